Background: an optimization exercise with open tools, aiming at small area and a short achievable clock period. Do not read the settings as production practice.
RTL that was checked went through simulation tests only; none was proved equivalent to the original.
Order is by start time. A run may have started before the one above it ended, and the first run may already hold edits.
Some runs may be left out. An edit can pass the tests and still lose a function that they never use.
For runs 2, 3, 11, 13, 15, 17, 25, 27, 30 to 32, 35, 36 and 39 to 41, only the layout was checked, not whether the RTL still works.

$ cat flow/run.sh
#!/bin/bash
# synth_recipe.tcl (not shown) runs the flow's synth.tcl, then flattens the netlist and writes it again
# the make line also repeats each setting of config.mk as NAME=value (left out here)
make -C /OpenROAD-flow-scripts/flow DESIGN_CONFIG=/design/flow/config.mk WORK_HOME=/design/flow/orfs CLKGATE_MAP_FILE= SYNTH_SCRIPT=/design/flow/synth_recipe.tcl finish
$ cat flow/config.mk
export PLATFORM = sky130hd
export DESIGN_NAME = top
export DESIGN_NICKNAME = top
export VERILOG_FILES = /design/flow/design.v
export SDC_FILE = /design/flow/constraint.sdc
export NUM_CORES = 4
export LEC_CHECK = 0
export CAP_MARGIN = 20
export CORE_MARGIN = 2
export CORE_UTILIZATION = 40
export SLEW_MARGIN = 20
$ cat flow/constraint.sdc
create_clock -name core_clock -period 12.5 [get_ports {clk}]
set_input_delay 2.5000 -clock core_clock [delete_from_list [all_inputs] [get_ports {clk}]]
set_output_delay 2.5000 -clock core_clock [all_outputs]
set_load 0.01 [all_outputs]
$ cat flow/design.v
`timescale 1ns / 1ps
module pid_controller(
    input  logic        clk,
    input  logic        rst_n,
    input  logic [15:0] setpoint,
    input  logic [15:0] feedback,
    input  logic [15:0] Kp,
    input  logic [15:0] Ki,
    input  logic [15:0] Kd,
    input  logic [15:0] clk_prescaler,
    output logic [15:0] control_signal
);
    logic signed [16:0]  error_s;         
    logic signed [16:0]  prev_error_s;
    logic signed [31:0]  integral_s;      
    logic signed [31:0]  derivative_s;
    logic [15:0] clk_divider;
    logic        sampling_flag;
    logic signed [31:0] kp_mul, ki_mul;
    logic signed [31:0] kd_mul;
    logic signed [31:0] control_calc;
    always_ff @(posedge clk or negedge rst_n) begin
        if (!rst_n) begin
            clk_divider    <= 16'h0000;
            sampling_flag  <= 1'b0;
        end else if (clk_divider == clk_prescaler) begin
            clk_divider    <= 16'h0000;
            sampling_flag  <= 1'b1;
        end else begin
            clk_divider    <= clk_divider + 16'd1;
            sampling_flag  <= 1'b0;
        end
    end
    always_comb begin
        error_s = $signed({1'b0, setpoint}) - $signed({1'b0, feedback});
        kp_mul = $signed({1'b0, Kp}) * error_s;
        ki_mul = $signed({1'b0, Ki}) * error_s;
        kd_mul = $signed({1'b0, Kd}) * (error_s - prev_error_s);
        control_calc = kp_mul + integral_s + kd_mul;
    end
    always_ff @(posedge clk or negedge rst_n) begin
        if (!rst_n) begin
            prev_error_s   <= '0;
            integral_s     <= '0;
            derivative_s   <= '0;
            control_signal <= 16'h0000;
        end else if (sampling_flag) begin
            integral_s   <= integral_s + ki_mul;
            derivative_s <= kd_mul;
            control_signal <= control_calc[15:0];
            prev_error_s <= error_s;
        end
    end
endmodule
`timescale 1ns/1ps
module top (
  input  logic        clk,
  input  logic        rst_n,
  input  logic [15:0] setpoint,
  input  logic [15:0] feedback,
  input  logic [15:0] Kp,
  input  logic [15:0] Ki,
  input  logic [15:0] Kd,
  input  logic [15:0] clk_prescaler,
  output logic [15:0] control_signal
);
  pid_controller u_dut (
    .clk(clk),
    .rst_n(rst_n),
    .setpoint(setpoint),
    .feedback(feedback),
    .Kp(Kp),
    .Ki(Ki),
    .Kd(Kd),
    .clk_prescaler(clk_prescaler),
    .control_signal(control_signal)
  );
endmodule
==> results of run 1 <==
-- cell usage after synthesis, types with 3 or more instances --
cell and number:
o21ai_0 39, a21oi_1 32, or2_2 4, xnor2_1 116
nand2b_1 26, a211oi_1 4, o41ai_1 3, nand4_1 4
o2111ai_1 4, dfrtp_1 65, clkbuf_1 57, nand3_1 14
o21a_1 6, nand3b_1 4, inv_1 412, and2_1 171
nand2_1 219, nor3_1 11, fa_1 293, nor4_1 3
and3_1 8, mux2_2 17, nor2_1 43, xnor3_1 6
o21bai_1 5, ha_1 195, xor2_1 33, a21o_1 14
nor2b_1 45, a31oi_1 5
-- layout by cell type (no fill, tap or decap), drive strengths merged, types with 14 or more instances in the layout --
cell type      instances
a21o                  14
a21oi                 32
and2                 172
buf                   34
clkdlybuf4s50        112
dfrtp                 65
fa                   293
ha                   195
inv                  414
mux2                  18
nand2                221
nand2b                26
nand3                 14
nor2                  43
nor2b                 45
o21ai                 41
xnor2                118
xor2                  36
-- metal layers --
metal / wire length [microns] / vias to the layer above / GRT usage
li1: - / 5922 / -
met1: 18200 / 6231 / 0.253
met2: 20800 / 262 / 0.354
met3: 1690 / 49 / 0.0266
met4: 1070 / 0 / 0.0542
met5: 0 / - / 0
-- logic make-up (layout without fill, tap and decap cells) --
| group | Yosys count | after routing | share of synthesized area |
|---|---|---|---|
| simple gates | 567 | 567 | 0.168 |
| flops | 65 | 65 | 0.0943 |
| fa+ha+maj | 488 | 488 | 0.481 |
| xor+xnor | 162 | 162 | 0.0917 |
| compound gates | 130 | 130 | 0.0476 |
| buf+inv | 475 | 575 | 0.105 |
| mux | 19 | 19 | 0.0123 |
| other cells | 0 | 2 | 0 |
-- metrics by stage --
step / setup TNS [ns] / instance area [sq um] / utilization / std cells / hold slack, ns
after global routing: -0.00639 / 19400 / 0.455 / 2553 / 0.513
after detailed placement: -0.0625 / 19100 / 0.446 / 2536 / 0.495
final: 0 / 19500 / 0.455 / 2554 / 0.503
after floorplan: 0 / 17300 / - / 1906 / 0.474
after CTS: 0 / 19400 / 0.453 / 2552 / 0.507
after global placement: 0 / 19100 / 0.446 / 2536 / 0.490
-- worst paths after layout --
check                                        start                       end  slack (ns)
min                        u_dut.control_signal[3]   u_dut.control_signal[3]        0.50
min reg2reg                u_dut.control_signal[3]   u_dut.control_signal[3]        0.50
min in group asynchronous                    rst_n      u_dut.clk_divider[1]        2.31
max                                    feedback[0]  u_dut.control_signal[15]        0.39
max reg2reg                  u_dut.prev_error_s[0]  u_dut.control_signal[15]        3.68
max in group asynchronous                    rst_n   u_dut.control_signal[7]        9.55
-- cell type report --
type | instances | area (sq um)
antenna | 2 | 5.00
tap | 546 | 683
inverter | 413 | 1550
sequential | 65 | 1630
timing repair buffer | 146 | 1370
fill | 4200 | 23300
multi-input combinational | 1366 | 13900
clock inverter | 7 | 78.8
clock buffer | 9 | 225
-- state kept, by name, summed over array words and instances (netlist names) --
name,count
u_dut.clk_divider,16
u_dut.control_signal,16
u_dut.integral_s,16
u_dut.prev_error_s,16
u_dut.sampling_flag,1
-- what timing repair did --
action / in CTS / in global routing
endpoints found under the setup margin: 0 / 1
hold endpoints to repair: 0 / 0
setup buffers: 0 / 0
gates resized for setup: 0 / 10
==> run_results.csv, run 1 <==
group,metric,value,unit
setup_path,cpPeakStageDelay,0.56,ns
synthesis,ys_ff_latch,65,
clock_network,clk_pin_slew,0.06,ns
drt,drtPass1Iterations,5,
setup_path,crit_top_cell,"fa_1",
clock_network,clk_latency,0.36,ns
clock_network,cts_tree,"done",
synthesis,synth_top_area_cell,"fa_1",
drt,wl_per_cell,16.3,microns
global_route,grt_max_degree,68,
floorplanning,num_rows,76,
floorplanning,die_w,212,microns
floorplanning,dieArea,0.0448,sq mm
drt,routed_wl,41700,microns
setup_path,critPathTopFamily,"adder cells",
worst_hold_path,hp-class,"reg -> reg",
setup_path,arrival,12.36,ns
global_route,grt_pass1_vias,13500,
placement,dp_slack,-0.0625,ns
placement,gp_congestion,0.863,
global_route,grt_use_total,0.199,
sta,setup_violations,0,
finish,drive_gt1_frac,0.0518,
sta,slew_violations,0,
setup_path,cp.buffers_inverters,9,
synthesis,synth_area_leaders,"fa_1 (34%), ha_1 (14%), dfrtp_1 (9.4%)",
clock_network,clock-sinks,65,
drt,route.detailed.drc,0,
synthesis,syn_area,0.0173,sq mm
setup_path,crit_cells,38,
drt,first_iter_violations,555,
setup_path,critPathLaunchType,"input pin",
sta,worst_slack,0.386,ns
setup_path,path_class,"in -> reg",
synthesis,synth_warnings,1,
synthesis,synth_top_area_frac,0.340,
global_route,antenna_found_initial,2,
sta,post-route-period-util,0.969,
sta,tightest_slew,0.896,ns
drt,dr_total_vias,12500,
synthesis,synth_flop_cell,"dfrtp_1",
sta,relSlewSlack,0.403,
setup_path,required,12.75,ns
placement,dp.final_hpwl,34700,microns
setup_path,end_kind,"flop",
clock_network,clockRootBuffer,"clkbuf_16",
clock_network,clock_path_buffers,2,
drt,antenna_left,0,
setup_path,cpMaxStageDelayCell,"fa_1",
synthesis,async_flop_share,1.00,
floorplanning,die_h,212,microns
sta,period_minus_slack,12.11,ns
finish,area_growth,12.7,%
floorplanning,start_util,0.403,
sta,max_freq,0.0825,GHz
floorplanning,core,0.0428,sq mm
clock_network,htree_levels,3,
synthesis,synth_enable_flop_cells,0,
setup_path,crit_fanout,7,
run,maxCapViolations,0,
synthesis,syn_area_per_cell,9.05,sq um
synthesis,synthCells,1906,
clock_network,hold_buffers,0,
drt,via_per_inst,4.88,
outcome,outcome,"finished clean",
clock_network,cts_buffers,9,
global_route,gr-total-overflow,0,
worst_hold_path,whs_path_depth,1,
finish,fin_nets,2587,
global_route,grt_pass1_wl,69000,microns
setup_path,reg2regPathDepth,33,
placement,port_buffers,113,
synthesis,ys_types,70,
floorplanning,num_io_pins,114,
synthesis,yosysSeqAreaShare,0.0943,
sta,finalHoldViolCount,0,
sta,skew,0.00950,ns
Power of run 1 is left out: the tool's default activity adds up to more than one toggle a clock period on the data nets, which glitch-free logic cannot reach.
==> run 2, diff against run 1 <==
==> flow/design.v (replaced) <==
`timescale 1ns / 1ps
module pid_controller(
    input  logic        clk,
    input  logic        rst_n,
    input  logic [15:0] setpoint,
    input  logic [15:0] feedback,
    input  logic [15:0] Kp,
    input  logic [15:0] Ki,
    input  logic [15:0] Kd,
    input  logic [15:0] clk_prescaler,
    output logic [15:0] control_signal
);
  logic [15:0] clk_divider;
  logic        smp;
  logic [15:0] prev;
  logic [15:0] I0, I1;    
  logic [15:0] C0, C1;    
  wire [16:0] inc_c;
  assign inc_c[0] = 1'b1;
  wire [15:0] cnt_inc;
  genvar g;
  generate for (g = 0; g < 16; g = g + 1) begin : g_inc
    assign cnt_inc[g] = clk_divider[g] ^ inc_c[g];
    assign inc_c[g+1] = clk_divider[g] & inc_c[g];
  end endgenerate
  always_ff @(posedge clk or negedge rst_n) begin
    if (!rst_n) begin
      clk_divider <= 16'h0000;
      smp <= 1'b0;
    end else if (clk_divider == clk_prescaler) begin
      clk_divider <= 16'h0000;
      smp <= 1'b1;
    end else begin
      clk_divider <= cnt_inc;
      smp <= 1'b0;
    end
  end
  wire [15:0] kig  = Ki & {16{smp}};
  wire [15:0] kpg  = Kp & {16{smp}};
  wire [15:0] kdg  = Kd & {16{smp}};
  wire [15:0] ksum = kpg + kdg;
  wire [15:0] e    = setpoint - feedback;
  wire [15:0] X0   = smp ? I0 : C0;
  wire [15:0] X1   = smp ? I1 : C1;
  wire ed_one0 = e[0] ^ 1'b0;
  wire ed_two0 = (e[1] & ~e[0] & ~1'b0) | (~e[1] & e[0] & 1'b0);
  wire ed_neg0 = e[1] & ~(e[0] & 1'b0);
  wire ed_one1 = e[2] ^ e[1];
  wire ed_two1 = (e[3] & ~e[2] & ~e[1]) | (~e[3] & e[2] & e[1]);
  wire ed_neg1 = e[3] & ~(e[2] & e[1]);
  wire ed_one2 = e[4] ^ e[3];
  wire ed_two2 = (e[5] & ~e[4] & ~e[3]) | (~e[5] & e[4] & e[3]);
  wire ed_neg2 = e[5] & ~(e[4] & e[3]);
  wire ed_one3 = e[6] ^ e[5];
  wire ed_two3 = (e[7] & ~e[6] & ~e[5]) | (~e[7] & e[6] & e[5]);
  wire ed_neg3 = e[7] & ~(e[6] & e[5]);
  wire ed_one4 = e[8] ^ e[7];
  wire ed_two4 = (e[9] & ~e[8] & ~e[7]) | (~e[9] & e[8] & e[7]);
  wire ed_neg4 = e[9] & ~(e[8] & e[7]);
  wire ed_one5 = e[10] ^ e[9];
  wire ed_two5 = (e[11] & ~e[10] & ~e[9]) | (~e[11] & e[10] & e[9]);
  wire ed_neg5 = e[11] & ~(e[10] & e[9]);
  wire ed_one6 = e[12] ^ e[11];
  wire ed_two6 = (e[13] & ~e[12] & ~e[11]) | (~e[13] & e[12] & e[11]);
  wire ed_neg6 = e[13] & ~(e[12] & e[11]);
  wire ed_one7 = e[14] ^ e[13];
  wire ed_two7 = (e[15] & ~e[14] & ~e[13]) | (~e[15] & e[14] & e[13]);
  wire ed_neg7 = e[15] & ~(e[14] & e[13]);
  wire pd_one0 = prev[0] ^ 1'b0;
  wire pd_two0 = (prev[1] & ~prev[0] & ~1'b0) | (~prev[1] & prev[0] & 1'b0);
  wire pd_neg0 = ~prev[1] & (prev[0] | 1'b0);
  wire pd_one1 = prev[2] ^ prev[1];
  wire pd_two1 = (prev[3] & ~prev[2] & ~prev[1]) | (~prev[3] & prev[2] & prev[1]);
  wire pd_neg1 = ~prev[3] & (prev[2] | prev[1]);
  wire pd_one2 = prev[4] ^ prev[3];
  wire pd_two2 = (prev[5] & ~prev[4] & ~prev[3]) | (~prev[5] & prev[4] & prev[3]);
  wire pd_neg2 = ~prev[5] & (prev[4] | prev[3]);
  wire pd_one3 = prev[6] ^ prev[5];
  wire pd_two3 = (prev[7] & ~prev[6] & ~prev[5]) | (~prev[7] & prev[6] & prev[5]);
  wire pd_neg3 = ~prev[7] & (prev[6] | prev[5]);
  wire pd_one4 = prev[8] ^ prev[7];
  wire pd_two4 = (prev[9] & ~prev[8] & ~prev[7]) | (~prev[9] & prev[8] & prev[7]);
  wire pd_neg4 = ~prev[9] & (prev[8] | prev[7]);
  wire pd_one5 = prev[10] ^ prev[9];
  wire pd_two5 = (prev[11] & ~prev[10] & ~prev[9]) | (~prev[11] & prev[10] & prev[9]);
  wire pd_neg5 = ~prev[11] & (prev[10] | prev[9]);
  wire pd_one6 = prev[12] ^ prev[11];
  wire pd_two6 = (prev[13] & ~prev[12] & ~prev[11]) | (~prev[13] & prev[12] & prev[11]);
  wire pd_neg6 = ~prev[13] & (prev[12] | prev[11]);
  wire pd_one7 = prev[14] ^ prev[13];
  wire pd_two7 = (prev[15] & ~prev[14] & ~prev[13]) | (~prev[15] & prev[14] & prev[13]);
  wire pd_neg7 = ~prev[15] & (prev[14] | prev[13]);
  wire [15:0] kie_x0 = kig ^ {16{ed_neg0}};
  wire kie_p0_0 = (ed_one0 & kie_x0[0]) | (ed_two0 & ed_neg0);
  wire kie_p0_1 = (ed_one0 & kie_x0[1]) | (ed_two0 & kie_x0[0]);
  wire kie_p0_2 = (ed_one0 & kie_x0[2]) | (ed_two0 & kie_x0[1]);
  wire kie_p0_3 = (ed_one0 & kie_x0[3]) | (ed_two0 & kie_x0[2]);
  wire kie_p0_4 = (ed_one0 & kie_x0[4]) | (ed_two0 & kie_x0[3]);
  wire kie_p0_5 = (ed_one0 & kie_x0[5]) | (ed_two0 & kie_x0[4]);
  wire kie_p0_6 = (ed_one0 & kie_x0[6]) | (ed_two0 & kie_x0[5]);
  wire kie_p0_7 = (ed_one0 & kie_x0[7]) | (ed_two0 & kie_x0[6]);
  wire kie_p0_8 = (ed_one0 & kie_x0[8]) | (ed_two0 & kie_x0[7]);
  wire kie_p0_9 = (ed_one0 & kie_x0[9]) | (ed_two0 & kie_x0[8]);
  wire kie_p0_10 = (ed_one0 & kie_x0[10]) | (ed_two0 & kie_x0[9]);
  wire kie_p0_11 = (ed_one0 & kie_x0[11]) | (ed_two0 & kie_x0[10]);
  wire kie_p0_12 = (ed_one0 & kie_x0[12]) | (ed_two0 & kie_x0[11]);
  wire kie_p0_13 = (ed_one0 & kie_x0[13]) | (ed_two0 & kie_x0[12]);
  wire kie_p0_14 = (ed_one0 & kie_x0[14]) | (ed_two0 & kie_x0[13]);
  wire kie_p0_15 = (ed_one0 & kie_x0[15]) | (ed_two0 & kie_x0[14]);
  wire [15:0] kie_x1 = kig ^ {16{ed_neg1}};
  wire kie_p1_0 = (ed_one1 & kie_x1[0]) | (ed_two1 & ed_neg1);
  wire kie_p1_1 = (ed_one1 & kie_x1[1]) | (ed_two1 & kie_x1[0]);
  wire kie_p1_2 = (ed_one1 & kie_x1[2]) | (ed_two1 & kie_x1[1]);
  wire kie_p1_3 = (ed_one1 & kie_x1[3]) | (ed_two1 & kie_x1[2]);
  wire kie_p1_4 = (ed_one1 & kie_x1[4]) | (ed_two1 & kie_x1[3]);
  wire kie_p1_5 = (ed_one1 & kie_x1[5]) | (ed_two1 & kie_x1[4]);
  wire kie_p1_6 = (ed_one1 & kie_x1[6]) | (ed_two1 & kie_x1[5]);
  wire kie_p1_7 = (ed_one1 & kie_x1[7]) | (ed_two1 & kie_x1[6]);
  wire kie_p1_8 = (ed_one1 & kie_x1[8]) | (ed_two1 & kie_x1[7]);
  wire kie_p1_9 = (ed_one1 & kie_x1[9]) | (ed_two1 & kie_x1[8]);
  wire kie_p1_10 = (ed_one1 & kie_x1[10]) | (ed_two1 & kie_x1[9]);
  wire kie_p1_11 = (ed_one1 & kie_x1[11]) | (ed_two1 & kie_x1[10]);
  wire kie_p1_12 = (ed_one1 & kie_x1[12]) | (ed_two1 & kie_x1[11]);
  wire kie_p1_13 = (ed_one1 & kie_x1[13]) | (ed_two1 & kie_x1[12]);
  wire [15:0] kie_x2 = kig ^ {16{ed_neg2}};
  wire kie_p2_0 = (ed_one2 & kie_x2[0]) | (ed_two2 & ed_neg2);
  wire kie_p2_1 = (ed_one2 & kie_x2[1]) | (ed_two2 & kie_x2[0]);
  wire kie_p2_2 = (ed_one2 & kie_x2[2]) | (ed_two2 & kie_x2[1]);
  wire kie_p2_3 = (ed_one2 & kie_x2[3]) | (ed_two2 & kie_x2[2]);
  wire kie_p2_4 = (ed_one2 & kie_x2[4]) | (ed_two2 & kie_x2[3]);
  wire kie_p2_5 = (ed_one2 & kie_x2[5]) | (ed_two2 & kie_x2[4]);
  wire kie_p2_6 = (ed_one2 & kie_x2[6]) | (ed_two2 & kie_x2[5]);
  wire kie_p2_7 = (ed_one2 & kie_x2[7]) | (ed_two2 & kie_x2[6]);
  wire kie_p2_8 = (ed_one2 & kie_x2[8]) | (ed_two2 & kie_x2[7]);
  wire kie_p2_9 = (ed_one2 & kie_x2[9]) | (ed_two2 & kie_x2[8]);
  wire kie_p2_10 = (ed_one2 & kie_x2[10]) | (ed_two2 & kie_x2[9]);
  wire kie_p2_11 = (ed_one2 & kie_x2[11]) | (ed_two2 & kie_x2[10]);
  wire [15:0] kie_x3 = kig ^ {16{ed_neg3}};
  wire kie_p3_0 = (ed_one3 & kie_x3[0]) | (ed_two3 & ed_neg3);
  wire kie_p3_1 = (ed_one3 & kie_x3[1]) | (ed_two3 & kie_x3[0]);
  wire kie_p3_2 = (ed_one3 & kie_x3[2]) | (ed_two3 & kie_x3[1]);
  wire kie_p3_3 = (ed_one3 & kie_x3[3]) | (ed_two3 & kie_x3[2]);
  wire kie_p3_4 = (ed_one3 & kie_x3[4]) | (ed_two3 & kie_x3[3]);
  wire kie_p3_5 = (ed_one3 & kie_x3[5]) | (ed_two3 & kie_x3[4]);
  wire kie_p3_6 = (ed_one3 & kie_x3[6]) | (ed_two3 & kie_x3[5]);
  wire kie_p3_7 = (ed_one3 & kie_x3[7]) | (ed_two3 & kie_x3[6]);
  wire kie_p3_8 = (ed_one3 & kie_x3[8]) | (ed_two3 & kie_x3[7]);
  wire kie_p3_9 = (ed_one3 & kie_x3[9]) | (ed_two3 & kie_x3[8]);
  wire [15:0] kie_x4 = kig ^ {16{ed_neg4}};
  wire kie_p4_0 = (ed_one4 & kie_x4[0]) | (ed_two4 & ed_neg4);
  wire kie_p4_1 = (ed_one4 & kie_x4[1]) | (ed_two4 & kie_x4[0]);
  wire kie_p4_2 = (ed_one4 & kie_x4[2]) | (ed_two4 & kie_x4[1]);
  wire kie_p4_3 = (ed_one4 & kie_x4[3]) | (ed_two4 & kie_x4[2]);
  wire kie_p4_4 = (ed_one4 & kie_x4[4]) | (ed_two4 & kie_x4[3]);
  wire kie_p4_5 = (ed_one4 & kie_x4[5]) | (ed_two4 & kie_x4[4]);
  wire kie_p4_6 = (ed_one4 & kie_x4[6]) | (ed_two4 & kie_x4[5]);
  wire kie_p4_7 = (ed_one4 & kie_x4[7]) | (ed_two4 & kie_x4[6]);
  wire [15:0] kie_x5 = kig ^ {16{ed_neg5}};
  wire kie_p5_0 = (ed_one5 & kie_x5[0]) | (ed_two5 & ed_neg5);
  wire kie_p5_1 = (ed_one5 & kie_x5[1]) | (ed_two5 & kie_x5[0]);
  wire kie_p5_2 = (ed_one5 & kie_x5[2]) | (ed_two5 & kie_x5[1]);
  wire kie_p5_3 = (ed_one5 & kie_x5[3]) | (ed_two5 & kie_x5[2]);
  wire kie_p5_4 = (ed_one5 & kie_x5[4]) | (ed_two5 & kie_x5[3]);
  wire kie_p5_5 = (ed_one5 & kie_x5[5]) | (ed_two5 & kie_x5[4]);
  wire [15:0] kie_x6 = kig ^ {16{ed_neg6}};
  wire kie_p6_0 = (ed_one6 & kie_x6[0]) | (ed_two6 & ed_neg6);
  wire kie_p6_1 = (ed_one6 & kie_x6[1]) | (ed_two6 & kie_x6[0]);
  wire kie_p6_2 = (ed_one6 & kie_x6[2]) | (ed_two6 & kie_x6[1]);
  wire kie_p6_3 = (ed_one6 & kie_x6[3]) | (ed_two6 & kie_x6[2]);
  wire [15:0] kie_x7 = kig ^ {16{ed_neg7}};
  wire kie_p7_0 = (ed_one7 & kie_x7[0]) | (ed_two7 & ed_neg7);
  wire kie_p7_1 = (ed_one7 & kie_x7[1]) | (ed_two7 & kie_x7[0]);
  wire [15:0] kse_x0 = ksum ^ {16{ed_neg0}};
  wire kse_p0_0 = (ed_one0 & kse_x0[0]) | (ed_two0 & ed_neg0);
  wire kse_p0_1 = (ed_one0 & kse_x0[1]) | (ed_two0 & kse_x0[0]);
  wire kse_p0_2 = (ed_one0 & kse_x0[2]) | (ed_two0 & kse_x0[1]);
  wire kse_p0_3 = (ed_one0 & kse_x0[3]) | (ed_two0 & kse_x0[2]);
  wire kse_p0_4 = (ed_one0 & kse_x0[4]) | (ed_two0 & kse_x0[3]);
  wire kse_p0_5 = (ed_one0 & kse_x0[5]) | (ed_two0 & kse_x0[4]);
  wire kse_p0_6 = (ed_one0 & kse_x0[6]) | (ed_two0 & kse_x0[5]);
  wire kse_p0_7 = (ed_one0 & kse_x0[7]) | (ed_two0 & kse_x0[6]);
  wire kse_p0_8 = (ed_one0 & kse_x0[8]) | (ed_two0 & kse_x0[7]);
  wire kse_p0_9 = (ed_one0 & kse_x0[9]) | (ed_two0 & kse_x0[8]);
  wire kse_p0_10 = (ed_one0 & kse_x0[10]) | (ed_two0 & kse_x0[9]);
  wire kse_p0_11 = (ed_one0 & kse_x0[11]) | (ed_two0 & kse_x0[10]);
  wire kse_p0_12 = (ed_one0 & kse_x0[12]) | (ed_two0 & kse_x0[11]);
  wire kse_p0_13 = (ed_one0 & kse_x0[13]) | (ed_two0 & kse_x0[12]);
  wire kse_p0_14 = (ed_one0 & kse_x0[14]) | (ed_two0 & kse_x0[13]);
  wire kse_p0_15 = (ed_one0 & kse_x0[15]) | (ed_two0 & kse_x0[14]);
  wire [15:0] kse_x1 = ksum ^ {16{ed_neg1}};
  wire kse_p1_0 = (ed_one1 & kse_x1[0]) | (ed_two1 & ed_neg1);
  wire kse_p1_1 = (ed_one1 & kse_x1[1]) | (ed_two1 & kse_x1[0]);
  wire kse_p1_2 = (ed_one1 & kse_x1[2]) | (ed_two1 & kse_x1[1]);
  wire kse_p1_3 = (ed_one1 & kse_x1[3]) | (ed_two1 & kse_x1[2]);
  wire kse_p1_4 = (ed_one1 & kse_x1[4]) | (ed_two1 & kse_x1[3]);
  wire kse_p1_5 = (ed_one1 & kse_x1[5]) | (ed_two1 & kse_x1[4]);
  wire kse_p1_6 = (ed_one1 & kse_x1[6]) | (ed_two1 & kse_x1[5]);
  wire kse_p1_7 = (ed_one1 & kse_x1[7]) | (ed_two1 & kse_x1[6]);
  wire kse_p1_8 = (ed_one1 & kse_x1[8]) | (ed_two1 & kse_x1[7]);
  wire kse_p1_9 = (ed_one1 & kse_x1[9]) | (ed_two1 & kse_x1[8]);
  wire kse_p1_10 = (ed_one1 & kse_x1[10]) | (ed_two1 & kse_x1[9]);
  wire kse_p1_11 = (ed_one1 & kse_x1[11]) | (ed_two1 & kse_x1[10]);
  wire kse_p1_12 = (ed_one1 & kse_x1[12]) | (ed_two1 & kse_x1[11]);
  wire kse_p1_13 = (ed_one1 & kse_x1[13]) | (ed_two1 & kse_x1[12]);
  wire [15:0] kse_x2 = ksum ^ {16{ed_neg2}};
  wire kse_p2_0 = (ed_one2 & kse_x2[0]) | (ed_two2 & ed_neg2);
  wire kse_p2_1 = (ed_one2 & kse_x2[1]) | (ed_two2 & kse_x2[0]);
  wire kse_p2_2 = (ed_one2 & kse_x2[2]) | (ed_two2 & kse_x2[1]);
  wire kse_p2_3 = (ed_one2 & kse_x2[3]) | (ed_two2 & kse_x2[2]);
  wire kse_p2_4 = (ed_one2 & kse_x2[4]) | (ed_two2 & kse_x2[3]);
  wire kse_p2_5 = (ed_one2 & kse_x2[5]) | (ed_two2 & kse_x2[4]);
  wire kse_p2_6 = (ed_one2 & kse_x2[6]) | (ed_two2 & kse_x2[5]);
  wire kse_p2_7 = (ed_one2 & kse_x2[7]) | (ed_two2 & kse_x2[6]);
  wire kse_p2_8 = (ed_one2 & kse_x2[8]) | (ed_two2 & kse_x2[7]);
  wire kse_p2_9 = (ed_one2 & kse_x2[9]) | (ed_two2 & kse_x2[8]);
  wire kse_p2_10 = (ed_one2 & kse_x2[10]) | (ed_two2 & kse_x2[9]);
  wire kse_p2_11 = (ed_one2 & kse_x2[11]) | (ed_two2 & kse_x2[10]);
  wire [15:0] kse_x3 = ksum ^ {16{ed_neg3}};
  wire kse_p3_0 = (ed_one3 & kse_x3[0]) | (ed_two3 & ed_neg3);
  wire kse_p3_1 = (ed_one3 & kse_x3[1]) | (ed_two3 & kse_x3[0]);
  wire kse_p3_2 = (ed_one3 & kse_x3[2]) | (ed_two3 & kse_x3[1]);
  wire kse_p3_3 = (ed_one3 & kse_x3[3]) | (ed_two3 & kse_x3[2]);
  wire kse_p3_4 = (ed_one3 & kse_x3[4]) | (ed_two3 & kse_x3[3]);
  wire kse_p3_5 = (ed_one3 & kse_x3[5]) | (ed_two3 & kse_x3[4]);
  wire kse_p3_6 = (ed_one3 & kse_x3[6]) | (ed_two3 & kse_x3[5]);
  wire kse_p3_7 = (ed_one3 & kse_x3[7]) | (ed_two3 & kse_x3[6]);
  wire kse_p3_8 = (ed_one3 & kse_x3[8]) | (ed_two3 & kse_x3[7]);
  wire kse_p3_9 = (ed_one3 & kse_x3[9]) | (ed_two3 & kse_x3[8]);
  wire [15:0] kse_x4 = ksum ^ {16{ed_neg4}};
  wire kse_p4_0 = (ed_one4 & kse_x4[0]) | (ed_two4 & ed_neg4);
  wire kse_p4_1 = (ed_one4 & kse_x4[1]) | (ed_two4 & kse_x4[0]);
  wire kse_p4_2 = (ed_one4 & kse_x4[2]) | (ed_two4 & kse_x4[1]);
  wire kse_p4_3 = (ed_one4 & kse_x4[3]) | (ed_two4 & kse_x4[2]);
  wire kse_p4_4 = (ed_one4 & kse_x4[4]) | (ed_two4 & kse_x4[3]);
  wire kse_p4_5 = (ed_one4 & kse_x4[5]) | (ed_two4 & kse_x4[4]);
  wire kse_p4_6 = (ed_one4 & kse_x4[6]) | (ed_two4 & kse_x4[5]);
  wire kse_p4_7 = (ed_one4 & kse_x4[7]) | (ed_two4 & kse_x4[6]);
  wire [15:0] kse_x5 = ksum ^ {16{ed_neg5}};
  wire kse_p5_0 = (ed_one5 & kse_x5[0]) | (ed_two5 & ed_neg5);
  wire kse_p5_1 = (ed_one5 & kse_x5[1]) | (ed_two5 & kse_x5[0]);
  wire kse_p5_2 = (ed_one5 & kse_x5[2]) | (ed_two5 & kse_x5[1]);
  wire kse_p5_3 = (ed_one5 & kse_x5[3]) | (ed_two5 & kse_x5[2]);
  wire kse_p5_4 = (ed_one5 & kse_x5[4]) | (ed_two5 & kse_x5[3]);
  wire kse_p5_5 = (ed_one5 & kse_x5[5]) | (ed_two5 & kse_x5[4]);
  wire [15:0] kse_x6 = ksum ^ {16{ed_neg6}};
  wire kse_p6_0 = (ed_one6 & kse_x6[0]) | (ed_two6 & ed_neg6);
  wire kse_p6_1 = (ed_one6 & kse_x6[1]) | (ed_two6 & kse_x6[0]);
  wire kse_p6_2 = (ed_one6 & kse_x6[2]) | (ed_two6 & kse_x6[1]);
  wire kse_p6_3 = (ed_one6 & kse_x6[3]) | (ed_two6 & kse_x6[2]);
  wire [15:0] kse_x7 = ksum ^ {16{ed_neg7}};
  wire kse_p7_0 = (ed_one7 & kse_x7[0]) | (ed_two7 & ed_neg7);
  wire kse_p7_1 = (ed_one7 & kse_x7[1]) | (ed_two7 & kse_x7[0]);
  wire [15:0] kdp_x0 = kdg ^ {16{pd_neg0}};
  wire kdp_p0_0 = (pd_one0 & kdp_x0[0]) | (pd_two0 & pd_neg0);
  wire kdp_p0_1 = (pd_one0 & kdp_x0[1]) | (pd_two0 & kdp_x0[0]);
  wire kdp_p0_2 = (pd_one0 & kdp_x0[2]) | (pd_two0 & kdp_x0[1]);
  wire kdp_p0_3 = (pd_one0 & kdp_x0[3]) | (pd_two0 & kdp_x0[2]);
  wire kdp_p0_4 = (pd_one0 & kdp_x0[4]) | (pd_two0 & kdp_x0[3]);
  wire kdp_p0_5 = (pd_one0 & kdp_x0[5]) | (pd_two0 & kdp_x0[4]);
  wire kdp_p0_6 = (pd_one0 & kdp_x0[6]) | (pd_two0 & kdp_x0[5]);
  wire kdp_p0_7 = (pd_one0 & kdp_x0[7]) | (pd_two0 & kdp_x0[6]);
  wire kdp_p0_8 = (pd_one0 & kdp_x0[8]) | (pd_two0 & kdp_x0[7]);
  wire kdp_p0_9 = (pd_one0 & kdp_x0[9]) | (pd_two0 & kdp_x0[8]);
  wire kdp_p0_10 = (pd_one0 & kdp_x0[10]) | (pd_two0 & kdp_x0[9]);
  wire kdp_p0_11 = (pd_one0 & kdp_x0[11]) | (pd_two0 & kdp_x0[10]);
  wire kdp_p0_12 = (pd_one0 & kdp_x0[12]) | (pd_two0 & kdp_x0[11]);
  wire kdp_p0_13 = (pd_one0 & kdp_x0[13]) | (pd_two0 & kdp_x0[12]);
  wire kdp_p0_14 = (pd_one0 & kdp_x0[14]) | (pd_two0 & kdp_x0[13]);
  wire kdp_p0_15 = (pd_one0 & kdp_x0[15]) | (pd_two0 & kdp_x0[14]);
  wire [15:0] kdp_x1 = kdg ^ {16{pd_neg1}};
  wire kdp_p1_0 = (pd_one1 & kdp_x1[0]) | (pd_two1 & pd_neg1);
  wire kdp_p1_1 = (pd_one1 & kdp_x1[1]) | (pd_two1 & kdp_x1[0]);
  wire kdp_p1_2 = (pd_one1 & kdp_x1[2]) | (pd_two1 & kdp_x1[1]);
  wire kdp_p1_3 = (pd_one1 & kdp_x1[3]) | (pd_two1 & kdp_x1[2]);
  wire kdp_p1_4 = (pd_one1 & kdp_x1[4]) | (pd_two1 & kdp_x1[3]);
  wire kdp_p1_5 = (pd_one1 & kdp_x1[5]) | (pd_two1 & kdp_x1[4]);
  wire kdp_p1_6 = (pd_one1 & kdp_x1[6]) | (pd_two1 & kdp_x1[5]);
  wire kdp_p1_7 = (pd_one1 & kdp_x1[7]) | (pd_two1 & kdp_x1[6]);
  wire kdp_p1_8 = (pd_one1 & kdp_x1[8]) | (pd_two1 & kdp_x1[7]);
  wire kdp_p1_9 = (pd_one1 & kdp_x1[9]) | (pd_two1 & kdp_x1[8]);
  wire kdp_p1_10 = (pd_one1 & kdp_x1[10]) | (pd_two1 & kdp_x1[9]);
  wire kdp_p1_11 = (pd_one1 & kdp_x1[11]) | (pd_two1 & kdp_x1[10]);
  wire kdp_p1_12 = (pd_one1 & kdp_x1[12]) | (pd_two1 & kdp_x1[11]);
  wire kdp_p1_13 = (pd_one1 & kdp_x1[13]) | (pd_two1 & kdp_x1[12]);
  wire [15:0] kdp_x2 = kdg ^ {16{pd_neg2}};
  wire kdp_p2_0 = (pd_one2 & kdp_x2[0]) | (pd_two2 & pd_neg2);
  wire kdp_p2_1 = (pd_one2 & kdp_x2[1]) | (pd_two2 & kdp_x2[0]);
  wire kdp_p2_2 = (pd_one2 & kdp_x2[2]) | (pd_two2 & kdp_x2[1]);
  wire kdp_p2_3 = (pd_one2 & kdp_x2[3]) | (pd_two2 & kdp_x2[2]);
  wire kdp_p2_4 = (pd_one2 & kdp_x2[4]) | (pd_two2 & kdp_x2[3]);
  wire kdp_p2_5 = (pd_one2 & kdp_x2[5]) | (pd_two2 & kdp_x2[4]);
  wire kdp_p2_6 = (pd_one2 & kdp_x2[6]) | (pd_two2 & kdp_x2[5]);
  wire kdp_p2_7 = (pd_one2 & kdp_x2[7]) | (pd_two2 & kdp_x2[6]);
  wire kdp_p2_8 = (pd_one2 & kdp_x2[8]) | (pd_two2 & kdp_x2[7]);
  wire kdp_p2_9 = (pd_one2 & kdp_x2[9]) | (pd_two2 & kdp_x2[8]);
  wire kdp_p2_10 = (pd_one2 & kdp_x2[10]) | (pd_two2 & kdp_x2[9]);
  wire kdp_p2_11 = (pd_one2 & kdp_x2[11]) | (pd_two2 & kdp_x2[10]);
  wire [15:0] kdp_x3 = kdg ^ {16{pd_neg3}};
  wire kdp_p3_0 = (pd_one3 & kdp_x3[0]) | (pd_two3 & pd_neg3);
  wire kdp_p3_1 = (pd_one3 & kdp_x3[1]) | (pd_two3 & kdp_x3[0]);
  wire kdp_p3_2 = (pd_one3 & kdp_x3[2]) | (pd_two3 & kdp_x3[1]);
  wire kdp_p3_3 = (pd_one3 & kdp_x3[3]) | (pd_two3 & kdp_x3[2]);
  wire kdp_p3_4 = (pd_one3 & kdp_x3[4]) | (pd_two3 & kdp_x3[3]);
  wire kdp_p3_5 = (pd_one3 & kdp_x3[5]) | (pd_two3 & kdp_x3[4]);
  wire kdp_p3_6 = (pd_one3 & kdp_x3[6]) | (pd_two3 & kdp_x3[5]);
  wire kdp_p3_7 = (pd_one3 & kdp_x3[7]) | (pd_two3 & kdp_x3[6]);
  wire kdp_p3_8 = (pd_one3 & kdp_x3[8]) | (pd_two3 & kdp_x3[7]);
  wire kdp_p3_9 = (pd_one3 & kdp_x3[9]) | (pd_two3 & kdp_x3[8]);
  wire [15:0] kdp_x4 = kdg ^ {16{pd_neg4}};
  wire kdp_p4_0 = (pd_one4 & kdp_x4[0]) | (pd_two4 & pd_neg4);
  wire kdp_p4_1 = (pd_one4 & kdp_x4[1]) | (pd_two4 & kdp_x4[0]);
  wire kdp_p4_2 = (pd_one4 & kdp_x4[2]) | (pd_two4 & kdp_x4[1]);
  wire kdp_p4_3 = (pd_one4 & kdp_x4[3]) | (pd_two4 & kdp_x4[2]);
  wire kdp_p4_4 = (pd_one4 & kdp_x4[4]) | (pd_two4 & kdp_x4[3]);
  wire kdp_p4_5 = (pd_one4 & kdp_x4[5]) | (pd_two4 & kdp_x4[4]);
  wire kdp_p4_6 = (pd_one4 & kdp_x4[6]) | (pd_two4 & kdp_x4[5]);
  wire kdp_p4_7 = (pd_one4 & kdp_x4[7]) | (pd_two4 & kdp_x4[6]);
  wire [15:0] kdp_x5 = kdg ^ {16{pd_neg5}};
  wire kdp_p5_0 = (pd_one5 & kdp_x5[0]) | (pd_two5 & pd_neg5);
  wire kdp_p5_1 = (pd_one5 & kdp_x5[1]) | (pd_two5 & kdp_x5[0]);
  wire kdp_p5_2 = (pd_one5 & kdp_x5[2]) | (pd_two5 & kdp_x5[1]);
  wire kdp_p5_3 = (pd_one5 & kdp_x5[3]) | (pd_two5 & kdp_x5[2]);
  wire kdp_p5_4 = (pd_one5 & kdp_x5[4]) | (pd_two5 & kdp_x5[3]);
  wire kdp_p5_5 = (pd_one5 & kdp_x5[5]) | (pd_two5 & kdp_x5[4]);
  wire [15:0] kdp_x6 = kdg ^ {16{pd_neg6}};
  wire kdp_p6_0 = (pd_one6 & kdp_x6[0]) | (pd_two6 & pd_neg6);
  wire kdp_p6_1 = (pd_one6 & kdp_x6[1]) | (pd_two6 & kdp_x6[0]);
  wire kdp_p6_2 = (pd_one6 & kdp_x6[2]) | (pd_two6 & kdp_x6[1]);
  wire kdp_p6_3 = (pd_one6 & kdp_x6[3]) | (pd_two6 & kdp_x6[2]);
  wire [15:0] kdp_x7 = kdg ^ {16{pd_neg7}};
  wire kdp_p7_0 = (pd_one7 & kdp_x7[0]) | (pd_two7 & pd_neg7);
  wire kdp_p7_1 = (pd_one7 & kdp_x7[1]) | (pd_two7 & kdp_x7[0]);
  wire it_1 = I0[0] ^ I1[0] ^ ed_neg0;
  wire it_2 = (I0[0] & I1[0]) | (I0[0] & ed_neg0) | (I1[0] & ed_neg0);
  wire it_3 = I0[1] ^ I1[1] ^ it_2;
  wire it_4 = (I0[1] & I1[1]) | (I0[1] & it_2) | (I1[1] & it_2);
  wire it_5 = I0[2] ^ I1[2] ^ ed_neg1;
  wire it_6 = (I0[2] & I1[2]) | (I0[2] & ed_neg1) | (I1[2] & ed_neg1);
  wire it_7 = kie_p0_2 ^ kie_p1_0 ^ it_5;
  wire it_8 = (kie_p0_2 & kie_p1_0) | (kie_p0_2 & it_5) | (kie_p1_0 & it_5);
  wire it_9 = I0[3] ^ I1[3] ^ it_6;
  wire it_10 = (I0[3] & I1[3]) | (I0[3] & it_6) | (I1[3] & it_6);
  wire it_11 = kie_p0_3 ^ kie_p1_1 ^ it_8;
  wire it_12 = (kie_p0_3 & kie_p1_1) | (kie_p0_3 & it_8) | (kie_p1_1 & it_8);
  wire it_13 = I0[4] ^ I1[4] ^ ed_neg2;
  wire it_14 = (I0[4] & I1[4]) | (I0[4] & ed_neg2) | (I1[4] & ed_neg2);
  wire it_15 = kie_p0_4 ^ kie_p1_2 ^ kie_p2_0;
  wire it_16 = (kie_p0_4 & kie_p1_2) | (kie_p0_4 & kie_p2_0) | (kie_p1_2 & kie_p2_0);
  wire it_17 = it_13 ^ it_10 ^ it_15;
  wire it_18 = (it_13 & it_10) | (it_13 & it_15) | (it_10 & it_15);
  wire it_19 = I0[5] ^ I1[5] ^ it_14;
  wire it_20 = (I0[5] & I1[5]) | (I0[5] & it_14) | (I1[5] & it_14);
  wire it_21 = kie_p0_5 ^ kie_p1_3 ^ kie_p2_1;
  wire it_22 = (kie_p0_5 & kie_p1_3) | (kie_p0_5 & kie_p2_1) | (kie_p1_3 & kie_p2_1);
  wire it_23 = it_16 ^ it_19 ^ it_21;
  wire it_24 = (it_16 & it_19) | (it_16 & it_21) | (it_19 & it_21);
  wire it_25 = I0[6] ^ I1[6] ^ ed_neg3;
  wire it_26 = (I0[6] & I1[6]) | (I0[6] & ed_neg3) | (I1[6] & ed_neg3);
  wire it_27 = kie_p0_6 ^ kie_p1_4 ^ kie_p2_2;
  wire it_28 = (kie_p0_6 & kie_p1_4) | (kie_p0_6 & kie_p2_2) | (kie_p1_4 & kie_p2_2);
  wire it_29 = kie_p3_0 ^ it_25 ^ it_20;
  wire it_30 = (kie_p3_0 & it_25) | (kie_p3_0 & it_20) | (it_25 & it_20);
  wire it_31 = it_22 ^ it_27 ^ it_29;
  wire it_32 = (it_22 & it_27) | (it_22 & it_29) | (it_27 & it_29);
  wire it_33 = I0[7] ^ I1[7] ^ it_26;
  wire it_34 = (I0[7] & I1[7]) | (I0[7] & it_26) | (I1[7] & it_26);
  wire it_35 = kie_p0_7 ^ kie_p1_5 ^ kie_p2_3;
  wire it_36 = (kie_p0_7 & kie_p1_5) | (kie_p0_7 & kie_p2_3) | (kie_p1_5 & kie_p2_3);
  wire it_37 = kie_p3_1 ^ it_28 ^ it_33;
  wire it_38 = (kie_p3_1 & it_28) | (kie_p3_1 & it_33) | (it_28 & it_33);
  wire it_39 = it_35 ^ it_30 ^ it_37;
  wire it_40 = (it_35 & it_30) | (it_35 & it_37) | (it_30 & it_37);
  wire it_41 = I0[8] ^ I1[8] ^ ed_neg4;
  wire it_42 = (I0[8] & I1[8]) | (I0[8] & ed_neg4) | (I1[8] & ed_neg4);
  wire it_43 = kie_p0_8 ^ kie_p1_6 ^ kie_p2_4;
  wire it_44 = (kie_p0_8 & kie_p1_6) | (kie_p0_8 & kie_p2_4) | (kie_p1_6 & kie_p2_4);
  wire it_45 = kie_p3_2 ^ kie_p4_0 ^ it_41;
  wire it_46 = (kie_p3_2 & kie_p4_0) | (kie_p3_2 & it_41) | (kie_p4_0 & it_41);
  wire it_47 = it_34 ^ it_36 ^ it_43;
  wire it_48 = (it_34 & it_36) | (it_34 & it_43) | (it_36 & it_43);
  wire it_49 = it_45 ^ it_38 ^ it_47;
  wire it_50 = (it_45 & it_38) | (it_45 & it_47) | (it_38 & it_47);
  wire it_51 = I0[9] ^ I1[9] ^ it_42;
  wire it_52 = (I0[9] & I1[9]) | (I0[9] & it_42) | (I1[9] & it_42);
  wire it_53 = kie_p0_9 ^ kie_p1_7 ^ kie_p2_5;
  wire it_54 = (kie_p0_9 & kie_p1_7) | (kie_p0_9 & kie_p2_5) | (kie_p1_7 & kie_p2_5);
  wire it_55 = kie_p3_3 ^ kie_p4_1 ^ it_44;
  wire it_56 = (kie_p3_3 & kie_p4_1) | (kie_p3_3 & it_44) | (kie_p4_1 & it_44);
  wire it_57 = it_46 ^ it_51 ^ it_53;
  wire it_58 = (it_46 & it_51) | (it_46 & it_53) | (it_51 & it_53);
  wire it_59 = it_48 ^ it_55 ^ it_57;
  wire it_60 = (it_48 & it_55) | (it_48 & it_57) | (it_55 & it_57);
  wire it_61 = I0[10] ^ I1[10] ^ ed_neg5;
  wire it_62 = (I0[10] & I1[10]) | (I0[10] & ed_neg5) | (I1[10] & ed_neg5);
  wire it_63 = kie_p0_10 ^ kie_p1_8 ^ kie_p2_6;
  wire it_64 = (kie_p0_10 & kie_p1_8) | (kie_p0_10 & kie_p2_6) | (kie_p1_8 & kie_p2_6);
  wire it_65 = kie_p3_4 ^ kie_p4_2 ^ kie_p5_0;
  wire it_66 = (kie_p3_4 & kie_p4_2) | (kie_p3_4 & kie_p5_0) | (kie_p4_2 & kie_p5_0);
  wire it_67 = it_61 ^ it_52 ^ it_54;
  wire it_68 = (it_61 & it_52) | (it_61 & it_54) | (it_52 & it_54);
  wire it_69 = it_63 ^ it_65 ^ it_56;
  wire it_70 = (it_63 & it_65) | (it_63 & it_56) | (it_65 & it_56);
  wire it_71 = it_58 ^ it_67 ^ it_69;
  wire it_72 = (it_58 & it_67) | (it_58 & it_69) | (it_67 & it_69);
  wire it_73 = I0[11] ^ I1[11] ^ it_62;
  wire it_74 = (I0[11] & I1[11]) | (I0[11] & it_62) | (I1[11] & it_62);
  wire it_75 = kie_p0_11 ^ kie_p1_9 ^ kie_p2_7;
  wire it_76 = (kie_p0_11 & kie_p1_9) | (kie_p0_11 & kie_p2_7) | (kie_p1_9 & kie_p2_7);
  wire it_77 = kie_p3_5 ^ kie_p4_3 ^ kie_p5_1;
  wire it_78 = (kie_p3_5 & kie_p4_3) | (kie_p3_5 & kie_p5_1) | (kie_p4_3 & kie_p5_1);
  wire it_79 = it_64 ^ it_66 ^ it_73;
  wire it_80 = (it_64 & it_66) | (it_64 & it_73) | (it_66 & it_73);
  wire it_81 = it_75 ^ it_77 ^ it_68;
  wire it_82 = (it_75 & it_77) | (it_75 & it_68) | (it_77 & it_68);
  wire it_83 = it_79 ^ it_70 ^ it_81;
  wire it_84 = (it_79 & it_70) | (it_79 & it_81) | (it_70 & it_81);
  wire it_85 = I0[12] ^ I1[12] ^ ed_neg6;
  wire it_86 = (I0[12] & I1[12]) | (I0[12] & ed_neg6) | (I1[12] & ed_neg6);
  wire it_87 = kie_p0_12 ^ kie_p1_10 ^ kie_p2_8;
  wire it_88 = (kie_p0_12 & kie_p1_10) | (kie_p0_12 & kie_p2_8) | (kie_p1_10 & kie_p2_8);
  wire it_89 = kie_p3_6 ^ kie_p4_4 ^ kie_p5_2;
  wire it_90 = (kie_p3_6 & kie_p4_4) | (kie_p3_6 & kie_p5_2) | (kie_p4_4 & kie_p5_2);
  wire it_91 = kie_p6_0 ^ it_85 ^ it_74;
  wire it_92 = (kie_p6_0 & it_85) | (kie_p6_0 & it_74) | (it_85 & it_74);
  wire it_93 = it_76 ^ it_78 ^ it_87;
  wire it_94 = (it_76 & it_78) | (it_76 & it_87) | (it_78 & it_87);
  wire it_95 = it_89 ^ it_80 ^ it_91;
  wire it_96 = (it_89 & it_80) | (it_89 & it_91) | (it_80 & it_91);
  wire it_97 = it_93 ^ it_82 ^ it_95;
  wire it_98 = (it_93 & it_82) | (it_93 & it_95) | (it_82 & it_95);
  wire it_99 = I0[13] ^ I1[13] ^ it_86;
  wire it_100 = (I0[13] & I1[13]) | (I0[13] & it_86) | (I1[13] & it_86);
  wire it_101 = kie_p0_13 ^ kie_p1_11 ^ kie_p2_9;
  wire it_102 = (kie_p0_13 & kie_p1_11) | (kie_p0_13 & kie_p2_9) | (kie_p1_11 & kie_p2_9);
  wire it_103 = kie_p3_7 ^ kie_p4_5 ^ kie_p5_3;
  wire it_104 = (kie_p3_7 & kie_p4_5) | (kie_p3_7 & kie_p5_3) | (kie_p4_5 & kie_p5_3);
  wire it_105 = kie_p6_1 ^ it_88 ^ it_90;
  wire it_106 = (kie_p6_1 & it_88) | (kie_p6_1 & it_90) | (it_88 & it_90);
  wire it_107 = it_99 ^ it_101 ^ it_103;
  wire it_108 = (it_99 & it_101) | (it_99 & it_103) | (it_101 & it_103);
  wire it_109 = it_92 ^ it_94 ^ it_105;
  wire it_110 = (it_92 & it_94) | (it_92 & it_105) | (it_94 & it_105);
  wire it_111 = it_107 ^ it_96 ^ it_109;
  wire it_112 = (it_107 & it_96) | (it_107 & it_109) | (it_96 & it_109);
  wire it_113 = I0[14] ^ I1[14] ^ ed_neg7;
  wire it_114 = (I0[14] & I1[14]) | (I0[14] & ed_neg7) | (I1[14] & ed_neg7);
  wire it_115 = kie_p0_14 ^ kie_p1_12 ^ kie_p2_10;
  wire it_116 = (kie_p0_14 & kie_p1_12) | (kie_p0_14 & kie_p2_10) | (kie_p1_12 & kie_p2_10);
  wire it_117 = kie_p3_8 ^ kie_p4_6 ^ kie_p5_4;
  wire it_118 = (kie_p3_8 & kie_p4_6) | (kie_p3_8 & kie_p5_4) | (kie_p4_6 & kie_p5_4);
  wire it_119 = kie_p6_2 ^ kie_p7_0 ^ it_113;
  wire it_120 = (kie_p6_2 & kie_p7_0) | (kie_p6_2 & it_113) | (kie_p7_0 & it_113);
  wire it_121 = it_100 ^ it_102 ^ it_104;
  wire it_122 = (it_100 & it_102) | (it_100 & it_104) | (it_102 & it_104);
  wire it_123 = it_115 ^ it_117 ^ it_119;
  wire it_124 = (it_115 & it_117) | (it_115 & it_119) | (it_117 & it_119);
  wire it_125 = it_106 ^ it_108 ^ it_121;
  wire it_126 = (it_106 & it_108) | (it_106 & it_121) | (it_108 & it_121);
  wire it_127 = it_123 ^ it_110 ^ it_125;
  wire it_128 = (it_123 & it_110) | (it_123 & it_125) | (it_110 & it_125);
  wire it_129 = I0[15] ^ I1[15] ^ it_114;
  wire it_130 = kie_p0_15 ^ kie_p1_13 ^ kie_p2_11;
  wire it_131 = kie_p3_9 ^ kie_p4_7 ^ kie_p5_5;
  wire it_132 = kie_p6_3 ^ kie_p7_1 ^ it_116;
  wire it_133 = it_118 ^ it_120 ^ it_129;
  wire it_134 = it_130 ^ it_131 ^ it_122;
  wire it_135 = it_124 ^ it_132 ^ it_133;
  wire it_136 = it_126 ^ it_134 ^ it_135;
  wire ct_1 = pd_neg0 ^ X0[0] ^ X1[0];
  wire ct_2 = (pd_neg0 & X0[0]) | (pd_neg0 & X1[0]) | (X0[0] & X1[0]);
  wire ct_3 = ct_1 ^ kdp_p0_0 ^ ed_neg0;
  wire ct_4 = (ct_1 & kdp_p0_0) | (ct_1 & ed_neg0) | (kdp_p0_0 & ed_neg0);
  wire ct_5 = X0[1] ^ X1[1] ^ ct_2;
  wire ct_6 = (X0[1] & X1[1]) | (X0[1] & ct_2) | (X1[1] & ct_2);
  wire ct_7 = ct_5 ^ kdp_p0_1 ^ ct_4;
  wire ct_8 = (ct_5 & kdp_p0_1) | (ct_5 & ct_4) | (kdp_p0_1 & ct_4);
  wire ct_9 = pd_neg1 ^ X0[2] ^ X1[2];
  wire ct_10 = (pd_neg1 & X0[2]) | (pd_neg1 & X1[2]) | (X0[2] & X1[2]);
  wire ct_11 = ct_9 ^ ct_6 ^ kdp_p0_2;
  wire ct_12 = (ct_9 & ct_6) | (ct_9 & kdp_p0_2) | (ct_6 & kdp_p0_2);
  wire ct_13 = kdp_p1_0 ^ ct_11 ^ ed_neg1;
  wire ct_14 = (kdp_p1_0 & ct_11) | (kdp_p1_0 & ed_neg1) | (ct_11 & ed_neg1);
  wire ct_15 = kse_p0_2 ^ kse_p1_0 ^ ct_13;
  wire ct_16 = (kse_p0_2 & kse_p1_0) | (kse_p0_2 & ct_13) | (kse_p1_0 & ct_13);
  wire ct_17 = X0[3] ^ X1[3] ^ ct_10;
  wire ct_18 = (X0[3] & X1[3]) | (X0[3] & ct_10) | (X1[3] & ct_10);
  wire ct_19 = ct_17 ^ kdp_p0_3 ^ kdp_p1_1;
  wire ct_20 = (ct_17 & kdp_p0_3) | (ct_17 & kdp_p1_1) | (kdp_p0_3 & kdp_p1_1);
  wire ct_21 = ct_12 ^ ct_19 ^ ct_14;
  wire ct_22 = (ct_12 & ct_19) | (ct_12 & ct_14) | (ct_19 & ct_14);
  wire ct_23 = kse_p0_3 ^ kse_p1_1 ^ ct_16;
  wire ct_24 = (kse_p0_3 & kse_p1_1) | (kse_p0_3 & ct_16) | (kse_p1_1 & ct_16);
  wire ct_25 = pd_neg2 ^ X0[4] ^ X1[4];
  wire ct_26 = (pd_neg2 & X0[4]) | (pd_neg2 & X1[4]) | (X0[4] & X1[4]);
  wire ct_27 = ct_25 ^ ct_18 ^ kdp_p0_4;
  wire ct_28 = (ct_25 & ct_18) | (ct_25 & kdp_p0_4) | (ct_18 & kdp_p0_4);
  wire ct_29 = kdp_p1_2 ^ kdp_p2_0 ^ ct_20;
  wire ct_30 = (kdp_p1_2 & kdp_p2_0) | (kdp_p1_2 & ct_20) | (kdp_p2_0 & ct_20);
  wire ct_31 = ct_27 ^ ed_neg2 ^ ct_29;
  wire ct_32 = (ct_27 & ed_neg2) | (ct_27 & ct_29) | (ed_neg2 & ct_29);
  wire ct_33 = kse_p0_4 ^ kse_p1_2 ^ kse_p2_0;
  wire ct_34 = (kse_p0_4 & kse_p1_2) | (kse_p0_4 & kse_p2_0) | (kse_p1_2 & kse_p2_0);
  wire ct_35 = ct_31 ^ ct_22 ^ ct_33;
  wire ct_36 = (ct_31 & ct_22) | (ct_31 & ct_33) | (ct_22 & ct_33);
  wire ct_37 = X0[5] ^ X1[5] ^ ct_26;
  wire ct_38 = (X0[5] & X1[5]) | (X0[5] & ct_26) | (X1[5] & ct_26);
  wire ct_39 = ct_37 ^ kdp_p0_5 ^ kdp_p1_3;
  wire ct_40 = (ct_37 & kdp_p0_5) | (ct_37 & kdp_p1_3) | (kdp_p0_5 & kdp_p1_3);
  wire ct_41 = kdp_p2_1 ^ ct_28 ^ ct_39;
  wire ct_42 = (kdp_p2_1 & ct_28) | (kdp_p2_1 & ct_39) | (ct_28 & ct_39);
  wire ct_43 = ct_30 ^ ct_41 ^ kse_p0_5;
  wire ct_44 = (ct_30 & ct_41) | (ct_30 & kse_p0_5) | (ct_41 & kse_p0_5);
  wire ct_45 = kse_p1_3 ^ kse_p2_1 ^ ct_32;
  wire ct_46 = (kse_p1_3 & kse_p2_1) | (kse_p1_3 & ct_32) | (kse_p2_1 & ct_32);
  wire ct_47 = ct_34 ^ ct_43 ^ ct_45;
  wire ct_48 = (ct_34 & ct_43) | (ct_34 & ct_45) | (ct_43 & ct_45);
  wire ct_49 = pd_neg3 ^ X0[6] ^ X1[6];
  wire ct_50 = (pd_neg3 & X0[6]) | (pd_neg3 & X1[6]) | (X0[6] & X1[6]);
  wire ct_51 = ct_49 ^ ct_38 ^ kdp_p0_6;
  wire ct_52 = (ct_49 & ct_38) | (ct_49 & kdp_p0_6) | (ct_38 & kdp_p0_6);
  wire ct_53 = kdp_p1_4 ^ kdp_p2_2 ^ kdp_p3_0;
  wire ct_54 = (kdp_p1_4 & kdp_p2_2) | (kdp_p1_4 & kdp_p3_0) | (kdp_p2_2 & kdp_p3_0);
  wire ct_55 = ct_40 ^ ct_51 ^ ct_53;
  wire ct_56 = (ct_40 & ct_51) | (ct_40 & ct_53) | (ct_51 & ct_53);
  wire ct_57 = ed_neg3 ^ ct_42 ^ ct_55;
  wire ct_58 = (ed_neg3 & ct_42) | (ed_neg3 & ct_55) | (ct_42 & ct_55);
  wire ct_59 = kse_p0_6 ^ kse_p1_4 ^ kse_p2_2;
  wire ct_60 = (kse_p0_6 & kse_p1_4) | (kse_p0_6 & kse_p2_2) | (kse_p1_4 & kse_p2_2);
  wire ct_61 = kse_p3_0 ^ ct_57 ^ ct_44;
  wire ct_62 = (kse_p3_0 & ct_57) | (kse_p3_0 & ct_44) | (ct_57 & ct_44);
  wire ct_63 = ct_59 ^ ct_46 ^ ct_61;
  wire ct_64 = (ct_59 & ct_46) | (ct_59 & ct_61) | (ct_46 & ct_61);
  wire ct_65 = X0[7] ^ X1[7] ^ ct_50;
  wire ct_66 = (X0[7] & X1[7]) | (X0[7] & ct_50) | (X1[7] & ct_50);
  wire ct_67 = ct_65 ^ kdp_p0_7 ^ kdp_p1_5;
  wire ct_68 = (ct_65 & kdp_p0_7) | (ct_65 & kdp_p1_5) | (kdp_p0_7 & kdp_p1_5);
  wire ct_69 = kdp_p2_3 ^ kdp_p3_1 ^ ct_52;
  wire ct_70 = (kdp_p2_3 & kdp_p3_1) | (kdp_p2_3 & ct_52) | (kdp_p3_1 & ct_52);
  wire ct_71 = ct_54 ^ ct_67 ^ ct_56;
  wire ct_72 = (ct_54 & ct_67) | (ct_54 & ct_56) | (ct_67 & ct_56);
  wire ct_73 = ct_69 ^ kse_p0_7 ^ kse_p1_5;
  wire ct_74 = (ct_69 & kse_p0_7) | (ct_69 & kse_p1_5) | (kse_p0_7 & kse_p1_5);
  wire ct_75 = kse_p2_3 ^ kse_p3_1 ^ ct_71;
  wire ct_76 = (kse_p2_3 & kse_p3_1) | (kse_p2_3 & ct_71) | (kse_p3_1 & ct_71);
  wire ct_77 = ct_58 ^ ct_60 ^ ct_73;
  wire ct_78 = (ct_58 & ct_60) | (ct_58 & ct_73) | (ct_60 & ct_73);
  wire ct_79 = ct_75 ^ ct_62 ^ ct_77;
  wire ct_80 = (ct_75 & ct_62) | (ct_75 & ct_77) | (ct_62 & ct_77);
  wire ct_81 = pd_neg4 ^ X0[8] ^ X1[8];
  wire ct_82 = (pd_neg4 & X0[8]) | (pd_neg4 & X1[8]) | (X0[8] & X1[8]);
  wire ct_83 = ct_81 ^ ct_66 ^ kdp_p0_8;
  wire ct_84 = (ct_81 & ct_66) | (ct_81 & kdp_p0_8) | (ct_66 & kdp_p0_8);
  wire ct_85 = kdp_p1_6 ^ kdp_p2_4 ^ kdp_p3_2;
  wire ct_86 = (kdp_p1_6 & kdp_p2_4) | (kdp_p1_6 & kdp_p3_2) | (kdp_p2_4 & kdp_p3_2);
  wire ct_87 = kdp_p4_0 ^ ct_68 ^ ct_83;
  wire ct_88 = (kdp_p4_0 & ct_68) | (kdp_p4_0 & ct_83) | (ct_68 & ct_83);
  wire ct_89 = ct_85 ^ ed_neg4 ^ ct_70;
  wire ct_90 = (ct_85 & ed_neg4) | (ct_85 & ct_70) | (ed_neg4 & ct_70);
  wire ct_91 = ct_87 ^ kse_p0_8 ^ kse_p1_6;
  wire ct_92 = (ct_87 & kse_p0_8) | (ct_87 & kse_p1_6) | (kse_p0_8 & kse_p1_6);
  wire ct_93 = kse_p2_4 ^ kse_p3_2 ^ kse_p4_0;
  wire ct_94 = (kse_p2_4 & kse_p3_2) | (kse_p2_4 & kse_p4_0) | (kse_p3_2 & kse_p4_0);
  wire ct_95 = ct_72 ^ ct_89 ^ ct_74;
  wire ct_96 = (ct_72 & ct_89) | (ct_72 & ct_74) | (ct_89 & ct_74);
  wire ct_97 = ct_91 ^ ct_93 ^ ct_76;
  wire ct_98 = (ct_91 & ct_93) | (ct_91 & ct_76) | (ct_93 & ct_76);
  wire ct_99 = ct_78 ^ ct_95 ^ ct_97;
  wire ct_100 = (ct_78 & ct_95) | (ct_78 & ct_97) | (ct_95 & ct_97);
  wire ct_101 = X0[9] ^ X1[9] ^ ct_82;
  wire ct_102 = (X0[9] & X1[9]) | (X0[9] & ct_82) | (X1[9] & ct_82);
  wire ct_103 = ct_101 ^ kdp_p0_9 ^ kdp_p1_7;
  wire ct_104 = (ct_101 & kdp_p0_9) | (ct_101 & kdp_p1_7) | (kdp_p0_9 & kdp_p1_7);
  wire ct_105 = kdp_p2_5 ^ kdp_p3_3 ^ kdp_p4_1;
  wire ct_106 = (kdp_p2_5 & kdp_p3_3) | (kdp_p2_5 & kdp_p4_1) | (kdp_p3_3 & kdp_p4_1);
  wire ct_107 = ct_84 ^ ct_86 ^ ct_103;
  wire ct_108 = (ct_84 & ct_86) | (ct_84 & ct_103) | (ct_86 & ct_103);
  wire ct_109 = ct_105 ^ ct_88 ^ ct_107;
  wire ct_110 = (ct_105 & ct_88) | (ct_105 & ct_107) | (ct_88 & ct_107);
  wire ct_111 = kse_p0_9 ^ kse_p1_7 ^ kse_p2_5;
  wire ct_112 = (kse_p0_9 & kse_p1_7) | (kse_p0_9 & kse_p2_5) | (kse_p1_7 & kse_p2_5);
  wire ct_113 = kse_p3_3 ^ kse_p4_1 ^ ct_90;
  wire ct_114 = (kse_p3_3 & kse_p4_1) | (kse_p3_3 & ct_90) | (kse_p4_1 & ct_90);
  wire ct_115 = ct_109 ^ ct_92 ^ ct_94;
  wire ct_116 = (ct_109 & ct_92) | (ct_109 & ct_94) | (ct_92 & ct_94);
  wire ct_117 = ct_111 ^ ct_113 ^ ct_96;
  wire ct_118 = (ct_111 & ct_113) | (ct_111 & ct_96) | (ct_113 & ct_96);
  wire ct_119 = ct_115 ^ ct_98 ^ ct_117;
  wire ct_120 = (ct_115 & ct_98) | (ct_115 & ct_117) | (ct_98 & ct_117);
  wire ct_121 = pd_neg5 ^ X0[10] ^ X1[10];
  wire ct_122 = (pd_neg5 & X0[10]) | (pd_neg5 & X1[10]) | (X0[10] & X1[10]);
  wire ct_123 = ct_121 ^ ct_102 ^ kdp_p0_10;
  wire ct_124 = (ct_121 & ct_102) | (ct_121 & kdp_p0_10) | (ct_102 & kdp_p0_10);
  wire ct_125 = kdp_p1_8 ^ kdp_p2_6 ^ kdp_p3_4;
  wire ct_126 = (kdp_p1_8 & kdp_p2_6) | (kdp_p1_8 & kdp_p3_4) | (kdp_p2_6 & kdp_p3_4);
  wire ct_127 = kdp_p4_2 ^ kdp_p5_0 ^ ct_104;
  wire ct_128 = (kdp_p4_2 & kdp_p5_0) | (kdp_p4_2 & ct_104) | (kdp_p5_0 & ct_104);
  wire ct_129 = ct_106 ^ ct_123 ^ ct_125;
  wire ct_130 = (ct_106 & ct_123) | (ct_106 & ct_125) | (ct_123 & ct_125);
  wire ct_131 = ed_neg5 ^ ct_108 ^ ct_127;
  wire ct_132 = (ed_neg5 & ct_108) | (ed_neg5 & ct_127) | (ct_108 & ct_127);
  wire ct_133 = ct_129 ^ kse_p0_10 ^ kse_p1_8;
  wire ct_134 = (ct_129 & kse_p0_10) | (ct_129 & kse_p1_8) | (kse_p0_10 & kse_p1_8);
  wire ct_135 = kse_p2_6 ^ kse_p3_4 ^ kse_p4_2;
  wire ct_136 = (kse_p2_6 & kse_p3_4) | (kse_p2_6 & kse_p4_2) | (kse_p3_4 & kse_p4_2);
  wire ct_137 = kse_p5_0 ^ ct_110 ^ ct_131;
  wire ct_138 = (kse_p5_0 & ct_110) | (kse_p5_0 & ct_131) | (ct_110 & ct_131);
  wire ct_139 = ct_112 ^ ct_133 ^ ct_135;
  wire ct_140 = (ct_112 & ct_133) | (ct_112 & ct_135) | (ct_133 & ct_135);
  wire ct_141 = ct_114 ^ ct_137 ^ ct_116;
  wire ct_142 = (ct_114 & ct_137) | (ct_114 & ct_116) | (ct_137 & ct_116);
  wire ct_143 = ct_139 ^ ct_118 ^ ct_141;
  wire ct_144 = (ct_139 & ct_118) | (ct_139 & ct_141) | (ct_118 & ct_141);
  wire ct_145 = X0[11] ^ X1[11] ^ ct_122;
  wire ct_146 = (X0[11] & X1[11]) | (X0[11] & ct_122) | (X1[11] & ct_122);
  wire ct_147 = ct_145 ^ kdp_p0_11 ^ kdp_p1_9;
  wire ct_148 = (ct_145 & kdp_p0_11) | (ct_145 & kdp_p1_9) | (kdp_p0_11 & kdp_p1_9);
  wire ct_149 = kdp_p2_7 ^ kdp_p3_5 ^ kdp_p4_3;
  wire ct_150 = (kdp_p2_7 & kdp_p3_5) | (kdp_p2_7 & kdp_p4_3) | (kdp_p3_5 & kdp_p4_3);
  wire ct_151 = kdp_p5_1 ^ ct_124 ^ ct_126;
  wire ct_152 = (kdp_p5_1 & ct_124) | (kdp_p5_1 & ct_126) | (ct_124 & ct_126);
  wire ct_153 = ct_147 ^ ct_149 ^ ct_128;
  wire ct_154 = (ct_147 & ct_149) | (ct_147 & ct_128) | (ct_149 & ct_128);
  wire ct_155 = ct_130 ^ ct_151 ^ kse_p0_11;
  wire ct_156 = (ct_130 & ct_151) | (ct_130 & kse_p0_11) | (ct_151 & kse_p0_11);
  wire ct_157 = kse_p1_9 ^ kse_p2_7 ^ kse_p3_5;
  wire ct_158 = (kse_p1_9 & kse_p2_7) | (kse_p1_9 & kse_p3_5) | (kse_p2_7 & kse_p3_5);
  wire ct_159 = kse_p4_3 ^ kse_p5_1 ^ ct_153;
  wire ct_160 = (kse_p4_3 & kse_p5_1) | (kse_p4_3 & ct_153) | (kse_p5_1 & ct_153);
  wire ct_161 = ct_132 ^ ct_134 ^ ct_136;
  wire ct_162 = (ct_132 & ct_134) | (ct_132 & ct_136) | (ct_134 & ct_136);
  wire ct_163 = ct_155 ^ ct_157 ^ ct_138;
  wire ct_164 = (ct_155 & ct_157) | (ct_155 & ct_138) | (ct_157 & ct_138);
  wire ct_165 = ct_159 ^ ct_140 ^ ct_161;
  wire ct_166 = (ct_159 & ct_140) | (ct_159 & ct_161) | (ct_140 & ct_161);
  wire ct_167 = ct_163 ^ ct_142 ^ ct_165;
  wire ct_168 = (ct_163 & ct_142) | (ct_163 & ct_165) | (ct_142 & ct_165);
  wire ct_169 = pd_neg6 ^ X0[12] ^ X1[12];
  wire ct_170 = (pd_neg6 & X0[12]) | (pd_neg6 & X1[12]) | (X0[12] & X1[12]);
  wire ct_171 = ct_169 ^ ct_146 ^ kdp_p0_12;
  wire ct_172 = (ct_169 & ct_146) | (ct_169 & kdp_p0_12) | (ct_146 & kdp_p0_12);
  wire ct_173 = kdp_p1_10 ^ kdp_p2_8 ^ kdp_p3_6;
  wire ct_174 = (kdp_p1_10 & kdp_p2_8) | (kdp_p1_10 & kdp_p3_6) | (kdp_p2_8 & kdp_p3_6);
  wire ct_175 = kdp_p4_4 ^ kdp_p5_2 ^ kdp_p6_0;
  wire ct_176 = (kdp_p4_4 & kdp_p5_2) | (kdp_p4_4 & kdp_p6_0) | (kdp_p5_2 & kdp_p6_0);
  wire ct_177 = ct_148 ^ ct_150 ^ ct_171;
  wire ct_178 = (ct_148 & ct_150) | (ct_148 & ct_171) | (ct_150 & ct_171);
  wire ct_179 = ct_173 ^ ct_175 ^ ed_neg6;
  wire ct_180 = (ct_173 & ct_175) | (ct_173 & ed_neg6) | (ct_175 & ed_neg6);
  wire ct_181 = ct_152 ^ ct_177 ^ kse_p0_12;
  wire ct_182 = (ct_152 & ct_177) | (ct_152 & kse_p0_12) | (ct_177 & kse_p0_12);
  wire ct_183 = kse_p1_10 ^ kse_p2_8 ^ kse_p3_6;
  wire ct_184 = (kse_p1_10 & kse_p2_8) | (kse_p1_10 & kse_p3_6) | (kse_p2_8 & kse_p3_6);
  wire ct_185 = kse_p4_4 ^ kse_p5_2 ^ kse_p6_0;
  wire ct_186 = (kse_p4_4 & kse_p5_2) | (kse_p4_4 & kse_p6_0) | (kse_p5_2 & kse_p6_0);
  wire ct_187 = ct_179 ^ ct_154 ^ ct_156;
  wire ct_188 = (ct_179 & ct_154) | (ct_179 & ct_156) | (ct_154 & ct_156);
  wire ct_189 = ct_158 ^ ct_181 ^ ct_183;
  wire ct_190 = (ct_158 & ct_181) | (ct_158 & ct_183) | (ct_181 & ct_183);
  wire ct_191 = ct_185 ^ ct_160 ^ ct_162;
  wire ct_192 = (ct_185 & ct_160) | (ct_185 & ct_162) | (ct_160 & ct_162);
  wire ct_193 = ct_187 ^ ct_189 ^ ct_164;
  wire ct_194 = (ct_187 & ct_189) | (ct_187 & ct_164) | (ct_189 & ct_164);
  wire ct_195 = ct_166 ^ ct_191 ^ ct_193;
  wire ct_196 = (ct_166 & ct_191) | (ct_166 & ct_193) | (ct_191 & ct_193);
  wire ct_197 = X0[13] ^ X1[13] ^ ct_170;
  wire ct_198 = (X0[13] & X1[13]) | (X0[13] & ct_170) | (X1[13] & ct_170);
  wire ct_199 = ct_197 ^ kdp_p0_13 ^ kdp_p1_11;
  wire ct_200 = (ct_197 & kdp_p0_13) | (ct_197 & kdp_p1_11) | (kdp_p0_13 & kdp_p1_11);
  wire ct_201 = kdp_p2_9 ^ kdp_p3_7 ^ kdp_p4_5;
  wire ct_202 = (kdp_p2_9 & kdp_p3_7) | (kdp_p2_9 & kdp_p4_5) | (kdp_p3_7 & kdp_p4_5);
  wire ct_203 = kdp_p5_3 ^ kdp_p6_1 ^ ct_172;
  wire ct_204 = (kdp_p5_3 & kdp_p6_1) | (kdp_p5_3 & ct_172) | (kdp_p6_1 & ct_172);
  wire ct_205 = ct_174 ^ ct_176 ^ ct_199;
  wire ct_206 = (ct_174 & ct_176) | (ct_174 & ct_199) | (ct_176 & ct_199);
  wire ct_207 = ct_201 ^ ct_178 ^ ct_203;
  wire ct_208 = (ct_201 & ct_178) | (ct_201 & ct_203) | (ct_178 & ct_203);
  wire ct_209 = ct_205 ^ ct_180 ^ kse_p0_13;
  wire ct_210 = (ct_205 & ct_180) | (ct_205 & kse_p0_13) | (ct_180 & kse_p0_13);
  wire ct_211 = kse_p1_11 ^ kse_p2_9 ^ kse_p3_7;
  wire ct_212 = (kse_p1_11 & kse_p2_9) | (kse_p1_11 & kse_p3_7) | (kse_p2_9 & kse_p3_7);
  wire ct_213 = kse_p4_5 ^ kse_p5_3 ^ kse_p6_1;
  wire ct_214 = (kse_p4_5 & kse_p5_3) | (kse_p4_5 & kse_p6_1) | (kse_p5_3 & kse_p6_1);
  wire ct_215 = ct_207 ^ ct_182 ^ ct_184;
  wire ct_216 = (ct_207 & ct_182) | (ct_207 & ct_184) | (ct_182 & ct_184);
  wire ct_217 = ct_186 ^ ct_209 ^ ct_211;
  wire ct_218 = (ct_186 & ct_209) | (ct_186 & ct_211) | (ct_209 & ct_211);
  wire ct_219 = ct_213 ^ ct_188 ^ ct_190;
  wire ct_220 = (ct_213 & ct_188) | (ct_213 & ct_190) | (ct_188 & ct_190);
  wire ct_221 = ct_215 ^ ct_217 ^ ct_192;
  wire ct_222 = (ct_215 & ct_217) | (ct_215 & ct_192) | (ct_217 & ct_192);
  wire ct_223 = ct_219 ^ ct_194 ^ ct_221;
  wire ct_224 = (ct_219 & ct_194) | (ct_219 & ct_221) | (ct_194 & ct_221);
  wire ct_225 = pd_neg7 ^ X0[14] ^ X1[14];
  wire ct_226 = (pd_neg7 & X0[14]) | (pd_neg7 & X1[14]) | (X0[14] & X1[14]);
  wire ct_227 = ct_225 ^ ct_198 ^ kdp_p0_14;
  wire ct_228 = (ct_225 & ct_198) | (ct_225 & kdp_p0_14) | (ct_198 & kdp_p0_14);
  wire ct_229 = kdp_p1_12 ^ kdp_p2_10 ^ kdp_p3_8;
  wire ct_230 = (kdp_p1_12 & kdp_p2_10) | (kdp_p1_12 & kdp_p3_8) | (kdp_p2_10 & kdp_p3_8);
  wire ct_231 = kdp_p4_6 ^ kdp_p5_4 ^ kdp_p6_2;
  wire ct_232 = (kdp_p4_6 & kdp_p5_4) | (kdp_p4_6 & kdp_p6_2) | (kdp_p5_4 & kdp_p6_2);
  wire ct_233 = kdp_p7_0 ^ ct_200 ^ ct_202;
  wire ct_234 = (kdp_p7_0 & ct_200) | (kdp_p7_0 & ct_202) | (ct_200 & ct_202);
  wire ct_235 = ct_227 ^ ct_229 ^ ct_231;
  wire ct_236 = (ct_227 & ct_229) | (ct_227 & ct_231) | (ct_229 & ct_231);
  wire ct_237 = ed_neg7 ^ ct_204 ^ ct_206;
  wire ct_238 = (ed_neg7 & ct_204) | (ed_neg7 & ct_206) | (ct_204 & ct_206);
  wire ct_239 = ct_233 ^ ct_235 ^ kse_p0_14;
  wire ct_240 = (ct_233 & ct_235) | (ct_233 & kse_p0_14) | (ct_235 & kse_p0_14);
  wire ct_241 = kse_p1_12 ^ kse_p2_10 ^ kse_p3_8;
  wire ct_242 = (kse_p1_12 & kse_p2_10) | (kse_p1_12 & kse_p3_8) | (kse_p2_10 & kse_p3_8);
  wire ct_243 = kse_p4_6 ^ kse_p5_4 ^ kse_p6_2;
  wire ct_244 = (kse_p4_6 & kse_p5_4) | (kse_p4_6 & kse_p6_2) | (kse_p5_4 & kse_p6_2);
  wire ct_245 = kse_p7_0 ^ ct_208 ^ ct_237;
  wire ct_246 = (kse_p7_0 & ct_208) | (kse_p7_0 & ct_237) | (ct_208 & ct_237);
  wire ct_247 = ct_210 ^ ct_212 ^ ct_214;
  wire ct_248 = (ct_210 & ct_212) | (ct_210 & ct_214) | (ct_212 & ct_214);
  wire ct_249 = ct_239 ^ ct_241 ^ ct_243;
  wire ct_250 = (ct_239 & ct_241) | (ct_239 & ct_243) | (ct_241 & ct_243);
  wire ct_251 = ct_245 ^ ct_216 ^ ct_218;
  wire ct_252 = (ct_245 & ct_216) | (ct_245 & ct_218) | (ct_216 & ct_218);
  wire ct_253 = ct_247 ^ ct_249 ^ ct_220;
  wire ct_254 = (ct_247 & ct_249) | (ct_247 & ct_220) | (ct_249 & ct_220);
  wire ct_255 = ct_251 ^ ct_222 ^ ct_253;
  wire ct_256 = (ct_251 & ct_222) | (ct_251 & ct_253) | (ct_222 & ct_253);
  wire ct_257 = X0[15] ^ X1[15] ^ ct_226;
  wire ct_258 = ct_257 ^ kdp_p0_15 ^ kdp_p1_13;
  wire ct_259 = kdp_p2_11 ^ kdp_p3_9 ^ kdp_p4_7;
  wire ct_260 = kdp_p5_5 ^ kdp_p6_3 ^ kdp_p7_1;
  wire ct_261 = ct_228 ^ ct_230 ^ ct_232;
  wire ct_262 = ct_258 ^ ct_259 ^ ct_260;
  wire ct_263 = ct_234 ^ ct_236 ^ ct_261;
  wire ct_264 = ct_262 ^ kse_p0_15 ^ kse_p1_13;
  wire ct_265 = kse_p2_11 ^ kse_p3_9 ^ kse_p4_7;
  wire ct_266 = kse_p5_5 ^ kse_p6_3 ^ kse_p7_1;
  wire ct_267 = ct_238 ^ ct_263 ^ ct_240;
  wire ct_268 = ct_242 ^ ct_244 ^ ct_264;
  wire ct_269 = ct_265 ^ ct_266 ^ ct_246;
  wire ct_270 = ct_248 ^ ct_250 ^ ct_267;
  wire ct_271 = ct_268 ^ ct_269 ^ ct_252;
  wire ct_272 = ct_270 ^ ct_254 ^ ct_271;
  always_ff @(posedge clk or negedge rst_n) begin
    if (!rst_n) begin
      prev <= 16'h0000;
      I0 <= 16'h0000;
      I1 <= 16'h0000;
      C0 <= 16'h0000;
      C1 <= 16'h0000;
    end else begin
      if (smp) prev <= e;
      I0 <= {it_128, it_112, it_98, it_84, it_72, it_60, it_50, it_40, it_32, it_24, it_18, it_12, it_9, it_4, kie_p0_1, kie_p0_0};
      I1 <= {it_136, it_127, it_111, it_97, it_83, it_71, it_59, it_49, it_39, it_31, it_23, it_17, it_11, it_7, it_3, it_1};
      C0 <= {ct_256, ct_224, ct_196, ct_168, ct_144, ct_120, ct_100, ct_80, ct_64, ct_48, ct_36, ct_24, ct_21, ct_8, kse_p0_1, kse_p0_0};
      C1 <= {ct_272, ct_255, ct_223, ct_195, ct_167, ct_143, ct_119, ct_99, ct_79, ct_63, ct_47, ct_35, ct_23, ct_15, ct_7, ct_3};
    end
  end
  assign control_signal = C0 + C1;
endmodule
`timescale 1ns/1ps
module top (
  input  logic        clk,
  input  logic        rst_n,
  input  logic [15:0] setpoint,
  input  logic [15:0] feedback,
  input  logic [15:0] Kp,
  input  logic [15:0] Ki,
  input  logic [15:0] Kd,
  input  logic [15:0] clk_prescaler,
  output logic [15:0] control_signal
);
  pid_controller u_dut (
    .clk(clk),
    .rst_n(rst_n),
    .setpoint(setpoint),
    .feedback(feedback),
    .Kp(Kp),
    .Ki(Ki),
    .Kd(Kd),
    .clk_prescaler(clk_prescaler),
    .control_signal(control_signal)
  );
endmodule
==> run 2 against run 1 <==
  * Synthesized area down 7.5%
  * Die area down 7.4%
  * Fmax up 21%
  * Sequential share of layout area up 5.2 points
  * Utilization down 0.20 points
  * Clock-buffer cell count up 3
  * Hold slack better by 0.014 ns
  * Critical path type unchanged
  * Highest routed layer unchanged
==> run_results.csv, run 2 <==
group,metric,value,unit
synthesis,synth_warnings,1,
clock_network,clock_path_buffers,2,
setup_path,end_kind,"flop",
outcome,outcome,"finished clean",
clock_network,clockRootBuffer,"clkbuf_16",
global_route,gr-total-overflow,0,
synthesis,async_flop_share,1.00,
finish,fin_nets,2214,
run,maxCapViolations,0,
floorplanning,core,0.0395,sq mm
setup_path,required,12.75,ns
drt,dr_total_vias,13200,
finish,multi_input_area,0.0121,sq mm
synthesis,syn_area,0.0160,sq mm
floorplanning,num_io_pins,114,
synthesis,yosysSeqAreaShare,0.152,
clock_network,cts_resized,0,
sta,tightest_slew,1.15,ns
drt,antenna_left,0,
drt,drtPass1Iterations,5,
drt,wl_met3,2820,microns
setup_path,arrival,10.25,ns
synthesis,synth_area_leaders,"fa_1 (24%), dfrtp_1 (15%), xnor2_1 (9.1%)",
drt,wl_met1,21300,microns
clock_network,cts_buffers,9,
drt,via_per_inst,5.57,
setup_path,crit_fanout,15,
sta,skew,0.0183,ns
setup_path,critPathLaunchType,"input pin",
finish,layout_commonest_cell,"inv_1",
finish,final_cell_mix,"inv_1 (254), fa_1 (194), xnor2_1 (165)",
synthesis,synth.most_common_cell,"inv_1",
finish,num-fill-cells,3876,
sta,slew_violations,0,
sta,period_minus_slack,10.0,ns
synthesis,synth.top_cells.by_count,"inv_1 (254), fa_1 (195), xnor2_1 (165)",
sta,rsz0062_at_grt,"no",
global_route,grt_use_total,0.246,
synthesis,synth_top_area_frac,0.245,
placement,dp.final_hpwl,40100,microns
drt,first_iter_violations,1285,
global_route,grt_pass1_wl,77700,microns
finish,n_antenna_cell,0,
sta,finalHoldViolCount,0,
finish,regArea,0.00243,sq mm
floorplanning,die_w,204,microns
clock_network,htree_levels,3,
placement,port_buffers,113,
finish,final_core_util,0.453,
drt,topRoutingLayerUsed,"met4",
clock_network,cts_tree,"done",
sta,post-route-period-util,0.800,
sta,fin_setup_tns,0,ns
floorplanning,start_util,0.404,
synthesis,ys_ff_latch,97,
drt,met2WireLength,24000,microns
global_route,antenna_found_initial,0,
drt,route.detailed.drc,0,
worst_hold_path,hp-class,"reg -> reg",
clock_network,hold_buffers,0,
synthesis,synth_top_area_cell,"fa_1",
clock_network,clk_latency,0.38,ns
synthesis,syn_area_per_cell,8.90,sq um
floorplanning,dieArea,0.0415,sq mm
drt,wl_per_cell,20.9,microns
clock_network,clock-sinks,97,
synthesis,synth_flop_cell,"dfrtp_1",
synthesis,ys_types,75,
synthesis,synth_enable_flop_cells,0,
clock_network,postCtsSetupRepairBufs,0,
floorplanning,die_h,204,microns
synthesis,synthCells,1794,
global_route,grt_max_degree,64,
clock_network,clk_pin_slew,0.07,ns
sta,relSlewSlack,0.227,
floorplanning,num_rows,73,
placement,gp_congestion,0.956,
finish,area_growth,12.1,%
finish,drive_gt1_frac,0.0491,
sta,max_freq,0.100,GHz
global_route,grt_pass1_vias,13300,
sta,setup_violations,0,
setup_path,path_class,"in -> reg",
drt,routed_wl,49800,microns
run 2: cell types whose count changed in the layout (fill, tap and decap cells not counted), sizes merged, moves of 89 or more:
cell / before / now
ha: 195 / 73
a22oi: 0 / 123
fa: 293 / 195
inv: 414 / 256
nand2: 221 / 96
and2: 172 / 33
o21ai: 41 / 130
run 2: worst max-delay path, stage by stage:
cell,delay (ns)
clkdlybuf4s50_1,0.45
inv_1,0.07
ha_1,0.29
nor2b_1,0.16
o31ai_1,0.92
a21oi_1,0.18
xnor2_1,0.46
inv_1,0.16
ha_1,0.67
clkinv_1,0.42
a21oi_1,0.46
o21ai_0,0.17
o21a_1,0.15
fa_1,0.41
fa_1,0.47
fa_1,0.39
xor2_1,0.16
xnor2_1,0.14
xnor2_1,0.25
xnor2_1,0.17
xnor2_1,0.17
xor3_1,0.31
xnor2_1,0.28
xnor3_1,0.27
xnor2_1,0.13
run 2: path summary, 6_finish.rpt:
kind                                            from               endpoint  slack, ns  depth (start not counted)
worst max-delay path                     feedback[1]           u_dut.I1[15]       2.50                         25
worst min register to register  u_dut.clk_divider[0]   u_dut.clk_divider[0]       0.52                          1
worst min-delay path            u_dut.clk_divider[0]   u_dut.clk_divider[0]       0.52                          1
max in group asynchronous                      rst_n           u_dut.I0[14]       9.15                          2
min in group asynchronous                      rst_n  u_dut.clk_divider[15]       2.09                          1
worst max register to register             u_dut.smp           u_dut.C1[15]       4.36                         29
run 2: area by class of cell:
class | count | share of cell area
Clock buffer | 12 | 0.0132
Inverter | 260 | 0.0552
Clock inverter | 4 | 0.00433
Multi-Input combinational cell | 1336 | 0.679
Sequential cell | 97 | 0.136
Tap cell | 525 | 0.0367
Timing Repair Buffer | 144 | 0.0761
run 2: cell families after synthesis:
kind of cell    count (synthesis)  synth area share
fa+ha+maj                     268             0.302
mux                            55            0.0364
buf+inv                       361            0.0875
flops                          97             0.152
xor+xnor                      232             0.133
simple gates                  290            0.0867
compound gates                491             0.203
run 2: routing by layer:
metal | GRT usage | vias up
li1 | - | 6131
met1 | 0.330 | 6557
met2 | 0.414 | 473
met3 | 0.0252 | 87
met4 | 0.0881 | 0
met5 | 0 | -
run 2: through the flow:
| stage | hold slack (ns) | instance area, sq um | cells | setup slack, ns |
|---|---|---|---|---|
| after floorplan | 0.449 | 16000 | 1794 | 3.49 |
| after CTS | 0.509 | 17900 | 2378 | 2.67 |
| after detailed placement | 0.499 | 17600 | 2362 | 2.29 |
| final | 0.517 | 17900 | 2378 | 2.50 |
| after global routing | 0.530 | 17900 | 2378 | 2.04 |
| after global placement | 0.492 | 17600 | 2362 | 2.36 |
Power of run 2 is not shown: the default activity estimate is doubtful for this run.
==> run 3, diff against run 2 <==
--- a/flow/config.mk
+++ b/flow/config.mk
@@ -5,6 +5,7 @@
 export SDC_FILE = /design/flow/constraint.sdc
 export NUM_CORES = 4
 export LEC_CHECK = 0
+export ABC_AREA = 1
 export CAP_MARGIN = 20
 export CORE_MARGIN = 2
 export CORE_UTILIZATION = 40
==> run 3 against run 2 <==
  * Critical path depth increased by 15
  * Sequential share of layout area decreased by 0.56 points
  * Register-to-register slack improved by 1.4 ns
  * Clock-buffer cell count decreased by 2
  * Global-route usage increased by 1.6 points
  * Die area increased by 4.9%
  * Hold slack got worse by 0.018 ns
  * Critical endpoint is now u_dut.C1[15]
  * Largest cell class unchanged
  * Highest routed layer unchanged
==> run_results.csv, run 3 <==
group,metric,value,unit
placement,dp.final_hpwl,47300,microns
floorplanning,dieArea,0.0436,sq mm
synthesis,syn_area_per_cell,7.17,sq um
sta,setup_violations,0,
drt,route.detailed.drc,0,
outcome,outcome,"finished clean",
finish,num-fill-cells,4288,
clock_network,clk_latency,0.39,ns
drt,dr_total_vias,15200,
synthesis,ys_types,47,
synthesis,async_flop_share,1.00,
synthesis,synth.most_common_cell,"nand2_1",
clock_network,hold_buffers,0,
sta,max_freq,0.120,GHz
drt,drtPass1Iterations,6,
worst_hold_path,whs_path_depth,1,
worst_hold_path,holdPathEnd,"u_dut.clk_divider[0]",
setup_path,reg2regPathDepth,37,
finish,drive_gt1_frac,0.0410,
global_route,met2_usage,0.420,
setup_path,path_class,"in -> reg",
synthesis,synth_enable_flop_cells,0,
setup_path,end_kind,"flop",
sta,tightest_slew,1.03,ns
floorplanning,num_rows,74,
sta,slew_violations,0,
setup_path,cpMaxStageDelayCell,"nand3_2",
synthesis,synth_warnings,1,
clock_network,htree_levels,3,
global_route,grt_pass1_wl,86300,microns
clock_network,clock_path_buffers,2,
setup_path,crit_fanout,27,
setup_path,critPathLaunchType,"input pin",
global_route,grt_max_degree,61,
clock_network,cts_resized,0,
finish,multi_input_area,0.0120,sq mm
setup_path,reg2reg_slack,5.78,ns
global_route,use_met1,0.355,
sta,post-route-period-util,0.669,
global_route,grt_use_total,0.263,
finish,final_cell_mix,"nand2_1 (578), inv_1 (528), fa_1 (195)",
drt,routed_wl,56000,microns
setup_path,r2r-start,"u_dut.smp",
finish,fin_nets,2776,
floorplanning,start_util,0.408,
placement,port_buffers,113,
clock_network,clock-sinks,97,
global_route,busiest_layer,"met2",
floorplanning,num_io_pins,114,
setup_path,crit_top_cell,"nand2_1",
synthesis,syn_area,0.0168,sq mm
floorplanning,die_h,209,microns
synthesis,synth_flop_cell,"dfrtp_1",
drt,via_per_inst,5.17,
clock_network,clockRootBuffer,"clkbuf_16",
floorplanning,core,0.0411,sq mm
global_route,grt_pass1_vias,15100,
clock_network,postCtsSetupRepairBufs,0,
finish,final_core_util,0.454,
drt,antenna_left,0,
clock_network,cts_buffers,9,
finish,layout_commonest_cell,"nand2_1",
setup_path,rr_endpoint,"u_dut.C1[15]",
setup_path,cpPeakStageDelay,0.76,ns
synthesis,yosysSeqAreaShare,0.145,
global_route,antenna_found_initial,1,
worst_hold_path,worstHoldStart,"u_dut.clk_divider[0]",
setup_path,arrival,8.66,ns
sta,fin_setup_tns,0,ns
finish,area_growth,11.4,%
floorplanning,die_w,209,microns
worst_hold_path,hp-class,"reg -> reg",
sta,skew,0.0184,ns
drt,first_iter_violations,1290,
setup_path,required,12.80,ns
sta,period_minus_slack,8.37,ns
synthesis,synth.top_cells.by_count,"nand2_1 (578), inv_1 (528), fa_1 (195)",
clock_network,cts_tree,"done",
clock_network,clk_pin_slew,0.08,ns
global_route,met3_usage,0.0494,
synthesis,synth_top_area_frac,0.233,
global_route,gr-total-overflow,0,
finish,n_antenna_cell,0,
sta,relSlewSlack,0.312,
drt,wl_per_cell,19.0,microns
finish,regArea,0.00243,sq mm
sta,finalHoldViolCount,0,
sta,rsz0062_at_grt,"no",
synthesis,ys_ff_latch,97,
synthesis,synth_area_leaders,"fa_1 (23%), dfrtp_1 (14%), nand2_1 (13%)",
run,maxCapViolations,0,
placement,gp_congestion,1.01,
synthesis,synthCells,2336,
synthesis,synth_top_area_cell,"fa_1",
## run 3: changes by cell type after synthesis, moves of 28 or more
| cell | before | now |
|---|---|---|
| a21oi_1 | 69 | 38 |
| a22oi_1 | 122 | 0 |
| and2_1 | 33 | 5 |
| clkbuf_1 | 75 | 39 |
| inv_1 | 254 | 528 |
| mux2i_1 | 40 | 10 |
| nand2_1 | 96 | 578 |
| nand3_1 | 9 | 130 |
| o21ai_0 | 125 | 94 |
| o22ai_1 | 45 | 142 |
| xnor2_1 | 165 | 26 |
| xor2_1 | 60 | 155 |
## run 3: final cells by class
cell class,instances,share of cell area
inverter,557,0.112
multi-input combinational,1624,0.643
clock buffer,10,0.0128
tap,532,0.0357
timing repair buffer,121,0.0637
sequential,97,0.130
clock inverter,6,0.00295
## run 3: metal layers
metal / wire length, microns / share of wire / vias up
li1: - / - / 7330
met1: 24800 / 0.44 / 7267
met2: 25100 / 0.45 / 553
met3: 4050 / 0.072 / 88
met4: 2050 / 0.037 / 0
met5: 0 / 0 / -
## run 3: how the worst max path moves through the flow
| stage | end | from | slack [ns] | depth (start not counted) |
|---|---|---|---|---|
| 3_5_place_dp | u_dut.C1[15] | feedback[0] | 3.75 | 40 |
| 4_1_cts | u_dut.C1[15] | feedback[0] | 4.15 | 40 |
| 2_1_floorplan | u_dut.C1[15] | setpoint[0] | 5.29 | 42 |
| 6_report | u_dut.C1[15] | feedback[0] | 4.13 | 40 |
| 5_1_grt | u_dut.C1[15] | feedback[0] | 3.62 | 40 |
| 3_3_place_gp | u_dut.C1[15] | feedback[0] | 3.88 | 40 |
## run 3: logic make-up after synthesis
logic type               synth area share
AND/OR/NAND/NOR                     0.217
XOR/XNOR                           0.0998
buffers and inverters               0.140
AO/OA/AOI/OAI                       0.105
adder cells (fa/ha/maj)             0.287
flip-flops                          0.145
multiplexers                      0.00597
## run 3: metrics by stage
| step | hold slack, ns | instances | cell area [sq um] | setup WS [ns] |
|---|---|---|---|---|
| detailed placement | 0.491 | 2930 | 18400 | 3.75 |
| CTS | 0.503 | 2946 | 18700 | 4.15 |
| floorplan | 0.453 | 2336 | 16800 | 5.29 |
| global route | 0.516 | 2947 | 18700 | 3.62 |
| global placement | 0.484 | 2930 | 18400 | 3.88 |
| finish | 0.500 | 2947 | 18700 | 4.13 |
## run 3: worst max-delay path, delay by kind of cell
family / cells / cell delay (ns)
compound gates: 1 / 0.11
xor+xnor: 2 / 0.73
fa+ha+maj: 7 / 2.15
buf+inv: 12 / 1.21
simple gates: 18 / 1.90
Power of run 3 is not shown: the default activity estimate is doubtful for this run.
==> run 4: too many edits to list; what changed since run 3 <==
flow/design.v: 781 -> 813 lines; modules unchanged: 1
  pid_controller: edited, 756 -> 780 lines, shown in part
  pid_fa: new, 4 lines
  pid_ha: new, 4 lines
==> module pid_controller as of run 4, first 44 of 780 lines <==
module pid_controller(
    input  logic        clk,
    input  logic        rst_n,
    input  logic [15:0] setpoint,
    input  logic [15:0] feedback,
    input  logic [15:0] Kp,
    input  logic [15:0] Ki,
    input  logic [15:0] Kd,
    input  logic [15:0] clk_prescaler,
    output logic [15:0] control_signal
);
  logic [15:0] clk_divider;
  logic        smp;
  logic [15:0] prev;
  logic [15:0] I0, I1;    
  logic [15:0] C0, C1;    
  wire [16:0] inc_c;
  assign inc_c[0] = 1'b1;
  wire [15:0] cnt_inc;
  genvar g;
  generate for (g = 0; g < 16; g = g + 1) begin : g_inc
    assign cnt_inc[g] = clk_divider[g] ^ inc_c[g];
    assign inc_c[g+1] = clk_divider[g] & inc_c[g];
  end endgenerate
  always_ff @(posedge clk or negedge rst_n) begin
    if (!rst_n) begin
      clk_divider <= 16'h0000;
      smp <= 1'b0;
    end else if (clk_divider == clk_prescaler) begin
      clk_divider <= 16'h0000;
      smp <= 1'b1;
    end else begin
      clk_divider <= cnt_inc;
      smp <= 1'b0;
    end
  end
  wire [15:0] kig  = Ki & {16{smp}};
  wire [15:0] kpg  = Kp & {16{smp}};
  wire [15:0] kdg  = Kd & {16{smp}};
  wire [15:0] ksum = kpg + kdg;
  wire [15:0] e    = setpoint - feedback;
  wire [15:0] X0   = smp ? I0 : C0;
  wire [15:0] X1   = smp ? I1 : C1;
  wire ed_one0 = e[0] ^ 1'b0;
==> module pid_fa as of run 4 <==
module pid_fa(input logic a, b, c, output logic s, co);
  assign s = a ^ b ^ c;
  assign co = (a & b) | (a & c) | (b & c);
endmodule
==> module pid_ha as of run 4 <==
module pid_ha(input logic a, b, output logic s, co);
  assign s = a ^ b;
  assign co = a & b;
endmodule
--- a/flow/config.mk
+++ b/flow/config.mk
@@ -5,8 +5,10 @@
 export SDC_FILE = /design/flow/constraint.sdc
 export NUM_CORES = 4
 export LEC_CHECK = 0
-export ABC_AREA = 1
 export CAP_MARGIN = 20
 export CORE_MARGIN = 2
 export CORE_UTILIZATION = 40
+export SETUP_SLACK_MARGIN = 4.5
 export SLEW_MARGIN = 20
+export SYNTH_HIERARCHICAL = 1
+export SYNTH_MINIMUM_KEEP_SIZE = 0
==> run 4 against run 3 <==
  * Clock skew is 0.0054 ns lower
  * Sequential share of layout area grew 1.0 points
  * Critical endpoint unchanged
  * Via count is 19% lower
  * Cell area decreased by 7.1%
  * Routed wire length decreased by 17%
  * Critical path depth fell by 22
  * Non-clock buffer count is 28 higher
  * Largest cell class unchanged
==> run_results.csv, run 4 <==
group,metric,value,unit
setup_path,cp.buffers_inverters,2,
finish,fin_nets,2047,
drt,via_per_inst,5.69,
synthesis,synthAdderAreaFrac,0.347,
finish,layout_commonest_cell,"fa_1",
global_route,grt_max_degree,64,
global_route,met2_usage,0.400,
synthesis,synth_top_area_frac,0.287,
finish,n_antenna_cell,0,
floorplanning,die_h,199,microns
finish,num-fill-cells,3588,
drt,dr_total_vias,12400,
setup_path,critPathTopFamily,"adder cells",
clock_network,clk_latency,0.37,ns
placement,gp_congestion,0.911,
setup_path,required,12.73,ns
global_route,busiest_layer,"met2",
sta,finalHoldViolCount,0,
global_route,met3_usage,0.0370,
synthesis,ys_ff_latch,97,
finish,regArea,0.00243,sq mm
drt,drtPass1Iterations,5,
clock_network,hold_buffers,0,
floorplanning,num_io_pins,114,
sta,rsz0062_at_grt,"no",
clock_network,clk_pin_slew,0.07,ns
drt,wl_per_cell,21.4,microns
sta,post-route-period-util,0.630,
placement,dp.final_hpwl,37200,microns
setup_path,cpMaxStageDelayCell,"fa_1",
setup_path,path_cells,"clkdlybuf4s50_1 > inv_1 > ha_1 > nor2b_1 > o2111a_1 > or3_4 > a31o_1 > a21oi_4 > xnor2_4 > ha_1 > or3_4 > xnor2_1 > a22o_1 > fa_1 > fa_1 > fa_1 > fa_1 > fa_1",
setup_path,path_class,"in -> reg",
global_route,antenna_found_initial,0,
sta,setup_violations,0,
floorplanning,dieArea,0.0397,sq mm
finish,drive_gt1_frac,0.0776,
synthesis,ys_types,64,
setup_path,cpPeakStageDelay,0.51,ns
drt,route.detailed.drc,0,
floorplanning,num_rows,71,
global_route,use_met1,0.333,
synthesis,synth-simple-area-share,0.0902,
sta,skew,0.0130,ns
synthesis,synth.most_common_cell,"fa_1",
synthesis,syn_area,0.0153,sq mm
synthesis,yosysSeqAreaShare,0.159,
clock_network,htree_levels,3,
synthesis,synth_xor_area_frac,0.103,
synthesis,synthCells,1611,
synthesis,synth_compound_area_frac,0.204,
synthesis,syn_area_per_cell,9.47,sq um
synthesis,synth_mux_area_frac,0.0467,
finish,final_cell_mix,"fa_1 (218), o21ai_0 (144), nand2_1 (120)",
finish,final_core_util,0.461,
clock_network,cts_buffers,9,
placement,port_buffers,113,
clock_network,clockRootBuffer,"clkbuf_16",
run,maxCapViolations,0,
clock_network,clock-sinks,97,
placement,dpl-instance-area,0.0168,sq mm
global_route,grt_pass1_wl,72500,microns
synthesis,synth_area_leaders,"fa_1 (29%), dfrtp_1 (16%), xor2_1 (6.4%)",
setup_path,crit_fanout,14,
worst_hold_path,hp-class,"reg -> reg",
finish,stdcell_area,0.0173,sq mm
synthesis,synth_enable_flop_cells,0,
sta,fin_setup_tns,0,ns
sta,max_freq,0.127,GHz
clock_network,cts_tree,"done",
global_route,grt_pass1_vias,12300,
synthesis,async_flop_share,1.00,
setup_path,crit_top_cell,"fa_1",
floorplanning,core,0.0376,sq mm
sta,worst_slack,4.63,ns
global_route,grt_use_total,0.241,
placement,dp_slack,3.78,ns
synthesis,synth_flop_cell,"dfrtp_1",
setup_path,critPathLaunchType,"input pin",
finish,multi_input_area,0.0122,sq mm
floorplanning,die_w,199,microns
synthesis,synth_top_area_cell,"fa_1",
sta,relSlewSlack,0.283,
clock_network,clock_path_buffers,2,
sta,period_minus_slack,7.87,ns
finish,area_growth,13.6,%
synthesis,synth_top_family_by_area,"adder cells",
global_route,gr-total-overflow,0,
drt,routed_wl,46500,microns
sta,slew_violations,0,
synthesis,synth_warnings,7,
setup_path,end_kind,"flop",
sta,tightest_slew,1.07,ns
outcome,outcome,"finished clean",
drt,first_iter_violations,1135,
drt,antenna_left,0,
floorplanning,start_util,0.406,
setup_path,arrival,8.11,ns
synthesis,synth.top_cells.by_count,"fa_1 (219), o21ai_0 (147), nand2_1 (122)",
-- run 4: per-module statistics from Yosys, one instance, submodules excluded, excerpt --
module	flip-flops and latches	area (sq um)
pid_fa	0	20.0
pid_controller	97	10900
-- run 4: repair_timing --
action / in CTS / in global routing
endpoints found under the setup margin: 7 / 14
pin swaps: 0 / 5
cloned: 0 / 1
gates resized for setup: 9 / 25
setup buffers: 0 / 8
-- run 4: layout make-up --
type                            instances  share of cell area
Timing Repair Buffer                  149              0.0811
Inverter                               84              0.0185
Clock buffer                           10              0.0132
Multi-Input combinational cell       1316               0.705
Tap cell                              511              0.0369
Clock inverter                          6             0.00469
Sequential cell                        97               0.140
-- run 4: cells by family (layout without fill, tap and decap cells) --
kind of cell | after synthesis | in the layout
compound gates | 484 | 484
xor+xnor | 178 | 178
fa+ha+maj | 292 | 292
buf+inv | 199 | 249
flops | 97 | 97
mux | 65 | 65
simple gates | 296 | 297
-- run 4: stage by stage --
step	hold slack, ns	cells
2_1_floorplan	0.449	1611
3_3_place_gp	0.506	2147
3_5_place_dp	0.515	2147
4_1_cts	0.530	2163
5_1_grt	0.552	2173
6_report	0.524	2173
-- run 4: per-layer routing --
metal | part of all wire | wire length [microns]
met5 | 0 | 0
met4 | 0.023 | 1050
met3 | 0.062 | 2860
met2 | 0.48 | 22400
met1 | 0.43 | 20200
-- run 4: path summary, 6_finish.rpt --
path / start / endpoint / slack, ns / cells past startpoint
max in group asynchronous: rst_n / u_dut.prev[14] / 9.18 / 2
hold reg to reg: u_dut.clk_divider[0] / u_dut.clk_divider[0] / 0.52 / 1
min in group asynchronous: rst_n / u_dut.clk_divider[12] / 2.16 / 1
setup / recovery: feedback[1] / u_dut.C1[15] / 4.63 / 18
setup reg to reg: u_dut.smp / u_dut.C1[15] / 5.93 / 17
hold / removal: u_dut.clk_divider[0] / u_dut.clk_divider[0] / 0.52 / 1
Power of run 4 is not shown: the default activity estimate is doubtful for this run.
==> run 5, diff against run 4 <==
--- a/flow/config.mk
+++ b/flow/config.mk
@@ -5,6 +5,7 @@
 export SDC_FILE = /design/flow/constraint.sdc
 export NUM_CORES = 4
 export LEC_CHECK = 0
+export ABC_AREA = 1
 export CAP_MARGIN = 20
 export CORE_MARGIN = 2
 export CORE_UTILIZATION = 40
==> run 5 against run 4 <==
  * Routed wire length rose by 9.6%
  * Via count is 13% higher
  * Final cell count up 21%
  * Fmax increased by 3.2%
  * First-iteration DRC count up 30%
  * Global-route usage grew 1.6 points
  * Critical endpoint unchanged
  * Largest cell class unchanged
==> run_results.csv, run 5 <==
group,metric,value,unit
finish,final_cell_mix,"nand2_1 (751), fa_1 (218), inv_1 (202)",
sta,rsz0062_at_grt,"no",
clock_network,cts_tree,"done",
global_route,grt_use_total,0.257,
drt,wl_per_cell,19.4,microns
sta,relSlewSlack,0.328,
global_route,grt_pass1_wl,80400,microns
sta,fin_setup_tns,0,ns
floorplanning,core,0.0386,sq mm
clock_network,clk_latency,0.39,ns
clock_network,clock-sinks,97,
synthesis,synth_warnings,7,
clock_network,hold_buffers,0,
drt,via_per_inst,5.29,
synthesis,synth_flop_cell,"dfrtp_1",
synthesis,synth_area_leaders,"fa_1 (28%), nand2_1 (18%), dfrtp_1 (15%)",
finish,layout_commonest_cell,"nand2_1",
clock_network,clk_pin_slew,0.09,ns
clock_network,cts_resized,0,
clock_network,cts_buffers,9,
setup_path,required,12.77,ns
placement,port_buffers,113,
finish,area_growth,11.8,%
run,maxCapViolations,0,
synthesis,syn_area,0.0157,sq mm
finish,final_core_util,0.453,
synthesis,syn_area_per_cell,7.70,sq um
global_route,grt_max_degree,74,
sta,skew,0.0157,ns
setup_path,end_kind,"flop",
floorplanning,start_util,0.405,
synthesis,synthCells,2034,
sta,finalHoldViolCount,0,
drt,topRoutingLayerUsed,"met4",
drt,wl_met3,4290,microns
sta,worst_slack,4.87,ns
floorplanning,num_rows,72,
setup_path,r2r-start,"u_dut.smp",
clock_network,clockRootBuffer,"clkbuf_16",
clock_network,postCtsSetupRepairBufs,0,
synthesis,async_flop_share,1.00,
synthesis,yosysSeqAreaShare,0.155,
synthesis,synth_enable_flop_cells,0,
synthesis,synth_top_area_cell,"fa_1",
placement,dp_slack,4.50,ns
drt,met2WireLength,23200,microns
synthesis,ys_ff_latch,97,
drt,route.detailed.drc,0,
sta,post-route-period-util,0.610,
sta,setup_violations,0,
sta,period_minus_slack,7.63,ns
floorplanning,die_h,202,microns
synthesis,synth_top_area_frac,0.280,
setup_path,path_class,"in -> reg",
finish,n_antenna_cell,0,
global_route,gr-total-overflow,0,
setup_path,critPathLaunchType,"input pin",
setup_path,crit_fanout,9,
drt,dr_total_vias,13900,
clock_network,clock_path_buffers,2,
floorplanning,dieArea,0.0408,sq mm
drt,wl_met1,22200,microns
synthesis,synth.most_common_cell,"nand2_1",
drt,drtPass1Iterations,6,
global_route,antenna_found_initial,0,
worst_hold_path,hp-class,"reg -> reg",
global_route,grt_pass1_vias,13800,
drt,antenna_left,0,
placement,dp.final_hpwl,41600,microns
outcome,outcome,"finished clean",
floorplanning,die_w,202,microns
sta,tightest_slew,1.01,ns
synthesis,synth.top_cells.by_count,"nand2_1 (751), fa_1 (219), inv_1 (202)",
finish,drive_gt1_frac,0.0365,
drt,routed_wl,51000,microns
setup_path,reg2reg_slack,5.77,ns
synthesis,ys_types,49,
setup_path,crit_path_start,"Kd[0]",
placement,dpl-instance-area,0.0172,sq mm
finish,fin_nets,2497,
sta,slew_violations,0,
setup_path,arrival,7.90,ns
drt,first_iter_violations,1470,
floorplanning,num_io_pins,114,
finish,stdcell_area,0.0175,sq mm
sta,max_freq,0.131,GHz
placement,gp_congestion,0.997,
worst_hold_path,worstHoldStart,"u_dut.prev[14]",
clock_network,htree_levels,3,
run 5: cell count changes after synthesis, sizes merged, moves of 33 or more:
| cell | previous run | this run |
|---|---|---|
| nand2 | 122 | 774 |
| inv | 83 | 206 |
| nand3 | 12 | 110 |
| o21ai | 157 | 75 |
| clkbuf | 89 | 32 |
| a22oi | 45 | 0 |
| a22o | 43 | 0 |
| and2 | 39 | 1 |
| xnor2 | 67 | 29 |
| mux2 | 33 | 0 |
run 5: per-stage QoR:
step | std cells | hold slack (ns)
finish | 2630 | 0.497
global placement | 2613 | 0.472
floorplan | 2034 | 0.453
global route | 2630 | 0.534
CTS | 2629 | 0.499
detailed placement | 2613 | 0.477
run 5: critical path: stages:
cell             delay, ns
clkdlybuf4s50_1       0.39
nand2_1               0.42
inv_1                 0.21
ha_1                  0.29
fa_1                  0.46
xor2_1                0.58
clkinv_1              0.47
nand2_1               0.18
nand2_1               0.08
nand2_1               0.06
nand2_1               0.08
fa_1                  0.44
fa_1                  0.44
fa_1                  0.39
fa_1                  0.51
fa_1                  0.40
run 5: logic make-up (layout without fill, tap and decap cells):
logic type               count (synthesis)  after routing  share of synthesized area
AND/OR/NAND/NOR                        979            979                      0.254
adder cells (fa/ha/maj)                292            292                      0.338
buffers and inverters                  281            359                     0.0739
AO/OA/AOI/OAI                          226            226                     0.0867
XOR/XNOR                               159            159                     0.0925
flip-flops                              97             97                      0.155
run 5: cell type report:
cell class | count | area, sq um
clock inverter | 7 | 81.3
fill | 3890 | 21100
inverter | 215 | 807
sequential | 97 | 2430
clock buffer | 9 | 225
tap | 518 | 648
multi-input combinational | 1656 | 12100
timing repair buffer | 128 | 1240
run 5: metal layers:
metal  up-vias  global-route usage
li1       6540                   -
met1      6706               0.363
met3        72              0.0384
met5         -                   0
met2       588               0.410
met4         0              0.0754
run 5: final timing paths:
check | to | cells past startpoint
min reg2reg | u_dut.prev[14] | 2
max reg2reg | u_dut.C1[15] | 14
min | u_dut.prev[14] | 2
max | u_dut.C1[15] | 16
max in group asynchronous | u_dut.smp | 2
min in group asynchronous | u_dut.prev[0] | 1
run 5: modules after synthesis (local to each module, per instance), excerpt:
module          copies in the design  flops+latches  cells
pid_fa                           216              0      1
pid_controller                     1             97   1818
Power of run 5 is not shown: the default activity estimate is doubtful for this run.
## Run 6: large edit since run 5, in outline
flow/design.v: 813 -> 968 lines; modules unchanged: 3
  pid_controller: edited, 780 -> 907 lines, not shown
  pid_pg: new, 4 lines
  pid_carry16: new, 24 lines
==> module pid_pg as of run 6 <==
module pid_pg(input logic a, b, output logic g, p);
  assign g = a & b;
  assign p = a ^ b;
endmodule
==> module pid_carry16 as of run 6 <==
module pid_carry16(input logic [15:0] g, input logic [15:0] p, input logic ci,
                   output logic [15:0] c);
  logic [15:0] G [0:4];
  logic [15:0] P [0:4];
  integer i, l;
  always_comb begin
    G[0] = g;
    P[0] = p;
    G[0][0] = g[0] | (p[0] & ci);
    for (l = 0; l < 4; l = l + 1) begin
      for (i = 0; i < 16; i = i + 1) begin
        if (((i >> l) & 1) == 1) begin
          G[l+1][i] = G[l][i] | (P[l][i] & G[l][((i >> l) << l) - 1]);
          P[l+1][i] = P[l][i] & P[l][((i >> l) << l) - 1];
        end else begin
          G[l+1][i] = G[l][i];
          P[l+1][i] = P[l][i];
        end
      end
    end
    c[0] = ci;
    for (i = 1; i < 16; i = i + 1) c[i] = G[4][i-1];
  end
endmodule
--- a/flow/config.mk
+++ b/flow/config.mk
@@ -9,7 +9,7 @@
 export CAP_MARGIN = 20
 export CORE_MARGIN = 2
 export CORE_UTILIZATION = 40
-export SETUP_SLACK_MARGIN = 4.5
+export SETUP_SLACK_MARGIN = 5
 export SLEW_MARGIN = 20
 export SYNTH_HIERARCHICAL = 1
 export SYNTH_MINIMUM_KEEP_SIZE = 0
==> run 6 against run 5 <==
  * Clock-buffer cell count stayed put
  * Sequential share of layout area shrank 0.43 points
  * Synthesized area is essentially flat
  * Die area hardly changed
==> run_results.csv, run 6 <==
group,metric,value,unit
clock_network,clock_path_buffers,2,
setup_path,crit_path_start,"feedback[1]",
setup_path,path_class,"in -> reg",
setup_path,arrival,7.54,ns
synthesis,synth_area_leaders,"fa_1 (28%), dfrtp_1 (15%), nand2_1 (15%)",
sta,fin_setup_tns,0,ns
synthesis,synth_warnings,10,
drt,via_per_inst,5.08,
setup_path,end_kind,"flop",
synthesis,synth_flop_cell,"dfrtp_1",
sta,slew_violations,0,
setup_path,critPathLaunchType,"input pin",
setup_path,worstSetupEndpoint,"u_dut.C1[15]",
setup_path,crit_fanout,8,
floorplanning,die_w,202,microns
sta,relSlewSlack,0.275,
global_route,gr-total-overflow,0,
synthesis,synth_top_area_cell,"fa_1",
finish,num-fill-cells,3814,
synthesis,async_flop_share,1.00,
global_route,grt_max_degree,67,
synthesis,synthCells,1923,
drt,routed_wl,47000,microns
sta,setup_violations,0,
synthesis,synth_top_area_frac,0.276,
placement,port_buffers,113,
global_route,antenna_found_initial,1,
finish,drive_gt1_frac,0.0766,
drt,route.detailed.drc,0,
drt,drtPass1Iterations,7,
placement,gp_congestion,0.981,
finish,fin_nets,2441,
global_route,grt_use_total,0.237,
drt,antenna_left,0,
synthesis,synth.most_common_cell,"nand2_1",
clock_network,cts_buffers,9,
setup_path,reg2regPathDepth,17,
synthesis,ys_types,43,
clock_network,clk_pin_slew,0.09,ns
floorplanning,num_io_pins,114,
synthesis,syn_area,0.0157,sq mm
floorplanning,start_util,0.405,
finish,layout_commonest_cell,"nand2_1",
global_route,grt_pass1_wl,74600,microns
floorplanning,core,0.0386,sq mm
synthesis,synth_enable_flop_cells,0,
synthesis,ys_ff_latch,97,
run,maxCapViolations,0,
global_route,grt_pass1_vias,13300,
drt,dr_total_vias,13000,
clock_network,hold_buffers,0,
setup_path,reg2reg_slack,6.48,ns
sta,rsz0062_at_grt,"no",
sta,skew,0.0200,ns
finish,final_cell_mix,"nand2_1 (632), inv_1 (215), fa_1 (215)",
setup_path,rr_endpoint,"u_dut.C1[14]",
setup_path,required,12.75,ns
drt,wl_per_cell,18.3,microns
sta,post-route-period-util,0.583,
outcome,outcome,"finished clean",
sta,max_freq,0.137,GHz
worst_hold_path,worstHoldStart,"u_dut.clk_divider[0]",
synthesis,yosysSeqAreaShare,0.155,
sta,tightest_slew,1.09,ns
clock_network,clockRootBuffer,"clkbuf_16",
sta,period_minus_slack,7.29,ns
clock_network,clock-sinks,97,
placement,dp.final_hpwl,38600,microns
synthesis,syn_area_per_cell,8.15,sq um
floorplanning,dieArea,0.0408,sq mm
sta,finalHoldViolCount,0,
clock_network,cts_tree,"done",
floorplanning,num_rows,72,
synthesis,synth.top_cells.by_count,"nand2_1 (637), inv_1 (217), fa_1 (216)",
clock_network,htree_levels,3,
clock_network,clk_latency,0.37,ns
drt,first_iter_violations,802,
setup_path,r2r-start,"u_dut.smp",
worst_hold_path,hp-class,"reg -> reg",
floorplanning,die_h,202,microns
finish,area_growth,15.3,%
## run 6: cell types whose count changed in the layout (fill, tap and decap cells not counted), moves of 13 or more
cell,delta
xor2_1,-28
buf_4,+33
nor2_1,-22
a21oi_1,+15
inv_1,+13
nand3_1,-87
o22ai_1,-17
xnor2_1,+81
o21ai_0,+21
nand2_4,+13
nand2_1,-119
## run 6: through the flow
stage	area (sq um)	setup WS, ns	hold WS, ns	instances	utilization
after floorplan	15700	5.31	0.449	1927	-
after global placement	17200	4.11	0.481	2513	0.446
after detailed placement	17200	4.02	0.489	2513	0.446
after CTS	17700	5.00	0.499	2537	0.458
after global routing	18100	4.99	0.516	2567	0.467
final	18100	5.21	0.493	2568	0.467
## run 6: worst min path at each step
| stage | cells past startpoint | to | slack, ns |
|---|---|---|---|
| 2_1_floorplan | 1 | u_dut.clk_divider[0] | 0.45 |
| 3_3_place_gp | 1 | u_dut.clk_divider[0] | 0.48 |
| 3_5_place_dp | 1 | u_dut.clk_divider[0] | 0.49 |
| 4_1_cts | 1 | u_dut.clk_divider[0] | 0.50 |
| 5_1_grt | 1 | u_dut.clk_divider[0] | 0.52 |
| 6_report | 1 | u_dut.clk_divider[0] | 0.49 |
## run 6: area by class of cell
class	instances	area, sq um	area share
inverter	223	843	0.0467
antenna	1	2.50	0.000139
sequential	97	2430	0.134
timing repair buffer	165	1560	0.0864
clock inverter	7	96.3	0.00533
tap	518	648	0.0359
clock buffer	9	225	0.0125
multi-input combinational	1548	12300	0.679
## run 6: kinds of logic after synthesis
| family | synth area share |
|---|---|
| adders and majority gates | 0.342 |
| buffers and inverters | 0.0752 |
| xor gates and xnor gates | 0.133 |
| other | 0.000479 |
| and+or+nand+nor | 0.199 |
| DFF | 0.155 |
| AOI/OAI and AO/OA | 0.0954 |
## run 6: critical path, stage by stage
cell	delay (ns)
clkdlybuf4s50_1	0.45
inv_1	0.04
ha_1	0.43
nand2_2	0.11
nand2_4	0.11
nand2_4	0.06
nand2_4	0.11
nand2_4	0.08
nand2_8	0.10
nand2_1	0.06
nand2_1	0.10
inv_1	0.05
nand2_1	0.10
nand2_4	0.14
inv_4	0.14
ha_2	0.22
nor2_4	0.07
fa_1	0.40
fa_1	0.53
fa_1	0.42
fa_1	0.39
fa_1	0.51
fa_1	0.40
## run 6: timing repair
item	in CTS	in global routing
buffers inserted	8	28
setup endpoints to repair	12	6
gates cloned	0	0
gates resized for setup	14	20
pin swaps	3	9
## run 6: modules after synthesis, one instance, submodules excluded, a selection
module	copies in the design	flip-flops and latches
pid_controller	1	97
pid_carry16	3	0
pid_pg	48	0
pid_fa	216	0
## run 6: per-layer routing
metal,global-route usage,share of wire,up-vias
met5,0,0,-
met2,0.396,0.47,427
li1,-,-,6209
met4,0.0562,0.022,0
met1,0.322,0.44,6336
met3,0.0397,0.060,64
Power of run 6 is not shown: the default activity estimate is doubtful for this run.
==> run 7, diff against run 6 <==
==> flow/flow/run.sh (new file) <==
#!/bin/bash
# The standard layout, with the port buffers made of plain buf_2 cells
# instead of the delay buffers buffer_ports picks on its own.
set -euo pipefail
export BUFFER_PORTS_ARGS="-buffer_cell sky130_fd_sc_hd__buf_2"
bash standard.sh finish > standard.log 2>&1
==> flow/standard.sh (new file) <==
#!/bin/bash
# synth_recipe.tcl (not shown) runs the flow's synth.tcl, then flattens the netlist and writes it again
# the make line also repeats each setting of config.mk as NAME=value (left out here)
make -C /OpenROAD-flow-scripts/flow DESIGN_CONFIG=/design/flow/config.mk WORK_HOME=/design/flow/orfs CLKGATE_MAP_FILE= SYNTH_SCRIPT=/design/flow/synth_recipe.tcl "${@:-finish}"
removed: flow/run.sh
==> run 7 against run 6 <==
  * Sequential share of layout area is 0.74 points higher
  * Worst setup slack worse by 0.033 ns
  * Hold slack worse by 0.0084 ns
  * Clock skew is 0.011 ns lower
  * Fmax is 0.45% lower
  * Global-route usage is 0.26 points higher
  * Routed wire length is 1.5% higher
  * Non-clock buffer count is 30 lower
  * Register-to-register slack worse by 0.17 ns
  * Critical path depth is 2 lower
  * Critical path type unchanged
  * Critical endpoint unchanged
  * Largest cell class unchanged
==> run_results.csv, run 7 <==
group,metric,value,unit
sta,post-route-period-util,0.586,
drt,wl_per_cell,18.8,microns
sta,slew_violations,0,
synthesis,syn_area_per_cell,8.15,sq um
sta,period_minus_slack,7.32,ns
floorplanning,num_rows,72,
setup_path,required,12.73,ns
synthesis,synth_area_leaders,"fa_1 (28%), dfrtp_1 (15%), nand2_1 (15%)",
global_route,antenna_found_initial,0,
drt,routed_wl,47700,microns
finish,fin_nets,2411,
floorplanning,start_util,0.405,
clock_network,hold_buffers,0,
sta,skew,0.00941,ns
clock_network,cts_tree,"done",
outcome,outcome,"finished clean",
worst_hold_path,holdPathEnd,"u_dut.clk_divider[0]",
run,maxCapViolations,0,
synthesis,synth_enable_flop_cells,0,
global_route,grt_pass1_vias,13000,
drt,route.detailed.drc,0,
floorplanning,die_w,202,microns
global_route,grt_max_degree,69,
setup_path,path_class,"in -> reg",
finish,final_cell_mix,"nand2_1 (635), inv_1 (217), fa_1 (216)",
drt,antenna_left,0,
synthesis,synth.top_cells.by_count,"nand2_1 (637), inv_1 (217), fa_1 (216)",
finish,drive_gt1_frac,0.114,
synthesis,synth_flop_cell,"dfrtp_1",
synthesis,yosysSeqAreaShare,0.155,
setup_path,critPathLaunchType,"input pin",
synthesis,syn_area,0.0157,sq mm
clock_network,clockRootBuffer,"clkbuf_16",
drt,drtPass1Iterations,7,
synthesis,ys_types,43,
synthesis,async_flop_share,1.00,
sta,rsz0062_at_grt,"no",
global_route,gr-total-overflow,0,
synthesis,ys_ff_latch,97,
setup_path,arrival,7.55,ns
placement,gp_congestion,0.964,
worst_hold_path,whs_path_depth,1,
floorplanning,core,0.0386,sq mm
setup_path,cpPeakStageDelay,0.62,ns
worst_hold_path,worstHoldStart,"u_dut.clk_divider[0]",
global_route,grt_pass1_wl,74400,microns
drt,first_iter_violations,1184,
drt,dr_total_vias,13000,
global_route,met2_usage,0.385,
synthesis,synthCells,1923,
worst_hold_path,hp-class,"reg -> reg",
sta,fin_setup_tns,0,ns
sta,tightest_slew,1.19,ns
synthesis,synth.most_common_cell,"nand2_1",
setup_path,rr_endpoint,"u_dut.C1[15]",
sta,setup_violations,0,
setup_path,reg2regPathDepth,21,
synthesis,synth_warnings,10,
synthesis,synth_top_area_frac,0.276,
placement,port_buffers,113,
finish,area_growth,9.24,%
floorplanning,num_io_pins,114,
global_route,busiest_layer,"met2",
synthesis,synth_top_area_cell,"fa_1",
clock_network,clock-sinks,97,
setup_path,crit_fanout,12,
finish,n_antenna_cell,0,
clock_network,htree_levels,3,
setup_path,reg2reg_slack,6.31,ns
global_route,use_met1,0.331,
clock_network,cts_buffers,9,
finish,layout_commonest_cell,"nand2_1",
setup_path,cpMaxStageDelayCell,"xnor2_1",
clock_network,clk_pin_slew,0.07,ns
sta,finalHoldViolCount,0,
global_route,grt_use_total,0.240,
clock_network,clk_latency,0.36,ns
drt,via_per_inst,5.13,
setup_path,r2r-start,"u_dut.smp",
floorplanning,dieArea,0.0408,sq mm
setup_path,end_kind,"flop",
sta,relSlewSlack,0.207,
setup_path,path_cells,"buf_2 > nand2_1 > inv_1 > ha_1 > nand2_2 > nand2_4 > nand2_4 > nand2_4 > nand2_4 > nand2_4 > nand2_1 > nand2_1 > xnor2_1 > xnor2_1 > nand2_1 > nand2_1 > fa_1 > fa_1 > fa_1 > fa_1 > fa_1",
placement,dp.final_hpwl,38600,microns
clock_network,clock_path_buffers,2,
sta,max_freq,0.137,GHz
global_route,met3_usage,0.0484,
floorplanning,die_h,202,microns
## run 7: cell families (layout without fill, tap and decap cells)
| family | Yosys count | after routing | synth area share |
|---|---|---|---|
| flops | 97 | 97 | 0.155 |
| fa+ha+maj | 299 | 299 | 0.342 |
| buf+inv | 282 | 374 | 0.0752 |
| xor+xnor | 224 | 224 | 0.133 |
| simple gates | 764 | 764 | 0.199 |
| other cells | 2 | 6 | 0.000479 |
| compound gates | 255 | 255 | 0.0954 |
## run 7: how the worst max path moves through the flow
stage	endpoint	slack [ns]	startpoint	cells past startpoint
2_1_floorplan	u_dut.C1[15]	5.31	feedback[0]	24
3_3_place_gp	u_dut.C1[15]	4.62	feedback[0]	26
3_5_place_dp	u_dut.C1[15]	4.49	feedback[0]	26
4_1_cts	u_dut.C1[15]	5.01	setpoint[0]	21
5_1_grt	u_dut.C1[15]	5.00	Kd[1]	21
6_report	u_dut.C1[15]	5.18	Kd[1]	21
## run 7: final cells by class
cell class / count / area (sq um)
clock inverter: 7 / 95.1
multi-input combinational: 1548 / 12100
sequential: 97 / 2430
tap: 518 / 648
timing repair buffer: 135 / 733
fill: 3874 / 21500
clock buffer: 9 / 225
inverter: 223 / 837
## run 7: what timing repair did
item	4_1_cts	5_1_grt
pin swaps	0	2
setup buffers	0	6
cloned	0	0
endpoints found under the setup margin	2	5
gates resized for setup	3	8
## run 7: critical path: cells and delay by family
family	cells	cell delay, ns
buffers and inverters	2	0.20
and+or+nand+nor	11	1.41
xor gates and xnor gates	2	0.81
adders and majority gates	6	2.61
## run 7: stage by stage
step | area (sq um) | util | worst slack (ns) | instances | hold WS, ns
global route | 17100 | 0.443 | 5.00 | 2537 | 0.540
floorplan | 15700 | - | 5.31 | 1927 | 0.449
CTS | 17000 | 0.440 | 5.01 | 2531 | 0.490
global placement | 16700 | 0.432 | 4.62 | 2515 | 0.476
finish | 17100 | 0.443 | 5.18 | 2537 | 0.485
detailed placement | 16700 | 0.432 | 4.49 | 2515 | 0.479
## run 7: per-module statistics from Yosys, one instance, submodules excluded, excerpt
module          cell area, sq um  cells  flip-flops and latches
pid_fa                      20.0      1                       0
pid_carry16                  350     69                       0
pid_controller              9690   1452                      97
pid_pg                      12.5      1                       0
## run 7: routing by layer
metal / vias to the layer above / routed length, microns
met5: - / 0
met4: 0 / 1360
met3: 71 / 3570
met2: 495 / 21900
met1: 6322 / 20900
li1: 6133 / -
Power of run 7 is not shown: the default activity estimate is doubtful for this run.
==> run 8, diff against run 7 <==
==> flow/flow/run.sh (replaced) <==
#!/bin/bash
# The standard layout, with the port buffers made of plain buf_1 cells
# instead of the delay buffers buffer_ports picks on its own, and power
# recovery (downsizing of cells off the critical paths) after global routing.
set -euo pipefail
export BUFFER_PORTS_ARGS="-buffer_cell sky130_fd_sc_hd__buf_1"
export RECOVER_POWER=100
bash standard.sh finish > standard.log 2>&1
==> run 8 against run 7 <==
  * Now fails the layout checks on max-capacitance violations, max-slew violations
  * First-iteration DRC count decreased by 13%
  * Worst setup slack got worse by 1.4 ns
  * Routed wire length decreased by 2.7%
  * Clock-buffer cell count unchanged
  * Utilization decreased by 0.87 points
  * Final cell count decreased by 0.12%
  * Synthesized area unchanged
  * Highest routed layer is now met5
==> run_results.csv, run 8 <==
group,metric,value,unit
floorplanning,num_io_pins,114,
sta,post-route-period-util,0.698,
synthesis,synth_area_leaders,"fa_1 (28%), dfrtp_1 (15%), nand2_1 (15%)",
finish,fin_nets,2408,
synthesis,synth_xor_area_frac,0.133,
synthesis,synth-simple-area-share,0.199,
global_route,grt_use_total,0.235,
clock_network,clockRootBuffer,"clkbuf_16",
clock_network,clock-sinks,97,
synthesis,synth_top_area_cell,"fa_1",
setup_path,end_kind,"flop",
sta,slew_violations,164,
setup_path,required,12.75,ns
placement,dp.final_hpwl,38200,microns
finish,area_growth,7.10,%
floorplanning,dieArea,0.0408,sq mm
run,maxCapViolations,6,
clock_network,hold_buffers,0,
finish,final_cell_mix,"nand2_1 (650), inv_1 (218), fa_1 (216)",
drt,routed_wl,46400,microns
outcome,outcome,"finished with violations",
synthesis,synthCells,1923,
floorplanning,start_util,0.405,
sta,tightest_slew,3.90,ns
synthesis,syn_area,0.0157,sq mm
synthesis,synth.top_cells.by_count,"nand2_1 (637), inv_1 (217), fa_1 (216)",
clock_network,htree_levels,3,
finish,layout_commonest_cell,"nand2_1",
synthesis,synth_warnings,10,
placement,gp_congestion,0.945,
clock_network,cts_tree,"done",
drt,via_per_inst,5.09,
synthesis,synth_top_family_by_area,"adder cells",
sta,fin_setup_tns,0,ns
global_route,grt_pass1_vias,13200,
drt,antenna_left,0,
drt,wl_met3,3630,microns
setup_path,path_class,"in -> reg",
synthesis,ys_ff_latch,97,
sta,max_freq,0.115,GHz
worst_hold_path,hp-class,"reg -> reg",
synthesis,synth_compound_area_frac,0.0954,
drt,dr_total_vias,12900,
placement,port_buffers,113,
finish,n_antenna_cell,0,
synthesis,synthAdderAreaFrac,0.342,
drt,met2WireLength,21000,microns
outcome,check.faults,"max-capacitance violations, max-slew violations",
global_route,grt_pass1_wl,73200,microns
sta,relSlewSlack,-1.60,
drt,first_iter_violations,1028,
drt,drtPass1Iterations,6,
drt,wl_per_cell,18.3,microns
clock_network,clk_latency,0.37,ns
synthesis,syn_area_per_cell,8.15,sq um
floorplanning,die_h,202,microns
synthesis,synth_top_area_frac,0.276,
clock_network,clk_pin_slew,0.08,ns
clock_network,cts_buffers,9,
synthesis,yosysSeqAreaShare,0.155,
drt,topRoutingLayerUsed,"met5",
finish,drive_gt1_frac,0.0422,
sta,period_minus_slack,8.73,ns
synthesis,synth_enable_flop_cells,0,
sta,skew,0.0152,ns
sta,finalHoldViolCount,0,
setup_path,arrival,8.98,ns
drt,wl_met1,20300,microns
sta,rsz0062_at_grt,"yes",
synthesis,synth.most_common_cell,"nand2_1",
sta,setup_violations,0,
floorplanning,num_rows,72,
setup_path,critPathLaunchType,"input pin",
setup_path,crit_fanout,16,
global_route,gr-total-overflow,0,
drt,route.detailed.drc,0,
synthesis,synth_mux_area_frac,0,
synthesis,ys_types,43,
floorplanning,die_w,202,microns
floorplanning,core,0.0386,sq mm
synthesis,async_flop_share,1.00,
synthesis,synth_flop_cell,"dfrtp_1",
global_route,antenna_found_initial,2,
global_route,grt_max_degree,72,
clock_network,clock_path_buffers,2,
[run 8: cell type report]
type                            count  area [sq um]
Inverter                          223           837
Tap cell                          518           648
Multi-Input combinational cell   1548         12000
Clock buffer                        9           225
Timing Repair Buffer              132           548
Clock inverter                      7          96.3
Sequential cell                    97          2430
Fill cell                        3929         21900
[run 8: timing repair]
item                       4_1_cts  5_1_grt
pin swaps                        0        1
hold endpoints to repair         0        0
setup buffers                    0        3
gates resized for setup          2        7
setup endpoints to repair        3        3
[run 8: stage by stage]
stage | worst slack, ns | instance area [sq um] | instances | util | hold slack (ns)
after floorplan | 5.31 | 15700 | 1927 | - | 0.449
after global placement | 4.50 | 16500 | 2514 | 0.428 | 0.469
after detailed placement | 4.40 | 16500 | 2514 | 0.428 | 0.480
after CTS | 5.06 | 16900 | 2530 | 0.436 | 0.495
after global routing | 3.49 | 16800 | 2534 | 0.434 | 0.512
final | 3.77 | 16800 | 2534 | 0.434 | 0.491
[run 8: cell families after synthesis]
kind of cell | count (synthesis)
buffers and inverters | 282
other | 2
adder cells (fa/ha/maj) | 299
AND/OR/NAND/NOR | 764
flip-flops | 97
XOR/XNOR | 224
AO/OA/AOI/OAI | 255
[run 8: path summary, 6_finish.rpt]
check,end,depth (start not counted),slack (ns),startpoint
worst max-delay path,u_dut.C1[15],20,3.77,feedback[0]
worst min-delay path,u_dut.clk_divider[0],1,0.49,u_dut.clk_divider[0]
worst max register to register,u_dut.C1[15],16,6.08,u_dut.smp
worst min register to register,u_dut.clk_divider[0],1,0.49,u_dut.clk_divider[0]
max in group asynchronous,u_dut.smp,2,5.26,rst_n
min in group asynchronous,u_dut.I0[15],1,2.53,rst_n
[run 8: metal layers]
layer / GRT usage / up-vias
met1: 0.320 / 6208
li1: - / 6124
met2: 0.372 / 467
met4: 0.0764 / 4
met5: 0 / -
met3: 0.0526 / 84
[run 8: per-module statistics from Yosys (local to each module, per instance), a selection]
module / cells / flops+latches / copies in the design
pid_carry16: 69 / 0 / 3
pid_controller: 1452 / 97 / 1
pid_fa: 1 / 0 / 216
pid_pg: 1 / 0 / 48
[run 8: worst max-delay path: stages]
cell and delay (ns):
buf_1 0.07, inv_1 0.04, ha_1 0.29, nand2_1 0.08
nand2_1 0.18, nand2_1 0.13, nand2_1 0.13, xnor2_1 1.41
inv_1 0.25, ha_1 0.32, nor2_2 0.10, clkbuf_1 0.89
xnor2_1 0.19, nand2_1 0.10, nand2_1 0.10, fa_1 0.50
fa_1 0.39, fa_1 0.39, fa_1 0.50, fa_1 0.42
Power of run 8 is not shown: the default activity estimate is doubtful for this run.
==> run 9, diff against run 8 <==
==> flow/flow/run.sh (replaced) <==
#!/bin/bash
# The standard layout, with the port buffers made of plain buf_1 cells
# instead of the delay buffers buffer_ports picks on its own, and a larger
# setup margin for timing repair.
set -euo pipefail
export BUFFER_PORTS_ARGS="-buffer_cell sky130_fd_sc_hd__buf_1"
bash standard.sh SETUP_SLACK_MARGIN=6.5 finish > standard.log 2>&1
--- a/flow/config.mk
+++ b/flow/config.mk
@@ -8,7 +8,7 @@
 export ABC_AREA = 1
 export CAP_MARGIN = 20
 export CORE_MARGIN = 2
-export CORE_UTILIZATION = 40
+export CORE_UTILIZATION = 55
 export SETUP_SLACK_MARGIN = 5
 export SLEW_MARGIN = 20
 export SYNTH_HIERARCHICAL = 1
==> run 9 against run 8 <==
  * The run now finishes clean
  * Register-to-register slack better by 0.49 ns
  * Synthesized cell count unchanged
  * Via count rose by 5.6%
  * Hold slack better by 0.0041 ns
  * Routed wire length is 5.3% higher
  * Final cell count fell by 2.1%
  * Fmax is 36% higher
  * Cell area rose by 12%
  * Critical path depth grew 5
==> run_results.csv, run 9 <==
group,metric,value,unit
outcome,outcome,"finished clean",
setup_path,r2r-start,"u_dut.smp",
drt,via_per_inst,5.49,
floorplanning,die_h,173,microns
synthesis,synth_top_area_frac,0.276,
drt,first_iter_violations,1309,
synthesis,yosysSeqAreaShare,0.155,
setup_path,crit_fanout,8,
setup_path,arrival,6.65,ns
finish,area_growth,20.3,%
global_route,antenna_found_initial,0,
synthesis,synthCells,1923,
clock_network,htree_levels,3,
setup_path,crit_path_start,"feedback[0]",
sta,max_freq,0.156,GHz
sta,tightest_slew,1.12,ns
finish,final_cell_mix,"nand2_1 (585), inv_1 (197), fa_1 (165)",
drt,dr_total_vias,13600,
floorplanning,num_rows,61,
sta,post-route-period-util,0.512,
clock_network,clock-sinks,97,
sta,slew_violations,0,
setup_path,rr_endpoint,"u_dut.C1[15]",
drt,route.detailed.drc,0,
placement,gp_congestion,0.985,
synthesis,ys_ff_latch,97,
global_route,grt_pass1_vias,13700,
clock_network,clock_path_buffers,2,
global_route,grt_max_degree,68,
synthesis,async_flop_share,1.00,
finish,fin_nets,2494,
global_route,gr-total-overflow,0,
synthesis,synth_warnings,10,
run,maxCapViolations,0,
clock_network,clk_latency,0.37,ns
clock_network,clockRootBuffer,"clkbuf_16",
global_route,grt_use_total,0.333,
drt,drtPass1Iterations,7,
sta,skew,0.0183,ns
clock_network,cts_buffers,9,
setup_path,cpPeakStageDelay,0.58,ns
synthesis,ys_types,43,
floorplanning,start_util,0.561,
sta,rsz0062_at_grt,"yes",
synthesis,synth_area_leaders,"fa_1 (28%), dfrtp_1 (15%), nand2_1 (15%)",
setup_path,required,12.75,ns
setup_path,critPathLaunchType,"input pin",
setup_path,cp.buffers_inverters,4,
finish,drive_gt1_frac,0.191,
synthesis,synth.most_common_cell,"nand2_1",
setup_path,end_kind,"flop",
placement,port_buffers,113,
synthesis,synth_enable_flop_cells,0,
floorplanning,num_io_pins,114,
placement,dp.final_hpwl,36800,microns
synthesis,synth_flop_cell,"dfrtp_1",
setup_path,crit_top_cell,"nand2_4",
drt,routed_wl,48800,microns
finish,layout_commonest_cell,"nand2_1",
sta,finalHoldViolCount,0,
setup_path,path_class,"in -> reg",
synthesis,syn_area_per_cell,8.15,sq um
sta,fin_setup_tns,0,ns
drt,antenna_left,0,
floorplanning,dieArea,0.0299,sq mm
worst_hold_path,hp-class,"reg -> reg",
clock_network,cts_tree,"done",
sta,setup_violations,0,
sta,relSlewSlack,0.249,
setup_path,reg2reg_slack,6.57,ns
floorplanning,die_w,173,microns
synthesis,synth.top_cells.by_count,"nand2_1 (637), inv_1 (217), fa_1 (216)",
setup_path,worstSetupEndpoint,"u_dut.C1[14]",
drt,wl_per_cell,19.7,microns
setup_path,critPathTopFamily,"adder cells",
synthesis,syn_area,0.0157,sq mm
sta,period_minus_slack,6.40,ns
setup_path,cpMaxStageDelayCell,"fa_1",
finish,n_antenna_cell,0,
clock_network,clk_pin_slew,0.08,ns
synthesis,synth_top_area_cell,"fa_1",
setup_path,reg2regPathDepth,12,
setup_path,crit_cells,25,
clock_network,hold_buffers,0,
global_route,grt_pass1_wl,76700,microns
floorplanning,core,0.0279,sq mm
==> run 9: cell counts after synthesis <==
Identical to the previous run, type by type.
==> run 9: kinds of logic (layout without fill, tap and decap cells) <==
group | count (synthesis) | count (layout) | synth area share
AOI/OAI and AO/OA | 255 | 255 | 0.0954
xor gates and xnor gates | 224 | 224 | 0.133
adders and majority gates | 299 | 299 | 0.342
buffers and inverters | 282 | 455 | 0.0752
DFF | 97 | 97 | 0.155
other | 2 | 6 | 0.000479
and+or+nand+nor | 764 | 766 | 0.199
==> run 9: through the flow <==
step | hold slack [ns] | util | cells | area (sq um) | worst slack, ns
6_report | 0.495 | 0.675 | 2480 | 18900 | 6.10
5_1_grt | 0.523 | 0.675 | 2480 | 18900 | 5.95
4_1_cts | 0.487 | 0.657 | 2461 | 18400 | 6.15
3_5_place_dp | 0.474 | 0.602 | 2368 | 16800 | 5.11
3_3_place_gp | 0.469 | 0.602 | 2368 | 16800 | 5.16
2_1_floorplan | 0.449 | - | 1927 | 16200 | 5.99
==> run 9: how the worst min path moves through the flow <==
stage | startpoint | end | cells after the start
5_1_grt | u_dut.clk_divider[0] | u_dut.clk_divider[0] | 1
4_1_cts | u_dut.clk_divider[0] | u_dut.clk_divider[0] | 1
6_report | u_dut.clk_divider[0] | u_dut.clk_divider[0] | 1
3_5_place_dp | u_dut.clk_divider[0] | u_dut.clk_divider[0] | 1
3_3_place_gp | u_dut.clk_divider[0] | u_dut.clk_divider[0] | 1
2_1_floorplan | u_dut.clk_divider[0] | u_dut.clk_divider[0] | 1
==> run 9: cell type report <==
| type | instances | area [sq um] |
|---|---|---|
| Tap cell | 378 | 473 |
| Timing Repair Buffer | 216 | 1370 |
| Clock inverter | 7 | 85.1 |
| Inverter | 223 | 877 |
| Sequential cell | 97 | 2430 |
| Fill cell | 2343 | 9080 |
| Multi-Input combinational cell | 1550 | 13400 |
| Clock buffer | 9 | 225 |
==> run 9: routing by layer <==
metal / vias up / global-route usage / part of all wire
met5: - / 0 / 0
met4: 0 / 0.103 / 0.039
met3: 124 / 0.0624 / 0.078
met2: 573 / 0.540 / 0.46
met1: 6587 / 0.458 / 0.43
li1: 6320 / - / -
==> run 9: modules after synthesis (local to each module, per instance), a selection <==
module | copies in the design | cell area [sq um]
pid_controller | 1 | 9690
pid_fa | 216 | 20.0
pid_carry16 | 3 | 350
pid_pg | 48 | 12.5
==> run 9: what timing repair did <==
action,CTS,global route
cloned,1,1
pin swaps,67,53
gates resized for setup,140,86
buffers inserted,76,18
setup endpoints to repair,26,24
Power of run 9 is not shown: the default activity estimate is doubtful for this run.
==> run 10, diff against run 9 <==
--- a/flow/flow/run.sh
+++ b/flow/flow/run.sh
@@ -4,4 +4,4 @@
 # setup margin for timing repair.
 set -euo pipefail
 export BUFFER_PORTS_ARGS="-buffer_cell sky130_fd_sc_hd__buf_1"
-bash standard.sh SETUP_SLACK_MARGIN=6.5 finish > standard.log 2>&1
+bash standard.sh SETUP_SLACK_MARGIN=8 finish > standard.log 2>&1
--- a/flow/config.mk
+++ b/flow/config.mk
@@ -8,7 +8,7 @@
 export ABC_AREA = 1
 export CAP_MARGIN = 20
 export CORE_MARGIN = 2
-export CORE_UTILIZATION = 55
+export CORE_UTILIZATION = 40
 export SETUP_SLACK_MARGIN = 5
 export SLEW_MARGIN = 20
 export SYNTH_HIERARCHICAL = 1
==> run 10 against run 9 <==
  * Still clean
  * Register-to-register slack worse by 0.04 ns
  * Clock-buffer cell count unchanged
  * Utilization down 15 points
  * Non-clock buffer count up 37
  * Critical path type unchanged
  * Critical endpoint unchanged
==> run_results.csv, run 10 <==
group,metric,value,unit
outcome,outcome,"finished clean",
clock_network,clk_pin_slew,0.08,ns
drt,route.detailed.drc,0,
setup_path,crit_fanout,7,
drt,wl_per_cell,19.0,microns
clock_network,htree_levels,3,
synthesis,synth_enable_flop_cells,0,
finish,layout_commonest_cell,"nand2_1",
floorplanning,die_h,202,microns
synthesis,synth_warnings,10,
floorplanning,num_io_pins,114,
setup_path,critPathTopFamily,"adder cells",
finish,n_antenna_cell,0,
setup_path,cp.buffers_inverters,6,
finish,final_cell_mix,"nand2_1 (554), inv_1 (185), fa_1 (137)",
placement,port_buffers,113,
sta,period_minus_slack,6.40,ns
run,maxCapViolations,0,
sta,fin_setup_tns,0,ns
synthesis,ys_ff_latch,97,
synthesis,async_flop_share,1.00,
placement,dpl-instance-area,0.0174,sq mm
setup_path,cpPeakStageDelay,0.55,ns
synthesis,ys_types,43,
synthesis,synth.most_common_cell,"nand2_1",
synthesis,syn_area_per_cell,8.15,sq um
global_route,antenna_found_initial,1,
sta,tightest_slew,1.21,ns
finish,stdcell_area,0.0204,sq mm
placement,dp.final_hpwl,38600,microns
synthesis,synth_top_area_frac,0.276,
worst_hold_path,worstHoldStart,"u_dut.clk_divider[0]",
floorplanning,num_rows,72,
floorplanning,start_util,0.405,
setup_path,reg2reg_slack,6.53,ns
drt,dr_total_vias,13600,
synthesis,synth_top_area_cell,"fa_1",
worst_hold_path,whs_path_depth,1,
sta,worst_slack,6.10,ns
setup_path,critPathLaunchType,"input pin",
drt,antenna_left,0,
setup_path,crit_top_cell,"nand2_4",
finish,area_growth,30.3,%
clock_network,clockRootBuffer,"clkbuf_16",
sta,slew_violations,0,
sta,setup_violations,0,
clock_network,clock_path_buffers,2,
clock_network,cts_tree,"done",
sta,finalHoldViolCount,0,
sta,skew,0.0163,ns
floorplanning,dieArea,0.0408,sq mm
floorplanning,core,0.0386,sq mm
drt,via_per_inst,5.13,
finish,drive_gt1_frac,0.276,
synthesis,synth.top_cells.by_count,"nand2_1 (637), inv_1 (217), fa_1 (216)",
global_route,grt_pass1_wl,78600,microns
sta,post-route-period-util,0.512,
finish,fin_nets,2530,
sta,max_freq,0.156,GHz
synthesis,syn_area,0.0157,sq mm
placement,dp_slack,5.06,ns
placement,gp_congestion,0.917,
setup_path,arrival,6.65,ns
floorplanning,die_w,202,microns
clock_network,hold_buffers,0,
drt,routed_wl,50300,microns
global_route,grt_pass1_vias,14000,
synthesis,yosysSeqAreaShare,0.155,
worst_hold_path,holdPathEnd,"u_dut.clk_divider[0]",
setup_path,reg2regPathDepth,12,
setup_path,end_kind,"flop",
global_route,grt_use_total,0.250,
clock_network,clock-sinks,97,
synthesis,synth_flop_cell,"dfrtp_1",
global_route,gr-total-overflow,0,
setup_path,required,12.75,ns
setup_path,cpMaxStageDelayCell,"fa_1",
sta,rsz0062_at_grt,"yes",
finish,num-fill-cells,3493,
clock_network,clk_latency,0.37,ns
setup_path,rr_endpoint,"u_dut.C1[14]",
clock_network,cts_buffers,9,
drt,drtPass1Iterations,5,
setup_path,path_class,"in -> reg",
setup_path,crit_path_start,"feedback[0]",
sta,relSlewSlack,0.194,
global_route,grt_max_degree,75,
setup_path,r2r-start,"u_dut.prev[9]",
drt,first_iter_violations,981,
synthesis,synth_area_leaders,"fa_1 (28%), dfrtp_1 (15%), nand2_1 (15%)",
synthesis,synthCells,1923,
worst_hold_path,hp-class,"reg -> reg",
==> run 10: cell families after synthesis <==
group | count (synthesis) | share of synthesized area
AO/OA/AOI/OAI | 255 | 0.0954
other | 2 | 0.000479
buffers and inverters | 282 | 0.0752
XOR/XNOR | 224 | 0.133
adder cells (fa/ha/maj) | 299 | 0.342
flip-flops | 97 | 0.155
AND/OR/NAND/NOR | 764 | 0.199
==> run 10: layout make-up <==
class | instances | area, sq um | area share
well taps | 518 | 648 | 0.0317
multi-input cells | 1549 | 14200 | 0.698
flip-flops and latches | 97 | 2430 | 0.119
repair buffers | 253 | 1890 | 0.0924
clock inverters | 7 | 81.3 | 0.00398
clock buffers | 9 | 225 | 0.0110
inverters | 223 | 900 | 0.0441
==> run 10: worst register-to-register path, delay by kind of cell, from the launching register on <==
kind                       cells  cell delay (ns)
buffers and inverters          1             0.16
adders and majority gates     10             4.37
DFF                            1             0.50
and+or+nand+nor                1             0.84
==> run 10: Yosys stat by module, one instance, submodules excluded, a selection <==
module          flops+latches  times used  cells
pid_carry16                 0           3     69
pid_fa                      0         216      1
pid_controller             97           1   1452
pid_pg                      0          48      1
==> run 10: layer usage <==
| layer | global-route usage | part of all wire |
|---|---|---|
| met5 | 0 | 0.00020 |
| met4 | 0.0796 | 0.032 |
| met3 | 0.0453 | 0.073 |
| met2 | 0.419 | 0.49 |
| met1 | 0.330 | 0.41 |
==> run 10: worst max-delay path by stage <==
stage / slack, ns / endpoint / depth (start not counted)
after floorplan: 5.99 / u_dut.C1[14] / 23
after global placement: 5.15 / u_dut.C1[14] / 22
after detailed placement: 5.06 / u_dut.C1[14] / 22
after CTS: 6.17 / u_dut.C1[15] / 25
after global routing: 5.95 / u_dut.C1[15] / 26
final: 6.10 / u_dut.C1[14] / 28
==> run 10: through the flow <==
step                instances  utilization  hold slack [ns]
CTS                      2625        0.505            0.501
global placement         2507        0.449            0.480
global route             2656        0.528            0.527
floorplan                1927            -            0.449
detailed placement       2507        0.449            0.487
finish                   2656        0.528            0.498
==> run 10: repair_timing <==
action,4_1_cts,5_1_grt
gates resized for setup,221,133
cloned,1,0
pin swaps,88,93
endpoints found under the setup margin,63,62
setup buffers,101,31
endpoints found under the hold margin,0,0
Power of run 10 is not shown: the default activity estimate is doubtful for this run.
## Run 11: large edit since run 10, in outline
flow/design.v: 968 -> 968 lines; modules unchanged: 5
  pid_controller: edited, 907 -> 907 lines, not shown
--- a/flow/flow/run.sh
+++ b/flow/flow/run.sh
@@ -4,4 +4,4 @@
 # setup margin for timing repair.
 set -euo pipefail
 export BUFFER_PORTS_ARGS="-buffer_cell sky130_fd_sc_hd__buf_1"
-bash standard.sh SETUP_SLACK_MARGIN=8 finish > standard.log 2>&1
+bash standard.sh SETUP_SLACK_MARGIN=6.5 finish > standard.log 2>&1
--- a/flow/config.mk
+++ b/flow/config.mk
@@ -5,7 +5,6 @@
 export SDC_FILE = /design/flow/constraint.sdc
 export NUM_CORES = 4
 export LEC_CHECK = 0
-export ABC_AREA = 1
 export CAP_MARGIN = 20
 export CORE_MARGIN = 2
 export CORE_UTILIZATION = 40
==> run 11 against run 10 <==
  * Worst setup slack worse by 0.48 ns
  * Cell area down 10%
  * Register-to-register slack better by 0.12 ns
  * Global-route usage down 1.8 points
  * Still clean on timing, DRC and antenna
  * Routed wire length down 11%
  * Sequential share of layout area up 1.3 points
  * Largest cell class unchanged
  * Utilization down 4.0 points
  * Sequential cell count unchanged
  * Via count down 14%
==> run_results.csv, run 11 <==
group,metric,value,unit
synthesis,synthAdderAreaFrac,0.350,
floorplanning,die_w,200,microns
synthesis,syn_area_per_cell,10.0,sq um
synthesis,synthCells,1532,
synthesis,ys_ff_latch,97,
sta,worst_slack,5.62,ns
global_route,grt_use_total,0.232,
drt,routed_wl,44700,microns
global_route,gr-total-overflow,0,
synthesis,synth.top_cells.by_count,"fa_1 (216), xnor2_1 (211), nand2_1 (150)",
setup_path,reg2reg_slack,6.65,ns
synthesis,synth_area_leaders,"fa_1 (28%), dfrtp_1 (16%), xnor2_1 (12%)",
drt,via_per_inst,5.35,
floorplanning,die_h,200,microns
synthesis,synth_compound_area_frac,0.141,
finish,drive_gt1_frac,0.199,
drt,route.detailed.drc,0,
finish,final_cell_mix,"xnor2_1 (178), fa_1 (168), nand2_1 (135)",
clock_network,clock_path_buffers,2,
global_route,grt_pass1_wl,68900,microns
setup_path,arrival,7.11,ns
synthesis,synth.most_common_cell,"fa_1",
synthesis,synth_top_area_frac,0.282,
outcome,outcome,"finished clean",
setup_path,end_kind,"flop",
sta,fin_setup_tns,0,ns
floorplanning,start_util,0.407,
sta,relSlewSlack,0.278,
sta,post-route-period-util,0.550,
floorplanning,num_io_pins,114,
floorplanning,core,0.0377,sq mm
synthesis,synth_enable_flop_cells,0,
setup_path,crit_fanout,4,
setup_path,required,12.73,ns
sta,period_minus_slack,6.88,ns
placement,port_buffers,113,
floorplanning,num_rows,71,
finish,layout_commonest_cell,"xnor2_1",
drt,antenna_left,0,
worst_hold_path,worstHoldStart,"u_dut.clk_divider[0]",
clock_network,hold_buffers,0,
floorplanning,dieArea,0.0399,sq mm
setup_path,path_class,"in -> reg",
global_route,grt_pass1_vias,11900,
global_route,grt_max_degree,78,
drt,drtPass1Iterations,5,
finish,fin_nets,2073,
synthesis,synth_top_family_by_area,"adder cells",
synthesis,syn_area,0.0153,sq mm
synthesis,async_flop_share,1.00,
finish,stdcell_count,2192,
sta,tightest_slew,1.08,ns
drt,wl_per_cell,20.4,microns
clock_network,clk_latency,0.37,ns
sta,rsz0062_at_grt,"yes",
synthesis,yosysSeqAreaShare,0.158,
synthesis,synth-simple-area-share,0.128,
drt,first_iter_violations,864,
setup_path,r2r-start,"u_dut.smp",
run,maxCapViolations,0,
setup_path,critPathLaunchType,"input pin",
worst_hold_path,hp-class,"reg -> reg",
clock_network,clockRootBuffer,"clkbuf_16",
synthesis,ys_types,51,
finish,area_growth,19.9,%
sta,slew_violations,0,
synthesis,synth_flop_cell,"dfrtp_1",
placement,dp.cells,2103,
placement,dp_slack,4.13,ns
setup_path,crit_path_start,"feedback[0]",
finish,n_antenna_cell,0,
finish,regArea,0.00243,sq mm
sta,skew,0.0113,ns
clock_network,clock-sinks,97,
placement,gp_congestion,0.914,
clock_network,clk_pin_slew,0.08,ns
sta,max_freq,0.145,GHz
drt,dr_total_vias,11700,
clock_network,cts_tree,"done",
global_route,antenna_found_initial,1,
synthesis,synth_top_area_cell,"fa_1",
sta,setup_violations,0,
synthesis,synth_mux_area_frac,0.0334,
synthesis,synth_xor_area_frac,0.147,
synthesis,synth_warnings,10,
clock_network,htree_levels,3,
sta,finalHoldViolCount,0,
clock_network,cts_buffers,9,
finish,num-fill-cells,3542,
placement,dp.final_hpwl,35700,microns
finish,multi_input_area,0.0134,sq mm
-- run 11: repair_timing --
action,in CTS,in global routing
cloned,0,0
pin swaps,80,19
setup buffers,58,15
endpoints found under the setup margin,39,33
resized for setup,140,41
-- run 11: through the flow --
| step | instance area, sq um | utilization | hold slack (ns) |
|---|---|---|---|
| 6_report | 18400 | 0.488 | 0.491 |
| 3_5_place_dp | 16600 | 0.442 | 0.487 |
| 5_1_grt | 18400 | 0.488 | 0.520 |
| 3_3_place_gp | 16600 | 0.442 | 0.483 |
| 4_1_cts | 18100 | 0.480 | 0.498 |
| 2_1_floorplan | 15800 | - | 0.449 |
-- run 11: logic make-up after synthesis --
group / after synthesis
simple gates: 389
other cells: 2
fa+ha+maj: 299
mux: 47
buf+inv: 151
compound gates: 294
flops: 97
xor+xnor: 253
-- run 11: area by class of cell --
cell class | instances | share of cell area
multi-input cells | 1288 | 0.727
flip-flops and latches | 97 | 0.132
repair buffers | 205 | 0.0722
well taps | 511 | 0.0348
inverters | 75 | 0.0171
clock buffers | 9 | 0.0123
clock inverters | 7 | 0.00443
-- run 11: worst paths after layout --
check / end / cells past startpoint
max: u_dut.C1[15] / 19
min: u_dut.clk_divider[0] / 1
max reg2reg: u_dut.C1[15] / 17
min reg2reg: u_dut.clk_divider[0] / 1
max in group asynchronous: u_dut.prev[5] / 2
min in group asynchronous: u_dut.clk_divider[2] / 1
-- run 11: critical path: stages --
cell and delay (ns):
buf_8 0.08, inv_8 0.03, ha_4 0.26, a21o_4 0.12, nand4_1 0.15, a21oi_2 0.24
o2111ai_4 0.19, buf_12 0.19, a31oi_4 0.18, xor2_4 0.20, ha_2 0.23, nor2_4 0.05
xnor2_1 0.14, a22o_1 0.30, fa_1 0.57, fa_1 0.43, fa_2 0.35, fa_1 0.50
fa_1 0.41
-- run 11: modules after synthesis, one instance, submodules excluded, excerpt --
module          times used  cells inside  area [sq um]  flip-flops and latches
pid_fa                 216             1          20.0                       0
pid_pg                  48             1          12.5                       0
pid_controller           1          1136          9590                      97
pid_carry16              3            44           272                       0
-- run 11: routing by layer --
metal / GRT usage / vias up / share of wire
li1: - / 5453 / -
met1: 0.315 / 5827 / 0.43
met2: 0.377 / 382 / 0.47
met3: 0.0460 / 59 / 0.069
met4: 0.0680 / 2 / 0.029
met5: 0 / - / 0.00029
Power of run 11 is not shown: the default activity estimate is doubtful for this run.
==> run 12, diff against run 11 <==
==> flow/design.v: back to that of run 6 <==
--- a/flow/config.mk
+++ b/flow/config.mk
@@ -5,6 +5,7 @@
 export SDC_FILE = /design/flow/constraint.sdc
 export NUM_CORES = 4
 export LEC_CHECK = 0
+export ABC_AREA = 1
 export CAP_MARGIN = 20
 export CORE_MARGIN = 2
 export CORE_UTILIZATION = 40
==> run 12 against run 11 <==
  * Fmax grew 7.3%
  * Synthesized area increased by 2.2%
  * Clock-buffer cell count unchanged
  * Sequential share of layout area is 0.18 points lower
  * Register-to-register slack worse by 0.03 ns
  * Largest cell class unchanged
  * Clock skew shrank 0.00051 ns
==> run_results.csv, run 12 <==
group,metric,value,unit
setup_path,required,12.74,ns
synthesis,yosysSeqAreaShare,0.155,
floorplanning,dieArea,0.0408,sq mm
sta,rsz0062_at_grt,"yes",
drt,dr_total_vias,13300,
drt,first_iter_violations,1042,
clock_network,htree_levels,3,
finish,area_growth,18.8,%
drt,routed_wl,48300,microns
placement,dp.final_hpwl,38400,microns
clock_network,clk_latency,0.38,ns
synthesis,syn_area,0.0157,sq mm
finish,num-fill-cells,3713,
global_route,gr-total-overflow,0,
global_route,grt_use_total,0.245,
sta,finalHoldViolCount,0,
sta,hold-worst-slack,0.491,ns
synthesis,ys_types,43,
floorplanning,core,0.0386,sq mm
sta,fin_setup_tns,0,ns
worst_hold_path,hp-class,"reg -> reg",
synthesis,synth.top_cells.by_count,"nand2_1 (637), inv_1 (217), fa_1 (216)",
drt,via_per_inst,5.13,
drt,drtPass1Iterations,5,
setup_path,r2r-start,"u_dut.smp",
clock_network,clk_pin_slew,0.08,ns
global_route,antenna_found_initial,0,
synthesis,async_flop_share,1.00,
synthesis,ys_ff_latch,97,
global_route,grt_pass1_wl,76300,microns
sta,worst_slack,6.09,ns
synthesis,synth.most_common_cell,"nand2_1",
finish,final_cell_mix,"nand2_1 (595), inv_1 (193), fa_1 (175)",
synthesis,synth_area_leaders,"fa_1 (28%), dfrtp_1 (15%), nand2_1 (15%)",
finish,stdcell_area,0.0186,sq mm
global_route,grt_pass1_vias,13800,
clock_network,clockRootBuffer,"clkbuf_16",
setup_path,end_kind,"flop",
sta,period_minus_slack,6.41,ns
synthesis,synthCells,1923,
placement,port_buffers,113,
drt,route.detailed.drc,0,
worst_hold_path,worstHoldStart,"u_dut.clk_divider[0]",
floorplanning,die_w,202,microns
sta,max_freq,0.156,GHz
floorplanning,die_h,202,microns
finish,n_antenna_cell,0,
setup_path,crit_fanout,5,
setup_path,path_class,"in -> reg",
drt,antenna_left,0,
sta,tightest_slew,1.10,ns
setup_path,arrival,6.65,ns
clock_network,clock-sinks,97,
floorplanning,start_util,0.405,
placement,gp_congestion,0.986,
placement,dp_slack,5.15,ns
sta,setup_violations,0,
placement,dpl-instance-area,0.0170,sq mm
outcome,outcome,"finished clean",
clock_network,clock_path_buffers,2,
floorplanning,num_rows,72,
run,maxCapViolations,0,
clock_network,cts_buffers,9,
sta,slew_violations,0,
drt,wl_per_cell,18.6,microns
finish,fin_nets,2472,
synthesis,synth_top_area_frac,0.276,
setup_path,crit_path_start,"Kd[7]",
sta,relSlewSlack,0.264,
clock_network,cts_tree,"done",
synthesis,synth_warnings,10,
sta,skew,0.0108,ns
setup_path,critPathLaunchType,"input pin",
synthesis,synth_flop_cell,"dfrtp_1",
synthesis,syn_area_per_cell,8.15,sq um
finish,layout_commonest_cell,"nand2_1",
synthesis,synth_top_area_cell,"fa_1",
floorplanning,num_io_pins,114,
synthesis,synth_enable_flop_cells,0,
global_route,grt_max_degree,82,
sta,post-route-period-util,0.513,
finish,drive_gt1_frac,0.165,
run 12: metal layers:
| metal | up-vias | track usage | share of wire |
|---|---|---|---|
| li1 | 6261 | - | - |
| met1 | 6517 | 0.321 | 0.42 |
| met2 | 454 | 0.400 | 0.47 |
| met3 | 107 | 0.0503 | 0.067 |
| met4 | 0 | 0.0911 | 0.041 |
| met5 | - | 0 | 0 |
run 12: critical path, cell delays in order:
cell and delay, ns:
buf_1 0.14, nand2_4 0.13, buf_4 0.24, xor2_1 0.22, o22ai_1 0.13, fa_1 0.46, fa_1 0.45, fa_1 0.47
fa_1 0.41, fa_1 0.60, fa_1 0.45, fa_1 0.46
run 12: kinds of logic (layout without fill, tap and decap cells):
| kind of cell | after synthesis | in the layout | synth area share |
|---|---|---|---|
| AND/OR/NAND/NOR | 764 | 765 | 0.199 |
| adder cells (fa/ha/maj) | 299 | 299 | 0.342 |
| buffers and inverters | 282 | 434 | 0.0752 |
| AO/OA/AOI/OAI | 255 | 255 | 0.0954 |
| XOR/XNOR | 224 | 224 | 0.133 |
| flip-flops | 97 | 97 | 0.155 |
| other | 2 | 6 | 0.000479 |
run 12: layout make-up:
cell class	count	area, sq um	share of cell area
inverters	223	880	0.0473
clock buffers	9	225	0.0121
well taps	518	648	0.0348
flip-flops and latches	97	2430	0.130
multi-input cells	1549	13100	0.706
clock inverters	7	81.3	0.00437
repair buffers	195	1200	0.0645
run 12: path summary, 6_finish.rpt:
kind                       cells past startpoint               endpoint  slack (ns)
max                                           12           u_dut.C1[15]        6.09
min                                            1   u_dut.clk_divider[0]        0.49
max reg2reg                                   12           u_dut.C1[15]        6.62
min reg2reg                                    1   u_dut.clk_divider[0]        0.49
max in group asynchronous                      2              u_dut.smp        9.43
min in group asynchronous                      1  u_dut.clk_divider[15]        2.00
run 12: Yosys stat by module (local to each module, per instance), a selection:
module	cell area [sq um]	copies in the design	cells	flip-flops and latches
pid_carry16	350	3	69	0
pid_controller	9690	1	1452	97
pid_fa	20.0	216	1	0
pid_pg	12.5	48	1	0
run 12: repair_timing:
action / 4_1_cts / 5_1_grt
cloned: 2 / 1
pin swaps: 53 / 52
hold buffers: 0 / 0
setup endpoints to repair: 21 / 24
setup buffers: 55 / 16
gates resized for setup: 96 / 69
run 12: stage by stage:
stage,std cells,utilization
after floorplan,1927,-
after global placement,2508,0.439
after detailed placement,2508,0.439
after CTS,2581,0.471
after global routing,2598,0.482
final,2598,0.482
Power of run 12 is not shown: the default activity estimate is doubtful for this run.
==> run 13, diff against run 12 <==
==> flow/design.v: back to that of run 11 <==
==> run 13 against run 12 <==
  * Still clean
  * Hold slack better by 0.0093 ns
  * Synthesized area is the same
  * Fmax is 2.3% lower
  * Critical endpoint unchanged
  * Largest cell class unchanged
==> run_results.csv, run 13 <==
group,metric,value,unit
synthesis,synth_area_leaders,"fa_1 (28%), dfrtp_1 (15%), nand2_1 (15%)",
floorplanning,dieArea,0.0408,sq mm
global_route,met2_usage,0.417,
drt,drtPass1Iterations,5,
finish,num-fill-cells,3667,
global_route,grt_pass1_wl,77200,microns
floorplanning,die_h,202,microns
global_route,grt_pass1_vias,13700,
placement,gp_congestion,0.966,
floorplanning,num_rows,72,
setup_path,crit_fanout,9,
clock_network,clockRootBuffer,"clkbuf_16",
synthesis,synth.most_common_cell,"nand2_1",
sta,rsz0062_at_grt,"yes",
sta,tightest_slew,1.22,ns
sta,max_freq,0.152,GHz
sta,post-route-period-util,0.525,
synthesis,synth_top_area_cell,"fa_1",
global_route,met3_usage,0.0385,
setup_path,reg2regPathDepth,16,
setup_path,crit_path_start,"Kd[0]",
sta,slew_violations,0,
outcome,outcome,"finished clean",
synthesis,synth.top_cells.by_count,"nand2_1 (637), inv_1 (217), fa_1 (216)",
synthesis,synth_warnings,10,
sta,setup_violations,0,
setup_path,arrival,6.80,ns
drt,routed_wl,49300,microns
finish,stdcell_count,2621,
drt,route.detailed.drc,0,
clock_network,cts_tree,"done",
setup_path,worstSetupEndpoint,"u_dut.C1[15]",
setup_path,end_kind,"flop",
global_route,antenna_found_initial,0,
drt,antenna_left,0,
synthesis,synth_top_area_frac,0.276,
placement,port_buffers,113,
finish,area_growth,21.7,%
placement,dp.final_hpwl,38600,microns
drt,first_iter_violations,1052,
finish,final_core_util,0.493,
drt,wl_per_cell,18.8,microns
sta,period_minus_slack,6.57,ns
drt,dr_total_vias,13400,
floorplanning,core,0.0386,sq mm
global_route,use_met1,0.335,
synthesis,yosysSeqAreaShare,0.155,
synthesis,synth_enable_flop_cells,0,
clock_network,clk_pin_slew,0.08,ns
global_route,grt_max_degree,65,
run,maxCapViolations,0,
synthesis,async_flop_share,1.00,
finish,final_cell_mix,"nand2_1 (590), inv_1 (199), fa_1 (166)",
worst_hold_path,hp-class,"reg -> reg",
setup_path,path_class,"in -> reg",
floorplanning,num_io_pins,114,
synthesis,synth_flop_cell,"dfrtp_1",
synthesis,syn_area,0.0157,sq mm
setup_path,r2r-start,"u_dut.smp",
clock_network,clk_latency,0.37,ns
finish,drive_gt1_frac,0.187,
finish,fin_nets,2495,
synthesis,ys_ff_latch,97,
setup_path,required,12.73,ns
drt,via_per_inst,5.10,
floorplanning,die_w,202,microns
global_route,busiest_layer,"met2",
clock_network,clock-sinks,97,
floorplanning,start_util,0.405,
sta,finalHoldViolCount,0,
finish,layout_commonest_cell,"nand2_1",
synthesis,syn_area_per_cell,8.15,sq um
global_route,gr-total-overflow,0,
sta,fin_setup_tns,0,ns
setup_path,reg2reg_slack,6.47,ns
synthesis,synthCells,1923,
clock_network,clock_path_buffers,2,
worst_hold_path,whs_path_depth,1,
placement,dp.cells,2508,
setup_path,critPathLaunchType,"input pin",
clock_network,htree_levels,3,
sta,relSlewSlack,0.180,
sta,skew,0.0122,ns
clock_network,cts_buffers,9,
global_route,grt_use_total,0.248,
setup_path,rr_endpoint,"u_dut.C1[15]",
synthesis,ys_types,43,
finish,n_antenna_cell,0,
## run 13: cell types whose count changed in the layout (fill, tap and decap cells not counted), moves of 4 or more
cell and change:
buf_4 +5, inv_1 +6, buf_6 +11, fa_2 +9, xnor2_2 +13, fa_1 -9
nand2_1 -5, xor2_1 -5, xnor2_1 -13, buf_12 +4, xor2_2 +5, nand2_4 +8
## run 13: metal layers
layer | up-vias | routed length (microns) | share of wire
met5 | - | 0 | 0
met4 | 0 | 1310 | 0.027
met3 | 72 | 3180 | 0.065
met2 | 428 | 23600 | 0.48
met1 | 6567 | 21200 | 0.43
li1 | 6305 | - | -
## run 13: repair_timing
action,CTS,global route
gates resized for setup,109,109
setup buffers,63,33
hold buffers,0,0
cloned,1,0
setup endpoints to repair,28,25
pin swaps,47,38
## run 13: how the worst min path moves through the flow
stage	start	to	slack, ns
4_1_cts	u_dut.prev[14]	u_dut.prev[14]	0.50
2_1_floorplan	u_dut.clk_divider[0]	u_dut.clk_divider[0]	0.45
6_report	u_dut.clk_divider[0]	u_dut.clk_divider[0]	0.50
5_1_grt	u_dut.clk_divider[0]	u_dut.clk_divider[0]	0.53
3_3_place_gp	u_dut.clk_divider[0]	u_dut.clk_divider[0]	0.48
3_5_place_dp	u_dut.prev[14]	u_dut.prev[14]	0.49
## run 13: final cells by class
class	instances	area, sq um	share of cell area
tap	518	648	0.0340
clock buffer	9	225	0.0118
inverter	223	870	0.0456
multi-input combinational	1549	13400	0.701
timing repair buffer	218	1440	0.0757
clock inverter	7	93.8	0.00492
sequential	97	2430	0.127
## run 13: Yosys stat by module, one instance, submodules excluded, a selection
module	cell area [sq um]	cells
pid_pg	12.5	1
pid_controller	9690	1452
pid_carry16	350	69
pid_fa	20.0	1
## run 13: cell families (layout without fill, tap and decap cells)
logic type               count (synthesis)  after routing  synth area share
adder cells (fa/ha/maj)                299            299             0.342
AND/OR/NAND/NOR                        764            765             0.199
buffers and inverters                  282            457            0.0752
flip-flops                              97             97             0.155
AO/OA/AOI/OAI                          255            255            0.0954
XOR/XNOR                               224            224             0.133
other                                    2              6          0.000479
## run 13: worst max-delay path, stage by stage
cell,delay (ns)
buf_1,0.10
nand2_4,0.08
inv_2,0.07
ha_1,0.18
inv_2,0.05
nand2_2,0.07
xnor2_2,0.95
inv_1,0.40
a21boi_0,0.28
o21ai_0,0.11
nand2_1,0.09
fa_1,0.46
fa_1,0.48
fa_1,0.57
fa_1,0.41
## run 13: per-stage QoR
stage / setup WS, ns / hold slack, ns / area (sq um)
6_report: 5.93 / 0.500 / 19100
5_1_grt: 5.77 / 0.528 / 19100
4_1_cts: 5.91 / 0.505 / 18400
3_5_place_dp: 4.84 / 0.487 / 17000
3_3_place_gp: 4.94 / 0.476 / 17000
2_1_floorplan: 5.80 / 0.449 / 16200
Power of run 13 is not shown: the default activity estimate is doubtful for this run.
==> run 14, diff against run 13 <==
==> flow/design.v: back to that of run 6 <==
--- a/flow/flow/run.sh
+++ b/flow/flow/run.sh
@@ -4,4 +4,4 @@
 # setup margin for timing repair.
 set -euo pipefail
 export BUFFER_PORTS_ARGS="-buffer_cell sky130_fd_sc_hd__buf_1"
-bash standard.sh SETUP_SLACK_MARGIN=6.5 finish > standard.log 2>&1
+bash standard.sh SETUP_SLACK_MARGIN=7.2 finish > standard.log 2>&1
==> run 14 against run 13 <==
  * Worst setup slack improved by 0.17 ns
  * Utilization increased by 1.5 points
  * Critical path depth grew 10
  * Die area stayed put
  * Synthesized area is the same
  * Hold slack got worse by 0.0064 ns
  * Sequential cell count did not move
  * Global-route usage grew 0.47 points
  * Cell area increased by 3.0%
  * Final cell count increased by 0.95%
  * Largest cell class unchanged
==> run_results.csv, run 14 <==
group,metric,value,unit
synthesis,synth_top_area_cell,"fa_1",
floorplanning,start_util,0.405,
floorplanning,dieArea,0.0408,sq mm
finish,layout_commonest_cell,"nand2_1",
synthesis,synth_flop_cell,"dfrtp_1",
floorplanning,die_h,202,microns
floorplanning,num_io_pins,114,
sta,fin_setup_tns,0,ns
setup_path,crit_fanout,8,
synthesis,synth_top_area_frac,0.276,
finish,n_antenna_cell,0,
run,maxCapViolations,0,
synthesis,synth_warnings,10,
setup_path,reg2reg_slack,6.77,ns
drt,drtPass1Iterations,5,
drt,first_iter_violations,1089,
sta,worst_slack,6.10,ns
placement,port_buffers,113,
global_route,grt_pass1_wl,78300,microns
drt,wl_per_cell,19.0,microns
sta,rsz0062_at_grt,"yes",
worst_hold_path,hp-class,"reg -> reg",
finish,num-fill-cells,3608,
clock_network,clock-sinks,97,
clock_network,clock_path_buffers,2,
synthesis,ys_types,43,
sta,period_minus_slack,6.40,ns
finish,area_growth,25.3,%
synthesis,synthCells,1923,
floorplanning,die_w,202,microns
clock_network,htree_levels,3,
global_route,grt_max_degree,74,
synthesis,async_flop_share,1.00,
placement,dp.final_hpwl,38800,microns
global_route,grt_pass1_vias,13700,
setup_path,end_kind,"flop",
drt,antenna_left,0,
setup_path,critPathLaunchType,"input pin",
outcome,outcome,"finished clean",
synthesis,yosysSeqAreaShare,0.155,
placement,dp_slack,5.07,ns
setup_path,arrival,6.64,ns
clock_network,clk_pin_slew,0.08,ns
setup_path,required,12.75,ns
finish,drive_gt1_frac,0.234,
clock_network,cts_tree,"done",
floorplanning,core,0.0386,sq mm
sta,relSlewSlack,0.169,
drt,routed_wl,50400,microns
sta,post-route-period-util,0.512,
placement,gp_congestion,0.974,
clock_network,clockRootBuffer,"clkbuf_16",
sta,setup_violations,0,
drt,route.detailed.drc,0,
clock_network,clk_latency,0.38,ns
drt,via_per_inst,5.16,
sta,tightest_slew,1.24,ns
sta,max_freq,0.156,GHz
sta,slew_violations,0,
synthesis,synth.most_common_cell,"nand2_1",
finish,final_cell_mix,"nand2_1 (579), inv_1 (187), fa_1 (141)",
global_route,gr-total-overflow,0,
clock_network,hold_buffers,0,
synthesis,syn_area_per_cell,8.15,sq um
synthesis,synth_area_leaders,"fa_1 (28%), dfrtp_1 (15%), nand2_1 (15%)",
sta,skew,0.00999,ns
drt,dr_total_vias,13600,
synthesis,ys_ff_latch,97,
sta,finalHoldViolCount,0,
synthesis,synth.top_cells.by_count,"nand2_1 (637), inv_1 (217), fa_1 (216)",
global_route,grt_use_total,0.253,
synthesis,synth_enable_flop_cells,0,
synthesis,syn_area,0.0157,sq mm
clock_network,cts_buffers,9,
finish,fin_nets,2520,
floorplanning,num_rows,72,
sta,hold-worst-slack,0.494,ns
setup_path,path_class,"in -> reg",
global_route,antenna_found_initial,0,
run 14: per-layer routing:
| metal | track usage | wire (microns) | vias to the layer above |
|---|---|---|---|
| li1 | - | - | 6364 |
| met1 | 0.342 | 21700 | 6710 |
| met2 | 0.431 | 24600 | 485 |
| met3 | 0.0264 | 2780 | 87 |
| met4 | 0.0691 | 1340 | 0 |
| met5 | 0 | 0 | - |
run 14: layout make-up:
type,instances,area (sq um),share of cell area
clock buffers,9,225,0.0115
well taps,518,648,0.0330
inverters,223,888,0.0452
repair buffers,244,1750,0.0890
flip-flops and latches,97,2430,0.124
multi-input cells,1548,13600,0.693
clock inverters,7,78.8,0.00401
run 14: critical path, cell delays in order:
cell     delay (ns)
buf_6          0.10
ha_4           0.24
nand2_4        0.06
nand2_4        0.05
nand2_4        0.06
nand2_4        0.06
nand2_4        0.09
nand2_8        0.07
nand2_4        0.09
nand2_8        0.09
buf_6          0.14
xnor2_4        0.25
inv_2          0.10
ha_4           0.17
nor2_4         0.11
buf_12         0.15
buf_12         0.12
xnor2_4        0.06
nand2_1        0.09
nand2_2        0.07
fa_2           0.34
fa_2           0.35
fa_2           0.34
fa_1           0.50
fa_2           0.44
run 14: repair_timing:
item,4_1_cts,5_1_grt
pin swaps,68,43
resized for setup,151,99
setup endpoints to repair,43,43
buffers inserted,81,42
run 14: path summary, 6_finish.rpt:
kind,start,to,depth (start not counted)
hold reg to reg,u_dut.clk_divider[0],u_dut.clk_divider[0],1
hold / removal,u_dut.clk_divider[0],u_dut.clk_divider[0],1
setup / recovery,setpoint[0],u_dut.C1[13],25
min in group asynchronous,rst_n,u_dut.clk_divider[14],1
max in group asynchronous,rst_n,u_dut.prev[10],2
setup reg to reg,u_dut.smp,u_dut.C1[15],12
run 14: Yosys stat by module (local to each module, per instance), a selection:
module / cell area (sq um) / copies in the design / flip-flops and latches
pid_controller: 9690 / 1 / 97
pid_carry16: 350 / 3 / 0
pid_fa: 20.0 / 216 / 0
pid_pg: 12.5 / 48 / 0
run 14: cells by family (layout without fill, tap and decap cells):
| kind of cell | count (synthesis) | count (layout) | synth area share |
|---|---|---|---|
| simple gates | 764 | 764 | 0.199 |
| other cells | 2 | 6 | 0.000479 |
| fa+ha+maj | 299 | 299 | 0.342 |
| buf+inv | 282 | 483 | 0.0752 |
| xor+xnor | 224 | 224 | 0.133 |
| flops | 97 | 97 | 0.155 |
| compound gates | 255 | 255 | 0.0954 |
run 14: per-stage QoR:
step	util	std cells	cell area, sq um
after floorplan	-	1927	16500
after global placement	0.446	2507	17200
after detailed placement	0.446	2507	17200
after CTS	0.489	2604	18900
after global routing	0.508	2646	19600
final	0.508	2646	19600
Power of run 14 is not shown: the default activity estimate is doubtful for this run.
==> run 15, diff against run 14 <==
--- a/flow/design.v
+++ b/flow/design.v
@@ -13,8 +13,11 @@
   logic [15:0] clk_divider;
   logic        smp;
   logic [15:0] prev;
-  logic [15:0] I0, I1;    
-  logic [15:0] C0, C1;    
+  logic [15:0] I0;
+  logic [15:0] I1;
+  logic [15:0] C0;
+  logic [15:0] C1;
+  logic [15:0] C2;
   wire [16:0] inc_c;
   assign inc_c[0] = 1'b1;
   wire [15:0] cnt_inc;
@@ -38,8 +41,57 @@
   wire [15:0] kig  = Ki & {16{smp}};
   wire [15:0] kpg  = Kp & {16{smp}};
   wire [15:0] kdg  = Kd & {16{smp}};
-  wire [15:0] X0   = smp ? I0 : C0;
-  wire [15:0] X1   = smp ? I1 : C1;
+  wire [15:0] X0;
+  assign X0[0] = smp ? I0[0] : C0[0];
+  assign X0[1] = smp ? I0[1] : C0[1];
+  assign X0[2] = smp ? I0[2] : C0[2];
+  assign X0[3] = smp ? I0[3] : C0[3];
+  assign X0[4] = smp ? I0[4] : C0[4];
+  assign X0[5] = smp ? I0[5] : C0[5];
+  assign X0[6] = smp ? I0[6] : C0[6];
+  assign X0[7] = smp ? I0[7] : C0[7];
+  assign X0[8] = smp ? I0[8] : C0[8];
+  assign X0[9] = smp ? I0[9] : C0[9];
+  assign X0[10] = smp ? I0[10] : C0[10];
+  assign X0[11] = smp ? I0[11] : C0[11];
+  assign X0[12] = smp ? I0[12] : C0[12];
+  assign X0[13] = smp ? I0[13] : C0[13];
+  assign X0[14] = smp ? I0[14] : C0[14];
+  assign X0[15] = smp ? I0[15] : C0[15];
+  wire [15:0] X1;
+  assign X1[0] = smp ? I1[0] : C1[0];
+  assign X1[1] = smp ? I1[1] : C1[1];
+  assign X1[2] = smp ? I1[2] : C1[2];
+  assign X1[3] = smp ? I1[3] : C1[3];
+  assign X1[4] = smp ? I1[4] : C1[4];
+  assign X1[5] = smp ? I1[5] : C1[5];
+  assign X1[6] = smp ? I1[6] : C1[6];
+  assign X1[7] = smp ? I1[7] : C1[7];
+  assign X1[8] = smp ? I1[8] : C1[8];
+  assign X1[9] = smp ? I1[9] : C1[9];
+  assign X1[10] = smp ? I1[10] : C1[10];
+  assign X1[11] = smp ? I1[11] : C1[11];
+  assign X1[12] = smp ? I1[12] : C1[12];
+  assign X1[13] = smp ? I1[13] : C1[13];
+  assign X1[14] = smp ? I1[14] : C1[14];
+  assign X1[15] = smp ? I1[15] : C1[15];
+  wire [15:0] X2;
+  assign X2[0] = 1'b0;
+  assign X2[1] = 1'b0;
+  assign X2[2] = 1'b0;
+  assign X2[3] = 1'b0;
+  assign X2[4] = 1'b0;
+  assign X2[5] = 1'b0;
+  assign X2[6] = 1'b0;
+  assign X2[7] = 1'b0;
+  assign X2[8] = 1'b0;
+  assign X2[9] = 1'b0;
+  assign X2[10] = 1'b0;
+  assign X2[11] = 1'b0;
+  assign X2[12] = ~smp & C2[12];
+  assign X2[13] = ~smp & C2[13];
+  assign X2[14] = ~smp & C2[14];
+  assign X2[15] = ~smp & C2[15];
   wire e_p0, e_g0;
   pid_pg u_e_pg0 (.a(setpoint[0]), .b(~feedback[0]), .g(e_g0), .p(e_p0));
   wire e_p1, e_g1;
@@ -737,123 +789,123 @@
   wire ct_169, ct_170;
   pid_fa u_ct_169 (.a(pd_neg6), .b(X0[12]), .c(X1[12]), .s(ct_169), .co(ct_170));
   wire ct_171, ct_172;
-  pid_fa u_ct_171 (.a(ct_169), .b(ct_146), .c(kdp_p0_12), .s(ct_171), .co(ct_172));
+  pid_fa u_ct_171 (.a(X2[12]), .b(ct_169), .c(ct_146), .s(ct_171), .co(ct_172));
   wire ct_173, ct_174;
-  pid_fa u_ct_173 (.a(kdp_p1_10), .b(kdp_p2_8), .c(kdp_p3_6), .s(ct_173), .co(ct_174));
+  pid_fa u_ct_173 (.a(ct_171), .b(kdp_p0_12), .c(kdp_p1_10), .s(ct_173), .co(ct_174));
   wire ct_175, ct_176;
-  pid_fa u_ct_175 (.a(kdp_p4_4), .b(kdp_p5_2), .c(kdp_p6_0), .s(ct_175), .co(ct_176));
+  pid_fa u_ct_175 (.a(kdp_p2_8), .b(kdp_p3_6), .c(kdp_p4_4), .s(ct_175), .co(ct_176));
   wire ct_177, ct_178;
-  pid_fa u_ct_177 (.a(ct_148), .b(ct_150), .c(ct_171), .s(ct_177), .co(ct_178));
+  pid_fa u_ct_177 (.a(kdp_p5_2), .b(kdp_p6_0), .c(ct_148), .s(ct_177), .co(ct_178));
   wire ct_179, ct_180;
-  pid_fa u_ct_179 (.a(ct_173), .b(ct_175), .c(ed_neg6), .s(ct_179), .co(ct_180));
+  pid_fa u_ct_179 (.a(ct_150), .b(ct_173), .c(ct_175), .s(ct_179), .co(ct_180));
   wire ct_181, ct_182;
-  pid_fa u_ct_181 (.a(ct_152), .b(ct_177), .c(kse_p0_12), .s(ct_181), .co(ct_182));
+  pid_fa u_ct_181 (.a(ed_neg6), .b(ct_152), .c(ct_177), .s(ct_181), .co(ct_182));
   wire ct_183, ct_184;
-  pid_fa u_ct_183 (.a(kse_p1_10), .b(kse_p2_8), .c(kse_p3_6), .s(ct_183), .co(ct_184));
+  pid_fa u_ct_183 (.a(ct_179), .b(kse_p0_12), .c(kse_p1_10), .s(ct_183), .co(ct_184));
   wire ct_185, ct_186;
-  pid_fa u_ct_185 (.a(kse_p4_4), .b(kse_p5_2), .c(kse_p6_0), .s(ct_185), .co(ct_186));
+  pid_fa u_ct_185 (.a(kse_p2_8), .b(kse_p3_6), .c(kse_p4_4), .s(ct_185), .co(ct_186));
   wire ct_187, ct_188;
-  pid_fa u_ct_187 (.a(ct_179), .b(ct_154), .c(ct_156), .s(ct_187), .co(ct_188));
+  pid_fa u_ct_187 (.a(kse_p5_2), .b(kse_p6_0), .c(ct_154), .s(ct_187), .co(ct_188));
   wire ct_189, ct_190;
-  pid_fa u_ct_189 (.a(ct_158), .b(ct_181), .c(ct_183), .s(ct_189), .co(ct_190));
+  pid_fa u_ct_189 (.a(ct_181), .b(ct_156), .c(ct_158), .s(ct_189), .co(ct_190));
   wire ct_191, ct_192;
-  pid_fa u_ct_191 (.a(ct_185), .b(ct_160), .c(ct_162), .s(ct_191), .co(ct_192));
+  pid_fa u_ct_191 (.a(ct_183), .b(ct_185), .c(ct_160), .s(ct_191), .co(ct_192));
   wire ct_193, ct_194;
-  pid_fa u_ct_193 (.a(ct_187), .b(ct_189), .c(ct_164), .s(ct_193), .co(ct_194));
+  pid_fa u_ct_193 (.a(ct_187), .b(ct_162), .c(ct_189), .s(ct_193), .co(ct_194));
   wire ct_195, ct_196;
-  pid_fa u_ct_195 (.a(ct_166), .b(ct_191), .c(ct_193), .s(ct_195), .co(ct_196));
+  pid_fa u_ct_195 (.a(ct_164), .b(ct_191), .c(ct_166), .s(ct_195), .co(ct_196));
   wire ct_197, ct_198;
-  pid_fa u_ct_197 (.a(X0[13]), .b(X1[13]), .c(ct_170), .s(ct_197), .co(ct_198));
+  pid_fa u_ct_197 (.a(X0[13]), .b(X1[13]), .c(X2[13]), .s(ct_197), .co(ct_198));
   wire ct_199, ct_200;
-  pid_fa u_ct_199 (.a(ct_197), .b(kdp_p0_13), .c(kdp_p1_11), .s(ct_199), .co(ct_200));
+  pid_fa u_ct_199 (.a(ct_170), .b(ct_197), .c(ct_172), .s(ct_199), .co(ct_200));
   wire ct_201, ct_202;
-  pid_fa u_ct_201 (.a(kdp_p2_9), .b(kdp_p3_7), .c(kdp_p4_5), .s(ct_201), .co(ct_202));
+  pid_fa u_ct_201 (.a(ct_199), .b(kdp_p0_13), .c(kdp_p1_11), .s(ct_201), .co(ct_202));
   wire ct_203, ct_204;
-  pid_fa u_ct_203 (.a(kdp_p5_3), .b(kdp_p6_1), .c(ct_172), .s(ct_203), .co(ct_204));
+  pid_fa u_ct_203 (.a(kdp_p2_9), .b(kdp_p3_7), .c(kdp_p4_5), .s(ct_203), .co(ct_204));
   wire ct_205, ct_206;
-  pid_fa u_ct_205 (.a(ct_174), .b(ct_176), .c(ct_199), .s(ct_205), .co(ct_206));
+  pid_fa u_ct_205 (.a(kdp_p5_3), .b(kdp_p6_1), .c(ct_174), .s(ct_205), .co(ct_206));
   wire ct_207, ct_208;
-  pid_fa u_ct_207 (.a(ct_201), .b(ct_178), .c(ct_203), .s(ct_207), .co(ct_208));
+  pid_fa u_ct_207 (.a(ct_176), .b(ct_201), .c(ct_203), .s(ct_207), .co(ct_208));
   wire ct_209, ct_210;
-  pid_fa u_ct_209 (.a(ct_205), .b(ct_180), .c(kse_p0_13), .s(ct_209), .co(ct_210));
+  pid_fa u_ct_209 (.a(ct_178), .b(ct_180), .c(ct_205), .s(ct_209), .co(ct_210));
   wire ct_211, ct_212;
-  pid_fa u_ct_211 (.a(kse_p1_11), .b(kse_p2_9), .c(kse_p3_7), .s(ct_211), .co(ct_212));
+  pid_fa u_ct_211 (.a(ct_207), .b(kse_p0_13), .c(kse_p1_11), .s(ct_211), .co(ct_212));
   wire ct_213, ct_214;
-  pid_fa u_ct_213 (.a(kse_p4_5), .b(kse_p5_3), .c(kse_p6_1), .s(ct_213), .co(ct_214));
+  pid_fa u_ct_213 (.a(kse_p2_9), .b(kse_p3_7), .c(kse_p4_5), .s(ct_213), .co(ct_214));
   wire ct_215, ct_216;
-  pid_fa u_ct_215 (.a(ct_207), .b(ct_182), .c(ct_184), .s(ct_215), .co(ct_216));
+  pid_fa u_ct_215 (.a(kse_p5_3), .b(kse_p6_1), .c(ct_182), .s(ct_215), .co(ct_216));
   wire ct_217, ct_218;
-  pid_fa u_ct_217 (.a(ct_186), .b(ct_209), .c(ct_211), .s(ct_217), .co(ct_218));
+  pid_fa u_ct_217 (.a(ct_209), .b(ct_184), .c(ct_186), .s(ct_217), .co(ct_218));
   wire ct_219, ct_220;
-  pid_fa u_ct_219 (.a(ct_213), .b(ct_188), .c(ct_190), .s(ct_219), .co(ct_220));
+  pid_fa u_ct_219 (.a(ct_211), .b(ct_213), .c(ct_188), .s(ct_219), .co(ct_220));
   wire ct_221, ct_222;
-  pid_fa u_ct_221 (.a(ct_215), .b(ct_217), .c(ct_192), .s(ct_221), .co(ct_222));
+  pid_fa u_ct_221 (.a(ct_215), .b(ct_190), .c(ct_217), .s(ct_221), .co(ct_222));
   wire ct_223, ct_224;
-  pid_fa u_ct_223 (.a(ct_219), .b(ct_194), .c(ct_221), .s(ct_223), .co(ct_224));
+  pid_fa u_ct_223 (.a(ct_192), .b(ct_219), .c(ct_194), .s(ct_223), .co(ct_224));
   wire ct_225, ct_226;
   pid_fa u_ct_225 (.a(pd_neg7), .b(X0[14]), .c(X1[14]), .s(ct_225), .co(ct_226));
   wire ct_227, ct_228;
-  pid_fa u_ct_227 (.a(ct_225), .b(ct_198), .c(kdp_p0_14), .s(ct_227), .co(ct_228));
+  pid_fa u_ct_227 (.a(X2[14]), .b(ct_198), .c(ct_225), .s(ct_227), .co(ct_228));
   wire ct_229, ct_230;
-  pid_fa u_ct_229 (.a(kdp_p1_12), .b(kdp_p2_10), .c(kdp_p3_8), .s(ct_229), .co(ct_230));
+  pid_fa u_ct_229 (.a(ct_227), .b(ct_200), .c(kdp_p0_14), .s(ct_229), .co(ct_230));
   wire ct_231, ct_232;
-  pid_fa u_ct_231 (.a(kdp_p4_6), .b(kdp_p5_4), .c(kdp_p6_2), .s(ct_231), .co(ct_232));
+  pid_fa u_ct_231 (.a(kdp_p1_12), .b(kdp_p2_10), .c(kdp_p3_8), .s(ct_231), .co(ct_232));
   wire ct_233, ct_234;
-  pid_fa u_ct_233 (.a(kdp_p7_0), .b(ct_200), .c(ct_202), .s(ct_233), .co(ct_234));
+  pid_fa u_ct_233 (.a(kdp_p4_6), .b(kdp_p5_4), .c(kdp_p6_2), .s(ct_233), .co(ct_234));
   wire ct_235, ct_236;
-  pid_fa u_ct_235 (.a(ct_227), .b(ct_229), .c(ct_231), .s(ct_235), .co(ct_236));
+  pid_fa u_ct_235 (.a(kdp_p7_0), .b(ct_202), .c(ct_204), .s(ct_235), .co(ct_236));
   wire ct_237, ct_238;
-  pid_fa u_ct_237 (.a(ed_neg7), .b(ct_204), .c(ct_206), .s(ct_237), .co(ct_238));
+  pid_fa u_ct_237 (.a(ct_229), .b(ct_231), .c(ct_233), .s(ct_237), .co(ct_238));
   wire ct_239, ct_240;
-  pid_fa u_ct_239 (.a(ct_233), .b(ct_235), .c(kse_p0_14), .s(ct_239), .co(ct_240));
+  pid_fa u_ct_239 (.a(ed_neg7), .b(ct_206), .c(ct_208), .s(ct_239), .co(ct_240));
   wire ct_241, ct_242;
-  pid_fa u_ct_241 (.a(kse_p1_12), .b(kse_p2_10), .c(kse_p3_8), .s(ct_241), .co(ct_242));
+  pid_fa u_ct_241 (.a(ct_235), .b(ct_237), .c(kse_p0_14), .s(ct_241), .co(ct_242));
   wire ct_243, ct_244;
-  pid_fa u_ct_243 (.a(kse_p4_6), .b(kse_p5_4), .c(kse_p6_2), .s(ct_243), .co(ct_244));
+  pid_fa u_ct_243 (.a(kse_p1_12), .b(kse_p2_10), .c(kse_p3_8), .s(ct_243), .co(ct_244));
   wire ct_245, ct_246;
-  pid_fa u_ct_245 (.a(kse_p7_0), .b(ct_208), .c(ct_237), .s(ct_245), .co(ct_246));
+  pid_fa u_ct_245 (.a(kse_p4_6), .b(kse_p5_4), .c(kse_p6_2), .s(ct_245), .co(ct_246));
   wire ct_247, ct_248;
-  pid_fa u_ct_247 (.a(ct_210), .b(ct_212), .c(ct_214), .s(ct_247), .co(ct_248));
+  pid_fa u_ct_247 (.a(kse_p7_0), .b(ct_210), .c(ct_239), .s(ct_247), .co(ct_248));
   wire ct_249, ct_250;
-  pid_fa u_ct_249 (.a(ct_239), .b(ct_241), .c(ct_243), .s(ct_249), .co(ct_250));
+  pid_fa u_ct_249 (.a(ct_212), .b(ct_214), .c(ct_241), .s(ct_249), .co(ct_250));
   wire ct_251, ct_252;
-  pid_fa u_ct_251 (.a(ct_245), .b(ct_216), .c(ct_218), .s(ct_251), .co(ct_252));
+  pid_fa u_ct_251 (.a(ct_243), .b(ct_245), .c(ct_216), .s(ct_251), .co(ct_252));
   wire ct_253, ct_254;
-  pid_fa u_ct_253 (.a(ct_247), .b(ct_249), .c(ct_220), .s(ct_253), .co(ct_254));
+  pid_fa u_ct_253 (.a(ct_247), .b(ct_218), .c(ct_220), .s(ct_253), .co(ct_254));
   wire ct_255, ct_256;
-  pid_fa u_ct_255 (.a(ct_251), .b(ct_222), .c(ct_253), .s(ct_255), .co(ct_256));
+  pid_fa u_ct_255 (.a(ct_249), .b(ct_251), .c(ct_222), .s(ct_255), .co(ct_256));
   wire ct_257, ct_258;
-  pid_fa u_ct_257 (.a(X0[15]), .b(X1[15]), .c(ct_226), .s(ct_257), .co(ct_258));
+  pid_fa u_ct_257 (.a(X0[15]), .b(X1[15]), .c(X2[15]), .s(ct_257), .co(ct_258));
   wire ct_259, ct_260;
-  pid_fa u_ct_259 (.a(ct_257), .b(kdp_p0_15), .c(kdp_p1_13), .s(ct_259), .co(ct_260));
+  pid_fa u_ct_259 (.a(ct_226), .b(ct_257), .c(ct_228), .s(ct_259), .co(ct_260));
   wire ct_261, ct_262;
-  pid_fa u_ct_261 (.a(kdp_p2_11), .b(kdp_p3_9), .c(kdp_p4_7), .s(ct_261), .co(ct_262));
+  pid_fa u_ct_261 (.a(ct_259), .b(kdp_p0_15), .c(kdp_p1_13), .s(ct_261), .co(ct_262));
   wire ct_263, ct_264;
-  pid_fa u_ct_263 (.a(kdp_p5_5), .b(kdp_p6_3), .c(kdp_p7_1), .s(ct_263), .co(ct_264));
+  pid_fa u_ct_263 (.a(kdp_p2_11), .b(kdp_p3_9), .c(kdp_p4_7), .s(ct_263), .co(ct_264));
   wire ct_265, ct_266;
-  pid_fa u_ct_265 (.a(ct_228), .b(ct_230), .c(ct_232), .s(ct_265), .co(ct_266));
+  pid_fa u_ct_265 (.a(kdp_p5_5), .b(kdp_p6_3), .c(kdp_p7_1), .s(ct_265), .co(ct_266));
   wire ct_267, ct_268;
-  pid_fa u_ct_267 (.a(ct_259), .b(ct_261), .c(ct_263), .s(ct_267), .co(ct_268));
+  pid_fa u_ct_267 (.a(ct_230), .b(ct_232), .c(ct_234), .s(ct_267), .co(ct_268));
   wire ct_269, ct_270;
-  pid_fa u_ct_269 (.a(ct_234), .b(ct_236), .c(ct_265), .s(ct_269), .co(ct_270));
+  pid_fa u_ct_269 (.a(ct_261), .b(ct_263), .c(ct_265), .s(ct_269), .co(ct_270));
   wire ct_271, ct_272;
-  pid_fa u_ct_271 (.a(ct_267), .b(kse_p0_15), .c(kse_p1_13), .s(ct_271), .co(ct_272));
+  pid_fa u_ct_271 (.a(ct_236), .b(ct_238), .c(ct_267), .s(ct_271), .co(ct_272));
   wire ct_273, ct_274;
-  pid_fa u_ct_273 (.a(kse_p2_11), .b(kse_p3_9), .c(kse_p4_7), .s(ct_273), .co(ct_274));
+  pid_fa u_ct_273 (.a(ct_269), .b(kse_p0_15), .c(kse_p1_13), .s(ct_273), .co(ct_274));
   wire ct_275, ct_276;
-  pid_fa u_ct_275 (.a(kse_p5_5), .b(kse_p6_3), .c(kse_p7_1), .s(ct_275), .co(ct_276));
+  pid_fa u_ct_275 (.a(kse_p2_11), .b(kse_p3_9), .c(kse_p4_7), .s(ct_275), .co(ct_276));
   wire ct_277, ct_278;
-  pid_fa u_ct_277 (.a(ct_238), .b(ct_269), .c(ct_240), .s(ct_277), .co(ct_278));
+  pid_fa u_ct_277 (.a(kse_p5_5), .b(kse_p6_3), .c(kse_p7_1), .s(ct_277), .co(ct_278));
   wire ct_279, ct_280;
-  pid_fa u_ct_279 (.a(ct_242), .b(ct_244), .c(ct_271), .s(ct_279), .co(ct_280));
+  pid_fa u_ct_279 (.a(ct_240), .b(ct_271), .c(ct_242), .s(ct_279), .co(ct_280));
   wire ct_281, ct_282;
-  pid_fa u_ct_281 (.a(ct_273), .b(ct_275), .c(ct_246), .s(ct_281), .co(ct_282));
+  pid_fa u_ct_281 (.a(ct_244), .b(ct_246), .c(ct_273), .s(ct_281), .co(ct_282));
   wire ct_283, ct_284;
-  pid_fa u_ct_283 (.a(ct_248), .b(ct_250), .c(ct_277), .s(ct_283), .co(ct_284));
+  pid_fa u_ct_283 (.a(ct_275), .b(ct_277), .c(ct_248), .s(ct_283), .co(ct_284));
   wire ct_285, ct_286;
-  pid_fa u_ct_285 (.a(ct_279), .b(ct_281), .c(ct_252), .s(ct_285), .co(ct_286));
+  pid_fa u_ct_285 (.a(ct_250), .b(ct_279), .c(ct_281), .s(ct_285), .co(ct_286));
   wire ct_287, ct_288;
-  pid_fa u_ct_287 (.a(ct_283), .b(ct_254), .c(ct_285), .s(ct_287), .co(ct_288));
+  pid_fa u_ct_287 (.a(ct_252), .b(ct_283), .c(ct_254), .s(ct_287), .co(ct_288));
   always_ff @(posedge clk or negedge rst_n) begin
     if (!rst_n) begin
       prev <= 16'h0000;
@@ -861,14 +913,24 @@
       I1 <= 16'h0000;
       C0 <= 16'h0000;
       C1 <= 16'h0000;
+      C2 <= 16'h0000;
     end else begin
       if (smp) prev <= e;
       I0 <= {it_128, it_112, it_98, it_84, it_72, it_60, it_50, it_40, it_37, it_24, it_18, it_15, it_8, kie_p1_0, it_3, it_1};
       I1 <= {it_143, it_127, it_111, it_97, it_83, it_71, it_59, it_49, it_39, it_31, it_23, it_17, it_11, it_7, kie_p0_1, kie_p0_0};
-      C0 <= {ct_256, ct_224, ct_196, ct_168, ct_144, ct_120, ct_100, ct_80, ct_64, ct_48, ct_36, ct_24, ct_21, ct_8, kse_p0_1, kse_p0_0};
-      C1 <= {ct_287, ct_255, ct_223, ct_195, ct_167, ct_143, ct_119, ct_99, ct_79, ct_63, ct_47, ct_35, ct_23, ct_15, ct_7, ct_3};
+      C0 <= {ct_285, ct_253, ct_221, ct_193, ct_144, ct_120, ct_100, ct_80, ct_64, ct_48, ct_36, ct_24, ct_21, ct_8, kse_p0_1, kse_p0_0};
+      C1 <= {ct_256, ct_224, ct_196, ct_168, ct_167, ct_143, ct_119, ct_99, ct_79, ct_63, ct_47, ct_35, ct_23, ct_15, ct_7, ct_3};
+      C2 <= {ct_287, ct_255, ct_223, ct_195, 1'b0, 1'b0, 1'b0, 1'b0, 1'b0, 1'b0, 1'b0, 1'b0, 1'b0, 1'b0, 1'b0, 1'b0};
     end
   end
+  wire ot_1, ot_2;
+  pid_ha u_ot_1 (.a(C0[12]), .b(C1[12]), .s(ot_1), .co(ot_2));
+  wire ot_3, ot_4;
+  pid_fa u_ot_3 (.a(C0[13]), .b(C1[13]), .c(C2[13]), .s(ot_3), .co(ot_4));
+  wire ot_5, ot_6;
+  pid_fa u_ot_5 (.a(C0[14]), .b(C1[14]), .c(C2[14]), .s(ot_5), .co(ot_6));
+  wire ot_7, ot_8;
+  pid_fa u_ot_7 (.a(C0[15]), .b(C1[15]), .c(C2[15]), .s(ot_7), .co(ot_8));
   wire csum_p0, csum_g0;
   pid_pg u_csum_pg0 (.a(C0[0]), .b(C1[0]), .g(csum_g0), .p(csum_p0));
   wire csum_p1, csum_g1;
@@ -894,13 +956,13 @@
   wire csum_p11, csum_g11;
   pid_pg u_csum_pg11 (.a(C0[11]), .b(C1[11]), .g(csum_g11), .p(csum_p11));
   wire csum_p12, csum_g12;
-  pid_pg u_csum_pg12 (.a(C0[12]), .b(C1[12]), .g(csum_g12), .p(csum_p12));
+  pid_pg u_csum_pg12 (.a(C2[12]), .b(ot_1), .g(csum_g12), .p(csum_p12));
   wire csum_p13, csum_g13;
-  pid_pg u_csum_pg13 (.a(C0[13]), .b(C1[13]), .g(csum_g13), .p(csum_p13));
+  pid_pg u_csum_pg13 (.a(ot_2), .b(ot_3), .g(csum_g13), .p(csum_p13));
   wire csum_p14, csum_g14;
-  pid_pg u_csum_pg14 (.a(C0[14]), .b(C1[14]), .g(csum_g14), .p(csum_p14));
+  pid_pg u_csum_pg14 (.a(ot_4), .b(ot_5), .g(csum_g14), .p(csum_p14));
   wire csum_p15, csum_g15;
-  pid_pg u_csum_pg15 (.a(C0[15]), .b(C1[15]), .g(csum_g15), .p(csum_p15));
+  pid_pg u_csum_pg15 (.a(ot_6), .b(ot_7), .g(csum_g15), .p(csum_p15));
   wire [15:0] csum_c;
   pid_carry16 u_csum_cy (.g({csum_g15, csum_g14, csum_g13, csum_g12, csum_g11, csum_g10, csum_g9, csum_g8, csum_g7, csum_g6, csum_g5, csum_g4, csum_g3, csum_g2, csum_g1, csum_g0}), .p({csum_p15, csum_p14, csum_p13, csum_p12, csum_p11, csum_p10, csum_p9, csum_p8, csum_p7, csum_p6, csum_p5, csum_p4, csum_p3, csum_p2, csum_p1, csum_p0}), .ci(1'b0), .c(csum_c));
   wire [15:0] csum = {csum_p15, csum_p14, csum_p13, csum_p12, csum_p11, csum_p10, csum_p9, csum_p8, csum_p7, csum_p6, csum_p5, csum_p4, csum_p3, csum_p2, csum_p1, csum_p0} ^ csum_c;
--- a/flow/flow/run.sh
+++ b/flow/flow/run.sh
@@ -4,4 +4,4 @@
 # setup margin for timing repair.
 set -euo pipefail
 export BUFFER_PORTS_ARGS="-buffer_cell sky130_fd_sc_hd__buf_1"
-bash standard.sh SETUP_SLACK_MARGIN=7.2 finish > standard.log 2>&1
+bash standard.sh SETUP_SLACK_MARGIN=6.5 finish > standard.log 2>&1
==> run 15 against run 14 <==
  * Clock skew grew 0.0024 ns
  * Routed wire length down 1.1%
  * Clock-buffer cell count unchanged
  * Synthesized cell count rose by 0.83%
  * Synthesized area up 1.4%
  * Fmax up 4.4%
  * Global-route usage is 0.16 points lower
  * Largest cell class unchanged
==> run_results.csv, run 15 <==
group,metric,value,unit
sta,finalHoldViolCount,0,
sta,relSlewSlack,0.245,
synthesis,async_flop_share,1.00,
setup_path,end_kind,"flop",
clock_network,clock_path_buffers,2,
floorplanning,dieArea,0.0413,sq mm
synthesis,ys_ff_latch,101,
sta,period_minus_slack,6.13,ns
setup_path,critPathLaunchType,"input pin",
synthesis,synth_area_leaders,"fa_1 (28%), dfrtp_1 (16%), nand2_1 (15%)",
setup_path,cpPeakStageDelay,0.58,ns
floorplanning,die_w,203,microns
floorplanning,num_io_pins,114,
clock_network,clk_pin_slew,0.08,ns
floorplanning,core,0.0395,sq mm
finish,final_core_util,0.486,
placement,dp.final_hpwl,39200,microns
clock_network,hold_buffers,0,
worst_hold_path,hp-class,"reg -> reg",
synthesis,yosysSeqAreaShare,0.159,
clock_network,cts_buffers,9,
floorplanning,num_rows,73,
clock_network,clockRootBuffer,"clkbuf_16",
setup_path,path_class,"in -> reg",
synthesis,syn_area,0.0159,sq mm
synthesis,synth_enable_flop_cells,0,
sta,rsz0062_at_grt,"yes",
clock_network,clk_latency,0.37,ns
finish,layout_commonest_cell,"nand2_1",
sta,tightest_slew,1.13,ns
clock_network,cts_tree,"done",
sta,slew_violations,0,
sta,skew,0.0124,ns
setup_path,required,12.81,ns
synthesis,synth_warnings,10,
placement,gp_congestion,0.968,
finish,fin_nets,2521,
setup_path,crit_top_cell,"nand2_4",
sta,setup_violations,0,
global_route,gr-total-overflow,0,
placement,dp_slack,5.00,ns
synthesis,synth.top_cells.by_count,"nand2_1 (631), inv_1 (222), fa_1 (219)",
drt,route.detailed.drc,0,
drt,via_per_inst,5.12,
global_route,grt_pass1_wl,78700,microns
floorplanning,start_util,0.403,
run,maxCapViolations,0,
sta,max_freq,0.163,GHz
drt,wl_per_cell,18.8,microns
finish,final_cell_mix,"nand2_1 (594), inv_1 (203), fa_1 (179)",
finish,multi_input_area,0.0133,sq mm
finish,num-fill-cells,3816,
finish,drive_gt1_frac,0.179,
floorplanning,die_h,203,microns
finish,area_growth,20.6,%
drt,dr_total_vias,13600,
setup_path,arrival,6.44,ns
synthesis,synth_top_area_cell,"fa_1",
setup_path,crit_fanout,7,
sta,post-route-period-util,0.491,
finish,n_antenna_cell,0,
drt,routed_wl,49800,microns
clock_network,htree_levels,3,
clock_network,clock-sinks,101,
setup_path,critPathTopFamily,"adder cells",
synthesis,ys_types,45,
setup_path,cp.buffers_inverters,4,
global_route,grt_pass1_vias,13800,
sta,fin_setup_tns,0,ns
finish,regArea,0.00253,sq mm
setup_path,cpMaxStageDelayCell,"fa_2",
drt,drtPass1Iterations,7,
global_route,grt_max_degree,85,
global_route,grt_use_total,0.251,
outcome,outcome,"finished clean",
drt,antenna_left,0,
global_route,antenna_found_initial,0,
synthesis,synth_flop_cell,"dfrtp_1",
sta,worst_slack,6.37,ns
drt,first_iter_violations,1124,
synthesis,synth.most_common_cell,"nand2_1",
synthesis,syn_area_per_cell,8.20,sq um
setup_path,path_cells,"buf_8 > inv_12 > ha_4 > nand2_4 > nand2_8 > nand2_4 > nand2_4 > nand2_4 > nand2_8 > nand2_4 > nand2_8 > nand2_1 > nand2_1 > nand2_1 > nand2_4 > inv_4 > ha_4 > nor2_4 > buf_4 > fa_1 > fa_1 > fa_1 > fa_2",
synthesis,synthCells,1939,
synthesis,synth_top_area_frac,0.276,
placement,port_buffers,113,
[run 15: final cells by class]
type | instances | share of cell area
multi-input combinational | 1555 | 0.693
clock buffer | 9 | 0.0118
timing repair buffer | 225 | 0.0749
clock inverter | 7 | 0.00673
inverter | 228 | 0.0471
sequential | 101 | 0.132
tap | 525 | 0.0343
[run 15: timing repair]
action                     CTS  global route
setup endpoints to repair   36            26
gates resized for setup     79            90
buffers inserted            79            24
pin swaps                   56            50
[run 15: layer usage]
metal	global-route usage	up-vias	routed length [microns]
met2	0.406	479	22900
met5	0	-	0
met1	0.344	6637	21800
met3	0.0431	89	3420
li1	-	6369	-
met4	0.0792	0	1730
[run 15: path summary, 6_finish.rpt]
path                            cells past startpoint            from  slack [ns]              to
max in group asynchronous                           2           rst_n        9.03       u_dut.smp
min in group asynchronous                           1           rst_n        2.15    u_dut.I1[15]
worst max-delay path                               23     feedback[0]        6.37    u_dut.C1[10]
worst max register to register                     13       u_dut.smp        6.67    u_dut.C2[15]
worst min register to register                      2  u_dut.prev[14]        0.50  u_dut.prev[14]
worst min-delay path                                2  u_dut.prev[14]        0.50  u_dut.prev[14]
[run 15: worst reg2reg max path, cell delays in order, from the launching register on]
cell     delay (ns)
dfrtp_2        0.42
buf_6          0.29
nand2_1        0.29
nand2_1        0.10
fa_1           0.41
fa_1           0.43
fa_1           0.40
fa_1           0.48
fa_1           0.58
fa_1           0.49
fa_1           0.54
fa_2           0.42
fa_2           0.37
fa_1           0.47
[run 15: per-stage QoR]
stage	cells	hold WS (ns)	instance area (sq um)
6_report	2650	0.503	19200
5_1_grt	2650	0.539	19200
4_1_cts	2625	0.502	18600
3_5_place_dp	2530	0.482	17200
3_3_place_gp	2530	0.476	17200
2_1_floorplan	1943	0.449	16400
[run 15: modules after synthesis, one instance, submodules excluded, a selection]
module / flip-flops and latches / cells inside
pid_fa: 0 / 1
pid_carry16: 0 / 69
pid_ha: 0 / 1
pid_pg: 0 / 1
pid_controller: 101 / 1464
[run 15: logic make-up after synthesis]
group	Yosys count	share of synthesized area
other	2	0.000473
XOR/XNOR	225	0.132
buffers and inverters	287	0.0744
adder cells (fa/ha/maj)	303	0.342
AND/OR/NAND/NOR	767	0.198
flip-flops	101	0.159
AO/OA/AOI/OAI	254	0.0936
Power of run 15 is not shown: the default activity estimate is doubtful for this run.
## Run 16: large edit since run 15, in outline
flow/design.v: 1030 -> 1069 lines; modules unchanged: 5
  pid_controller: edited, 969 -> 1008 lines, not shown
--- a/flow/flow/run.sh
+++ b/flow/flow/run.sh
@@ -4,4 +4,4 @@
 # setup margin for timing repair.
 set -euo pipefail
 export BUFFER_PORTS_ARGS="-buffer_cell sky130_fd_sc_hd__buf_1"
-bash standard.sh SETUP_SLACK_MARGIN=6.5 finish > standard.log 2>&1
+bash standard.sh SETUP_SLACK_MARGIN=7.5 finish > standard.log 2>&1
==> run 16 against run 15 <==
  * Synthesized cell count grew 2.4%
  * Clock skew down 0.0020 ns
  * Via count increased by 6.6%
  * Worst setup slack improved by 0.54 ns
  * Clock-buffer cell count up 8
  * Routed wire length rose by 9.5%
  * Non-clock buffer count grew 64
  * Still clean on timing, DRC and antenna
  * Cell area rose by 14%
  * Utilization up 5.2 points
  * Sequential cell count rose by 14
  * Fmax is 9.6% higher
  * First-iteration DRC count shrank 7.6%
==> run_results.csv, run 16 <==
group,metric,value,unit
clock_network,clock-sinks,115,
sta,period_minus_slack,5.59,ns
synthesis,synth_top_area_frac,0.274,
floorplanning,die_h,207,microns
synthesis,synth_warnings,10,
finish,multi_input_area,0.0145,sq mm
floorplanning,num_rows,74,
clock_network,clock_path_buffers,2,
synthesis,synth.most_common_cell,"nand2_1",
placement,port_buffers,113,
placement,dp.final_hpwl,40800,microns
synthesis,synth.top_cells.by_count,"nand2_1 (652), fa_1 (226), inv_1 (224)",
drt,routed_wl,54600,microns
floorplanning,num_io_pins,114,
synthesis,yosysSeqAreaShare,0.175,
clock_network,clk_latency,0.44,ns
worst_hold_path,hp-class,"reg -> reg",
floorplanning,core,0.0407,sq mm
clock_network,htree_levels,4,
synthesis,async_flop_share,1.00,
clock_network,clockRootBuffer,"clkbuf_16",
finish,drive_gt1_frac,0.281,
sta,skew,0.0103,ns
setup_path,cpPeakStageDelay,0.60,ns
outcome,outcome,"finished clean",
setup_path,crit_top_cell,"fa_2",
sta,relSlewSlack,0.177,
synthesis,syn_area_per_cell,8.31,sq um
global_route,gr-total-overflow,0,
global_route,antenna_found_initial,1,
drt,dr_total_vias,14500,
drt,first_iter_violations,1039,
sta,worst_slack,6.91,ns
synthesis,syn_area,0.0165,sq mm
synthesis,synth_flop_cell,"dfrtp_1",
finish,n_antenna_cell,0,
sta,max_freq,0.179,GHz
synthesis,ys_ff_latch,115,
synthesis,synthCells,1985,
sta,slew_violations,0,
setup_path,cpMaxStageDelayCell,"fa_2",
run,maxCapViolations,0,
setup_path,path_class,"reg -> reg",
finish,stdcell_area,0.0219,sq mm
floorplanning,start_util,0.405,
setup_path,critPathLaunchType,"flop",
floorplanning,die_w,207,microns
clock_network,cts_buffers,17,
sta,finalHoldViolCount,0,
synthesis,synth_area_leaders,"fa_1 (27%), dfrtp_1 (17%), nand2_1 (15%)",
finish,area_growth,32.9,%
setup_path,path_cells,"clkinv_8 > buf_12 > nand2_4 > nand2_2 > fa_1 > fa_2 > fa_2 > fa_2 > fa_2 > fa_2 > fa_2 > fa_2 > fa_2 > fa_2",
placement,gp_congestion,0.953,
sta,hold-worst-slack,0.494,ns
synthesis,ys_types,43,
synthesis,synth_enable_flop_cells,0,
drt,drtPass1Iterations,6,
clock_network,cts_tree,"done",
global_route,grt_use_total,0.258,
setup_path,required,12.87,ns
finish,layout_commonest_cell,"nand2_1",
placement,dpl-instance-area,0.0182,sq mm
setup_path,crit_fanout,6,
sta,post-route-period-util,0.447,
sta,rsz0062_at_grt,"yes",
setup_path,end_kind,"flop",
drt,via_per_inst,5.20,
global_route,grt_pass1_wl,85000,microns
finish,fin_nets,2647,
finish,final_cell_mix,"nand2_1 (576), inv_1 (201), fa_1 (136)",
finish,regArea,0.00288,sq mm
drt,antenna_left,0,
synthesis,synth_top_area_cell,"fa_1",
sta,tightest_slew,1.23,ns
floorplanning,dieArea,0.0429,sq mm
finish,num-fill-cells,3704,
placement,dp_slack,5.65,ns
sta,fin_setup_tns,0,ns
clock_network,clk_pin_slew,0.06,ns
drt,wl_per_cell,19.6,microns
drt,route.detailed.drc,0,
global_route,grt_max_degree,64,
global_route,grt_pass1_vias,15000,
setup_path,arrival,5.96,ns
sta,setup_violations,0,
-- run 16: changes by cell type after synthesis, sizes merged, moves of 3 or more --
cell / previous run / this run
nand2: 664 / 684
dfrtp: 101 / 115
fa: 219 / 226
buf: 39 / 42
-- run 16: final timing paths --
path                                      start                   end  slack [ns]  cells past startpoint
max in group asynchronous                 rst_n          u_dut.C0[10]        8.95                      2
min reg2reg                u_dut.clk_divider[0]  u_dut.clk_divider[0]        0.49                      1
min in group asynchronous                 rst_n  u_dut.clk_divider[7]        2.22                      1
max                                   u_dut.smp          u_dut.C3[14]        6.91                     14
min                        u_dut.clk_divider[0]  u_dut.clk_divider[0]        0.49                      1
max reg2reg                           u_dut.smp          u_dut.C3[14]        6.91                     14
-- run 16: worst max-delay path: cells and delay by family, from the launching register on --
| family | cells | cell delay, ns |
|---|---|---|
| adders and majority gates | 10 | 4.53 |
| buffers and inverters | 2 | 0.30 |
| DFF | 1 | 0.56 |
| and+or+nand+nor | 2 | 0.12 |
-- run 16: metal layers --
layer / track usage / wire length (microns) / part of all wire / up-vias
met1: 0.344 / 23200 / 0.43 / 7210
li1: - / - / - / 6641
met4: 0.0988 / 2010 / 0.037 / 2
met3: 0.0461 / 3360 / 0.062 / 119
met2: 0.421 / 25900 / 0.48 / 501
met5: 0 / 13 / 0.00024 / -
-- run 16: repair_timing --
item / in CTS / in global routing
hold endpoints to repair: 0 / 0
pin swaps: 141 / 106
setup buffers: 117 / 38
cloned: 7 / 2
hold buffers: 0 / 0
resized for setup: 252 / 112
endpoints found under the setup margin: 69 / 70
-- run 16: final cells by class --
cell class	instances	share of cell area
Timing Repair Buffer	289	0.109
Sequential cell	115	0.132
Tap cell	532	0.0304
Inverter	231	0.0428
Clock buffer	17	0.0194
Clock inverter	15	0.00668
Multi-Input combinational cell	1584	0.660
-- run 16: logic make-up (layout without fill, tap and decap cells) --
group	after synthesis	count (layout)	share of synthesized area
and+or+nand+nor	790	791	0.195
adders and majority gates	311	311	0.339
buffers and inverters	291	552	0.0740
AOI/OAI and AO/OA	251	251	0.0893
xor gates and xnor gates	225	225	0.128
DFF	115	115	0.175
other	2	6	0.000456
-- run 16: modules after synthesis (local to each module, per instance), excerpt --
module / flops+latches / cells inside
pid_carry16: 0 / 69
pid_controller: 115 / 1502
pid_pg: 0 / 1
pid_fa: 0 / 1
pid_ha: 0 / 1
-- run 16: per-stage QoR --
step / std cells / utilization
after floorplan: 1989 / -
after global placement: 2586 / 0.446
after detailed placement: 2586 / 0.446
after CTS: 2742 / 0.516
after global routing: 2783 / 0.538
final: 2783 / 0.538
Power of run 16 is not shown: the default activity estimate is doubtful for this run.
--- run 17: outline of the changes from run 16 ---
flow/design.v: 1069 -> 1077 lines; modules unchanged: 5
  pid_controller: edited, 1008 -> 1016 lines, shown in part
==> module pid_controller, changes in run 17, first 43 of 479 lines <==
@@ -83,10 +83,10 @@
   assign X2[3] = 1'b0;
   assign X2[4] = 1'b0;
   assign X2[5] = 1'b0;
-  assign X2[6] = 1'b0;
-  assign X2[7] = 1'b0;
-  assign X2[8] = ~smp & C2[8];
-  assign X2[9] = ~smp & C2[9];
+  assign X2[6] = ~smp & C2[6];
+  assign X2[7] = ~smp & C2[7];
+  assign X2[8] = smp ? I2[8] : C2[8];
+  assign X2[9] = smp ? I2[9] : C2[9];
   assign X2[10] = smp ? I2[10] : C2[10];
   assign X2[11] = smp ? I2[11] : C2[11];
   assign X2[12] = smp ? I2[12] : C2[12];
@@ -104,8 +104,8 @@
   assign X3[7] = 1'b0;
   assign X3[8] = 1'b0;
   assign X3[9] = 1'b0;
-  assign X3[10] = 1'b0;
-  assign X3[11] = 1'b0;
+  assign X3[10] = ~smp & C3[10];
+  assign X3[11] = ~smp & C3[11];
   assign X3[12] = ~smp & C3[12];
   assign X3[13] = ~smp & C3[13];
   assign X3[14] = ~smp & C3[14];
@@ -533,47 +533,47 @@
   wire it_39, it_40;
   pid_fa u_it_39 (.a(it_30), .b(it_35), .c(it_32), .s(it_39), .co(it_40));
   wire it_41, it_42;
-  pid_fa u_it_41 (.a(I0[8]), .b(I1[8]), .c(kid_neg4), .s(it_41), .co(it_42));
+  pid_fa u_it_41 (.a(I0[8]), .b(I1[8]), .c(I2[8]), .s(it_41), .co(it_42));
   wire it_43, it_44;
-  pid_fa u_it_43 (.a(it_41), .b(it_34), .c(kie_p0_8), .s(it_43), .co(it_44));
+  pid_fa u_it_43 (.a(it_41), .b(kid_neg4), .c(it_34), .s(it_43), .co(it_44));
   wire it_45, it_46;
-  pid_fa u_it_45 (.a(kie_p1_6), .b(kie_p2_4), .c(kie_p3_2), .s(it_45), .co(it_46));
+  pid_fa u_it_45 (.a(kie_p0_8), .b(kie_p1_6), .c(kie_p2_4), .s(it_45), .co(it_46));
   wire it_47, it_48;
-  pid_fa u_it_47 (.a(kie_p4_0), .b(it_36), .c(it_43), .s(it_47), .co(it_48));
+  pid_fa u_it_47 (.a(kie_p3_2), .b(kie_p4_0), .c(it_43), .s(it_47), .co(it_48));
   wire it_49, it_50;
-  pid_fa u_it_49 (.a(it_45), .b(it_38), .c(it_47), .s(it_49), .co(it_50));
==> run 17 against run 16 <==
  * Final cell count is 0.40% higher
  * Via count is 0.53% lower
  * Still clean on timing, DRC and antenna
  * Critical endpoint is now u_dut.C3[15]
  * Global-route usage is 0.57 points lower
  * Sequential cell count is 6 higher
==> run_results.csv, run 17 <==
group,metric,value,unit
clock_network,clk_latency,0.45,ns
finish,fin_nets,2662,
sta,finalHoldViolCount,0,
finish,final_cell_mix,"nand2_1 (578), inv_1 (193), fa_1 (134)",
sta,rsz0062_at_grt,"yes",
floorplanning,start_util,0.408,
synthesis,syn_area_per_cell,8.35,sq um
sta,setup_violations,0,
synthesis,ys_types,44,
finish,stdcell_area,0.0221,sq mm
floorplanning,die_h,209,microns
finish,drive_gt1_frac,0.286,
synthesis,synth.top_cells.by_count,"nand2_1 (657), fa_1 (230), inv_1 (224)",
sta,fin_setup_tns,0,ns
synthesis,synth_top_area_frac,0.275,
sta,worst_slack,6.87,ns
drt,wl_per_cell,19.3,microns
synthesis,yosysSeqAreaShare,0.181,
synthesis,synth_flop_cell,"dfrtp_1",
drt,route.detailed.drc,0,
sta,period_minus_slack,5.63,ns
sta,slew_violations,0,
floorplanning,die_w,209,microns
finish,num-fill-cells,3662,
synthesis,async_flop_share,1.00,
clock_network,clock_path_buffers,2,
clock_network,clk_pin_slew,0.07,ns
floorplanning,core,0.0411,sq mm
drt,antenna_left,0,
synthesis,syn_area,0.0168,sq mm
sta,post-route-period-util,0.450,
setup_path,critPathLaunchType,"input pin",
outcome,outcome,"finished clean",
worst_hold_path,hp-class,"reg -> reg",
sta,relSlewSlack,0.242,
drt,via_per_inst,5.15,
synthesis,ys_ff_latch,121,
sta,tightest_slew,1.13,ns
synthesis,synth_area_leaders,"fa_1 (27%), dfrtp_1 (18%), nand2_1 (15%)",
global_route,gr-total-overflow,0,
global_route,grt_pass1_wl,83600,microns
drt,first_iter_violations,975,
finish,regArea,0.00303,sq mm
synthesis,synthCells,2006,
synthesis,synth.most_common_cell,"nand2_1",
placement,gp_congestion,0.923,
placement,dp_slack,5.60,ns
finish,multi_input_area,0.0147,sq mm
floorplanning,dieArea,0.0435,sq mm
setup_path,required,12.82,ns
run,maxCapViolations,0,
finish,layout_commonest_cell,"nand2_1",
clock_network,clockRootBuffer,"clkbuf_16",
synthesis,synth_enable_flop_cells,0,
drt,dr_total_vias,14400,
clock_network,cts_tree,"done",
synthesis,synth_top_area_cell,"fa_1",
drt,drtPass1Iterations,5,
finish,area_growth,32.0,%
placement,dpl-instance-area,0.0184,sq mm
global_route,grt_pass1_vias,14900,
global_route,antenna_found_initial,0,
sta,max_freq,0.178,GHz
global_route,grt_use_total,0.253,
clock_network,cts_buffers,17,
placement,port_buffers,113,
floorplanning,num_io_pins,114,
synthesis,synth_warnings,10,
clock_network,clock-sinks,121,
drt,routed_wl,54000,microns
setup_path,crit_fanout,7,
global_route,grt_max_degree,70,
setup_path,arrival,5.95,ns
sta,skew,0.00909,ns
floorplanning,num_rows,74,
finish,n_antenna_cell,0,
clock_network,htree_levels,4,
setup_path,end_kind,"flop",
setup_path,path_class,"in -> reg",
placement,dp.final_hpwl,40300,microns
## run 17: cell count changes after synthesis, moves of 3 or more
cell,previous run,this run
buf_1,10,4
buf_2,13,19
dfrtp_1,115,121
fa_1,226,230
nand2_1,652,657
nand3_1,26,23
nor2_1,58,61
## run 17: final timing paths
check | start | endpoint | slack [ns] | cells after the start
worst max-delay path | feedback[0] | u_dut.C3[15] | 6.87 | 25
worst min-delay path | u_dut.clk_divider[0] | u_dut.clk_divider[0] | 0.48 | 1
worst max register to register | u_dut.prev[7] | u_dut.C3[14] | 7.10 | 13
worst min register to register | u_dut.clk_divider[0] | u_dut.clk_divider[0] | 0.48 | 1
max in group asynchronous | rst_n | u_dut.prev[7] | 8.83 | 2
min in group asynchronous | rst_n | u_dut.clk_divider[15] | 2.13 | 1
## run 17: routing by layer
metal	up-vias	track usage	wire length [microns]
met5	-	0	0
met4	0	0.0938	2060
met3	112	0.0582	3320
met2	476	0.418	26100
met1	7111	0.324	22600
li1	6698	-	-
## run 17: worst max-delay path, cell delays in order
cell and delay, ns:
buf_8 0.10, inv_8 0.04, ha_4 0.19, nand2_4 0.06
nand2_4 0.05, nand2_4 0.09, nand2_8 0.06, nand2_4 0.08
nand2_8 0.06, nand2_4 0.09, nand2_8 0.07, nand2_4 0.07
nand2_4 0.06, xnor2_4 0.23, inv_2 0.09, ha_4 0.17
nor2_4 0.10, buf_6 0.13, buf_6 0.11, xnor2_4 0.11
nand2_1 0.08, nand2_2 0.08, fa_2 0.45, fa_2 0.37
fa_1 0.49
## run 17: per-module statistics from Yosys, one instance, submodules excluded, a selection
module / cells inside / copies in the design / cell area, sq um
pid_controller: 1519 / 1 / 10500
pid_carry16: 69 / 3 / 350
pid_fa: 1 / 230 / 20.0
pid_ha: 1 / 2 / 12.5
pid_pg: 1 / 48 / 12.5
## run 17: metrics by stage
stage | hold slack [ns] | utilization | std cells
final | 0.478 | 0.538 | 2794
after global routing | 0.517 | 0.538 | 2794
after CTS | 0.487 | 0.522 | 2765
after floorplan | 0.449 | - | 2010
after detailed placement | 0.476 | 0.448 | 2606
after global placement | 0.475 | 0.448 | 2606
## run 17: cell families after synthesis
family                     after synthesis  synth area share
AOI/OAI and AO/OA                      254            0.0887
xor gates and xnor gates               225             0.126
adders and majority gates              315             0.338
buffers and inverters                  293            0.0726
DFF                                    121             0.181
other                                    2          0.000448
and+or+nand+nor                        796             0.194
## run 17: what timing repair did
item,4_1_cts,5_1_grt
pin swaps,135,88
cloned,4,0
endpoints found under the hold margin,0,0
setup endpoints to repair,77,73
buffers inserted,123,29
resized for setup,294,112
hold buffers,0,0
## run 17: layout make-up
| cell class | instances | share of cell area |
|---|---|---|
| Tap cell | 532 | 0.0301 |
| Multi-Input combinational cell | 1596 | 0.663 |
| Sequential cell | 121 | 0.137 |
| Clock inverter | 15 | 0.00701 |
| Timing Repair Buffer | 281 | 0.101 |
| Inverter | 232 | 0.0426 |
| Clock buffer | 17 | 0.0192 |
Power of run 17 is not shown: the default activity estimate is doubtful for this run.
==> run 18, diff against run 17 <==
==> flow/design.v: back to that of run 16 <==
--- a/flow/flow/run.sh
+++ b/flow/flow/run.sh
@@ -4,4 +4,4 @@
 # setup margin for timing repair.
 set -euo pipefail
 export BUFFER_PORTS_ARGS="-buffer_cell sky130_fd_sc_hd__buf_1"
-bash standard.sh SETUP_SLACK_MARGIN=7.5 finish > standard.log 2>&1
+bash standard.sh SETUP_SLACK_MARGIN=5.5 finish > standard.log 2>&1
==> run 18 against run 17 <==
  * Still clean on timing, DRC and antenna
  * Via count down 6.9%
  * Die area down 1.6%
  * Critical path depth down 2
  * Cell area down 19%
  * Synthesized area down 1.6%
  * Synthesized cell count down 1.0%
  * Register-to-register slack worse by 1.1 ns
  * Final cell count down 6.2%
  * First-iteration DRC count up 9.5%
  * Routed wire length down 9.4%
  * Fmax down 16%
  * Non-clock buffer count down 154
  * Largest cell class unchanged
==> run_results.csv, run 18 <==
group,metric,value,unit
global_route,grt_pass1_vias,13500,
setup_path,crit_path_start,"feedback[0]",
clock_network,cts_buffers,17,
finish,layout_commonest_cell,"nand2_1",
clock_network,clock-sinks,115,
drt,wl_per_cell,18.7,microns
drt,drtPass1Iterations,5,
synthesis,synthAdderAreaFrac,0.339,
drt,dr_total_vias,13400,
setup_path,arrival,6.97,ns
sta,worst_slack,5.83,ns
drt,via_per_inst,5.11,
placement,dpl-instance-area,0.0174,sq mm
sta,finalHoldViolCount,0,
setup_path,r2r-start,"u_dut.prev[9]",
sta,max_freq,0.150,GHz
setup_path,end_kind,"flop",
sta,skew,0.0105,ns
sta,relSlewSlack,0.239,
finish,regArea,0.00288,sq mm
synthesis,synthCells,1985,
synthesis,synth_xor_area_frac,0.128,
placement,gp_congestion,0.920,
sta,setup_violations,0,
synthesis,synth_top_family_by_area,"adder cells",
floorplanning,num_io_pins,114,
setup_path,reg2reg_slack,5.95,ns
clock_network,postCtsSetupRepairBufs,0,
worst_hold_path,hp-class,"reg -> reg",
setup_path,critPathLaunchType,"input pin",
floorplanning,core,0.0407,sq mm
floorplanning,start_util,0.405,
floorplanning,die_h,207,microns
synthesis,ys_types,43,
setup_path,cpMaxStageDelayCell,"xnor2_1",
setup_path,path_class,"in -> reg",
synthesis,synth_compound_area_frac,0.0893,
synthesis,synth_top_area_frac,0.274,
drt,antenna_left,0,
sta,rsz0062_at_grt,"no",
finish,final_cell_mix,"nand2_1 (652), fa_1 (226), inv_1 (224)",
synthesis,synth_area_leaders,"fa_1 (27%), dfrtp_1 (17%), nand2_1 (15%)",
setup_path,required,12.80,ns
setup_path,path_cells,"buf_1 > inv_1 > ha_1 > nand2_1 > nand2_2 > nand2_2 > nand2_4 > nand2_4 > nand2_4 > nand2_4 > nand2_4 > nand2_1 > nand2_1 > xnor2_1 > inv_1 > ha_1 > nor2_2 > xnor2_1 > nand2_1 > nand2_1 > fa_1 > fa_1 > fa_1",
synthesis,async_flop_share,1.00,
sta,post-route-period-util,0.533,
floorplanning,dieArea,0.0429,sq mm
synthesis,ys_ff_latch,115,
clock_network,clk_latency,0.43,ns
clock_network,clock_path_buffers,2,
finish,stdcell_area,0.0180,sq mm
worst_hold_path,worstHoldStart,"u_dut.clk_divider[0]",
drt,routed_wl,49000,microns
synthesis,synth_flop_cell,"dfrtp_1",
outcome,outcome,"finished clean",
placement,dp.final_hpwl,40100,microns
drt,route.detailed.drc,0,
global_route,grt_use_total,0.234,
worst_hold_path,whs_path_depth,1,
synthesis,synth_warnings,10,
placement,port_buffers,113,
sta,period_minus_slack,6.67,ns
run,maxCapViolations,0,
finish,num-fill-cells,4093,
synthesis,syn_area,0.0165,sq mm
global_route,antenna_found_initial,0,
finish,fin_nets,2484,
synthesis,synth_mux_area_frac,0,
floorplanning,die_w,207,microns
clock_network,cts_tree,"done",
global_route,grt_max_degree,71,
sta,hold-worst-slack,0.483,ns
clock_network,htree_levels,4,
setup_path,crit_fanout,8,
synthesis,synth.top_cells.by_count,"nand2_1 (652), fa_1 (226), inv_1 (224)",
synthesis,synth.most_common_cell,"nand2_1",
finish,drive_gt1_frac,0.0584,
global_route,gr-total-overflow,0,
global_route,grt_pass1_wl,77400,microns
sta,fin_setup_tns,0,ns
floorplanning,num_rows,74,
synthesis,synth-simple-area-share,0.195,
clock_network,clockRootBuffer,"clkbuf_16",
drt,first_iter_violations,1068,
synthesis,synth_top_area_cell,"fa_1",
clock_network,clk_pin_slew,0.06,ns
sta,slew_violations,0,
setup_path,reg2regPathDepth,13,
placement,dp_slack,5.26,ns
setup_path,cpPeakStageDelay,0.66,ns
synthesis,syn_area_per_cell,8.31,sq um
finish,multi_input_area,0.0124,sq mm
finish,area_growth,8.89,%
synthesis,synth_enable_flop_cells,0,
synthesis,yosysSeqAreaShare,0.175,
clock_network,hold_buffers,0,
sta,tightest_slew,1.13,ns
==> run 18: final timing paths <==
path | to
setup / recovery | u_dut.C3[15]
hold / removal | u_dut.clk_divider[0]
setup reg to reg | u_dut.C3[14]
hold reg to reg | u_dut.clk_divider[0]
max in group asynchronous | u_dut.C3[15]
min in group asynchronous | u_dut.clk_divider[8]
==> run 18: metrics by stage <==
stage,utilization,cells
after floorplan,-,1989
after global placement,0.426,2588
after detailed placement,0.426,2588
after CTS,0.440,2620
after global routing,0.441,2620
final,0.441,2621
==> run 18: timing repair <==
action                                  4_1_cts  5_1_grt
endpoints found under the hold margin         0        0
endpoints found under the setup margin        0        5
gates resized for setup                       0        1
==> run 18: cells by family (layout without fill, tap and decap cells) <==
| logic type | after synthesis | in the layout |
|---|---|---|
| xor+xnor | 225 | 225 |
| simple gates | 790 | 790 |
| flops | 115 | 115 |
| buf+inv | 291 | 390 |
| other cells | 2 | 7 |
| fa+ha+maj | 311 | 311 |
| compound gates | 251 | 251 |
==> run 18: per-layer routing <==
layer	global-route usage	routed length, microns	vias up	part of all wire
met2	0.393	23800	456	0.48
met4	0.0552	885	0	0.018
met5	0	0	-	0
met1	0.321	21600	6562	0.44
met3	0.0337	2760	53	0.056
li1	-	-	6333	-
==> run 18: area by class of cell <==
| type | count | area share |
|---|---|---|
| multi-input combinational | 1583 | 0.692 |
| timing repair buffer | 127 | 0.0297 |
| sequential | 115 | 0.161 |
| inverter | 231 | 0.0483 |
| clock inverter | 15 | 0.00892 |
| tap | 532 | 0.0371 |
| antenna | 1 | 0.000139 |
| clock buffer | 17 | 0.0237 |
==> run 18: worst max-delay path, delay by kind of cell <==
family,cells,cell delay [ns]
simple gates,13,1.45
xor+xnor,2,0.81
buf+inv,3,0.28
fa+ha+maj,5,1.91
==> run 18: Yosys stat by module (local to each module, per instance), a selection <==
| module | flops+latches | copies in the design | cells inside | area [sq um] |
|---|---|---|---|---|
| pid_pg | 0 | 48 | 1 | 12.5 |
| pid_controller | 115 | 1 | 1502 | 10300 |
| pid_ha | 0 | 2 | 1 | 12.5 |
| pid_carry16 | 0 | 3 | 69 | 350 |
| pid_fa | 0 | 226 | 1 | 20.0 |
Power of run 18 is not shown: the default activity estimate is doubtful for this run.
==> run 19, diff against run 18 <==
--- a/flow/flow/run.sh
+++ b/flow/flow/run.sh
@@ -4,4 +4,4 @@
 # setup margin for timing repair.
 set -euo pipefail
 export BUFFER_PORTS_ARGS="-buffer_cell sky130_fd_sc_hd__buf_1"
-bash standard.sh SETUP_SLACK_MARGIN=5.5 finish > standard.log 2>&1
+bash standard.sh SETUP_SLACK_MARGIN=6.0 finish > standard.log 2>&1
==> run 19 against run 18 <==
  * Critical endpoint unchanged
  * Clock skew rose by 0.0029 ns
  * Synthesized cell count did not move
  * Clock-buffer cell count did not move
  * Highest routed layer unchanged
  * Critical path depth rose by 1
  * Final cell count barely moved
  * Utilization rose by 0.27 points
  * Die area did not move
  * Sequential cell count did not move
  * First-iteration DRC count rose by 2.5%
  * Global-route usage barely moved
==> run_results.csv, run 19 <==
group,metric,value,unit
drt,dr_total_vias,13400,
sta,max_freq,0.157,GHz
global_route,met3_usage,0.0337,
outcome,outcome,"finished clean",
floorplanning,start_util,0.405,
setup_path,cpMaxStageDelayCell,"fa_1",
synthesis,synth.top_cells.by_count,"nand2_1 (652), fa_1 (226), inv_1 (224)",
synthesis,synth_flop_cell,"dfrtp_1",
sta,finalHoldViolCount,0,
synthesis,synth_warnings,10,
setup_path,crit_fanout,9,
sta,tightest_slew,1.13,ns
finish,multi_input_area,0.0125,sq mm
synthesis,ys_types,43,
setup_path,critPathLaunchType,"input pin",
synthesis,syn_area_per_cell,8.31,sq um
finish,stdcell_area,0.0181,sq mm
floorplanning,num_rows,74,
synthesis,ys_ff_latch,115,
drt,route.detailed.drc,0,
clock_network,hold_buffers,0,
global_route,antenna_found_initial,0,
setup_path,end_kind,"flop",
synthesis,synthCells,1985,
global_route,grt_pass1_wl,77500,microns
placement,port_buffers,113,
setup_path,reg2reg_slack,6.22,ns
run,maxCapViolations,0,
floorplanning,die_w,207,microns
finish,drive_gt1_frac,0.0627,
setup_path,rr_endpoint,"u_dut.C3[15]",
sta,fin_setup_tns,0,ns
clock_network,clk_latency,0.44,ns
placement,dp.final_hpwl,40100,microns
synthesis,synth_top_area_cell,"fa_1",
synthesis,synth_area_leaders,"fa_1 (27%), dfrtp_1 (17%), nand2_1 (15%)",
setup_path,arrival,6.67,ns
finish,final_cell_mix,"nand2_1 (651), fa_1 (226), inv_1 (224)",
global_route,grt_pass1_vias,13600,
synthesis,yosysSeqAreaShare,0.175,
drt,antenna_left,0,
setup_path,cpPeakStageDelay,0.53,ns
clock_network,clock-sinks,115,
synthesis,syn_area,0.0165,sq mm
finish,layout_commonest_cell,"nand2_1",
global_route,use_met1,0.321,
global_route,gr-total-overflow,0,
drt,drtPass1Iterations,6,
sta,post-route-period-util,0.509,
synthesis,async_flop_share,1.00,
floorplanning,core,0.0407,sq mm
worst_hold_path,hp-class,"reg -> reg",
global_route,grt_max_degree,71,
placement,dp_slack,5.26,ns
sta,relSlewSlack,0.240,
sta,period_minus_slack,6.36,ns
placement,gp_congestion,0.920,
setup_path,r2r-start,"u_dut.prev[9]",
global_route,busiest_layer,"met2",
finish,fin_nets,2486,
drt,first_iter_violations,1095,
finish,regArea,0.00288,sq mm
finish,n_antenna_cell,0,
setup_path,crit_path_start,"feedback[0]",
synthesis,synth_top_area_frac,0.274,
setup_path,reg2regPathDepth,13,
floorplanning,die_h,207,microns
finish,num-fill-cells,4087,
floorplanning,dieArea,0.0429,sq mm
setup_path,crit_top_cell,"nand2_1",
global_route,grt_use_total,0.234,
setup_path,worstSetupEndpoint,"u_dut.C3[15]",
clock_network,cts_buffers,17,
clock_network,clock_path_buffers,2,
setup_path,required,12.81,ns
synthesis,synth_enable_flop_cells,0,
placement,dpl-instance-area,0.0174,sq mm
sta,rsz0062_at_grt,"yes",
sta,slew_violations,0,
sta,skew,0.0134,ns
finish,area_growth,9.56,%
drt,via_per_inst,5.11,
drt,wl_per_cell,18.7,microns
global_route,met2_usage,0.393,
sta,worst_slack,6.14,ns
floorplanning,num_io_pins,114,
clock_network,clk_pin_slew,0.07,ns
clock_network,htree_levels,4,
drt,routed_wl,49100,microns
clock_network,clockRootBuffer,"clkbuf_16",
setup_path,path_class,"in -> reg",
clock_network,cts_tree,"done",
setup_path,path_cells,"buf_1 > inv_1 > ha_1 > nand2_1 > nand2_2 > nand2_2 > nand2_4 > nand2_4 > nand2_4 > nand2_4 > nand2_4 > nand2_1 > nand2_1 > nand2_1 > nand2_2 > inv_1 > ha_1 > nor2_2 > xnor2_1 > nand2_1 > nand2_1 > fa_1 > fa_1 > fa_1",
synthesis,synth.most_common_cell,"nand2_1",
sta,setup_violations,0,
-- run 19: stage by stage --
step	util	hold WS, ns	std cells
2_1_floorplan	-	0.449	1989
3_3_place_gp	0.426	0.477	2588
3_5_place_dp	0.426	0.481	2588
4_1_cts	0.441	0.490	2620
5_1_grt	0.443	0.502	2622
6_report	0.443	0.483	2622
-- run 19: worst min path at each step --
stage / to / start / cells after the start / slack [ns]
6_report: u_dut.clk_divider[0] / u_dut.clk_divider[0] / 1 / 0.48
5_1_grt: u_dut.clk_divider[0] / u_dut.clk_divider[0] / 1 / 0.50
4_1_cts: u_dut.clk_divider[0] / u_dut.clk_divider[0] / 1 / 0.49
3_5_place_dp: u_dut.clk_divider[0] / u_dut.clk_divider[0] / 1 / 0.48
3_3_place_gp: u_dut.clk_divider[0] / u_dut.clk_divider[0] / 1 / 0.48
2_1_floorplan: u_dut.clk_divider[0] / u_dut.clk_divider[0] / 1 / 0.45
-- run 19: cells by family after synthesis --
family	count (synthesis)	share of synthesized area
AND/OR/NAND/NOR	790	0.195
buffers and inverters	291	0.0740
XOR/XNOR	225	0.128
adder cells (fa/ha/maj)	311	0.339
flip-flops	115	0.175
other	2	0.000456
AO/OA/AOI/OAI	251	0.0893
-- run 19: repair_timing --
action	CTS	global route
pin swaps	0	3
endpoints found under the setup margin	18	18
gates resized for setup	7	10
buffers inserted	0	2
-- run 19: worst max-delay path: cells and delay by family --
kind          cells  cell delay (ns)
buf+inv           3             0.31
simple gates     15             1.79
xor+xnor          1             0.14
fa+ha+maj         5             1.91
-- run 19: cell type report --
class	instances	area share
clock buffer	17	0.0236
clock inverter	15	0.00887
inverter	231	0.0480
multi-input combinational	1583	0.692
sequential	115	0.160
tap	532	0.0368
timing repair buffer	129	0.0314
-- run 19: routing by layer --
| layer | part of all wire | routed length [microns] |
|---|---|---|
| met1 | 0.44 | 21800 |
| met5 | 0 | 0 |
| met4 | 0.020 | 996 |
| met3 | 0.054 | 2650 |
| met2 | 0.48 | 23700 |
-- run 19: modules after synthesis, one instance, submodules excluded, excerpt --
module | times used | area [sq um]
pid_controller | 1 | 10300
pid_ha | 2 | 12.5
pid_pg | 48 | 12.5
pid_carry16 | 3 | 350
pid_fa | 226 | 20.0
Power of run 19 is not shown: the default activity estimate is doubtful for this run.
## Run 20: large edit since run 19, in outline
flow/design.v: 1069 -> 1288 lines; modules unchanged: 5
  pid_controller: edited, 1008 -> 1224 lines, not shown
  pid_bpp: new, 3 lines
==> module pid_bpp as of run 20 <==
module pid_bpp(input logic one, two, a, b, output logic p);
  assign p = (one & a) | (two & b);
endmodule
--- a/flow/flow/run.sh
+++ b/flow/flow/run.sh
@@ -4,4 +4,4 @@
 # setup margin for timing repair.
 set -euo pipefail
 export BUFFER_PORTS_ARGS="-buffer_cell sky130_fd_sc_hd__buf_1"
-bash standard.sh SETUP_SLACK_MARGIN=6.0 finish > standard.log 2>&1
+bash standard.sh SETUP_SLACK_MARGIN=6.5 finish > standard.log 2>&1
--- a/flow/config.mk
+++ b/flow/config.mk
@@ -5,7 +5,6 @@
 export SDC_FILE = /design/flow/constraint.sdc
 export NUM_CORES = 4
 export LEC_CHECK = 0
-export ABC_AREA = 1
 export CAP_MARGIN = 20
 export CORE_MARGIN = 2
 export CORE_UTILIZATION = 40
==> run 20 against run 19 <==
  * Still clean
  * Register-to-register slack gained 0.45 ns
  * Sequential share of layout area shrank 0.39 points
  * Utilization grew 3.7 points
  * Via count shrank 15%
  * Largest cell class unchanged
==> run_results.csv, run 20 <==
group,metric,value,unit
finish,final_cell_mix,"a22o_1 (216), fa_1 (212), xnor2_1 (209)",
synthesis,synthAdderAreaFrac,0.358,
sta,slew_violations,0,
sta,max_freq,0.168,GHz
worst_hold_path,hp-class,"reg -> reg",
synthesis,synth_top_area_cell,"fa_1",
global_route,grt_pass1_vias,11800,
clock_network,cts_buffers,17,
clock_network,clockRootBuffer,"clkbuf_16",
synthesis,synth.most_common_cell,"xnor2_1",
synthesis,syn_area,0.0156,sq mm
clock_network,htree_levels,4,
global_route,grt_max_degree,63,
global_route,grt_use_total,0.219,
outcome,outcome,"finished clean",
drt,antenna_left,0,
drt,route.detailed.drc,0,
synthesis,synth.top_cells.by_count,"xnor2_1 (233), fa_1 (226), a22o_1 (216)",
synthesis,synth_flop_cell,"dfrtp_1",
setup_path,required,12.79,ns
clock_network,clk_latency,0.42,ns
synthesis,synth_warnings,10,
finish,fin_nets,1958,
setup_path,reg2regPathDepth,11,
sta,worst_slack,6.55,ns
setup_path,arrival,6.24,ns
global_route,grt_pass1_wl,68100,microns
finish,area_growth,18.7,%
drt,routed_wl,43200,microns
finish,drive_gt1_frac,0.181,
placement,gp_congestion,0.872,
sta,tightest_slew,0.953,ns
placement,dp.cells,1999,
synthesis,synthCells,1385,
clock_network,cts_tree,"done",
placement,port_buffers,113,
floorplanning,start_util,0.405,
floorplanning,dieArea,0.0406,sq mm
floorplanning,die_h,202,microns
floorplanning,num_io_pins,114,
clock_network,clk_pin_slew,0.06,ns
clock_network,clock-sinks,115,
setup_path,r2r-start,"u_dut.smp",
floorplanning,num_rows,72,
placement,dp.final_hpwl,34800,microns
drt,wl_per_cell,20.8,microns
setup_path,crit_fanout,7,
synthesis,syn_area_per_cell,11.3,sq um
setup_path,critPathLaunchType,"input pin",
clock_network,hold_buffers,0,
synthesis,synth_top_area_frac,0.290,
sta,skew,0.00966,ns
run,maxCapViolations,0,
clock_network,clock_path_buffers,2,
sta,setup_violations,0,
synthesis,async_flop_share,1.00,
synthesis,synth_compound_area_frac,0.170,
synthesis,synth-simple-area-share,0.0684,
drt,first_iter_violations,818,
global_route,antenna_found_initial,0,
synthesis,ys_ff_latch,115,
sta,period_minus_slack,5.95,ns
finish,num-fill-cells,3635,
synthesis,synth_enable_flop_cells,0,
finish,regArea,0.00288,sq mm
global_route,gr-total-overflow,0,
floorplanning,die_w,202,microns
synthesis,synth_area_leaders,"fa_1 (29%), dfrtp_1 (18%), xnor2_1 (13%)",
finish,stdcell_count,2081,
setup_path,rr_endpoint,"u_dut.C3[14]",
synthesis,synth_mux_area_frac,0.0281,
sta,post-route-period-util,0.476,
setup_path,end_kind,"flop",
sta,relSlewSlack,0.359,
setup_path,reg2reg_slack,6.67,ns
sta,rsz0062_at_grt,"yes",
floorplanning,core,0.0386,sq mm
drt,via_per_inst,5.44,
sta,fin_setup_tns,0,ns
finish,multi_input_area,0.0130,sq mm
finish,layout_commonest_cell,"a22o_1",
synthesis,synth_top_family_by_area,"adder cells",
setup_path,path_class,"in -> reg",
setup_path,worstSetupEndpoint,"u_dut.C3[15]",
sta,finalHoldViolCount,0,
drt,drtPass1Iterations,5,
drt,dr_total_vias,11300,
synthesis,yosysSeqAreaShare,0.184,
synthesis,synth_xor_area_frac,0.160,
setup_path,crit_path_start,"feedback[5]",
synthesis,ys_types,45,
placement,dp_slack,5.38,ns
-- run 20: cell types whose count changed in the layout (fill, tap and decap cells not counted), moves of 28 or more --
cell     change
o22ai_1     -63
buf_4       +44
mux2_2      +39
xor2_1      -58
and2_1      +38
nand2_1    -615
xnor2_1     +98
inv_1      -161
a22o_1     +216
nor2_1      -28
o21ai_0     -69
-- run 20: per-stage QoR --
| stage | hold slack, ns | utilization | area (sq um) |
|---|---|---|---|
| 6_report | 0.523 | 0.480 | 18500 |
| 5_1_grt | 0.560 | 0.480 | 18500 |
| 4_1_cts | 0.541 | 0.472 | 18200 |
| 3_5_place_dp | 0.532 | 0.438 | 16900 |
| 3_3_place_gp | 0.530 | 0.438 | 16900 |
| 2_1_floorplan | 0.449 | - | 15900 |
-- run 20: worst max-delay path: stages --
cell and delay, ns:
buf_1 0.06, inv_1 0.04, ha_2 0.43, a21oi_1 0.11, o21ai_2 0.21, nor2_1 0.09
a21oi_2 0.20, xnor2_2 0.15, inv_2 0.15, ha_1 0.26, nor2_4 0.21, xnor2_1 0.18
a22o_1 0.29, fa_2 0.40, fa_1 0.53, fa_1 0.42
-- run 20: Yosys stat by module (local to each module, per instance), excerpt --
module          cells inside  times used  area [sq um]  flip-flops and latches
pid_bpp                    1         216          8.76                       0
pid_pg                     1          48          12.5                       0
pid_carry16               44           3           272                       0
pid_ha                     1           2          12.5                       0
pid_fa                     1         226          20.0                       0
pid_controller           761           1          7750                     115
-- run 20: cell families after synthesis --
logic type,after synthesis
flops,115
other cells,2
mux,39
simple gates,197
fa+ha+maj,311
xor+xnor,281
buf+inv,111
compound gates,329
-- run 20: area by class of cell --
cell class | instances | area share
multi-input combinational | 1163 | 0.704
clock inverter | 15 | 0.00878
inverter | 70 | 0.0154
tap | 518 | 0.0350
sequential | 115 | 0.156
timing repair buffer | 182 | 0.0581
antenna | 1 | 0.000135
clock buffer | 17 | 0.0230
-- run 20: timing repair --
action / in CTS / in global routing
resized for setup: 54 / 51
endpoints found under the hold margin: 0 / 0
pin swaps: 23 / 27
buffers inserted: 38 / 11
setup endpoints to repair: 43 / 26
-- run 20: how the worst min path moves through the flow --
stage / startpoint / to / slack [ns] / cells after the start
3_3_place_gp: u_dut.clk_divider[0] / u_dut.clk_divider[0] / 0.53 / 1
2_1_floorplan: u_dut.clk_divider[0] / u_dut.clk_divider[0] / 0.45 / 1
6_report: u_dut.clk_divider[0] / u_dut.clk_divider[0] / 0.52 / 1
3_5_place_dp: u_dut.clk_divider[0] / u_dut.clk_divider[0] / 0.53 / 1
4_1_cts: u_dut.clk_divider[0] / u_dut.clk_divider[0] / 0.54 / 1
5_1_grt: u_dut.clk_divider[0] / u_dut.clk_divider[0] / 0.56 / 1
-- run 20: layer usage --
layer,global-route usage,vias up,wire length [microns]
met4,0.0685,0,1190
li1,-,5166,-
met2,0.349,366,20400
met5,0,-,0
met1,0.306,5745,19400
met3,0.0340,53,2270
Power of run 20 is not shown: the default activity estimate is doubtful for this run.
==> run 21, diff against run 20 <==
==> flow/design.v: back to that of run 16 <==
--- a/flow/config.mk
+++ b/flow/config.mk
@@ -5,6 +5,7 @@
 export SDC_FILE = /design/flow/constraint.sdc
 export NUM_CORES = 4
 export LEC_CHECK = 0
+export ABC_AREA = 1
 export CAP_MARGIN = 20
 export CORE_MARGIN = 2
 export CORE_UTILIZATION = 40
==> run 21 against run 20 <==
  * Still clean on timing, DRC and antenna
  * First-iteration DRC count grew 25%
  * Non-clock buffer count fell by 12
  * Critical path depth increased by 1
  * Global-route usage is 1.2 points higher
  * Utilization down 2.1 points
==> run_results.csv, run 21 <==
group,metric,value,unit
worst_hold_path,hp-class,"reg -> reg",
finish,drive_gt1_frac,0.0933,
clock_network,htree_levels,4,
sta,setup_violations,0,
synthesis,synth_flop_cell,"dfrtp_1",
drt,first_iter_violations,1024,
outcome,outcome,"finished clean",
setup_path,crit_fanout,10,
clock_network,clockRootBuffer,"clkbuf_16",
finish,area_growth,13.5,%
floorplanning,die_w,207,microns
floorplanning,core,0.0407,sq mm
finish,fin_nets,2528,
sta,post-route-period-util,0.472,
floorplanning,die_h,207,microns
clock_network,cts_tree,"done",
synthesis,synth_enable_flop_cells,0,
setup_path,end_kind,"flop",
synthesis,yosysSeqAreaShare,0.175,
synthesis,synthCells,1985,
finish,layout_commonest_cell,"nand2_1",
floorplanning,start_util,0.405,
finish,multi_input_area,0.0127,sq mm
floorplanning,num_rows,74,
setup_path,crit_path_start,"Kd[5]",
clock_network,cts_buffers,17,
sta,rsz0062_at_grt,"yes",
synthesis,synth_top_area_frac,0.274,
finish,n_antenna_cell,0,
sta,max_freq,0.169,GHz
global_route,grt_pass1_wl,76200,microns
setup_path,crit_top_cell,"nand2_1",
sta,hold-worst-slack,0.496,ns
placement,gp_congestion,0.903,
synthesis,synth_area_leaders,"fa_1 (27%), dfrtp_1 (17%), nand2_1 (15%)",
drt,antenna_left,0,
global_route,gr-total-overflow,0,
synthesis,synth.most_common_cell,"nand2_1",
global_route,grt_pass1_vias,13500,
global_route,grt_max_degree,64,
synthesis,synth.top_cells.by_count,"nand2_1 (652), fa_1 (226), inv_1 (224)",
setup_path,r2r-start,"u_dut.prev[9]",
drt,drtPass1Iterations,7,
setup_path,required,12.80,ns
floorplanning,num_io_pins,114,
drt,routed_wl,49300,microns
synthesis,synth_warnings,10,
synthesis,synth_top_area_cell,"fa_1",
sta,period_minus_slack,5.91,ns
drt,route.detailed.drc,0,
synthesis,ys_ff_latch,115,
clock_network,clk_latency,0.44,ns
sta,skew,0.0140,ns
setup_path,path_cells,"buf_1 > nand2_4 > inv_1 > ha_1 > a21o_1 > inv_1 > o21a_1 > nand2_4 > nand2_1 > nand2_1 > xnor2_1 > xnor2_1 > nand2_1 > nand2_1 > fa_1 > fa_1 > fa_1",
synthesis,async_flop_share,1.00,
sta,finalHoldViolCount,0,
setup_path,cpMaxStageDelayCell,"fa_1",
drt,dr_total_vias,13600,
sta,relSlewSlack,0.233,
clock_network,clock-sinks,115,
sta,fin_setup_tns,0,ns
finish,regArea,0.00288,sq mm
drt,wl_per_cell,18.5,microns
floorplanning,dieArea,0.0429,sq mm
setup_path,critPathLaunchType,"input pin",
drt,via_per_inst,5.09,
synthesis,syn_area_per_cell,8.31,sq um
synthesis,syn_area,0.0165,sq mm
clock_network,clock_path_buffers,2,
worst_hold_path,worstHoldStart,"u_dut.clk_divider[0]",
setup_path,arrival,6.21,ns
placement,port_buffers,113,
setup_path,cpPeakStageDelay,0.59,ns
clock_network,hold_buffers,0,
placement,dp.final_hpwl,39300,microns
sta,slew_violations,0,
setup_path,path_class,"in -> reg",
finish,final_cell_mix,"nand2_1 (642), fa_1 (223), inv_1 (221)",
global_route,antenna_found_initial,2,
synthesis,ys_types,43,
finish,num-fill-cells,3979,
run,maxCapViolations,0,
sta,tightest_slew,1.14,ns
clock_network,clk_pin_slew,0.07,ns
global_route,grt_use_total,0.231,
-- run 21: cell count changes in the layout (fill, tap and decap cells not counted), moves of 25 or more --
cell,previous run,this run
nand2_1,36,642
xor2_1,39,97
mux2_2,39,0
a21oi_1,19,44
xnor2_1,209,108
inv_1,63,221
a22o_1,216,0
o21ai_0,21,88
and2_1,39,1
o22ai_1,1,64
nor2_1,26,54
-- run 21: what timing repair did --
action                                  4_1_cts  5_1_grt
setup buffers                                15       29
pin swaps                                     5       12
endpoints found under the setup margin       22       19
gates cloned                                  0        2
gates resized for setup                      26       27
-- run 21: critical path, delay by kind of cell --
family | cells | cell delay (ns)
AO/OA/AOI/OAI | 2 | 0.36
XOR/XNOR | 2 | 0.64
adder cells (fa/ha/maj) | 4 | 1.83
buffers and inverters | 3 | 0.25
AND/OR/NAND/NOR | 6 | 0.62
-- run 21: cells by family (layout without fill, tap and decap cells) --
logic type / Yosys count / in the layout / synth area share
AO/OA/AOI/OAI: 251 / 251 / 0.0893
XOR/XNOR: 225 / 225 / 0.128
adder cells (fa/ha/maj): 311 / 311 / 0.339
buffers and inverters: 291 / 434 / 0.0740
flip-flops: 115 / 115 / 0.175
other: 2 / 6 / 0.000456
AND/OR/NAND/NOR: 790 / 790 / 0.195
-- run 21: cell type report --
class | count | share of cell area
timing repair buffer | 170 | 0.0517
inverter | 231 | 0.0473
clock buffer | 17 | 0.0227
timing repair inverter | 1 | 0.000468
sequential | 115 | 0.154
clock inverter | 15 | 0.00883
multi-input combinational | 1583 | 0.679
tap | 532 | 0.0356
-- run 21: layer usage --
layer	global-route usage	routed length, microns	share of wire
met1	0.312	21000	0.43
met2	0.368	22900	0.46
met3	0.0499	3480	0.071
met4	0.0793	1880	0.038
met5	0	25	0.00051
-- run 21: worst paths after layout --
| kind | to | depth (start not counted) | slack [ns] |
|---|---|---|---|
| worst max-delay path | u_dut.C3[15] | 17 | 6.59 |
| min in group asynchronous | u_dut.clk_divider[8] | 1 | 2.21 |
| worst max register to register | u_dut.C3[15] | 13 | 6.62 |
| max in group asynchronous | u_dut.C3[15] | 2 | 9.03 |
| worst min-delay path | u_dut.clk_divider[0] | 1 | 0.50 |
| worst min register to register | u_dut.clk_divider[0] | 1 | 0.50 |
-- run 21: through the flow --
step	utilization	std cells	worst slack (ns)	cell area, sq um
2_1_floorplan	-	1989	6.47	16600
3_3_place_gp	0.428	2586	5.78	17400
3_5_place_dp	0.428	2586	5.65	17400
4_1_cts	0.449	2633	6.45	18300
5_1_grt	0.459	2664	6.46	18700
6_report	0.459	2664	6.59	18700
-- run 21: Yosys stat by module (local to each module, per instance), excerpt --
module	area, sq um	flip-flops and latches	cells	copies in the design
pid_carry16	350	0	69	3
pid_controller	10300	115	1502	1
pid_fa	20.0	0	1	226
pid_ha	12.5	0	1	2
pid_pg	12.5	0	1	48
Power of run 21 is not shown: the default activity estimate is doubtful for this run.
## Run 22: large edit since run 21, in outline
flow/design.v: 1069 -> 1264 lines; modules unchanged: 5
  pid_controller: edited, 1008 -> 1200 lines, shown in part
  pid_bpp: new, 3 lines
==> module pid_controller as of run 22, first 55 of 1200 lines <==
module pid_controller(
    input  logic        clk,
    input  logic        rst_n,
    input  logic [15:0] setpoint,
    input  logic [15:0] feedback,
    input  logic [15:0] Kp,
    input  logic [15:0] Ki,
    input  logic [15:0] Kd,
    input  logic [15:0] clk_prescaler,
    output logic [15:0] control_signal
);
  logic [15:0] clk_divider;
  logic        smp;
  logic [15:0] prev;
  logic [15:0] I0;
  logic [15:0] I1;
  logic [15:0] I2;
  logic [15:0] C0;
  logic [15:0] C1;
  logic [15:0] C2;
  logic [15:0] C3;
  wire [16:0] inc_c;
  assign inc_c[0] = 1'b1;
  wire [15:0] cnt_inc;
  genvar g;
  generate for (g = 0; g < 16; g = g + 1) begin : g_inc
    assign cnt_inc[g] = clk_divider[g] ^ inc_c[g];
    assign inc_c[g+1] = clk_divider[g] & inc_c[g];
  end endgenerate
  always_ff @(posedge clk or negedge rst_n) begin
    if (!rst_n) begin
      clk_divider <= 16'h0000;
      smp <= 1'b0;
    end else if (clk_divider == clk_prescaler) begin
      clk_divider <= 16'h0000;
      smp <= 1'b1;
    end else begin
      clk_divider <= cnt_inc;
      smp <= 1'b0;
    end
  end
  wire [15:0] kig  = Ki & {16{smp}};
  wire [15:0] kpg  = Kp & {16{smp}};
  wire [15:0] kdg  = Kd & {16{smp}};
  wire [15:0] X0;
  assign X0[0] = smp ? I0[0] : C0[0];
  assign X0[1] = smp ? I0[1] : C0[1];
  assign X0[2] = smp ? I0[2] : C0[2];
  assign X0[3] = smp ? I0[3] : C0[3];
  assign X0[4] = smp ? I0[4] : C0[4];
  assign X0[5] = smp ? I0[5] : C0[5];
  assign X0[6] = smp ? I0[6] : C0[6];
  assign X0[7] = smp ? I0[7] : C0[7];
  assign X0[8] = smp ? I0[8] : C0[8];
  assign X0[9] = smp ? I0[9] : C0[9];
==> module pid_bpp as of run 22 <==
module pid_bpp(input logic one, two, a, b, output logic p);
  assign p = (one & a) | (two & b);
endmodule
--- a/flow/config.mk
+++ b/flow/config.mk
@@ -5,7 +5,6 @@
 export SDC_FILE = /design/flow/constraint.sdc
 export NUM_CORES = 4
 export LEC_CHECK = 0
-export ABC_AREA = 1
 export CAP_MARGIN = 20
 export CORE_MARGIN = 2
 export CORE_UTILIZATION = 40
==> run 22 against run 21 <==
  * Die area fell by 7.4%
  * Synthesized cell count shrank 32%
  * Global-route usage fell by 0.33 points
  * Routed wire length shrank 12%
  * Register-to-register slack got worse by 0.07 ns
  * Critical path depth grew 1
  * Still clean
  * Sequential cell count unchanged
  * Final cell count fell by 23%
  * Clock-buffer cell count rose by 1
  * Via count is 17% lower
  * First-iteration DRC count down 7.7%
  * Non-clock buffer count increased by 22
==> run_results.csv, run 22 <==
group,metric,value,unit
outcome,outcome,"finished clean",
sta,period_minus_slack,6.01,ns
placement,dp.final_hpwl,32800,microns
clock_network,clockRootBuffer,"clkbuf_16",
clock_network,cts_buffers,17,
setup_path,critPathLaunchType,"input pin",
sta,rsz0062_at_grt,"yes",
clock_network,cts_tree,"done",
synthesis,synth_flop_cell,"dfrtp_1",
clock_network,clock_path_buffers,2,
sta,relSlewSlack,0.251,
finish,layout_commonest_cell,"a22o_1",
sta,max_freq,0.166,GHz
drt,drtPass1Iterations,5,
floorplanning,core,0.0376,sq mm
drt,antenna_left,0,
floorplanning,num_io_pins,114,
clock_network,clk_latency,0.44,ns
setup_path,reg2reg_slack,6.55,ns
finish,final_cell_mix,"a22o_1 (216), xnor2_1 (208), fa_1 (194)",
clock_network,hold_buffers,0,
drt,routed_wl,43600,microns
drt,first_iter_violations,945,
synthesis,synth.top_cells.by_count,"xnor2_1 (242), fa_1 (226), a22o_1 (216)",
global_route,grt_max_degree,69,
synthesis,synth_top_area_frac,0.297,
setup_path,end_kind,"flop",
finish,drive_gt1_frac,0.194,
drt,wl_met1,18500,microns
worst_hold_path,holdPathEnd,"u_dut.clk_divider[0]",
synthesis,synthCells,1344,
sta,fin_setup_tns,0,ns
synthesis,ys_ff_latch,115,
worst_hold_path,hp-class,"reg -> reg",
sta,tightest_slew,1.12,ns
synthesis,synth_top_area_cell,"fa_1",
floorplanning,start_util,0.406,
placement,gp_congestion,0.878,
synthesis,synth_warnings,10,
drt,via_per_inst,5.47,
sta,post-route-period-util,0.481,
synthesis,syn_area,0.0152,sq mm
floorplanning,num_rows,71,
global_route,grt_pass1_wl,67500,microns
drt,wl_met3,2430,microns
worst_hold_path,worstHoldStart,"u_dut.clk_divider[0]",
drt,topRoutingLayerUsed,"met4",
synthesis,synth_area_leaders,"fa_1 (30%), dfrtp_1 (19%), xnor2_1 (14%)",
drt,route.detailed.drc,0,
finish,area_growth,20.3,%
setup_path,required,12.87,ns
synthesis,synth_enable_flop_cells,0,
synthesis,async_flop_share,1.00,
setup_path,path_class,"in -> reg",
drt,met2WireLength,21600,microns
setup_path,rr_endpoint,"u_dut.C3[14]",
synthesis,yosysSeqAreaShare,0.189,
finish,fin_nets,1926,
worst_hold_path,whs_path_depth,1,
clock_network,clock-sinks,115,
global_route,grt_pass1_vias,11500,
sta,slew_violations,0,
floorplanning,dieArea,0.0397,sq mm
clock_network,htree_levels,4,
setup_path,arrival,6.39,ns
clock_network,clk_pin_slew,0.07,ns
synthesis,synth.most_common_cell,"xnor2_1",
global_route,antenna_found_initial,0,
finish,final_core_util,0.488,
drt,wl_per_cell,21.3,microns
sta,finalHoldViolCount,0,
setup_path,crit_fanout,5,
synthesis,ys_types,38,
global_route,grt_use_total,0.228,
drt,dr_total_vias,11200,
setup_path,reg2regPathDepth,11,
global_route,gr-total-overflow,0,
finish,n_antenna_cell,0,
sta,setup_violations,0,
floorplanning,die_h,199,microns
finish,num-fill-cells,3441,
floorplanning,die_w,199,microns
setup_path,r2r-start,"u_dut.smp",
sta,skew,0.0160,ns
placement,port_buffers,113,
run,maxCapViolations,0,
synthesis,syn_area_per_cell,11.3,sq um
-- run 22: cell types whose count changed in the layout (fill, tap and decap cells not counted), sizes merged, moves of 64 or more --
cell / delta
nand2: -630
a22o: +216
inv: -163
xnor2: +118
o21ai: -76
o22ai: -64
-- run 22: layout make-up --
| type | count | area, sq um | area share |
|---|---|---|---|
| clock buffer | 18 | 439 | 0.0239 |
| sequential | 115 | 2880 | 0.157 |
| multi-input combinational | 1128 | 12700 | 0.691 |
| timing repair buffer | 192 | 1310 | 0.0715 |
| inverter | 70 | 265 | 0.0145 |
| clock inverter | 14 | 128 | 0.00696 |
| tap | 511 | 639 | 0.0349 |
-- run 22: stage by stage --
stage	hold WS, ns	cell area, sq um	std cells	setup slack, ns
6_report	0.477	18300	2048	6.49
4_1_cts	0.483	17800	2030	6.44
5_1_grt	0.514	18300	2048	6.37
3_3_place_gp	0.466	16500	1957	5.43
3_5_place_dp	0.471	16500	1957	5.31
2_1_floorplan	0.449	15500	1348	6.20
-- run 22: timing repair --
action,in CTS,in global routing
buffers inserted,38,17
gates resized for setup,71,66
cloned,3,1
pin swaps,36,56
setup endpoints to repair,50,38
hold endpoints to repair,0,0
-- run 22: how the worst max path moves through the flow --
stage	startpoint	depth (start not counted)	to
after global placement	feedback[0]	17	u_dut.I2[15]
after global routing	feedback[0]	18	u_dut.I2[15]
final	setpoint[2]	18	u_dut.I2[11]
after CTS	setpoint[0]	17	u_dut.I2[15]
after detailed placement	feedback[2]	17	u_dut.I2[15]
after floorplan	setpoint[2]	15	u_dut.I1[9]
-- run 22: modules after synthesis (local to each module, per instance), a selection --
module          area [sq um]  flip-flops and latches  cells inside  times used
pid_ha                  12.5                       0             1           2
pid_fa                  20.0                       0             1         226
pid_pg                  12.5                       0             1          48
pid_carry16              272                       0            44           3
pid_bpp                 8.76                       0             1         216
pid_controller          7390                     115           720           1
-- run 22: critical path: stages --
cell	delay [ns]
buf_6	0.10
ha_4	0.24
a21o_1	0.20
a21oi_4	0.17
nand2_2	0.09
a21o_4	0.24
a21o_1	0.21
xnor2_2	0.19
inv_2	0.07
ha_4	0.16
nor2_4	0.20
buf_12	0.15
buf_16	0.15
xnor2_2	0.10
a22o_1	0.24
fa_1	0.45
fa_2	0.37
fa_2	0.54
-- run 22: cell families after synthesis --
kind of cell | Yosys count | share of synthesized area
compound gates | 320 | 0.170
fa+ha+maj | 304 | 0.361
xor+xnor | 281 | 0.162
simple gates | 177 | 0.0581
flops | 115 | 0.189
buf+inv | 106 | 0.0312
mux | 39 | 0.0288
other cells | 2 | 0.000493
-- run 22: per-layer routing --
layer	track usage	vias up
li1	-	5050
met1	0.307	5716
met2	0.385	389
met3	0.0314	51
met4	0.0605	0
met5	0	-
Power of run 22 is not shown: the default activity estimate is doubtful for this run.
==> run 23, diff against run 22 <==
==> flow/design.v: back to that of run 20 <==
--- a/flow/flow/run.sh
+++ b/flow/flow/run.sh
@@ -4,4 +4,4 @@
 # setup margin for timing repair.
 set -euo pipefail
 export BUFFER_PORTS_ARGS="-buffer_cell sky130_fd_sc_hd__buf_1"
-bash standard.sh SETUP_SLACK_MARGIN=6.5 finish > standard.log 2>&1
+bash standard.sh SETUP_SLACK_MARGIN=6.8 finish > standard.log 2>&1
==> run 23 against run 22 <==
  * Die area up 2.3%
  * Clock-buffer cell count fell by 1
  * Final cell count up 2.6%
  * Critical path depth did not move
  * Synthesized area up 2.3%
  * Fmax is 0.99% higher
  * Routed wire length increased by 4.2%
==> run_results.csv, run 23 <==
group,metric,value,unit
outcome,outcome,"finished clean",
clock_network,clockRootBuffer,"clkbuf_16",
setup_path,critPathLaunchType,"input pin",
synthesis,synth.most_common_cell,"xnor2_1",
finish,layout_commonest_cell,"a22o_1",
setup_path,end_kind,"flop",
global_route,grt_use_total,0.229,
setup_path,path_cells,"buf_6 > ha_4 > a21o_1 > a21oi_4 > nand2_2 > a21o_4 > a31o_4 > xnor2_4 > inv_4 > ha_4 > nor2_4 > buf_12 > buf_8 > xnor2_2 > a22o_1 > fa_2 > fa_1 > fa_2",
drt,route.detailed.drc,0,
setup_path,arrival,6.27,ns
finish,fin_nets,1980,
placement,dp.final_hpwl,35700,microns
floorplanning,die_h,202,microns
synthesis,synth_warnings,10,
synthesis,ys_types,45,
setup_path,crit_fanout,4,
sta,rsz0062_at_grt,"yes",
synthesis,synth_top_area_frac,0.290,
floorplanning,core,0.0386,sq mm
setup_path,reg2regPathDepth,14,
global_route,grt_max_degree,68,
synthesis,synth_top_area_cell,"fa_1",
drt,first_iter_violations,789,
floorplanning,dieArea,0.0406,sq mm
worst_hold_path,hp-class,"reg -> reg",
drt,via_per_inst,5.49,
sta,post-route-period-util,0.476,
setup_path,path_class,"in -> reg",
worst_hold_path,worstHoldStart,"u_dut.clk_divider[0]",
clock_network,clock-sinks,115,
synthesis,yosysSeqAreaShare,0.184,
synthesis,synth.top_cells.by_count,"xnor2_1 (233), fa_1 (226), a22o_1 (216)",
setup_path,cpMaxStageDelayCell,"fa_1",
synthesis,synth_area_leaders,"fa_1 (29%), dfrtp_1 (18%), xnor2_1 (13%)",
sta,fin_setup_tns,0,ns
sta,hold-worst-slack,0.496,ns
finish,regArea,0.00288,sq mm
synthesis,syn_area_per_cell,11.3,sq um
placement,dp.cells,2000,
sta,skew,0.0110,ns
setup_path,cpPeakStageDelay,0.53,ns
placement,gp_congestion,0.907,
drt,routed_wl,45400,microns
finish,drive_gt1_frac,0.226,
sta,slew_violations,0,
drt,wl_per_cell,21.6,microns
sta,period_minus_slack,5.95,ns
global_route,grt_pass1_vias,12200,
placement,port_buffers,113,
drt,drtPass1Iterations,5,
sta,max_freq,0.168,GHz
sta,relSlewSlack,0.264,
drt,dr_total_vias,11500,
finish,final_cell_mix,"a22o_1 (216), xnor2_1 (199), fa_1 (185)",
sta,tightest_slew,1.09,ns
floorplanning,die_w,202,microns
synthesis,async_flop_share,1.00,
sta,finalHoldViolCount,0,
clock_network,htree_levels,4,
setup_path,required,12.81,ns
finish,final_core_util,0.496,
synthesis,ys_ff_latch,115,
global_route,antenna_found_initial,0,
finish,n_antenna_cell,0,
synthesis,synth_enable_flop_cells,0,
clock_network,clock_path_buffers,2,
clock_network,cts_tree,"done",
finish,area_growth,22.5,%
setup_path,rr_endpoint,"u_dut.C3[15]",
synthesis,syn_area,0.0156,sq mm
clock_network,clk_pin_slew,0.07,ns
worst_hold_path,whs_path_depth,1,
synthesis,synthCells,1385,
clock_network,hold_buffers,0,
global_route,grt_pass1_wl,70700,microns
setup_path,reg2reg_slack,6.70,ns
floorplanning,num_rows,72,
floorplanning,num_io_pins,114,
finish,num-fill-cells,3547,
finish,stdcell_count,2102,
floorplanning,start_util,0.405,
sta,setup_violations,0,
synthesis,synth_flop_cell,"dfrtp_1",
run,maxCapViolations,0,
clock_network,cts_buffers,17,
clock_network,clk_latency,0.44,ns
finish,multi_input_area,0.0134,sq mm
global_route,gr-total-overflow,0,
worst_hold_path,holdPathEnd,"u_dut.clk_divider[0]",
setup_path,r2r-start,"u_dut.prev[9]",
drt,antenna_left,0,
[run 23: cell count changes after synthesis, sizes merged, moves of 8 or more]
cell / before / now
xor2: 37 / 46
o21ai: 21 / 29
and2: 33 / 47
xnor2: 244 / 235
[run 23: per-module statistics from Yosys (local to each module, per instance), a selection]
module | cell area (sq um) | times used | cells | flops+latches
pid_bpp | 8.76 | 216 | 1 | 0
pid_fa | 20.0 | 226 | 1 | 0
pid_ha | 12.5 | 2 | 1 | 0
pid_controller | 7750 | 1 | 761 | 115
pid_pg | 12.5 | 48 | 1 | 0
pid_carry16 | 272 | 3 | 44 | 0
[run 23: logic make-up (layout without fill, tap and decap cells)]
family,after synthesis,after routing,share of synthesized area
AOI/OAI and AO/OA,329,329,0.170
adders and majority gates,311,311,0.358
xor gates and xnor gates,281,281,0.160
and+or+nand+nor,197,197,0.0684
DFF,115,115,0.184
buffers and inverters,111,306,0.0310
muxes,39,39,0.0281
other,2,6,0.000481
[run 23: timing repair]
item                                    in CTS  in global routing
endpoints found under the setup margin      64                 46
gates resized for setup                    116                 70
buffers inserted                            57                 13
pin swaps                                   42                 49
[run 23: area by class of cell]
type / instances / area share
clock buffer: 17 / 0.0222
inverter: 70 / 0.0154
tap: 518 / 0.0339
sequential: 115 / 0.151
multi-input combinational: 1163 / 0.698
clock inverter: 15 / 0.00772
timing repair buffer: 204 / 0.0717
[run 23: through the flow]
step / cell area [sq um] / setup WS (ns)
5_1_grt: 19100 / 6.45
6_report: 19100 / 6.55
2_1_floorplan: 15900 / 6.30
3_5_place_dp: 16900 / 5.47
3_3_place_gp: 16900 / 5.57
4_1_cts: 18700 / 6.60
[run 23: how the worst max path moves through the flow]
stage | startpoint | endpoint | slack, ns
5_1_grt | feedback[0] | u_dut.C2[11] | 6.45
3_3_place_gp | feedback[0] | u_dut.C3[15] | 5.57
6_report | setpoint[2] | u_dut.C2[11] | 6.55
2_1_floorplan | setpoint[2] | u_dut.C3[15] | 6.30
3_5_place_dp | feedback[0] | u_dut.C3[15] | 5.47
4_1_cts | feedback[2] | u_dut.C2[11] | 6.60
[run 23: metal layers]
| metal | part of all wire | track usage | wire [microns] | vias to the layer above |
|---|---|---|---|---|
| met5 | 0 | 0 | 0 | - |
| met4 | 0.034 | 0.0843 | 1550 | 0 |
| met3 | 0.054 | 0.0444 | 2430 | 78 |
| met2 | 0.49 | 0.376 | 22100 | 374 |
| met1 | 0.43 | 0.302 | 19300 | 5874 |
| li1 | - | - | - | 5206 |
[run 23: worst max-delay path: cells and delay by family]
family / cells / cell delay [ns]
adder cells (fa/ha/maj): 5 / 1.75
AO/OA/AOI/OAI: 5 / 1.11
buffers and inverters: 4 / 0.40
XOR/XNOR: 2 / 0.30
AND/OR/NAND/NOR: 2 / 0.20
Power of run 23 is not shown: the default activity estimate is doubtful for this run.
==> run 24, diff against run 23 <==
==> flow/design.v: back to that of run 22 <==
--- a/flow/flow/run.sh
+++ b/flow/flow/run.sh
@@ -4,4 +4,4 @@
 # setup margin for timing repair.
 set -euo pipefail
 export BUFFER_PORTS_ARGS="-buffer_cell sky130_fd_sc_hd__buf_1"
-bash standard.sh SETUP_SLACK_MARGIN=6.8 finish > standard.log 2>&1
+bash standard.sh SETUP_SLACK_MARGIN=6.5 finish > standard.log 2>&1
--- a/flow/config.mk
+++ b/flow/config.mk
@@ -7,7 +7,7 @@
 export LEC_CHECK = 0
 export CAP_MARGIN = 20
 export CORE_MARGIN = 2
-export CORE_UTILIZATION = 40
+export CORE_UTILIZATION = 30
 export SETUP_SLACK_MARGIN = 5
 export SLEW_MARGIN = 20
 export SYNTH_HIERARCHICAL = 1
==> run 24 against run 23 <==
  * Still clean on timing, DRC and antenna
  * Fmax is 2.5% lower
  * Critical path depth decreased by 1
  * Via count down 1.5%
  * Global-route usage shrank 5.4 points
  * Sequential cell count is the same
  * Clock-buffer cell count unchanged
==> run_results.csv, run 24 <==
group,metric,value,unit
setup_path,end_kind,"flop",
setup_path,reg2reg_slack,6.45,ns
sta,period_minus_slack,6.11,ns
global_route,met2_usage,0.306,
floorplanning,die_w,229,microns
clock_network,clock_path_buffers,2,
setup_path,r2r-start,"u_dut.prev[9]",
drt,via_per_inst,5.13,
synthesis,ys_types,38,
outcome,outcome,"finished clean",
floorplanning,num_rows,82,
global_route,gr-total-overflow,0,
synthesis,synth_area_leaders,"fa_1 (30%), dfrtp_1 (19%), xnor2_1 (14%)",
placement,dp.final_hpwl,34500,microns
placement,port_buffers,113,
finish,layout_commonest_cell,"a22o_1",
global_route,grt_pass1_vias,11900,
drt,wl_per_cell,20.7,microns
synthesis,syn_area_per_cell,11.3,sq um
worst_hold_path,holdPathEnd,"u_dut.clk_divider[0]",
sta,setup_violations,0,
synthesis,synth_top_area_cell,"fa_1",
sta,rsz0062_at_grt,"yes",
setup_path,reg2regPathDepth,13,
sta,skew,0.0162,ns
setup_path,crit_fanout,5,
finish,final_cell_mix,"a22o_1 (216), xnor2_1 (213), fa_1 (195)",
run,maxCapViolations,0,
sta,fin_setup_tns,0,ns
clock_network,cts_tree,"done",
global_route,antenna_found_initial,0,
sta,tightest_slew,1.11,ns
synthesis,synth.top_cells.by_count,"xnor2_1 (242), fa_1 (226), a22o_1 (216)",
floorplanning,start_util,0.304,
clock_network,cts_buffers,17,
finish,num-fill-cells,4916,
synthesis,async_flop_share,1.00,
clock_network,htree_levels,4,
synthesis,synth_compound_area_frac,0.170,
finish,area_growth,21.6,%
synthesis,synth_warnings,10,
synthesis,syn_area,0.0152,sq mm
synthesis,synth-simple-area-share,0.0581,
finish,drive_gt1_frac,0.190,
drt,drtPass1Iterations,6,
floorplanning,core,0.0502,sq mm
sta,relSlewSlack,0.257,
clock_network,clock-sinks,115,
drt,first_iter_violations,807,
global_route,grt_pass1_wl,70600,microns
setup_path,rr_endpoint,"u_dut.C3[14]",
global_route,grt_max_degree,69,
finish,n_antenna_cell,0,
global_route,use_met1,0.220,
clock_network,clk_pin_slew,0.06,ns
synthesis,synth_top_area_frac,0.297,
synthesis,synthCells,1344,
synthesis,synth_top_family_by_area,"adder cells",
floorplanning,num_io_pins,114,
synthesis,ys_ff_latch,115,
synthesis,yosysSeqAreaShare,0.189,
drt,antenna_left,0,
global_route,grt_use_total,0.175,
sta,finalHoldViolCount,0,
setup_path,required,12.80,ns
global_route,met3_usage,0.0313,
clock_network,clockRootBuffer,"clkbuf_16",
sta,post-route-period-util,0.488,
worst_hold_path,worstHoldStart,"u_dut.clk_divider[0]",
sta,max_freq,0.164,GHz
synthesis,synthAdderAreaFrac,0.361,
synthesis,synth_xor_area_frac,0.162,
finish,fin_nets,1931,
setup_path,arrival,6.41,ns
synthesis,synth_flop_cell,"dfrtp_1",
drt,route.detailed.drc,0,
global_route,busiest_layer,"met2",
synthesis,synth_mux_area_frac,0.0288,
setup_path,critPathLaunchType,"input pin",
floorplanning,die_h,229,microns
worst_hold_path,hp-class,"reg -> reg",
sta,slew_violations,0,
worst_hold_path,whs_path_depth,1,
clock_network,clk_latency,0.44,ns
drt,dr_total_vias,11400,
clock_network,hold_buffers,0,
floorplanning,dieArea,0.0526,sq mm
placement,gp_congestion,0.839,
drt,routed_wl,45800,microns
synthesis,synth.most_common_cell,"xnor2_1",
synthesis,synth_enable_flop_cells,0,
setup_path,path_class,"in -> reg",
[run 24: metrics by stage]
stage	instances	util	hold slack, ns	worst slack [ns]	area, sq um
5_1_grt	2214	0.370	0.531	6.26	18500
4_1_cts	2207	0.363	0.484	6.40	18200
3_5_place_dp	2118	0.332	0.476	5.16	16700
6_report	2214	0.370	0.481	6.39	18500
3_3_place_gp	2118	0.332	0.467	5.27	16700
2_1_floorplan	1348	-	0.449	6.20	15500
[run 24: metal layers]
metal | up-vias | wire [microns] | part of all wire
met3 | 76 | 2970 | 0.065
met2 | 450 | 23400 | 0.51
li1 | 5059 | - | -
met1 | 5772 | 18100 | 0.40
met4 | 0 | 1290 | 0.028
met5 | - | 0 | 0
[run 24: worst max-delay path: stages]
cell and delay [ns]:
buf_1 0.09, inv_2 0.05, ha_4 0.28, a21o_4 0.13
nand4_1 0.14, buf_4 0.19, a21oi_4 0.15, o2111ai_4 0.18
a32oi_2 0.31, xnor2_2 0.16, inv_1 0.09, ha_2 0.19
nor2_4 0.17, fa_1 0.48, fa_2 0.48, fa_2 0.36
fa_1 0.47
[run 24: layout make-up]
| cell class | instances | area, sq um | area share |
|---|---|---|---|
| Sequential cell | 115 | 2880 | 0.155 |
| Clock inverter | 15 | 140 | 0.00756 |
| Tap cell | 672 | 841 | 0.0454 |
| Inverter | 70 | 265 | 0.0143 |
| Timing Repair Buffer | 196 | 1340 | 0.0723 |
| Clock buffer | 17 | 425 | 0.0229 |
| Multi-Input combinational cell | 1129 | 12600 | 0.682 |
[run 24: worst max-delay path by stage]
stage / startpoint / end / slack (ns)
after floorplan: setpoint[2] / u_dut.I1[9] / 6.20
after global routing: feedback[0] / u_dut.I2[15] / 6.26
final: feedback[0] / u_dut.I2[15] / 6.39
after CTS: feedback[0] / u_dut.I2[15] / 6.40
after detailed placement: feedback[5] / u_dut.I2[15] / 5.16
after global placement: feedback[5] / u_dut.I2[15] / 5.27
[run 24: Yosys stat by module, one instance, submodules excluded, excerpt]
module	copies in the design	cells inside	cell area, sq um
pid_controller	1	720	7390
pid_pg	48	1	12.5
pid_bpp	216	1	8.76
pid_ha	2	1	12.5
pid_fa	226	1	20.0
pid_carry16	3	44	272
[run 24: what timing repair did]
item                       4_1_cts  5_1_grt
pin swaps                       45       32
buffers inserted                53        6
gates cloned                     4        1
gates resized for setup         76       54
setup endpoints to repair       64       39
[run 24: kinds of logic after synthesis]
group	after synthesis
other	2
buffers and inverters	106
XOR/XNOR	281
AND/OR/NAND/NOR	177
adder cells (fa/ha/maj)	304
multiplexers	39
flip-flops	115
AO/OA/AOI/OAI	320
Power of run 24 is not shown: the default activity estimate is doubtful for this run.
--- run 25: outline of the changes from run 24 ---
flow/design.v: 1264 -> 1296 lines; modules unchanged: 6
  pid_controller: edited, 1200 -> 1232 lines, not shown
--- a/flow/config.mk
+++ b/flow/config.mk
@@ -7,7 +7,7 @@
 export LEC_CHECK = 0
 export CAP_MARGIN = 20
 export CORE_MARGIN = 2
-export CORE_UTILIZATION = 30
+export CORE_UTILIZATION = 40
 export SETUP_SLACK_MARGIN = 5
 export SLEW_MARGIN = 20
 export SYNTH_HIERARCHICAL = 1
==> run 25 against run 24 <==
  * Sequential share of layout area grew 0.50 points
  * Cell area grew 1.9%
  * Register-to-register slack gained 0.23 ns
  * Largest cell class unchanged
  * Critical path depth grew 1
  * Clock skew shrank 0.0054 ns
  * Worst setup slack gained 0.16 ns
  * Final cell count shrank 4.8%
  * Non-clock buffer count is the same
  * Utilization grew 12 points
  * Critical endpoint is now u_dut.C3[12]
  * Via count grew 1.5%
  * Fmax grew 2.7%
  * Global-route usage grew 4.8 points
==> run_results.csv, run 25 <==
group,metric,value,unit
outcome,outcome,"finished clean",
finish,drive_gt1_frac,0.182,
setup_path,arrival,6.31,ns
clock_network,htree_levels,4,
floorplanning,num_rows,72,
run,maxCapViolations,0,
floorplanning,num_io_pins,114,
placement,port_buffers,113,
setup_path,required,12.87,ns
clock_network,clockRootBuffer,"clkbuf_16",
setup_path,path_class,"in -> reg",
drt,via_per_inst,5.47,
sta,skew,0.0108,ns
synthesis,syn_area_per_cell,11.3,sq um
clock_network,clock_path_buffers,2,
drt,routed_wl,44500,microns
clock_network,cts_tree,"done",
finish,area_growth,19.1,%
floorplanning,die_w,203,microns
finish,layout_commonest_cell,"fa_1",
synthesis,synth_warnings,10,
setup_path,critPathLaunchType,"input pin",
drt,drtPass1Iterations,5,
placement,gp_congestion,0.893,
clock_network,clk_latency,0.43,ns
setup_path,critPathTopFamily,"adder cells",
synthesis,synth_top_area_cell,"fa_1",
finish,fin_nets,1990,
placement,dp_slack,5.21,ns
synthesis,ys_types,45,
synthesis,synth_area_leaders,"fa_1 (29%), dfrtp_1 (19%), xnor2_1 (13%)",
sta,max_freq,0.168,GHz
sta,fin_setup_tns,0,ns
sta,finalHoldViolCount,0,
setup_path,cp.buffers_inverters,4,
setup_path,cpMaxStageDelayCell,"fa_2",
clock_network,cts_buffers,17,
worst_hold_path,hp-class,"reg -> reg",
global_route,grt_pass1_vias,12000,
global_route,grt_max_degree,71,
global_route,antenna_found_initial,0,
setup_path,crit_top_cell,"fa_2",
floorplanning,dieArea,0.0413,sq mm
drt,route.detailed.drc,0,
synthesis,syn_area,0.0159,sq mm
synthesis,synth_enable_flop_cells,0,
synthesis,ys_ff_latch,121,
global_route,gr-total-overflow,0,
finish,final_cell_mix,"fa_1 (222), a22o_1 (216), xnor2_1 (204)",
setup_path,reg2reg_slack,6.68,ns
global_route,grt_pass1_wl,70100,microns
sta,relSlewSlack,0.298,
sta,post-route-period-util,0.476,
floorplanning,core,0.0389,sq mm
drt,dr_total_vias,11500,
floorplanning,start_util,0.408,
synthesis,synth_flop_cell,"dfrtp_1",
sta,period_minus_slack,5.95,ns
clock_network,clk_pin_slew,0.06,ns
finish,num-fill-cells,3580,
sta,slew_violations,0,
setup_path,crit_fanout,6,
sta,setup_violations,0,
clock_network,clock-sinks,121,
setup_path,path_cells,"clkbuf_2 > ha_4 > a21o_4 > nand4_1 > nand2_2 > a21o_4 > a31o_4 > xnor2_4 > inv_6 > ha_4 > nor2_4 > buf_12 > buf_4 > xnor2_1 > a22o_1 > fa_2 > fa_2 > fa_2",
synthesis,synth_top_area_frac,0.290,
setup_path,cpPeakStageDelay,0.54,ns
finish,multi_input_area,0.0131,sq mm
synthesis,yosysSeqAreaShare,0.191,
synthesis,synth.most_common_cell,"xnor2_1",
placement,dp.final_hpwl,35700,microns
floorplanning,die_h,203,microns
synthesis,async_flop_share,1.00,
setup_path,end_kind,"flop",
finish,n_antenna_cell,0,
global_route,grt_use_total,0.224,
sta,rsz0062_at_grt,"yes",
finish,regArea,0.00303,sq mm
synthesis,synth.top_cells.by_count,"xnor2_1 (233), fa_1 (230), a22o_1 (216)",
sta,tightest_slew,1.04,ns
drt,first_iter_violations,728,
synthesis,synthCells,1399,
drt,antenna_left,0,
drt,wl_per_cell,21.1,microns
sta,worst_slack,6.55,ns
[run 25: modules after synthesis, one instance, submodules excluded, excerpt]
module | cell area, sq um | flip-flops and latches
pid_controller | 7930 | 121
pid_carry16 | 272 | 0
pid_fa | 20.0 | 0
pid_ha | 12.5 | 0
pid_pg | 12.5 | 0
pid_bpp | 8.76 | 0
[run 25: cells by family (layout without fill, tap and decap cells)]
family | after synthesis | count (layout) | synth area share
AO/OA/AOI/OAI | 329 | 329 | 0.167
XOR/XNOR | 281 | 281 | 0.157
adder cells (fa/ha/maj) | 315 | 315 | 0.357
buffers and inverters | 111 | 298 | 0.0304
flip-flops | 121 | 121 | 0.191
multiplexers | 41 | 41 | 0.0291
other | 2 | 6 | 0.000473
AND/OR/NAND/NOR | 199 | 199 | 0.0682
[run 25: final timing paths]
| check | from | end | depth (start not counted) |
|---|---|---|---|
| setup / recovery | setpoint[0] | u_dut.C3[12] | 18 |
| max in group asynchronous | rst_n | u_dut.prev[6] | 2 |
| hold / removal | u_dut.clk_divider[0] | u_dut.clk_divider[0] | 1 |
| setup reg to reg | u_dut.smp | u_dut.C3[14] | 12 |
| min in group asynchronous | rst_n | u_dut.clk_divider[0] | 1 |
| hold reg to reg | u_dut.clk_divider[0] | u_dut.clk_divider[0] | 1 |
[run 25: stage by stage]
stage          cell area (sq um)  std cells   util  hold slack, ns
2_1_floorplan              16100       1403      -           0.449
3_3_place_gp               17200       2017  0.442           0.488
3_5_place_dp               17200       2017  0.442           0.499
4_1_cts                    18400       2083  0.474           0.508
5_1_grt                    18900       2108  0.486           0.522
6_report                   18900       2108  0.486           0.496
[run 25: timing repair]
action / CTS / global route
hold buffers: 0 / 0
endpoints found under the setup margin: 43 / 15
setup buffers: 33 / 25
cloned: 1 / 0
pin swaps: 25 / 38
resized for setup: 46 / 52
[run 25: per-layer routing]
| layer | GRT usage | up-vias | routed length [microns] | part of all wire |
|---|---|---|---|---|
| met3 | 0.0324 | 37 | 2350 | 0.053 |
| met4 | 0.0469 | 0 | 771 | 0.017 |
| met1 | 0.311 | 5920 | 19600 | 0.44 |
| li1 | - | 5233 | - | - |
| met5 | 0 | - | 0 | 0 |
| met2 | 0.372 | 343 | 21800 | 0.49 |
[run 25: cell type report]
class | count | share of cell area
clock buffer | 18 | 0.0227
clock inverter | 14 | 0.00861
inverter | 70 | 0.0151
multi-input combinational | 1171 | 0.693
sequential | 121 | 0.160
tap | 518 | 0.0343
timing repair buffer | 196 | 0.0657
Power of run 25 is not shown: the default activity estimate is doubtful for this run.
==> run 26, diff against run 25 <==
==> flow/design.v: back to that of run 22 <==
--- a/flow/config.mk
+++ b/flow/config.mk
@@ -8,6 +8,8 @@
 export CAP_MARGIN = 20
 export CORE_MARGIN = 2
 export CORE_UTILIZATION = 40
+export CTS_BUF_LIST = sky130_fd_sc_hd__clkbuf_4 sky130_fd_sc_hd__clkbuf_8
+export CTS_CLUSTER_SIZE = 40
 export SETUP_SLACK_MARGIN = 5
 export SLEW_MARGIN = 20
 export SYNTH_HIERARCHICAL = 1
==> run 26 against run 25 <==
  * Synthesized area decreased by 3.9%
  * Utilization fell by 0.23 points
  * Via count fell by 2.3%
  * Hold slack worse by 0.015 ns
==> run_results.csv, run 26 <==
group,metric,value,unit
setup_path,crit_top_cell,"fa_1",
synthesis,ys_ff_latch,115,
global_route,gr-total-overflow,0,
synthesis,synth_top_area_frac,0.297,
sta,max_freq,0.165,GHz
floorplanning,core,0.0376,sq mm
floorplanning,num_io_pins,114,
floorplanning,dieArea,0.0397,sq mm
finish,drive_gt1_frac,0.188,
synthesis,synthAdderAreaFrac,0.361,
synthesis,ys_types,38,
synthesis,synth.most_common_cell,"xnor2_1",
global_route,grt_use_total,0.226,
synthesis,synth.top_cells.by_count,"xnor2_1 (242), fa_1 (226), a22o_1 (216)",
finish,final_cell_mix,"a22o_1 (216), xnor2_1 (210), fa_1 (198)",
placement,gp_congestion,0.878,
setup_path,reg2reg_slack,6.63,ns
synthesis,syn_area,0.0152,sq mm
floorplanning,num_rows,71,
sta,skew,0.0244,ns
setup_path,cpPeakStageDelay,0.53,ns
setup_path,critPathTopFamily,"adder cells",
setup_path,reg2regPathDepth,13,
synthesis,synth_compound_area_frac,0.170,
synthesis,synth_top_area_cell,"fa_1",
sta,setup_violations,0,
placement,dp.final_hpwl,32800,microns
synthesis,yosysSeqAreaShare,0.189,
worst_hold_path,holdPathEnd,"u_dut.clk_divider[0]",
placement,dp_slack,5.31,ns
setup_path,required,12.85,ns
synthesis,synth_mux_area_frac,0.0288,
setup_path,rr_endpoint,"u_dut.C3[15]",
setup_path,crit_fanout,5,
worst_hold_path,whs_path_depth,1,
drt,first_iter_violations,908,
sta,tightest_slew,1.12,ns
synthesis,syn_area_per_cell,11.3,sq um
setup_path,path_class,"in -> reg",
global_route,antenna_found_initial,0,
synthesis,synthCells,1344,
drt,via_per_inst,5.50,
synthesis,synth-simple-area-share,0.0581,
drt,wl_per_cell,21.3,microns
setup_path,crit_cells,16,
global_route,grt_pass1_wl,67100,microns
clock_network,clock_path_buffers,2,
drt,antenna_left,0,
sta,period_minus_slack,6.05,ns
setup_path,end_kind,"flop",
clock_network,cts_tree,"done",
drt,routed_wl,43600,microns
clock_network,htree_levels,4,
worst_hold_path,hp-class,"reg -> reg",
clock_network,hold_buffers,0,
drt,dr_total_vias,11300,
floorplanning,die_h,199,microns
synthesis,synth_area_leaders,"fa_1 (30%), dfrtp_1 (19%), xnor2_1 (14%)",
sta,fin_setup_tns,0,ns
finish,n_antenna_cell,0,
run,maxCapViolations,0,
outcome,outcome,"finished clean",
global_route,grt_pass1_vias,11500,
drt,drtPass1Iterations,7,
synthesis,synth_warnings,10,
setup_path,critPathLaunchType,"input pin",
synthesis,synth_xor_area_frac,0.162,
synthesis,async_flop_share,1.00,
setup_path,cpMaxStageDelayCell,"fa_1",
clock_network,cts_buffers,17,
setup_path,cp.buffers_inverters,3,
synthesis,synth_flop_cell,"dfrtp_1",
setup_path,path_cells,"clkbuf_2 > ha_4 > a21o_4 > nand4_1 > nand2_2 > a21o_4 > a31o_1 > xnor2_2 > inv_2 > ha_4 > nor2_4 > buf_12 > fa_1 > fa_2 > fa_1 > fa_1",
synthesis,synth_enable_flop_cells,0,
finish,area_growth,19.1,%
global_route,grt_max_degree,69,
finish,layout_commonest_cell,"a22o_1",
sta,post-route-period-util,0.484,
floorplanning,die_w,199,microns
setup_path,r2r-start,"u_dut.prev[9]",
setup_path,arrival,6.41,ns
sta,finalHoldViolCount,0,
floorplanning,start_util,0.406,
clock_network,clk_latency,0.48,ns
synthesis,synth_top_family_by_area,"adder cells",
clock_network,clock-sinks,115,
setup_path,crit_path_start,"setpoint[0]",
sta,relSlewSlack,0.249,
worst_hold_path,worstHoldStart,"u_dut.clk_divider[0]",
finish,num-fill-cells,3470,
placement,port_buffers,113,
sta,worst_slack,6.45,ns
clock_network,clk_pin_slew,0.10,ns
sta,rsz0062_at_grt,"yes",
finish,final_core_util,0.483,
drt,route.detailed.drc,0,
sta,slew_violations,0,
clock_network,clockRootBuffer,"clkbuf_8",
finish,fin_nets,1924,
sta,hold-worst-slack,0.481,ns
run 26: changes by cell type in the layout (fill, tap and decap cells not counted), moves of 8 or more:
| cell | previous run | this run |
|---|---|---|
| a21oi_1 | 21 | 29 |
| and2_1 | 39 | 25 |
| buf_4 | 67 | 52 |
| clkbuf_16 | 17 | 2 |
| clkbuf_8 | 0 | 18 |
| fa_1 | 222 | 198 |
| fa_2 | 8 | 28 |
| ha_1 | 74 | 65 |
run 26: worst max-delay path by stage:
stage	endpoint	slack, ns
2_1_floorplan	u_dut.I1[9]	6.20
4_1_cts	u_dut.I2[15]	6.48
5_1_grt	u_dut.I2[15]	6.32
3_5_place_dp	u_dut.I2[15]	5.31
6_report	u_dut.I1[9]	6.45
3_3_place_gp	u_dut.I2[15]	5.43
run 26: final cells by class:
cell class | instances | area [sq um] | share of cell area
Clock buffer | 18 | 248 | 0.0136
Sequential cell | 115 | 2880 | 0.159
Timing Repair Buffer | 190 | 1290 | 0.0711
Inverter | 70 | 265 | 0.0146
Tap cell | 511 | 639 | 0.0352
Multi-Input combinational cell | 1128 | 12700 | 0.700
Clock inverter | 14 | 128 | 0.00703
run 26: stage by stage:
step | area, sq um | std cells
finish | 18200 | 2046
floorplan | 15500 | 1348
CTS | 17500 | 2020
detailed placement | 16500 | 1957
global placement | 16500 | 1957
global route | 18200 | 2046
run 26: worst register-to-register path: stages (launching register included):
cell     delay (ns)
dfrtp_1        0.47
inv_1          0.12
ha_1           0.24
nor2_4         0.24
fa_1           0.45
fa_1           0.40
fa_1           0.39
fa_1           0.38
fa_1           0.54
fa_1           0.60
fa_1           0.48
fa_1           0.49
fa_1           0.47
fa_1           0.49
run 26: cell families (layout without fill, tap and decap cells):
family,after synthesis,in the layout
AO/OA/AOI/OAI,320,320
XOR/XNOR,281,281
adder cells (fa/ha/maj),304,304
buffers and inverters,106,292
flip-flops,115,115
multiplexers,39,39
other,2,6
AND/OR/NAND/NOR,177,178
run 26: repair_timing:
item	CTS	global route
setup endpoints to repair	50	38
gates cloned	3	2
pin swaps	23	63
resized for setup	55	76
setup buffers	28	24
run 26: layer usage:
layer  vias up  track usage  part of all wire
li1       5040            -                 -
met3        74       0.0299             0.061
met5         -            0                 0
met2       405        0.377              0.49
met4         0       0.0647             0.030
met1      5744        0.307              0.42
run 26: per-module statistics from Yosys (local to each module, per instance), a selection:
module,copies in the design,cell area (sq um),flops+latches,cells
pid_bpp,216,8.76,0,1
pid_carry16,3,272,0,44
pid_controller,1,7390,115,720
pid_fa,226,20.0,0,1
pid_ha,2,12.5,0,1
pid_pg,48,12.5,0,1
Power of run 26 is not shown: the default activity estimate is doubtful for this run.
==> run 27: too many edits to list; what changed since run 26 <==
flow/design.v: 1264 -> 1285 lines; modules unchanged: 6
  pid_controller: edited, 1200 -> 1221 lines, shown in part
==> module pid_controller, changes in run 27, first 45 of 523 lines <==
@@ -14,7 +14,6 @@
   logic [15:0] prev;
   logic [15:0] I0;
   logic [15:0] I1;
-  logic [15:0] I2;
   logic [15:0] C0;
   logic [15:0] C1;
   logic [15:0] C2;
@@ -87,12 +86,12 @@
   assign X2[7] = 1'b0;
   assign X2[8] = ~smp & C2[8];
   assign X2[9] = ~smp & C2[9];
-  assign X2[10] = smp ? I2[10] : C2[10];
-  assign X2[11] = smp ? I2[11] : C2[11];
-  assign X2[12] = smp ? I2[12] : C2[12];
-  assign X2[13] = smp ? I2[13] : C2[13];
-  assign X2[14] = smp ? I2[14] : C2[14];
-  assign X2[15] = smp ? I2[15] : C2[15];
+  assign X2[10] = ~smp & C2[10];
+  assign X2[11] = ~smp & C2[11];
+  assign X2[12] = ~smp & C2[12];
+  assign X2[13] = ~smp & C2[13];
+  assign X2[14] = ~smp & C2[14];
+  assign X2[15] = ~smp & C2[15];
   wire [15:0] X3;
   assign X3[0] = 1'b0;
   assign X3[1] = 1'b0;
@@ -228,158 +227,182 @@
   wire pd_one7 = prev[14] ^ prev[13];
   wire pd_two7 = (prev[15] & ~prev[14] & ~prev[13]) | (~prev[15] & prev[14] & prev[13]);
   wire pd_neg7 = ~prev[15] & (prev[14] | prev[13]);
-  wire [15:0] kie_x0 = kig ^ {16{ed_neg0}};
+  wire kid_one0 = kig[0] ^ 1'b0;
+  wire kid_two0 = (kig[1] & ~kig[0] & ~1'b0) | (~kig[1] & kig[0] & 1'b0);
+  wire kid_neg0 = kig[1] & ~(kig[0] & 1'b0);
+  wire kid_one1 = kig[2] ^ kig[1];
+  wire kid_two1 = (kig[3] & ~kig[2] & ~kig[1]) | (~kig[3] & kig[2] & kig[1]);
+  wire kid_neg1 = kig[3] & ~(kig[2] & kig[1]);
+  wire kid_one2 = kig[4] ^ kig[3];
+  wire kid_two2 = (kig[5] & ~kig[4] & ~kig[3]) | (~kig[5] & kig[4] & kig[3]);
+  wire kid_neg2 = kig[5] & ~(kig[4] & kig[3]);
+  wire kid_one3 = kig[6] ^ kig[5];
+  wire kid_two3 = (kig[7] & ~kig[6] & ~kig[5]) | (~kig[7] & kig[6] & kig[5]);
+  wire kid_neg3 = kig[7] & ~(kig[6] & kig[5]);
+  wire kid_one4 = kig[8] ^ kig[7];
==> run 27 against run 26 <==
  * Worst setup slack got worse by 0.065 ns
  * Critical path type unchanged
  * Routed wire length increased by 1.6%
  * Highest routed layer unchanged
  * Fmax decreased by 1.1%
  * Utilization increased by 0.25 points
==> run_results.csv, run 27 <==
group,metric,value,unit
setup_path,cpMaxStageDelayCell,"fa_1",
floorplanning,core,0.0378,sq mm
synthesis,synth_mux_area_frac,0.0241,
floorplanning,num_rows,71,
synthesis,synth_enable_flop_cells,0,
run,maxCapViolations,0,
setup_path,required,12.79,ns
setup_path,critPathLaunchType,"input pin",
clock_network,clock-sinks,109,
floorplanning,die_w,200,microns
finish,drive_gt1_frac,0.200,
drt,dr_total_vias,11500,
clock_network,cts_tree,"done",
finish,final_cell_mix,"a22o_1 (216), xnor2_1 (200), fa_1 (197)",
setup_path,arrival,6.41,ns
placement,port_buffers,113,
sta,max_freq,0.163,GHz
setup_path,path_cells,"buf_1 > inv_1 > ha_4 > nand4_1 > a21oi_2 > o2111ai_4 > a31oi_4 > xor2_4 > xnor2_2 > a22o_1 > fa_2 > fa_1 > fa_1 > fa_1",
finish,multi_input_area,0.0131,sq mm
synthesis,synth.most_common_cell,"xnor2_1",
sta,finalHoldViolCount,0,
clock_network,clockRootBuffer,"clkbuf_8",
global_route,grt_use_total,0.224,
sta,relSlewSlack,0.308,
finish,layout_commonest_cell,"a22o_1",
synthesis,ys_types,45,
sta,post-route-period-util,0.490,
floorplanning,dieArea,0.0401,sq mm
global_route,grt_max_degree,63,
finish,num-fill-cells,3540,
floorplanning,num_io_pins,114,
placement,dp.final_hpwl,34900,microns
drt,drtPass1Iterations,6,
synthesis,synth_top_family_by_area,"adder cells",
synthesis,synth_top_area_frac,0.293,
sta,rsz0062_at_grt,"yes",
sta,fin_setup_tns,0,ns
synthesis,synth_top_area_cell,"fa_1",
outcome,outcome,"finished clean",
finish,n_antenna_cell,0,
synthesis,synth_flop_cell,"dfrtp_1",
synthesis,synth_warnings,10,
sta,slew_violations,0,
synthesis,syn_area,0.0154,sq mm
floorplanning,start_util,0.407,
worst_hold_path,hp-class,"reg -> reg",
synthesis,async_flop_share,1.00,
sta,skew,0.0149,ns
global_route,antenna_found_initial,0,
clock_network,htree_levels,3,
drt,routed_wl,44300,microns
synthesis,synth.top_cells.by_count,"xnor2_1 (233), fa_1 (226), a22o_1 (216)",
floorplanning,die_h,200,microns
drt,antenna_left,0,
finish,stdcell_area,0.0184,sq mm
setup_path,crit_top_cell,"fa_1",
synthesis,ys_ff_latch,109,
synthesis,yosysSeqAreaShare,0.177,
setup_path,cp.buffers_inverters,2,
placement,dpl-instance-area,0.0167,sq mm
finish,regArea,0.00273,sq mm
synthesis,synth_xor_area_frac,0.162,
synthesis,synth_area_leaders,"fa_1 (29%), dfrtp_1 (18%), xnor2_1 (13%)",
clock_network,clk_pin_slew,0.12,ns
synthesis,synthCells,1379,
sta,tightest_slew,1.03,ns
drt,wl_per_cell,21.3,microns
finish,fin_nets,1974,
global_route,grt_pass1_wl,69800,microns
synthesis,syn_area_per_cell,11.2,sq um
setup_path,crit_fanout,5,
sta,hold-worst-slack,0.509,ns
clock_network,cts_buffers,9,
drt,route.detailed.drc,0,
synthesis,synth-simple-area-share,0.0716,
global_route,gr-total-overflow,0,
sta,period_minus_slack,6.12,ns
setup_path,cpPeakStageDelay,0.57,ns
synthesis,synth_compound_area_frac,0.172,
placement,gp_congestion,0.900,
clock_network,clk_latency,0.41,ns
synthesis,synthAdderAreaFrac,0.362,
finish,area_growth,19.2,%
clock_network,hold_buffers,0,
setup_path,critPathTopFamily,"adder cells",
sta,setup_violations,0,
setup_path,end_kind,"flop",
drt,first_iter_violations,829,
clock_network,clock_path_buffers,2,
drt,via_per_inst,5.52,
global_route,grt_pass1_vias,11900,
setup_path,path_class,"in -> reg",
run 27: cell types whose count changed in the layout (fill, tap and decap cells not counted), sizes merged, moves of 8 or more:
cell	delta
and2	+14
buf	+24
clkbuf	-12
o21ai	+8
xnor2	-9
xor2	+9
run 27: cell families (layout without fill, tap and decap cells):
kind of cell    count (synthesis)  count (layout)
xor+xnor                      281             281
compound gates                329             329
fa+ha+maj                     311             311
other cells                     2               6
simple gates                  203             203
mux                            33              33
flops                         109             109
buf+inv                       111             298
run 27: layer usage:
layer | track usage | vias up | routed length, microns
met5 | 0 | - | 0
met4 | 0.0627 | 0 | 1170
met3 | 0.0301 | 50 | 2470
met2 | 0.370 | 377 | 21600
met1 | 0.309 | 5879 | 19100
li1 | - | 5173 | -
run 27: repair_timing:
item,in CTS,in global routing
setup endpoints to repair,48,29
gates cloned,1,1
pin swaps,48,44
gates resized for setup,78,56
buffers inserted,48,27
run 27: layout make-up:
class	instances	area share
Inverter	70	0.0157
Tap cell	511	0.0348
Clock buffer	9	0.00674
Sequential cell	109	0.149
Timing Repair Buffer	212	0.0762
Multi-Input combinational cell	1163	0.714
Clock inverter	7	0.00361
run 27: modules after synthesis, one instance, submodules excluded, a selection:
| module | flip-flops and latches | cells inside | copies in the design | area (sq um) |
|---|---|---|---|---|
| pid_fa | 0 | 1 | 226 | 20.0 |
| pid_carry16 | 0 | 44 | 3 | 272 |
| pid_pg | 0 | 1 | 48 | 12.5 |
| pid_ha | 0 | 1 | 2 | 12.5 |
| pid_controller | 109 | 755 | 1 | 7560 |
| pid_bpp | 0 | 1 | 216 | 8.76 |
run 27: path summary, 6_finish.rpt:
path	start	depth (start not counted)	to	slack, ns
setup / recovery	feedback[6]	14	u_dut.I1[15]	6.38
hold / removal	u_dut.clk_divider[0]	1	u_dut.clk_divider[0]	0.51
setup reg to reg	u_dut.smp	12	u_dut.C3[14]	6.57
hold reg to reg	u_dut.clk_divider[0]	1	u_dut.clk_divider[0]	0.51
max in group asynchronous	rst_n	2	u_dut.prev[9]	8.98
min in group asynchronous	rst_n	1	u_dut.clk_divider[0]	2.14
run 27: metrics by stage:
step	cells	setup slack (ns)	utilization
floorplan	1383	6.23	-
global placement	1988	5.55	0.442
detailed placement	1988	5.42	0.442
CTS	2053	6.41	0.473
global route	2081	6.26	0.486
finish	2081	6.38	0.486
Power of run 27 is not shown: the default activity estimate is doubtful for this run.
==> run 28, diff against run 27 <==
==> flow/design.v: back to that of run 20 <==
==> run 28 against run 27 <==
  * Routed wire length down 3.0%
  * Utilization is 1.3 points lower
  * Still clean
  * Highest routed layer unchanged
  * Clock-buffer cell count rose by 8
  * Worst setup slack better by 0.18 ns
  * First-iteration DRC count up 6.6%
  * Sequential cell count rose by 6
==> run_results.csv, run 28 <==
group,metric,value,unit
sta,post-route-period-util,0.475,
clock_network,clock-sinks,115,
floorplanning,start_util,0.405,
global_route,grt_pass1_vias,11700,
floorplanning,core,0.0386,sq mm
finish,final_core_util,0.473,
clock_network,clk_latency,0.46,ns
global_route,gr-total-overflow,0,
global_route,busiest_layer,"met2",
placement,dp.final_hpwl,34800,microns
synthesis,syn_area,0.0156,sq mm
finish,stdcell_area,0.0182,sq mm
global_route,grt_pass1_wl,67500,microns
setup_path,required,12.82,ns
finish,area_growth,16.9,%
sta,tightest_slew,1.00,ns
synthesis,synth.most_common_cell,"xnor2_1",
synthesis,ys_ff_latch,115,
setup_path,crit_fanout,12,
sta,skew,0.0174,ns
sta,max_freq,0.168,GHz
sta,period_minus_slack,5.94,ns
synthesis,synth_xor_area_frac,0.160,
sta,slew_violations,0,
synthesis,async_flop_share,1.00,
floorplanning,num_io_pins,114,
worst_hold_path,hp-class,"reg -> reg",
clock_network,cts_buffers,17,
global_route,met2_usage,0.354,
global_route,grt_use_total,0.216,
synthesis,synth_top_area_cell,"fa_1",
sta,finalHoldViolCount,0,
clock_network,clockRootBuffer,"clkbuf_8",
drt,antenna_left,0,
synthesis,synthCells,1385,
synthesis,synth.top_cells.by_count,"xnor2_1 (233), fa_1 (226), a22o_1 (216)",
synthesis,syn_area_per_cell,11.3,sq um
synthesis,synth_warnings,10,
sta,setup_violations,0,
floorplanning,die_h,202,microns
setup_path,end_kind,"flop",
outcome,outcome,"finished clean",
sta,hold-worst-slack,0.526,ns
synthesis,ys_types,45,
setup_path,critPathLaunchType,"input pin",
finish,drive_gt1_frac,0.175,
placement,dpl-instance-area,0.0169,sq mm
run,maxCapViolations,0,
setup_path,path_class,"in -> reg",
finish,num-fill-cells,3660,
synthesis,synthAdderAreaFrac,0.358,
floorplanning,die_w,202,microns
synthesis,synth_compound_area_frac,0.170,
finish,fin_nets,1953,
placement,port_buffers,113,
floorplanning,num_rows,72,
clock_network,cts_tree,"done",
drt,wl_per_cell,20.7,microns
finish,layout_commonest_cell,"a22o_1",
clock_network,clk_pin_slew,0.09,ns
sta,rsz0062_at_grt,"yes",
drt,drtPass1Iterations,6,
drt,routed_wl,43000,microns
finish,final_cell_mix,"a22o_1 (216), fa_1 (215), xnor2_1 (209)",
drt,dr_total_vias,11300,
synthesis,synth_top_family_by_area,"adder cells",
sta,relSlewSlack,0.325,
drt,via_per_inst,5.44,
placement,gp_congestion,0.872,
global_route,antenna_found_initial,0,
drt,first_iter_violations,884,
synthesis,synth_enable_flop_cells,0,
clock_network,clock_path_buffers,2,
synthesis,synth_area_leaders,"fa_1 (29%), dfrtp_1 (18%), xnor2_1 (13%)",
global_route,use_met1,0.306,
floorplanning,dieArea,0.0406,sq mm
setup_path,arrival,6.26,ns
synthesis,synth_mux_area_frac,0.0281,
synthesis,yosysSeqAreaShare,0.184,
clock_network,htree_levels,4,
global_route,grt_max_degree,63,
synthesis,synth_flop_cell,"dfrtp_1",
global_route,met3_usage,0.0292,
synthesis,synth-simple-area-share,0.0684,
drt,route.detailed.drc,0,
synthesis,synth_top_area_frac,0.290,
sta,fin_setup_tns,0,ns
-- run 28: cell types whose count changed in the layout (fill, tap and decap cells not counted), sizes merged, moves of 6 or more --
| cell | previous run | this run |
|---|---|---|
| inv | 73 | 79 |
| dfrtp | 109 | 115 |
| nor2b | 15 | 9 |
| buf | 209 | 175 |
| clkbuf | 11 | 19 |
| mux2 | 33 | 39 |
-- run 28: repair_timing --
action	in CTS	in global routing
setup buffers	35	9
pin swaps	17	21
endpoints found under the setup margin	36	27
resized for setup	43	50
gates cloned	0	0
hold buffers	0	0
-- run 28: per-stage QoR --
stage               std cells  setup WS, ns
floorplan                1389          6.30
global placement         1998          5.27
detailed placement       1999          5.38
CTS                      2066          6.48
global route             2075          6.44
finish                   2076          6.56
-- run 28: layer usage --
| metal | routed length [microns] | vias to the layer above | part of all wire |
|---|---|---|---|
| met5 | 0 | - | 0 |
| met4 | 659 | 0 | 0.015 |
| met3 | 2260 | 33 | 0.052 |
| met2 | 20800 | 360 | 0.48 |
| met1 | 19200 | 5750 | 0.45 |
| li1 | - | 5156 | - |
-- run 28: area by class of cell --
class	instances	area [sq um]	area share
Sequential cell	115	2880	0.158
Multi-Input combinational cell	1163	13000	0.712
Tap cell	518	648	0.0355
Inverter	70	283	0.0155
Antenna cell	1	2.50	0.000137
Timing Repair Buffer	177	1040	0.0571
Clock buffer	17	234	0.0128
Clock inverter	15	163	0.00891
-- run 28: worst paths after layout --
path | startpoint | to | slack [ns] | cells past startpoint
setup / recovery | feedback[0] | u_dut.C3[15] | 6.56 | 16
hold / removal | u_dut.clk_divider[0] | u_dut.clk_divider[0] | 0.53 | 1
setup reg to reg | u_dut.smp | u_dut.C3[14] | 6.68 | 11
hold reg to reg | u_dut.clk_divider[0] | u_dut.clk_divider[0] | 0.53 | 1
max in group asynchronous | rst_n | u_dut.prev[9] | 9.01 | 2
min in group asynchronous | rst_n | u_dut.clk_divider[15] | 2.16 | 1
-- run 28: Yosys stat by module, one instance, submodules excluded, a selection --
module,copies in the design,cells inside
pid_controller,1,761
pid_carry16,3,44
pid_bpp,216,1
pid_pg,48,1
pid_ha,2,1
pid_fa,226,1
-- run 28: critical path, stage by stage --
cell and delay, ns:
buf_1 0.07, inv_1 0.08, ha_4 0.21, a21o_4 0.22, a21o_1 0.20, a21o_1 0.24
xnor2_4 0.33, inv_4 0.18, ha_4 0.21, nor2_4 0.12, buf_12 0.16, xnor2_1 0.09
a22o_1 0.25, fa_1 0.42, fa_1 0.56, fa_1 0.41
-- run 28: cell families after synthesis --
kind of cell / count (synthesis)
compound gates: 329
fa+ha+maj: 311
xor+xnor: 281
simple gates: 197
flops: 115
buf+inv: 111
mux: 39
other cells: 2
Power of run 28 is not shown: the default activity estimate is doubtful for this run.
==> run 29, diff against run 28 <==
==> flow/run.sh (new file) <==
#!/bin/bash
# synth_recipe.tcl (not shown) runs the flow's synth.tcl, then flattens the netlist and writes it again
# the make line also repeats each setting of config.mk as NAME=value (left out here)
make -C /OpenROAD-flow-scripts/flow DESIGN_CONFIG=/design/flow/config.mk WORK_HOME=/design/flow/orfs CLKGATE_MAP_FILE= SYNTH_SCRIPT=/design/flow/synth_recipe.tcl finish
removed: flow/flow/run.sh
removed: flow/standard.sh
==> run 29 against run 28 <==
  * Synthesized cell count unchanged
  * Die area unchanged
  * First-iteration DRC count decreased by 20%
  * Utilization decreased by 0.96 points
  * Sequential cell count unchanged
  * Critical endpoint unchanged
  * Still clean
  * Critical path type unchanged
==> run_results.csv, run 29 <==
group,metric,value,unit
worst_hold_path,worstHoldStart,"u_dut.clk_divider[0]",
global_route,antenna_found_initial,0,
drt,route.detailed.drc,0,
synthesis,synth.top_cells.by_count,"xnor2_1 (233), fa_1 (226), a22o_1 (216)",
finish,fin_nets,1920,
finish,final_cell_mix,"xnor2_1 (233), fa_1 (226), a22o_1 (216)",
synthesis,synth_top_family_by_area,"adder cells",
finish,n_antenna_cell,0,
sta,period_minus_slack,7.28,ns
worst_hold_path,hp-class,"reg -> reg",
setup_path,rr_endpoint,"u_dut.C3[14]",
floorplanning,die_h,202,microns
setup_path,r2r-start,"u_dut.smp",
global_route,gr-total-overflow,0,
global_route,grt_pass1_wl,67000,microns
floorplanning,dieArea,0.0406,sq mm
placement,gp_congestion,0.887,
synthesis,ys_types,45,
placement,dp.final_hpwl,34900,microns
finish,final_core_util,0.464,
global_route,grt_pass1_vias,11500,
setup_path,cpMaxStageDelayCell,"xnor2_1",
floorplanning,num_io_pins,114,
sta,skew,0.0179,ns
run,maxCapViolations,0,
drt,drtPass1Iterations,5,
sta,finalHoldViolCount,0,
synthesis,synth.most_common_cell,"xnor2_1",
clock_network,cts_buffers,17,
clock_network,clockRootBuffer,"clkbuf_8",
drt,via_per_inst,5.40,
setup_path,arrival,7.60,ns
sta,fin_setup_tns,0,ns
clock_network,clock-sinks,115,
synthesis,synthCells,1385,
synthesis,synthAdderAreaFrac,0.358,
floorplanning,num_rows,72,
synthesis,synth_enable_flop_cells,0,
synthesis,yosysSeqAreaShare,0.184,
sta,worst_slack,5.22,ns
finish,area_growth,14.6,%
synthesis,syn_area_per_cell,11.3,sq um
clock_network,clock_path_buffers,2,
sta,setup_violations,0,
synthesis,async_flop_share,1.00,
sta,slew_violations,0,
synthesis,syn_area,0.0156,sq mm
global_route,grt_max_degree,80,
drt,antenna_left,0,
drt,first_iter_violations,711,
synthesis,synth_top_area_cell,"fa_1",
placement,dp_slack,4.70,ns
synthesis,synth-simple-area-share,0.0684,
setup_path,path_cells,"clkdlybuf4s50_1 > inv_1 > ha_1 > a21o_1 > a21oi_2 > nand2_1 > a21o_1 > a31o_1 > xnor2_1 > inv_2 > ha_1 > nor2_4 > xnor2_1 > a22o_1 > fa_1 > fa_1 > fa_1",
clock_network,htree_levels,4,
synthesis,synth_flop_cell,"dfrtp_1",
setup_path,reg2reg_slack,6.13,ns
synthesis,synth_top_area_frac,0.290,
clock_network,clk_pin_slew,0.09,ns
drt,wl_per_cell,20.4,microns
clock_network,clk_latency,0.45,ns
setup_path,reg2regPathDepth,12,
drt,routed_wl,41600,microns
clock_network,postCtsSetupRepairBufs,0,
synthesis,ys_ff_latch,115,
clock_network,cts_tree,"done",
sta,relSlewSlack,0.247,
setup_path,path_class,"in -> reg",
setup_path,required,12.82,ns
sta,max_freq,0.137,GHz
placement,port_buffers,113,
finish,layout_commonest_cell,"xnor2_1",
floorplanning,die_w,202,microns
setup_path,crit_fanout,10,
sta,tightest_slew,1.13,ns
sta,rsz0062_at_grt,"no",
synthesis,synth_xor_area_frac,0.160,
synthesis,synth_compound_area_frac,0.170,
outcome,outcome,"finished clean",
finish,drive_gt1_frac,0.0984,
setup_path,end_kind,"flop",
global_route,grt_use_total,0.213,
setup_path,crit_top_cell,"fa_1",
floorplanning,start_util,0.405,
floorplanning,core,0.0386,sq mm
setup_path,critPathLaunchType,"input pin",
clock_network,hold_buffers,0,
synthesis,synth_area_leaders,"fa_1 (29%), dfrtp_1 (18%), xnor2_1 (13%)",
synthesis,synth_mux_area_frac,0.0281,
sta,post-route-period-util,0.583,
worst_hold_path,whs_path_depth,1,
worst_hold_path,holdPathEnd,"u_dut.clk_divider[0]",
drt,dr_total_vias,11000,
synthesis,synth_warnings,10,
setup_path,cpPeakStageDelay,0.54,ns
## run 29: metal layers
layer,track usage,vias up,share of wire
met2,0.354,305,0.48
met1,0.302,5621,0.45
met3,0.0274,32,0.049
met4,0.0399,0,0.013
met5,0,-,0
li1,-,5079,-
## run 29: stage by stage
| step | std cells | hold slack, ns | cell area, sq um |
|---|---|---|---|
| 2_1_floorplan | 1389 | 0.449 | 15600 |
| 3_3_place_gp | 2010 | 0.478 | 17400 |
| 3_5_place_dp | 2010 | 0.477 | 17400 |
| 4_1_cts | 2042 | 0.489 | 17900 |
| 5_1_grt | 2042 | 0.514 | 17900 |
| 6_report | 2042 | 0.483 | 17900 |
## run 29: worst max path at each step
stage / start / to
floorplan: feedback[2] / u_dut.C3[15]
global placement: feedback[0] / u_dut.C3[14]
detailed placement: feedback[2] / u_dut.C3[15]
CTS: feedback[2] / u_dut.C3[15]
global route: feedback[2] / u_dut.C3[15]
finish: feedback[2] / u_dut.C3[15]
## run 29: Yosys stat by module, one instance, submodules excluded, excerpt
module          cells  cell area [sq um]  flip-flops and latches
pid_bpp             1               8.76                       0
pid_fa              1               20.0                       0
pid_carry16        44                272                       0
pid_pg              1               12.5                       0
pid_ha              1               12.5                       0
pid_controller    761               7750                     115
## run 29: repair_timing
item	CTS	global route
setup endpoints to repair	0	1
hold endpoints to repair	0	0
resized for setup	0	2
## run 29: cell type report
cell class,instances,area [sq um]
fillers,3649,20700
multi-input cells,1163,12300
flip-flops and latches,115,2880
repair buffers,144,1360
well taps,518,648
inverters,70,263
clock buffers,18,248
clock inverters,14,189
## run 29: logic make-up (layout without fill, tap and decap cells)
family | Yosys count | count (layout)
adders and majority gates | 311 | 311
and+or+nand+nor | 197 | 197
other | 2 | 6
DFF | 115 | 115
AOI/OAI and AO/OA | 329 | 329
muxes | 39 | 39
xor gates and xnor gates | 281 | 281
buffers and inverters | 111 | 246
## run 29: worst max-delay path: cells and delay by family
family / cells / cell delay, ns
xor gates and xnor gates: 2 / 0.72
adders and majority gates: 5 / 2.05
buffers and inverters: 3 / 0.76
AOI/OAI and AO/OA: 5 / 1.12
and+or+nand+nor: 2 / 0.46
Power of run 29 is not shown: the default activity estimate is doubtful for this run.
## Run 30: large edit since run 29, in outline
flow/design.v: 1288 -> 1288 lines; modules unchanged: 6
  pid_controller: edited, 1224 -> 1224 lines, not shown
removed: flow/run.sh
==> flow/flow/run.sh (new file) <==
#!/bin/bash
# The standard layout, with the port buffers made of plain buf_1 cells
# instead of the delay buffers buffer_ports picks on its own, and a larger
# setup margin for timing repair.
set -euo pipefail
export BUFFER_PORTS_ARGS="-buffer_cell sky130_fd_sc_hd__buf_1"
bash standard.sh SETUP_SLACK_MARGIN=6.5 finish > standard.log 2>&1
==> flow/standard.sh (new file) <==
#!/bin/bash
# synth_recipe.tcl (not shown) runs the flow's synth.tcl, then flattens the netlist and writes it again
# the make line also repeats each setting of config.mk as NAME=value (left out here)
make -C /OpenROAD-flow-scripts/flow DESIGN_CONFIG=/design/flow/config.mk WORK_HOME=/design/flow/orfs CLKGATE_MAP_FILE= SYNTH_SCRIPT=/design/flow/synth_recipe.tcl "${@:-finish}"
==> run 30 against run 29 <==
  * Still clean on timing, DRC and antenna
  * Via count increased by 3.9%
  * Global-route usage increased by 1.0 points
  * Sequential cell count unchanged
  * Synthesized cell count unchanged
  * First-iteration DRC count increased by 22%
  * Synthesized area unchanged
  * Critical path type unchanged
  * Highest routed layer is now met5
==> run_results.csv, run 30 <==
group,metric,value,unit
outcome,outcome,"finished clean",
finish,drive_gt1_frac,0.178,
synthesis,synthCells,1385,
setup_path,critPathTopFamily,"adder cells",
setup_path,path_cells,"buf_1 > nand2_4 > inv_1 > ha_1 > nand4_1 > a21oi_1 > o2111ai_2 > a32oi_2 > xnor2_2 > xnor2_1 > a22o_1 > fa_1 > fa_2 > fa_2",
finish,n_antenna_cell,0,
synthesis,synth_top_area_frac,0.290,
sta,max_freq,0.168,GHz
synthesis,synth.most_common_cell,"xnor2_1",
finish,area_growth,17.2,%
worst_hold_path,hp-class,"reg -> reg",
synthesis,synth_top_area_cell,"fa_1",
drt,route.detailed.drc,0,
setup_path,reg2regPathDepth,12,
clock_network,cts_tree,"done",
finish,stdcell_count,2087,
synthesis,ys_types,45,
floorplanning,core,0.0386,sq mm
floorplanning,die_w,202,microns
synthesis,syn_area_per_cell,11.3,sq um
sta,period_minus_slack,5.95,ns
finish,final_core_util,0.474,
global_route,grt_max_degree,70,
run,maxCapViolations,0,
setup_path,cp.buffers_inverters,2,
setup_path,cpPeakStageDelay,0.54,ns
setup_path,path_class,"in -> reg",
setup_path,crit_cells,14,
sta,finalHoldViolCount,0,
synthesis,ys_ff_latch,115,
drt,routed_wl,44400,microns
drt,first_iter_violations,867,
clock_network,clk_latency,0.47,ns
drt,wl_per_cell,21.3,microns
finish,fin_nets,1965,
synthesis,syn_area,0.0156,sq mm
sta,post-route-period-util,0.476,
setup_path,crit_top_cell,"fa_2",
global_route,grt_pass1_vias,11900,
sta,hold-worst-slack,0.494,ns
setup_path,arrival,6.36,ns
setup_path,cpMaxStageDelayCell,"fa_2",
setup_path,end_kind,"flop",
setup_path,critPathLaunchType,"input pin",
placement,port_buffers,113,
synthesis,synth_enable_flop_cells,0,
global_route,grt_use_total,0.224,
drt,antenna_left,0,
setup_path,required,12.91,ns
clock_network,cts_buffers,17,
sta,setup_violations,0,
clock_network,clock_path_buffers,2,
setup_path,crit_fanout,8,
placement,gp_congestion,0.905,
placement,dp.final_hpwl,35000,microns
sta,relSlewSlack,0.303,
floorplanning,die_h,202,microns
floorplanning,start_util,0.405,
floorplanning,num_rows,72,
global_route,grt_pass1_wl,69400,microns
placement,dp.cells,1997,
global_route,antenna_found_initial,1,
synthesis,synth_flop_cell,"dfrtp_1",
clock_network,hold_buffers,0,
drt,dr_total_vias,11500,
clock_network,clock-sinks,115,
sta,tightest_slew,1.04,ns
synthesis,synth_area_leaders,"fa_1 (29%), dfrtp_1 (18%), xnor2_1 (13%)",
sta,fin_setup_tns,0,ns
sta,rsz0062_at_grt,"yes",
global_route,gr-total-overflow,0,
drt,drtPass1Iterations,5,
finish,layout_commonest_cell,"a22o_1",
drt,via_per_inst,5.49,
worst_hold_path,whs_path_depth,1,
synthesis,synth_warnings,10,
synthesis,yosysSeqAreaShare,0.184,
floorplanning,dieArea,0.0406,sq mm
finish,final_cell_mix,"a22o_1 (216), fa_1 (210), xnor2_1 (205)",
sta,skew,0.0208,ns
synthesis,async_flop_share,1.00,
synthesis,synth.top_cells.by_count,"xnor2_1 (233), fa_1 (226), a22o_1 (216)",
floorplanning,num_io_pins,114,
clock_network,htree_levels,4,
clock_network,clk_pin_slew,0.09,ns
sta,slew_violations,0,
clock_network,clockRootBuffer,"clkbuf_8",
==> run 30: cell counts after synthesis <==
Identical to the previous run, type by type.
==> run 30: cells by family (layout without fill, tap and decap cells) <==
logic type	Yosys count	count (layout)	synth area share
AOI/OAI and AO/OA	329	329	0.170
xor gates and xnor gates	281	281	0.160
adders and majority gates	311	311	0.358
buffers and inverters	111	290	0.0310
DFF	115	115	0.184
muxes	39	39	0.0281
other	2	6	0.000481
and+or+nand+nor	197	198	0.0684
==> run 30: layout make-up <==
cell class / count / area, sq um
clock buffer: 17 / 234
clock inverter: 15 / 160
fill: 3659 / 20300
inverter: 70 / 278
multi-input combinational: 1164 / 12900
sequential: 115 / 2880
tap: 518 / 648
timing repair buffer: 188 / 1140
==> run 30: stage by stage <==
step / worst slack, ns / instance area (sq um)
floorplan: 6.34 / 15900
global placement: 5.50 / 16900
detailed placement: 5.39 / 16900
CTS: 6.43 / 17700
global route: 6.44 / 18300
finish: 6.55 / 18300
==> run 30: final timing paths <==
path / from / endpoint / slack (ns)
setup / recovery: Kd[3] / u_dut.C3[14] / 6.55
hold reg to reg: u_dut.clk_divider[0] / u_dut.clk_divider[0] / 0.49
max in group asynchronous: rst_n / u_dut.smp / 8.93
min in group asynchronous: rst_n / u_dut.clk_divider[14] / 2.08
setup reg to reg: u_dut.smp / u_dut.C3[15] / 6.56
hold / removal: u_dut.clk_divider[0] / u_dut.clk_divider[0] / 0.49
==> run 30: repair_timing <==
action	in CTS	in global routing
endpoints found under the setup margin	45	33
buffers inserted	24	31
pin swaps	8	28
gates cloned	1	2
resized for setup	40	50
==> run 30: Yosys stat by module (local to each module, per instance), a selection <==
module | flip-flops and latches | cells
pid_carry16 | 0 | 44
pid_controller | 115 | 761
pid_bpp | 0 | 1
pid_pg | 0 | 1
pid_ha | 0 | 1
pid_fa | 0 | 1
==> run 30: layer usage <==
layer	GRT usage	vias up	part of all wire
met2	0.364	373	0.48
met5	0	-	0.00016
met3	0.0361	69	0.052
met1	0.304	5852	0.43
li1	-	5169	-
met4	0.0772	2	0.034
Power of run 30 is not shown: the default activity estimate is doubtful for this run.
==> run 31: too many edits to list; what changed since run 30 <==
flow/design.v: 1288 -> 1400 lines; modules unchanged: 6
  pid_controller: edited, 1224 -> 1336 lines, not shown
==> run 31 against run 30 <==
  * Via count rose by 5.1%
  * Synthesized area rose by 5.4%
  * Still clean on timing, DRC and antenna
  * Non-clock buffer count fell by 18
  * Utilization fell by 0.94 points
  * Die area rose by 5.3%
  * Global-route usage fell by 0.46 points
==> run_results.csv, run 31 <==
group,metric,value,unit
outcome,outcome,"finished clean",
worst_hold_path,hp-class,"reg -> reg",
sta,setup_violations,0,
placement,gp_congestion,0.905,
finish,final_cell_mix,"fa_1 (222), a22o_1 (216), xnor2_1 (213)",
floorplanning,die_w,207,microns
floorplanning,dieArea,0.0428,sq mm
sta,slew_violations,0,
clock_network,cts_tree,"done",
setup_path,crit_top_cell,"fa_1",
sta,fin_setup_tns,0,ns
placement,dp.cells,2105,
setup_path,required,12.83,ns
drt,routed_wl,45300,microns
synthesis,synth.top_cells.by_count,"xnor2_1 (227), fa_1 (226), a22o_1 (216)",
sta,period_minus_slack,5.96,ns
floorplanning,die_h,207,microns
setup_path,end_kind,"flop",
finish,n_antenna_cell,0,
global_route,antenna_found_initial,0,
placement,dp.final_hpwl,37400,microns
synthesis,async_flop_share,1.00,
clock_network,clock-sinks,115,
synthesis,syn_area_per_cell,11.2,sq um
synthesis,synthCells,1474,
synthesis,ys_types,48,
finish,fin_nets,2056,
run,maxCapViolations,0,
drt,wl_per_cell,20.9,microns
setup_path,arrival,6.29,ns
clock_network,clk_latency,0.46,ns
synthesis,synth.most_common_cell,"xnor2_1",
setup_path,path_class,"in -> reg",
floorplanning,num_rows,74,
sta,rsz0062_at_grt,"yes",
clock_network,clock_path_buffers,2,
sta,post-route-period-util,0.477,
global_route,gr-total-overflow,0,
setup_path,cpPeakStageDelay,0.47,ns
finish,area_growth,15.2,%
clock_network,htree_levels,4,
drt,via_per_inst,5.55,
synthesis,synth_top_area_cell,"fa_1",
drt,first_iter_violations,845,
synthesis,yosysSeqAreaShare,0.175,
synthesis,synth_enable_flop_cells,0,
sta,hold-worst-slack,0.521,ns
drt,dr_total_vias,12000,
drt,route.detailed.drc,0,
sta,tightest_slew,0.966,ns
sta,max_freq,0.168,GHz
synthesis,synth_top_area_frac,0.275,
finish,drive_gt1_frac,0.150,
synthesis,ys_ff_latch,115,
finish,num-fill-cells,3808,
clock_network,clockRootBuffer,"clkbuf_8",
clock_network,clk_pin_slew,0.08,ns
synthesis,synth_flop_cell,"dfrtp_1",
sta,finalHoldViolCount,0,
sta,relSlewSlack,0.353,
drt,drtPass1Iterations,5,
sta,skew,0.0204,ns
synthesis,synth_area_leaders,"fa_1 (27%), dfrtp_1 (17%), xnor2_1 (12%)",
drt,antenna_left,0,
setup_path,cpMaxStageDelayCell,"fa_1",
setup_path,path_cells,"buf_1 > nand2_2 > inv_1 > ha_2 > nand4_1 > a21oi_2 > o2111ai_2 > a31oi_2 > xnor2_2 > xor2_1 > a22o_1 > fa_1 > fa_1 > fa_1",
floorplanning,start_util,0.404,
floorplanning,num_io_pins,114,
floorplanning,core,0.0407,sq mm
setup_path,critPathLaunchType,"input pin",
synthesis,synth_warnings,10,
global_route,grt_pass1_wl,70700,microns
global_route,grt_max_degree,67,
global_route,grt_pass1_vias,12400,
synthesis,syn_area,0.0165,sq mm
clock_network,cts_buffers,17,
finish,stdcell_count,2171,
global_route,grt_use_total,0.219,
finish,final_core_util,0.465,
setup_path,crit_fanout,7,
finish,layout_commonest_cell,"fa_1",
placement,port_buffers,113,
==> run 31: cell count changes after synthesis, sizes merged, moves of 5 or more <==
cell	change
xor2	+24
ha	+21
nor2	+14
and2	+12
mux2	+8
xnor2	-8
nand2b	+7
o32ai	+7
or2	+7
a21oi	-6
buf	-6
clkbuf	+6
nand3	-6
mux4	+5
==> run 31: through the flow <==
step                setup slack [ns]  cell area, sq um
finish                          6.54             18900
global route                    6.39             18900
CTS                             6.42             18600
detailed placement              5.48             17700
global placement                5.61             17700
floorplan                       6.47             16600
==> run 31: repair_timing <==
item | CTS | global route
endpoints found under the setup margin | 40 | 34
hold buffers | 0 | 0
setup buffers | 15 | 19
resized for setup | 33 | 31
cloned | 0 | 0
pin swaps | 8 | 17
==> run 31: area by class of cell <==
type	count	area, sq um	share of cell area
multi-input combinational	1250	13700	0.722
sequential	115	2880	0.152
timing repair buffer	170	980	0.0517
tap	532	666	0.0351
inverter	72	270	0.0143
clock buffer	19	262	0.0138
clock inverter	13	205	0.0108
==> run 31: per-layer routing <==
metal,part of all wire,track usage
met2,0.49,0.368
met1,0.43,0.294
met3,0.052,0.0350
met4,0.026,0.0633
met5,0,0
==> run 31: modules after synthesis (local to each module, per instance), a selection <==
module          copies in the design  flops+latches  area, sq um
pid_controller                     1            115         8600
pid_carry16                        3              0          272
pid_fa                           226              0         20.0
pid_ha                             2              0         12.5
pid_pg                            48              0         12.5
pid_bpp                          216              0         8.76
==> run 31: logic make-up (layout without fill, tap and decap cells) <==
kind of cell / after synthesis / in the layout / synth area share
AOI/OAI and AO/OA: 333 / 333 / 0.168
xor gates and xnor gates: 297 / 297 / 0.158
adders and majority gates: 332 / 332 / 0.356
buffers and inverters: 113 / 274 / 0.0294
DFF: 115 / 115 / 0.175
muxes: 52 / 52 / 0.0395
other: 2 / 6 / 0.000456
and+or+nand+nor: 230 / 230 / 0.0745
==> run 31: worst paths after layout <==
path                                             end  slack, ns            startpoint  cells past startpoint
worst max-delay path                    u_dut.C3[14]       6.54                 Kd[5]                     14
max in group asynchronous               u_dut.I0[10]       9.05                 rst_n                      2
worst min register to register  u_dut.clk_divider[0]       0.52  u_dut.clk_divider[0]                      1
worst max register to register          u_dut.C3[15]       6.60         u_dut.prev[9]                     13
worst min-delay path            u_dut.clk_divider[0]       0.52  u_dut.clk_divider[0]                      1
min in group asynchronous       u_dut.clk_divider[4]       2.21                 rst_n                      1
==> run 31: critical path: cells and delay by family <==
family          cells  cell delay (ns)
compound gates      4             0.97
buf+inv             2             0.17
fa+ha+maj           4             1.77
simple gates        2             0.41
xor+xnor            2             0.46
Power of run 31 is not shown: the default activity estimate is doubtful for this run.
==> run 32, diff against run 31 <==
==> flow/design.v: back to that of run 25 <==
--- a/flow/flow/run.sh
+++ b/flow/flow/run.sh
@@ -4,4 +4,4 @@
 # setup margin for timing repair.
 set -euo pipefail
 export BUFFER_PORTS_ARGS="-buffer_cell sky130_fd_sc_hd__buf_1"
-bash standard.sh SETUP_SLACK_MARGIN=6.5 finish > standard.log 2>&1
+bash standard.sh SETUP_SLACK_MARGIN=7.0 finish > standard.log 2>&1
==> run 32 against run 31 <==
  * Still clean on timing, DRC and antenna
  * Register-to-register slack better by 0.24 ns
  * Clock-buffer cell count is 2 lower
  * Utilization is 5.0 points higher
  * Synthesized cell count is 5.1% lower
  * Non-clock buffer count is 78 higher
  * Die area is 3.5% lower
  * Routed wire length is 4.9% higher
  * Worst setup slack better by 0.14 ns
  * Global-route usage is 1.4 points higher
  * Largest cell class unchanged
  * Highest routed layer unchanged
==> run_results.csv, run 32 <==
group,metric,value,unit
outcome,outcome,"finished clean",
placement,gp_congestion,0.888,
sta,rsz0062_at_grt,"yes",
sta,finalHoldViolCount,0,
finish,drive_gt1_frac,0.278,
global_route,antenna_found_initial,0,
floorplanning,num_io_pins,114,
drt,routed_wl,47500,microns
synthesis,synth.most_common_cell,"xnor2_1",
setup_path,crit_top_cell,"fa_2",
finish,area_growth,26.4,%
global_route,use_met1,0.311,
sta,fin_setup_tns,0,ns
floorplanning,num_rows,72,
finish,final_cell_mix,"a22o_1 (216), xnor2_1 (186), fa_1 (165)",
setup_path,path_class,"in -> reg",
placement,dp.cells,2014,
global_route,grt_max_degree,66,
sta,tightest_slew,1.07,ns
placement,dp.final_hpwl,35900,microns
worst_hold_path,hp-class,"reg -> reg",
setup_path,end_kind,"flop",
drt,via_per_inst,5.54,
synthesis,synth_flop_cell,"dfrtp_1",
floorplanning,start_util,0.408,
clock_network,cts_buffers,17,
placement,port_buffers,113,
global_route,grt_use_total,0.233,
global_route,grt_pass1_wl,72600,microns
finish,num-fill-cells,3438,
global_route,met2_usage,0.380,
setup_path,cpPeakStageDelay,0.54,ns
drt,dr_total_vias,12000,
global_route,met3_usage,0.0417,
synthesis,synth_enable_flop_cells,0,
finish,fin_nets,2042,
setup_path,cp.buffers_inverters,2,
run,maxCapViolations,0,
drt,route.detailed.drc,0,
clock_network,cts_tree,"done",
floorplanning,core,0.0389,sq mm
floorplanning,dieArea,0.0413,sq mm
clock_network,clock-sinks,121,
sta,max_freq,0.172,GHz
synthesis,syn_area_per_cell,11.3,sq um
sta,slew_violations,0,
sta,post-route-period-util,0.466,
sta,period_minus_slack,5.82,ns
global_route,grt_pass1_vias,12400,
sta,relSlewSlack,0.281,
setup_path,critPathLaunchType,"input pin",
drt,wl_per_cell,22.0,microns
synthesis,synth_warnings,10,
setup_path,cpMaxStageDelayCell,"fa_2",
synthesis,yosysSeqAreaShare,0.191,
sta,skew,0.0160,ns
floorplanning,die_w,203,microns
synthesis,synth_top_area_cell,"fa_1",
finish,stdcell_count,2160,
synthesis,async_flop_share,1.00,
global_route,gr-total-overflow,0,
synthesis,ys_types,45,
global_route,busiest_layer,"met2",
clock_network,htree_levels,4,
setup_path,arrival,6.22,ns
finish,regArea,0.00303,sq mm
setup_path,critPathTopFamily,"adder cells",
synthesis,synthCells,1399,
clock_network,clk_latency,0.47,ns
synthesis,synth_top_area_frac,0.290,
finish,n_antenna_cell,0,
finish,multi_input_area,0.0139,sq mm
setup_path,path_cells,"buf_6 > ha_4 > a21o_1 > a21oi_2 > a21oi_2 > o2111ai_4 > a31oi_4 > xor2_2 > buf_6 > ha_4 > nor2b_4 > xnor2_2 > a22o_1 > fa_2 > fa_2 > fa_2",
synthesis,ys_ff_latch,121,
clock_network,clock_path_buffers,2,
setup_path,required,12.90,ns
finish,layout_commonest_cell,"a22o_1",
synthesis,synth.top_cells.by_count,"xnor2_1 (233), fa_1 (230), a22o_1 (216)",
drt,antenna_left,0,
clock_network,clk_pin_slew,0.08,ns
drt,first_iter_violations,905,
synthesis,synth_area_leaders,"fa_1 (29%), dfrtp_1 (19%), xnor2_1 (13%)",
drt,drtPass1Iterations,5,
floorplanning,die_h,203,microns
sta,setup_violations,0,
clock_network,clockRootBuffer,"clkbuf_8",
setup_path,crit_fanout,5,
synthesis,syn_area,0.0159,sq mm
[run 32: final cells by class]
class	instances	area share
multi-input cells	1171	0.692
flip-flops and latches	121	0.151
repair buffers	248	0.0899
well taps	518	0.0323
inverters	70	0.0150
clock buffers	17	0.0117
clock inverters	15	0.00805
[run 32: final timing paths]
| kind | cells past startpoint | endpoint | slack, ns | startpoint |
|---|---|---|---|---|
| max in group asynchronous | 2 | u_dut.prev[7] | 8.96 | rst_n |
| worst min register to register | 1 | u_dut.clk_divider[0] | 0.51 | u_dut.clk_divider[0] |
| min in group asynchronous | 1 | u_dut.clk_divider[11] | 2.17 | rst_n |
| worst min-delay path | 1 | u_dut.clk_divider[0] | 0.51 | u_dut.clk_divider[0] |
| worst max register to register | 12 | u_dut.C3[14] | 6.84 | u_dut.smp |
| worst max-delay path | 16 | u_dut.C3[14] | 6.68 | setpoint[2] |
[run 32: worst reg2reg max path, stage by stage, from the launching register on]
cell and delay, ns:
dfrtp_4 0.54, buf_16 0.17, mux2_2 0.29, fa_1 0.45, fa_1 0.42, fa_1 0.40, fa_2 0.38, fa_2 0.42
fa_1 0.47, fa_1 0.55, fa_2 0.49, fa_1 0.46, fa_2 0.55
[run 32: stage by stage]
stage / setup WS (ns) / hold slack (ns) / cell area (sq um) / utilization
floorplan: 6.33 / 0.449 / 16300 / -
global placement: 5.37 / 0.502 / 17300 / 0.444
detailed placement: 5.25 / 0.510 / 17300 / 0.444
CTS: 6.70 / 0.523 / 19300 / 0.497
global route: 6.61 / 0.536 / 20100 / 0.515
finish: 6.68 / 0.508 / 20100 / 0.515
[run 32: metal layers]
layer  up-vias  wire (microns)
met4         0            1690
li1       5334               -
met5         -               0
met1      6138           19800
met3        75            2870
met2       412           23100
[run 32: per-module statistics from Yosys, one instance, submodules excluded, excerpt]
| module | flip-flops and latches | copies in the design | area, sq um | cells |
|---|---|---|---|---|
| pid_controller | 121 | 1 | 7930 | 771 |
| pid_carry16 | 0 | 3 | 272 | 44 |
| pid_fa | 0 | 230 | 20.0 | 1 |
| pid_ha | 0 | 2 | 12.5 | 1 |
| pid_pg | 0 | 48 | 12.5 | 1 |
| pid_bpp | 0 | 216 | 8.76 | 1 |
[run 32: timing repair]
item	in CTS	in global routing
gates resized for setup	172	85
setup endpoints to repair	68	55
hold buffers	0	0
hold endpoints to repair	0	0
setup buffers	75	36
gates cloned	3	0
pin swaps	84	63
[run 32: cells by family after synthesis]
kind of cell / share of synthesized area
AO/OA/AOI/OAI: 0.167
adder cells (fa/ha/maj): 0.357
XOR/XNOR: 0.157
AND/OR/NAND/NOR: 0.0682
flip-flops: 0.191
buffers and inverters: 0.0304
multiplexers: 0.0291
other: 0.000473
Power of run 32 is not shown: the default activity estimate is doubtful for this run.
==> run 33, diff against run 32 <==
==> flow/design.v: back to that of run 20 <==
--- a/flow/flow/run.sh
+++ b/flow/flow/run.sh
@@ -4,4 +4,4 @@
 # setup margin for timing repair.
 set -euo pipefail
 export BUFFER_PORTS_ARGS="-buffer_cell sky130_fd_sc_hd__buf_1"
-bash standard.sh SETUP_SLACK_MARGIN=7.0 finish > standard.log 2>&1
+bash standard.sh SETUP_SLACK_MARGIN=6.5 finish > standard.log 2>&1
--- a/flow/config.mk
+++ b/flow/config.mk
@@ -8,8 +8,9 @@
 export CAP_MARGIN = 20
 export CORE_MARGIN = 2
 export CORE_UTILIZATION = 40
-export CTS_BUF_LIST = sky130_fd_sc_hd__clkbuf_4 sky130_fd_sc_hd__clkbuf_8
-export CTS_CLUSTER_SIZE = 40
+export CTS_BUF_LIST = sky130_fd_sc_hd__clkbuf_2 sky130_fd_sc_hd__clkbuf_4 sky130_fd_sc_hd__clkbuf_8
+export CTS_CLUSTER_DIAMETER = 100
+export CTS_CLUSTER_SIZE = 60
 export SETUP_SLACK_MARGIN = 5
 export SLEW_MARGIN = 20
 export SYNTH_HIERARCHICAL = 1
==> run 33 against run 32 <==
  * Still clean
  * Utilization shrank 4.2 points
  * Cell area decreased by 9.0%
  * Hold slack improved by 0.018 ns
  * Global-route usage decreased by 1.6 points
  * Register-to-register slack got worse by 0.16 ns
  * Clock-buffer cell count stayed put
  * Synthesized area down 1.7%
  * Routed wire length shrank 9.5%
  * Synthesized cell count decreased by 1.0%
  * Non-clock buffer count is 71 lower
  * Worst setup slack lost 0.11 ns
  * Largest cell class unchanged
  * Highest routed layer unchanged
==> run_results.csv, run 33 <==
group,metric,value,unit
outcome,outcome,"finished clean",
floorplanning,dieArea,0.0406,sq mm
synthesis,async_flop_share,1.00,
finish,area_growth,16.9,%
clock_network,cts_buffers,17,
finish,regArea,0.00288,sq mm
setup_path,r2r-start,"u_dut.smp",
synthesis,synth_top_area_cell,"fa_1",
worst_hold_path,whs_path_depth,1,
floorplanning,die_w,202,microns
finish,final_core_util,0.473,
synthesis,yosysSeqAreaShare,0.184,
synthesis,synthCells,1385,
sta,finalHoldViolCount,0,
worst_hold_path,worstHoldStart,"u_dut.clk_divider[0]",
setup_path,crit_top_cell,"fa_1",
sta,hold-worst-slack,0.526,ns
synthesis,synth_flop_cell,"dfrtp_1",
synthesis,syn_area_per_cell,11.3,sq um
global_route,grt_pass1_vias,11700,
drt,routed_wl,43000,microns
worst_hold_path,holdPathEnd,"u_dut.clk_divider[0]",
clock_network,cts_tree,"done",
setup_path,crit_fanout,12,
setup_path,path_cells,"buf_1 > inv_1 > ha_4 > a21o_4 > a21o_1 > a21o_1 > xnor2_4 > inv_4 > ha_4 > nor2_4 > buf_12 > xnor2_1 > a22o_1 > fa_1 > fa_1 > fa_1",
run,maxCapViolations,0,
finish,final_cell_mix,"a22o_1 (216), fa_1 (215), xnor2_1 (209)",
global_route,grt_use_total,0.216,
finish,layout_commonest_cell,"a22o_1",
floorplanning,core,0.0386,sq mm
synthesis,ys_types,45,
global_route,grt_max_degree,63,
sta,slew_violations,0,
setup_path,crit_path_start,"feedback[0]",
sta,period_minus_slack,5.94,ns
setup_path,rr_endpoint,"u_dut.C3[14]",
synthesis,ys_ff_latch,115,
placement,dp.final_hpwl,34800,microns
floorplanning,num_rows,72,
finish,multi_input_area,0.0130,sq mm
worst_hold_path,hp-class,"reg -> reg",
placement,dpl-instance-area,0.0169,sq mm
synthesis,synth.most_common_cell,"xnor2_1",
drt,drtPass1Iterations,6,
sta,setup_violations,0,
drt,first_iter_violations,884,
clock_network,clk_latency,0.46,ns
floorplanning,num_io_pins,114,
sta,tightest_slew,1.00,ns
clock_network,clockRootBuffer,"clkbuf_8",
finish,stdcell_area,0.0182,sq mm
drt,wl_per_cell,20.7,microns
global_route,antenna_found_initial,0,
synthesis,synth_area_leaders,"fa_1 (29%), dfrtp_1 (18%), xnor2_1 (13%)",
synthesis,synth_warnings,10,
placement,port_buffers,113,
sta,post-route-period-util,0.475,
placement,gp_congestion,0.872,
setup_path,reg2reg_slack,6.68,ns
finish,fin_nets,1953,
drt,via_per_inst,5.44,
setup_path,arrival,6.26,ns
setup_path,required,12.82,ns
sta,fin_setup_tns,0,ns
setup_path,reg2regPathDepth,11,
drt,dr_total_vias,11300,
finish,drive_gt1_frac,0.175,
global_route,gr-total-overflow,0,
clock_network,hold_buffers,0,
synthesis,synth_top_area_frac,0.290,
clock_network,htree_levels,4,
drt,route.detailed.drc,0,
sta,rsz0062_at_grt,"yes",
sta,relSlewSlack,0.325,
setup_path,cpMaxStageDelayCell,"fa_1",
floorplanning,die_h,202,microns
drt,antenna_left,0,
sta,skew,0.0174,ns
finish,num-fill-cells,3660,
clock_network,clk_pin_slew,0.09,ns
global_route,grt_pass1_wl,67500,microns
sta,max_freq,0.168,GHz
setup_path,end_kind,"flop",
clock_network,clock-sinks,115,
clock_network,clock_path_buffers,2,
synthesis,synth.top_cells.by_count,"xnor2_1 (233), fa_1 (226), a22o_1 (216)",
synthesis,syn_area,0.0156,sq mm
setup_path,path_class,"in -> reg",
synthesis,synth_enable_flop_cells,0,
setup_path,critPathLaunchType,"input pin",
setup_path,cpPeakStageDelay,0.56,ns
floorplanning,start_util,0.405,
run 33: changes by cell type after synthesis, sizes merged:
| cell | delta |
|---|---|
| fa | -4 |
| dfrtp | -6 |
| nor2b | -2 |
| mux2 | -2 |
run 33: logic make-up after synthesis:
family	count (synthesis)	synth area share
multiplexers	39	0.0281
adder cells (fa/ha/maj)	311	0.358
AND/OR/NAND/NOR	197	0.0684
buffers and inverters	111	0.0310
XOR/XNOR	281	0.160
AO/OA/AOI/OAI	329	0.170
flip-flops	115	0.184
other	2	0.000481
run 33: layout make-up:
cell class / count / share of cell area
Inverter: 70 / 0.0155
Clock inverter: 15 / 0.00891
Timing Repair Buffer: 177 / 0.0571
Sequential cell: 115 / 0.158
Clock buffer: 17 / 0.0128
Multi-Input combinational cell: 1163 / 0.712
Antenna cell: 1 / 0.000137
Tap cell: 518 / 0.0355
run 33: what timing repair did:
item	CTS	global route
cloned	0	0
buffers inserted	35	9
gates resized for setup	43	50
endpoints found under the setup margin	36	27
pin swaps	17	21
run 33: worst max path at each step:
stage	end	slack [ns]	cells past startpoint
2_1_floorplan	u_dut.C3[15]	6.30	16
3_3_place_gp	u_dut.C3[15]	5.27	16
3_5_place_dp	u_dut.C3[15]	5.38	15
4_1_cts	u_dut.C3[15]	6.48	17
5_1_grt	u_dut.C3[15]	6.44	15
6_report	u_dut.C3[15]	6.56	16
run 33: per-module statistics from Yosys, one instance, submodules excluded, a selection:
| module | copies in the design | flops+latches |
|---|---|---|
| pid_fa | 226 | 0 |
| pid_pg | 48 | 0 |
| pid_bpp | 216 | 0 |
| pid_carry16 | 3 | 0 |
| pid_controller | 1 | 115 |
| pid_ha | 2 | 0 |
run 33: per-layer routing:
metal  vias to the layer above  share of wire  wire length [microns]  track usage
met1                      5750           0.45                  19200        0.306
met4                         0          0.015                    659       0.0496
met2                       360           0.48                  20800        0.354
met5                         -              0                      0            0
li1                       5156              -                      -            -
met3                        33          0.052                   2260       0.0292
run 33: metrics by stage:
stage	instances	worst slack, ns
floorplan	1389	6.30
global placement	1998	5.27
detailed placement	1999	5.38
finish	2076	6.56
CTS	2066	6.48
global route	2075	6.44
run 33: worst max-delay path: cells and delay by family:
kind            cells  cell delay [ns]
buf+inv             4             0.49
xor+xnor            2             0.42
fa+ha+maj           5             1.81
compound gates      4             0.91
simple gates        1             0.12
Power of run 33 is not shown: the default activity estimate is doubtful for this run.
==> run 34, diff against run 33 <==
--- a/flow/config.mk
+++ b/flow/config.mk
@@ -8,9 +8,10 @@
 export CAP_MARGIN = 20
 export CORE_MARGIN = 2
 export CORE_UTILIZATION = 40
-export CTS_BUF_LIST = sky130_fd_sc_hd__clkbuf_2 sky130_fd_sc_hd__clkbuf_4 sky130_fd_sc_hd__clkbuf_8
-export CTS_CLUSTER_DIAMETER = 100
-export CTS_CLUSTER_SIZE = 60
+export CTS_BUF_LIST = sky130_fd_sc_hd__clkbuf_4 sky130_fd_sc_hd__clkbuf_8
+export CTS_CLUSTER_SIZE = 40
+export GPL_ROUTABILITY_DRIVEN = 0
+export PLACE_DENSITY = 0.7
 export SETUP_SLACK_MARGIN = 5
 export SLEW_MARGIN = 20
 export SYNTH_HIERARCHICAL = 1
==> run 34 against run 33 <==
  * Still clean on timing, DRC and antenna
  * Non-clock buffer count rose by 12
  * Register-to-register slack got worse by 0.08 ns
  * Cell area rose by 1.1%
  * First-iteration DRC count rose by 15%
  * Fmax fell by 0.36%
  * Global-route usage fell by 0.15 points
  * Synthesized cell count did not move
  * Sequential cell count did not move
  * Utilization rose by 0.54 points
  * Clock skew rose by 0.0094 ns
  * Largest cell class unchanged
==> run_results.csv, run 34 <==
group,metric,value,unit
global_route,grt_max_degree,83,
setup_path,reg2reg_slack,6.60,ns
setup_path,r2r-start,"u_dut.smp",
clock_network,clk_pin_slew,0.09,ns
placement,dp.final_hpwl,33900,microns
clock_network,cts_tree,"done",
setup_path,end_kind,"flop",
sta,finalHoldViolCount,0,
drt,first_iter_violations,1021,
placement,port_buffers,113,
sta,tightest_slew,1.02,ns
synthesis,synth_warnings,10,
setup_path,crit_fanout,7,
floorplanning,core,0.0386,sq mm
clock_network,cts_buffers,17,
synthesis,synth_top_area_frac,0.290,
clock_network,htree_levels,4,
synthesis,async_flop_share,1.00,
setup_path,cpMaxStageDelayCell,"fa_1",
sta,setup_violations,0,
global_route,gr-total-overflow,0,
finish,fin_nets,1965,
synthesis,synthCells,1385,
setup_path,cpPeakStageDelay,0.53,ns
setup_path,path_cells,"buf_1 > inv_1 > ha_2 > a21oi_1 > o21ai_4 > nor2_1 > a21oi_4 > a21o_1 > xor2_4 > ha_2 > nor2_4 > xnor2_2 > a22o_1 > fa_2 > fa_1 > fa_1",
run,maxCapViolations,0,
setup_path,required,12.85,ns
floorplanning,die_h,202,microns
setup_path,critPathTopFamily,"adder cells",
clock_network,clk_latency,0.48,ns
floorplanning,dieArea,0.0406,sq mm
outcome,outcome,"finished clean",
drt,dr_total_vias,11700,
global_route,grt_use_total,0.215,
floorplanning,start_util,0.405,
setup_path,rr_endpoint,"u_dut.C3[15]",
drt,drtPass1Iterations,5,
floorplanning,num_rows,72,
worst_hold_path,worstHoldStart,"u_dut.clk_divider[0]",
finish,drive_gt1_frac,0.182,
worst_hold_path,whs_path_depth,1,
finish,layout_commonest_cell,"fa_1",
finish,final_cell_mix,"fa_1 (219), a22o_1 (216), xnor2_1 (208)",
clock_network,clockRootBuffer,"clkbuf_8",
placement,dp_slack,5.12,ns
synthesis,ys_types,45,
sta,rsz0062_at_grt,"yes",
synthesis,yosysSeqAreaShare,0.184,
setup_path,cp.buffers_inverters,2,
drt,route.detailed.drc,0,
worst_hold_path,holdPathEnd,"u_dut.clk_divider[0]",
sta,slew_violations,0,
global_route,grt_pass1_vias,12200,
drt,wl_per_cell,20.7,microns
synthesis,synth.most_common_cell,"xnor2_1",
setup_path,reg2regPathDepth,11,
sta,fin_setup_tns,0,ns
synthesis,syn_area_per_cell,11.3,sq um
finish,area_growth,18.3,%
setup_path,path_class,"in -> reg",
setup_path,arrival,6.31,ns
synthesis,synth_top_area_cell,"fa_1",
synthesis,synth_area_leaders,"fa_1 (29%), dfrtp_1 (18%), xnor2_1 (13%)",
sta,relSlewSlack,0.314,
sta,period_minus_slack,5.96,ns
sta,max_freq,0.168,GHz
finish,n_antenna_cell,0,
synthesis,syn_area,0.0156,sq mm
global_route,antenna_found_initial,0,
sta,skew,0.0268,ns
sta,post-route-period-util,0.477,
drt,via_per_inst,5.59,
floorplanning,die_w,202,microns
synthesis,ys_ff_latch,115,
global_route,grt_pass1_wl,67700,microns
drt,routed_wl,43100,microns
sta,worst_slack,6.54,ns
clock_network,clock_path_buffers,2,
worst_hold_path,hp-class,"reg -> reg",
clock_network,clock-sinks,115,
synthesis,synth_flop_cell,"dfrtp_1",
floorplanning,num_io_pins,114,
synthesis,synth.top_cells.by_count,"xnor2_1 (233), fa_1 (226), a22o_1 (216)",
setup_path,critPathLaunchType,"input pin",
synthesis,synth_enable_flop_cells,0,
drt,antenna_left,0,
[run 34: changes by cell type in the layout (fill, tap and decap cells not counted), sizes merged]
| cell | delta |
|---|---|
| clkinv | +1 |
| diode | -1 |
| buf | +11 |
| clkinvlp | +1 |
| inv | -3 |
| clkbuf | +2 |
[run 34: cell families after synthesis]
kind of cell,after synthesis,synth area share
compound gates,329,0.170
fa+ha+maj,311,0.358
xor+xnor,281,0.160
simple gates,197,0.0684
flops,115,0.184
buf+inv,111,0.0310
mux,39,0.0281
other cells,2,0.000481
[run 34: modules after synthesis (local to each module, per instance), excerpt]
module / flops+latches / cell area, sq um / copies in the design / cells
pid_bpp: 0 / 8.76 / 216 / 1
pid_carry16: 0 / 272 / 3 / 44
pid_controller: 115 / 7750 / 1 / 761
pid_fa: 0 / 20.0 / 226 / 1
pid_ha: 0 / 12.5 / 2 / 1
pid_pg: 0 / 12.5 / 48 / 1
[run 34: how the worst max path moves through the flow]
| stage | from | endpoint | slack [ns] | cells past startpoint |
|---|---|---|---|---|
| floorplan | setpoint[2] | u_dut.C3[15] | 6.30 | 16 |
| global placement | feedback[0] | u_dut.C3[15] | 5.30 | 16 |
| detailed placement | feedback[0] | u_dut.C3[15] | 5.12 | 16 |
| CTS | u_dut.smp | u_dut.C3[15] | 6.49 | 11 |
| global route | feedback[7] | u_dut.C3[15] | 6.40 | 16 |
| finish | feedback[7] | u_dut.C3[15] | 6.54 | 16 |
[run 34: cell type report]
| class | instances | area [sq um] |
|---|---|---|
| clock buffers | 18 | 248 |
| fillers | 3504 | 20100 |
| clock inverters | 14 | 143 |
| well taps | 518 | 648 |
| multi-input cells | 1163 | 13000 |
| inverters | 70 | 290 |
| flip-flops and latches | 115 | 2880 |
| repair buffers | 189 | 1200 |
[run 34: timing repair]
item	4_1_cts	5_1_grt
gates cloned	0	1
setup buffers	34	22
gates resized for setup	52	56
hold buffers	0	0
setup endpoints to repair	33	22
endpoints found under the hold margin	0	0
pin swaps	22	37
[run 34: routing by layer]
| layer | global-route usage | vias to the layer above | part of all wire |
|---|---|---|---|
| met5 | 0 | - | 0 |
| met4 | 0.0822 | 0 | 0.043 |
| met3 | 0.0491 | 109 | 0.081 |
| met2 | 0.353 | 525 | 0.48 |
| met1 | 0.276 | 5862 | 0.39 |
| li1 | - | 5178 | - |
[run 34: stage by stage]
stage / hold slack, ns / area [sq um] / std cells / utilization
6_report: 0.496 / 18500 / 2087 / 0.479
3_5_place_dp: 0.482 / 16900 / 1997 / 0.438
3_3_place_gp: 0.477 / 16900 / 1997 / 0.438
5_1_grt: 0.526 / 18500 / 2087 / 0.479
4_1_cts: 0.498 / 17900 / 2063 / 0.465
2_1_floorplan: 0.449 / 15900 / 1389 / -
Power of run 34 is not shown: the default activity estimate is doubtful for this run.
==> run 35, diff against run 34 <==
--- a/flow/design.v
+++ b/flow/design.v
@@ -143,9 +143,10 @@
   pid_pg u_e_pg14 (.a(setpoint[14]), .b(~feedback[14]), .g(e_g14), .p(e_p14));
   wire e_p15, e_g15;
   pid_pg u_e_pg15 (.a(setpoint[15]), .b(~feedback[15]), .g(e_g15), .p(e_p15));
+  wire e_g0c = setpoint[0] | ~feedback[0];
   wire [15:0] e_c;
-  pid_carry16 u_e_cy (.g({e_g15, e_g14, e_g13, e_g12, e_g11, e_g10, e_g9, e_g8, e_g7, e_g6, e_g5, e_g4, e_g3, e_g2, e_g1, e_g0}), .p({e_p15, e_p14, e_p13, e_p12, e_p11, e_p10, e_p9, e_p8, e_p7, e_p6, e_p5, e_p4, e_p3, e_p2, e_p1, e_p0}), .ci(1'b1), .c(e_c));
-  wire [15:0] e = {e_p15, e_p14, e_p13, e_p12, e_p11, e_p10, e_p9, e_p8, e_p7, e_p6, e_p5, e_p4, e_p3, e_p2, e_p1, e_p0} ^ e_c;
+  pid_carry16ks u_e_cy (.g({e_g15, e_g14, e_g13, e_g12, e_g11, e_g10, e_g9, e_g8, e_g7, e_g6, e_g5, e_g4, e_g3, e_g2, e_g1, e_g0c}), .p({e_p15, e_p14, e_p13, e_p12, e_p11, e_p10, e_p9, e_p8, e_p7, e_p6, e_p5, e_p4, e_p3, e_p2, e_p1, e_p0}), .ci(1'b0), .c(e_c));
+  wire [15:0] e = {e_p15, e_p14, e_p13, e_p12, e_p11, e_p10, e_p9, e_p8, e_p7, e_p6, e_p5, e_p4, e_p3, e_p2, e_p1, e_p0} ^ {e_c[15:1], 1'b1};
   wire ksum_p0, ksum_g0;
   pid_pg u_ksum_pg0 (.a(kpg[0]), .b(kdg[0]), .g(ksum_g0), .p(ksum_p0));
   wire ksum_p1, ksum_g1;
@@ -179,7 +180,7 @@
   wire ksum_p15, ksum_g15;
   pid_pg u_ksum_pg15 (.a(kpg[15]), .b(kdg[15]), .g(ksum_g15), .p(ksum_p15));
   wire [15:0] ksum_c;
-  pid_carry16 u_ksum_cy (.g({ksum_g15, ksum_g14, ksum_g13, ksum_g12, ksum_g11, ksum_g10, ksum_g9, ksum_g8, ksum_g7, ksum_g6, ksum_g5, ksum_g4, ksum_g3, ksum_g2, ksum_g1, ksum_g0}), .p({ksum_p15, ksum_p14, ksum_p13, ksum_p12, ksum_p11, ksum_p10, ksum_p9, ksum_p8, ksum_p7, ksum_p6, ksum_p5, ksum_p4, ksum_p3, ksum_p2, ksum_p1, ksum_p0}), .ci(1'b0), .c(ksum_c));
+  pid_carry16ks u_ksum_cy (.g({ksum_g15, ksum_g14, ksum_g13, ksum_g12, ksum_g11, ksum_g10, ksum_g9, ksum_g8, ksum_g7, ksum_g6, ksum_g5, ksum_g4, ksum_g3, ksum_g2, ksum_g1, ksum_g0}), .p({ksum_p15, ksum_p14, ksum_p13, ksum_p12, ksum_p11, ksum_p10, ksum_p9, ksum_p8, ksum_p7, ksum_p6, ksum_p5, ksum_p4, ksum_p3, ksum_p2, ksum_p1, ksum_p0}), .ci(1'b0), .c(ksum_c));
   wire [15:0] ksum = {ksum_p15, ksum_p14, ksum_p13, ksum_p12, ksum_p11, ksum_p10, ksum_p9, ksum_p8, ksum_p7, ksum_p6, ksum_p5, ksum_p4, ksum_p3, ksum_p2, ksum_p1, ksum_p0} ^ ksum_c;
   wire ed_one0 = e[0] ^ 1'b0;
   wire ed_two0 = (e[1] & ~e[0] & ~1'b0) | (~e[1] & e[0] & 1'b0);
@@ -1248,6 +1249,30 @@
         end else begin
           G[l+1][i] = G[l][i];
           P[l+1][i] = P[l][i];
+        end
+      end
+    end
+    c[0] = ci;
+    for (i = 1; i < 16; i = i + 1) c[i] = G[4][i-1];
+  end
+endmodule
+module pid_carry16ks(input logic [15:0] g, input logic [15:0] p, input logic ci,
+                     output logic [15:0] c);
+  logic [15:0] G [0:4];
+  logic [15:0] P [0:4];
+  integer i, l;
+  always_comb begin
+    G[0] = g;
+    P[0] = p;
+    G[0][0] = g[0] | (p[0] & ci);
+    for (l = 0; l < 4; l = l + 1) begin
+      for (i = 0; i < 16; i = i + 1) begin
+        if (i >= (1 << l)) begin
+          G[l+1][i] = G[l][i] | (P[l][i] & G[l][i - (1 << l)]);
+          P[l+1][i] = P[l][i] & P[l][i - (1 << l)];
+        end else begin
+          G[l+1][i] = G[l][i];
+          P[l+1][i] = P[l][i];
         end
       end
     end
--- a/flow/config.mk
+++ b/flow/config.mk
@@ -10,8 +10,6 @@
 export CORE_UTILIZATION = 40
 export CTS_BUF_LIST = sky130_fd_sc_hd__clkbuf_4 sky130_fd_sc_hd__clkbuf_8
 export CTS_CLUSTER_SIZE = 40
-export GPL_ROUTABILITY_DRIVEN = 0
-export PLACE_DENSITY = 0.7
 export SETUP_SLACK_MARGIN = 5
 export SLEW_MARGIN = 20
 export SYNTH_HIERARCHICAL = 1
==> run 35 against run 34 <==
  * Still clean
  * Register-to-register slack gained 0.03 ns
  * Synthesized area up 0.95%
  * First-iteration DRC count is 30% lower
  * Critical endpoint is now u_dut.C3[14]
  * Critical path type unchanged
==> run_results.csv, run 35 <==
group,metric,value,unit
sta,slew_violations,0,
setup_path,cpMaxStageDelayCell,"fa_2",
finish,drive_gt1_frac,0.171,
global_route,grt_max_degree,77,
drt,wl_per_cell,20.9,microns
finish,n_antenna_cell,0,
finish,num-fill-cells,3607,
floorplanning,dieArea,0.0410,sq mm
floorplanning,num_io_pins,114,
synthesis,synthCells,1400,
finish,layout_commonest_cell,"fa_1",
clock_network,clk_pin_slew,0.08,ns
finish,final_cell_mix,"fa_1 (220), a22o_1 (218), xnor2_1 (210)",
drt,route.detailed.drc,0,
sta,period_minus_slack,6.00,ns
setup_path,arrival,6.32,ns
setup_path,crit_fanout,7,
floorplanning,core,0.0387,sq mm
worst_hold_path,worstHoldStart,"u_dut.clk_divider[0]",
setup_path,critPathTopFamily,"adder cells",
setup_path,end_kind,"flop",
clock_network,clockRootBuffer,"clkbuf_8",
finish,fin_nets,1969,
sta,hold-worst-slack,0.527,ns
clock_network,clk_latency,0.45,ns
floorplanning,start_util,0.407,
run,maxCapViolations,0,
floorplanning,die_h,202,microns
drt,antenna_left,0,
global_route,grt_pass1_vias,12000,
global_route,gr-total-overflow,0,
sta,max_freq,0.167,GHz
drt,drtPass1Iterations,5,
synthesis,synth_warnings,13,
setup_path,r2r-start,"u_dut.smp",
drt,first_iter_violations,717,
setup_path,cp.buffers_inverters,2,
placement,dp.final_hpwl,35700,microns
synthesis,syn_area,0.0158,sq mm
sta,setup_violations,0,
setup_path,rr_endpoint,"u_dut.C3[14]",
floorplanning,die_w,202,microns
worst_hold_path,holdPathEnd,"u_dut.clk_divider[0]",
sta,fin_setup_tns,0,ns
global_route,grt_pass1_wl,69500,microns
placement,dp_slack,5.41,ns
setup_path,cpPeakStageDelay,0.49,ns
setup_path,reg2reg_slack,6.63,ns
clock_network,cts_buffers,17,
sta,worst_slack,6.50,ns
drt,routed_wl,43800,microns
placement,gp_congestion,0.871,
sta,tightest_slew,0.992,ns
setup_path,path_class,"in -> reg",
global_route,antenna_found_initial,0,
clock_network,clock-sinks,115,
floorplanning,num_rows,72,
synthesis,syn_area_per_cell,11.3,sq um
clock_network,cts_tree,"done",
sta,finalHoldViolCount,0,
sta,post-route-period-util,0.480,
sta,relSlewSlack,0.336,
setup_path,reg2regPathDepth,12,
clock_network,clock_path_buffers,2,
sta,rsz0062_at_grt,"yes",
worst_hold_path,hp-class,"reg -> reg",
drt,via_per_inst,5.51,
worst_hold_path,whs_path_depth,1,
setup_path,path_cells,"buf_1 > nand2_4 > inv_1 > ha_2 > and3_2 > nand3_1 > nand3_1 > a41o_4 > o41a_1 > xnor2_2 > xnor2_1 > a22o_1 > fa_2 > fa_2 > fa_1",
placement,dpl-instance-area,0.0172,sq mm
outcome,outcome,"finished clean",
placement,port_buffers,113,
finish,area_growth,17.2,%
drt,dr_total_vias,11500,
sta,skew,0.0174,ns
clock_network,htree_levels,4,
setup_path,required,12.82,ns
global_route,grt_use_total,0.221,
finish,stdcell_area,0.0185,sq mm
setup_path,critPathLaunchType,"input pin",
-- run 35: worst max path at each step --
| stage | from | slack [ns] | endpoint | depth (start not counted) |
|---|---|---|---|---|
| 2_1_floorplan | feedback[2] | 6.33 | u_dut.C3[15] | 15 |
| 5_1_grt | Kd[7] | 6.44 | u_dut.C3[15] | 15 |
| 6_report | Kd[5] | 6.50 | u_dut.C3[14] | 15 |
| 4_1_cts | setpoint[0] | 6.43 | u_dut.C3[15] | 12 |
| 3_3_place_gp | feedback[2] | 5.53 | u_dut.C3[15] | 15 |
| 3_5_place_dp | feedback[2] | 5.41 | u_dut.C3[15] | 15 |
-- run 35: metal layers --
| layer | global-route usage | up-vias | share of wire |
|---|---|---|---|
| met5 | 0 | - | 0 |
| met4 | 0.0618 | 0 | 0.029 |
| met3 | 0.0303 | 55 | 0.052 |
| met2 | 0.365 | 334 | 0.49 |
| met1 | 0.304 | 5867 | 0.43 |
| li1 | - | 5258 | - |
-- run 35: final cells by class --
cell class                      instances  area, sq um  share of cell area
Clock buffer                           18          248              0.0134
Clock inverter                         14          145             0.00786
Inverter                               65          270              0.0146
Multi-Input combinational cell       1185        13200               0.716
Sequential cell                       115         2880               0.156
Tap cell                              518          648              0.0351
Timing Repair Buffer                  176         1050              0.0571
-- run 35: repair_timing --
| item | 4_1_cts | 5_1_grt |
|---|---|---|
| setup buffers | 18 | 27 |
| endpoints found under the setup margin | 34 | 24 |
| gates cloned | 0 | 0 |
| hold buffers | 0 | 0 |
| resized for setup | 35 | 50 |
| hold endpoints to repair | 0 | 0 |
| pin swaps | 9 | 26 |
-- run 35: metrics by stage --
stage,cells,util
final,2091,0.477
after global routing,2091,0.477
after CTS,2064,0.465
after detailed placement,2014,0.443
after global placement,2014,0.443
after floorplan,1404,-
Power of run 35 is not shown: the default activity estimate is doubtful for this run.
==> run 36, diff against run 35 <==
--- a/flow/design.v
+++ b/flow/design.v
@@ -145,7 +145,7 @@
   pid_pg u_e_pg15 (.a(setpoint[15]), .b(~feedback[15]), .g(e_g15), .p(e_p15));
   wire e_g0c = setpoint[0] | ~feedback[0];
   wire [15:0] e_c;
-  pid_carry16ks u_e_cy (.g({e_g15, e_g14, e_g13, e_g12, e_g11, e_g10, e_g9, e_g8, e_g7, e_g6, e_g5, e_g4, e_g3, e_g2, e_g1, e_g0c}), .p({e_p15, e_p14, e_p13, e_p12, e_p11, e_p10, e_p9, e_p8, e_p7, e_p6, e_p5, e_p4, e_p3, e_p2, e_p1, e_p0}), .ci(1'b0), .c(e_c));
+  pid_carry16 u_e_cy (.g({e_g15, e_g14, e_g13, e_g12, e_g11, e_g10, e_g9, e_g8, e_g7, e_g6, e_g5, e_g4, e_g3, e_g2, e_g1, e_g0c}), .p({e_p15, e_p14, e_p13, e_p12, e_p11, e_p10, e_p9, e_p8, e_p7, e_p6, e_p5, e_p4, e_p3, e_p2, e_p1, e_p0}), .ci(1'b0), .c(e_c));
   wire [15:0] e = {e_p15, e_p14, e_p13, e_p12, e_p11, e_p10, e_p9, e_p8, e_p7, e_p6, e_p5, e_p4, e_p3, e_p2, e_p1, e_p0} ^ {e_c[15:1], 1'b1};
   wire ksum_p0, ksum_g0;
   pid_pg u_ksum_pg0 (.a(kpg[0]), .b(kdg[0]), .g(ksum_g0), .p(ksum_p0));
@@ -180,7 +180,7 @@
   wire ksum_p15, ksum_g15;
   pid_pg u_ksum_pg15 (.a(kpg[15]), .b(kdg[15]), .g(ksum_g15), .p(ksum_p15));
   wire [15:0] ksum_c;
-  pid_carry16ks u_ksum_cy (.g({ksum_g15, ksum_g14, ksum_g13, ksum_g12, ksum_g11, ksum_g10, ksum_g9, ksum_g8, ksum_g7, ksum_g6, ksum_g5, ksum_g4, ksum_g3, ksum_g2, ksum_g1, ksum_g0}), .p({ksum_p15, ksum_p14, ksum_p13, ksum_p12, ksum_p11, ksum_p10, ksum_p9, ksum_p8, ksum_p7, ksum_p6, ksum_p5, ksum_p4, ksum_p3, ksum_p2, ksum_p1, ksum_p0}), .ci(1'b0), .c(ksum_c));
+  pid_carry16 u_ksum_cy (.g({ksum_g15, ksum_g14, ksum_g13, ksum_g12, ksum_g11, ksum_g10, ksum_g9, ksum_g8, ksum_g7, ksum_g6, ksum_g5, ksum_g4, ksum_g3, ksum_g2, ksum_g1, ksum_g0}), .p({ksum_p15, ksum_p14, ksum_p13, ksum_p12, ksum_p11, ksum_p10, ksum_p9, ksum_p8, ksum_p7, ksum_p6, ksum_p5, ksum_p4, ksum_p3, ksum_p2, ksum_p1, ksum_p0}), .ci(1'b0), .c(ksum_c));
   wire [15:0] ksum = {ksum_p15, ksum_p14, ksum_p13, ksum_p12, ksum_p11, ksum_p10, ksum_p9, ksum_p8, ksum_p7, ksum_p6, ksum_p5, ksum_p4, ksum_p3, ksum_p2, ksum_p1, ksum_p0} ^ ksum_c;
   wire ed_one0 = e[0] ^ 1'b0;
   wire ed_two0 = (e[1] & ~e[0] & ~1'b0) | (~e[1] & e[0] & 1'b0);
@@ -1249,30 +1249,6 @@
         end else begin
           G[l+1][i] = G[l][i];
           P[l+1][i] = P[l][i];
-        end
-      end
-    end
-    c[0] = ci;
-    for (i = 1; i < 16; i = i + 1) c[i] = G[4][i-1];
-  end
-endmodule
-module pid_carry16ks(input logic [15:0] g, input logic [15:0] p, input logic ci,
-                     output logic [15:0] c);
-  logic [15:0] G [0:4];
-  logic [15:0] P [0:4];
-  integer i, l;
-  always_comb begin
-    G[0] = g;
-    P[0] = p;
-    G[0][0] = g[0] | (p[0] & ci);
-    for (l = 0; l < 4; l = l + 1) begin
-      for (i = 0; i < 16; i = i + 1) begin
-        if (i >= (1 << l)) begin
-          G[l+1][i] = G[l][i] | (P[l][i] & G[l][i - (1 << l)]);
-          P[l+1][i] = P[l][i] & P[l][i - (1 << l)];
-        end else begin
-          G[l+1][i] = G[l][i];
-          P[l+1][i] = P[l][i];
         end
       end
     end
==> run 36 against run 35 <==
  * Routed wire length up 2.6%
  * Clock-buffer cell count shrank 1
  * Cell area fell by 0.53%
  * Register-to-register slack gained 0.02 ns
  * Sequential cell count did not move
  * Still clean on timing, DRC and antenna
  * Synthesized area down 1.1%
  * Sequential share of layout area increased by 0.083 points
==> run_results.csv, run 36 <==
group,metric,value,unit
global_route,grt_pass1_wl,70200,microns
setup_path,required,12.84,ns
drt,drtPass1Iterations,5,
synthesis,syn_area,0.0156,sq mm
clock_network,htree_levels,4,
global_route,antenna_found_initial,0,
clock_network,clk_latency,0.46,ns
sta,period_minus_slack,5.92,ns
sta,fin_setup_tns,0,ns
finish,area_growth,17.8,%
drt,antenna_left,0,
setup_path,end_kind,"flop",
drt,via_per_inst,5.50,
global_route,grt_pass1_vias,12000,
placement,dp_slack,5.45,ns
clock_network,clk_pin_slew,0.08,ns
global_route,use_met1,0.309,
drt,dr_total_vias,11500,
global_route,grt_max_degree,61,
setup_path,path_class,"in -> reg",
sta,relSlewSlack,0.304,
setup_path,critPathLaunchType,"input pin",
floorplanning,num_io_pins,114,
floorplanning,dieArea,0.0406,sq mm
global_route,gr-total-overflow,0,
global_route,met2_usage,0.362,
worst_hold_path,hp-class,"reg -> reg",
synthesis,syn_area_per_cell,11.3,sq um
global_route,busiest_layer,"met2",
drt,first_iter_violations,761,
floorplanning,num_rows,72,
finish,drive_gt1_frac,0.180,
placement,gp_congestion,0.909,
floorplanning,start_util,0.404,
sta,skew,0.0108,ns
clock_network,hold_buffers,0,
finish,num-fill-cells,3594,
synthesis,synth_warnings,10,
synthesis,synthCells,1384,
drt,route.detailed.drc,0,
finish,final_cell_mix,"a22o_1 (216), fa_1 (215), xnor2_1 (208)",
sta,slew_violations,0,
finish,layout_commonest_cell,"a22o_1",
sta,rsz0062_at_grt,"yes",
setup_path,crit_fanout,7,
global_route,met3_usage,0.0360,
sta,hold-worst-slack,0.519,ns
outcome,outcome,"finished clean",
floorplanning,die_w,201,microns
global_route,grt_use_total,0.227,
clock_network,clock_path_buffers,2,
floorplanning,core,0.0386,sq mm
drt,routed_wl,44900,microns
clock_network,clock-sinks,115,
clock_network,clockRootBuffer,"clkbuf_8",
placement,dp.final_hpwl,35600,microns
run,maxCapViolations,0,
sta,max_freq,0.169,GHz
sta,tightest_slew,1.04,ns
finish,fin_nets,1971,
clock_network,cts_tree,"done",
clock_network,cts_buffers,17,
floorplanning,die_h,201,microns
sta,worst_slack,6.58,ns
finish,n_antenna_cell,0,
setup_path,arrival,6.26,ns
placement,port_buffers,113,
drt,wl_per_cell,21.5,microns
sta,setup_violations,0,
sta,finalHoldViolCount,0,
sta,post-route-period-util,0.474,
[run 36: final cells by class]
cell class	count	area [sq um]	area share
Inverter	71	287	0.0156
Tap cell	518	648	0.0353
Clock inverter	15	196	0.0107
Multi-Input combinational cell	1164	12900	0.703
Clock buffer	17	234	0.0127
Sequential cell	115	2880	0.157
Timing Repair Buffer	193	1210	0.0659
[run 36: layer usage]
layer / share of wire / routed length [microns] / vias to the layer above
li1: - / - / 5188
met1: 0.43 / 19500 / 5864
met2: 0.47 / 21200 / 390
met3: 0.053 / 2370 / 77
met4: 0.041 / 1840 / 0
met5: 0 / 0 / -
[run 36: worst max-delay path, cell delays in order]
cell and delay, ns:
clkbuf_2 0.10, inv_4 0.03, ha_4 0.22, a21o_1 0.19
a21oi_4 0.19, nand2_2 0.08, a21o_4 0.23, a31o_4 0.25
xnor2_4 0.24, buf_6 0.15, buf_4 0.10, nor2_1 0.04
buf_6 0.14, buf_4 0.13, xnor2_1 0.13, a22o_1 0.24
fa_1 0.37, fa_1 0.50, fa_1 0.40
[run 36: stage by stage]
| stage | cells | util | cell area [sq um] |
|---|---|---|---|
| after floorplan | 1388 | - | 15800 |
| after global placement | 2001 | 0.437 | 16900 |
| after detailed placement | 2001 | 0.438 | 16900 |
| after CTS | 2058 | 0.461 | 17800 |
| after global routing | 2093 | 0.476 | 18400 |
| final | 2093 | 0.476 | 18400 |
[run 36: repair_timing]
item / CTS / global route
setup buffers: 23 / 33
endpoints found under the setup margin: 32 / 32
resized for setup: 34 / 58
pin swaps: 12 / 25
cloned: 2 / 2
[run 36: path summary, 6_finish.rpt]
kind / start / to / slack (ns) / cells past startpoint
worst min register to register: u_dut.clk_divider[0] / u_dut.clk_divider[0] / 0.52 / 1
worst max-delay path: feedback[2] / u_dut.C3[12] / 6.58 / 19
max in group asynchronous: rst_n / u_dut.prev[9] / 8.99 / 2
worst min-delay path: u_dut.clk_divider[0] / u_dut.clk_divider[0] / 0.52 / 1
min in group asynchronous: rst_n / u_dut.clk_divider[15] / 2.15 / 1
worst max register to register: u_dut.smp / u_dut.C3[14] / 6.65 / 12
Power of run 36 is not shown: the default activity estimate is doubtful for this run.
==> run 37, diff against run 36 <==
--- a/flow/design.v
+++ b/flow/design.v
@@ -143,10 +143,9 @@
   pid_pg u_e_pg14 (.a(setpoint[14]), .b(~feedback[14]), .g(e_g14), .p(e_p14));
   wire e_p15, e_g15;
   pid_pg u_e_pg15 (.a(setpoint[15]), .b(~feedback[15]), .g(e_g15), .p(e_p15));
-  wire e_g0c = setpoint[0] | ~feedback[0];
   wire [15:0] e_c;
-  pid_carry16 u_e_cy (.g({e_g15, e_g14, e_g13, e_g12, e_g11, e_g10, e_g9, e_g8, e_g7, e_g6, e_g5, e_g4, e_g3, e_g2, e_g1, e_g0c}), .p({e_p15, e_p14, e_p13, e_p12, e_p11, e_p10, e_p9, e_p8, e_p7, e_p6, e_p5, e_p4, e_p3, e_p2, e_p1, e_p0}), .ci(1'b0), .c(e_c));
-  wire [15:0] e = {e_p15, e_p14, e_p13, e_p12, e_p11, e_p10, e_p9, e_p8, e_p7, e_p6, e_p5, e_p4, e_p3, e_p2, e_p1, e_p0} ^ {e_c[15:1], 1'b1};
+  pid_carry16 u_e_cy (.g({e_g15, e_g14, e_g13, e_g12, e_g11, e_g10, e_g9, e_g8, e_g7, e_g6, e_g5, e_g4, e_g3, e_g2, e_g1, e_g0}), .p({e_p15, e_p14, e_p13, e_p12, e_p11, e_p10, e_p9, e_p8, e_p7, e_p6, e_p5, e_p4, e_p3, e_p2, e_p1, e_p0}), .ci(1'b1), .c(e_c));
+  wire [15:0] e = {e_p15, e_p14, e_p13, e_p12, e_p11, e_p10, e_p9, e_p8, e_p7, e_p6, e_p5, e_p4, e_p3, e_p2, e_p1, e_p0} ^ e_c;
   wire ksum_p0, ksum_g0;
   pid_pg u_ksum_pg0 (.a(kpg[0]), .b(kdg[0]), .g(ksum_g0), .p(ksum_p0));
   wire ksum_p1, ksum_g1;
--- a/flow/flow/run.sh
+++ b/flow/flow/run.sh
@@ -4,4 +4,4 @@
 # setup margin for timing repair.
 set -euo pipefail
 export BUFFER_PORTS_ARGS="-buffer_cell sky130_fd_sc_hd__buf_1"
-bash standard.sh SETUP_SLACK_MARGIN=6.5 finish > standard.log 2>&1
+bash standard.sh SETUP_SLACK_MARGIN=6.5 SKIP_GATE_CLONING=1 finish > standard.log 2>&1
==> run 37 against run 36 <==
  * Still clean on timing, DRC and antenna
  * Hold slack better by 0.0072 ns
  * Via count is 1.9% lower
  * First-iteration DRC count is 16% higher
  * Utilization is 0.31 points lower
  * Worst setup slack worse by 0.011 ns
  * Register-to-register slack better by 0.03 ns
  * Sequential cell count stayed put
  * Clock skew is 0.0065 ns higher
  * Synthesized cell count hardly changed
==> run_results.csv, run 37 <==
group,metric,value,unit
global_route,gr-total-overflow,0,
synthesis,synth_top_area_frac,0.290,
clock_network,htree_levels,4,
run,maxCapViolations,0,
synthesis,async_flop_share,1.00,
worst_hold_path,worstHoldStart,"u_dut.clk_divider[0]",
drt,routed_wl,43000,microns
floorplanning,dieArea,0.0406,sq mm
outcome,outcome,"finished clean",
placement,dp.final_hpwl,34800,microns
clock_network,hold_buffers,0,
sta,slew_violations,0,
floorplanning,num_rows,72,
synthesis,syn_area_per_cell,11.3,sq um
floorplanning,die_h,202,microns
placement,gp_congestion,0.872,
setup_path,path_class,"in -> reg",
sta,fin_setup_tns,0,ns
clock_network,clock-sinks,115,
sta,tightest_slew,1.00,ns
drt,drtPass1Iterations,6,
setup_path,path_cells,"buf_1 > inv_1 > ha_4 > a21o_4 > a21o_1 > a21o_1 > xnor2_4 > inv_4 > ha_4 > nor2_4 > buf_12 > xnor2_1 > a22o_1 > fa_1 > fa_1 > fa_1",
sta,finalHoldViolCount,0,
setup_path,cpMaxStageDelayCell,"fa_1",
drt,first_iter_violations,884,
clock_network,cts_tree,"done",
drt,route.detailed.drc,0,
global_route,antenna_found_initial,0,
drt,dr_total_vias,11300,
finish,area_growth,16.9,%
synthesis,ys_ff_latch,115,
floorplanning,core,0.0386,sq mm
synthesis,synth_flop_cell,"dfrtp_1",
synthesis,synth_area_leaders,"fa_1 (29%), dfrtp_1 (18%), xnor2_1 (13%)",
placement,port_buffers,113,
sta,skew,0.0174,ns
global_route,grt_use_total,0.216,
sta,rsz0062_at_grt,"yes",
setup_path,r2r-start,"u_dut.smp",
setup_path,required,12.82,ns
finish,fin_nets,1953,
sta,max_freq,0.168,GHz
synthesis,yosysSeqAreaShare,0.184,
finish,layout_commonest_cell,"a22o_1",
synthesis,synth_enable_flop_cells,0,
drt,via_per_inst,5.44,
finish,final_cell_mix,"a22o_1 (216), fa_1 (215), xnor2_1 (209)",
drt,wl_per_cell,20.7,microns
clock_network,clk_pin_slew,0.09,ns
synthesis,synth.top_cells.by_count,"xnor2_1 (233), fa_1 (226), a22o_1 (216)",
global_route,grt_max_degree,63,
placement,dpl-instance-area,0.0169,sq mm
synthesis,synth_warnings,10,
clock_network,cts_buffers,17,
synthesis,synth_top_area_cell,"fa_1",
floorplanning,die_w,202,microns
floorplanning,num_io_pins,114,
setup_path,end_kind,"flop",
clock_network,clk_latency,0.46,ns
setup_path,crit_path_start,"feedback[0]",
synthesis,synthCells,1385,
sta,period_minus_slack,5.94,ns
global_route,grt_pass1_wl,67500,microns
synthesis,ys_types,45,
global_route,grt_pass1_vias,11700,
setup_path,arrival,6.26,ns
clock_network,clockRootBuffer,"clkbuf_8",
setup_path,crit_top_cell,"fa_1",
synthesis,syn_area,0.0156,sq mm
clock_network,clock_path_buffers,2,
setup_path,cpPeakStageDelay,0.56,ns
sta,post-route-period-util,0.475,
drt,antenna_left,0,
sta,setup_violations,0,
setup_path,critPathLaunchType,"input pin",
floorplanning,start_util,0.405,
finish,final_core_util,0.473,
finish,drive_gt1_frac,0.175,
finish,stdcell_area,0.0182,sq mm
setup_path,crit_fanout,12,
worst_hold_path,hp-class,"reg -> reg",
synthesis,synth.most_common_cell,"xnor2_1",
sta,relSlewSlack,0.325,
==> run 37: cell families (layout without fill, tap and decap cells) <==
logic type      after synthesis  count (layout)  synth area share
simple gates                197             197            0.0684
xor+xnor                    281             281             0.160
compound gates              329             329             0.170
other cells                   2               7          0.000481
buf+inv                     111             279            0.0310
flops                       115             115             0.184
fa+ha+maj                   311             311             0.358
mux                          39              39            0.0281
==> run 37: worst paths after layout <==
| path | to | slack (ns) | depth (start not counted) |
|---|---|---|---|
| max in group asynchronous | u_dut.prev[9] | 9.01 | 2 |
| worst max register to register | u_dut.C3[14] | 6.68 | 11 |
| worst min register to register | u_dut.clk_divider[0] | 0.53 | 1 |
| worst max-delay path | u_dut.C3[15] | 6.56 | 16 |
| min in group asynchronous | u_dut.clk_divider[15] | 2.16 | 1 |
| worst min-delay path | u_dut.clk_divider[0] | 0.53 | 1 |
==> run 37: area by class of cell <==
class                   instances  area (sq um)
clock buffers                  17           234
inverters                      70           283
diodes                          1          2.50
well taps                     518           648
fillers                      3660         20300
clock inverters                15           163
flip-flops and latches        115          2880
repair buffers                177          1040
multi-input cells            1163         13000
==> run 37: per-module statistics from Yosys, one instance, submodules excluded, a selection <==
module | flip-flops and latches | area (sq um) | cells | copies in the design
pid_ha | 0 | 12.5 | 1 | 2
pid_carry16 | 0 | 272 | 44 | 3
pid_controller | 115 | 7750 | 761 | 1
pid_fa | 0 | 20.0 | 1 | 226
pid_pg | 0 | 12.5 | 1 | 48
pid_bpp | 0 | 8.76 | 1 | 216
==> run 37: worst max-delay path, delay by kind of cell <==
| kind | cells | cell delay, ns |
|---|---|---|
| AOI/OAI and AO/OA | 4 | 0.91 |
| xor gates and xnor gates | 2 | 0.42 |
| adders and majority gates | 5 | 1.81 |
| buffers and inverters | 4 | 0.49 |
| and+or+nand+nor | 1 | 0.12 |
==> run 37: per-layer routing <==
metal / track usage / up-vias / share of wire / wire, microns
met3: 0.0292 / 33 / 0.052 / 2260
li1: - / 5156 / - / -
met5: 0 / - / 0 / 0
met4: 0.0496 / 0 / 0.015 / 659
met1: 0.306 / 5750 / 0.45 / 19200
met2: 0.354 / 360 / 0.48 / 20800
==> run 37: through the flow <==
step | hold slack [ns] | std cells | setup WS (ns)
after floorplan | 0.449 | 1389 | 6.30
after global placement | 0.530 | 1998 | 5.27
after detailed placement | 0.532 | 1999 | 5.38
after CTS | 0.545 | 2066 | 6.48
after global routing | 0.564 | 2075 | 6.44
final | 0.526 | 2076 | 6.56
==> run 37: what timing repair did <==
item	4_1_cts	5_1_grt
gates resized for setup	43	50
setup endpoints to repair	36	27
pin swaps	17	21
setup buffers	35	9
Power of run 37 is not shown: the default activity estimate is doubtful for this run.
==> run 38, diff against run 37 <==
--- a/flow/flow/run.sh
+++ b/flow/flow/run.sh
@@ -4,4 +4,4 @@
 # setup margin for timing repair.
 set -euo pipefail
 export BUFFER_PORTS_ARGS="-buffer_cell sky130_fd_sc_hd__buf_1"
-bash standard.sh SETUP_SLACK_MARGIN=6.5 SKIP_GATE_CLONING=1 finish > standard.log 2>&1
+bash standard.sh SETUP_SLACK_MARGIN=6.5 SETUP_MOVE_SEQUENCE=unbuffer,sizeup,swap,buffer finish > standard.log 2>&1
==> run 38 against run 37 <==
  * Sequential share of layout area barely moved
  * Synthesized area did not move
  * Critical path depth fell by 5
  * Routed wire length fell by 1.7%
  * Critical endpoint is now u_dut.C3[14]
==> run_results.csv, run 38 <==
group,metric,value,unit
outcome,outcome,"finished clean",
synthesis,yosysSeqAreaShare,0.184,
drt,route.detailed.drc,0,
clock_network,clock_path_buffers,2,
clock_network,cts_buffers,17,
setup_path,end_kind,"flop",
synthesis,synth_flop_cell,"dfrtp_1",
drt,drtPass1Iterations,5,
finish,layout_commonest_cell,"a22o_1",
synthesis,ys_ff_latch,115,
finish,final_cell_mix,"a22o_1 (216), xnor2_1 (210), fa_1 (197)",
global_route,grt_use_total,0.215,
sta,tightest_slew,0.983,ns
finish,n_antenna_cell,0,
setup_path,crit_fanout,78,
floorplanning,num_io_pins,114,
sta,skew,0.0184,ns
setup_path,r2r-start,"u_dut.smp",
synthesis,synth.top_cells.by_count,"xnor2_1 (233), fa_1 (226), a22o_1 (216)",
floorplanning,num_rows,72,
synthesis,synthCells,1385,
finish,drive_gt1_frac,0.180,
setup_path,rr_endpoint,"u_dut.C3[14]",
worst_hold_path,hp-class,"reg -> reg",
drt,first_iter_violations,833,
sta,rsz0062_at_grt,"yes",
placement,dp.final_hpwl,34800,microns
clock_network,clock-sinks,115,
floorplanning,dieArea,0.0406,sq mm
clock_network,htree_levels,4,
setup_path,path_cells,"mux2_4 > fa_1 > fa_2 > fa_2 > fa_2 > fa_2 > fa_1 > fa_2 > fa_1 > fa_2 > fa_2",
floorplanning,die_w,202,microns
synthesis,synth_warnings,10,
worst_hold_path,holdPathEnd,"u_dut.clk_divider[0]",
worst_hold_path,worstHoldStart,"u_dut.clk_divider[0]",
clock_network,cts_tree,"done",
drt,via_per_inst,5.41,
synthesis,synth_enable_flop_cells,0,
setup_path,arrival,6.37,ns
placement,port_buffers,113,
floorplanning,die_h,202,microns
setup_path,required,12.89,ns
setup_path,cpPeakStageDelay,1.01,ns
sta,post-route-period-util,0.478,
synthesis,synth.most_common_cell,"xnor2_1",
setup_path,crit_top_cell,"fa_2",
setup_path,reg2regPathDepth,11,
finish,fin_nets,1952,
sta,period_minus_slack,5.97,ns
setup_path,path_class,"reg -> reg",
global_route,grt_pass1_vias,11700,
worst_hold_path,whs_path_depth,1,
clock_network,clk_latency,0.46,ns
sta,fin_setup_tns,0,ns
setup_path,critPathLaunchType,"flop",
setup_path,reg2reg_slack,6.53,ns
floorplanning,core,0.0386,sq mm
finish,area_growth,17.0,%
global_route,gr-total-overflow,0,
floorplanning,start_util,0.405,
sta,finalHoldViolCount,0,
setup_path,critPathTopFamily,"adder cells",
placement,gp_congestion,0.872,
sta,relSlewSlack,0.339,
clock_network,hold_buffers,0,
clock_network,clockRootBuffer,"clkbuf_8",
synthesis,syn_area,0.0156,sq mm
run,maxCapViolations,0,
synthesis,async_flop_share,1.00,
sta,slew_violations,0,
setup_path,cpMaxStageDelayCell,"dfrtp_4",
drt,wl_per_cell,20.4,microns
synthesis,synth_area_leaders,"fa_1 (29%), dfrtp_1 (18%), xnor2_1 (13%)",
sta,setup_violations,0,
synthesis,synth_top_area_cell,"fa_1",
drt,routed_wl,42300,microns
drt,dr_total_vias,11200,
sta,max_freq,0.167,GHz
global_route,grt_pass1_wl,67100,microns
clock_network,clk_pin_slew,0.09,ns
drt,antenna_left,0,
global_route,antenna_found_initial,0,
setup_path,cp.buffers_inverters,0,
synthesis,syn_area_per_cell,11.3,sq um
synthesis,ys_types,45,
synthesis,synth_top_area_frac,0.290,
global_route,grt_max_degree,79,
## run 38: repair_timing
action	in CTS	in global routing
buffers inserted	33	10
gates resized for setup	61	48
pin swaps	23	23
endpoints found under the setup margin	36	27
## run 38: kinds of logic (layout without fill, tap and decap cells)
group | Yosys count | in the layout | synth area share
and+or+nand+nor | 197 | 197 | 0.0684
other | 2 | 6 | 0.000481
buffers and inverters | 111 | 278 | 0.0310
xor gates and xnor gates | 281 | 281 | 0.160
muxes | 39 | 39 | 0.0281
adders and majority gates | 311 | 311 | 0.358
DFF | 115 | 115 | 0.184
AOI/OAI and AO/OA | 329 | 329 | 0.170
## run 38: area by class of cell
| cell class | instances | area (sq um) |
|---|---|---|
| clock buffer | 17 | 234 |
| clock inverter | 15 | 163 |
| fill | 3651 | 20300 |
| inverter | 70 | 283 |
| multi-input combinational | 1163 | 13000 |
| sequential | 115 | 2880 |
| tap | 518 | 648 |
| timing repair buffer | 176 | 1020 |
## run 38: how the worst max path moves through the flow
stage                startpoint            to  slack, ns  depth (start not counted)
global placement    feedback[0]  u_dut.C3[15]       5.27                         16
global route          u_dut.smp  u_dut.C3[15]       6.36                         10
floorplan           setpoint[2]  u_dut.C3[15]       6.30                         16
detailed placement  feedback[0]  u_dut.C3[15]       5.38                         15
CTS                 feedback[0]  u_dut.C3[14]       6.46                         15
finish                u_dut.smp  u_dut.C3[14]       6.53                         11
## run 38: per-layer routing
layer | GRT usage | up-vias | routed length (microns) | part of all wire
met4 | 0.0431 | 0 | 539 | 0.013
met5 | 0 | - | 0 | 0
met3 | 0.0295 | 34 | 2320 | 0.055
met1 | 0.303 | 5673 | 18800 | 0.44
met2 | 0.355 | 361 | 20600 | 0.49
li1 | - | 5148 | - | -
## run 38: through the flow
step                      setup WS, ns  cell area, sq um  instances  hold WS [ns]   util
after floorplan                   6.30             15900       1389         0.449      -
after global placement            5.27             16900       1998         0.530  0.438
after detailed placement          5.38             16900       1999         0.532  0.438
after CTS                         6.46             17900       2064         0.545  0.465
after global routing              6.36             18300       2074         0.564  0.473
final                             6.53             18300       2074         0.526  0.473
## run 38: Yosys stat by module (local to each module, per instance), excerpt
module / cells inside / flip-flops and latches / copies in the design / area, sq um
pid_bpp: 1 / 0 / 216 / 8.76
pid_carry16: 44 / 0 / 3 / 272
pid_controller: 761 / 115 / 1 / 7750
pid_fa: 1 / 0 / 226 / 20.0
pid_ha: 1 / 0 / 2 / 12.5
pid_pg: 1 / 0 / 48 / 12.5
Power of run 38 is not shown: the default activity estimate is doubtful for this run.
## Run 39: large edit since run 38, in outline
flow/design.v: 1288 -> 1336 lines; modules unchanged: 6
  pid_controller: edited, 1224 -> 1272 lines, not shown
==> flow/flow/run.sh (replaced) <==
#!/bin/bash
# The standard layout, with the port buffers made of plain buf_1 cells
# instead of the delay buffers buffer_ports picks on its own, and a larger
# setup margin for timing repair.
set -euo pipefail
export BUFFER_PORTS_ARGS="-buffer_cell sky130_fd_sc_hd__buf_1"
bash standard.sh SETUP_SLACK_MARGIN=6.5 finish > standard.log 2>&1
==> run 39 against run 38 <==
  * Non-clock buffer count is 14 higher
  * Die area grew 0.47%
  * Clock-buffer cell count rose by 2
  * Cell area barely moved
  * Final cell count is 0.24% lower
  * First-iteration DRC count grew 10%
  * Utilization down 0.12 points
  * Sequential cell count unchanged
  * Routed wire length increased by 5.8%
  * Clock skew up 0.0059 ns
  * Critical path depth increased by 6
  * Still clean on timing, DRC and antenna
==> run_results.csv, run 39 <==
group,metric,value,unit
floorplanning,dieArea,0.0408,sq mm
synthesis,synth.most_common_cell,"fa_1",
setup_path,critPathLaunchType,"input pin",
floorplanning,core,0.0386,sq mm
synthesis,synth_top_area_frac,0.289,
sta,slew_violations,0,
worst_hold_path,holdPathEnd,"u_dut.clk_divider[0]",
synthesis,synth_area_leaders,"fa_1 (29%), dfrtp_1 (18%), a22o_1 (12%)",
clock_network,clock-sinks,115,
sta,max_freq,0.168,GHz
synthesis,synth.top_cells.by_count,"fa_1 (226), a22o_1 (216), xnor2_1 (164)",
synthesis,yosysSeqAreaShare,0.184,
sta,rsz0062_at_grt,"yes",
setup_path,reg2reg_slack,6.70,ns
sta,post-route-period-util,0.476,
sta,tightest_slew,1.03,ns
setup_path,r2r-start,"u_dut.smp",
setup_path,reg2regPathDepth,12,
sta,hold-worst-slack,0.484,ns
drt,drtPass1Iterations,5,
finish,final_cell_mix,"fa_1 (218), a22o_1 (216), xnor2_1 (161)",
sta,setup_violations,0,
drt,via_per_inst,5.52,
sta,period_minus_slack,5.94,ns
setup_path,crit_fanout,8,
finish,area_growth,16.4,%
worst_hold_path,hp-class,"reg -> reg",
setup_path,rr_endpoint,"u_dut.C3[15]",
synthesis,async_flop_share,1.00,
setup_path,crit_path_start,"Kp[2]",
clock_network,clk_latency,0.48,ns
synthesis,synth_warnings,10,
clock_network,clockRootBuffer,"clkbuf_8",
finish,n_antenna_cell,0,
floorplanning,die_w,202,microns
synthesis,synth_enable_flop_cells,0,
finish,fin_nets,1947,
placement,port_buffers,113,
worst_hold_path,worstHoldStart,"u_dut.clk_divider[0]",
worst_hold_path,whs_path_depth,1,
drt,wl_per_cell,21.6,microns
placement,dpl-instance-area,0.0168,sq mm
sta,skew,0.0242,ns
global_route,met3_usage,0.0401,
drt,route.detailed.drc,0,
setup_path,arrival,6.35,ns
synthesis,synth_top_area_cell,"fa_1",
global_route,met2_usage,0.369,
global_route,grt_pass1_wl,69300,microns
sta,fin_setup_tns,0,ns
drt,dr_total_vias,11400,
floorplanning,die_h,202,microns
clock_network,htree_levels,4,
global_route,busiest_layer,"met2",
synthesis,ys_ff_latch,115,
drt,routed_wl,44700,microns
clock_network,clk_pin_slew,0.08,ns
clock_network,cts_buffers,17,
finish,final_core_util,0.472,
synthesis,synthCells,1371,
run,maxCapViolations,0,
global_route,antenna_found_initial,0,
drt,first_iter_violations,917,
clock_network,clock_path_buffers,2,
sta,relSlewSlack,0.306,
clock_network,cts_tree,"done",
finish,stdcell_area,0.0182,sq mm
setup_path,required,12.91,ns
floorplanning,num_io_pins,114,
global_route,use_met1,0.296,
placement,dp.final_hpwl,34700,microns
synthesis,synth_flop_cell,"dfrtp_1",
synthesis,syn_area_per_cell,11.4,sq um
outcome,outcome,"finished clean",
setup_path,end_kind,"flop",
sta,finalHoldViolCount,0,
placement,gp_congestion,0.947,
synthesis,ys_types,46,
setup_path,path_class,"in -> reg",
global_route,grt_use_total,0.222,
global_route,grt_pass1_vias,12000,
finish,drive_gt1_frac,0.170,
drt,antenna_left,0,
global_route,grt_max_degree,55,
finish,layout_commonest_cell,"fa_1",
floorplanning,num_rows,72,
synthesis,syn_area,0.0157,sq mm
global_route,gr-total-overflow,0,
floorplanning,start_util,0.406,
run 39: changes by cell type in the layout (fill, tap and decap cells not counted), moves of 10 or more:
cell | before | now
fa_2 | 29 | 8
xor2_2 | 4 | 20
mux2_4 | 10 | 0
mux2_2 | 29 | 40
xor2_1 | 39 | 89
fa_1 | 197 | 218
xnor2_2 | 16 | 4
a21oi_1 | 22 | 11
xnor2_1 | 210 | 161
run 39: worst max path at each step:
stage	to	slack [ns]	cells after the start
6_report	u_dut.C3[15]	6.56	17
5_1_grt	u_dut.C2[11]	6.45	17
3_3_place_gp	u_dut.C3[14]	5.49	15
3_5_place_dp	u_dut.C3[14]	5.40	15
4_1_cts	u_dut.C3[14]	6.49	14
2_1_floorplan	u_dut.C3[15]	6.43	15
run 39: cells by family (layout without fill, tap and decap cells):
family,Yosys count,in the layout,share of synthesized area
simple gates,189,190,0.0685
flops,115,115,0.184
other cells,2,6,0.000479
mux,40,40,0.0287
fa+ha+maj,311,311,0.356
xor+xnor,281,281,0.160
buf+inv,104,279,0.0320
compound gates,329,329,0.170
run 39: repair_timing:
action	4_1_cts	5_1_grt
hold buffers	0	0
pin swaps	9	39
cloned	1	4
gates resized for setup	21	76
setup buffers	21	30
endpoints found under the setup margin	37	34
run 39: per-module statistics from Yosys (local to each module, per instance), excerpt:
| module | copies in the design | cell area, sq um | flops+latches |
|---|---|---|---|
| pid_fa | 226 | 20.0 | 0 |
| pid_pg | 48 | 12.5 | 0 |
| pid_carry16 | 3 | 272 | 0 |
| pid_controller | 1 | 7820 | 115 |
| pid_bpp | 216 | 8.76 | 0 |
| pid_ha | 2 | 12.5 | 0 |
run 39: area by class of cell:
| class | instances | area [sq um] |
|---|---|---|
| flip-flops and latches | 115 | 2880 |
| inverters | 57 | 214 |
| fillers | 3586 | 20400 |
| clock buffers | 19 | 255 |
| repair buffers | 190 | 1200 |
| well taps | 518 | 648 |
| multi-input cells | 1157 | 12900 |
| clock inverters | 13 | 149 |
run 39: stage by stage:
step	cells	worst slack (ns)
finish	2069	6.56
CTS	2034	6.49
detailed placement	1980	5.40
floorplan	1375	6.43
global placement	1980	5.49
global route	2069	6.45
run 39: worst max-delay path, cell delays in order:
cell and delay (ns):
buf_6 0.10, ha_4 0.22, a21o_1 0.16, a21oi_2 0.21
nand2_2 0.08, a21o_1 0.22, buf_6 0.14, a21o_1 0.21
xor2_2 0.16, ha_2 0.21, nor3b_4 0.22, buf_12 0.17
xor2_2 0.09, a22o_1 0.29, fa_2 0.37, fa_1 0.47
fa_1 0.54
run 39: metal layers:
metal / up-vias / wire length, microns
li1: 5129 / -
met1: 5779 / 19000
met2: 445 / 21800
met3: 73 / 2640
met4: 2 / 1300
met5: - / 49
Power of run 39 is not shown: the default activity estimate is doubtful for this run.
==> run 40, diff against run 39 <==
--- a/flow/flow/run.sh
+++ b/flow/flow/run.sh
@@ -4,4 +4,4 @@
 # setup margin for timing repair.
 set -euo pipefail
 export BUFFER_PORTS_ARGS="-buffer_cell sky130_fd_sc_hd__buf_1"
-bash standard.sh SETUP_SLACK_MARGIN=6.5 finish > standard.log 2>&1
+bash standard.sh SETUP_SLACK_MARGIN=6.8 finish > standard.log 2>&1
==> run 40 against run 39 <==
  * Clock skew decreased by 0.0063 ns
  * Synthesized area unchanged
  * Largest cell class unchanged
  * Still clean on timing, DRC and antenna
  * Die area unchanged
  * Utilization increased by 1.6 points
  * Worst setup slack improved by 0.057 ns
  * Routed wire length increased by 1.5%
  * Cell area increased by 3.4%
  * Critical path depth decreased by 2
  * Via count increased by 0.85%
  * Synthesized cell count unchanged
  * Clock-buffer cell count decreased by 1
==> run_results.csv, run 40 <==
group,metric,value,unit
outcome,outcome,"finished clean",
clock_network,clock_path_buffers,2,
drt,wl_per_cell,21.7,microns
setup_path,cpPeakStageDelay,0.53,ns
clock_network,clock-sinks,115,
setup_path,cp.buffers_inverters,2,
setup_path,r2r-start,"u_dut.smp",
setup_path,end_kind,"flop",
synthesis,syn_area_per_cell,11.4,sq um
finish,multi_input_area,0.0133,sq mm
setup_path,rr_endpoint,"u_dut.C3[14]",
placement,dp_slack,5.41,ns
sta,rsz0062_at_grt,"yes",
finish,fin_nets,1969,
setup_path,arrival,6.30,ns
finish,final_core_util,0.488,
sta,max_freq,0.170,GHz
clock_network,clockRootBuffer,"clkbuf_8",
synthesis,synth_warnings,10,
global_route,grt_pass1_vias,12200,
placement,port_buffers,113,
finish,layout_commonest_cell,"a22o_1",
setup_path,reg2regPathDepth,12,
sta,hold-worst-slack,0.507,ns
finish,drive_gt1_frac,0.221,
worst_hold_path,hp-class,"reg -> reg",
synthesis,synth_top_area_cell,"fa_1",
setup_path,crit_fanout,8,
setup_path,critPathTopFamily,"adder cells",
global_route,grt_max_degree,64,
placement,dp.final_hpwl,34600,microns
floorplanning,die_h,202,microns
finish,regArea,0.00288,sq mm
sta,worst_slack,6.61,ns
synthesis,yosysSeqAreaShare,0.184,
setup_path,worstSetupEndpoint,"u_dut.C2[11]",
clock_network,clk_latency,0.48,ns
worst_hold_path,worstHoldStart,"u_dut.clk_divider[0]",
drt,drtPass1Iterations,5,
finish,num-fill-cells,3514,
synthesis,synth_top_area_frac,0.289,
floorplanning,start_util,0.406,
drt,antenna_left,0,
setup_path,critPathLaunchType,"input pin",
finish,final_cell_mix,"a22o_1 (216), fa_1 (183), xnor2_1 (150)",
setup_path,crit_top_cell,"fa_2",
synthesis,synthCells,1371,
floorplanning,num_io_pins,114,
sta,fin_setup_tns,0,ns
placement,gp_congestion,0.910,
synthesis,syn_area,0.0157,sq mm
global_route,antenna_found_initial,0,
floorplanning,num_rows,72,
setup_path,required,12.91,ns
sta,setup_violations,0,
clock_network,clk_pin_slew,0.08,ns
setup_path,cpMaxStageDelayCell,"fa_2",
sta,tightest_slew,1.06,ns
clock_network,cts_buffers,17,
global_route,grt_use_total,0.226,
synthesis,synth_flop_cell,"dfrtp_1",
synthesis,synth.top_cells.by_count,"fa_1 (226), a22o_1 (216), xnor2_1 (164)",
synthesis,async_flop_share,1.00,
drt,routed_wl,45400,microns
finish,area_growth,20.4,%
sta,finalHoldViolCount,0,
drt,via_per_inst,5.51,
sta,period_minus_slack,5.89,ns
setup_path,path_cells,"buf_6 > ha_4 > a21o_1 > a21oi_2 > nand2_1 > a21o_1 > a31o_1 > xnor2_2 > inv_2 > or3_1 > a21boi_4 > a22o_1 > fa_2 > fa_2 > fa_2",
synthesis,ys_types,46,
global_route,gr-total-overflow,0,
floorplanning,core,0.0386,sq mm
sta,relSlewSlack,0.285,
sta,slew_violations,0,
drt,dr_total_vias,11500,
global_route,grt_pass1_wl,70500,microns
setup_path,crit_path_start,"Kp[2]",
clock_network,htree_levels,4,
setup_path,reg2reg_slack,6.74,ns
drt,route.detailed.drc,0,
drt,first_iter_violations,921,
synthesis,synth.most_common_cell,"fa_1",
synthesis,synth_enable_flop_cells,0,
setup_path,crit_cells,15,
sta,post-route-period-util,0.471,
synthesis,synth_area_leaders,"fa_1 (29%), dfrtp_1 (18%), a22o_1 (12%)",
clock_network,cts_tree,"done",
finish,n_antenna_cell,0,
setup_path,path_class,"in -> reg",
floorplanning,dieArea,0.0408,sq mm
run,maxCapViolations,0,
floorplanning,die_w,202,microns
sta,skew,0.0179,ns
synthesis,ys_ff_latch,115,
==> run 40: cell counts after synthesis <==
No cell type changed its count.
==> run 40: per-module statistics from Yosys, one instance, submodules excluded, a selection <==
module          cell area [sq um]  cells inside  times used
pid_bpp                      8.76             1         216
pid_carry16                   272            44           3
pid_controller               7820           747           1
pid_fa                       20.0             1         226
pid_ha                       12.5             1           2
pid_pg                       12.5             1          48
==> run 40: kinds of logic after synthesis <==
family / synth area share
buf+inv: 0.0320
mux: 0.0287
other cells: 0.000479
fa+ha+maj: 0.356
compound gates: 0.170
xor+xnor: 0.160
flops: 0.184
simple gates: 0.0685
==> run 40: worst reg2reg max path, cell delays in order (launching register included) <==
cell and delay, ns:
dfrtp_4 0.48, buf_16 0.18, mux2_2 0.36, fa_1 0.47, fa_1 0.39, fa_1 0.39
fa_1 0.43, fa_1 0.49, fa_1 0.57, fa_1 0.46, fa_1 0.54, fa_2 0.41
fa_2 0.52
==> run 40: per-stage QoR <==
step | cells | cell area [sq um]
floorplan | 1375 | 16000
global placement | 1983 | 17000
detailed placement | 1983 | 17000
CTS | 2062 | 18300
global route | 2091 | 18900
finish | 2091 | 18900
==> run 40: worst min-delay path by stage <==
| stage | endpoint | slack [ns] | cells past startpoint |
|---|---|---|---|
| after floorplan | u_dut.clk_divider[0] | 0.45 | 1 |
| after global placement | u_dut.clk_divider[0] | 0.50 | 1 |
| after detailed placement | u_dut.clk_divider[0] | 0.50 | 1 |
| after CTS | u_dut.clk_divider[0] | 0.51 | 1 |
| after global routing | u_dut.clk_divider[0] | 0.55 | 1 |
| final | u_dut.clk_divider[0] | 0.51 | 1 |
==> run 40: cell type report <==
type                       instances  area share
sequential                       115       0.153
inverter                          57      0.0113
clock buffer                      18      0.0131
timing repair buffer             212      0.0782
clock inverter                    14     0.00762
tap                              518      0.0343
multi-input combinational       1157       0.703
==> run 40: layer usage <==
layer | vias up | wire [microns] | track usage | share of wire
met4 | 0 | 1250 | 0.0764 | 0.028
met5 | - | 0 | 0 | 0
met2 | 455 | 22500 | 0.378 | 0.50
li1 | 5159 | - | - | -
met1 | 5838 | 18800 | 0.295 | 0.42
met3 | 73 | 2780 | 0.0439 | 0.061
==> run 40: timing repair <==
item | 4_1_cts | 5_1_grt
pin swaps | 25 | 35
buffers inserted | 44 | 27
gates resized for setup | 61 | 67
hold buffers | 0 | 0
endpoints found under the setup margin | 50 | 42
gates cloned | 3 | 2
Power of run 40 is not shown: the default activity estimate is doubtful for this run.
==> run 41, diff against run 40 <==
--- a/flow/flow/run.sh
+++ b/flow/flow/run.sh
@@ -4,4 +4,4 @@
 # setup margin for timing repair.
 set -euo pipefail
 export BUFFER_PORTS_ARGS="-buffer_cell sky130_fd_sc_hd__buf_1"
-bash standard.sh SETUP_SLACK_MARGIN=6.8 finish > standard.log 2>&1
+bash standard.sh SETUP_SLACK_MARGIN=7.1 finish > standard.log 2>&1
==> run 41 against run 40 <==
  * Global-route usage is 0.52 points higher
  * Synthesized area stayed put
  * First-iteration DRC count is 6.9% higher
  * Clock skew hardly changed
  * Highest routed layer unchanged
  * Routed wire length is 0.64% higher
  * Register-to-register slack worse by 0.06 ns
  * Final cell count is 0.43% higher
  * Non-clock buffer count is 10 higher
  * Still clean
  * Fmax is 0.50% lower
  * Critical path depth is 1 higher
==> run_results.csv, run 41 <==
group,metric,value,unit
placement,dp.cells,1981,
clock_network,clock_path_buffers,2,
synthesis,ys_ff_latch,115,
run,maxCapViolations,0,
setup_path,path_class,"in -> reg",
global_route,gr-total-overflow,0,
sta,slew_violations,0,
finish,final_cell_mix,"a22o_1 (216), fa_1 (160), xnor2_1 (146)",
floorplanning,num_io_pins,114,
finish,n_antenna_cell,0,
finish,area_growth,23.9,%
clock_network,hold_buffers,0,
synthesis,synth_top_area_frac,0.289,
global_route,grt_use_total,0.232,
floorplanning,die_h,202,microns
floorplanning,start_util,0.406,
setup_path,crit_fanout,8,
drt,drtPass1Iterations,5,
finish,drive_gt1_frac,0.261,
setup_path,r2r-start,"u_dut.prev[9]",
floorplanning,dieArea,0.0408,sq mm
global_route,grt_max_degree,61,
global_route,grt_pass1_wl,71600,microns
setup_path,reg2reg_slack,6.68,ns
worst_hold_path,hp-class,"reg -> reg",
clock_network,clk_latency,0.48,ns
synthesis,synth_enable_flop_cells,0,
synthesis,syn_area,0.0157,sq mm
synthesis,syn_area_per_cell,11.4,sq um
setup_path,required,12.93,ns
finish,layout_commonest_cell,"a22o_1",
setup_path,critPathLaunchType,"input pin",
sta,max_freq,0.169,GHz
synthesis,async_flop_share,1.00,
synthesis,synth_flop_cell,"dfrtp_1",
placement,gp_congestion,0.903,
drt,dr_total_vias,11600,
synthesis,synth.most_common_cell,"fa_1",
setup_path,rr_endpoint,"u_dut.C3[14]",
setup_path,reg2regPathDepth,13,
drt,wl_per_cell,21.8,microns
clock_network,cts_tree,"done",
global_route,antenna_found_initial,0,
sta,fin_setup_tns,0,ns
sta,rsz0062_at_grt,"yes",
drt,first_iter_violations,985,
clock_network,clockRootBuffer,"clkbuf_8",
setup_path,worstSetupEndpoint,"u_dut.C2[11]",
drt,via_per_inst,5.55,
clock_network,clock-sinks,115,
global_route,grt_pass1_vias,12300,
floorplanning,die_w,202,microns
placement,port_buffers,113,
synthesis,synth_area_leaders,"fa_1 (29%), dfrtp_1 (18%), a22o_1 (12%)",
finish,stdcell_count,2100,
clock_network,clk_pin_slew,0.08,ns
drt,route.detailed.drc,0,
sta,skew,0.0181,ns
finish,fin_nets,1978,
setup_path,end_kind,"flop",
synthesis,synth_warnings,10,
placement,dp.final_hpwl,35000,microns
synthesis,ys_types,46,
synthesis,synthCells,1371,
sta,relSlewSlack,0.315,
sta,finalHoldViolCount,0,
synthesis,synth_top_area_cell,"fa_1",
sta,post-route-period-util,0.473,
sta,tightest_slew,1.02,ns
drt,routed_wl,45700,microns
drt,antenna_left,0,
setup_path,arrival,6.35,ns
outcome,outcome,"finished clean",
synthesis,synth.top_cells.by_count,"fa_1 (226), a22o_1 (216), xnor2_1 (164)",
sta,period_minus_slack,5.92,ns
setup_path,crit_path_start,"Kp[2]",
clock_network,htree_levels,4,
synthesis,yosysSeqAreaShare,0.184,
sta,setup_violations,0,
floorplanning,num_rows,72,
clock_network,cts_buffers,17,
floorplanning,core,0.0386,sq mm
==> run 41: kinds of logic (layout without fill, tap and decap cells) <==
logic type / count (synthesis) / in the layout / share of synthesized area
AOI/OAI and AO/OA: 329 / 329 / 0.170
adders and majority gates: 311 / 311 / 0.356
xor gates and xnor gates: 281 / 281 / 0.160
and+or+nand+nor: 189 / 189 / 0.0685
DFF: 115 / 115 / 0.184
buffers and inverters: 104 / 311 / 0.0320
muxes: 40 / 40 / 0.0287
other: 2 / 6 / 0.000479
==> run 41: what timing repair did <==
item | 4_1_cts | 5_1_grt
gates cloned | 3 | 0
pin swaps | 76 | 41
gates resized for setup | 123 | 55
setup buffers | 60 | 24
setup endpoints to repair | 71 | 58
==> run 41: worst min path at each step <==
stage	startpoint	to	slack, ns	cells after the start
floorplan	u_dut.clk_divider[0]	u_dut.clk_divider[0]	0.45	1
global placement	u_dut.clk_divider[0]	u_dut.clk_divider[0]	0.48	1
detailed placement	u_dut.clk_divider[0]	u_dut.clk_divider[0]	0.48	1
CTS	u_dut.clk_divider[0]	u_dut.clk_divider[0]	0.49	1
global route	u_dut.clk_divider[0]	u_dut.clk_divider[0]	0.51	1
finish	u_dut.clk_divider[0]	u_dut.clk_divider[0]	0.49	1
==> run 41: cell type report <==
| cell class | count | area, sq um |
|---|---|---|
| inverter | 57 | 220 |
| timing repair buffer | 222 | 1690 |
| clock buffer | 20 | 263 |
| fill | 3403 | 19200 |
| clock inverter | 12 | 131 |
| multi-input combinational | 1156 | 13600 |
| sequential | 115 | 2880 |
| tap | 518 | 648 |
==> run 41: metrics by stage <==
stage          utilization  worst slack [ns]  hold slack, ns  cell area [sq um]
6_report             0.503              6.58           0.488              19400
3_5_place_dp         0.444              5.45           0.483              17100
3_3_place_gp         0.444              5.54           0.475              17100
2_1_floorplan            -              6.43           0.449              16200
5_1_grt              0.503              6.52           0.515              19400
4_1_cts              0.489              6.62           0.494              18900
==> run 41: layer usage <==
metal  global-route usage  wire, microns  up-vias
li1                     -              -     5174
met1                0.299          18400     5926
met2                0.387          22600      458
met3               0.0435           2910       89
met4               0.0856           1700        0
met5                    0              0        -
==> run 41: per-module statistics from Yosys, one instance, submodules excluded, excerpt <==
module / flip-flops and latches / copies in the design
pid_fa: 0 / 226
pid_pg: 0 / 48
pid_carry16: 0 / 3
pid_ha: 0 / 2
pid_controller: 115 / 1
pid_bpp: 0 / 216
==> run 41: worst max-delay path, stage by stage <==
cell	delay, ns
buf_6	0.10
ha_4	0.23
a21o_1	0.16
a21oi_2	0.20
nand2_2	0.10
a21o_4	0.25
a31o_1	0.23
xnor2_2	0.15
buf_4	0.16
nor3b_4	0.23
buf_12	0.18
xor2_1	0.29
a22o_1	0.23
fa_2	0.46
fa_2	0.36
fa_2	0.53
Power of run 41 is not shown: the default activity estimate is doubtful for this run.

[separate check: timing with driven ports]
How much do the figures lean on ideal ports? The routed layouts below were timed once more, with nothing changed but the port constraints. Step 1 assumes that a clkbuf_16 drives the clock port and a buf_2 every other input. Step 2 also shifts input and output timing later by t, the mid clock arrival at the registers, as if the neighbouring blocks saw the same clock. Slacks: ideal / step 1 / step 2; pairs: ideal / step 1.
| run | t (ns) | setup WS [ns] | worst hold slack (ns) | worst data-port slew with drivers (ns) | pins driven straight from the clock port |
|---|---|---|---|---|---|
| run 1 | 0.403 | 0.386 / 0.412 / 0.008 | 0.503 / 0.503 / 0.503 | 0.10 | 1 |
| run 2 | 0.426 | 2.500 / 2.527 / 2.101 | 0.517 / 0.517 / 0.517 | 0.06 | 1 |
| run 3 | 0.438 | 4.135 / 4.166 / 3.728 | 0.500 / 0.500 / 0.500 | 0.06 | 1 |
| run 4 | 0.414 | 4.626 / 4.652 / 4.238 | 0.524 / 0.524 / 0.524 | 0.04 | 1 |
| run 5 | 0.434 | 4.870 / 4.902 / 4.468 | 0.497 / 0.497 / 0.497 | 0.05 | 1 |
| run 6 | 0.410 | 5.214 / 5.234 / 4.824 | 0.493 / 0.493 / 0.493 | 0.05 | 1 |
| run 7 | 0.410 | 5.181 / 5.214 / 4.804 | 0.485 / 0.485 / 0.485 | 0.05 | 1 |
| run 8 | 0.415 | 3.770 / 3.798 / 3.382 | 0.491 / 0.491 / 0.491 | 0.04 | 1 |
| run 9 | 0.410 | 6.099 / 6.083 / 5.673 | 0.495 / 0.495 / 0.495 | 0.06 | 1 |
| run 10 | 0.413 | 6.096 / 6.096 / 5.683 | 0.498 / 0.498 / 0.498 | 0.05 | 1 |
| run 11 | 0.407 | 5.620 / 5.605 / 5.198 | 0.491 / 0.491 / 0.491 | 0.06 | 1 |
| run 12 | 0.422 | 6.085 / 6.093 / 5.671 | 0.491 / 0.491 / 0.491 | 0.05 | 1 |
| run 13 | 0.412 | 5.932 / 5.961 / 5.549 | 0.500 / 0.500 / 0.500 | 0.04 | 1 |
| run 14 | 0.423 | 6.101 / 6.116 / 5.693 | 0.494 / 0.494 / 0.494 | 0.05 | 1 |
| run 15 | 0.417 | 6.368 / 6.367 / 5.950 | 0.503 / 0.503 / 0.503 | 0.05 | 1 |
| run 16 | 0.484 | 6.907 / 6.907 / 6.426 | 0.494 / 0.494 / 0.494 | 0.05 | 1 |
| run 17 | 0.491 | 6.872 / 6.837 / 6.381 | 0.478 / 0.478 / 0.478 | 0.06 | 1 |
| run 18 | 0.481 | 5.834 / 5.863 / 5.381 | 0.483 / 0.483 / 0.483 | 0.04 | 1 |
| run 19 | 0.482 | 6.135 / 6.163 / 5.681 | 0.483 / 0.483 / 0.483 | 0.04 | 1 |
| run 20 | 0.470 | 6.554 / 6.568 / 6.114 | 0.523 / 0.523 / 0.523 | 0.04 | 1 |
| run 21 | 0.484 | 6.594 / 6.569 / 6.140 | 0.496 / 0.496 / 0.496 | 0.04 | 1 |
| run 22 | 0.485 | 6.486 / 6.505 / 6.020 | 0.477 / 0.477 / 0.477 | 0.04 | 1 |
| run 23 | 0.479 | 6.545 / 6.557 / 6.077 | 0.496 / 0.496 / 0.496 | 0.05 | 1 |
| run 24 | 0.478 | 6.394 / 6.421 / 5.943 | 0.481 / 0.481 / 0.481 | 0.05 | 1 |
| run 25 | 0.478 | 6.554 / 6.581 / 6.103 | 0.496 / 0.496 / 0.496 | 0.04 | 1 |
| run 26 | 0.514 | 6.445 / 6.469 / 5.955 | 0.481 / 0.481 / 0.481 | 0.04 | 1 |
| run 27 | 0.447 | 6.380 / 6.405 / 5.958 | 0.509 / 0.509 / 0.509 | 0.04 | 1 |
| run 28 | 0.493 | 6.564 / 6.590 / 6.097 | 0.526 / 0.526 / 0.526 | 0.04 | 1 |
| run 29 | 0.481 | 5.217 / 5.235 / 4.754 | 0.483 / 0.483 / 0.483 | 0.05 | 1 |
| run 30 | 0.506 | 6.548 / 6.563 / 6.066 | 0.494 / 0.494 / 0.494 | 0.05 | 1 |
| run 31 | 0.493 | 6.536 / 6.561 / 6.068 | 0.521 / 0.521 / 0.521 | 0.07 | 1 |
| run 32 | 0.500 | 6.677 / 6.685 / 6.185 | 0.508 / 0.508 / 0.508 | 0.04 | 1 |
| run 33 | 0.493 | 6.564 / 6.590 / 6.097 | 0.526 / 0.526 / 0.526 | 0.04 | 1 |
| run 34 | 0.508 | 6.542 / 6.568 / 6.060 | 0.496 / 0.496 / 0.496 | 0.04 | 1 |
| run 35 | 0.486 | 6.495 / 6.516 / 6.030 | 0.527 / 0.527 / 0.527 | 0.06 | 1 |
| run 36 | 0.500 | 6.575 / 6.595 / 6.094 | 0.519 / 0.519 / 0.519 | 0.03 | 1 |
| run 37 | 0.493 | 6.564 / 6.590 / 6.097 | 0.526 / 0.526 / 0.526 | 0.04 | 1 |
| run 38 | 0.494 | 6.527 / 6.527 / 6.076 | 0.526 / 0.526 / 0.526 | 0.04 | 1 |
| run 39 | 0.512 | 6.555 / 6.568 / 6.056 | 0.484 / 0.484 / 0.484 | 0.05 | 1 |
| run 40 | 0.515 | 6.613 / 6.625 / 6.110 | 0.507 / 0.507 / 0.507 | 0.04 | 1 |
| run 41 | 0.523 | 6.584 / 6.598 / 6.075 | 0.488 / 0.488 / 0.488 | 0.05 | 1 |
For run 41, which loses most, drivers alone change the setup slack by +0.014 ns; drivers and shift together by -0.509 ns.
